Source: an optimization exercise on an open RTL-to-GDS flow (aim: small area). Production flows keep margins and buffers that such runs may drop. RTL that was checked went through simulation tests only; none was proved equivalent to the original. Order is by start time. A run may have started before the one above it ended, and the first run may already hold edits. Some runs may be left out. An edit can pass the tests and still lose a function that they never use. The RTL of runs 6, 8, 9, 15, 16, 22, 25 and 26 was laid out without a check of its function. No driver is modelled on the clock port, so clocking that relies on it looks cheaper here than on a real chip. Power and IR drop assume default switching activity.

--- flow/config.mk ---
export PLATFORM = sky130hd
export DESIGN_NAME = PongGame
export DESIGN_NICKNAME = PongGame
export VERILOG_FILES = /design/flow/design.v
export SDC_FILE = /design/flow/constraint.sdc
export NUM_CORES = 4
export LEC_CHECK = 0
export CAP_MARGIN = 20
export CORE_MARGIN = 2
export CORE_UTILIZATION = 40
export SLEW_MARGIN = 20
--- flow/constraint.sdc ---
create_clock -name core_clock -period 10.0 [get_ports {CLOCK_50}]
set_input_delay 2.0000 -clock core_clock [delete_from_list [all_inputs] [get_ports {CLOCK_50}]]
set_output_delay 2.0000 -clock core_clock [all_outputs]
set_load 0.01 [all_outputs]
--- flow/design.v ---
module slowClock #(parameter N = 20)
(
	input	 logic	Clock,
	input  logic	Reset,
	output logic	Enable
);
	logic [N-1:0] Count;
	always_ff @(posedge Clock, posedge Reset)
	begin
		if( Reset )
			begin
				Count <= 0;
				Enable <= 0;
			end
		else
			begin
				Count <= Count + 1;
				Enable <= ~| Count;
			end
	end
endmodule
module Divider
#(										 
	dividerTop = 10,				 
	dividerLeft = 10,				 
	dividerWidth = 10,			 
	dividerHeight = 900,			 
	screenWidth = 800,			 
	screenHeight = 600  			 
)
(
	input logic [9:0] yPosition,		 
	input logic [10:0] xPosition,		 
	output logic DrawDivider				 
);	
	logic [10:0] top;
	logic [10:0] bottom;
   	logic [10:0] left;
	logic [10:0] right;
	assign left = dividerLeft;							 
	assign top = dividerTop;							 
	assign right = dividerLeft+ dividerWidth;		 
	assign bottom = dividerTop + dividerHeight;	 
   assign DrawDivider = ((xPosition > left) & (xPosition < right) & (yPosition > top) & (yPosition < bottom)) ? 1 : 0;
endmodule
module Paddle
#(
	paddleTop = 10,			 
   paddleLeft = 10,			 
	paddleWidth = 50,			 
	paddleHeight = 150,		 
	screenWidth = 800,		 
	screenHeight = 600	    
	)
	(
	input Clock,							 
	input Enable,						 
	input Reset,
	input logic upPaddle,
	input logic downPaddle,			 
	input logic [9:0] yPosition,	 
	input logic [10:0] xPosition,	 
	output logic [10:0] topPaddle,
	output logic [10:0] bottomPaddle,
	output logic [10:0] leftPaddle,						
	output logic [10:0] rightPaddle,		
	output logic drawPaddle			 
);
	logic [10:0] top;
	logic [10:0] bottom;
	logic [10:0] left;
	logic [10:0] right;
	logic [10:0] yPaddle;
	logic [10:0] xPaddle;
	assign top = yPaddle;							 
	assign left = xPaddle;							 
	assign right= xPaddle + paddleWidth;		 
	assign bottom = yPaddle + paddleHeight;	 
	always_ff @(posedge Clock)
	begin
	if( Reset == 1 )	
   begin                           		 
		xPaddle <= paddleLeft;				
		yPaddle <= paddleTop;
		topPaddle <= paddleTop;
		bottomPaddle <= paddleTop + paddleHeight;
		leftPaddle <= paddleLeft;
		rightPaddle <= paddleLeft + paddleWidth;
	end			
	else if( Enable )
   begin				  							 
	if ((yPaddle > '0) && (upPaddle == 1))
		yPaddle <= yPaddle - 1 ;
	else if ((yPaddle <= 449) && (downPaddle == 1))	
		yPaddle <= yPaddle + 1;
	else 
		yPaddle <= yPaddle;
	topPaddle <= top;
	bottomPaddle <= bottom;
	leftPaddle <= left;
	rightPaddle <= right;
	end
	end
	assign drawPaddle = ((xPosition > leftPaddle) & (xPosition < rightPaddle) & (yPosition > topPaddle) & (yPosition < bottomPaddle)) ? 1 : '0;
endmodule
module ball
#(								 
	oLeft = 10,				 
	oTop = 10,				 
	oHeight = 20,			 
	oWidth = 20,			 
	screenWidth = 800,			 
	screenHeight = 600,			 
	xDirMove = 1,			 
	yDirMove = 1			 
)
(
	input Clock,						 
	input Enable,						 
	input Reset,						 
	input  logic [10:0] xPosition,		 
	input  logic [ 9:0] yPosition,      
	input logic [10:0] leftPlaneR,
	input logic [10:0] rightPlaneR,
	input logic [10:0] bottomPlaneR,
	input logic [10:0] topPlaneR,
	input logic [10:0] leftPlaneL,
	input logic [10:0] rightPlaneL,
	input logic [10:0] bottomPlaneL,
	input logic [10:0] topPlaneL,
	output logic drawBall			 
);
	logic [10:0] leftBall;						
	logic [10:0] rightBall;						
	logic [10:0] topBall;
	logic [10:0] bottomBall;
	logic [10:0] ballX;
	logic [10:0] ballY;
	logic xdir;
	logic ydir;	
	assign leftBall = ballX;						 
	assign rightBall = ballX + oWidth;		    
	assign topBall = ballY;						 
	assign bottomBall = ballY + oHeight;		 
	always_ff @(posedge Clock)
	begin
		if( Reset == 1 )						 
		begin									 
			ballX <= oLeft;			
			ballY <= oTop;
			xdir <= xDirMove;
			ydir <= yDirMove;
		end
		else if( Enable )
		begin
		ballX <= (xdir == 1) ? ballX + 1 : ballX - 1;	 
		ballY <= (ydir == 1) ? ballY + 1 : ballY - 1;	 
		if( topBall  <= 1 )                                 
				ydir <= 1;
		if ( bottomBall >= screenHeight )
				ydir <= '0;
		if( leftBall <= 1 )                                  
		begin 
			xdir <= 1;
			ydir<= 1;
			ballX <= oLeft;
			ballY <= oTop;
		end
      if( rightBall >= screenWidth )
		begin
		   xdir <= '0;
			ydir<= '0;
		   ballX <= oLeft;
			ballY <= oTop;
		end
		if ((rightBall >= leftPlaneR) & (rightBall <= rightPlaneR)  & (bottomPlaneR > topBall) & (topPlaneR < bottomBall))
			ydir <= '0;
		if ((leftBall <= rightPlaneL) & (leftBall >= leftPlaneL) & ( topBall<bottomPlaneL ) & ( bottomBall > topPlaneL))
			ydir <= '0;
		if ( (rightBall >= leftPlaneR) & (rightBall <= rightPlaneR) & (topPlaneR < topBall) & (bottomPlaneR > topBall))
			ydir <= 1;
		if ((leftBall <= rightPlaneL) & (leftBall >= leftPlaneL) & (bottomBall >= bottomPlaneL) & (topBall<= bottomPlaneL))
			ydir <= 1;		
		if ((bottomBall <= bottomPlaneR) & (topBall >= topPlaneR) &  (rightBall == leftPlaneR))
			xdir <= '0;
		if ((topBall >= topPlaneL) &  (leftBall == rightPlaneL) & (bottomBall <= bottomPlaneL))
			xdir <= 1;		
		end
	end
	assign drawBall = ((xPosition > leftBall) & (yPosition > topBall) & (xPosition < rightBall) & (yPosition < bottomBall) ) ? 1 : '0;
endmodule
module VgaController 
(
 input logic Clock,
 input logic Reset,
 output logic vSync_n,
 output logic hSync_n,
 output logic sync_n,
 output logic blank_n,
 output logic [9:0] nextY,
 output logic [10:0] nextX
 );
 logic [10:0] hCount;
 logic [9:0] vCount;
 always_ff@(posedge Clock, posedge Reset)
 begin
 if(Reset)
	begin
		hCount <= 0;
		vCount <= 0;
	end
 else if (hCount > 1039)
	begin
		hCount <= 0;
		vCount <= vCount + 1;
	end
 else if (vCount > 665)
	vCount <= 0;
 else
	hCount <= hCount + 1;
 end
 always_comb
	begin
		if (hCount < 800)
			nextX = hCount;
		else
			nextX = 0;
		if (vCount < 600)
			nextY = vCount;
		else
			nextY = 0;
		if((hCount >= 800) || (vCount >= 600))
			blank_n = 0;
		else
			blank_n = 1;
		if((hCount >= 856) && (hCount < 976))
			hSync_n = 0;
		else
			hSync_n = 1;
		if((vCount >= 637) && (hCount < 643))
			vSync_n = 0;
		else
			vSync_n = 1;
		if((hCount >= 856 && hCount < 976) || (vCount >= 637 && vCount < 643))
			sync_n = 0;
		else
			sync_n = 1;
	end 
 endmodule
module PongGame
(
	input CLOCK_50,
	input [3:0] KEY,
	input [9:0] SW,
	output logic VGA_BLANK_N,
	output logic VGA_SYNC_N,
	output logic VGA_HS,
	output logic VGA_VS,
	output logic [ 7:0] VGA_R,
	output logic [ 7:0] VGA_G,
	output logic [ 7:0] VGA_B
);
	logic [10:0] xPosition;			 
	logic [ 9:0] yPosition;			 
	logic [10:0] leftPlaneL;
	logic [10:0] rightPlaneL;
	logic [10:0] topPlaneL;
	logic [10:0] bottomPlaneL;
	logic [10:0] leftPlaneR;
	logic [10:0] rightPlaneR;
	logic [10:0] topPlaneR;
	logic [10:0] bottomPlaneR;
	logic drawBall;
	logic pix_stb;					 
	logic DrawDivider;
	VgaController vgaDisplay
	(
		.Clock(CLOCK_50),
		.Reset(SW[9]),
		.blank_n(VGA_BLANK_N),
		.sync_n(VGA_SYNC_N),
		.hSync_n(VGA_HS),
		.vSync_n(VGA_VS),
		.nextX(xPosition),
		.nextY(yPosition)
	);
	slowClock #(10) tick(CLOCK_50, SW[9], pix_stb);
	ball #(.oLeft(390), .oTop(290)) BallObj
	(
		.Clock(CLOCK_50),
		.Enable(pix_stb),
		.Reset(SW[9]),
		.xPosition(xPosition),
		.yPosition(yPosition),
		.drawBall(drawBall),
		.topPlaneL(topPlaneL),
		.topPlaneR(topPlaneR),
		.bottomPlaneL(bottomPlaneL),
		.bottomPlaneR(bottomPlaneR),
		.leftPlaneL(leftPlaneL),
		.leftPlaneR(leftPlaneR),
		.rightPlaneL(rightPlaneL),
		.rightPlaneR(rightPlaneR)
	);
logic drawPaddle_L;
	Paddle #(.paddleLeft(30), .paddleTop(225)) paddle_LObj
	(
		.Clock(CLOCK_50),
		.Enable(pix_stb),
		.Reset(SW[9]),
		.downPaddle(~KEY[3]),
      .upPaddle(~KEY[2]),
		.yPosition(yPosition),
		.xPosition(xPosition),
		.drawPaddle(drawPaddle_L),
		.bottomPaddle(bottomPlaneL),
		.topPaddle(topPlaneL),
		.rightPaddle(rightPlaneL),
		.leftPaddle(leftPlaneL)
	);
	logic drawPaddle_R;
	Paddle #(.paddleLeft(720), .paddleTop(225)) paddle_RObj
	(
		.Clock(CLOCK_50),
		.Enable(pix_stb),
		.Reset(SW[9]),
		.downPaddle(~KEY[1]),
      .upPaddle(~KEY[0]),
		.yPosition(yPosition),
		.xPosition(xPosition),
		.drawPaddle(drawPaddle_R),
		.bottomPaddle(bottomPlaneR),
		.topPaddle(topPlaneR),
		.rightPaddle(rightPlaneR),
		.leftPaddle(leftPlaneR)
	);
	Divider #(.dividerLeft(300), .dividerTop(300)) DividerObj
	(
		.yPosition(yPosition),
		.xPosition(xPosition),
		.DrawDivider(DrawDivider)
	);
	always_comb
	begin
	if( drawBall )													 
	{VGA_R, VGA_G, VGA_B} = {8'hFF, 8'hFF, 8'hFF};
	else if( drawPaddle_R )														
		{VGA_R, VGA_G, VGA_B} = {8'hEF, 8'h2F, 8'h2F};	 
	else if ( drawPaddle_L ) 
		{VGA_R, VGA_G, VGA_B} = {8'h07, 8'h37, 8'hF7};   
	else if( DrawDivider )										 
		{VGA_R, VGA_G, VGA_B} = {8'hFF, 8'hFF, 8'hFF};
	else
		{VGA_R, VGA_G, VGA_B} = {8'h00, 8'h00, 8'h00};	 
	end
endmodule
--- flow/run.sh ---
#!/bin/bash
# synth_recipe.tcl (not shown) runs the flow's synth.tcl, then flattens the netlist and writes it again
# the make line also repeats each setting of config.mk as NAME=value (left out here)
make -C /OpenROAD-flow-scripts/flow DESIGN_CONFIG=/design/flow/config.mk WORK_HOME=/design/flow/orfs CLKGATE_MAP_FILE= SYNTH_SCRIPT=/design/flow/synth_recipe.tcl finish
==> flow_results.org, run 1 <==
** STA
- Setup repair after global routing left no endpoint under its margin.
- For the pin with the worst max-slew slack, the measured transition is roughly 1000 ps.
- Max Slew Vio Count :: 0
- Adding up every negative setup slack in the final design gives 0 ps.
- Number of failing hold endpoints at the final stage :: 0
- Dividing the final minimum period by the clock period gives 0.693.
- Final setup viols :: 0
- Static timing analysis puts the maximum clock frequency at 0.144 GHz.
- Final clock skew :: 10.3 ps
- Max_slew headroom :: 0.306
- Shortest clock period the worst path allows after layout :: 6930 ps

** Cells and area
- The library cells used most frequently in the layout, excluding fill and tap cells, are 192 x sky130_fd_sc_hd__ha_1, 125 x sky130_fd_sc_hd__nand2_1, 117 x sky130_fd_sc_hd__nor2_1.
- Fraction of final layout cells sized beyond drive strength 1 :: 0.0373
- Area occupied by multi-input gates :: 0.00788 mm²
- The final layout contains 1591 nets.
- Layout Area Growth over Synthesis :: 9.78%
- Cell Count, Final, Fillers Out :: 1773
- Number of filler cells placed in the layout :: 2771
- Final Cell Area :: 0.0123 mm²
- Antenna diode count :: 0
- Measured on the finished design, the core utilization comes to 0.444.
- Across the whole layout, storage elements account for 0.00257 mm².
- The library cell used most frequently in the layout, excluding fill and tap cells, is sky130_fd_sc_hd__ha_1.

** Pwr
- In this run the power density over the cells is 95.9 mW/mm².
- The worst-case IR drop observed on VDD is 97.2 µV.
- Leakage power of the design :: 5.41 nW
- Total power draw :: 1.18 mW

** Detailed routing
- For this run, design rule violations remaining after detail routing come to 0.
- WL final :: 30.1 mm
- First drt pass iteration count :: 5
- Drt first-iter violations :: 690
- Summing over every cut layer, the via total after detailed routing is 9731.
- The count of nets left with antenna violations once routing finished came out at 0.
- Vias per cell :: 5.49
- After detailed routing, the average wire length per cell comes to 17.0 µm.

** Global routing
- First-pass GRT wire length :: between 40 and 50 mm
- Entering global routing, the biggest net connects 65 pins.
- Total global routing track utilization :: 0.211
- Summed over all layers, the global routing overflow is 0.
- The number of antenna violations at the first check in global routing was 0.
- Vias in the first global route :: 8916

** CTS
- Worst-Skew Late Latency :: about 430 ps
- Clock tree from TritonCTS :: done
- The clock tree synthesis step divided the H-tree into 4 levels.
- After clock tree synthesis, the clock-pin slew on the worst setup and hold paths is roughly 60 ps.
- For this design, the sink count on the clock tree is 120.
- Clock tree synthesis inserted a total of 17 buffers.
- Cts hold-fix bufs :: 0
- After clock tree synthesis, the setup repair step added 0 buffers.
- Once the clock tree was built, the resizer swapped 0 gates to a different size.
- In this run the deepest clock path goes through 2 buffers.
- Buffer cell driving the clock tree root :: sky130_fd_sc_hd__clkbuf_16

** Job
- Maximum capacitance violations :: 0

** Die
- Chip height :: 171 µm
- Die W :: 171 µm
- Starting utilization of the core area :: 0.404
- Placement Rows :: 61
- Placeable Area :: 0.0277 mm²
- Number of primary I/O pins :: 43
- The floorplan step defined a die boundary enclosing a little under 0.03 mm².

** Critical path
- Startpoint class of the critical path :: register
- Data arrives at the worst endpoint at 4930 ps.
- Required arrival time at the worst endpoint :: 8000 ps
- The worst setup path is captured at an output pin.
- Worst Setup Path Type :: reg2out
- Reg2Reg Depth :: 12
- Worst-path maximum fanout :: 11

** Placed design
- HPWL after detailed placement :: between 20 and 25 mm
- Global placer's final weighted congestion :: a little over 0.9
- Summing all placed instances gives a cell area of 0.0117 mm².
- Placed cell count :: around 1.7k
- Count of input and output buffers :: 33

** Run status
- The run finished with no timing, DRC or antenna violations.

** Hold path
- Along the worst hold path, the cell count comes to 1.
- Worst hold-check path type :: reg2reg

** Synthesis
- In this run, synthesis inferred 0 flip-flops with an integrated enable.
- In this run the cell area of the synthesized design comes to 0.0112 mm².
- Number of distinct standard cells referenced by the synthesized netlist :: between 70 and 80
- For this run, the leading register cell type out of synthesis is sky130_fd_sc_hd__dfxtp_1.
- Largest area contributor in the netlist :: sky130_fd_sc_hd__ha_1
- For this run, the register share of the synthesized area comes to 0.229.
- Mapped Avg Cell Area :: 8.01 µm²
- Yosys attributes the largest share of cell area to sky130_fd_sc_hd__ha_1 21%, sky130_fd_sc_hd__dfxtp_1 16%, sky130_fd_sc_hd__dfrtp_1 7.1%.
- The Yosys step of the flow raised 6 warnings.
- FFs w/ async S/R, synth :: 0.267
- Cell count after synthesis :: 1399
- The share of synthesized area in the top cell type comes to 0.214.
- Register bit count reported by yosys :: 120
[through the flow]
step | setup slack, ps | hold WS [ps]
finish | 3070 | 459
global route | 2580 | 495
CTS | 2930 | 466
detailed placement | 3420 | 454
global placement | 3510 | 451
floorplan | 4660 | 433
[sequential cells by signal, indices dropped and copies added, names as in the netlist, 10 cells and up]
signal and cells:
vgaDisplay.vCount 10, paddle_RObj.bottomPaddle 10, paddle_RObj.topPaddle 11, vgaDisplay.hCount 11, paddle_LObj.bottomPaddle 10, paddle_LObj.topPaddle 11
tick.Count 10, BallObj.ballY 11, paddle_LObj.yPaddle 11, paddle_RObj.yPaddle 11, BallObj.ballX 11
[where the power goes]
part           internal [mW]  switching [mW]  leakage, nW
sequential             0.481         0.00355         1.13
combinational         0.0161          0.0262         3.99
clock                  0.392           0.261        0.293
total                  0.888           0.291         5.41
[area by class of cell]
type                            count  area share
Sequential cell                   120       0.209
Timing Repair Buffer               39      0.0301
Multi-Input combinational cell   1096       0.641
Tap cell                          378      0.0385
Inverter                          108      0.0330
Clock inverter                     12      0.0112
Clock buffer                       20      0.0381
[per-layer routing]
| metal | share of wire | track usage | vias to the layer above | wire, µm |
|---|---|---|---|---|
| met2 | 0.44 | 0.328 | 232 | 13100 |
| li1 | - | - | 4934 | - |
| met5 | 0 | 0 | - | 0 |
| met1 | 0.50 | 0.301 | 4533 | 15000 |
| met3 | 0.050 | 0.0320 | 32 | 1500 |
| met4 | 0.014 | 0.0578 | 0 | 435 |
[worst paths after layout]
kind	startpoint	endpoint	slack, ps
max reg2reg	BallObj.ballY[2]$_SDFFE_PP0P_	BallObj.ydir$_SDFFE_PP1P_	6110
max	vgaDisplay.vCount[7]$_DFFE_PP0P_	VGA_B[1]	3070
max in group asynchronous	SW[9]	tick.Enable$_DFF_PP0_	7110
min in group asynchronous	SW[9]	vgaDisplay.hCount[9]$_DFFE_PP0P_	2260
min	tick.Count[9]$_DFF_PP0_	tick.Count[9]$_DFF_PP0_	460
min reg2reg	tick.Count[9]$_DFF_PP0_	tick.Count[9]$_DFF_PP0_	460
[cell usage after synthesis, drive strengths merged (7+ instances only)]
library cell	count
a211oi	12
a21boi	7
a21o	24
a21oi	85
a31oi	8
and2	19
and3	15
buf	26
clkbuf	50
dfrtp	32
dfxtp	88
ha	192
inv	106
mux2i	20
nand2	125
nand2b	15
nand3	44
nand4	23
nor2	117
nor2b	22
nor3	20
nor4	18
o2111ai	9
o211ai	39
o21a	13
o21ai	75
or3	19
xnor2	64
xor2	23
[worst max-delay path, cell delays in order (launching register included)]
cell,delay [ps]
sky130_fd_sc_hd__dfrtp_1,470
sky130_fd_sc_hd__nor2_1,210
sky130_fd_sc_hd__o21ai_0,160
sky130_fd_sc_hd__a21oi_1,680
sky130_fd_sc_hd__ha_1,370
sky130_fd_sc_hd__nor2b_1,150
sky130_fd_sc_hd__o21a_1,160
sky130_fd_sc_hd__o21ai_0,150
sky130_fd_sc_hd__nand2b_1,100
sky130_fd_sc_hd__maj3_1,400
sky130_fd_sc_hd__a2111oi_0,520
sky130_fd_sc_hd__or4_1,280
sky130_fd_sc_hd__nand3_1,270
sky130_fd_sc_hd__clkdlybuf4s50_1,580
[logic make-up after synthesis]
group | synth area share
adder cells (fa/ha/maj) | 0.221
AO/OA/AOI/OAI | 0.189
flip-flops | 0.229
XOR/XNOR | 0.0680
buffers and inverters | 0.0697
other | 0.000335
multiplexers | 0.0199
AND/OR/NAND/NOR | 0.204
==> run 2, diff against run 1 <==
==> flow/design.v (replaced) <==
module slowClock #(parameter N = 20)
(
	input  logic Clock,
	input  logic Reset,
	output logic Enable
);
	logic [N-1:0] Count;
	logic [N-1:0] CountInc;
	RippleInc #(N) add (.q(Count), .en(1'b1), .d(CountInc));
	always_ff @(posedge Clock, posedge Reset)
	begin
		if (Reset)
		begin
			Count  <= 0;
			Enable <= 0;
		end
		else
		begin
			Count  <= CountInc;
			Enable <= ~|Count;
		end
	end
endmodule
module RippleInc #(parameter W = 8)
(
	input  logic [W-1:0] q,
	input  logic         en,
	output logic [W-1:0] d
);
	logic [W:0] t;
	assign t[0] = en;
	genvar i;
	for (i = 0; i < W; i++) begin : g
		assign d[i]   = q[i] ^ t[i];
		assign t[i+1] = q[i] & t[i];
	end
endmodule
module RippleUpDown #(parameter W = 8)
(
	input  logic [W-1:0] q,
	input  logic         en,
	input  logic         dn,
	output logic [W-1:0] d
);
	logic [W:0] t;
	assign t[0] = en;
	genvar i;
	for (i = 0; i < W; i++) begin : g
		assign d[i]   = q[i] ^ t[i];
		assign t[i+1] = (q[i] ^ dn) & t[i];
	end
endmodule
module RippleSub #(parameter W = 8)
(
	input  logic [W-1:0] a,
	input  logic [W-1:0] b,
	input  logic         cin,
	output logic [W-1:0] s,
	output logic         cout
);
	logic [W:0] c;
	assign c[0] = cin;
	genvar i;
	for (i = 0; i < W; i++) begin : g
		assign s[i]   = a[i] ^ ~b[i] ^ c[i];
		assign c[i+1] = (a[i] & ~b[i]) | (c[i] & (a[i] ^ ~b[i]));
	end
	assign cout = c[W];
endmodule
module Divider
(
	input  logic [9:0]  yPosition,
	input  logic [10:0] xPosition,
	output logic        DrawDivider
);
	assign DrawDivider = xPosition >= 11'd301 && xPosition <= 11'd309 && yPosition >= 10'd301;
endmodule
module Paddle
#(
	paddleTop = 225
)
(
	input  logic       Clock,
	input  logic       Enable,
	input  logic       Reset,
	input  logic       upPaddle,
	input  logic       downPaddle,
	output logic [8:0] topPaddle
);
	logic movedUp, movedDown;
	logic atTop, atBottom;
	assign atTop = (topPaddle == 9'd0 && !movedUp && !movedDown) || (topPaddle == 9'd1 && movedUp);
	assign atBottom = (topPaddle >= 9'd449 && movedDown) || (topPaddle >= 9'd450 && !movedUp);
	logic [8:0] topNext;
	RippleUpDown #(9) step (.q(topPaddle), .en(Enable & (movedUp | movedDown)), .dn(movedUp), .d(topNext));
	always_ff @(posedge Clock)
	begin
		if (Reset)
		begin
			topPaddle <= paddleTop;
			movedUp   <= 0;
			movedDown <= 0;
		end
		else
		begin
			topPaddle <= topNext;
			if (Enable)
			begin
				movedUp   <= !atTop && upPaddle;
				movedDown <= !(!atTop && upPaddle) && !atBottom && downPaddle;
			end
		end
	end
endmodule
module ball
#(
	oLeft = 390,
	oTop = 290
)
(
	input  logic        Clock,
	input  logic        Enable,
	input  logic        Reset,
	input  logic [8:0]  topPlaneL,
	input  logic [8:0]  topPlaneR,
	output logic [9:0]  ballX,
	output logic [10:0] ballY
);
	logic xdir, ydir;
	logic atLeft, atRight;
	assign atLeft  = ballX[9:1] == 9'd0;                                   
	assign atRight = ballX[9] & ballX[8] & ballX[3] & ballX[2];            
	logic zoneR, zoneL, faceR, faceL;
	assign zoneR = ballX >= 10'd700 && ballX <= 10'd750;
	assign zoneL = ballX >= 10'd30 && ballX <= 10'd80;
	assign faceR = ballX == 10'd700;
	assign faceL = ballX == 10'd80;
	logic [8:0]  pTop;
	logic [11:0] d;
	logic        dc;
	assign pTop = ballX[9] ? topPlaneR : topPlaneL;
	RippleSub #(12) sub (.a({1'b0, ballY}), .b({3'b0, pTop}), .cin(1'b1), .s(d), .cout(dc));
	logic wrapB;                          
	assign wrapB = ballY >= 11'd2028;
	logic dNeg, dPos, dLt150, dLe150, dGeM19, dLe130, dGe130;
	assign dNeg   = d[11];
	assign dPos   = !d[11] && d != 12'd0;
	assign dLt150 = d[11] || d[10:0] < 11'd150;
	assign dLe150 = d[11] || d[10:0] <= 11'd150;
	assign dGeM19 = !d[11] || d[10:0] >= 11'd2029;
	assign dLe130 = d[11] || d[10:0] <= 11'd130;
	assign dGe130 = !d[11] && d[10:0] >= 11'd130;
	logic hitTopSide, hitBottomSide, hitLeftBottom, hitFace;
	assign hitTopSide    = dLt150 && dGeM19;                   
	assign hitBottomSide = dPos && dLt150;                     
	assign hitLeftBottom = dGe130 && dLe150;                   
	assign hitFace       = !dNeg && (dLe130 || wrapB);         
	logic atCeil, atFloor;
	assign atCeil  = ballY[10:1] == 10'd0;                     
	assign atFloor = ballY >= 11'd580 && ballY < 11'd2028;     
	logic ydirNext, xdirNext;
	always_comb
	begin
		ydirNext = ydir;
		xdirNext = xdir;
		if (atCeil)  ydirNext = 1;
		if (atFloor) ydirNext = 0;
		if (atLeft)  begin xdirNext = 1; ydirNext = 1; end
		if (atRight) begin xdirNext = 0; ydirNext = 0; end
		if ((zoneR || zoneL) && hitTopSide) ydirNext = 0;
		if (zoneR && hitBottomSide) ydirNext = 1;
		if (zoneL && hitLeftBottom) ydirNext = 1;
		if (faceR && hitFace) xdirNext = 0;
		if (faceL && hitFace) xdirNext = 1;
	end
	logic        recentre;
	logic [9:0]  xStep;
	logic [10:0] yStep;
	assign recentre = atLeft | atRight;
	RippleUpDown #(10) xs (.q(ballX), .en(Enable), .dn(!xdir), .d(xStep));
	RippleUpDown #(11) ys (.q(ballY), .en(Enable), .dn(!ydir), .d(yStep));
	always_ff @(posedge Clock)
	begin
		if (Reset || (Enable && recentre))
		begin
			ballX <= oLeft;
			ballY <= oTop;
		end
		else
		begin
			ballX <= xStep;
			ballY <= yStep;
		end
		if (Reset)
		begin
			xdir <= 1;
			ydir <= 1;
		end
		else if (Enable)
		begin
			xdir <= xdirNext;
			ydir <= ydirNext;
		end
	end
endmodule
module VgaController
(
	input  logic        Clock,
	input  logic        Reset,
	output logic        vSync_n,
	output logic        hSync_n,
	output logic        sync_n,
	output logic        blank_n,
	output logic [10:0] hCount,
	output logic [9:0]  vCount
);
	logic hWrap, vWrap;
	assign hWrap = hCount[10] & hCount[4];
	assign vWrap = vCount[9] & vCount[7] & vCount[4] & vCount[3] & vCount[1];
	logic [10:0] hInc;
	logic [9:0]  vInc;
	RippleInc #(11) hAdd (.q(hCount), .en(1'b1),  .d(hInc));
	RippleInc #(10) vAdd (.q(vCount), .en(hWrap), .d(vInc));
	always_ff @(posedge Clock, posedge Reset)
	begin
		if (Reset)
		begin
			hCount <= 0;
			vCount <= 0;
		end
		else
		begin
			hCount <= (hWrap | vWrap) ? 11'd0 : hInc;
			vCount <= vWrap ? 10'd0 : vInc;
		end
	end
	logic hVis, vVis, hSync, vSyncBand;
	assign hVis = ~(hCount[10] | (hCount[9] & hCount[8] & (hCount[7] | hCount[6] | hCount[5])));   
	assign vVis = ~(vCount[9] & (vCount[8] | vCount[7] | (vCount[6] & (vCount[5] | (vCount[4] & vCount[3])))));   
	assign hSync = (hCount >= 11'd856) && (hCount < 11'd976);
	assign vSyncBand = (vCount >= 10'd637) && (vCount < 10'd643);
	assign blank_n = hVis & vVis;
	assign hSync_n = ~hSync;
	assign vSync_n = ~((vCount >= 10'd637) && (hCount < 11'd643));
	assign sync_n  = ~(hSync | vSyncBand);
endmodule
module PongGame
(
	input CLOCK_50,
	input [3:0] KEY,
	input [9:0] SW,
	output logic VGA_BLANK_N,
	output logic VGA_SYNC_N,
	output logic VGA_HS,
	output logic VGA_VS,
	output logic [ 7:0] VGA_R,
	output logic [ 7:0] VGA_G,
	output logic [ 7:0] VGA_B
);
	logic [10:0] hCount;
	logic [9:0]  vCount;
	logic        pix_stb;
	logic [8:0]  topL, topR;
	logic [9:0]  ballX;
	logic [10:0] ballY;
	VgaController vgaDisplay
	(
		.Clock(CLOCK_50),
		.Reset(SW[9]),
		.blank_n(VGA_BLANK_N),
		.sync_n(VGA_SYNC_N),
		.hSync_n(VGA_HS),
		.vSync_n(VGA_VS),
		.hCount(hCount),
		.vCount(vCount)
	);
	slowClock #(10) tick(CLOCK_50, SW[9], pix_stb);
	ball #(.oLeft(390), .oTop(290)) BallObj
	(
		.Clock(CLOCK_50),
		.Enable(pix_stb),
		.Reset(SW[9]),
		.topPlaneL(topL),
		.topPlaneR(topR),
		.ballX(ballX),
		.ballY(ballY)
	);
	Paddle #(.paddleTop(225)) paddle_LObj
	(
		.Clock(CLOCK_50),
		.Enable(pix_stb),
		.Reset(SW[9]),
		.downPaddle(~KEY[3]),
		.upPaddle(~KEY[2]),
		.topPaddle(topL)
	);
	Paddle #(.paddleTop(225)) paddle_RObj
	(
		.Clock(CLOCK_50),
		.Enable(pix_stb),
		.Reset(SW[9]),
		.downPaddle(~KEY[1]),
		.upPaddle(~KEY[0]),
		.topPaddle(topR)
	);
	logic [10:0] bx, by;
	logic        bxc, byc;
	RippleSub #(11) subBX (.a({1'b0, hCount[9:0]}), .b({1'b0, ballX}), .cin(1'b0), .s(bx), .cout(bxc));
	RippleSub #(11) subBY (.a({1'b0, vCount}), .b({1'b0, ballY[9:0]}), .cin(1'b0), .s(by), .cout(byc));
	logic drawBall;
	assign drawBall = !ballY[10] && bx <= 11'd18 && by <= 11'd18;
	logic [8:0]  pTop;
	logic [10:0] py;
	logic        pyc;
	assign pTop = hCount[9] ? topR : topL;
	RippleSub #(11) subPY (.a({1'b0, vCount}), .b({2'b0, pTop}), .cin(1'b0), .s(py), .cout(pyc));
	logic inPaddleRows, drawPaddle_R, drawPaddle_L;
	assign inPaddleRows = py <= 11'd148;
	assign drawPaddle_R = inPaddleRows && hCount >= 11'd721 && hCount <= 11'd769;
	assign drawPaddle_L = inPaddleRows && hCount >= 11'd31 && hCount <= 11'd79;
	logic DrawDivider;
	Divider DividerObj (.yPosition(vCount), .xPosition(hCount), .DrawDivider(DrawDivider));
	logic white, red, blue;
	assign white = VGA_BLANK_N && (drawBall || DrawDivider);
	assign red   = VGA_BLANK_N && !drawBall && drawPaddle_R;
	assign blue  = VGA_BLANK_N && !drawBall && drawPaddle_L;
	assign VGA_R = {8{white}} | {8{red}} & 8'hEF | {8{blue}} & 8'h07;
	assign VGA_G = {8{white}} | {8{red}} & 8'h2F | {8{blue}} & 8'h37;
	assign VGA_B = {8{white}} | {8{red}} & 8'h2F | {8{blue}} & 8'hF7;
endmodule
==> run 2 against run 1 <==
  * Sequential cell count fell by 43
  * Hold slack worse by 9.3 ps
  * Sequential share of layout area is 5.5 points higher
==> flow_results.org, run 2 <==
** Run status
- The flow ran to the end and the layout has no timing, DRC or antenna violations.

** Detailed routing
- The wire length on met3 came to 561 µm (-63%).
- Met1 layer wirelength in the final routing :: 6.04 mm (-60%)
- Vias per cell :: 5.47 (-0.33%)
- Highest layer used for signal routing :: met4
- The DRC violation count after routing came to 0 (unchanged).
- Routed length on met2 :: 6.14 mm (-53%)
- Wirelength per Cell :: 15.6 µm (-7.9%)
- Antenna Violating Nets Remaining :: 0 (unchanged)
- First drt pass iteration count :: 5 (unchanged)
- The number of DRC violations after detailed-routing iteration 0 is 258 (-63%).
- DR vias :: 4557 (-53%)
- The total detailed-routing wirelength was 13.0 mm (-57%).

** Critical path
- Worst setup slack for register-to-register paths :: 4630 ps (-1480 ps)
- The largest fanout on the critical path is 11 (unchanged).
- The worst endpoint required time came to 8000 ps (about the same).
- Worst Setup Path Type :: reg2out
- Nature of the critical path endpoint :: output pin
- The signal arrival time at the worst endpoint was 6840 ps (+1910 ps).
- Startpoint class of the critical path :: register

** STA
- Period Utilization, post-route :: 0.884 (+0.191)
- The final max-slew violation count is 0 (unchanged).
- The slew of the pin with the lowest slew margin came to 916 ps (-125 ps).
- The headroom to the max-slew limit was 0.383 (+0.0766).
- Shortest clock period the worst path allows after layout :: 8840 ps (+1910 ps)
- Final setup viols :: 0 (unchanged)
- Setup repair after global routing left no endpoint under its margin.
- The total negative setup slack came to 0 ps (unchanged).
- Fmax :: 0.113 GHz (-22%)
- Final clock skew :: 6.83 ps (-3.49 ps)
- The number of hold violations in the final report is 0 (unchanged).

** CTS
- The buffer count from post-CTS setup fixing is 0 (unchanged).
- TritonCTS built the clock tree.
- The later-pin clock latency in the skew report is 350 ps (-80 ps).
- Cts hold-fix bufs :: 0 (unchanged)
- H-tree levels :: 3 (-1)
- The post-cts gate resize count came to 0 (unchanged).
- Number of buffers created by CTS :: 9 (-8)
- The maximum buffer depth of the clock tree is 2 (unchanged).
- The tree is rooted in a sky130_fd_sc_hd__clkbuf_16.
- Clock transition at path regs :: 60 ps (about the same)
- Clock sink total :: 77 (-36%)

** Placed design
- The total instance count after detailed placement is 817 (-53%).
- HPWL after detailed placement :: 9.55 mm (-58%)
- Global placer's final weighted congestion :: 0.826 (-12%)
- The number of input and output port buffers inserted was 33 (unchanged).

** Synthesis
- Largest area contributor in the netlist :: sky130_fd_sc_hd__dfxtp_1
- The post-synthesis instance area was 0.00595 mm² (-47%).
- Area share of the largest cell type after synthesis :: 0.151 (-0.0630)
- Synth Warn # :: 4 (-2)
- Post-synth top cells :: 55 x sky130_fd_sc_hd__inv_1, 50 x sky130_fd_sc_hd__nor2_1, 47 x sky130_fd_sc_hd__nand2_1
- sky130_fd_sc_hd__inv_1 is the most common cell in the netlist.
- The share of synthesized area occupied by flip-flops and latches came to 0.286 (+0.0574).
- The distinct cell type count after synthesis is 73 (-1.4%).
- Cell count after synthesis :: 657 (-53%)
- Main flop type after synthesis :: sky130_fd_sc_hd__dfxtp_1
- Top cells by area in the synthesized netlist :: sky130_fd_sc_hd__dfxtp_1 15%, sky130_fd_sc_hd__dfrtp_1 13%, sky130_fd_sc_hd__fa_1 11%
- The number of flops mapped to enable cells by yosys was 0 (unchanged).
- Mapped Avg Cell Area :: 9.05 µm² (+13%)
- FFs w/ async S/R, synth :: 0.416 (+0.149)
- The number of synthesized register bits was 77 (-36%).

** Cells and area
- Storage cell area :: 0.00170 mm² (-34%)
- Antenna diode count :: 0 (unchanged)
- Final core occ :: 0.445 (+0.000930)
- Layout Area Growth over Synthesis :: 8.71%
- Leading cell types in the layout, fill and taps excluded :: 55 x sky130_fd_sc_hd__inv_1, 50 x sky130_fd_sc_hd__nor2_1, 47 x sky130_fd_sc_hd__nand2_1
- Area occupied by multi-input gates :: 0.00369 mm² (-53%)
- The library cell used most frequently in the layout, excluding fill and tap cells, is sky130_fd_sc_hd__inv_1.
- Cell Count, Final, Fillers Out :: 833 (-53%)
- Number of filler cells placed in the layout :: 1434 (-48%)
- The share of post-route cells with drive strength above 1 came to 0.0647 (+0.0274).
- Final nets :: 728 (-54%)
- Registers with the most flip-flops :: BallObj.ballY x11, vgaDisplay.hCount x11

** Die
- The top-level I/O count was 43 (unchanged).
- The starting utilization of the core area was 0.409 (+0.00485).
- The row count is 44 (-28%).
- The width of the die was 126 µm (-27%).
- The die footprint was 0.0159 mm² (-46%).
- Chip height :: 126 µm (-27%)
- Placeable Area :: 0.0145 mm² (-48%)

** Global routing
- The first-pass GRT wire length is 22.4 mm (-54%).
- The all-layer global routing usage was 0.175 (-0.0358).
- The maximum number of pins on one net before global-route repair is 35 (-46%).
- Number of antenna violations at the first check in global routing :: 0 (unchanged)
- Remaining global-route overflow :: 0 (unchanged)
- The via count of the first global-routing pass is 4651 (-48%).

** Job
- Maximum capacitance violations :: 0 (unchanged)

** Hold path
- Worst hold-check path type :: reg2reg
## run 2: layer usage
layer	GRT usage	vias to the layer above
li1	-	2212
met1	0.233	2222
met2	0.279	101
met3	0.0319	22
met4	0.0769	0
met5	0	-
## run 2: final cells by class
type | count | share of cell area
inverter | 56 | 0.0325
sequential | 77 | 0.263
clock inverter | 7 | 0.0101
multi-input combinational | 465 | 0.570
timing repair buffer | 35 | 0.0534
clock buffer | 9 | 0.0348
tap | 184 | 0.0356
## run 2: cells by family (layout without fill, tap and decap cells)
kind of cell	count (synthesis)	count (layout)	share of synthesized area
xor+xnor	52	52	0.0766
flops	77	77	0.286
simple gates	223	223	0.202
fa+ha+maj	69	69	0.188
mux	21	21	0.0368
buf+inv	115	107	0.0938
compound gates	100	100	0.117
## run 2: per-stage QoR
step / hold WS (ps) / area [µm²] / setup slack [ps]
3_5_place_dp: 444 / 6170 / 1490
6_report: 450 / 6460 / 1160
5_1_grt: 464 / 6460 / 706
3_3_place_gp: 424 / 6170 / 1660
4_1_cts: 453 / 6460 / 1090
2_1_floorplan: 413 / 5950 / 2240
## run 2: path summary, 6_finish.rpt
check / endpoint / from / cells past startpoint
worst max-delay path: VGA_B[2] / BallObj.ballX[0]$_SDFF_PP0_ / 23
worst min-delay path: tick.Enable$_DFF_PP0_ / tick.Count[8]$_DFF_PP0_ / 1
worst max register to register: BallObj.ydir$_SDFFE_PP1P_ / BallObj.ballX[9]$_SDFF_PP0_ / 19
worst min register to register: tick.Enable$_DFF_PP0_ / tick.Count[8]$_DFF_PP0_ / 1
max in group asynchronous: tick.Enable$_DFF_PP0_ / SW[9] / 4
min in group asynchronous: vgaDisplay.hCount[9]$_DFF_PP0_ / SW[9] / 3
## run 2: critical path, stage by stage (launching register included)
cell                              delay, ps
sky130_fd_sc_hd__dfxtp_1                450
sky130_fd_sc_hd__inv_1                  110
sky130_fd_sc_hd__ha_1                   140
sky130_fd_sc_hd__inv_1                   50
sky130_fd_sc_hd__fa_1                   420
sky130_fd_sc_hd__inv_1                   90
sky130_fd_sc_hd__fa_1                   170
sky130_fd_sc_hd__inv_1                   60
sky130_fd_sc_hd__fa_1                   410
sky130_fd_sc_hd__inv_1                   80
sky130_fd_sc_hd__fa_1                   180
sky130_fd_sc_hd__inv_1                   60
sky130_fd_sc_hd__fa_1                   440
sky130_fd_sc_hd__fa_1                   460
sky130_fd_sc_hd__fa_1                   430
sky130_fd_sc_hd__inv_1                   90
sky130_fd_sc_hd__fa_1                   200
sky130_fd_sc_hd__fa_1                   390
sky130_fd_sc_hd__nand4bb_1              190
sky130_fd_sc_hd__nor4b_1                300
sky130_fd_sc_hd__nand4_1                170
sky130_fd_sc_hd__o31a_1                 170
sky130_fd_sc_hd__o21ai_0                730
sky130_fd_sc_hd__clkdlybuf4s50_1        690
Power of run 2 is not shown: the default activity estimate is doubtful for this run.
==> run 3, diff against run 2 <==
--- a/flow/design.v
+++ b/flow/design.v
@@ -10,16 +10,11 @@
 	always_ff @(posedge Clock, posedge Reset)
 	begin
 		if (Reset)
-		begin
-			Count  <= 0;
-			Enable <= 0;
-		end
+			Count <= 0;
 		else
-		begin
-			Count  <= CountInc;
-			Enable <= ~|Count;
-		end
+			Count <= CountInc;
 	end
+	assign Enable = Count == 1;
 endmodule
 module RippleInc #(parameter W = 8)
 (
@@ -221,18 +216,10 @@
 	logic [9:0]  vInc;
 	RippleInc #(11) hAdd (.q(hCount), .en(1'b1),  .d(hInc));
 	RippleInc #(10) vAdd (.q(vCount), .en(hWrap), .d(vInc));
-	always_ff @(posedge Clock, posedge Reset)
+	always_ff @(posedge Clock)
 	begin
-		if (Reset)
-		begin
-			hCount <= 0;
-			vCount <= 0;
-		end
-		else
-		begin
-			hCount <= (hWrap | vWrap) ? 11'd0 : hInc;
-			vCount <= vWrap ? 10'd0 : vInc;
-		end
+		hCount <= (Reset | hWrap | vWrap) ? 11'd0 : hInc;
+		vCount <= (Reset | vWrap) ? 10'd0 : vInc;
 	end
 	logic hVis, vVis, hSync, vSyncBand;
 	assign hVis = ~(hCount[10] | (hCount[9] & hCount[8] & (hCount[7] | hCount[6] | hCount[5])));   
--- a/flow/config.mk
+++ b/flow/config.mk
@@ -8,4 +8,5 @@
 export CAP_MARGIN = 20
 export CORE_MARGIN = 2
 export CORE_UTILIZATION = 40
+export CTS_BUF_LIST = sky130_fd_sc_hd__clkbuf_8
 export SLEW_MARGIN = 20
==> run 3 against run 2 <==
  * Area after synthesis is 4.4% lower
  * Sequential cell count is 1 lower
  * Count of clock-buffer cells in the layout is 1 higher
  * Non-clock buffer count stayed put
  * Setup slack worse by 86 ps
  * Sequential share of layout area is 0.69 points lower
  * Critical path depth is 1 lower
  * Synthesized cell count is 0.91% lower
  * Critical path type unchanged
==> flow_results.org, run 3 <==
** STA
- The final max-slew violation count is 0 (unchanged).
- The slew of the pin with the lowest slew margin came to 943 ps (+27.1 ps).
- Fmax :: 0.112 GHz (-0.97%)
- The total negative setup slack came to 0 ps (unchanged).
- Shortest clock period the worst path allows after layout :: 8930 ps (+86.3 ps)
- The headroom to the max-slew limit came to 0.365 (-0.0182).
- The final-report setup violation count was 0 (unchanged).
- The number of hold violations in the final report is 0 (unchanged).
- The worst clock skew on the final layout came to 11.8 ps (+4.93 ps).
- Worst hold-check slack :: 461 ps (+11.4 ps)
- Period Utilization, post-route :: 0.893 (+0.00863)
- Unrepaired setup endpoints after global routing :: false

** Critical path
- The slowest stage of the critical path belongs to the cell sky130_fd_sc_hd__dfxtp_1.
- The maximum cell stage delay along the critical path was 830 ps (+100 ps).
- The worst endpoint required time came to 8000 ps (about the same).
- STA classifies the critical path endpoint as an output pin.
- The critical path starts at vgaDisplay.hCount[9]$_SDFF_PP0_.
- Arrival time reported for the critical path endpoint :: 6930 ps (+90 ps)
- Among cell families on the critical path, the largest total delay comes from adder cells.
- The startpoint identified for the worst register-to-register timing path is BallObj.ballX[9]$_SDFF_PP0_.
- STA classifies the critical path startpoint as a register.
- The largest fanout on the critical path was 16 (+5).
- In this design, the critical path's most frequently occurring cell is sky130_fd_sc_hd__fa_1.
- Number of buffers and inverters on the critical path :: 6 (-2)
- Cells along the critical path :: mux2i_1 > ha_1 > fa_1 > inv_1 > fa_1 > fa_1 > inv_1 > fa_1 > inv_1 > fa_1 > fa_1 > fa_1 > inv_1 > fa_1 > inv_1 > ha_1 > nor3_1 > o21ai_0 > a21oi_1 > o2111ai_1 > o21ai_0 > clkdlybuf4s50_1
- Worst Setup Path Type :: reg2out

** Cells and area
- The share of post-route cells with drive strength above 1 is 0.0477 (-0.0170).
- The area of all sequential standard cells is 0.00157 mm² (-7.6%).
- The library cell used most frequently in the layout, excluding fill and tap cells, is sky130_fd_sc_hd__dfxtp_1.
- From synthesis to final layout, the design area changed by 7.83%.
- Antenna diode count :: 0 (unchanged)
- In the layout the commonest cells are 66 x sky130_fd_sc_hd__dfxtp_1, 53 x sky130_fd_sc_hd__inv_1, 53 x sky130_fd_sc_hd__nor2_1.
- The total number of nets in the final design is 729 (+0.14%).
- Area occupied by multi-input gates :: 0.00362 mm² (-1.7%)
- Registers with the most flip-flops :: BallObj.ballY x11, vgaDisplay.hCount x11
- Final Cell Area :: 0.00613 mm² (-5.1%)
- Number of filler cells placed in the layout :: 1376 (-4.0%)

** Detailed routing
- Antenna Violating Nets Remaining :: 0 (unchanged)
- The number of DRC violations after detailed-routing iteration 0 was 271 (+5.0%).
- First drt pass iteration count :: 5 (unchanged)
- DR vias :: 4450 (-2.3%)
- Remaining DRCs :: 0 (unchanged)
- The routed wirelength normalized by instance count came to 14.8 µm (-5.6%).
- WL final :: 12.3 mm (-5.9%)
- Vias per cell :: 5.36 (-2.0%)

** Pwr
- IR analysis of the VDD net gives a maximum drop of around 70 µV.
- Summed over all cells, the static leakage comes to roughly 2.3 nW.
- Power spread over the standard cell area amounts to 87.1 mW/mm².

** Placed design
- Count of input and output buffers :: 33 (unchanged)
- The global placement routability congestion is 0.863 (+4.5%).
- Post-place instance area :: 0.00596 mm² (-3.4%)
- HPWL after detailed placement :: 9.26 mm (-3.0%)

** Run status
- Status :: no timing/DRC/antenna violations

** Synthesis
- The share of synthesized area occupied by flip-flops and latches came to 0.276 (-0.00979).
- The synthesized area per cell is 8.74 µm² (-3.5%).
- Synth Warn # :: 4 (unchanged)
- Yosys attributes the largest share of cell area to sky130_fd_sc_hd__dfxtp_1 23%, sky130_fd_sc_hd__fa_1 12%, sky130_fd_sc_hd__ha_1 7.7%.
- The area share of the largest cell type after synthesis is 0.232 (+0.0809).
- Cell count after synthesis :: 651 (-0.91%)
- FFs w/ async S/R, synth :: 0.132 (-0.284)
- Combinational family with the most area after synthesis :: simple AND/OR/NAND/NOR gates
- Register bit count reported by yosys :: 76 (-1.3%)
- In the post-synthesis netlist, the cell with the most instances is sky130_fd_sc_hd__dfxtp_1.
- Multiplexer share of the synthesized area :: 0.0420 (+0.00521)
- Post-synth EDFFs :: 0 (unchanged)
- Area share of and/or/nand/nor cells after synthesis :: 0.217 (+0.0152)
- Post-synth top cells :: 66 x sky130_fd_sc_hd__dfxtp_1, 53 x sky130_fd_sc_hd__nor2_1, 51 x sky130_fd_sc_hd__inv_1
- Among all flip-flop cells after synthesis, the most frequent one is sky130_fd_sc_hd__dfxtp_1.
- Of all cell types, the one taking the most synthesized area is sky130_fd_sc_hd__dfxtp_1.
- The post-synthesis instance area came to 0.00569 mm² (-4.4%).
- The compound-gate portion of the synthesized area is 0.113 (-0.00433).
- The fraction of synthesized cell area in xor and xnor cells was 0.0693 (-0.00728).
- The distinct cell type count after synthesis was 62 (-15%).
- Adder-cell share of the synthesized area :: 0.197 (+0.00861)

** CTS
- The later-pin clock latency in the skew report came to 370 ps (+20 ps).
- Buffer cell driving the clock tree root :: sky130_fd_sc_hd__clkbuf_8
- The maximum buffer depth of the clock tree came to 2 (unchanged).
- The clock buffer count from CTS came to 9 (unchanged).
- The CTS clock-pin slew for the worst setup and hold paths is 80 ps (+20 ps).
- Clock sink total :: 76 (-1.3%)
- Cts hold-fix bufs :: 0 (unchanged)
- The post-cts gate resize count was 0 (unchanged).
- # Post-CTS Setup Buffers :: 0 (unchanged)
- The maximum level of the CTS H-tree was 3 (unchanged).
- Clock tree from TritonCTS :: done

** Hold path
- HP Start :: tick.Count[0]$_DFF_PP0_
- The tightest min-delay check is of the reg2reg type.

** Die
- The width of the die came to 123 µm (-2.1%).
- Die Footprint :: 0.0152 mm² (-4.2%)
- Chip height :: 123 µm (-2.1%)
- The row count was 43 (-2.3%).
- The starting utilization of the core area came to 0.410 (+0.000504).
- Number of primary I/O pins :: 43 (unchanged)
- Placeable Area :: 0.0139 mm² (-4.5%)

** Job
- The max-capacitance violation count was 0 (unchanged).

** Global routing
- Pin count of the biggest net entering global routing :: 20 (-43%)
- The global route total overflow was 0 (unchanged).
- The via count of the first global-routing pass came to 4203 (-9.6%).
- First-pass GRT wire length :: 20.7 mm (-7.5%)
- Total global routing track utilization :: 0.173 (-0.00177)
- Number of antenna violations at the first check in global routing :: 0 (unchanged)
[run 3: cell count changes after synthesis, moves of 5 or more]
cell / delta
sky130_fd_sc_hd__nor3_1: -7
sky130_fd_sc_hd__a21oi_1: +10
sky130_fd_sc_hd__dfrtp_1: -22
sky130_fd_sc_hd__dfxtp_1: +21
sky130_fd_sc_hd__buf_2: -6
sky130_fd_sc_hd__or3_1: +9
sky130_fd_sc_hd__o21ai_0: +7
sky130_fd_sc_hd__nand3_1: +5
[run 3: worst paths after layout]
path	cells past startpoint	end	slack, ps
worst min register to register	1	tick.Count[0]$_DFF_PP0_	460
worst max register to register	19	BallObj.ydir$_SDFFE_PP1P_	4010
worst max-delay path	22	VGA_R[1]	1070
min in group asynchronous	3	tick.Count[4]$_DFF_PP0_	2170
max in group asynchronous	3	tick.Count[8]$_DFF_PP0_	7510
worst min-delay path	1	tick.Count[0]$_DFF_PP0_	460
[run 3: logic make-up after synthesis]
| family | Yosys count |
|---|---|
| simple gates | 231 |
| mux | 23 |
| fa+ha+maj | 69 |
| flops | 76 |
| compound gates | 103 |
| buf+inv | 104 |
| xor+xnor | 45 |
[run 3: per-stage QoR]
step | power, mW | std cells | util | setup WS [ps]
floorplan | 0.322 | 651 | - | 2310
global placement | 0.328 | 814 | 0.430 | 1590
detailed placement | 0.329 | 814 | 0.430 | 1430
CTS | 0.541 | 830 | 0.442 | 978
global route | 0.557 | 830 | 0.442 | 574
finish | 0.534 | 830 | 0.442 | 1070
[run 3: per-layer routing]
metal / GRT usage / wire length [µm]
met1: 0.236 / 5930
met4: 0.0483 / 159
met2: 0.280 / 5750
met3: 0.0341 / 416
met5: 0 / 0
[run 3: power by group]
part | total (mW) | switching [mW] | internal [mW]
combinational | 0.0158 | 0.00988 | 0.00589
clock | 0.212 | 0.118 | 0.0942
sequential | 0.306 | 0.00202 | 0.304
[run 3: area by class of cell]
class,instances,area share
Clock buffer,10,0.0224
Clock inverter,6,0.00531
Multi-Input combinational cell,471,0.591
Inverter,52,0.0318
Sequential cell,76,0.256
Tap cell,180,0.0367
Timing Repair Buffer,35,0.0563
[run 3: worst register-to-register path: stages (launching register included)]
cell and delay, ps:
sky130_fd_sc_hd__dfxtp_1 800, sky130_fd_sc_hd__mux2_2 300, sky130_fd_sc_hd__ha_1 130, sky130_fd_sc_hd__inv_1 40, sky130_fd_sc_hd__fa_1 370, sky130_fd_sc_hd__fa_1 400, sky130_fd_sc_hd__fa_1 400, sky130_fd_sc_hd__fa_1 400
sky130_fd_sc_hd__fa_1 390, sky130_fd_sc_hd__fa_1 390, sky130_fd_sc_hd__fa_1 380, sky130_fd_sc_hd__inv_1 80, sky130_fd_sc_hd__fa_1 170, sky130_fd_sc_hd__ha_1 150, sky130_fd_sc_hd__ha_1 230, sky130_fd_sc_hd__nor4b_1 310
sky130_fd_sc_hd__nand4_1 140, sky130_fd_sc_hd__o211ai_1 170, sky130_fd_sc_hd__a31oi_1 100, sky130_fd_sc_hd__or4_1 520
==> run 4, diff against run 3 <==
==> flow/flow/run.sh (new file) <==
#!/bin/bash
# Standard layout, with the port buffers made from the smallest buffer,
# a clock tree of clkbuf_4 with no dummy loads, and clock-tree leaves whose
# estimated output slew is high upsized to clkbuf_8.
cp standard.sh standard.sh.log
export BUFFER_PORTS_ARGS="-buffer_cell sky130_fd_sc_hd__buf_1"
export CTS_ARGS="-sink_clustering_enable -repair_clock_nets -buf_list sky130_fd_sc_hd__clkbuf_4 -dont_use_dummy_load"
export POST_CTS_TCL="$(pwd)/flow/cts_post.tcl"
bash standard.sh > standard.log 2>&1
==> flow/flow/cts_post.tcl (new file) <==
estimate_parasitics -placement
set n 0
foreach inst [[ord::get_db_block] getInsts] {
  if {[[$inst getMaster] getName] ne "sky130_fd_sc_hd__clkbuf_4"} { continue }
  set pin [get_pins [$inst getName]/X]
  set s [expr {max([get_property $pin slew_max_rise], [get_property $pin slew_max_fall])}]
  if {$s > 0.100} {
    puts "cts_post: upsizing [$inst getName] (slew $s)"
    replace_cell [$inst getName] sky130_fd_sc_hd__clkbuf_8
    incr n
  }
}
puts "cts_post: upsized $n clock buffers"
if {$n > 0} {
  detailed_placement
  check_placement -verbose
  estimate_parasitics -placement
}
==> flow/standard.sh (new file) <==
#!/bin/bash
# synth_recipe.tcl (not shown) runs the flow's synth.tcl, then flattens the netlist and writes it again
# the make line also repeats each setting of config.mk as NAME=value (left out here)
make -C /OpenROAD-flow-scripts/flow DESIGN_CONFIG=/design/flow/config.mk WORK_HOME=/design/flow/orfs CLKGATE_MAP_FILE= SYNTH_SCRIPT=/design/flow/synth_recipe.tcl "${@:-finish}"
--- a/flow/config.mk
+++ b/flow/config.mk
@@ -7,6 +7,6 @@
 export LEC_CHECK = 0
 export CAP_MARGIN = 20
 export CORE_MARGIN = 2
-export CORE_UTILIZATION = 40
-export CTS_BUF_LIST = sky130_fd_sc_hd__clkbuf_8
+export CORE_UTILIZATION = 65
+export CTS_BUF_LIST = sky130_fd_sc_hd__clkbuf_4
 export SLEW_MARGIN = 20
removed: flow/run.sh
==> run 4 against run 3 <==
  * Sequential cell count is the same
  * Die area is 37% lower
  * Non-clock buffer count is 1 higher
  * Count of clock-buffer cells in the layout decreased by 1
  * Clock power down 18%
  * Synthesized cell count unchanged
  * Global-route usage up 9.1 points
  * Setup slack better by 650 ps
  * Clock skew is 15 ps higher
  * Via count rose by 1.6%
  * First-iteration DRC count down 45%
  * Critical endpoint is now VGA_B[5]
  * Largest cell class unchanged
  * Highest routed layer unchanged
==> flow_results.org, run 4 <==
** Critical path
- The signal arrival time at the worst endpoint is 6270 ps (-660 ps).
- The largest fanout on the critical path was 16 (unchanged).
- Timing endpoint of the critical path :: VGA_B[5]
- The worst setup path is captured at an output pin.
- The critical path starts at vgaDisplay.hCount[9]$_SDFF_PP0_.
- The worst setup path is launched from a register.
- The depth of the worst register-to-register path came to 19 (unchanged).
- Worst setup slack for register-to-register paths :: 4010 ps (about the same)
- Required arrival time at the worst endpoint :: 8000 ps (about the same)
- Worst r2r src :: BallObj.ballX[9]$_SDFF_PP0_
- Capture point of the worst reg-to-reg path :: BallObj.ydir$_SDFFE_PP1P_
- Worst Setup Path Type :: reg2out

** STA
- Fmax :: 0.121 GHz (+7.9%)
- Unrepaired setup endpoints after global routing :: false
- Final setup viols :: 0 (unchanged)
- Final clock skew :: 26.3 ps (+14.5 ps)
- Period Utilization, post-route :: 0.827 (-0.0653)
- The number of hold violations in the final report was 0 (unchanged).
- Max_slew headroom :: 0.419 (+0.0542)
- Max Slew Vio Count :: 0 (unchanged)
- Slew of the pin with the lowest slew margin :: 863 ps (-80.5 ps)
- Shortest clock period the worst path allows after layout :: 8270 ps (-653 ps)
- Sum Neg Setup Slack :: 0 ps (unchanged)

** Global routing
- The global route total overflow came to 0 (unchanged).
- The via count of the first global-routing pass was 4216 (+0.31%).
- Number of antenna violations at the first check in global routing :: 0 (unchanged)
- Total global routing track utilization :: 0.264 (+0.0908)
- The maximum number of pins on one net before global-route repair is 20 (unchanged).
- The first-pass GRT wire length is 20.5 mm (-1.4%).

** Cells and area
- Layout Area Growth over Synthesis :: 1.72%
- Fraction of final layout cells sized beyond drive strength 1 :: 0.0419 (-0.00577)
- The final instance area was 0.00578 mm² (-5.7%).
- The antenna cell count came to 0 (unchanged).
- Most common library cell in the layout ignoring fill and taps :: sky130_fd_sc_hd__dfxtp_1
- The top cell types in the final layout, fill and taps aside, are 66 x sky130_fd_sc_hd__dfxtp_1, 53 x sky130_fd_sc_hd__nor2_1, 51 x sky130_fd_sc_hd__inv_1.
- The count of placed standard cells in the final layout, fillers left out is 752 (-9.4%).
- The utilization after layout is 0.673 (+0.231).
- The largest registers in the layout are BallObj.ballY x11, vgaDisplay.hCount x11.
- The total number of nets in the final design is 730 (+0.14%).

** Die
- Number of primary I/O pins :: 43 (unchanged)
- Starting utilization of the core area :: 0.662 (+0.252)
- The width of the die came to 97.5 µm (-21%).
- The row count is 34 (-21%).
- Placeable Area :: 0.00859 mm² (-38%)
- Die Footprint :: 0.00951 mm² (-37%)
- The vertical extent of the die was 97.5 µm (-21%).

** Synthesis
- Number of distinct standard cells referenced by the synthesized netlist :: 62 (unchanged)
- Main flop type after synthesis :: sky130_fd_sc_hd__dfxtp_1
- Combinational family with the most area after synthesis :: simple AND/OR/NAND/NOR gates
- The warning count from the yosys run was 4 (unchanged).
- After synthesis, the cell types taking the most area are sky130_fd_sc_hd__dfxtp_1 23%, sky130_fd_sc_hd__fa_1 12%, sky130_fd_sc_hd__ha_1 7.7%.
- The share of synthesized area occupied by flip-flops and latches came to 0.276 (unchanged).
- The commonest cells after synthesis are 66 x sky130_fd_sc_hd__dfxtp_1, 53 x sky130_fd_sc_hd__nor2_1, 51 x sky130_fd_sc_hd__inv_1.
- Mapped Avg Cell Area :: 8.74 µm² (unchanged)
- The fraction of synthesized cell area in xor and xnor cells was 0.0693 (unchanged).
- The post-synthesis instance area came to 0.00569 mm² (unchanged).
- Post-synth EDFFs :: 0 (unchanged)
- Area share of the largest cell type after synthesis :: 0.232 (unchanged)
- Multiplexer share of the synthesized area :: 0.0420 (unchanged)
- The adder and majority cell fraction of the synthesized area was 0.197 (unchanged).
- FFs w/ async S/R, synth :: 0.132 (unchanged)
- Post-synthesis compound-gate area fraction :: 0.113 (unchanged)
- The synthesized design spends more area on one cell type than any other, namely sky130_fd_sc_hd__dfxtp_1.
- The fraction of the mapped netlist area in simple logic gates came to 0.217 (unchanged).
- The cell count after synthesis was 651 (unchanged).
- Register bit count reported by yosys :: 76 (unchanged)
- Library cell with the highest instance count after synthesis :: sky130_fd_sc_hd__dfxtp_1

** Detailed routing
- The final antenna-violating net count is 0 (unchanged).
- Drt first-iter violations :: 150 (-45%)
- Remaining DRCs :: 0 (unchanged)
- The total detailed-routing wirelength is 11.9 mm (-2.8%).
- The routed wirelength normalized by instance count was 15.8 µm (+7.3%).
- The iteration count of the initial detailed-routing pass came to 4 (-1).
- The ratio of routed vias to standard cells came to 6.01 (+12%).
- The via count came to 4520 (+1.6%).

** Run status
- The flow ran to the end and the layout has no timing, DRC or antenna violations.

** Pwr
- Total power divided by cell area :: 85.4 mW/mm² (-2.0%)
- The leakage power total was 2.23 nW (-4.6%).
- Worst vdd ir :: 59.1 µV (-15%)

** Placed design
- The total instance count after detailed placement came to 743 (-8.7%).
- HPWL after detailed placement :: 8.87 mm (-4.2%)
- Count of input and output buffers :: 33 (unchanged)
- Global placer's final weighted congestion :: 0.959 (+11%)
- Post-place instance area :: 0.00567 mm² (-4.8%)

** CTS
- Worst-Skew Late Latency :: 360 ps (about the same)
- The CTS clock-pin slew for the worst setup and hold paths came to 100 ps (+20 ps).
- TritonCTS built the clock tree.
- The TritonCTS sink count came to 76 (unchanged).

** Hold path
- Worst hold-check path type :: reg2reg

** Job
- The max-capacitance violation count came to 0 (unchanged).
==> run 4: cell count changes in the layout (fill, tap and decap cells not counted), sizes merged <==
cell | previous run | this run
clkbuf | 10 | 9
inv | 53 | 51
clkinv | 3 | 1
clkdlybuf4s50 | 33 | 0
buf | 2 | 36
clkinvlp | 2 | 0
==> run 4: cells by family (layout without fill, tap and decap cells) <==
kind of cell | Yosys count | after routing
AO/OA/AOI/OAI | 103 | 103
XOR/XNOR | 45 | 45
adder cells (fa/ha/maj) | 69 | 69
buffers and inverters | 104 | 97
flip-flops | 76 | 76
multiplexers | 23 | 23
AND/OR/NAND/NOR | 231 | 231
==> run 4: power breakdown <==
part | internal, mW | leakage (nW) | switching (mW) | total, mW
logic | 0.00462 | 1.52 | 0.00970 | 0.0143
registers | 0.304 | 0.658 | 0.00185 | 0.306
clock network | 0.0721 | 0.0595 | 0.102 | 0.174
total | 0.381 | 2.23 | 0.113 | 0.494
==> run 4: area by class of cell <==
cell class / count / area [µm²]
multi-input cells: 471 / 3620
fillers: 739 / 2810
repair buffers: 36 / 146
clock buffers: 9 / 111
inverters: 52 / 195
well taps: 108 / 135
flip-flops and latches: 76 / 1570
==> run 4: worst min-delay path by stage <==
| stage | start | to | slack (ps) | cells past startpoint |
|---|---|---|---|---|
| 3_5_place_dp | tick.Count[0]$_DFF_PP0_ | tick.Count[0]$_DFF_PP0_ | 450 | 1 |
| 3_3_place_gp | tick.Count[0]$_DFF_PP0_ | tick.Count[0]$_DFF_PP0_ | 440 | 1 |
| 5_1_grt | tick.Count[0]$_DFF_PP0_ | tick.Count[0]$_DFF_PP0_ | 480 | 1 |
| 6_report | tick.Count[0]$_DFF_PP0_ | tick.Count[0]$_DFF_PP0_ | 460 | 1 |
| 2_1_floorplan | tick.Count[0]$_DFF_PP0_ | tick.Count[0]$_DFF_PP0_ | 430 | 1 |
==> run 4: through the flow <==
step           hold slack [ps]  total power [mW]  setup WS (ps)
2_1_floorplan              428             0.322           2310
3_3_place_gp               442             0.327           2230
3_5_place_dp               451             0.327           2120
5_1_grt                    483             0.511           1320
6_report                   463             0.494           1730
==> run 4: critical path, cell delays in order (launching register included) <==
cell and delay, ps:
sky130_fd_sc_hd__dfxtp_1 800, sky130_fd_sc_hd__mux2i_1 270, sky130_fd_sc_hd__ha_1 200, sky130_fd_sc_hd__fa_1 170
sky130_fd_sc_hd__inv_1 50, sky130_fd_sc_hd__fa_1 410, sky130_fd_sc_hd__fa_1 390, sky130_fd_sc_hd__inv_1 80
sky130_fd_sc_hd__fa_1 170, sky130_fd_sc_hd__inv_1 50, sky130_fd_sc_hd__fa_1 430, sky130_fd_sc_hd__fa_1 450
sky130_fd_sc_hd__fa_1 400, sky130_fd_sc_hd__inv_1 80, sky130_fd_sc_hd__fa_1 170, sky130_fd_sc_hd__inv_1 40
sky130_fd_sc_hd__ha_1 190, sky130_fd_sc_hd__nor3_1 120, sky130_fd_sc_hd__o21ai_0 100, sky130_fd_sc_hd__a21oi_1 180
sky130_fd_sc_hd__o2111ai_1 190, sky130_fd_sc_hd__o21ai_0 740, sky130_fd_sc_hd__buf_1 220
==> run 4: per-layer routing <==
metal  up-vias  wire [µm]  GRT usage
li1       2219          -          -
met3        23        541     0.0345
met5         -          0          0
met2       111       5450      0.413
met4         0        282      0.110
met1      2167       5630      0.370
==> run 5, diff against run 4 <==
--- a/flow/flow/cts_post.tcl
+++ b/flow/flow/cts_post.tcl
@@ -2,9 +2,14 @@
 set n 0
 foreach inst [[ord::get_db_block] getInsts] {
   if {[[$inst getMaster] getName] ne "sky130_fd_sc_hd__clkbuf_4"} { continue }
+  set leaf 0
+  foreach it [[[$inst findITerm X] getNet] getITerms] {
+    if {[[$it getMTerm] getName] eq "CLK"} { set leaf 1 }
+  }
+  if {!$leaf} { continue }
   set pin [get_pins [$inst getName]/X]
   set s [expr {max([get_property $pin slew_max_rise], [get_property $pin slew_max_fall])}]
-  if {$s > 0.100} {
+  if {$s > 0.105} {
     puts "cts_post: upsizing [$inst getName] (slew $s)"
     replace_cell [$inst getName] sky130_fd_sc_hd__clkbuf_8
     incr n
==> run 5 against run 4 <==
  * Setup slack worse by 48 ps
  * Highest routed layer unchanged
  * Sequential cell count stayed put
  * Critical path depth unchanged
  * Critical endpoint unchanged
  * Still clean on timing, DRC and antenna
  * Register-to-register slack gained 20 ps
  * Final cell count did not move
  * Sequential power hardly changed
==> flow_results.org, run 5 <==
** Run status
- The flow ran to the end and the layout has no timing, DRC or antenna violations.

** Global routing
- The maximum number of pins on one net before global-route repair came to 20 (unchanged).
- Vias in the first global route :: 4219 (+0.071%)
- The all-layer global routing usage came to 0.263 (-0.000915).
- The first-pass GRT wire length came to 20.4 mm (-0.30%).
- Remaining global-route overflow :: 0 (unchanged)
- Number of antenna violations at the first check in global routing :: 0 (unchanged)

** Die
- Starting utilization of the core area :: 0.662 (unchanged)
- The vertical extent of the die came to 97.5 µm (unchanged).
- The width of the die is 97.5 µm (unchanged).
- The top-level I/O count is 43 (unchanged).
- The row count was 34 (unchanged).
- The area of the core was 0.00859 mm² (unchanged).
- The die footprint is 0.00951 mm² (unchanged).

** Hold path
- The tightest min-delay check is of the reg2reg type.
- Number of cells on the worst hold path :: 1 (unchanged)
- WHS Endpoint :: tick.Count[0]$_DFF_PP0_
- HP Start :: tick.Count[0]$_DFF_PP0_

** Critical path
- Worst setup slack for register-to-register paths :: 4030 ps (+20 ps)
- The depth of the worst register-to-register path came to 19 (unchanged).
- The worst endpoint required time is 8000 ps (about the same).
- The maximum cell stage delay along the critical path was 790 ps (about the same).
- Capture point of the worst reg-to-reg path :: BallObj.ydir$_SDFFE_PP1P_
- The signal arrival time at the worst endpoint was 6320 ps (+50 ps).
- STA classifies the critical path endpoint as an output pin.
- The largest fanout on the critical path is 16 (unchanged).
- In this run the critical register-to-register path is launched from BallObj.ballX[9]$_SDFF_PP0_.
- Worst Setup Path Type :: reg2out
- Walking the worst path, the cells encountered are mux2i_1 > ha_1 > fa_1 > inv_1 > fa_1 > fa_1 > inv_1 > fa_1 > inv_1 > fa_1 > fa_1 > fa_1 > inv_1 > fa_1 > inv_1 > ha_1 > nor3_1 > o21ai_0 > a21oi_1 > o2111ai_1 > o21ai_0 > buf_1.
- The critical path buffer and inverter count is 6 (unchanged).
- Startpoint class of the critical path :: register
- The slowest stage of the critical path is the sky130_fd_sc_hd__dfxtp_1 cell.
- Most frequent cell on the critical path :: sky130_fd_sc_hd__fa_1
- Grouping stages by cell kind, the critical path spends the most delay in adder cells.

** Placed design
- The total instance count after detailed placement came to 743 (unchanged).
- Global placer's final weighted congestion :: 0.959 (unchanged)
- HPWL after detailed placement :: 8.87 mm (unchanged)
- Count of input and output buffers :: 33 (unchanged)
- The area of placed instances is 0.00567 mm² (unchanged).

** Synthesis
- The number of flops mapped to enable cells by yosys came to 0 (unchanged).
- sky130_fd_sc_hd__dfxtp_1 takes more of the synthesized area than any other cell.
- The number of synthesized register bits came to 76 (unchanged).
- The area share of the largest cell type after synthesis is 0.232 (unchanged).
- FFs w/ async S/R, synth :: 0.132 (unchanged)
- The distinct cell type count after synthesis is 62 (unchanged).
- Sorting the synthesized cells by area gives the leading types as sky130_fd_sc_hd__dfxtp_1 23%, sky130_fd_sc_hd__fa_1 12%, sky130_fd_sc_hd__ha_1 7.7%.
- Ranked by instance count, the synthesized netlist is headed by 66 x sky130_fd_sc_hd__dfxtp_1, 53 x sky130_fd_sc_hd__nor2_1, 51 x sky130_fd_sc_hd__inv_1.
- The warning count from the yosys run was 4 (unchanged).
- Cell area after synthesis :: 0.00569 mm² (unchanged)
- In the post-synthesis netlist, the cell with the most instances is sky130_fd_sc_hd__dfxtp_1.
- The most used flip-flop cell after synthesis is sky130_fd_sc_hd__dfxtp_1.
- Cell count after synthesis :: 651 (unchanged)
- Register area share after synthesis :: 0.276 (unchanged)
- The synthesized area per cell was 8.74 µm² (unchanged).

** STA
- Unrepaired setup endpoints after global routing :: false
- Max Slew Vio Count :: 0 (unchanged)
- The total negative setup slack came to 0 ps (unchanged).
- Slew of the pin with the lowest slew margin :: 862 ps (-0.983 ps)
- The time the worst path needs with I/O delays and setup came to 8320 ps (+47.7 ps).
- Period Utilization, post-route :: 0.832 (+0.00477)
- The final-report setup violation count came to 0 (unchanged).
- Final clock skew :: 28.1 ps (+1.84 ps)
- Max_slew headroom :: 0.420 (+0.000662)
- The number of hold violations in the final report came to 0 (unchanged).
- The highest attainable clock frequency was 0.120 GHz (-0.57%).

** CTS
- Clock sink total :: 76 (unchanged)
- Worst-Skew Late Latency :: 430 ps (+70 ps)
- The CTS clock-pin slew for the worst setup and hold paths came to 100 ps (about the same).
- TritonCTS built the clock tree.

** Detailed routing
- Antenna Violating Nets Remaining :: 0 (unchanged)
- Remaining DRCs :: 0 (unchanged)
- Vias per cell :: 5.99 (-0.35%)
- The number of DRC violations after detailed-routing iteration 0 was 124 (-17%).
- The via count is 4504 (-0.35%).
- First drt pass iteration count :: 5 (+1)
- The total detailed-routing wirelength is 11.8 mm (-0.65%).
- Wirelength per Cell :: 15.7 µm (-0.65%)

** Cells and area
- The antenna cell count was 0 (unchanged).
- In the final layout, the registers with the most flip-flops are BallObj.ballY x11, vgaDisplay.hCount x11.
- In the layout the commonest cells are 66 x sky130_fd_sc_hd__dfxtp_1, 53 x sky130_fd_sc_hd__nor2_1, 51 x sky130_fd_sc_hd__inv_1.
- Final nets :: 730 (unchanged)
- Cell Count, Final, Fillers Out :: 752 (unchanged)
- The library cell used most frequently in the layout, excluding fill and tap cells, is sky130_fd_sc_hd__dfxtp_1.
- Final Cell Area :: 0.00576 mm² (-0.43%)
- Layout Area Growth over Synthesis :: 1.28%
- Fraction of final layout cells sized beyond drive strength 1 :: 0.0419 (unchanged)
- The final-layout fill cell count was 744 (+0.68%).

** Job
- Maximum capacitance violations :: 0 (unchanged)

** Pwr
- The maximum resistive drop on vdd came to 56.1 µV (-5.2%).
- The leakage power total was 2.22 nW (-0.46%).
- The power per cell area is 82.5 mW/mm² (-3.4%).
[run 5: power by group]
| group | switching (mW) | leakage, nW | internal (mW) |
|---|---|---|---|
| Sequential | 0.00189 | 0.658 | 0.304 |
| Clock | 0.100 | 0.0492 | 0.0545 |
| Combinational | 0.00963 | 1.52 | 0.00462 |
[run 5: cell families (layout without fill, tap and decap cells)]
logic type,after synthesis,count (layout),synth area share
simple gates,231,231,0.217
xor+xnor,45,45,0.0693
compound gates,103,103,0.113
flops,76,76,0.276
fa+ha+maj,69,69,0.197
buf+inv,104,97,0.0862
mux,23,23,0.0420
[run 5: how the worst max path moves through the flow]
stage          cells after the start        to                            start  slack, ps
2_1_floorplan                     23  VGA_B[1]  vgaDisplay.hCount[9]$_SDFF_PP0_       2310
3_3_place_gp                      22  VGA_R[1]  vgaDisplay.hCount[9]$_SDFF_PP0_       2230
3_5_place_dp                      22  VGA_B[5]  vgaDisplay.hCount[9]$_SDFF_PP0_       2120
5_1_grt                           24  VGA_G[0]      BallObj.ballY[0]$_SDFF_PP0_       1250
6_report                          22  VGA_B[5]  vgaDisplay.hCount[9]$_SDFF_PP0_       1680
[run 5: stage by stage]
stage	hold WS, ps	util	power [mW]	worst slack (ps)
2_1_floorplan	428	-	0.322	2310
3_3_place_gp	442	0.660	0.327	2230
3_5_place_dp	451	0.660	0.327	2120
5_1_grt	483	0.670	0.492	1250
6_report	463	0.670	0.475	1680
[run 5: cell type report]
| type | count | area [µm²] | share of cell area |
|---|---|---|---|
| inverters | 52 | 195 | 0.0339 |
| well taps | 108 | 135 | 0.0235 |
| clock buffers | 9 | 86.3 | 0.0150 |
| multi-input cells | 471 | 3620 | 0.629 |
| flip-flops and latches | 76 | 1570 | 0.273 |
| repair buffers | 36 | 146 | 0.0254 |
[run 5: routing by layer]
metal / vias to the layer above / part of all wire / track usage
met1: 2149 / 0.47 / 0.370
met4: 0 / 0.027 / 0.110
met2: 112 / 0.46 / 0.410
li1: 2213 / - / -
met3: 30 / 0.040 / 0.0345
met5: - / 0 / 0
==> run 6, diff against run 5 <==
--- a/flow/design.v
+++ b/flow/design.v
@@ -131,25 +131,26 @@
 	assign faceR = ballX == 10'd700;
 	assign faceL = ballX == 10'd80;
 	logic [8:0]  pTop;
-	logic [11:0] d;
+	logic [10:0] d;
 	logic        dc;
 	assign pTop = ballX[9] ? topPlaneR : topPlaneL;
-	RippleSub #(12) sub (.a({1'b0, ballY}), .b({3'b0, pTop}), .cin(1'b1), .s(d), .cout(dc));
-	logic wrapB;                          
-	assign wrapB = ballY >= 11'd2028;
+	RippleSub #(11) sub (.a({1'b0, ballY[9:0]}), .b({2'b0, pTop}), .cin(1'b1), .s(d), .cout(dc));
+	logic wrapped, wrapB;
+	assign wrapped = ballY[10];
+	assign wrapB = ballY >= 11'd2028;     
 	logic dNeg, dPos, dLt150, dLe150, dGeM19, dLe130, dGe130;
-	assign dNeg   = d[11];
-	assign dPos   = !d[11] && d != 12'd0;
-	assign dLt150 = d[11] || d[10:0] < 11'd150;
-	assign dLe150 = d[11] || d[10:0] <= 11'd150;
-	assign dGeM19 = !d[11] || d[10:0] >= 11'd2029;
-	assign dLe130 = d[11] || d[10:0] <= 11'd130;
-	assign dGe130 = !d[11] && d[10:0] >= 11'd130;
+	assign dNeg   = d[10];
+	assign dPos   = !d[10] && d != 11'd0;
+	assign dLt150 = d[10] || d[9:0] < 10'd150;
+	assign dLe150 = d[10] || d[9:0] <= 10'd150;
+	assign dGeM19 = !d[10] || d[9:0] >= 10'd1005;
+	assign dLe130 = d[10] || d[9:0] <= 10'd130;
+	assign dGe130 = !d[10] && d[9:0] >= 10'd130;
 	logic hitTopSide, hitBottomSide, hitLeftBottom, hitFace;
-	assign hitTopSide    = dLt150 && dGeM19;                   
-	assign hitBottomSide = dPos && dLt150;                     
-	assign hitLeftBottom = dGe130 && dLe150;                   
-	assign hitFace       = !dNeg && (dLe130 || wrapB);         
+	assign hitTopSide    = !wrapped && dLt150 && dGeM19;                   
+	assign hitBottomSide = !wrapped && dPos && dLt150;                     
+	assign hitLeftBottom = !wrapped && dGe130 && dLe150;                   
+	assign hitFace       = wrapped ? wrapB : (!dNeg && dLe130);            
 	logic atCeil, atFloor;
 	assign atCeil  = ballY[10:1] == 10'd0;                     
 	assign atFloor = ballY >= 11'd580 && ballY < 11'd2028;     
@@ -290,19 +291,19 @@
 		.upPaddle(~KEY[0]),
 		.topPaddle(topR)
 	);
-	logic [10:0] bx, by;
-	logic        bxc, byc;
-	RippleSub #(11) subBX (.a({1'b0, hCount[9:0]}), .b({1'b0, ballX}), .cin(1'b0), .s(bx), .cout(bxc));
-	RippleSub #(11) subBY (.a({1'b0, vCount}), .b({1'b0, ballY[9:0]}), .cin(1'b0), .s(by), .cout(byc));
+	logic [9:0] bx, by;
+	logic       bxc, byc;
+	RippleSub #(10) subBX (.a(hCount[9:0]), .b(ballX), .cin(1'b0), .s(bx), .cout(bxc));
+	RippleSub #(10) subBY (.a(vCount), .b(ballY[9:0]), .cin(1'b0), .s(by), .cout(byc));
 	logic drawBall;
-	assign drawBall = !ballY[10] && bx <= 11'd18 && by <= 11'd18;
-	logic [8:0]  pTop;
-	logic [10:0] py;
-	logic        pyc;
+	assign drawBall = !ballY[10] && bx <= 10'd18 && by <= 10'd18;
+	logic [8:0] pTop;
+	logic [9:0] py;
+	logic       pyc;
 	assign pTop = hCount[9] ? topR : topL;
-	RippleSub #(11) subPY (.a({1'b0, vCount}), .b({2'b0, pTop}), .cin(1'b0), .s(py), .cout(pyc));
+	RippleSub #(10) subPY (.a(vCount), .b({1'b0, pTop}), .cin(1'b0), .s(py), .cout(pyc));
 	logic inPaddleRows, drawPaddle_R, drawPaddle_L;
-	assign inPaddleRows = py <= 11'd148;
+	assign inPaddleRows = py <= 10'd148;
 	assign drawPaddle_R = inPaddleRows && hCount >= 11'd721 && hCount <= 11'd769;
 	assign drawPaddle_L = inPaddleRows && hCount >= 11'd31 && hCount <= 11'd79;
 	logic DrawDivider;
==> flow/flow/run.sh (replaced) <==
#!/bin/bash
# Standard layout, with the port buffers made from the smallest buffer,
# cells downsized after floorplan (placement repair restores any that need it),
# a clock tree of clkbuf_4 with no dummy loads, and clock-tree leaves whose
# estimated output slew is high upsized to clkbuf_8.
cp standard.sh standard.sh.log
export BUFFER_PORTS_ARGS="-buffer_cell sky130_fd_sc_hd__buf_1"
export CTS_ARGS="-sink_clustering_enable -repair_clock_nets -buf_list sky130_fd_sc_hd__clkbuf_4 -dont_use_dummy_load"
export POST_CTS_TCL="$(pwd)/flow/cts_post.tcl"
export POST_FLOORPLAN_TCL="$(pwd)/flow/downsize.tcl"
bash standard.sh > standard.log 2>&1
==> flow/flow/downsize.tcl (new file) <==
# Replace each cell by the smallest-area cell of the same function family
# (same name up to the drive-strength suffix). The later placement repair
# steps restore drive strength where timing, slew or capacitance need it.
set smallest [dict create]
foreach lc [get_lib_cells sky130_fd_sc_hd__*] {
  set name [get_name $lc]
  if {![regexp {^(sky130_fd_sc_hd__.*)_(\d+)$} $name -> base size]} { continue }
  if {[get_property $lc dont_use]} { continue }
  set area [get_property $lc area]
  if {![dict exists $smallest $base] || $area < [lindex [dict get $smallest $base] 0]} {
    dict set smallest $base [list $area $name]
  }
}
set n 0
set saved 0.0
foreach inst [[ord::get_db_block] getInsts] {
  set name [[$inst getMaster] getName]
  if {![regexp {^(sky130_fd_sc_hd__.*)_(\d+)$} $name -> base size]} { continue }
  if {![dict exists $smallest $base]} { continue }
  lassign [dict get $smallest $base] area best
  set cur [get_property [get_lib_cells $name] area]
  if {$area < $cur} {
    replace_cell [$inst getName] $best
    incr n
    set saved [expr {$saved + $cur - $area}]
  }
}
puts "downsize: replaced $n cells, [format %.1f $saved] um2 less"
==> run 6 against run 5 <==
  * Utilization rose by 0.16 points
  * Sequential power barely moved
  * Critical path depth fell by 1
  * Clock skew fell by 1.6 ps
  * Maximum frequency rose by 4.4%
  * Final cell count rose by 0.80%
  * Setup slack improved by 350 ps
  * Clock power rose by 8%
  * Global-route usage rose by 0.70 points
  * Die area rose by 1.8%
  * Critical endpoint is now VGA_R[1]
==> flow_results.org, run 6 <==
** Detailed routing
- The ratio of routed vias to standard cells was 6.13 (+2.3%).
- The iteration count of the initial detailed-routing pass was 5 (unchanged).
- Drt first-iter violations :: 228 (+84%)
- Antenna Violating Nets Remaining :: 0 (unchanged)
- The total detailed-routing wirelength was 12.5 mm (+6.1%).
- DR vias :: 4646 (+3.2%)
- Remaining DRCs :: 0 (unchanged)
- Wirelength per Cell :: 16.6 µm (+5.2%)

** STA
- The share of the clock period used by the worst path after layout was 0.797 (-0.0351).
- The time the worst path needs with I/O delays and setup came to 7970 ps (-351 ps).
- The final max-slew violation count was 0 (unchanged).
- Unrepaired setup endpoints after global routing :: false
- The headroom to the max-slew limit is 0.449 (+0.0294).
- Worst hold-check slack :: 465 ps (+1.81 ps)
- The slew of the pin with the lowest slew margin is 826 ps (-36.1 ps).
- The number of hold violations in the final report is 0 (unchanged).
- Final worst slack :: 2030 ps (+351 ps)
- Sum Neg Setup Slack :: 0 ps (unchanged)
- The highest attainable clock frequency came to 0.125 GHz (+4.4%).
- The final-report setup violation count came to 0 (unchanged).
- The worst clock skew on the final layout was 26.5 ps (-1.63 ps).

** Synthesis
- The post-synthesis instance area was 0.00579 mm² (+1.9%).
- Post-synth EDFFs :: 0 (unchanged)
- The proportion of register bits with asynchronous set or reset after synthesis was 0.132 (unchanged).
- The warning count from the yosys run is 4 (unchanged).
- For this run, the leading register cell type out of synthesis is sky130_fd_sc_hd__dfxtp_1.
- By count the netlist is led by 66 x sky130_fd_sc_hd__dfxtp_1, 50 x sky130_fd_sc_hd__nand2_1, 49 x sky130_fd_sc_hd__inv_1.
- The synthesized area per cell was 8.71 µm² (-0.27%).
- Cell count after synthesis :: 665 (+2.2%)
- Summed over all instances, the cell type with the most area after synthesis is sky130_fd_sc_hd__dfxtp_1.
- Sorting the synthesized cells by area gives the leading types as sky130_fd_sc_hd__dfxtp_1 23%, sky130_fd_sc_hd__fa_1 11%, sky130_fd_sc_hd__ha_1 7.1%.
- The number of synthesized register bits came to 76 (unchanged).
- Area share of the largest cell type after synthesis :: 0.228 (-0.00427)
- The share of synthesized area occupied by flip-flops and latches is 0.271 (-0.00507).
- The distinct cell type count after synthesis came to 69 (+11%).
- The most common cell in the synthesized netlist is sky130_fd_sc_hd__dfxtp_1.

** Critical path
- Startpoint class of the critical path :: register
- Nature of the critical path endpoint :: output pin
- Worst-path maximum fanout :: 11 (-5)
- Worst setup slack for register-to-register paths :: 3660 ps (-370 ps)
- Reg2Reg Depth :: 18 (-1)
- The signal arrival time at the worst endpoint came to 5970 ps (-350 ps).
- The worst endpoint required time came to 8000 ps (about the same).
- Worst r2r src :: BallObj.ballX[9]$_SDFF_PP0_
- The endpoint identified for the worst register-to-register timing path is BallObj.xdir$_SDFFE_PP1P_.
- The critical path is of the reg2out type.
- In this run the worst setup path begins at BallObj.ballX[0]$_SDFF_PP0_.
- Timing endpoint of the critical path :: VGA_R[1]

** Die
- Die Footprint :: 0.00968 mm² (+1.8%)
- The top-level I/O count is 43 (unchanged).
- Die W :: 98.4 µm (+0.89%)
- The vertical extent of the die came to 98.4 µm (+0.89%).
- Placement Rows :: 34 (unchanged)
- The starting utilization of the core area is 0.668 (+0.00577).
- The area of the core was 0.00868 mm² (+0.99%).

** Job
- Maximum capacitance violations :: 0 (unchanged)

** Run status
- The run finished with no timing, DRC or antenna violations.

** Global routing
- The all-layer global routing usage came to 0.270 (+0.00703).
- The global route total overflow came to 0 (unchanged).
- The maximum number of pins on one net before global-route repair is 35 (+75%).
- The via count of the first global-routing pass came to 4410 (+4.5%).
- The first-pass GRT wire length is 21.1 mm (+3.5%).
- The number of antenna violations at the first check in global routing was 0 (unchanged).

** Cells and area
- Registers with the most flip-flops :: BallObj.ballY x11, vgaDisplay.hCount x11
- Antenna diode count :: 0 (unchanged)
- The total number of nets in the final design is 732 (+0.27%).
- Layout Area Growth over Synthesis :: 0.648%
- The share of post-route cells with drive strength above 1 was 0.0385 (-0.00346).
- Most common library cell in the layout ignoring fill and taps :: sky130_fd_sc_hd__dfxtp_1
- Final Cell Area :: 0.00583 mm² (+1.2%)
- The final-layout fill cell count came to 750 (+0.81%).
- Leading cell types in the layout, fill and taps excluded :: 66 x sky130_fd_sc_hd__dfxtp_1, 50 x sky130_fd_sc_hd__nand2_1, 49 x sky130_fd_sc_hd__inv_1

** Placed design
- The global placement routability congestion came to 0.838 (-13%).
- Post-place instance area :: 0.00573 mm² (+1.0%)
- Count of input and output buffers :: 33 (unchanged)
- The sum of net half-perimeters after detailed placement is 9.22 mm (+4.0%).
- Post-Place Setup Slack :: 2400 ps (+285 ps)

** Pwr
- Worst vdd ir :: 62.4 µV (+11%)
- The power per cell area is 83.5 mW/mm² (+1.2%).
- Leakage power of the design :: 2.38 nW (+6.9%)

** CTS
- The CTS clock-pin slew for the worst setup and hold paths was 90 ps (about the same).
- Clock sink total :: 76 (unchanged)
- Worst-Skew Late Latency :: 430 ps (about the same)
- Clock tree from TritonCTS :: done

** Hold path
- The worst hold path belongs to the class reg2reg.
==> run 6: worst min path at each step <==
stage | cells after the start | from | end
detailed placement | 1 | tick.Count[0]$_DFF_PP0_ | tick.Count[0]$_DFF_PP0_
finish | 1 | tick.Count[0]$_DFF_PP0_ | tick.Count[0]$_DFF_PP0_
global placement | 1 | tick.Count[0]$_DFF_PP0_ | tick.Count[0]$_DFF_PP0_
global route | 1 | tick.Count[0]$_DFF_PP0_ | tick.Count[0]$_DFF_PP0_
floorplan | 1 | tick.Count[0]$_DFF_PP0_ | tick.Count[0]$_DFF_PP0_
==> run 6: kinds of logic after synthesis <==
| group | after synthesis | synth area share |
|---|---|---|
| simple gates | 242 | 0.225 |
| buf+inv | 111 | 0.0898 |
| compound gates | 98 | 0.115 |
| flops | 76 | 0.271 |
| fa+ha+maj | 65 | 0.182 |
| xor+xnor | 51 | 0.0771 |
| mux | 22 | 0.0395 |
==> run 6: where the power goes <==
group          internal (mW)  switching (mW)  leakage (nW)  total (mW)
clock network         0.0630           0.104        0.0544       0.167
registers              0.304         0.00166         0.658       0.306
logic                0.00482         0.00949          1.66      0.0143
==> run 6: cell type report <==
cell class | instances | area [µm²] | area share
multi-input combinational | 478 | 3680 | 0.632
sequential | 76 | 1570 | 0.270
inverter | 50 | 188 | 0.0322
timing repair buffer | 37 | 154 | 0.0264
tap | 108 | 135 | 0.0232
clock buffer | 9 | 98.8 | 0.0170
==> run 6: through the flow <==
step | power (mW) | cells | utilization
after floorplan | 0.322 | 665 | -
after global placement | 0.326 | 749 | 0.660
after detailed placement | 0.327 | 749 | 0.660
after global routing | 0.503 | 758 | 0.672
final | 0.487 | 758 | 0.672
==> run 6: layer usage <==
layer | track usage | part of all wire
met5 | 0 | 0
met4 | 0.0738 | 0.012
met3 | 0.0437 | 0.057
met2 | 0.418 | 0.46
met1 | 0.395 | 0.47
==> run 6: worst max-delay path: stages (launching register included) <==
cell and delay (ps):
sky130_fd_sc_hd__dfxtp_1 490, sky130_fd_sc_hd__inv_1 80, sky130_fd_sc_hd__ha_1 200, sky130_fd_sc_hd__inv_1 70, sky130_fd_sc_hd__fa_1 160, sky130_fd_sc_hd__inv_1 60
sky130_fd_sc_hd__fa_1 410, sky130_fd_sc_hd__inv_1 80, sky130_fd_sc_hd__fa_1 160, sky130_fd_sc_hd__inv_1 50, sky130_fd_sc_hd__fa_1 450, sky130_fd_sc_hd__fa_1 470
sky130_fd_sc_hd__fa_1 420, sky130_fd_sc_hd__inv_1 80, sky130_fd_sc_hd__fa_1 160, sky130_fd_sc_hd__inv_1 50, sky130_fd_sc_hd__fa_1 460, sky130_fd_sc_hd__or3_1 300
sky130_fd_sc_hd__a2111oi_0 320, sky130_fd_sc_hd__a32oi_1 270, sky130_fd_sc_hd__a31oi_1 590, sky130_fd_sc_hd__buf_1 220
==> run 7, diff against run 6 <==
==> flow/design.v: back to that of run 3 <==
==> run 7 against run 6 <==
  * Count of clock-buffer cells in the layout did not move
  * Clock skew fell by 3.1 ps
  * Final cell count down 1.1%
  * Largest power group unchanged
  * Still clean on timing, DRC and antenna
  * Cell area is 1.7% lower
  * Synthesized cell count is 2.1% lower
==> flow_results.org, run 7 <==
** Run status
- Status :: no timing/DRC/antenna violations

** Synthesis
- The synthesized area per cell is 8.74 µm² (+0.28%).
- Post-synth EDFFs :: 0 (unchanged)
- Register bit count reported by yosys :: 76 (unchanged)
- Number of distinct standard cells referenced by the synthesized netlist :: 62 (-10%)
- Post-synth top cells :: 66 x sky130_fd_sc_hd__dfxtp_1, 53 x sky130_fd_sc_hd__nor2_1, 51 x sky130_fd_sc_hd__inv_1
- The proportion of register bits with asynchronous set or reset after synthesis is 0.132 (unchanged).
- The cell count after synthesis is 651 (-2.1%).
- Largest area contributor in the netlist :: sky130_fd_sc_hd__dfxtp_1
- Register area share after synthesis :: 0.276 (+0.00507)
- Top cells by area in the synthesized netlist :: sky130_fd_sc_hd__dfxtp_1 23%, sky130_fd_sc_hd__fa_1 12%, sky130_fd_sc_hd__ha_1 7.7%
- The area share of the largest cell type after synthesis is 0.232 (+0.00427).
- In the synthesized netlist the dominant register cell turns out to be sky130_fd_sc_hd__dfxtp_1.
- The warning count from the yosys run is 4 (unchanged).
- Cell area after synthesis :: 0.00569 mm² (-1.8%)
- Library cell with the highest instance count after synthesis :: sky130_fd_sc_hd__dfxtp_1

** STA
- Fmax :: 0.119 GHz (-5.0%)
- The worst clock skew on the final layout came to 23.4 ps (-3.12 ps).
- The share of the clock period used by the worst path after layout is 0.839 (+0.0422).
- Final setup viols :: 0 (unchanged)
- Shortest clock period the worst path allows after layout :: 8390 ps (+422 ps)
- The number of hold violations in the final report was 0 (unchanged).
- The final max-slew violation count is 0 (unchanged).
- Slew of the pin with the lowest slew margin :: 952 ps (+126 ps)
- Setup repair after global routing left no endpoint under its margin.
- Max_slew headroom :: 0.359 (-0.0902)
- The total negative setup slack came to 0 ps (unchanged).

** Global routing
- Pin count of the biggest net entering global routing :: 20 (-43%)
- The global route total overflow came to 0 (unchanged).
- Number of antenna violations at the first check in global routing :: 0 (unchanged)
- The via count of the first global-routing pass is 4251 (-3.6%).
- First-pass GRT wire length :: 20.0 mm (-5.4%)
- The all-layer global routing usage came to 0.258 (-0.0118).

** Placed design
- Global placer's final weighted congestion :: 0.945 (+13%)
- The number of input and output port buffers inserted came to 33 (unchanged).
- HPWL after detailed placement :: 8.72 mm (-5.5%)

** Critical path
- The largest fanout on the critical path came to 16 (+5).
- The critical path buffer and inverter count was 6 (-2).
- Most frequent cell on the critical path :: sky130_fd_sc_hd__fa_1
- Startpoint class of the critical path :: register
- Cells along the critical path :: mux2i_1 > ha_1 > fa_1 > inv_1 > fa_1 > fa_1 > inv_1 > fa_1 > inv_1 > fa_1 > fa_1 > fa_1 > inv_1 > fa_1 > inv_1 > ha_1 > nor3_1 > o21ai_0 > a21oi_1 > o2111ai_1 > o21ai_0 > buf_1
- Required arrival time at the worst endpoint :: 8000 ps (about the same)
- The slowest stage of the critical path belongs to the cell sky130_fd_sc_hd__o21ai_0.
- Worst Setup Path Type :: reg2out
- The maximum cell stage delay along the critical path came to 790 ps (+200 ps).
- Category of cells accounting for the largest share of critical-path delay :: adder cells
- The worst setup path is captured at an output pin.
- Worst setup slack for register-to-register paths :: 4040 ps (+380 ps)
- The signal arrival time at the worst endpoint came to 6390 ps (+420 ps).

** Cells and area
- Relative to the synthesized area, the layout overhead comes to 0.770%.
- Number of filler cells placed in the layout :: 759 (+1.2%)
- Leaving out fill and tap cells, the most frequent cells in the layout are 66 x sky130_fd_sc_hd__dfxtp_1, 53 x sky130_fd_sc_hd__nor2_1, 51 x sky130_fd_sc_hd__inv_1.
- Storage cell area :: 0.00157 mm² (unchanged)
- Most common library cell in the layout ignoring fill and taps :: sky130_fd_sc_hd__dfxtp_1
- Final nets :: 728 (-0.55%)
- The share of post-route cells with drive strength above 1 was 0.0312 (-0.00731).
- Antenna diode count :: 0 (unchanged)
- Registers with the most flip-flops :: BallObj.ballY x11, vgaDisplay.hCount x11
- The area taken by multi-input logic gates came to 0.00360 mm² (-2.3%).

** Detailed routing
- The final antenna-violating net count is 0 (unchanged).
- First drt pass iteration count :: 5 (unchanged)
- DR vias :: 4474 (-3.7%)
- The ratio of routed vias to standard cells came to 5.97 (-2.7%).
- Remaining DRCs :: 0 (unchanged)
- WL final :: 11.6 mm (-7.2%)
- Wirelength per Cell :: 15.5 µm (-6.2%)
- Drt first-iter violations :: 219 (-3.9%)

** Pwr
- Leakage power of the design :: 2.21 nW (-6.8%)
- Total power divided by cell area :: 84.0 mW/mm² (+0.58%)
- The overall power consumption came to 0.481 mW (-1.2%).
- The maximum resistive drop on vdd was 105 µV (+69%).

** Die
- Placement Rows :: 34 (unchanged)
- The starting utilization of the core area was 0.662 (-0.00577).
- Die W :: 97.5 µm (-0.88%)
- The vertical extent of the die came to 97.5 µm (-0.88%).
- The die footprint was 0.00951 mm² (-1.8%).
- Number of primary I/O pins :: 43 (unchanged)
- Placeable Area :: 0.00859 mm² (-0.98%)

** Hold path
- Worst hold-check path type :: reg2reg

** Job
- Maximum capacitance violations :: 0 (unchanged)

** CTS
- TritonCTS built the clock tree.
- Clock transition at path regs :: 90 ps (about the same)
- Worst-Skew Late Latency :: 410 ps (-20 ps)
- The TritonCTS sink count was 76 (unchanged).
-- run 7: per-stage QoR --
step | cell area, µm² | std cells | setup WS, ps | hold slack, ps | utilization
2_1_floorplan | 5690 | 651 | 2310 | 428 | -
3_3_place_gp | 5620 | 741 | 2180 | 442 | 0.654
3_5_place_dp | 5620 | 741 | 2040 | 467 | 0.654
5_1_grt | 5730 | 750 | 1180 | 503 | 0.667
6_report | 5730 | 750 | 1610 | 473 | 0.667
-- run 7: metal layers --
layer / vias to the layer above / track usage / wire length, µm
met4: 0 / 0.0865 / 248
met3: 18 / 0.0417 / 335
met2: 85 / 0.399 / 5390
met1: 2159 / 0.371 / 5670
met5: - / 0 / 0
li1: 2212 / - / -
-- run 7: report_power, final --
group          switching [mW]  internal (mW)  leakage, nW  total [mW]
logic                 0.00966        0.00440         1.50      0.0141
clock network          0.0980         0.0629       0.0544       0.161
registers             0.00209          0.304        0.658       0.306
-- run 7: path summary, 6_finish.rpt --
| check | from | endpoint | cells past startpoint |
|---|---|---|---|
| min reg2reg | tick.Count[0]$_DFF_PP0_ | tick.Count[0]$_DFF_PP0_ | 1 |
| max in group asynchronous | SW[9] | tick.Count[4]$_DFF_PP0_ | 3 |
| max | vgaDisplay.hCount[9]$_SDFF_PP0_ | VGA_R[2] | 22 |
| min | tick.Count[0]$_DFF_PP0_ | tick.Count[0]$_DFF_PP0_ | 1 |
| max reg2reg | BallObj.ballX[9]$_SDFF_PP0_ | BallObj.ydir$_SDFFE_PP1P_ | 19 |
| min in group asynchronous | SW[9] | tick.Count[0]$_DFF_PP0_ | 3 |
-- run 7: final cells by class --
cell class | count | share of cell area
flip-flops and latches | 76 | 0.274
multi-input cells | 471 | 0.628
inverters | 52 | 0.0341
repair buffers | 34 | 0.0229
well taps | 108 | 0.0236
clock buffers | 9 | 0.0172
-- run 7: cell families after synthesis --
logic type,Yosys count,share of synthesized area
xor gates and xnor gates,45,0.0693
muxes,23,0.0420
and+or+nand+nor,231,0.217
adders and majority gates,69,0.197
buffers and inverters,104,0.0862
DFF,76,0.276
AOI/OAI and AO/OA,103,0.113
==> run 8, diff against run 7 <==
--- a/flow/design.v
+++ b/flow/design.v
@@ -62,6 +62,23 @@
 	end
 	assign cout = c[W];
 endmodule
+module RippleAdd #(parameter W = 8)
+(
+	input  logic [W-1:0] a,
+	input  logic [W-1:0] b,
+	input  logic         cin,
+	output logic [W-1:0] s,
+	output logic         cout
+);
+	logic [W:0] c;
+	assign c[0] = cin;
+	genvar i;
+	for (i = 0; i < W; i++) begin : g
+		assign s[i]   = a[i] ^ b[i] ^ c[i];
+		assign c[i+1] = (a[i] & b[i]) | (c[i] & (a[i] ^ b[i]));
+	end
+	assign cout = c[W];
+endmodule
 module Divider
 (
 	input  logic [9:0]  yPosition,
@@ -118,10 +135,14 @@
 	input  logic        Reset,
 	input  logic [8:0]  topPlaneL,
 	input  logic [8:0]  topPlaneR,
-	output logic [9:0]  ballX,
-	output logic [10:0] ballY
+	output logic [9:0]  ballXn,
+	output logic [10:0] ballYn
 );
 	logic xdir, ydir;
+	logic [9:0]  ballX;
+	logic [10:0] ballY;
+	assign ballX = ~ballXn;
+	assign ballY = ~ballYn;
 	logic atLeft, atRight;
 	assign atLeft  = ballX[9:1] == 9'd0;                                   
 	assign atRight = ballX[9] & ballX[8] & ballX[3] & ballX[2];            
@@ -131,20 +152,20 @@
 	assign faceR = ballX == 10'd700;
 	assign faceL = ballX == 10'd80;
 	logic [8:0]  pTop;
-	logic [11:0] d;
-	logic        dc;
+	logic [11:0] e;
+	logic        ec;
 	assign pTop = ballX[9] ? topPlaneR : topPlaneL;
-	RippleSub #(12) sub (.a({1'b0, ballY}), .b({3'b0, pTop}), .cin(1'b1), .s(d), .cout(dc));
+	RippleAdd #(12) add (.a({1'b0, ballYn}), .b({3'b0, pTop}), .cin(1'b1), .s(e), .cout(ec));
 	logic wrapB;                          
 	assign wrapB = ballY >= 11'd2028;
-	logic dNeg, dPos, dLt150, dLe150, dGeM19, dLe130, dGe130;
-	assign dNeg   = d[11];
-	assign dPos   = !d[11] && d != 12'd0;
-	assign dLt150 = d[11] || d[10:0] < 11'd150;
-	assign dLe150 = d[11] || d[10:0] <= 11'd150;
-	assign dGeM19 = !d[11] || d[10:0] >= 11'd2029;
-	assign dLe130 = d[11] || d[10:0] <= 11'd130;
-	assign dGe130 = !d[11] && d[10:0] >= 11'd130;
+	logic dNeg, dPos, dLt150, dLe150, dGeM19, dLe130, dGe130;    
+	assign dNeg   = e > 12'd2048;
+	assign dPos   = e < 12'd2048;
+	assign dLt150 = e > 12'd1898;
+	assign dLe150 = e >= 12'd1898;
+	assign dGeM19 = e <= 12'd2067;
+	assign dLe130 = e >= 12'd1918;
+	assign dGe130 = e <= 12'd1918;
 	logic hitTopSide, hitBottomSide, hitLeftBottom, hitFace;
 	assign hitTopSide    = dLt150 && dGeM19;                   
 	assign hitBottomSide = dPos && dLt150;                     
@@ -172,19 +193,19 @@
 	logic [9:0]  xStep;
 	logic [10:0] yStep;
 	assign recentre = atLeft | atRight;
-	RippleUpDown #(10) xs (.q(ballX), .en(Enable), .dn(!xdir), .d(xStep));
-	RippleUpDown #(11) ys (.q(ballY), .en(Enable), .dn(!ydir), .d(yStep));
+	RippleUpDown #(10) xs (.q(ballXn), .en(Enable), .dn(xdir), .d(xStep));
+	RippleUpDown #(11) ys (.q(ballYn), .en(Enable), .dn(ydir), .d(yStep));
 	always_ff @(posedge Clock)
 	begin
 		if (Reset || (Enable && recentre))
 		begin
-			ballX <= oLeft;
-			ballY <= oTop;
+			ballXn <= ~(10'(oLeft));
+			ballYn <= ~(11'(oTop));
 		end
 		else
 		begin
-			ballX <= xStep;
-			ballY <= yStep;
+			ballXn <= xStep;
+			ballYn <= yStep;
 		end
 		if (Reset)
 		begin
@@ -248,8 +269,8 @@
 	logic [9:0]  vCount;
 	logic        pix_stb;
 	logic [8:0]  topL, topR;
-	logic [9:0]  ballX;
-	logic [10:0] ballY;
+	logic [9:0]  ballXn;
+	logic [10:0] ballYn;
 	VgaController vgaDisplay
 	(
 		.Clock(CLOCK_50),
@@ -269,8 +290,8 @@
 		.Reset(SW[9]),
 		.topPlaneL(topL),
 		.topPlaneR(topR),
-		.ballX(ballX),
-		.ballY(ballY)
+		.ballXn(ballXn),
+		.ballYn(ballYn)
 	);
 	Paddle #(.paddleTop(225)) paddle_LObj
 	(
@@ -292,10 +313,10 @@
 	);
 	logic [10:0] bx, by;
 	logic        bxc, byc;
-	RippleSub #(11) subBX (.a({1'b0, hCount[9:0]}), .b({1'b0, ballX}), .cin(1'b0), .s(bx), .cout(bxc));
-	RippleSub #(11) subBY (.a({1'b0, vCount}), .b({1'b0, ballY[9:0]}), .cin(1'b0), .s(by), .cout(byc));
+	RippleAdd #(11) subBX (.a({1'b0, hCount[9:0]}), .b({1'b1, ballXn}), .cin(1'b0), .s(bx), .cout(bxc));
+	RippleAdd #(11) subBY (.a({1'b0, vCount}), .b({1'b1, ballYn[9:0]}), .cin(1'b0), .s(by), .cout(byc));
 	logic drawBall;
-	assign drawBall = !ballY[10] && bx <= 11'd18 && by <= 11'd18;
+	assign drawBall = ballYn[10] && bx <= 11'd18 && by <= 11'd18;
 	logic [8:0]  pTop;
 	logic [10:0] py;
 	logic        pyc;
==> run 8 against run 7 <==
  * Clock skew shrank 1.8 ps
  * Cell area grew 1.7%
  * Critical path type unchanged
  * Largest power group unchanged
  * Clock power is essentially flat
  * Critical endpoint is now VGA_G[5]
==> flow_results.org, run 8 <==
** Synthesis
- By count the netlist is led by 69 x sky130_fd_sc_hd__nand2_1, 66 x sky130_fd_sc_hd__dfxtp_1, 61 x sky130_fd_sc_hd__nor2_1.
- The number of synthesized register bits is 76 (unchanged).
- The share of synthesized area occupied by flip-flops and latches was 0.273 (-0.00342).
- Top cells by area in the synthesized netlist :: sky130_fd_sc_hd__dfxtp_1 23%, sky130_fd_sc_hd__fa_1 12%, sky130_fd_sc_hd__ha_1 7.6%
- Area share of the largest cell type after synthesis :: 0.229 (-0.00288)
- The synthesized area per cell is 8.54 µm² (-2.2%).
- The post-synthesis instance area is 0.00576 mm² (+1.3%).
- Synth Warn # :: 4 (unchanged)
- The cell count after synthesis came to 674 (+3.5%).
- In the synthesized netlist the dominant register cell turns out to be sky130_fd_sc_hd__dfxtp_1.
- The number of flops mapped to enable cells by yosys is 0 (unchanged).
- The distinct cell type count after synthesis is 58 (-6.5%).
- FFs w/ async S/R, synth :: 0.132 (unchanged)
- Among all cell types in the netlist, the one instantiated most often is sky130_fd_sc_hd__nand2_1.
- Largest area contributor in the netlist :: sky130_fd_sc_hd__dfxtp_1

** STA
- The highest attainable clock frequency was 0.118 GHz (-1.0%).
- Final clock skew :: 21.5 ps (-1.84 ps)
- The headroom to the max-slew limit is 0.349 (-0.00985).
- The slew of the pin with the lowest slew margin came to 973 ps (+21.2 ps).
- The number of hold violations in the final report came to 0 (unchanged).
- Unrepaired setup endpoints after global routing :: false
- Max Slew Vio Count :: 0 (unchanged)
- Sum Neg Setup Slack :: 0 ps (unchanged)
- The share of the clock period used by the worst path after layout came to 0.848 (+0.00887).
- Shortest clock period the worst path allows after layout :: 8480 ps (+88.7 ps)
- The final-report setup violation count came to 0 (unchanged).

** Critical path
- Worst-path maximum fanout :: 15 (-1)
- Worst setup slack for register-to-register paths :: 4100 ps (+60 ps)
- STA classifies the critical path startpoint as a register.
- Grouping stages by cell kind, the critical path spends the most delay in adder cells.
- Timing startpoint of the critical path :: vgaDisplay.hCount[9]$_SDFF_PP0_
- Reg2Reg Depth :: 20 (+1)
- The largest individual stage delay along the critical path comes from the cell sky130_fd_sc_hd__dfxtp_1.
- In this design, the critical path's most frequently occurring cell is sky130_fd_sc_hd__fa_1.
- Number of buffers and inverters on the critical path :: 6 (unchanged)
- Critical Path Max Stage Delay :: 780 ps (about the same)
- Worst r2r src :: BallObj.ballXn[9]$_SDFF_PP1_
- Instance count on the critical path :: 23 (+4.5%)
- The worst setup path is captured at an output pin.
- Worst Setup Path Type :: reg2out
- The critical path ends at VGA_G[5].
- Arrival time reported for the critical path endpoint :: 6480 ps (+90 ps)
- Cells along the critical path :: mux2i_1 > ha_1 > fa_1 > inv_1 > fa_1 > fa_1 > inv_1 > fa_1 > inv_1 > fa_1 > fa_1 > inv_1 > fa_1 > inv_1 > fa_1 > ha_1 > nor3_1 > o21ai_0 > nand2_1 > a31oi_1 > or4b_1 > o21ai_1 > buf_1
- Capture point of the worst reg-to-reg path :: BallObj.xdir$_SDFFE_PP1P_
- The worst endpoint required time came to 8000 ps (about the same).

** Global routing
- Pin count of the biggest net entering global routing :: 28 (+40%)
- Total global routing track utilization :: 0.266 (+0.00830)
- Vias in the first global route :: 4359 (+2.5%)
- Number of antenna violations at the first check in global routing :: 1 (+1)
- Remaining global-route overflow :: 0 (unchanged)
- First-pass GRT wire length :: 20.7 mm (+3.7%)

** Cells and area
- Leaving out fill and tap cells, the most frequent cells in the layout are 69 x sky130_fd_sc_hd__nand2_1, 66 x sky130_fd_sc_hd__dfxtp_1, 61 x sky130_fd_sc_hd__nor2_1.
- The share of post-route cells with drive strength above 1 is 0.0375 (+0.00638).
- Registers with the most flip-flops :: BallObj.ballYn x11, vgaDisplay.hCount x11
- Final nets :: 752 (+3.3%)
- The utilization after layout was 0.675 (+0.00773).
- Relative to the synthesized area, the layout overhead comes to 1.17%.
- The library cell used most frequently in the layout, excluding fill and tap cells, is sky130_fd_sc_hd__nand2_1.

** Detailed routing
- DR vias :: 4572 (+2.2%)
- Vias per cell :: 5.90 (-1.1%)
- The final antenna-violating net count came to 0 (unchanged).
- Highest layer used for signal routing :: met4
- The met2 wirelength from detailed routing came to 6.30 mm (+17%).
- The total detailed-routing wirelength is 12.4 mm (+6.7%).
- The DRC violation count after routing came to 0 (unchanged).
- First drt pass iteration count :: 8 (+3)
- The wire length on met3 was 681 µm (+100%).
- Wirelength per Cell :: 16.0 µm (+3.2%)
- The routed length on met1 is 5.26 mm (-7.2%).
- The number of DRC violations after detailed-routing iteration 0 was 223 (+1.8%).

** Die
- Starting utilization of the core area :: 0.667 (+0.00500)
- The vertical extent of the die is 98.1 µm (+0.60%).
- Number of primary I/O pins :: 43 (unchanged)
- The die footprint came to 0.00963 mm² (+1.2%).
- The width of the die is 98.1 µm (+0.60%).
- The area of the core came to 0.00864 mm² (+0.50%).
- Placement Rows :: 34 (unchanged)

** CTS
- The TritonCTS sink count is 76 (unchanged).
- The later-pin clock latency in the skew report is 430 ps (+20 ps).
- Clock tree from TritonCTS :: done
- Clock transition at path regs :: 80 ps (about the same)

** Pwr
- The maximum resistive drop on vdd is 57.6 µV (-45%).
- Proportion of power drawn by flip-flops and latches :: 0.638 (+0.002)
- The overall power consumption is 0.479 mW (-0.36%).
- The power per cell area was 82.3 mW/mm² (-2.0%).
- Switching Power :: 0.108 mW (-1.4%)
- Switching Share :: 0.226 (-0.00234)
- Leakage power of the design :: 2.43 nW (+9.5%)
- The combinational cell fraction of total power is 0.029 (about the same).
- Share of power burned in the clock network :: 0.333 (about the same)
- The internal power component came to 0.371 mW (about the same).

** Run status
- Status :: no timing/DRC/antenna violations

** Hold path
- The tightest min-delay check is of the reg2reg type.
- The startpoint identified for the worst hold timing path is tick.Count[0]$_DFF_PP0_.

** Placed design
- Count of input and output buffers :: 33 (unchanged)
- The global placement routability congestion came to 0.875 (-7.4%).
- HPWL after detailed placement :: 9.23 mm (+5.9%)

** Job
- Maximum capacitance violations :: 0 (unchanged)
run 8: cell type report:
class,instances,area (µm²)
sequential,76,1570
multi-input combinational,490,3660
antenna,1,2.50
fill,769,2810
tap,108,135
timing repair buffer,36,146
clock buffer,9,98.8
inverter,55,206
run 8: worst min path at each step:
stage,end,slack (ps),cells after the start
after floorplan,tick.Count[0]$_DFF_PP0_,430,1
after global placement,tick.Count[0]$_DFF_PP0_,440,1
after detailed placement,tick.Count[0]$_DFF_PP0_,460,1
after global routing,tick.Count[9]$_DFF_PP0_,490,1
final,tick.Count[0]$_DFF_PP0_,460,1
run 8: cell families (layout without fill, tap and decap cells):
kind of cell,count (synthesis),after routing,share of synthesized area
AND/OR/NAND/NOR,245,245,0.219
buffers and inverters,108,100,0.0876
AO/OA/AOI/OAI,105,105,0.111
flip-flops,76,76,0.273
adder cells (fa/ha/maj),69,69,0.194
XOR/XNOR,52,52,0.0791
multiplexers,19,19,0.0354
other,0,1,0
run 8: worst reg2reg max path: stages (launching register included):
cell,delay (ps)
sky130_fd_sc_hd__dfxtp_1,700
sky130_fd_sc_hd__mux2i_1,260
sky130_fd_sc_hd__ha_1,160
sky130_fd_sc_hd__inv_1,40
sky130_fd_sc_hd__fa_1,380
sky130_fd_sc_hd__fa_1,390
sky130_fd_sc_hd__fa_1,360
sky130_fd_sc_hd__inv_1,80
sky130_fd_sc_hd__fa_1,190
sky130_fd_sc_hd__fa_1,180
sky130_fd_sc_hd__inv_1,50
sky130_fd_sc_hd__fa_1,390
sky130_fd_sc_hd__fa_1,400
sky130_fd_sc_hd__fa_1,430
sky130_fd_sc_hd__ha_1,250
sky130_fd_sc_hd__xnor2_1,160
sky130_fd_sc_hd__nor4_1,520
sky130_fd_sc_hd__nand3b_1,180
sky130_fd_sc_hd__nand2_1,110
sky130_fd_sc_hd__o21a_1,210
sky130_fd_sc_hd__o41ai_1,350
run 8: stage by stage:
stage,area (µm²),cells,hold WS (ps),setup slack (ps)
6_report,5830,775,459,1520
5_1_grt,5830,775,491,1160
3_5_place_dp,5720,765,457,2060
3_3_place_gp,5720,765,441,2170
2_1_floorplan,5760,674,428,2290
run 8: routing by layer:
metal	track usage	vias to the layer above
met5	0	-
met4	0.0812	0
met3	0.0444	18
met2	0.469	120
met1	0.336	2179
li1	-	2255
run 8: power groups by stage:
| stage | Combinational (mW) | Clock (mW) | Sequential, mW |
|---|---|---|---|
| 3_3_place_gp | 0.0133 | 0 | 0.313 |
| 3_5_place_dp | 0.0140 | 0 | 0.313 |
| 5_1_grt | 0.0157 | 0.173 | 0.306 |
| 2_1_floorplan | 0.00958 | 0 | 0.313 |
| 6_report | 0.0139 | 0.160 | 0.306 |
==> run 9, diff against run 8 <==
--- a/flow/design.v
+++ b/flow/design.v
@@ -1,18 +1,18 @@
-module slowClock #(parameter N = 20)
+module slowClock #(parameter N = 10)
 (
 	input  logic Clock,
 	input  logic Reset,
 	output logic Enable
 );
 	logic [N-1:0] Count;
-	logic [N-1:0] CountInc;
-	RippleInc #(N) add (.q(Count), .en(1'b1), .d(CountInc));
+	logic feedback;
+	assign feedback = Count[N-1] ^ Count[N-4] ^ (Count[N-2:0] == '0);
 	always_ff @(posedge Clock, posedge Reset)
 	begin
 		if (Reset)
 			Count <= 0;
 		else
-			Count <= CountInc;
+			Count <= {Count[N-2:0], feedback};
 	end
 	assign Enable = Count == 1;
 endmodule
@@ -62,23 +62,6 @@
 	end
 	assign cout = c[W];
 endmodule
-module RippleAdd #(parameter W = 8)
-(
-	input  logic [W-1:0] a,
-	input  logic [W-1:0] b,
-	input  logic         cin,
-	output logic [W-1:0] s,
-	output logic         cout
-);
-	logic [W:0] c;
-	assign c[0] = cin;
-	genvar i;
-	for (i = 0; i < W; i++) begin : g
-		assign s[i]   = a[i] ^ b[i] ^ c[i];
-		assign c[i+1] = (a[i] & b[i]) | (c[i] & (a[i] ^ b[i]));
-	end
-	assign cout = c[W];
-endmodule
 module Divider
 (
 	input  logic [9:0]  yPosition,
@@ -135,14 +118,10 @@
 	input  logic        Reset,
 	input  logic [8:0]  topPlaneL,
 	input  logic [8:0]  topPlaneR,
-	output logic [9:0]  ballXn,
-	output logic [10:0] ballYn
+	output logic [9:0]  ballX,
+	output logic [10:0] ballY
 );
 	logic xdir, ydir;
-	logic [9:0]  ballX;
-	logic [10:0] ballY;
-	assign ballX = ~ballXn;
-	assign ballY = ~ballYn;
 	logic atLeft, atRight;
 	assign atLeft  = ballX[9:1] == 9'd0;                                   
 	assign atRight = ballX[9] & ballX[8] & ballX[3] & ballX[2];            
@@ -152,20 +131,20 @@
 	assign faceR = ballX == 10'd700;
 	assign faceL = ballX == 10'd80;
 	logic [8:0]  pTop;
-	logic [11:0] e;
-	logic        ec;
+	logic [11:0] d;
+	logic        dc;
 	assign pTop = ballX[9] ? topPlaneR : topPlaneL;
-	RippleAdd #(12) add (.a({1'b0, ballYn}), .b({3'b0, pTop}), .cin(1'b1), .s(e), .cout(ec));
+	RippleSub #(12) sub (.a({1'b0, ballY}), .b({3'b0, pTop}), .cin(1'b1), .s(d), .cout(dc));
 	logic wrapB;                          
 	assign wrapB = ballY >= 11'd2028;
-	logic dNeg, dPos, dLt150, dLe150, dGeM19, dLe130, dGe130;    
-	assign dNeg   = e > 12'd2048;
-	assign dPos   = e < 12'd2048;
-	assign dLt150 = e > 12'd1898;
-	assign dLe150 = e >= 12'd1898;
-	assign dGeM19 = e <= 12'd2067;
-	assign dLe130 = e >= 12'd1918;
-	assign dGe130 = e <= 12'd1918;
+	logic dNeg, dPos, dLt150, dLe150, dGeM19, dLe130, dGe130;
+	assign dNeg   = d[11];
+	assign dPos   = !d[11] && d != 12'd0;
+	assign dLt150 = d[11] || d[10:0] < 11'd150;
+	assign dLe150 = d[11] || d[10:0] <= 11'd150;
+	assign dGeM19 = !d[11] || d[10:0] >= 11'd2029;
+	assign dLe130 = d[11] || d[10:0] <= 11'd130;
+	assign dGe130 = !d[11] && d[10:0] >= 11'd130;
 	logic hitTopSide, hitBottomSide, hitLeftBottom, hitFace;
 	assign hitTopSide    = dLt150 && dGeM19;                   
 	assign hitBottomSide = dPos && dLt150;                     
@@ -193,19 +172,19 @@
 	logic [9:0]  xStep;
 	logic [10:0] yStep;
 	assign recentre = atLeft | atRight;
-	RippleUpDown #(10) xs (.q(ballXn), .en(Enable), .dn(xdir), .d(xStep));
-	RippleUpDown #(11) ys (.q(ballYn), .en(Enable), .dn(ydir), .d(yStep));
+	RippleUpDown #(10) xs (.q(ballX), .en(Enable), .dn(!xdir), .d(xStep));
+	RippleUpDown #(11) ys (.q(ballY), .en(Enable), .dn(!ydir), .d(yStep));
 	always_ff @(posedge Clock)
 	begin
 		if (Reset || (Enable && recentre))
 		begin
-			ballXn <= ~(10'(oLeft));
-			ballYn <= ~(11'(oTop));
+			ballX <= oLeft;
+			ballY <= oTop;
 		end
 		else
 		begin
-			ballXn <= xStep;
-			ballYn <= yStep;
+			ballX <= xStep;
+			ballY <= yStep;
 		end
 		if (Reset)
 		begin
@@ -269,8 +248,8 @@
 	logic [9:0]  vCount;
 	logic        pix_stb;
 	logic [8:0]  topL, topR;
-	logic [9:0]  ballXn;
-	logic [10:0] ballYn;
+	logic [9:0]  ballX;
+	logic [10:0] ballY;
 	VgaController vgaDisplay
 	(
 		.Clock(CLOCK_50),
@@ -290,8 +269,8 @@
 		.Reset(SW[9]),
 		.topPlaneL(topL),
 		.topPlaneR(topR),
-		.ballXn(ballXn),
-		.ballYn(ballYn)
+		.ballX(ballX),
+		.ballY(ballY)
 	);
 	Paddle #(.paddleTop(225)) paddle_LObj
 	(
@@ -313,10 +292,10 @@
 	);
 	logic [10:0] bx, by;
 	logic        bxc, byc;
-	RippleAdd #(11) subBX (.a({1'b0, hCount[9:0]}), .b({1'b1, ballXn}), .cin(1'b0), .s(bx), .cout(bxc));
-	RippleAdd #(11) subBY (.a({1'b0, vCount}), .b({1'b1, ballYn[9:0]}), .cin(1'b0), .s(by), .cout(byc));
+	RippleSub #(11) subBX (.a({1'b0, hCount[9:0]}), .b({1'b0, ballX}), .cin(1'b0), .s(bx), .cout(bxc));
+	RippleSub #(11) subBY (.a({1'b0, vCount}), .b({1'b0, ballY[9:0]}), .cin(1'b0), .s(by), .cout(byc));
 	logic drawBall;
-	assign drawBall = ballYn[10] && bx <= 11'd18 && by <= 11'd18;
+	assign drawBall = !ballY[10] && bx <= 11'd18 && by <= 11'd18;
 	logic [8:0]  pTop;
 	logic [10:0] py;
 	logic        pyc;
==> run 9 against run 8 <==
  * First-iteration DRC count is 5.4% higher
  * Maximum frequency up 5.6%
  * Synthesized cell count is 4.7% lower
  * Final cell count down 4.6%
  * Area after synthesis is 3.0% lower
  * Utilization is 1.3 points higher
  * Die area is 2.8% lower
  * Largest cell class unchanged
  * Routed wire length shrank 3.7%
  * Setup slack better by 450 ps
  * Largest power group unchanged
  * Critical path depth fell by 1
  * Sequential cell count stayed put
==> flow_results.org, run 9 <==
** Placed design
- Count of input and output buffers :: 33 (unchanged)
- Post-place instance area :: 0.00557 mm² (-2.7%)
- The global placement routability congestion is 0.877 (+0.14%).
- The pre-CTS setup slack came to 2420 ps (+360 ps).
- The total instance count after detailed placement is 730 (-4.6%).
- HPWL after detailed placement :: 8.93 mm (-3.2%)

** Synthesis
- Parity-gate share of the synthesized area counting xor and xnor cells :: 0.0752 (-0.00386)
- The adder and majority cell fraction of the synthesized area was 0.180 (-0.0142).
- Register area share after synthesis :: 0.281 (+0.00831)
- Area share of and/or/nand/nor cells after synthesis :: 0.213 (-0.00609)
- Register bit count reported by yosys :: 76 (unchanged)
- The proportion of register bits with asynchronous set or reset after synthesis was 0.132 (unchanged).
- The multiplexer share of the synthesized area came to 0.0434 (+0.00802).
- The cell count after synthesis came to 642 (-4.7%).
- Area share of the largest cell type after synthesis :: 0.236 (+0.00699)
- Post-synthesis compound-gate area fraction :: 0.121 (+0.00966)
- The synthesized area per cell came to 8.70 µm² (+1.9%).
- Largest area contributor in the netlist :: sky130_fd_sc_hd__dfxtp_1
- By area, the combinational part of the netlist is dominated by simple AND/OR/NAND/NOR gates.
- The number of flops mapped to enable cells by yosys is 0 (unchanged).
- Among all cell types in the netlist, the one instantiated most often is sky130_fd_sc_hd__dfxtp_1.
- The warning count from the yosys run came to 4 (unchanged).
- Post-synth top cells :: 66 x sky130_fd_sc_hd__dfxtp_1, 52 x sky130_fd_sc_hd__inv_1, 52 x sky130_fd_sc_hd__nor2_1
- Among all flip-flop cells after synthesis, the most frequent one is sky130_fd_sc_hd__dfxtp_1.
- By area the synthesized netlist is led by sky130_fd_sc_hd__dfxtp_1 24%, sky130_fd_sc_hd__fa_1 12%, sky130_fd_sc_hd__ha_1 5.8%.
- Number of distinct standard cells referenced by the synthesized netlist :: 65 (+12%)
- Cell area after synthesis :: 0.00559 mm² (-3.0%)

** Detailed routing
- The total detailed-routing wirelength came to 12.0 mm (-3.7%).
- The routed wirelength normalized by instance count is 16.2 µm (+0.95%).
- Remaining DRCs :: 0 (unchanged)
- The iteration count of the initial detailed-routing pass came to 6 (-2).
- The ratio of routed vias to standard cells came to 5.98 (+1.4%).
- The final antenna-violating net count came to 0 (unchanged).
- DR vias :: 4420 (-3.3%)
- Drt first-iter violations :: 235 (+5.4%)

** STA
- The slew of the pin with the lowest slew margin came to 879 ps (-93.9 ps).
- The headroom to the max-slew limit was 0.399 (+0.0499).
- Setup repair after global routing left no endpoint under its margin.
- The share of the clock period used by the worst path after layout is 0.803 (-0.0449).
- The number of hold violations in the final report came to 0 (unchanged).
- Fmax :: 0.124 GHz (+5.6%)
- The final-report setup violation count is 0 (unchanged).
- The setup slack after layout was 1970 ps (+449 ps).
- Shortest clock period the worst path allows after layout :: 8030 ps (-449 ps)
- The total negative setup slack came to 0 ps (unchanged).
- The final max-slew violation count was 0 (unchanged).
- Final clock skew :: 24.5 ps (+2.95 ps)

** Critical path
- STA classifies the critical path endpoint as an output pin.
- By startpoint and endpoint, the worst setup path is classified as reg2out.
- The worst setup path is launched from a register.
- The worst endpoint required time is 8000 ps (about the same).
- The signal arrival time at the worst endpoint was 6030 ps (-450 ps).
- Worst-path maximum fanout :: 16 (+1)

** Run status
- Status :: no timing/DRC/antenna violations

** Die
- Placeable Area :: 0.00826 mm² (-4.4%)
- Number of primary I/O pins :: 43 (unchanged)
- Starting utilization of the core area :: 0.677 (+0.00990)
- The die footprint came to 0.00935 mm² (-2.8%).
- Die W :: 96.7 µm (-1.4%)
- The row count was 33 (-2.9%).
- The vertical extent of the die was 96.7 µm (-1.4%).

** Cells and area
- The final instance area is 0.00568 mm² (-2.5%).
- Most common library cell in the layout ignoring fill and taps :: sky130_fd_sc_hd__dfxtp_1
- The utilization after layout was 0.688 (+0.0131).
- The final-layout fill cell count was 692 (-10%).
- Leading cell types in the layout, fill and taps excluded :: 66 x sky130_fd_sc_hd__dfxtp_1, 52 x sky130_fd_sc_hd__inv_1, 52 x sky130_fd_sc_hd__nor2_1
- The antenna cell count came to 0 (-1).
- Layout Area Growth over Synthesis :: 1.63%
- The share of post-route cells with drive strength above 1 was 0.0394 (+0.00189).
- Cell Count, Final, Fillers Out :: 739 (-4.6%)
- Final nets :: 711 (-5.5%)
- Registers with the most flip-flops :: BallObj.ballY x11, vgaDisplay.hCount x11

** CTS
- Worst-Skew Late Latency :: 440 ps (about the same)
- Clock transition at path regs :: 80 ps (about the same)
- Clock sink total :: 76 (unchanged)
- Clock tree from TritonCTS :: done

** Global routing
- Total global routing track utilization :: 0.266 (about the same)
- Vias in the first global route :: 4295 (-1.5%)
- The global route total overflow was 0 (unchanged).
- The first-pass GRT wire length was 20.5 mm (-1.0%).
- The number of antenna violations at the first check in global routing was 0 (-1).
- Pin count of the biggest net entering global routing :: 22 (-21%)

** Hold path
- The worst hold path belongs to the class reg2reg.

** Job
- Maximum capacitance violations :: 0 (unchanged)

** Pwr
- Leakage power of the design :: 2.10 nW (-14%)
- Total power divided by cell area :: 86.0 mW/mm² (+4.5%)
- Worst vdd ir :: 61.4 µV (+6.6%)
[run 9: critical path, stage by stage, from the launching register on]
cell,delay (ps)
sky130_fd_sc_hd__dfxtp_1,780
sky130_fd_sc_hd__mux2i_1,270
sky130_fd_sc_hd__ha_1,190
sky130_fd_sc_hd__fa_1,170
sky130_fd_sc_hd__inv_1,50
sky130_fd_sc_hd__fa_1,410
sky130_fd_sc_hd__fa_1,390
sky130_fd_sc_hd__inv_1,80
sky130_fd_sc_hd__fa_1,160
sky130_fd_sc_hd__inv_1,50
sky130_fd_sc_hd__fa_1,410
sky130_fd_sc_hd__fa_1,420
sky130_fd_sc_hd__fa_1,390
sky130_fd_sc_hd__inv_1,80
sky130_fd_sc_hd__fa_1,160
sky130_fd_sc_hd__inv_1,50
sky130_fd_sc_hd__ha_1,200
sky130_fd_sc_hd__nor3_1,130
sky130_fd_sc_hd__o21ai_0,100
sky130_fd_sc_hd__a21oi_1,190
sky130_fd_sc_hd__o2111ai_1,180
sky130_fd_sc_hd__o21ai_0,530
sky130_fd_sc_hd__buf_1,210
[run 9: final timing paths]
kind                                                 start                   endpoint  slack [ps]  cells after the start
min in group asynchronous                            SW[9]    tick.Count[6]$_DFF_PP0_        1920                      3
max in group asynchronous                            SW[9]    tick.Count[1]$_DFF_PP0_        7590                      3
setup reg to reg               BallObj.ballX[9]$_SDFF_PP0_  BallObj.ydir$_SDFFE_PP1P_        4490                     20
hold / removal                     tick.Count[7]$_DFF_PP0_    tick.Count[8]$_DFF_PP0_         380                      0
setup / recovery           vgaDisplay.hCount[9]$_SDFF_PP0_                   VGA_G[3]        1970                     22
hold reg to reg                    tick.Count[7]$_DFF_PP0_    tick.Count[8]$_DFF_PP0_         380                      0
[run 9: cells by family after synthesis]
group                      Yosys count
buffers and inverters              104
muxes                               23
adders and majority gates           60
AOI/OAI and AO/OA                  107
and+or+nand+nor                    224
DFF                                 76
xor gates and xnor gates            48
[run 9: metal layers]
metal  track usage  part of all wire  vias to the layer above
li1              -                 -                     2178
met5             0                 0                        -
met3        0.0513             0.046                       19
met2         0.452              0.49                      118
met1         0.342              0.44                     2105
met4        0.0899             0.018                        0
[run 9: cell type report]
type	instances	area (µm²)	area share
clock buffer	9	105	0.0185
sequential	76	1570	0.277
inverter	52	195	0.0344
timing repair buffer	35	139	0.0245
multi-input combinational	462	3540	0.623
tap	105	131	0.0231
[run 9: power breakdown]
group,switching [mW],internal (mW)
Sequential,0.00178,0.304
Combinational,0.00978,0.00508
Clock,0.101,0.0670
Total,0.112,0.376
[run 9: stage by stage]
| step | hold slack, ps | power (mW) |
|---|---|---|
| after global placement | 361 | 0.327 |
| after floorplan | 354 | 0.323 |
| after global routing | 389 | 0.508 |
| after detailed placement | 358 | 0.328 |
| final | 376 | 0.489 |
==> run 10, diff against run 9 <==
--- a/flow/design.v
+++ b/flow/design.v
@@ -131,25 +131,26 @@
 	assign faceR = ballX == 10'd700;
 	assign faceL = ballX == 10'd80;
 	logic [8:0]  pTop;
-	logic [11:0] d;
+	logic [10:0] d;
 	logic        dc;
 	assign pTop = ballX[9] ? topPlaneR : topPlaneL;
-	RippleSub #(12) sub (.a({1'b0, ballY}), .b({3'b0, pTop}), .cin(1'b1), .s(d), .cout(dc));
-	logic wrapB;                          
-	assign wrapB = ballY >= 11'd2028;
+	RippleSub #(11) sub (.a({1'b0, ballY[9:0]}), .b({2'b0, pTop}), .cin(1'b1), .s(d), .cout(dc));
+	logic wrapped, wrapB;
+	assign wrapped = ballY[10];
+	assign wrapB = ballY >= 11'd2028;     
 	logic dNeg, dPos, dLt150, dLe150, dGeM19, dLe130, dGe130;
-	assign dNeg   = d[11];
-	assign dPos   = !d[11] && d != 12'd0;
-	assign dLt150 = d[11] || d[10:0] < 11'd150;
-	assign dLe150 = d[11] || d[10:0] <= 11'd150;
-	assign dGeM19 = !d[11] || d[10:0] >= 11'd2029;
-	assign dLe130 = d[11] || d[10:0] <= 11'd130;
-	assign dGe130 = !d[11] && d[10:0] >= 11'd130;
+	assign dNeg   = d[10];
+	assign dPos   = !d[10] && d != 11'd0;
+	assign dLt150 = d[10] || d[9:0] < 10'd150;
+	assign dLe150 = d[10] || d[9:0] <= 10'd150;
+	assign dGeM19 = !d[10] || d[9:0] >= 10'd1005;
+	assign dLe130 = d[10] || d[9:0] <= 10'd130;
+	assign dGe130 = !d[10] && d[9:0] >= 10'd130;
 	logic hitTopSide, hitBottomSide, hitLeftBottom, hitFace;
-	assign hitTopSide    = dLt150 && dGeM19;                   
-	assign hitBottomSide = dPos && dLt150;                     
-	assign hitLeftBottom = dGe130 && dLe150;                   
-	assign hitFace       = !dNeg && (dLe130 || wrapB);         
+	assign hitTopSide    = !wrapped && dLt150 && dGeM19;                   
+	assign hitBottomSide = !wrapped && dPos && dLt150;                     
+	assign hitLeftBottom = !wrapped && dGe130 && dLe150;                   
+	assign hitFace       = wrapped ? wrapB : (!dNeg && dLe130);            
 	logic atCeil, atFloor;
 	assign atCeil  = ballY[10:1] == 10'd0;                     
 	assign atFloor = ballY >= 11'd580 && ballY < 11'd2028;     
@@ -290,19 +291,19 @@
 		.upPaddle(~KEY[0]),
 		.topPaddle(topR)
 	);
-	logic [10:0] bx, by;
-	logic        bxc, byc;
-	RippleSub #(11) subBX (.a({1'b0, hCount[9:0]}), .b({1'b0, ballX}), .cin(1'b0), .s(bx), .cout(bxc));
-	RippleSub #(11) subBY (.a({1'b0, vCount}), .b({1'b0, ballY[9:0]}), .cin(1'b0), .s(by), .cout(byc));
+	logic [9:0] bx, by;
+	logic       bxc, byc;
+	RippleSub #(10) subBX (.a(hCount[9:0]), .b(ballX), .cin(1'b0), .s(bx), .cout(bxc));
+	RippleSub #(10) subBY (.a(vCount), .b(ballY[9:0]), .cin(1'b0), .s(by), .cout(byc));
 	logic drawBall;
-	assign drawBall = !ballY[10] && bx <= 11'd18 && by <= 11'd18;
-	logic [8:0]  pTop;
-	logic [10:0] py;
-	logic        pyc;
+	assign drawBall = !ballY[10] && bx <= 10'd18 && by <= 10'd18;
+	logic [8:0] pTop;
+	logic [9:0] py;
+	logic       pyc;
 	assign pTop = hCount[9] ? topR : topL;
-	RippleSub #(11) subPY (.a({1'b0, vCount}), .b({2'b0, pTop}), .cin(1'b0), .s(py), .cout(pyc));
+	RippleSub #(10) subPY (.a(vCount), .b({1'b0, pTop}), .cin(1'b0), .s(py), .cout(pyc));
 	logic inPaddleRows, drawPaddle_R, drawPaddle_L;
-	assign inPaddleRows = py <= 11'd148;
+	assign inPaddleRows = py <= 10'd148;
 	assign drawPaddle_R = inPaddleRows && hCount >= 11'd721 && hCount <= 11'd769;
 	assign drawPaddle_L = inPaddleRows && hCount >= 11'd31 && hCount <= 11'd79;
 	logic DrawDivider;
--- a/flow/config.mk
+++ b/flow/config.mk
@@ -7,6 +7,6 @@
 export LEC_CHECK = 0
 export CAP_MARGIN = 20
 export CORE_MARGIN = 2
-export CORE_UTILIZATION = 65
+export CORE_UTILIZATION = 55
 export CTS_BUF_LIST = sky130_fd_sc_hd__clkbuf_4
 export SLEW_MARGIN = 20
==> run 10 against run 9 <==
  * Die area increased by 16%
  * Combinational power is 38% higher
  * Sequential share of layout area is 0.12 points higher
  * Routed wire length up 1.7%
  * Synthesized cell count shrank 0.93%
  * Count of clock-buffer cells in the layout stayed put
  * Power rose by 3.4%
  * Via count fell by 2.5%
  * Hold slack better by 4.3 ps
  * Utilization decreased by 11 points
  * Sequential cell count unchanged
  * Still clean
==> flow_results.org, run 10 <==
** Synthesis
- Library cell with the highest instance count after synthesis :: sky130_fd_sc_hd__dfxtp_1
- The area share of the largest cell type after synthesis was 0.239 (+0.00257).
- By area, the combinational part of the netlist is dominated by simple AND/OR/NAND/NOR gates.
- Largest area contributor in the netlist :: sky130_fd_sc_hd__dfxtp_1
- Cell area after synthesis :: 0.00553 mm² (-1.1%)
- The proportion of register bits with asynchronous set or reset after synthesis came to 0.132 (unchanged).
- Parity-gate share of the synthesized area counting xor and xnor cells :: 0.0903 (+0.0151)
- Adder-cell share of the synthesized area :: 0.170 (-0.00981)
- Ranked by total cell area, the synthesized netlist is headed by sky130_fd_sc_hd__dfxtp_1 24%, sky130_fd_sc_hd__fa_1 12%, sky130_fd_sc_hd__xnor2_1 5.9%.
- The number of flops mapped to enable cells by yosys came to 0 (unchanged).
- Post-synth top cells :: 66 x sky130_fd_sc_hd__dfxtp_1, 53 x sky130_fd_sc_hd__nor2_1, 47 x sky130_fd_sc_hd__inv_1
- The number of synthesized register bits was 76 (unchanged).
- Area share of and/or/nand/nor cells after synthesis :: 0.211 (-0.00221)
- Register area share after synthesis :: 0.284 (+0.00306)
- The distinct cell type count after synthesis is 61 (-6.2%).
- The cell count after synthesis came to 636 (-0.93%).
- Multiplexer share of the synthesized area :: 0.0437 (+0.000246)
- The synthesized area per cell was 8.69 µm² (-0.14%).
- The warning count from the yosys run was 4 (unchanged).
- Main flop type after synthesis :: sky130_fd_sc_hd__dfxtp_1
- Post-synthesis compound-gate area fraction :: 0.115 (-0.00593)

** Job
- The max-capacitance violation count is 0 (unchanged).

** Pwr
- Proportion of power drawn by flip-flops and latches :: 0.614 (-0.012)
- Switching Power :: 0.125 mW (+11%)
- The share of total power in the clock network was 0.345 (about the same).
- The overall power consumption was 0.505 mW (+3.4%).
- The power per cell area was 89.4 mW/mm² (+3.9%).
- The internal power component is 0.380 mW (+1.1%).
- Logic pwr share :: 0.041 (+0.011)
- Switching Share :: 0.247 (+0.0170)
- Worst vdd ir :: 92.6 µV (+51%)
- Leakage power of the design :: 2.11 nW (+0.61%)

** Critical path
- Worst r2r src :: BallObj.ballX[9]$_SDFF_PP0_
- Critical Path Max Stage Delay :: 690 ps (-90 ps)
- Walking the worst path, the cells encountered are inv_1 > ha_1 > inv_1 > fa_1 > inv_1 > fa_1 > inv_1 > fa_1 > inv_1 > fa_1 > fa_1 > fa_1 > inv_1 > fa_1 > inv_1 > fa_1 > nor2_1 > nand4_1 > a221oi_1 > nand3_1 > or3b_2 > o21ai_0 > buf_1.
- The most numerous cell type found on the critical path is sky130_fd_sc_hd__fa_1.
- Worst Setup Path Type :: reg2out
- Master of the slowest instance on the critical path :: sky130_fd_sc_hd__o21ai_0
- The signal arrival time at the worst endpoint is 6020 ps (about the same).
- Startpoint class of the critical path :: register
- Nature of the critical path endpoint :: output pin
- Worst-path maximum fanout :: 11 (-5)
- The worst endpoint required time came to 8000 ps (about the same).
- Timing startpoint of the critical path :: BallObj.ballY[0]$_SDFF_PP0_
- The depth of the worst register-to-register path came to 19 (-5.0%).

** Detailed routing
- Vias per cell :: 5.67 (-5.2%)
- Drt first-iter violations :: 207 (-12%)
- Antenna Violating Nets Remaining :: 0 (unchanged)
- Wirelength per Cell :: 16.0 µm (-1.1%)
- Remaining DRCs :: 0 (unchanged)
- WL final :: 12.2 mm (+1.7%)
- DR vias :: 4311 (-2.5%)
- First drt pass iteration count :: 7 (+1)

** STA
- Final setup viols :: 0 (unchanged)
- Max Slew Vio Count :: 0 (unchanged)
- Sum Neg Setup Slack :: 0 ps (unchanged)
- The share of the clock period used by the worst path after layout came to 0.802 (-0.00158).
- Max_slew headroom :: 0.437 (+0.0380)
- The slew of the pin with the lowest slew margin is 836 ps (-43.1 ps).
- Worst hold-check slack :: 381 ps (+4.32 ps)
- Setup repair after global routing left no endpoint under its margin.
- Final clock skew :: 23.2 ps (-1.22 ps)
- Number of failing hold endpoints at the final stage :: 0 (unchanged)
- Shortest clock period the worst path allows after layout :: 8020 ps (-15.8 ps)
- The highest attainable clock frequency was 0.125 GHz (+0.20%).

** Global routing
- The global route total overflow is 0 (unchanged).
- The number of antenna violations at the first check in global routing is 0 (unchanged).
- The via count of the first global-routing pass came to 4157 (-3.2%).
- First-pass GRT wire length :: 20.8 mm (+1.6%)
- The maximum number of pins on one net before global-route repair is 21 (-4.5%).
- Total global routing track utilization :: 0.237 (-0.0294)

** Die
- Starting utilization of the core area :: 0.566 (-0.111)
- Die Footprint :: 0.0109 mm² (+16%)
- The row count is 36 (+9.1%).
- The area of the core was 0.00977 mm² (+18%).
- Die W :: 104 µm (+7.8%)
- Chip height :: 104 µm (+7.8%)
- Number of primary I/O pins :: 43 (unchanged)

** Cells and area
- Layout Area Growth over Synthesis :: 2.29%
- Antenna diode count :: 0 (unchanged)
- Final nets :: 700 (-1.5%)
- The final instance area came to 0.00565 mm² (-0.44%).
- Fraction of final layout cells sized beyond drive strength 1 :: 0.0494 (+0.0100)
- Registers with the most flip-flops :: BallObj.ballY x11, vgaDisplay.hCount x11
- Leaving out fill and tap cells, the most frequent cells in the layout are 66 x sky130_fd_sc_hd__dfxtp_1, 53 x sky130_fd_sc_hd__nor2_1, 47 x sky130_fd_sc_hd__inv_1.
- The utilization after layout came to 0.578 (-0.109).
- The final-layout fill cell count is 933 (+35%).
- The library cell used most frequently in the layout, excluding fill and tap cells, is sky130_fd_sc_hd__dfxtp_1.

** Placed design
- HPWL after detailed placement :: 9.05 mm (+1.3%)
- Global placer's final weighted congestion :: 0.880 (+0.41%)
- The number of input and output port buffers inserted is 33 (unchanged).
- The area of placed instances is 0.00555 mm² (-0.45%).

** Run status
- Status :: no timing/DRC/antenna violations

** CTS
- TritonCTS built the clock tree.
- Clock sink total :: 76 (unchanged)
- Worst-Skew Late Latency :: 430 ps (about the same)
- Clock transition at path regs :: 90 ps (about the same)

** Hold path
- In this run the most critical hold path is launched from tick.Count[3]$_DFF_PP0_.
- Number of cells on the worst hold path :: 0 (unchanged)
- Worst hold-check path type :: reg2reg
## run 10: path summary, 6_finish.rpt
path	endpoint	slack [ps]
max in group asynchronous	tick.Count[1]$_DFF_PP0_	7780
worst min-delay path	tick.Count[4]$_DFF_PP0_	380
worst max register to register	BallObj.ydir$_SDFFE_PP1P_	4280
min in group asynchronous	tick.Count[2]$_DFF_PP0_	1740
worst max-delay path	VGA_G[5]	1980
worst min register to register	tick.Count[4]$_DFF_PP0_	380
## run 10: through the flow
step / cells / worst slack (ps)
floorplan: 636 / 2360
global placement: 751 / 2450
detailed placement: 751 / 2390
global route: 760 / 1450
finish: 760 / 1980
## run 10: per-layer routing
layer / part of all wire / track usage
met5: 0 / 0
met4: 0.019 / 0.0685
met3: 0.043 / 0.0451
met2: 0.44 / 0.354
met1: 0.50 / 0.350
## run 10: cell type report
| cell class | count | area, µm² | share of cell area |
|---|---|---|---|
| Sequential cell | 76 | 1570 | 0.278 |
| Timing Repair Buffer | 38 | 161 | 0.0285 |
| Inverter | 47 | 176 | 0.0312 |
| Clock buffer | 9 | 105 | 0.0186 |
| Tap cell | 133 | 166 | 0.0294 |
| Multi-Input combinational cell | 457 | 3470 | 0.614 |
## run 10: cell families (layout without fill, tap and decap cells)
family / after synthesis / in the layout
buffers and inverters: 103 / 94
DFF: 76 / 76
and+or+nand+nor: 220 / 220
muxes: 23 / 23
AOI/OAI and AO/OA: 101 / 101
xor gates and xnor gates: 57 / 57
adders and majority gates: 56 / 56
## run 10: worst max-delay path: cells and delay by family, from the launching register on
family,cells,cell delay (ps)
simple gates,4,720
flops,1,420
compound gates,2,740
fa+ha+maj,9,2960
buf+inv,8,740
## run 10: power groups by stage
stage	Clock (mW)	Combinational (mW)	Sequential, mW
6_report	0.174	0.0206	0.310
2_1_floorplan	0	0.0166	0.314
5_1_grt	0.189	0.0240	0.311
3_3_place_gp	0	0.0198	0.317
3_5_place_dp	0	0.0203	0.317
==> run 11, diff against run 10 <==
--- a/flow/config.mk
+++ b/flow/config.mk
@@ -7,6 +7,6 @@
 export LEC_CHECK = 0
 export CAP_MARGIN = 20
 export CORE_MARGIN = 2
-export CORE_UTILIZATION = 55
+export CORE_UTILIZATION = 80
 export CTS_BUF_LIST = sky130_fd_sc_hd__clkbuf_4
 export SLEW_MARGIN = 20
==> run 11 against run 10 <==
  * Maximum frequency down 2.0%
  * Non-clock buffer count decreased by 2
  * Routed wire length rose by 1.4%
  * Highest routed layer unchanged
  * Hold slack worse by 3.7 ps
  * First-iteration DRC count up 100%
  * Sequential cell count is the same
  * Sequential power about the same
  * Clock power shrank 5%
  * Utilization increased by 25 points
  * Largest power group unchanged
==> flow_results.org, run 11 <==
** Critical path
- The worst setup path is captured at an output pin.
- Critical Path Max Stage Delay :: 720 ps (+30 ps)
- For this design, the slowest cell found on the critical path is sky130_fd_sc_hd__o21ai_0.
- Most frequent cell on the critical path :: sky130_fd_sc_hd__fa_1
- Required arrival time at the worst endpoint :: 8000 ps (about the same)
- Walking the worst path, the cells encountered are inv_1 > ha_1 > inv_1 > fa_1 > inv_1 > fa_1 > inv_1 > fa_1 > inv_1 > fa_1 > fa_1 > fa_1 > inv_1 > fa_1 > inv_1 > fa_1 > xnor2_1 > xnor2_1 > nand3_1 > or3b_2 > o21ai_0 > buf_1.
- The worst setup path is launched from a register.
- Arrival time reported for the critical path endpoint :: 6180 ps (+160 ps)
- Worst Setup Path Type :: reg2out
- The largest fanout on the critical path was 11 (unchanged).

** Detailed routing
- The total detailed-routing wirelength came to 12.3 mm (+1.4%).
- The DRC violation count after routing is 0 (unchanged).
- The ratio of routed vias to standard cells came to 6.48 (+14%).
- The number of DRC violations after detailed-routing iteration 0 is 414 (+100%).
- Wirelength per Cell :: 17.5 µm (+9.3%)
- DR vias :: 4568 (+6.0%)
- First drt pass iteration count :: 5 (-2)
- Antenna Violating Nets Remaining :: 0 (unchanged)

** Placed design
- Placed cell count :: 696 (-7.3%)
- HPWL after detailed placement :: 9.11 mm (+0.65%)
- Global placer's final weighted congestion :: 0.971 (+10%)
- Count of input and output buffers :: 33 (unchanged)
- Post-Place Setup Slack :: 2280 ps (-101 ps)

** Synthesis
- Largest area contributor in the netlist :: sky130_fd_sc_hd__dfxtp_1
- Post-synth top cells :: 66 x sky130_fd_sc_hd__dfxtp_1, 53 x sky130_fd_sc_hd__nor2_1, 47 x sky130_fd_sc_hd__inv_1
- Register bit count reported by yosys :: 76 (unchanged)
- Mapped Avg Cell Area :: 8.69 µm² (unchanged)
- Yosys attributes the largest share of cell area to sky130_fd_sc_hd__dfxtp_1 24%, sky130_fd_sc_hd__fa_1 12%, sky130_fd_sc_hd__xnor2_1 5.9%.
- The area share of the largest cell type after synthesis came to 0.239 (unchanged).
- Library cell with the highest instance count after synthesis :: sky130_fd_sc_hd__dfxtp_1
- The share of synthesized area occupied by flip-flops and latches is 0.284 (unchanged).
- Synth Warn # :: 4 (unchanged)
- Post-synth EDFFs :: 0 (unchanged)
- The post-synthesis instance area was 0.00553 mm² (unchanged).
- FFs w/ async S/R, synth :: 0.132 (unchanged)
- Number of distinct standard cells referenced by the synthesized netlist :: 61 (unchanged)
- Main flop type after synthesis :: sky130_fd_sc_hd__dfxtp_1
- Cell count after synthesis :: 636 (unchanged)

** Die
- Starting utilization of the core area :: 0.818 (+0.253)
- The die footprint is 0.00759 mm² (-30%).
- Placeable Area :: 0.00676 mm² (-31%)
- The top-level I/O count came to 43 (unchanged).
- The vertical extent of the die came to 87.1 µm (-16%).
- Die W :: 87.1 µm (-16%)
- The row count was 30 (-17%).

** STA
- The share of the clock period used by the worst path after layout was 0.818 (+0.0161).
- Final clock skew :: 27.1 ps (+3.89 ps)
- The final max-slew violation count is 0 (unchanged).
- Number of failing hold endpoints at the final stage :: 0 (unchanged)
- The time the worst path needs with I/O delays and setup was 8180 ps (+161 ps).
- Setup repair after global routing left no endpoint under its margin.
- Max_slew headroom :: 0.412 (-0.0248)
- The slew of the pin with the lowest slew margin is 873 ps (+36.9 ps).
- Final setup viols :: 0 (unchanged)
- The final-layout worst hold slack was 377 ps (-3.69 ps).
- The highest attainable clock frequency came to 0.122 GHz (-2.0%).
- Final worst slack :: 1820 ps (-161 ps)
- The total negative setup slack was 0 ps (unchanged).

** Global routing
- Pin count of the biggest net entering global routing :: 21 (unchanged)
- The first-pass GRT wire length is 20.5 mm (-1.5%).
- The number of antenna violations at the first check in global routing was 0 (unchanged).
- Total global routing track utilization :: 0.346 (+0.109)
- The global route total overflow was 0 (unchanged).
- The via count of the first global-routing pass is 4313 (+3.8%).

** Cells and area
- Fraction of final layout cells sized beyond drive strength 1 :: 0.0480 (-0.00144)
- Leaving out fill and tap cells, the most frequent cells in the layout are 66 x sky130_fd_sc_hd__dfxtp_1, 53 x sky130_fd_sc_hd__nor2_1, 47 x sky130_fd_sc_hd__inv_1.
- The antenna cell count came to 0 (unchanged).
- Most common library cell in the layout ignoring fill and taps :: sky130_fd_sc_hd__dfxtp_1
- In the final layout, the registers with the most flip-flops are BallObj.ballY x11, vgaDisplay.hCount x11.
- Final nets :: 698 (-0.29%)
- The count of placed standard cells in the final layout, fillers left out came to 705 (-7.2%).
- Relative to the synthesized area, the layout overhead comes to 0.838%.

** Pwr
- The power per cell area was 89.1 mW/mm² (-0.33%).
- The leakage power total is 2.10 nW (-0.53%).
- Worst vdd ir :: 96.7 µV (+4.5%)
- Total power draw :: 0.496 mW (-1.7%)

** CTS
- The later-pin clock latency in the skew report was 440 ps (about the same).
- Clock sink total :: 76 (unchanged)
- TritonCTS built the clock tree.
- Clock transition at path regs :: 90 ps (about the same)

** Hold path
- The path class of the tightest hold or removal check is reg2reg.

** Run status
- The flow ran to the end and the layout has no timing, DRC or antenna violations.

** Job
- Maximum capacitance violations :: 0 (unchanged)
[run 11: cell types whose count changed in the layout (fill, tap and decap cells not counted)]
| cell | delta |
|---|---|
| sky130_fd_sc_hd__a41oi_1 | -1 |
| sky130_fd_sc_hd__clkbuf_8 | -1 |
| sky130_fd_sc_hd__a41oi_2 | +1 |
| sky130_fd_sc_hd__buf_4 | -2 |
| sky130_fd_sc_hd__clkbuf_4 | +1 |
[run 11: cell families (layout without fill, tap and decap cells)]
family                   Yosys count  in the layout  synth area share
flip-flops                        76             76             0.284
XOR/XNOR                          57             57            0.0903
adder cells (fa/ha/maj)           56             56             0.170
multiplexers                      23             23            0.0437
AO/OA/AOI/OAI                    101            101             0.115
AND/OR/NAND/NOR                  220            220             0.211
buffers and inverters            103             92            0.0853
[run 11: final cells by class]
type / count / area [µm²]
Sequential cell: 76 / 1570
Timing Repair Buffer: 36 / 146
Inverter: 47 / 176
Clock buffer: 9 / 98.8
Tap cell: 80 / 100
Fill cell: 443 / 1180
Multi-Input combinational cell: 457 / 3480
[run 11: worst paths after layout]
path | cells after the start | end | startpoint | slack [ps]
hold reg to reg | 0 | tick.Count[2]$_DFF_PP0_ | tick.Count[1]$_DFF_PP0_ | 380
setup / recovery | 22 | VGA_B[0] | BallObj.ballX[0]$_SDFF_PP0_ | 1820
min in group asynchronous | 3 | tick.Count[2]$_DFF_PP0_ | SW[9] | 1650
hold / removal | 0 | tick.Count[2]$_DFF_PP0_ | tick.Count[1]$_DFF_PP0_ | 380
setup reg to reg | 19 | BallObj.xdir$_SDFFE_PP1P_ | BallObj.ballX[9]$_SDFF_PP0_ | 4120
max in group asynchronous | 4 | tick.Count[1]$_DFF_PP0_ | SW[9] | 7880
[run 11: per-stage QoR]
step,utilization,instance area [µm²]
global placement,0.809,5460
finish,0.825,5570
global route,0.825,5570
floorplan,-,5530
detailed placement,0.809,5460
[run 11: report_power, final]
group / internal, mW / leakage (nW) / switching, mW / total (mW)
sequential: 0.305 / 0.655 / 0.00565 / 0.310
clock: 0.0628 / 0.0544 / 0.103 / 0.165
combinational: 0.00838 / 1.39 / 0.0122 / 0.0206
total: 0.376 / 2.10 / 0.121 / 0.496
[run 11: layer usage]
metal | track usage | wire length, µm | vias up
li1 | - | - | 2151
met1 | 0.469 | 5330 | 2170
met2 | 0.560 | 5910 | 217
met3 | 0.0815 | 869 | 30
met4 | 0.0951 | 215 | 0
met5 | 0 | 0 | -
[run 11: critical path, delay by kind of cell (launching register included)]
kind            cells  cell delay [ps]
fa+ha+maj           9             2880
buf+inv             8              730
compound gates      1              720
simple gates        2              620
flops               1              470
xor+xnor            2              310
==> run 12, diff against run 11 <==
--- a/flow/config.mk
+++ b/flow/config.mk
@@ -7,6 +7,6 @@
 export LEC_CHECK = 0
 export CAP_MARGIN = 20
 export CORE_MARGIN = 2
-export CORE_UTILIZATION = 80
+export CORE_UTILIZATION = 65
 export CTS_BUF_LIST = sky130_fd_sc_hd__clkbuf_4
 export SLEW_MARGIN = 20
==> run 12 against run 11 <==
  * Global-route usage is 6.9 points lower
  * Final cell count is 3.7% higher
  * Clock power is 8% higher
  * Area after synthesis stayed put
  * Clock skew is 0.67 ps lower
  * First-iteration DRC count is 28% lower
  * Die area is 22% higher
  * Utilization is 14 points lower
  * Count of clock-buffer cells in the layout stayed put
  * Largest cell class unchanged
==> flow_results.org, run 12 <==
** Run status
- The flow ran to the end and the layout has no timing, DRC or antenna violations.

** Global routing
- Pin count of the biggest net entering global routing :: 21 (unchanged)
- The all-layer global routing usage is 0.277 (-0.0694).
- Number of antenna violations at the first check in global routing :: 0 (unchanged)
- Remaining global-route overflow :: 0 (unchanged)
- First-pass GRT wire length :: 19.8 mm (-3.7%)
- Vias in the first global route :: 4072 (-5.6%)

** Cells and area
- Registers with the most flip-flops :: BallObj.ballY x11, vgaDisplay.hCount x11
- Leaving out fill and tap cells, the most frequent cell in the layout is sky130_fd_sc_hd__dfxtp_1.
- The share of post-route cells with drive strength above 1 was 0.0463 (-0.00167).
- Layout Area Growth over Synthesis :: 1.56%
- The area taken by multi-input logic gates came to 0.00347 mm² (-0.32%).
- In the layout the commonest cells are 66 x sky130_fd_sc_hd__dfxtp_1, 53 x sky130_fd_sc_hd__nor2_1, 47 x sky130_fd_sc_hd__inv_1.
- Final nets :: 699 (+0.14%)
- Storage cell area :: 0.00157 mm² (unchanged)
- The antenna cell count came to 0 (unchanged).
- Number of filler cells placed in the layout :: 718 (+62%)

** Detailed routing
- The via count came to 4423 (-3.2%).
- The DRC violation count after routing came to 0 (unchanged).
- The iteration count of the initial detailed-routing pass came to 5 (unchanged).
- Wirelength per Cell :: 16.1 µm (-7.7%)
- Antenna Violating Nets Remaining :: 0 (unchanged)
- The total detailed-routing wirelength was 11.8 mm (-4.3%).
- The ratio of routed vias to standard cells is 6.05 (-6.6%).
- Drt first-iter violations :: 300 (-28%)

** Die
- The top-level I/O count is 43 (unchanged).
- Die W :: 96.2 µm (+10%)
- The starting utilization of the core area is 0.673 (-0.145).
- The die footprint was 0.00926 mm² (+22%).
- The row count was 33 (+10%).
- The vertical extent of the die was 96.2 µm (+10%).
- The area of the core came to 0.00822 mm² (+22%).

** STA
- Final setup viols :: 0 (unchanged)
- Slew of the pin with the lowest slew margin :: 1140 ps (+270 ps)
- The share of the clock period used by the worst path after layout is 0.811 (-0.00657).
- Sum Neg Setup Slack :: 0 ps (unchanged)
- The number of hold violations in the final report came to 0 (unchanged).
- The headroom to the max-slew limit was 0.233 (-0.179).
- Final clock skew :: 26.5 ps (-0.670 ps)
- Unrepaired setup endpoints after global routing :: false
- Shortest clock period the worst path allows after layout :: 8110 ps (-65.7 ps)
- Fmax :: 0.123 GHz (+0.81%)
- Max Slew Vio Count :: 0 (unchanged)

** Critical path
- The worst setup path is of the reg2out kind.
- Nature of the critical path endpoint :: output pin
- The signal on the critical path passes through inv_1 > ha_1 > inv_1 > fa_1 > inv_1 > fa_1 > inv_1 > fa_1 > inv_1 > fa_1 > fa_1 > fa_1 > inv_1 > fa_1 > inv_1 > fa_1 > nor2_1 > nand4_1 > a221oi_1 > nand3_1 > or3b_2 > o21ai_0 > buf_1.
- Required arrival time at the worst endpoint :: 8000 ps (about the same)
- Master of the slowest instance on the critical path :: sky130_fd_sc_hd__o21ai_0
- The number of cells on the critical path is 23 (+4.5%).
- The critical path buffer and inverter count is 8 (unchanged).
- The depth of the worst register-to-register path came to 19 (unchanged).
- The worst setup path is launched from a register.
- Most frequent cell on the critical path :: sky130_fd_sc_hd__fa_1
- Critical Path Max Stage Delay :: 720 ps (about the same)
- The largest fanout on the critical path was 11 (unchanged).
- Category of cells accounting for the largest share of critical-path delay :: adder cells
- Arrival time reported for the critical path endpoint :: 6110 ps (-70 ps)

** Pwr
- Total power draw :: 0.508 mW (+2.3%)
- The part of the total power dissipated in sequential elements was 0.611 (-0.014).
- The switching component of the power came to 0.124 mW (+2.6%).
- Switching Share :: 0.243 (+0.000606)
- The maximum resistive drop on vdd came to 64.4 µV (-33%).
- The internal power component came to 0.384 mW (+2.3%).
- Leakage power of the design :: 2.11 nW (+0.39%)
- The share of total power in the clock network came to 0.350 (+0.017).
- Total power divided by cell area :: 90.5 mW/mm² (+1.6%)
- The combinational cell fraction of total power is 0.039 (-0.003).

** Synthesis
- The biggest area contributor in the post-synthesis netlist is sky130_fd_sc_hd__dfxtp_1.
- The fraction of synthesized cell area in xor and xnor cells was 0.0903 (unchanged).
- The compound-gate portion of the synthesized area came to 0.115 (unchanged).
- The post-synthesis instance area is 0.00553 mm² (unchanged).
- Number of distinct standard cells referenced by the synthesized netlist :: 61 (unchanged)
- The adder and majority cell fraction of the synthesized area was 0.170 (unchanged).
- Among all flip-flop cells after synthesis, the most frequent one is sky130_fd_sc_hd__dfxtp_1.
- Cell count after synthesis :: 636 (unchanged)
- Register bit count reported by yosys :: 76 (unchanged)
- Library cell with the highest instance count after synthesis :: sky130_fd_sc_hd__dfxtp_1
- Multiplexer share of the synthesized area :: 0.0437 (unchanged)
- Register area share after synthesis :: 0.284 (unchanged)
- The fraction of the mapped netlist area in simple logic gates came to 0.211 (unchanged).
- FFs w/ async S/R, synth :: 0.132 (unchanged)
- Post-synth EDFFs :: 0 (unchanged)
- Area share of the largest cell type after synthesis :: 0.239 (unchanged)
- Post-synth top cells :: 66 x sky130_fd_sc_hd__dfxtp_1, 53 x sky130_fd_sc_hd__nor2_1, 47 x sky130_fd_sc_hd__inv_1
- After synthesis, the largest family of logic cells by area is simple AND/OR/NAND/NOR gates.
- The synthesized area per cell came to 8.69 µm² (unchanged).
- By area the synthesized netlist is led by sky130_fd_sc_hd__dfxtp_1 24%, sky130_fd_sc_hd__fa_1 12%, sky130_fd_sc_hd__xnor2_1 5.9%.
- Synth Warn # :: 4 (unchanged)

** Hold path
- The path class of the tightest hold or removal check is reg2reg.
- Number of cells on the worst hold path :: 0 (unchanged)

** CTS
- Clock tree from TritonCTS :: done
- Clock transition at path regs :: 80 ps (about the same)
- Worst-Skew Late Latency :: 440 ps (about the same)
- Clock sink total :: 76 (unchanged)

** Job
- Maximum capacitance violations :: 0 (unchanged)

** Placed design
- HPWL after detailed placement :: 8.70 mm (-4.5%)
- The global placement routability congestion was 0.905 (-6.7%).
- The number of input and output port buffers inserted is 33 (unchanged).
[run 12: cell counts after synthesis]
Identical to the previous run, type by type.
[run 12: metal layers]
metal | wire length (µm) | vias to the layer above | GRT usage
li1 | - | 2149 | -
met1 | 5710 | 2133 | 0.405
met2 | 5340 | 127 | 0.424
met3 | 570 | 14 | 0.0352
met4 | 176 | 0 | 0.0905
met5 | 0 | - | 0
[run 12: area by class of cell]
type	instances	share of cell area
repair buffers	37	0.0274
multi-input cells	457	0.618
inverters	47	0.0314
clock buffers	9	0.0198
flip-flops and latches	76	0.280
well taps	105	0.0234
[run 12: power by group through the flow]
stage | Sequential (mW) | Clock (mW) | Combinational (mW)
2_1_floorplan | 0.314 | 0 | 0.0166
3_5_place_dp | 0.317 | 0 | 0.0199
3_3_place_gp | 0.317 | 0 | 0.0196
6_report | 0.310 | 0.178 | 0.0200
5_1_grt | 0.311 | 0.195 | 0.0229
[run 12: kinds of logic (layout without fill, tap and decap cells)]
logic type	after synthesis	in the layout
mux	23	23
fa+ha+maj	56	56
simple gates	220	220
flops	76	76
buf+inv	103	93
xor+xnor	57	57
compound gates	101	101
[run 12: worst paths after layout]
kind	slack [ps]	end	start
hold / removal	370	tick.Count[8]$_DFF_PP0_	tick.Count[7]$_DFF_PP0_
min in group asynchronous	1670	tick.Count[9]$_DFF_PP0_	SW[9]
setup reg to reg	4260	BallObj.ydir$_SDFFE_PP1P_	BallObj.ballX[9]$_SDFF_PP0_
setup / recovery	1890	VGA_B[0]	BallObj.ballY[0]$_SDFF_PP0_
max in group asynchronous	7880	tick.Count[0]$_DFF_PP0_	SW[9]
hold reg to reg	370	tick.Count[8]$_DFF_PP0_	tick.Count[7]$_DFF_PP0_
[run 12: worst reg2reg max path: cells and delay by family (launching register included)]
kind,cells,cell delay (ps)
mux,1,300
buf+inv,2,110
flops,1,830
fa+ha+maj,10,3360
compound gates,4,650
simple gates,2,390
[run 12: metrics by stage]
stage          hold WS (ps)  std cells  utilization  worst slack (ps)  area (µm²)
3_3_place_gp            349        722        0.670              2450        5500
6_report                375        731        0.683              1890        5610
5_1_grt                 385        731        0.683              1370        5610
2_1_floorplan           355        636            -              2360        5530
3_5_place_dp            357        722        0.670              2310        5500
==> run 13, diff against run 12 <==
==> flow/config.mk (replaced) <==
export PLATFORM = sky130hd
export DESIGN_NAME = PongGame
export DESIGN_NICKNAME = PongGame
export VERILOG_FILES = /design/flow/design.v
export SDC_FILE = /design/flow/constraint.sdc
export NUM_CORES = 4
export LEC_CHECK = 0
export CAP_MARGIN = 0
export CORE_MARGIN = 2
export CORE_UTILIZATION = 80
export CTS_BUF_LIST = sky130_fd_sc_hd__clkbuf_4
export SLEW_MARGIN = 0
==> run 13 against run 12 <==
  * Via count increased by 3.0%
  * Routed wire length increased by 3.8%
  * Utilization increased by 14 points
  * Clock skew increased by 1.7 ps
  * Area after synthesis unchanged
  * Hold slack improved by 3.4 ps
  * Count of clock-buffer cells in the layout unchanged
  * Die area decreased by 18%
  * Critical path depth decreased by 1
  * Synthesized cell count unchanged
  * Combinational power increased by 2%
  * Largest power group unchanged
==> flow_results.org, run 13 <==
** Run status
- Status :: no timing/DRC/antenna violations

** Pwr
- Leakage power of the design :: 2.10 nW (-0.47%)
- Total power divided by cell area :: 89.1 mW/mm² (-1.5%)
- Worst vdd ir :: 96.5 µV (+50%)

** Cells and area
- Leading cell types in the layout, fill and taps excluded :: 66 x sky130_fd_sc_hd__dfxtp_1, 53 x sky130_fd_sc_hd__nor2_1, 47 x sky130_fd_sc_hd__inv_1
- The final instance area came to 0.00556 mm² (-0.91%).
- Final nets :: 698 (-0.14%)
- Fraction of final layout cells sized beyond drive strength 1 :: 0.0448 (-0.00153)
- Compared with the post-synthesis result, the final layout area differs by 0.634%.
- Number of filler cells placed in the layout :: 447 (-38%)
- The library cell used most frequently in the layout, excluding fill and tap cells, is sky130_fd_sc_hd__dfxtp_1.
- Antenna diode count :: 0 (unchanged)
- The utilization after layout was 0.823 (+0.140).
- In the final layout, the registers with the most flip-flops are BallObj.ballY x11, vgaDisplay.hCount x11.

** Synthesis
- The number of synthesized register bits came to 76 (unchanged).
- FFs w/ async S/R, synth :: 0.132 (unchanged)
- Register area share after synthesis :: 0.284 (unchanged)
- The distinct cell type count after synthesis was 61 (unchanged).
- Top cells by area in the synthesized netlist :: sky130_fd_sc_hd__dfxtp_1 24%, sky130_fd_sc_hd__fa_1 12%, sky130_fd_sc_hd__xnor2_1 5.9%
- Among all flip-flop cells after synthesis, the most frequent one is sky130_fd_sc_hd__dfxtp_1.
- Post-synth top cells :: 66 x sky130_fd_sc_hd__dfxtp_1, 53 x sky130_fd_sc_hd__nor2_1, 47 x sky130_fd_sc_hd__inv_1
- The number of flops mapped to enable cells by yosys came to 0 (unchanged).
- The synthesized area per cell came to 8.69 µm² (unchanged).
- Area share of the largest cell type after synthesis :: 0.239 (unchanged)
- Library cell with the highest instance count after synthesis :: sky130_fd_sc_hd__dfxtp_1
- Of all cell types, the one taking the most synthesized area is sky130_fd_sc_hd__dfxtp_1.
- Synth Warn # :: 4 (unchanged)
- The post-synthesis instance area was 0.00553 mm² (unchanged).
- Cell count after synthesis :: 636 (unchanged)

** Global routing
- First-pass GRT wire length :: 20.5 mm (+3.9%)
- Total global routing track utilization :: 0.346 (+0.0694)
- Number of antenna violations at the first check in global routing :: 0 (unchanged)
- Vias in the first global route :: 4313 (+5.9%)
- Remaining global-route overflow :: 0 (unchanged)
- Pin count of the biggest net entering global routing :: 21 (unchanged)

** STA
- The total negative setup slack came to 0 ps (unchanged).
- Max_slew headroom :: 0.168 (-0.0648)
- The final max-slew violation count came to 0 (unchanged).
- Period Utilization, post-route :: 0.817 (+0.00561)
- The slew of the pin with the lowest slew margin was 1230 ps (+88.6 ps).
- Setup repair after global routing left no endpoint under its margin.
- Worst hold-check slack :: 378 ps (+3.43 ps)
- Fmax :: 0.122 GHz (-0.69%)
- Shortest clock period the worst path allows after layout :: 8170 ps (+56.1 ps)
- The number of hold violations in the final report came to 0 (unchanged).
- Final clock skew :: 28.2 ps (+1.73 ps)
- The final-report setup violation count came to 0 (unchanged).

** Die
- The row count is 30 (-9.1%).
- Die W :: 87.1 µm (-9.5%)
- The starting utilization of the core area was 0.818 (+0.145).
- The area of the core is 0.00676 mm² (-18%).
- Die Footprint :: 0.00759 mm² (-18%)
- The top-level I/O count was 43 (unchanged).
- The vertical extent of the die came to 87.1 µm (-9.5%).

** Critical path
- The worst setup path is captured at an output pin.
- Most frequent cell on the critical path :: sky130_fd_sc_hd__fa_1
- Among cell families on the critical path, the largest total delay comes from adder cells.
- Worst-path maximum fanout :: 11 (unchanged)
- STA classifies the critical path startpoint as a register.
- The critical path buffer and inverter count came to 8 (unchanged).
- Master of the slowest instance on the critical path :: sky130_fd_sc_hd__o21ai_0
- Arrival time reported for the critical path endpoint :: 6170 ps (+60 ps)
- Required arrival time at the worst endpoint :: 8000 ps (about the same)
- The worst setup path is of the reg2out kind.
- Traced cell by cell, the critical path runs through inv_1 > ha_1 > inv_1 > fa_1 > inv_1 > fa_1 > inv_1 > fa_1 > inv_1 > fa_1 > fa_1 > fa_1 > inv_1 > fa_1 > inv_1 > fa_1 > xnor2_1 > xnor2_1 > nand3_1 > or3b_2 > o21ai_0 > buf_1.
- Critical Path Max Stage Delay :: 710 ps (about the same)
- The register-to-register setup slack is 4110 ps (-150 ps).

** Detailed routing
- The via count is 4554 (+3.0%).
- Remaining DRCs :: 0 (unchanged)
- The routed wirelength normalized by instance count came to 17.4 µm (+7.6%).
- Antenna Violating Nets Remaining :: 0 (unchanged)
- WL final :: 12.2 mm (+3.8%)
- First drt pass iteration count :: 7 (+2)
- Vias per cell :: 6.46 (+6.8%)
- Drt first-iter violations :: 399 (+33%)

** Placed design
- The area of placed instances was 0.00546 mm² (-0.70%).
- Count of input and output buffers :: 33 (unchanged)
- The sum of net half-perimeters after detailed placement came to 9.11 mm (+4.7%).
- Global placer's final weighted congestion :: 0.971 (+7.2%)

** Job
- The max-capacitance violation count came to 0 (unchanged).

** CTS
- Clock tree from TritonCTS :: done
- The later-pin clock latency in the skew report was 440 ps (about the same).
- Clock transition at path regs :: 90 ps (about the same)
- Clock sink total :: 76 (unchanged)

** Hold path
- Worst hold-check path type :: reg2reg
-- run 13: area by class of cell --
class | instances | area [µm²] | area share
Multi-Input combinational cell | 457 | 3470 | 0.624
Timing Repair Buffer | 36 | 146 | 0.0263
Tap cell | 80 | 100 | 0.0180
Inverter | 47 | 176 | 0.0317
Sequential cell | 76 | 1570 | 0.283
Clock buffer | 9 | 98.8 | 0.0178
-- run 13: per-stage QoR --
stage	power, mW	setup WS [ps]	std cells
2_1_floorplan	0.331	2360	636
3_3_place_gp	0.336	2450	696
3_5_place_dp	0.337	2280	696
5_1_grt	0.511	1400	705
6_report	0.496	1830	705
-- run 13: final timing paths --
path                                             startpoint                        end  cells after the start
worst max-delay path            BallObj.ballX[0]$_SDFF_PP0_                   VGA_B[0]                     22
worst min-delay path                tick.Count[1]$_DFF_PP0_    tick.Count[2]$_DFF_PP0_                      0
worst max register to register  BallObj.ballX[9]$_SDFF_PP0_  BallObj.xdir$_SDFFE_PP1P_                     19
worst min register to register      tick.Count[1]$_DFF_PP0_    tick.Count[2]$_DFF_PP0_                      0
max in group asynchronous                             SW[9]    tick.Count[1]$_DFF_PP0_                      4
min in group asynchronous                             SW[9]    tick.Count[2]$_DFF_PP0_                      3
-- run 13: kinds of logic (layout without fill, tap and decap cells) --
family,Yosys count,after routing,synth area share
buffers and inverters,103,92,0.0853
AOI/OAI and AO/OA,101,101,0.115
adders and majority gates,56,56,0.170
and+or+nand+nor,220,220,0.211
muxes,23,23,0.0437
xor gates and xnor gates,57,57,0.0903
DFF,76,76,0.284
-- run 13: power breakdown --
group / leakage, nW / switching, mW / internal, mW
sequential: 0.655 / 0.00564 / 0.305
clock: 0.0544 / 0.102 / 0.0628
combinational: 1.39 / 0.0121 / 0.00827
-- run 13: routing by layer --
| metal | up-vias | wire length, µm | track usage |
|---|---|---|---|
| met1 | 2135 | 5200 | 0.469 |
| li1 | 2141 | - | - |
| met3 | 38 | 929 | 0.0815 |
| met5 | - | 0 | 0 |
| met2 | 240 | 5850 | 0.560 |
| met4 | 0 | 262 | 0.0951 |
-- run 13: worst reg2reg max path, cell delays in order, from the launching register on --
cell                       delay, ps
sky130_fd_sc_hd__dfxtp_1         820
sky130_fd_sc_hd__mux2_2          300
sky130_fd_sc_hd__ha_1            160
sky130_fd_sc_hd__inv_1            60
sky130_fd_sc_hd__fa_1            380
sky130_fd_sc_hd__fa_1            390
sky130_fd_sc_hd__fa_1            400
sky130_fd_sc_hd__fa_1            400
sky130_fd_sc_hd__fa_1            390
sky130_fd_sc_hd__fa_1            390
sky130_fd_sc_hd__fa_1            400
sky130_fd_sc_hd__fa_1            380
sky130_fd_sc_hd__inv_1            70
sky130_fd_sc_hd__ha_1            130
sky130_fd_sc_hd__nor2b_1         260
sky130_fd_sc_hd__nand4_1         160
sky130_fd_sc_hd__o221ai_1        240
sky130_fd_sc_hd__o21ai_0         180
sky130_fd_sc_hd__a21oi_1         170
sky130_fd_sc_hd__o22ai_1          90
==> run 14, diff against run 13 <==
--- a/flow/flow/cts_post.tcl
+++ b/flow/flow/cts_post.tcl
@@ -16,7 +16,10 @@
   }
 }
 puts "cts_post: upsized $n clock buffers"
-if {$n > 0} {
+# Downsize again what placement and clock-tree repair upsized; global
+# routing's repair restores any cell that needs the drive.
+source [file join [file dirname $::env(POST_CTS_TCL)] downsize.tcl]
+if {1} {
   detailed_placement
   check_placement -verbose
   estimate_parasitics -placement
--- a/flow/flow/downsize.tcl
+++ b/flow/flow/downsize.tcl
@@ -17,6 +17,7 @@
   set name [[$inst getMaster] getName]
   if {![regexp {^(sky130_fd_sc_hd__.*)_(\d+)$} $name -> base size]} { continue }
   if {![dict exists $smallest $base]} { continue }
+  if {[string match *clk* $base]} { continue }
   lassign [dict get $smallest $base] area best
   set cur [get_property [get_lib_cells $name] area]
   if {$area < $cur} {
==> run 14 against run 13 <==
  * Routed wire length barely moved
  * Die area did not move
  * Cell area fell by 0.29%
  * Global-route usage barely moved
  * Power fell by 0.12%
  * Hold slack improved by 0.61 ps
  * Clock power barely moved
  * Combinational power fell by 2%
  * Critical endpoint unchanged
  * Highest routed layer unchanged
==> flow_results.org, run 14 <==
** Detailed routing
- The number of DRC violations after detailed-routing iteration 0 came to 429 (+7.5%).
- DR vias :: 4518 (-0.79%)
- First drt pass iteration count :: 5 (-2)
- WL final :: 12.3 mm (about the same)
- The final antenna-violating net count came to 0 (unchanged).
- The DRC violation count after routing was 0 (unchanged).
- Wirelength per Cell :: 17.4 µm (about the same)
- Vias per cell :: 6.41 (-0.79%)

** Critical path
- The cell that appears most often on the critical path is sky130_fd_sc_hd__fa_1.
- Cells along the critical path :: inv_1 > ha_1 > inv_1 > fa_1 > inv_1 > fa_1 > inv_1 > fa_1 > inv_1 > fa_1 > fa_1 > fa_1 > inv_1 > fa_1 > inv_1 > fa_1 > xnor2_1 > xnor2_1 > nand3_1 > or3b_2 > o21ai_0 > buf_1
- Required arrival time at the worst endpoint :: 8000 ps (about the same)
- Startpoint class of the critical path :: register
- The largest fanout on the critical path came to 11 (unchanged).
- The maximum cell stage delay along the critical path came to 720 ps (about the same).
- Arrival time reported for the critical path endpoint :: 6180 ps (about the same)
- The worst setup path is captured at an output pin.
- Worst Setup Path Type :: reg2out
- Among all stages on the critical path, the largest delay is contributed by sky130_fd_sc_hd__o21ai_0.

** STA
- The worst clock skew on the final layout was 28.0 ps (-0.154 ps).
- The final max-slew violation count was 0 (unchanged).
- Period Utilization, post-route :: 0.818 (+0.00137)
- The highest attainable clock frequency came to 0.122 GHz (-0.17%).
- Unrepaired setup endpoints after global routing :: false
- Number of failing hold endpoints at the final stage :: 0 (unchanged)
- The total negative setup slack came to 0 ps (unchanged).
- The time the worst path needs with I/O delays and setup is 8180 ps (+13.7 ps).
- Final setup viols :: 0 (unchanged)
- The slew of the pin with the lowest slew margin came to 1210 ps (-16.5 ps).
- Max_slew headroom :: 0.180 (+0.0111)
- Worst hold-check slack :: 379 ps (+0.614 ps)

** Synthesis
- Top cells by area in the synthesized netlist :: sky130_fd_sc_hd__dfxtp_1 24%, sky130_fd_sc_hd__fa_1 12%, sky130_fd_sc_hd__xnor2_1 5.9%
- Largest area contributor in the netlist :: sky130_fd_sc_hd__dfxtp_1
- The share of synthesized area occupied by flip-flops and latches is 0.284 (unchanged).
- Area share of the largest cell type after synthesis :: 0.239 (unchanged)
- Library cell with the highest instance count after synthesis :: sky130_fd_sc_hd__dfxtp_1
- FFs w/ async S/R, synth :: 0.132 (unchanged)
- Main flop type after synthesis :: sky130_fd_sc_hd__dfxtp_1
- Post-synth EDFFs :: 0 (unchanged)
- Cell count after synthesis :: 636 (unchanged)
- Mapped Avg Cell Area :: 8.69 µm² (unchanged)
- The warning count from the yosys run is 4 (unchanged).
- The commonest cells after synthesis are 66 x sky130_fd_sc_hd__dfxtp_1, 53 x sky130_fd_sc_hd__nor2_1, 47 x sky130_fd_sc_hd__inv_1.
- Register bit count reported by yosys :: 76 (unchanged)
- The distinct cell type count after synthesis was 61 (unchanged).
- Cell area after synthesis :: 0.00553 mm² (unchanged)

** Global routing
- The maximum number of pins on one net before global-route repair came to 21 (unchanged).
- Total global routing track utilization :: 0.346 (about the same)
- The first-pass GRT wire length is 20.5 mm (about the same).
- The via count of the first global-routing pass was 4308 (-0.12%).
- Number of antenna violations at the first check in global routing :: 0 (unchanged)
- The global route total overflow came to 0 (unchanged).

** Die
- Placement Rows :: 30 (unchanged)
- The width of the die came to 87.1 µm (unchanged).
- The die footprint is 0.00759 mm² (unchanged).
- The vertical extent of the die came to 87.1 µm (unchanged).
- Starting utilization of the core area :: 0.818 (unchanged)
- Number of primary I/O pins :: 43 (unchanged)
- The area of the core came to 0.00676 mm² (unchanged).

** Pwr
- The internal power component is 0.375 mW (about the same).
- The combinational cell fraction of total power is 0.040 (about the same).
- Share of power burned in the clock network :: 0.333 (about the same)
- The maximum resistive drop on vdd was 96.7 µV (+0.24%).
- Total power divided by cell area :: 89.3 mW/mm² (+0.17%)
- The switching component of the power was 0.120 mW (-0.22%).
- Leakage power of the design :: 2.09 nW (-0.55%)
- The switching power as a share of total power came to 0.242 (-0.000255).
- The part of the total power dissipated in sequential elements came to 0.627 (about the same).

** Cells and area
- Fraction of final layout cells sized beyond drive strength 1 :: 0.0384 (-0.00640)
- Layout Area Growth over Synthesis :: 0.340%
- Final nets :: 698 (unchanged)
- Most common library cell in the layout ignoring fill and taps :: sky130_fd_sc_hd__dfxtp_1
- The library cells used most frequently in the layout, excluding fill and tap cells, are 66 x sky130_fd_sc_hd__dfxtp_1, 53 x sky130_fd_sc_hd__nor2_1, 47 x sky130_fd_sc_hd__inv_1.
- The final-layout fill cell count is 450 (+0.67%).
- Antenna diode count :: 0 (unchanged)
- The largest registers in the layout are BallObj.ballY x11, vgaDisplay.hCount x11.

** CTS
- Worst-Skew Late Latency :: 440 ps (about the same)
- TritonCTS built the clock tree.
- The CTS clock-pin slew for the worst setup and hold paths is 90 ps (about the same).
- Clock sink total :: 76 (unchanged)

** Run status
- Status :: no timing/DRC/antenna violations

** Hold path
- The min-delay analysis places its worst path in the category reg2reg.

** Placed design
- Count of input and output buffers :: 33 (unchanged)
- Global placer's final weighted congestion :: 0.971 (unchanged)
- HPWL after detailed placement :: 9.11 mm (unchanged)

** Job
- The max-capacitance violation count was 0 (unchanged).
==> run 14: final timing paths <==
path / from / to / slack, ps / cells past startpoint
worst max-delay path: BallObj.ballX[0]$_SDFF_PP0_ / VGA_B[0] / 1820 / 22
worst min-delay path: tick.Count[1]$_DFF_PP0_ / tick.Count[2]$_DFF_PP0_ / 380 / 0
worst max register to register: BallObj.ballX[9]$_SDFF_PP0_ / BallObj.xdir$_SDFFE_PP1P_ / 4120 / 19
worst min register to register: tick.Count[1]$_DFF_PP0_ / tick.Count[2]$_DFF_PP0_ / 380 / 0
max in group asynchronous: SW[9] / tick.Count[1]$_DFF_PP0_ / 6930 / 4
min in group asynchronous: SW[9] / tick.Count[2]$_DFF_PP0_ / 1990 / 3
==> run 14: kinds of logic after synthesis <==
| logic type | count (synthesis) | share of synthesized area |
|---|---|---|
| AOI/OAI and AO/OA | 101 | 0.115 |
| xor gates and xnor gates | 57 | 0.0903 |
| adders and majority gates | 56 | 0.170 |
| buffers and inverters | 103 | 0.0853 |
| DFF | 76 | 0.284 |
| muxes | 23 | 0.0437 |
| and+or+nand+nor | 220 | 0.211 |
==> run 14: final cells by class <==
type,count,area (µm²),area share
inverters,47,176,0.0318
clock buffers,9,98.8,0.0178
repair buffers,36,135,0.0244
multi-input cells,457,3460,0.625
flip-flops and latches,76,1570,0.283
well taps,80,100,0.0180
==> run 14: critical path: cells and delay by family, from the launching register on <==
| family | cells | cell delay [ps] |
|---|---|---|
| adders and majority gates | 9 | 2890 |
| buffers and inverters | 8 | 750 |
| AOI/OAI and AO/OA | 1 | 720 |
| and+or+nand+nor | 2 | 620 |
| DFF | 1 | 480 |
| xor gates and xnor gates | 2 | 310 |
==> run 14: metrics by stage <==
| stage | area (µm²) | util | std cells | power [mW] | setup slack, ps |
|---|---|---|---|---|---|
| 6_report | 5550 | 0.821 | 705 | 0.495 | 1820 |
| 5_1_grt | 5550 | 0.821 | 705 | 0.511 | 1400 |
| 3_5_place_dp | 5460 | 0.809 | 696 | 0.337 | 2280 |
| 3_3_place_gp | 5460 | 0.809 | 696 | 0.336 | 2450 |
| 2_1_floorplan | 5530 | - | 636 | 0.331 | 2360 |
==> run 14: power groups by stage <==
stage	Sequential [mW]	Combinational, mW	Clock (mW)
floorplan	0.314	0.0166	0
global placement	0.317	0.0189	0
detailed placement	0.317	0.0198	0
global route	0.311	0.0225	0.178
finish	0.310	0.0200	0.165
==> run 14: per-layer routing <==
| metal | wire length, µm | track usage | up-vias |
|---|---|---|---|
| li1 | - | - | 2143 |
| met1 | 5210 | 0.469 | 2117 |
| met2 | 5830 | 0.560 | 222 |
| met3 | 950 | 0.0815 | 36 |
| met4 | 265 | 0.0951 | 0 |
| met5 | 0 | 0 | - |
==> run 15, diff against run 14 <==
--- a/flow/design.v
+++ b/flow/design.v
@@ -224,12 +224,14 @@
 	end
 	logic hVis, vVis, hSync, vSyncBand;
 	assign hVis = ~(hCount[10] | (hCount[9] & hCount[8] & (hCount[7] | hCount[6] | hCount[5])));   
-	assign vVis = ~(vCount[9] & (vCount[8] | vCount[7] | (vCount[6] & (vCount[5] | (vCount[4] & vCount[3])))));   
+	assign vVis = ~(vCount[9] & (vCount[7] | (vCount[6] & (vCount[5] | (vCount[4] & vCount[3])))));   
 	assign hSync = (hCount >= 11'd856) && (hCount < 11'd976);
-	assign vSyncBand = (vCount >= 10'd637) && (vCount < 10'd643);
+	logic vGe637;                                                           
+	assign vGe637 = vCount[9] & (vCount[7] | (&vCount[6:2] & (vCount[1] | vCount[0])));
+	assign vSyncBand = vGe637 && (vCount < 10'd643);
 	assign blank_n = hVis & vVis;
 	assign hSync_n = ~hSync;
-	assign vSync_n = ~((vCount >= 10'd637) && (hCount < 11'd643));
+	assign vSync_n = ~(vGe637 && (hCount < 11'd643));
 	assign sync_n  = ~(hSync | vSyncBand);
 endmodule
 module PongGame
@@ -310,8 +312,8 @@
 	Divider DividerObj (.yPosition(vCount), .xPosition(hCount), .DrawDivider(DrawDivider));
 	logic white, red, blue;
 	assign white = VGA_BLANK_N && (drawBall || DrawDivider);
-	assign red   = VGA_BLANK_N && !drawBall && drawPaddle_R;
-	assign blue  = VGA_BLANK_N && !drawBall && drawPaddle_L;
+	assign red   = drawPaddle_R;
+	assign blue  = drawPaddle_L;
 	assign VGA_R = {8{white}} | {8{red}} & 8'hEF | {8{blue}} & 8'h07;
 	assign VGA_G = {8{white}} | {8{red}} & 8'h2F | {8{blue}} & 8'h37;
 	assign VGA_B = {8{white}} | {8{red}} & 8'h2F | {8{blue}} & 8'hF7;
==> run 15 against run 14 <==
  * Combinational power fell by about 30%
  * Power fell by 3.8%
  * Die area rose by 0.97%
  * Count of clock-buffer cells in the layout did not move
  * Clock skew rose by 2.2 ps
  * Global-route usage fell by 2.1 points
  * Register-to-register slack got worse by 40 ps
  * Critical endpoint is now VGA_B[5]
  * Largest cell class unchanged
==> flow_results.org, run 15 <==
** Pwr
- The maximum resistive drop on vdd was 94.1 µV (-2.7%).
- Leakage power of the design :: 2.22 nW (+6.6%)
- Total power divided by cell area :: 85.9 mW/mm² (-3.8%)

** Synthesis
- Of all cell types, the one taking the most synthesized area is sky130_fd_sc_hd__dfxtp_1.
- The proportion of register bits with asynchronous set or reset after synthesis came to 0.132 (unchanged).
- Library cell with the highest instance count after synthesis :: sky130_fd_sc_hd__dfxtp_1
- By count the netlist is led by 66 x sky130_fd_sc_hd__dfxtp_1, 54 x sky130_fd_sc_hd__nand2_1, 53 x sky130_fd_sc_hd__nor2_1.
- By area the synthesized netlist is led by sky130_fd_sc_hd__dfxtp_1 24%, sky130_fd_sc_hd__fa_1 11%, sky130_fd_sc_hd__xnor2_1 5.6%.
- The post-synthesis instance area came to 0.00558 mm² (+1.0%).
- Cell count after synthesis :: 641 (+0.79%)
- The area share of the largest cell type after synthesis was 0.237 (-0.00241).
- The distinct cell type count after synthesis is 64 (+4.9%).
- The share of synthesized area occupied by flip-flops and latches was 0.281 (-0.00287).
- Synth Warn # :: 4 (unchanged)
- Post-synth EDFFs :: 0 (unchanged)
- Register bit count reported by yosys :: 76 (unchanged)
- Main flop type after synthesis :: sky130_fd_sc_hd__dfxtp_1
- The synthesized area per cell was 8.71 µm² (+0.23%).

** Critical path
- Reg2Reg Depth :: 19 (unchanged)
- STA classifies the critical path startpoint as a register.
- Most frequent cell on the critical path :: sky130_fd_sc_hd__fa_1
- Arrival time reported for the critical path endpoint :: 6160 ps (-20 ps)
- The largest fanout on the critical path is 11 (unchanged).
- Cells along the critical path :: inv_1 > ha_1 > inv_1 > fa_1 > inv_1 > fa_1 > inv_1 > fa_1 > inv_1 > fa_1 > fa_1 > fa_1 > inv_1 > fa_1 > inv_1 > fa_1 > nor4b_1 > nand4b_1 > a221oi_1 > a32oi_1 > nor2b_1 > or3_1 > buf_1
- On the critical path, the stage with the largest delay is an instance of sky130_fd_sc_hd__dfxtp_1.
- The worst endpoint required time is 8000 ps (about the same).
- The critical path is of the reg2out type.
- STA classifies the critical path endpoint as an output pin.
- On the critical path the largest part of the delay comes from adder cells.
- Critical Path Max Stage Delay :: 570 ps (-150 ps)
- The critical path buffer and inverter count was 8 (unchanged).
- The number of cells on the critical path was 23 (+4.5%).

** Global routing
- The global route total overflow was 0 (unchanged).
- Vias in the first global route :: 4326 (+0.42%)
- The number of antenna violations at the first check in global routing was 0 (unchanged).
- First-pass GRT wire length :: 19.6 mm (-4.3%)
- Pin count of the biggest net entering global routing :: 21 (unchanged)
- The all-layer global routing usage is 0.325 (-0.0208).

** STA
- Max Slew Vio Count :: 0 (unchanged)
- The final-report setup violation count is 0 (unchanged).
- The share of the clock period used by the worst path after layout was 0.816 (-0.00178).
- Unrepaired setup endpoints after global routing :: false
- The final-layout worst hold slack came to 384 ps (+4.85 ps).
- Shortest clock period the worst path allows after layout :: 8160 ps (-17.8 ps)
- Sum Neg Setup Slack :: 0 ps (unchanged)
- The headroom to the max-slew limit is 0.254 (+0.0747).
- Number of failing hold endpoints at the final stage :: 0 (unchanged)
- Slew of the pin with the lowest slew margin :: 1110 ps (-101 ps)
- The worst clock skew on the final layout was 30.2 ps (+2.18 ps).
- The highest attainable clock frequency was 0.122 GHz (+0.22%).

** CTS
- Clock sink total :: 76 (unchanged)
- TritonCTS built the clock tree.
- Clock transition at path regs :: 100 ps (about the same)
- The later-pin clock latency in the skew report came to 440 ps (about the same).

** Cells and area
- Final nets :: 700 (+0.29%)
- Layout Area Growth over Synthesis :: -0.650%
- Cell Count, Final, Fillers Out :: 707 (+0.28%)
- Antenna diode count :: 0 (unchanged)
- The largest registers in the layout are BallObj.ballY x11, vgaDisplay.hCount x11.
- Number of filler cells placed in the layout :: 417 (-7.3%)
- Most common library cell in the layout ignoring fill and taps :: sky130_fd_sc_hd__dfxtp_1
- Fraction of final layout cells sized beyond drive strength 1 :: 0.0239 (-0.0145)
- The library cells used most frequently in the layout, excluding fill and tap cells, are 66 x sky130_fd_sc_hd__dfxtp_1, 54 x sky130_fd_sc_hd__nand2_1, 53 x sky130_fd_sc_hd__nor2_1.

** Detailed routing
- Antenna Violating Nets Remaining :: 0 (unchanged)
- The total detailed-routing wirelength is 12.1 mm (-1.4%).
- The DRC violation count after routing is 0 (unchanged).
- The routed wirelength normalized by instance count was 17.1 µm (-1.7%).
- First drt pass iteration count :: 7 (+2)
- The via count came to 4579 (+1.4%).
- Drt first-iter violations :: 343 (-20%)
- The ratio of routed vias to standard cells came to 6.48 (+1.1%).

** Hold path
- The number of cells on the worst hold path was 0 (unchanged).
- The path class of the tightest hold or removal check is reg2reg.

** Die
- The area of the core was 0.00676 mm² (unchanged).
- Chip height :: 87.5 µm (+0.48%)
- Starting utilization of the core area :: 0.826 (+0.00833)
- The width of the die is 87.5 µm (+0.48%).
- The die footprint was 0.00766 mm² (+0.97%).
- The top-level I/O count was 43 (unchanged).
- Placement Rows :: 30 (unchanged)

** Placed design
- The sum of net half-perimeters after detailed placement was 8.97 mm (-1.5%).
- Count of input and output buffers :: 33 (unchanged)
- The total instance count after detailed placement is 698 (+0.29%).
- The global placement routability congestion came to 0.906 (-6.6%).

** Job
- The max-capacitance violation count was 0 (unchanged).

** Run status
- The run finished with no timing, DRC or antenna violations.
## run 15: cell families after synthesis
group | share of synthesized area
AO/OA/AOI/OAI | 0.102
adder cells (fa/ha/maj) | 0.168
multiplexers | 0.0408
flip-flops | 0.281
buffers and inverters | 0.0804
AND/OR/NAND/NOR | 0.238
XOR/XNOR | 0.0894
## run 15: report_power, final
part	internal, mW	switching, mW
Sequential	0.304	0.00161
Combinational	0.00433	0.00968
Clock	0.0586	0.0983
Total	0.367	0.110
## run 15: worst register-to-register path, delay by kind of cell, from the launching register on
family / cells / cell delay (ps)
fa+ha+maj: 10 / 3450
flops: 1 / 840
simple gates: 3 / 620
compound gates: 3 / 480
mux: 1 / 310
buf+inv: 2 / 130
## run 15: stage by stage
stage / power [mW] / worst slack (ps) / util / cell area, µm²
finish: 0.477 / 1840 / 0.821 / 5550
floorplan: 0.322 / 2670 / - / 5580
detailed placement: 0.327 / 2320 / 0.808 / 5460
global placement: 0.326 / 2520 / 0.808 / 5460
global route: 0.490 / 1490 / 0.821 / 5550
## run 15: cell type report
cell class,count,area [µm²],area share
Multi-Input combinational cell,468,3510,0.632
Sequential cell,76,1570,0.283
Inverter,40,150,0.0271
Timing Repair Buffer,34,128,0.0230
Tap cell,80,100,0.0180
Clock buffer,9,92.6,0.0167
## run 15: metal layers
layer	global-route usage	vias up	wire length [µm]
met3	0.0603	50	942
met1	0.446	2133	5200
li1	-	2157	-
met4	0.129	0	444
met2	0.513	239	5490
met5	0	-	0
## run 15: worst paths after layout
kind | start | endpoint | slack [ps]
setup / recovery | BallObj.ballX[0]$_SDFF_PP0_ | VGA_B[5] | 1840
hold / removal | tick.Count[2]$_DFF_PP0_ | tick.Count[3]$_DFF_PP0_ | 380
setup reg to reg | BallObj.ballX[9]$_SDFF_PP0_ | BallObj.xdir$_SDFFE_PP1P_ | 4080
hold reg to reg | tick.Count[2]$_DFF_PP0_ | tick.Count[3]$_DFF_PP0_ | 380
max in group asynchronous | SW[9] | tick.Count[3]$_DFF_PP0_ | 7260
min in group asynchronous | SW[9] | tick.Count[1]$_DFF_PP0_ | 2250
==> run 16, diff against run 15 <==
==> flow/flow/run.sh (replaced) <==
#!/bin/bash
# The standard layout (standard.sh, standard synthesis unchanged), with:
# - the port buffers made from the smallest buffer;
# - cells downsized to their smallest drive strength after floorplan and again
#   after clock-tree synthesis (the repair steps that follow restore drive
#   where timing, slew or capacitance need it);
# - after floorplan, the combinational logic re-mapped for area by OpenROAD's
#   restructure (ABC; registers untouched), its files and ABC log in rmp/;
# - a clock tree of clkbuf_4 with no dummy loads, whose leaf buffers with a
#   high estimated output slew are upsized to clkbuf_8.
# The make output of every step goes to standard.log; ORFS keeps each tool's
# own log under orfs/logs.
cp standard.sh standard.sh.log
export BUFFER_PORTS_ARGS="-buffer_cell sky130_fd_sc_hd__buf_1"
export CTS_ARGS="-sink_clustering_enable -repair_clock_nets -buf_list sky130_fd_sc_hd__clkbuf_4 -dont_use_dummy_load"
export POST_CTS_TCL="$(pwd)/flow/cts_post.tcl"
export POST_FLOORPLAN_TCL="$(pwd)/flow/floorplan_post.tcl"
export RMP_WORK="$(pwd)/rmp"
bash standard.sh > standard.log 2>&1
==> flow/flow/floorplan_post.tcl (new file) <==
# After floorplan: downsize every cell to its smallest drive strength, then
# re-map the combinational logic for area with OpenROAD's restructure (ABC).
# Registers are not touched. Placement and repair restore drive strength where
# timing, slew or capacitance need it.
set flowdir [file dirname $::env(POST_FLOORPLAN_TCL)]
source [file join $flowdir downsize.tcl]
report_design_area

# restructure hands ABC a liberty file and does not honour dont_use, so give
# it a copy of the platform's library without the don't-use cells.
file mkdir $::env(RMP_WORK)
set lib_in [lindex $::env(LIB_FILES) 0]
set lib_out [file join $::env(RMP_WORK) no_dont_use.lib]
set patterns {}
foreach c $::env(DONT_USE_CELLS) { lappend patterns $c }
set fin [open $lib_in r]
set fout [open $lib_out w]
set skip 0
set depth 0
set dropped 0
while {[gets $fin line] >= 0} {
  if {!$skip && [regexp {^\s*cell\s*\(\s*"?([A-Za-z0-9_]+)"?\s*\)} $line -> cname]} {
    foreach p $patterns {
      if {[string match $p $cname]} { set skip 1; set depth 0; incr dropped; break }
    }
  }
  if {$skip} {
    incr depth [expr {[regexp -all {\{} $line] - [regexp -all {\}} $line]}]
    if {$depth <= 0 && [regexp {\}} $line]} { set skip 0 }
    continue
  }
  puts $fout $line
}
close $fin
close $fout
puts "floorplan_post: dropped $dropped don't-use cells from the library given to restructure"

restructure -target area -slack_threshold 0.5 \
  -liberty_file $lib_out \
  -tielo_port sky130_fd_sc_hd__conb_1/LO -tiehi_port sky130_fd_sc_hd__conb_1/HI \
  -work_dir $::env(RMP_WORK) -abc_logfile $::env(RMP_WORK)/abc.log
file delete $lib_out
report_design_area
source [file join $flowdir downsize.tcl]
report_design_area
==> run 16 against run 15 <==
  * Still clean on timing, DRC and antenna
  * Cell area down 3.7%
  * Via count increased by 31%
  * Count of clock-buffer cells in the layout stayed put
  * Hold slack got worse by 19 ps
  * First-iteration DRC count is 110% higher
  * Critical endpoint is now VGA_R[1]
==> flow_results.org, run 16 <==
** Die
- The area of the core was 0.00676 mm² (unchanged).
- The top-level I/O count was 43 (unchanged).
- The row count came to 30 (unchanged).
- Starting utilization of the core area :: 0.826 (unchanged)
- Die W :: 87.5 µm (unchanged)
- Die Footprint :: 0.00766 mm² (unchanged)
- Chip height :: 87.5 µm (unchanged)

** Synthesis
- In the synthesized netlist the dominant register cell turns out to be sky130_fd_sc_hd__dfxtp_1.
- By area the synthesized netlist is led by sky130_fd_sc_hd__dfxtp_1 24%, sky130_fd_sc_hd__fa_1 11%, sky130_fd_sc_hd__xnor2_1 5.6%.
- Register bit count reported by yosys :: 76 (unchanged)
- Largest area contributor in the netlist :: sky130_fd_sc_hd__dfxtp_1
- The proportion of register bits with asynchronous set or reset after synthesis was 0.132 (unchanged).
- Synth Warn # :: 4 (unchanged)
- Cell area after synthesis :: 0.00558 mm² (unchanged)
- The synthesized area per cell is 8.71 µm² (unchanged).
- Yosys instantiated no cell more often than sky130_fd_sc_hd__dfxtp_1.
- The area share of the largest cell type after synthesis is 0.237 (unchanged).
- Register area share after synthesis :: 0.281 (unchanged)
- By count the netlist is led by 66 x sky130_fd_sc_hd__dfxtp_1, 54 x sky130_fd_sc_hd__nand2_1, 53 x sky130_fd_sc_hd__nor2_1.
- Post-synth EDFFs :: 0 (unchanged)
- The cell count after synthesis is 641 (unchanged).
- Number of distinct standard cells referenced by the synthesized netlist :: 64 (unchanged)

** Global routing
- The all-layer global routing usage is 0.408 (+0.0833).
- The via count of the first global-routing pass was 5253 (+21%).
- The global route total overflow is 0 (unchanged).
- Pin count of the biggest net entering global routing :: 28 (+33%)
- The number of antenna violations at the first check in global routing was 0 (unchanged).
- First-pass GRT wire length :: 24.6 mm (+26%)

** STA
- The number of hold violations in the final report is 0 (unchanged).
- Max Slew Vio Count :: 0 (unchanged)
- Fmax :: 0.120 GHz (-1.7%)
- Final setup viols :: 0 (unchanged)
- Max_slew headroom :: 0.158 (-0.0961)
- Final clock skew :: 31.8 ps (+1.60 ps)
- Shortest clock period the worst path allows after layout :: 8310 ps (+145 ps)
- The slew of the pin with the lowest slew margin came to 1250 ps (+136 ps).
- The total negative setup slack was 0 ps (unchanged).
- Setup repair after global routing left no endpoint under its margin.
- Period Utilization, post-route :: 0.831 (+0.0145)
- The final-layout worst hold slack was 365 ps (-18.8 ps).

** CTS
- Clock transition at path regs :: 100 ps (about the same)
- TritonCTS built the clock tree.
- The TritonCTS sink count came to 76 (unchanged).
- Worst-Skew Late Latency :: 440 ps (about the same)

** Critical path
- The maximum cell stage delay along the critical path came to 670 ps (+100 ps).
- The endpoint identified for the worst register-to-register timing path is BallObj.xdir$_SDFFE_PP1P_.
- The signal arrival time at the worst endpoint came to 6310 ps (+150 ps).
- Startpoint class of the critical path :: register
- The register-to-register setup slack was 3430 ps (-650 ps).
- The slowest stage of the critical path is the sky130_fd_sc_hd__dfxtp_1 cell.
- Required arrival time at the worst endpoint :: 8000 ps (about the same)
- The setup path with the least slack is of type reg2out.
- Among the stages of the critical path, the cell type that occurs most often is sky130_fd_sc_hd__nor2b_1.
- Cells along the critical path :: clkinv_1 > o22ai_1 > nor2_1 > o22ai_1 > nor2b_1 > o22ai_1 > nor2b_1 > o22ai_1 > nor2b_1 > nor2_1 > nor3_1 > nor3_1 > nor2_1 > o21ai_0 > o21ai_0 > nor2b_1 > a21oi_1 > nor2b_1 > nor2b_1 > a31o_1 > or2_0 > buf_1
- Timing startpoint of the critical path :: vgaDisplay.hCount[9]$_SDFF_PP0_
- The worst setup path is captured at an output pin.
- The largest fanout on the critical path came to 14 (+3).
- Reg2Reg Depth :: 28 (+9)
- Category of cells accounting for the largest share of critical-path delay :: simple AND/OR/NAND/NOR gates
- Worst r2r src :: BallObj.ballX[9]$_SDFF_PP0_
- Number of buffers and inverters on the critical path :: 2 (-6)

** Hold path
- The startpoint identified for the worst hold timing path is tick.Count[1]$_DFF_PP0_.
- For hold timing, the worst endpoint is tick.Count[2]$_DFF_PP0_.
- Number of cells on the worst hold path :: 0 (unchanged)
- In this run the worst hold path is classified as reg2reg.

** Detailed routing
- The final antenna-violating net count is 0 (unchanged).
- Drt first-iter violations :: 734 (+110%)
- The total detailed-routing wirelength came to 15.4 mm (+27%).
- Vias per cell :: 7.22 (+11%)
- The DRC violation count after routing came to 0 (unchanged).
- First drt pass iteration count :: 6 (-1)
- DR vias :: 5991 (+31%)
- Wirelength per Cell :: 18.5 µm (+8.3%)

** Run status
- The flow ran to the end and the layout has no timing, DRC or antenna violations.

** Placed design
- Count of input and output buffers :: 33 (unchanged)
- The sum of net half-perimeters after detailed placement is 11.0 mm (+23%).
- The global placement routability congestion was 0.948 (+4.6%).
- Post-place instance area :: 0.00527 mm² (-3.5%)

** Cells and area
- Antenna diode count :: 0 (unchanged)
- The top cell types in the final layout, fill and taps aside, are 116 x sky130_fd_sc_hd__nor2_1, 108 x sky130_fd_sc_hd__clkinv_1, 80 x sky130_fd_sc_hd__o21ai_0.
- The share of post-route cells with drive strength above 1 is 0.0133 (-0.0106).
- Layout Area Growth over Synthesis :: -4.37%
- Most common library cell in the layout ignoring fill and taps :: sky130_fd_sc_hd__nor2_1
- Registers with the most flip-flops :: BallObj.ballY x11, vgaDisplay.hCount x11
- Final nets :: 767 (+9.6%)
- The final instance area came to 0.00534 mm² (-3.7%).
- The utilization after layout was 0.790 (-0.0307).

** Job
- Maximum capacitance violations :: 0 (unchanged)
## run 16: cell counts after synthesis
No cell type changed its count.
## run 16: area by class of cell
cell class              count  area [µm²]
clock buffers               9        86.3
repair buffers             37         140
fillers                   522        1420
well taps                  80         100
multi-input cells         520        3040
inverters                 108         405
flip-flops and latches     76        1570
## run 16: worst max-delay path by stage
| stage | endpoint | slack, ps | depth (start not counted) |
|---|---|---|---|
| 6_report | VGA_R[1] | 1690 | 22 |
| 3_3_place_gp | VGA_B[0] | 2920 | 22 |
| 5_1_grt | VGA_B[0] | 1280 | 22 |
| 2_1_floorplan | VGA_B[1] | 2670 | 24 |
| 3_5_place_dp | VGA_R[1] | 2480 | 22 |
## run 16: metrics by stage
step	cells	setup WS, ps
detailed placement	821	2480
global placement	821	2920
finish	830	1690
floorplan	641	2670
global route	830	1280
## run 16: metal layers
layer / global-route usage / wire [µm] / vias up
met3: 0.0943 / 1520 / 93
met2: 0.665 / 7070 / 415
li1: - / - / 2768
met1: 0.515 / 6030 / 2715
met4: 0.189 / 734 / 0
met5: 0 / 0 / -
## run 16: logic make-up after synthesis
family | synth area share
xor gates and xnor gates | 0.0894
muxes | 0.0408
AOI/OAI and AO/OA | 0.102
adders and majority gates | 0.168
buffers and inverters | 0.0804
and+or+nand+nor | 0.238
DFF | 0.281
Power of run 16 is not shown: the default activity estimate is doubtful for this run.
==> run 17, diff against run 16 <==
--- a/flow/design.v
+++ b/flow/design.v
@@ -224,14 +224,12 @@
 	end
 	logic hVis, vVis, hSync, vSyncBand;
 	assign hVis = ~(hCount[10] | (hCount[9] & hCount[8] & (hCount[7] | hCount[6] | hCount[5])));   
-	assign vVis = ~(vCount[9] & (vCount[7] | (vCount[6] & (vCount[5] | (vCount[4] & vCount[3])))));   
+	assign vVis = ~(vCount[9] & (vCount[8] | vCount[7] | (vCount[6] & (vCount[5] | (vCount[4] & vCount[3])))));   
 	assign hSync = (hCount >= 11'd856) && (hCount < 11'd976);
-	logic vGe637;                                                           
-	assign vGe637 = vCount[9] & (vCount[7] | (&vCount[6:2] & (vCount[1] | vCount[0])));
-	assign vSyncBand = vGe637 && (vCount < 10'd643);
+	assign vSyncBand = (vCount >= 10'd637) && (vCount < 10'd643);
 	assign blank_n = hVis & vVis;
 	assign hSync_n = ~hSync;
-	assign vSync_n = ~(vGe637 && (hCount < 11'd643));
+	assign vSync_n = ~((vCount >= 10'd637) && (hCount < 11'd643));
 	assign sync_n  = ~(hSync | vSyncBand);
 endmodule
 module PongGame
@@ -312,8 +310,8 @@
 	Divider DividerObj (.yPosition(vCount), .xPosition(hCount), .DrawDivider(DrawDivider));
 	logic white, red, blue;
 	assign white = VGA_BLANK_N && (drawBall || DrawDivider);
-	assign red   = drawPaddle_R;
-	assign blue  = drawPaddle_L;
+	assign red   = VGA_BLANK_N && !drawBall && drawPaddle_R;
+	assign blue  = VGA_BLANK_N && !drawBall && drawPaddle_L;
 	assign VGA_R = {8{white}} | {8{red}} & 8'hEF | {8{blue}} & 8'h07;
 	assign VGA_G = {8{white}} | {8{red}} & 8'h2F | {8{blue}} & 8'h37;
 	assign VGA_B = {8{white}} | {8{red}} & 8'h2F | {8{blue}} & 8'hF7;
==> run 17 against run 16 <==
  * Setup slack got worse by 28 ps
  * Critical path type unchanged
  * First-iteration DRC count rose by 0.27%
  * Global-route usage fell by 1.2 points
  * Sequential cell count did not move
  * Area after synthesis fell by 1.0%
  * Critical path depth rose by 5
  * Maximum frequency fell by 0.33%
  * Die area fell by 0.96%
  * Synthesized cell count fell by 0.78%
  * Register-to-register slack improved by 510 ps
  * Via count fell by 1.8%
  * Non-clock buffer count fell by 1
==> flow_results.org, run 17 <==
** Critical path
- The cell that appears most often on the critical path is sky130_fd_sc_hd__o21ai_0.
- On the critical path the largest part of the delay comes from compound AO/OA/AOI/OAI gates.
- STA classifies the critical path endpoint as an output pin.
- The slowest stage of the critical path is the sky130_fd_sc_hd__dfxtp_1 cell.
- Number of buffers and inverters on the critical path :: 3 (+1)
- The largest fanout on the critical path was 14 (unchanged).
- The maximum cell stage delay along the critical path came to 670 ps (about the same).
- Arrival time reported for the critical path endpoint :: 6340 ps (+30 ps)
- The worst endpoint required time came to 8000 ps (about the same).
- The worst setup path is of the reg2out kind.
- Startpoint class of the critical path :: register

** Detailed routing
- Drt first-iter violations :: 736 (+0.27%)
- DR vias :: 5885 (-1.8%)
- Remaining DRCs :: 0 (unchanged)
- The total detailed-routing wirelength was 14.9 mm (-3.0%).
- Vias per cell :: 7.01 (-2.8%)
- First drt pass iteration count :: 7 (+1)
- The routed wirelength normalized by instance count came to 17.7 µm (-4.1%).
- The final antenna-violating net count was 0 (unchanged).

** Pwr
- Leakage power of the design :: 1.61 nW
- IR analysis of the VDD net gives a maximum drop of 143 µV.
- Total power divided by cell area :: 90.4 mW/mm²

** STA
- The final max-slew violation count came to 0 (unchanged).
- Fmax :: 0.120 GHz (-0.33%)
- The worst clock skew on the final layout came to 34.1 ps (+2.32 ps).
- The number of hold violations in the final report came to 0 (unchanged).
- The headroom to the max-slew limit is 0.184 (+0.0258).
- Period Utilization, post-route :: 0.834 (+0.00277)
- Slew of the pin with the lowest slew margin :: 1210 ps (-38.3 ps)
- The total negative setup slack came to 0 ps (unchanged).
- Final setup viols :: 0 (unchanged)
- Unrepaired setup endpoints after global routing :: false
- The time the worst path needs with I/O delays and setup is 8340 ps (+27.7 ps).

** CTS
- The CTS clock-pin slew for the worst setup and hold paths was 80 ps (-20 ps).
- The later-pin clock latency in the skew report was 440 ps (about the same).
- Clock tree from TritonCTS :: done
- The TritonCTS sink count is 76 (unchanged).

** Placed design
- The number of input and output port buffers inserted was 33 (unchanged).
- The global placement routability congestion came to 0.958 (+1.1%).
- HPWL after detailed placement :: 11.0 mm (about the same)

** Cells and area
- The share of post-route cells with drive strength above 1 was 0.0119 (-0.00148).
- Registers with the most flip-flops :: BallObj.ballY x11, vgaDisplay.hCount x11
- The total number of nets in the final design is 776 (+1.2%).
- Leading cell types in the layout, fill and taps excluded :: 121 x sky130_fd_sc_hd__clkinv_1, 113 x sky130_fd_sc_hd__nor2_1, 80 x sky130_fd_sc_hd__o21ai_0
- Antenna diode count :: 0 (unchanged)
- The area growth from synthesis to layout is -4.07%.
- The library cell used most frequently in the layout, excluding fill and tap cells, is sky130_fd_sc_hd__clkinv_1.
- The utilization after layout came to 0.785 (-0.00555).

** Global routing
- The first-pass GRT wire length was 24.0 mm (-2.8%).
- The global route total overflow is 0 (unchanged).
- The via count of the first global-routing pass came to 5308 (+1.0%).
- Number of antenna violations at the first check in global routing :: 0 (unchanged)
- Total global routing track utilization :: 0.397 (-0.0119)
- Pin count of the biggest net entering global routing :: 23 (-18%)

** Die
- Placement Rows :: 30 (unchanged)
- The vertical extent of the die came to 87.1 µm (-0.48%).
- Die Footprint :: 0.00759 mm² (-0.96%)
- Number of primary I/O pins :: 43 (unchanged)
- Die W :: 87.1 µm (-0.48%)
- Starting utilization of the core area :: 0.818 (-0.00833)
- Placeable Area :: 0.00676 mm² (unchanged)

** Synthesis
- Register area share after synthesis :: 0.284 (+0.00287)
- Library cell with the highest instance count after synthesis :: sky130_fd_sc_hd__dfxtp_1
- Register bit count reported by yosys :: 76 (unchanged)
- The proportion of register bits with asynchronous set or reset after synthesis came to 0.132 (unchanged).
- The cell count after synthesis was 636 (-0.78%).
- The synthesized area per cell came to 8.69 µm² (-0.23%).
- The area share of the largest cell type after synthesis came to 0.239 (+0.00241).
- In the synthesized netlist, the cells that appear most often are 66 x sky130_fd_sc_hd__dfxtp_1, 53 x sky130_fd_sc_hd__nor2_1, 47 x sky130_fd_sc_hd__inv_1.
- The distinct cell type count after synthesis is 61 (-4.7%).
- Sorting the synthesized cells by area gives the leading types as sky130_fd_sc_hd__dfxtp_1 24%, sky130_fd_sc_hd__fa_1 12%, sky130_fd_sc_hd__xnor2_1 5.9%.
- The post-synthesis instance area came to 0.00553 mm² (-1.0%).
- Synth Warn # :: 4 (unchanged)
- Post-synth EDFFs :: 0 (unchanged)
- The largest total area in the synthesized netlist belongs to sky130_fd_sc_hd__dfxtp_1.
- In the synthesized netlist the dominant register cell turns out to be sky130_fd_sc_hd__dfxtp_1.

** Run status
- The run finished with no timing, DRC or antenna violations.

** Hold path
- Worst hold-check path type :: reg2reg

** Job
- The max-capacitance violation count is 0 (unchanged).
run 17: metrics by stage:
stage	cells	hold WS, ps	area (µm²)	worst slack, ps	power [mW]
after global routing	839	391	5300	1250	0.496
final	839	376	5300	1660	0.480
after global placement	830	350	5230	2830	0.331
after floorplan	636	355	5530	2360	0.331
after detailed placement	830	361	5230	2410	0.332
run 17: worst register-to-register path: cells and delay by family, from the launching register on:
family                 cells  cell delay (ps)
AND/OR/NAND/NOR           11             1120
buffers and inverters      1              520
flip-flops                 1              660
AO/OA/AOI/OAI             15             3690
run 17: area by class of cell:
| cell class | count | area, µm² |
|---|---|---|
| multi-input combinational | 517 | 2960 |
| timing repair buffer | 36 | 135 |
| sequential | 76 | 1570 |
| tap | 80 | 100 |
| inverter | 121 | 454 |
| clock buffer | 9 | 86.3 |
| fill | 514 | 1450 |
run 17: cells by family after synthesis:
family | count (synthesis) | synth area share
compound gates | 101 | 0.115
fa+ha+maj | 56 | 0.170
buf+inv | 103 | 0.0853
mux | 23 | 0.0437
flops | 76 | 0.284
simple gates | 220 | 0.211
xor+xnor | 57 | 0.0903
run 17: path summary, 6_finish.rpt:
path / cells after the start / slack (ps) / to / start
worst max-delay path: 27 / 1660 / VGA_B[2] / vgaDisplay.hCount[9]$_SDFF_PP0_
worst min-delay path: 0 / 380 / tick.Count[9]$_DFF_PP0_ / tick.Count[8]$_DFF_PP0_
worst max register to register: 27 / 3940 / BallObj.xdir$_SDFFE_PP1P_ / BallObj.ballX[9]$_SDFF_PP0_
worst min register to register: 0 / 380 / tick.Count[9]$_DFF_PP0_ / tick.Count[8]$_DFF_PP0_
max in group asynchronous: 3 / 7450 / tick.Count[1]$_DFF_PP0_ / SW[9]
min in group asynchronous: 3 / 2170 / tick.Count[9]$_DFF_PP0_ / SW[9]
run 17: metal layers:
metal / GRT usage / part of all wire / up-vias
met5: 0 / 0 / -
met4: 0.215 / 0.051 / 0
met3: 0.0863 / 0.097 / 100
met2: 0.635 / 0.46 / 384
met1: 0.498 / 0.39 / 2626
li1: - / - / 2775
run 17: report_power, final:
group	internal (mW)	leakage (nW)	switching, mW	total, mW
Sequential	0.305	0.655	0.00322	0.308
Clock	0.0545	0.0492	0.100	0.155
Combinational	0.00463	0.903	0.0125	0.0171
==> run 18, diff against run 17 <==
--- a/flow/flow/floorplan_post.tcl
+++ b/flow/flow/floorplan_post.tcl
@@ -35,10 +35,14 @@
 close $fout
 puts "floorplan_post: dropped $dropped don't-use cells from the library given to restructure"
 
-restructure -target area -slack_threshold 0.5 \
-  -liberty_file $lib_out \
-  -tielo_port sky130_fd_sc_hd__conb_1/LO -tiehi_port sky130_fd_sc_hd__conb_1/HI \
-  -work_dir $::env(RMP_WORK) -abc_logfile $::env(RMP_WORK)/abc.log
+# two passes: the second finds a little more to share
+foreach pass {1 2} {
+  restructure -target area -slack_threshold 0.5 \
+    -liberty_file $lib_out \
+    -tielo_port sky130_fd_sc_hd__conb_1/LO -tiehi_port sky130_fd_sc_hd__conb_1/HI \
+    -work_dir $::env(RMP_WORK) -abc_logfile $::env(RMP_WORK)/abc$pass.log
+  report_design_area
+}
 file delete $lib_out
 report_design_area
 source [file join $flowdir downsize.tcl]
==> run 18 against run 17 <==
  * Area after synthesis did not move
  * Die area unchanged
  * Still clean on timing, DRC and antenna
  * Largest cell class unchanged
  * Clock power is essentially flat
  * Routed wire length is 0.32% lower
  * Critical path type unchanged
  * Via count grew 0.65%
  * Hold slack got worse by 0.56 ps
  * Sequential share of layout area is 0.11 points higher
  * Clock skew down 5.9 ps
  * Final cell count decreased by 0.60%
  * Combinational power hardly changed
  * Maximum frequency up 1.8%
==> flow_results.org, run 18 <==
** Cells and area
- Antenna diode count :: 0 (unchanged)
- Most common library cell in the layout ignoring fill and taps :: sky130_fd_sc_hd__nor2_1
- In the final layout, the registers with the most flip-flops are BallObj.ballY x11, vgaDisplay.hCount x11.
- The top cell types in the final layout, fill and taps aside, are 121 x sky130_fd_sc_hd__nor2_1, 113 x sky130_fd_sc_hd__clkinv_1, 70 x sky130_fd_sc_hd__o21ai_0.
- Layout Area Growth over Synthesis :: -4.44%
- Fraction of final layout cells sized beyond drive strength 1 :: 0.0133 (+0.00140)
- The utilization after layout was 0.782 (-0.00296).
- Final nets :: 771 (-0.64%)

** Global routing
- First-pass GRT wire length :: 24.0 mm (+0.18%)
- Total global routing track utilization :: 0.395 (-0.00170)
- The number of antenna violations at the first check in global routing was 0 (unchanged).
- Vias in the first global route :: 5341 (+0.62%)
- The global route total overflow was 0 (unchanged).
- The maximum number of pins on one net before global-route repair is 24 (+4.3%).

** Synthesis
- After synthesis, the largest family of logic cells by area is simple AND/OR/NAND/NOR gates.
- The multiplexer share of the synthesized area was 0.0437 (unchanged).
- The fraction of the mapped netlist area in simple logic gates is 0.211 (unchanged).
- The biggest area contributor in the post-synthesis netlist is sky130_fd_sc_hd__dfxtp_1.
- Register area share after synthesis :: 0.284 (unchanged)
- Register bit count reported by yosys :: 76 (unchanged)
- The commonest cells after synthesis are 66 x sky130_fd_sc_hd__dfxtp_1, 53 x sky130_fd_sc_hd__nor2_1, 47 x sky130_fd_sc_hd__inv_1.
- The fraction of synthesized cell area in xor and xnor cells was 0.0903 (unchanged).
- The post-synthesis instance area is 0.00553 mm² (unchanged).
- The warning count from the yosys run came to 4 (unchanged).
- Library cell with the highest instance count after synthesis :: sky130_fd_sc_hd__dfxtp_1
- Mapped Avg Cell Area :: 8.69 µm² (unchanged)
- Top cells by area in the synthesized netlist :: sky130_fd_sc_hd__dfxtp_1 24%, sky130_fd_sc_hd__fa_1 12%, sky130_fd_sc_hd__xnor2_1 5.9%
- Post-synth EDFFs :: 0 (unchanged)
- Area share of the largest cell type after synthesis :: 0.239 (unchanged)
- FFs w/ async S/R, synth :: 0.132 (unchanged)
- The compound-gate portion of the synthesized area was 0.115 (unchanged).
- The distinct cell type count after synthesis is 61 (unchanged).
- Main flop type after synthesis :: sky130_fd_sc_hd__dfxtp_1
- The cell count after synthesis is 636 (unchanged).
- The adder and majority cell fraction of the synthesized area is 0.170 (unchanged).

** STA
- The share of the clock period used by the worst path after layout is 0.819 (-0.0145).
- Sum Neg Setup Slack :: 0 ps (unchanged)
- Number of failing hold endpoints at the final stage :: 0 (unchanged)
- Max_slew headroom :: 0.409 (+0.226)
- Shortest clock period the worst path allows after layout :: 8190 ps (-145 ps)
- Final setup viols :: 0 (unchanged)
- The highest attainable clock frequency was 0.122 GHz (+1.8%).
- The final max-slew violation count was 0 (unchanged).
- Setup repair after global routing left no endpoint under its margin.
- The slew of the pin with the lowest slew margin was 886 ps (-325 ps).
- Worst hold-check slack :: 375 ps (-0.561 ps)
- Final clock skew :: 28.2 ps (-5.91 ps)

** Critical path
- Worst Setup Path Type :: reg2out
- Timing startpoint of the critical path :: vgaDisplay.hCount[9]$_SDFF_PP0_
- The worst endpoint required time is 8000 ps (about the same).
- The signal arrival time at the worst endpoint came to 6190 ps (-150 ps).
- Startpoint class of the critical path :: register
- Nature of the critical path endpoint :: output pin
- In this run the critical register-to-register path is launched from BallObj.ballX[9]$_SDFF_PP0_.
- Worst-path maximum fanout :: 14 (unchanged)

** Pwr
- Proportion of power drawn by flip-flops and latches :: 0.637 (-0.005)
- Switching Share :: 0.238 (-0.00338)
- Share of power burned in the clock network :: 0.328 (+0.006)
- The power per cell area is 91.5 mW/mm² (+1.2%).
- P_int :: 0.368 mW (+1.2%)
- The combinational cell fraction of total power was 0.035 (about the same).
- Leakage power of the design :: 1.63 nW (+1.6%)
- The maximum resistive drop on vdd came to 93.2 µV (-35%).
- The overall power consumption was 0.483 mW (+0.77%).
- Switching Power :: 0.115 mW (-0.64%)

** Job
- The max-capacitance violation count came to 0 (unchanged).

** CTS
- The CTS clock-pin slew for the worst setup and hold paths is 80 ps (about the same).
- Clock sink total :: 76 (unchanged)
- The later-pin clock latency in the skew report was 430 ps (about the same).
- Clock tree from TritonCTS :: done

** Detailed routing
- The iteration count of the initial detailed-routing pass is 8 (+1).
- Vias per cell :: 7.10 (+1.2%)
- Drt first-iter violations :: 743 (+0.95%)
- The DRC violation count after routing is 0 (unchanged).
- The routed wirelength normalized by instance count came to 17.8 µm (+0.28%).
- WL final :: 14.8 mm (-0.32%)
- The via count is 5923 (+0.65%).
- Antenna Violating Nets Remaining :: 0 (unchanged)

** Die
- Die W :: 87.1 µm (unchanged)
- The die footprint is 0.00759 mm² (unchanged).
- The area of the core is 0.00676 mm² (unchanged).
- Placement Rows :: 30 (unchanged)
- The starting utilization of the core area is 0.818 (unchanged).
- Chip height :: 87.1 µm (unchanged)
- The top-level I/O count is 43 (unchanged).

** Placed design
- The number of input and output port buffers inserted came to 33 (unchanged).
- HPWL after detailed placement :: 11.0 mm (-0.39%)
- The global placement routability congestion was 0.978 (+2.1%).

** Run status
- Status :: no timing/DRC/antenna violations

** Hold path
- Worst hold-check path type :: reg2reg
- The startpoint identified for the worst hold timing path is tick.Count[8]$_DFF_PP0_.
==> run 18: cell count changes in the layout (fill, tap and decap cells not counted), moves of 3 or more <==
| cell | previous run | this run |
|---|---|---|
| sky130_fd_sc_hd__o21ai_0 | 80 | 70 |
| sky130_fd_sc_hd__nor4_1 | 26 | 17 |
| sky130_fd_sc_hd__clkinv_1 | 121 | 113 |
| sky130_fd_sc_hd__nand2_1 | 32 | 40 |
| sky130_fd_sc_hd__nor2_1 | 113 | 121 |
| sky130_fd_sc_hd__nor4b_1 | 2 | 7 |
| sky130_fd_sc_hd__a211oi_1 | 33 | 29 |
| sky130_fd_sc_hd__a221oi_1 | 11 | 7 |
| sky130_fd_sc_hd__a222oi_1 | 1 | 4 |
| sky130_fd_sc_hd__nor2b_1 | 4 | 1 |
| sky130_fd_sc_hd__o21a_1 | 8 | 11 |
| sky130_fd_sc_hd__o22a_1 | 2 | 5 |
| sky130_fd_sc_hd__o32ai_1 | 3 | 0 |
==> run 18: cell families after synthesis <==
logic type               after synthesis
AND/OR/NAND/NOR                      220
adder cells (fa/ha/maj)               56
multiplexers                          23
AO/OA/AOI/OAI                        101
XOR/XNOR                              57
buffers and inverters                103
flip-flops                            76
==> run 18: layout make-up <==
class / instances / area (µm²)
sequential: 76 / 1570
timing repair buffer: 37 / 143
clock buffer: 9 / 92.6
tap: 80 / 100
fill: 510 / 1470
inverter: 113 / 424
multi-input combinational: 519 / 2950
==> run 18: critical path: stages, from the launching register on <==
cell and delay (ps):
sky130_fd_sc_hd__dfxtp_1 710, sky130_fd_sc_hd__clkinv_1 590, sky130_fd_sc_hd__o22ai_1 390, sky130_fd_sc_hd__nand2_1 140, sky130_fd_sc_hd__nand2_1 100, sky130_fd_sc_hd__o21ai_0 110
sky130_fd_sc_hd__nor2b_1 180, sky130_fd_sc_hd__nor2_1 110, sky130_fd_sc_hd__nor2_1 70, sky130_fd_sc_hd__nand2_1 90, sky130_fd_sc_hd__clkinv_1 70, sky130_fd_sc_hd__o22ai_1 200
sky130_fd_sc_hd__nor2_1 60, sky130_fd_sc_hd__nor2_1 190, sky130_fd_sc_hd__o21a_1 160, sky130_fd_sc_hd__nor2_1 70, sky130_fd_sc_hd__nor3_1 380, sky130_fd_sc_hd__nor3_1 120
sky130_fd_sc_hd__a2111oi_0 400, sky130_fd_sc_hd__a222oi_1 200, sky130_fd_sc_hd__nor2_1 150, sky130_fd_sc_hd__nand2_1 60, sky130_fd_sc_hd__o21bai_1 160, sky130_fd_sc_hd__o21bai_1 150
sky130_fd_sc_hd__nand2b_1 180, sky130_fd_sc_hd__a21oi_1 120, sky130_fd_sc_hd__or2_0 390, sky130_fd_sc_hd__buf_1 210
==> run 18: path summary, 6_finish.rpt <==
| check | endpoint | slack, ps | cells after the start |
|---|---|---|---|
| worst max-delay path | VGA_G[2] | 1810 | 27 |
| worst min-delay path | tick.Count[9]$_DFF_PP0_ | 380 | 0 |
| worst max register to register | BallObj.xdir$_SDFFE_PP1P_ | 4010 | 28 |
| worst min register to register | tick.Count[9]$_DFF_PP0_ | 380 | 0 |
| max in group asynchronous | tick.Count[4]$_DFF_PP0_ | 7490 | 3 |
| min in group asynchronous | tick.Count[5]$_DFF_PP0_ | 2120 | 3 |
==> run 18: layer usage <==
layer | part of all wire | GRT usage | vias to the layer above
met1 | 0.39 | 0.472 | 2670
li1 | - | - | 2740
met2 | 0.48 | 0.678 | 438
met5 | 0 | 0 | -
met3 | 0.093 | 0.0891 | 75
met4 | 0.034 | 0.173 | 0
==> run 18: power groups by stage <==
stage	clock, mW	combinational [mW]	sequential [mW]
6_report	0.158	0.0170	0.308
5_1_grt	0.170	0.0181	0.308
3_5_place_dp	0	0.0165	0.315
3_3_place_gp	0	0.0158	0.314
2_1_floorplan	0	0.0166	0.314
==> run 18: through the flow <==
stage | instance area [µm²] | setup slack, ps | std cells
after global routing | 5280 | 1410 | 834
after detailed placement | 5200 | 2510 | 824
after floorplan | 5530 | 2360 | 636
final | 5280 | 1810 | 834
after global placement | 5200 | 2850 | 824
==> run 19, diff against run 18 <==
--- a/flow/design.v
+++ b/flow/design.v
@@ -62,6 +62,23 @@
 	end
 	assign cout = c[W];
 endmodule
+module RippleAdd #(parameter W = 8)
+(
+	input  logic [W-1:0] a,
+	input  logic [W-1:0] b,
+	input  logic         cin,
+	output logic [W-1:0] s,
+	output logic         cout
+);
+	logic [W:0] c;
+	assign c[0] = cin;
+	genvar i;
+	for (i = 0; i < W; i++) begin : g
+		assign s[i]   = a[i] ^ b[i] ^ c[i];
+		assign c[i+1] = (a[i] & b[i]) | (c[i] & (a[i] ^ b[i]));
+	end
+	assign cout = c[W];
+endmodule
 module Divider
 (
 	input  logic [9:0]  yPosition,
@@ -118,10 +135,14 @@
 	input  logic        Reset,
 	input  logic [8:0]  topPlaneL,
 	input  logic [8:0]  topPlaneR,
-	output logic [9:0]  ballX,
-	output logic [10:0] ballY
+	output logic [9:0]  ballXn,
+	output logic [10:0] ballYn
 );
 	logic xdir, ydir;
+	logic [9:0]  ballX;
+	logic [10:0] ballY;
+	assign ballX = ~ballXn;
+	assign ballY = ~ballYn;
 	logic atLeft, atRight;
 	assign atLeft  = ballX[9:1] == 9'd0;                                   
 	assign atRight = ballX[9] & ballX[8] & ballX[3] & ballX[2];            
@@ -131,21 +152,21 @@
 	assign faceR = ballX == 10'd700;
 	assign faceL = ballX == 10'd80;
 	logic [8:0]  pTop;
-	logic [10:0] d;
-	logic        dc;
+	logic [10:0] e;
+	logic        ec;
 	assign pTop = ballX[9] ? topPlaneR : topPlaneL;
-	RippleSub #(11) sub (.a({1'b0, ballY[9:0]}), .b({2'b0, pTop}), .cin(1'b1), .s(d), .cout(dc));
+	RippleAdd #(11) add (.a({1'b0, ballYn[9:0]}), .b({2'b0, pTop}), .cin(1'b1), .s(e), .cout(ec));
 	logic wrapped, wrapB;
 	assign wrapped = ballY[10];
 	assign wrapB = ballY >= 11'd2028;     
-	logic dNeg, dPos, dLt150, dLe150, dGeM19, dLe130, dGe130;
-	assign dNeg   = d[10];
-	assign dPos   = !d[10] && d != 11'd0;
-	assign dLt150 = d[10] || d[9:0] < 10'd150;
-	assign dLe150 = d[10] || d[9:0] <= 10'd150;
-	assign dGeM19 = !d[10] || d[9:0] >= 10'd1005;
-	assign dLe130 = d[10] || d[9:0] <= 10'd130;
-	assign dGe130 = !d[10] && d[9:0] >= 10'd130;
+	logic dNeg, dPos, dLt150, dLe150, dGeM19, dLe130, dGe130;    
+	assign dNeg   = e > 11'd1024;
+	assign dPos   = e < 11'd1024;
+	assign dLt150 = e > 11'd874;
+	assign dLe150 = e >= 11'd874;
+	assign dGeM19 = e <= 11'd1043;
+	assign dLe130 = e >= 11'd894;
+	assign dGe130 = e <= 11'd894;
 	logic hitTopSide, hitBottomSide, hitLeftBottom, hitFace;
 	assign hitTopSide    = !wrapped && dLt150 && dGeM19;                   
 	assign hitBottomSide = !wrapped && dPos && dLt150;                     
@@ -173,19 +194,19 @@
 	logic [9:0]  xStep;
 	logic [10:0] yStep;
 	assign recentre = atLeft | atRight;
-	RippleUpDown #(10) xs (.q(ballX), .en(Enable), .dn(!xdir), .d(xStep));
-	RippleUpDown #(11) ys (.q(ballY), .en(Enable), .dn(!ydir), .d(yStep));
+	RippleUpDown #(10) xs (.q(ballXn), .en(Enable), .dn(xdir), .d(xStep));
+	RippleUpDown #(11) ys (.q(ballYn), .en(Enable), .dn(ydir), .d(yStep));
 	always_ff @(posedge Clock)
 	begin
 		if (Reset || (Enable && recentre))
 		begin
-			ballX <= oLeft;
-			ballY <= oTop;
+			ballXn <= ~(10'(oLeft));
+			ballYn <= ~(11'(oTop));
 		end
 		else
 		begin
-			ballX <= xStep;
-			ballY <= yStep;
+			ballXn <= xStep;
+			ballYn <= yStep;
 		end
 		if (Reset)
 		begin
@@ -249,8 +270,8 @@
 	logic [9:0]  vCount;
 	logic        pix_stb;
 	logic [8:0]  topL, topR;
-	logic [9:0]  ballX;
-	logic [10:0] ballY;
+	logic [9:0]  ballXn;
+	logic [10:0] ballYn;
 	VgaController vgaDisplay
 	(
 		.Clock(CLOCK_50),
@@ -270,8 +291,8 @@
 		.Reset(SW[9]),
 		.topPlaneL(topL),
 		.topPlaneR(topR),
-		.ballX(ballX),
-		.ballY(ballY)
+		.ballXn(ballXn),
+		.ballYn(ballYn)
 	);
 	Paddle #(.paddleTop(225)) paddle_LObj
 	(
@@ -293,10 +314,10 @@
 	);
 	logic [9:0] bx, by;
 	logic       bxc, byc;
-	RippleSub #(10) subBX (.a(hCount[9:0]), .b(ballX), .cin(1'b0), .s(bx), .cout(bxc));
-	RippleSub #(10) subBY (.a(vCount), .b(ballY[9:0]), .cin(1'b0), .s(by), .cout(byc));
+	RippleAdd #(10) subBX (.a(hCount[9:0]), .b(ballXn), .cin(1'b0), .s(bx), .cout(bxc));
+	RippleAdd #(10) subBY (.a(vCount), .b(ballYn[9:0]), .cin(1'b0), .s(by), .cout(byc));
 	logic drawBall;
-	assign drawBall = !ballY[10] && bx <= 10'd18 && by <= 10'd18;
+	assign drawBall = ballYn[10] && bx <= 10'd18 && by <= 10'd18;
 	logic [8:0] pTop;
 	logic [9:0] py;
 	logic       pyc;
==> run 19 against run 18 <==
  * Synthesized cell count grew 0.94%
  * Sequential share of layout area down 0.084 points
  * Cell area is 0.28% higher
  * Power shrank 2.1%
  * Maximum frequency rose by 3.8%
  * Largest power group unchanged
  * Final cell count up 1.3%
  * Setup slack better by 300 ps
  * Critical endpoint is now VGA_R[1]
  * Via count fell by 5.1%
==> flow_results.org, run 19 <==
** Critical path
- The largest fanout on the critical path came to 17 (+3).
- Worst setup slack for register-to-register paths :: 3850 ps (-160 ps)
- Required arrival time at the worst endpoint :: 8000 ps (about the same)
- The worst setup path is launched from a register.
- STA classifies the critical path endpoint as an output pin.
- Tracing the worst setup path back leads to its startpoint at vgaDisplay.hCount[9]$_SDFF_PP0_.
- The critical path is of the reg2out type.
- Following the worst setup path forward leads to its endpoint at VGA_R[1].
- Reg2Reg Depth :: 29 (+3.6%)
- Capture point of the worst reg-to-reg path :: BallObj.xdir$_SDFFE_PP1P_
- The worst register-to-register path begins at BallObj.ballXn[9]$_SDFF_PP1_.
- Arrival time reported for the critical path endpoint :: 5890 ps (-300 ps)

** Synthesis
- In the post-synthesis netlist, the cell with the most instances is sky130_fd_sc_hd__dfxtp_1.
- In the synthesized netlist the dominant register cell turns out to be sky130_fd_sc_hd__dfxtp_1.
- Area share of and/or/nand/nor cells after synthesis :: 0.220 (+0.00907)
- Register bit count reported by yosys :: 76 (unchanged)
- Number of distinct standard cells referenced by the synthesized netlist :: 74 (+21%)
- Parity-gate share of the synthesized area counting xor and xnor cells :: 0.0772 (-0.0131)
- Largest area contributor in the netlist :: sky130_fd_sc_hd__dfxtp_1
- The multiplexer share of the synthesized area came to 0.0350 (-0.00870).
- The cell count after synthesis was 642 (+0.94%).
- After synthesis, the cell types taking the most area are sky130_fd_sc_hd__dfxtp_1 23%, sky130_fd_sc_hd__fa_1 11%, sky130_fd_sc_hd__ha_1 5.3%.
- After synthesis, the largest family of logic cells by area is simple AND/OR/NAND/NOR gates.
- Adder-cell share of the synthesized area :: 0.165 (-0.00476)
- Synth Warn # :: 4 (unchanged)
- Post-synth EDFFs :: 0 (unchanged)
- The post-synthesis instance area is 0.00569 mm² (+2.9%).
- Counting instances in the post-synthesis netlist gives the leading cell types as 66 x sky130_fd_sc_hd__dfxtp_1, 54 x sky130_fd_sc_hd__nand2_1, 43 x sky130_fd_sc_hd__inv_1.
- Area share of the largest cell type after synthesis :: 0.232 (-0.00668)
- The compound-gate portion of the synthesized area was 0.142 (+0.0271).
- The synthesized area per cell is 8.86 µm² (+1.9%).
- FFs w/ async S/R, synth :: 0.132 (unchanged)
- Register area share after synthesis :: 0.276 (-0.00794)

** Cells and area
- In the layout the commonest cells are 114 x sky130_fd_sc_hd__nor2_1, 113 x sky130_fd_sc_hd__clkinv_1, 66 x sky130_fd_sc_hd__dfxtp_1, 66 x sky130_fd_sc_hd__o21ai_0, 44 x sky130_fd_sc_hd__a21oi_1.
- The total number of nets in the final design was 766 (-0.65%).
- The final instance area is 0.00530 mm² (+0.28%).
- Compared with the post-synthesis result, the final layout area differs by -6.84%.
- Antenna diode count :: 0 (unchanged)
- The share of post-route cells with drive strength above 1 was 0.0120 (-0.00125).
- Number of filler cells placed in the layout :: 553 (+8.4%)
- The largest registers in the layout are BallObj.ballYn x11, vgaDisplay.hCount x11.
- The library cell used most frequently in the layout, excluding fill and tap cells, is sky130_fd_sc_hd__nor2_1.

** Global routing
- Remaining global-route overflow :: 0 (unchanged)
- Most Used Layer, Global Route :: met2
- The met3 track demand over resource was 0.0625 (-0.0266).
- The via count of the first global-routing pass is 5126 (-4.0%).
- The first-pass GRT wire length came to 22.7 mm (-5.3%).
- The global routing usage on met1 is 0.438 (-0.0341).
- The all-layer global routing usage is 0.366 (-0.0291).
- Number of antenna violations at the first check in global routing :: 0 (unchanged)
- Met2 track demand over resource :: 0.641 (-0.0369)
- Pin count of the biggest net entering global routing :: 21 (-13%)

** STA
- Final worst slack :: 2110 ps (+301 ps)
- The final max-slew violation count is 0 (unchanged).
- The highest attainable clock frequency came to 0.127 GHz (+3.8%).
- Final clock skew :: 37.0 ps (+8.77 ps)
- Final setup viols :: 0 (unchanged)
- Max_slew headroom :: 0.354 (-0.0550)
- The time the worst path needs with I/O delays and setup came to 7890 ps (-301 ps).
- Slew of the pin with the lowest slew margin :: 968 ps (+82.5 ps)
- Number of failing hold endpoints at the final stage :: 0 (unchanged)
- The total negative setup slack is 0 ps (unchanged).
- The share of the clock period used by the worst path after layout is 0.789 (-0.0301).
- Unrepaired setup endpoints after global routing :: false

** Die
- Placeable Area :: 0.00683 mm² (+1.1%)
- The vertical extent of the die is 88.3 µm (+1.4%).
- The width of the die was 88.3 µm (+1.4%).
- The top-level I/O count is 43 (unchanged).
- Die Footprint :: 0.00780 mm² (+2.7%)
- The row count is 30 (unchanged).
- The starting utilization of the core area was 0.832 (+0.0143).

** Run status
- The run finished with no timing, DRC or antenna violations.

** Detailed routing
- The number of DRC violations after detailed-routing iteration 0 was 547 (-26%).
- Antenna Violating Nets Remaining :: 0 (unchanged)
- DR vias :: 5618 (-5.1%)
- The total detailed-routing wirelength is 13.8 mm (-7.2%).
- The routed wirelength normalized by instance count is 16.3 µm (-8.4%).
- The iteration count of the initial detailed-routing pass is 6 (-2).
- The DRC violation count after routing is 0 (unchanged).
- Vias per cell :: 6.65 (-6.4%)

** Placed design
- Post-Place Setup Slack :: 2630 ps (+122 ps)
- HPWL after detailed placement :: 10.5 mm (-4.9%)
- The number of input and output port buffers inserted came to 33 (unchanged).
- Post-place instance area :: 0.00523 mm² (+0.51%)
- The global placement routability congestion came to 0.965 (-1.4%).

** Pwr
- The leakage power total was 1.64 nW (+0.15%).
- The maximum resistive drop on vdd came to 87.4 µV (-6.2%).
- Switching Power :: 0.107 mW (-6.6%)
- Logic pwr share :: 0.028 (-0.007)
- Total power divided by cell area :: 89.3 mW/mm² (-2.3%)
- The share of total power in the clock network is 0.328 (about the same).
- Switching Share :: 0.227 (-0.0110)
- P_int :: 0.366 mW (-0.65%)
- Proportion of power drawn by flip-flops and latches :: 0.644 (+0.007)

** Job
- The max-capacitance violation count came to 0 (unchanged).

** CTS
- The later-pin clock latency in the skew report is 440 ps (about the same).
- Clock tree from TritonCTS :: done
- Clock transition at path regs :: 80 ps (about the same)
- The TritonCTS sink count came to 76 (unchanged).

** Hold path
- In this run the worst hold path is classified as reg2reg.
run 19: cell count changes in the layout (fill, tap and decap cells not counted), sizes merged, moves of 4 or more:
cell / change
a211oi: -4
a21oi: +15
a22oi: -7
a2bb2oi: +5
nand2: -8
nor2: -7
nor4b: -5
o21a: +5
o21ai: -4
run 19: logic make-up after synthesis:
logic type	count (synthesis)
xor gates and xnor gates	47
muxes	19
DFF	76
adders and majority gates	56
buffers and inverters	100
AOI/OAI and AO/OA	120
and+or+nand+nor	224
run 19: metal layers:
layer,routed length (µm),part of all wire,up-vias
met5,0,0,-
met4,403,0.029,0
met3,1000,0.073,46
met2,6790,0.49,279
met1,5580,0.41,2562
li1,-,-,2731
run 19: how the worst min path moves through the flow:
stage	start	end	cells after the start
2_1_floorplan	tick.Count[0]$_DFF_PP0_	tick.Count[1]$_DFF_PP0_	0
3_3_place_gp	tick.Count[8]$_DFF_PP0_	tick.Count[9]$_DFF_PP0_	0
3_5_place_dp	tick.Count[5]$_DFF_PP0_	tick.Count[6]$_DFF_PP0_	0
5_1_grt	tick.Count[5]$_DFF_PP0_	tick.Count[6]$_DFF_PP0_	0
6_report	tick.Count[5]$_DFF_PP0_	tick.Count[6]$_DFF_PP0_	0
run 19: area by class of cell:
| cell class | instances | area, µm² | share of cell area |
|---|---|---|---|
| clock buffer | 9 | 92.6 | 0.0175 |
| sequential | 76 | 1570 | 0.297 |
| multi-input combinational | 514 | 2950 | 0.557 |
| tap | 96 | 120 | 0.0227 |
| timing repair buffer | 37 | 139 | 0.0262 |
| inverter | 113 | 424 | 0.0801 |
run 19: worst max-delay path, cell delays in order, from the launching register on:
cell                       delay [ps]
sky130_fd_sc_hd__dfxtp_1          560
sky130_fd_sc_hd__clkinv_1         480
sky130_fd_sc_hd__o22ai_1          350
sky130_fd_sc_hd__nand2_1          130
sky130_fd_sc_hd__nand2_1          100
sky130_fd_sc_hd__o21ai_0          130
sky130_fd_sc_hd__a21oi_1          240
sky130_fd_sc_hd__nor2_1           100
sky130_fd_sc_hd__nor2_1           120
sky130_fd_sc_hd__o21ai_0          120
sky130_fd_sc_hd__nor2b_1          170
sky130_fd_sc_hd__nor2_1           160
sky130_fd_sc_hd__o21a_1           160
sky130_fd_sc_hd__nor2_1            70
sky130_fd_sc_hd__nor3_1           240
sky130_fd_sc_hd__nor2_1           100
sky130_fd_sc_hd__nor2_1           170
sky130_fd_sc_hd__nor2_1            80
sky130_fd_sc_hd__o21ai_0          320
sky130_fd_sc_hd__nand2_1          100
sky130_fd_sc_hd__a32oi_1          200
sky130_fd_sc_hd__o21ai_0          110
sky130_fd_sc_hd__nor2_1            90
sky130_fd_sc_hd__nor2b_1          120
sky130_fd_sc_hd__o21ai_0          140
sky130_fd_sc_hd__o21ai_0          710
sky130_fd_sc_hd__buf_1            220
run 19: power groups by stage:
stage          registers [mW]  logic [mW]  clock network (mW)
2_1_floorplan           0.312     0.00965                   0
3_3_place_gp            0.312      0.0128                   0
3_5_place_dp            0.312      0.0134                   0
5_1_grt                 0.305      0.0145               0.168
6_report                0.305      0.0132               0.155
run 19: metrics by stage:
step / std cells / hold WS [ps] / total power [mW] / utilization
after floorplan: 642 / 367 / 0.322 / -
after global placement: 836 / 355 / 0.325 / 0.765
after detailed placement: 836 / 363 / 0.325 / 0.765
after global routing: 845 / 393 / 0.487 / 0.775
final: 845 / 383 / 0.473 / 0.775
==> run 20, diff against run 19 <==
==> flow/design.v: back to that of run 10 <==
--- a/flow/config.mk
+++ b/flow/config.mk
@@ -5,6 +5,7 @@
 export SDC_FILE = /design/flow/constraint.sdc
 export NUM_CORES = 4
 export LEC_CHECK = 0
+export ABC_AREA = 1
 export CAP_MARGIN = 0
 export CORE_MARGIN = 2
 export CORE_UTILIZATION = 80
==> run 20 against run 19 <==
  * Synthesized cell count up 36%
  * Non-clock buffer count down 1
  * Still clean on timing, DRC and antenna
  * Setup slack worse by 200 ps
  * Area after synthesis up 6.9%
  * Utilization down 4.9 points
  * Sequential share of layout area about the same
==> flow_results.org, run 20 <==
** Run status
- Status :: no timing/DRC/antenna violations

** Critical path
- Worst-path maximum fanout :: 16 (-1)
- Grouping stages by cell kind, the critical path spends the most delay in compound AO/OA/AOI/OAI gates.
- Critical Path Max Stage Delay :: 680 ps (-30 ps)
- Startpoint class of the critical path :: register
- The worst endpoint required time came to 8000 ps (about the same).
- Master of the slowest instance on the critical path :: sky130_fd_sc_hd__dfxtp_1
- The worst setup path is of the reg2out kind.
- Number of buffers and inverters on the critical path :: 2 (unchanged)
- Most frequent cell on the critical path :: sky130_fd_sc_hd__nor2_1
- Nature of the critical path endpoint :: output pin
- Arrival time reported for the critical path endpoint :: 6090 ps (+200 ps)

** Global routing
- Total global routing track utilization :: 0.349 (-0.0172)
- First-pass GRT wire length :: 23.7 mm (+4.3%)
- Pin count of the biggest net entering global routing :: 21 (unchanged)
- The global route total overflow came to 0 (unchanged).
- Number of antenna violations at the first check in global routing :: 0 (unchanged)
- Vias in the first global route :: 5015 (-2.2%)

** CTS
- The TritonCTS sink count was 76 (unchanged).
- TritonCTS built the clock tree.
- Worst-Skew Late Latency :: 450 ps (about the same)
- Clock transition at path regs :: 90 ps (about the same)

** Synthesis
- The proportion of register bits with asynchronous set or reset after synthesis came to 0.132 (unchanged).
- The number of flops mapped to enable cells by yosys was 0 (unchanged).
- Summed over all instances, the cell type with the most area after synthesis is sky130_fd_sc_hd__dfxtp_1.
- The area share of the largest cell type after synthesis was 0.217 (-0.0150).
- Library cell with the highest instance count after synthesis :: sky130_fd_sc_hd__nand2_1
- The warning count from the yosys run is 4 (unchanged).
- The synthesized area per cell was 6.97 µm² (-21%).
- The number of synthesized register bits was 76 (unchanged).
- The cell count after synthesis came to 872 (+36%).
- Top cells by area in the synthesized netlist :: sky130_fd_sc_hd__dfxtp_1 22%, sky130_fd_sc_hd__nand2_1 11%, sky130_fd_sc_hd__fa_1 11%
- Main flop type after synthesis :: sky130_fd_sc_hd__dfxtp_1
- Register area share after synthesis :: 0.259 (-0.0178)
- The distinct cell type count after synthesis came to 52 (-30%).
- The post-synthesis instance area came to 0.00608 mm² (+6.9%).
- Post-synth top cells :: 185 x sky130_fd_sc_hd__nand2_1, 130 x sky130_fd_sc_hd__inv_1, 94 x sky130_fd_sc_hd__nor2_1

** Die
- The width of the die came to 91.2 µm (+3.2%).
- The starting utilization of the core area is 0.834 (+0.00114).
- Chip height :: 91.2 µm (+3.2%)
- The area of the core is 0.00729 mm² (+6.7%).
- Die Footprint :: 0.00831 mm² (+6.6%)
- Placement Rows :: 31 (+3.3%)
- Number of primary I/O pins :: 43 (unchanged)

** STA
- Shortest clock period the worst path allows after layout :: 8090 ps (+203 ps)
- Setup repair after global routing left no endpoint under its margin.
- The highest attainable clock frequency was 0.124 GHz (-2.5%).
- Max_slew headroom :: 0.325 (-0.0289)
- The share of the clock period used by the worst path after layout is 0.809 (+0.0203).
- Final clock skew :: 30.9 ps (-6.07 ps)
- The slew of the pin with the lowest slew margin was 1010 ps (+43.4 ps).
- The number of hold violations in the final report was 0 (unchanged).
- The final max-slew violation count came to 0 (unchanged).
- Final setup viols :: 0 (unchanged)
- The total negative setup slack is 0 ps (unchanged).

** Cells and area
- Storage cell area :: 0.00157 mm² (unchanged)
- Area occupied by multi-input gates :: 0.00298 mm² (+1.1%)
- The final-layout fill cell count is 651 (+18%).
- From synthesis to final layout, the design area changed by -12.8%.
- The share of post-route cells with drive strength above 1 came to 0.0120 (-0.0000320).
- Final nets :: 768 (+0.26%)
- Most common library cell in the layout ignoring fill and taps :: sky130_fd_sc_hd__nor2_1
- Registers with the most flip-flops :: BallObj.ballY x11, vgaDisplay.hCount x11
- The antenna cell count was 0 (unchanged).
- In the layout the commonest cells are 131 x sky130_fd_sc_hd__nor2_1, 103 x sky130_fd_sc_hd__clkinv_1, 75 x sky130_fd_sc_hd__o21ai_0.

** Detailed routing
- The iteration count of the initial detailed-routing pass came to 5 (-1).
- The final antenna-violating net count was 0 (unchanged).
- Length of routed met3 wiring :: 1.23 mm (+23%)
- Routed length on met2 :: 7.00 mm (+3.0%)
- The DRC violation count after routing is 0 (unchanged).
- The routed wirelength normalized by instance count came to 17.2 µm (+5.6%).
- The ratio of routed vias to standard cells was 6.69 (+0.63%).
- The routed length on met1 is 6.06 mm (+8.5%).
- DR vias :: 5687 (+1.2%)
- The total detailed-routing wirelength is 14.6 mm (+6.3%).
- Highest layer used for signal routing :: met4
- The number of DRC violations after detailed-routing iteration 0 came to 565 (+3.3%).

** Placed design
- HPWL after detailed placement :: 10.8 mm (+2.9%)
- The number of input and output port buffers inserted is 33 (unchanged).
- Global placer's final weighted congestion :: 0.925 (-4.2%)

** Hold path
- The min-delay analysis places its worst path in the category reg2reg.

** Job
- The max-capacitance violation count came to 0 (unchanged).
-- run 20: cell types whose count changed after synthesis, sizes merged, moves of 16 or more --
| cell | previous run | this run |
|---|---|---|
| nand2 | 54 | 193 |
| nor2 | 34 | 105 |
| xnor2 | 29 | 8 |
| and3 | 17 | 0 |
| nand3 | 13 | 67 |
| clkbuf | 24 | 8 |
| o21ai | 32 | 65 |
| inv | 44 | 156 |
-- run 20: cell type report --
cell class / count / area share
Inverter: 103 / 0.0729
Multi-Input combinational cell: 527 / 0.563
Timing Repair Buffer: 36 / 0.0255
Tap cell: 99 / 0.0234
Sequential cell: 76 / 0.297
Clock buffer: 9 / 0.0186
-- run 20: through the flow --
step	cells	utilization	worst slack, ps	hold slack, ps	area, µm²
3_5_place_dp	841	0.715	2620	361	5210
5_1_grt	850	0.727	1300	384	5300
2_1_floorplan	872	-	3150	354	6080
3_3_place_gp	841	0.715	2770	360	5210
6_report	850	0.727	1910	365	5300
-- run 20: logic make-up after synthesis --
| kind of cell | Yosys count | share of synthesized area |
|---|---|---|
| and+or+nand+nor | 403 | 0.303 |
| buffers and inverters | 197 | 0.140 |
| AOI/OAI and AO/OA | 126 | 0.124 |
| DFF | 76 | 0.259 |
| adders and majority gates | 56 | 0.155 |
| xor gates and xnor gates | 14 | 0.0202 |
-- run 20: worst paths after layout --
check                                           startpoint                         to  slack, ps  cells after the start
max in group asynchronous                            SW[9]    tick.Count[1]$_DFF_PP0_       7530                      3
min reg2reg                        tick.Count[4]$_DFF_PP0_    tick.Count[5]$_DFF_PP0_        360                      0
max                        vgaDisplay.hCount[9]$_SDFF_PP0_                   VGA_R[2]       1910                     25
min in group asynchronous                            SW[9]    tick.Count[3]$_DFF_PP0_       2140                      3
min                                tick.Count[4]$_DFF_PP0_    tick.Count[5]$_DFF_PP0_        360                      0
max reg2reg                    BallObj.ballX[9]$_SDFF_PP0_  BallObj.xdir$_SDFFE_PP1P_       3910                     28
-- run 20: metal layers --
layer | track usage | vias to the layer above
met4 | 0.128 | 0
met5 | 0 | -
met2 | 0.595 | 296
li1 | - | 2751
met1 | 0.434 | 2589
met3 | 0.0705 | 51
Power of run 20 is not shown: the default activity estimate is doubtful for this run.
==> run 21, diff against run 20 <==
==> flow/design.v: back to that of run 19 <==
==> run 21 against run 20 <==
  * Still clean on timing, DRC and antenna
  * Sequential cell count stayed put
  * Clock skew about the same
  * Sequential share of layout area is 0.25 points higher
  * Area after synthesis down 3.7%
  * Via count down 1.7%
  * Synthesized cell count shrank 4.0%
  * First-iteration DRC count up 7.3%
  * Critical path depth stayed put
  * Count of clock-buffer cells in the layout is the same
  * Setup slack got worse by 160 ps
==> flow_results.org, run 21 <==
** Synthesis
- The number of synthesized register bits is 76 (unchanged).
- FFs w/ async S/R, synth :: 0.132 (unchanged)
- The share of synthesized area occupied by flip-flops and latches came to 0.268 (+0.00989).
- The post-synthesis instance area is 0.00585 mm² (-3.7%).
- In the post-synthesis netlist, the cell with the most instances is sky130_fd_sc_hd__nand2_1.
- Of all cell types, the one taking the most synthesized area is sky130_fd_sc_hd__dfxtp_1.
- Area share of the largest cell type after synthesis :: 0.226 (+0.00832)
- Among all flip-flop cells after synthesis, the most frequent one is sky130_fd_sc_hd__dfxtp_1.
- The synthesized area per cell is 6.99 µm² (+0.34%).
- Cell count after synthesis :: 837 (-4.0%)
- The distinct cell type count after synthesis came to 45 (-13%).
- Post-synth EDFFs :: 0 (unchanged)
- The warning count from the yosys run was 4 (unchanged).
- Sorting the synthesized cells by how often they occur yields 173 x sky130_fd_sc_hd__nand2_1, 130 x sky130_fd_sc_hd__inv_1, 89 x sky130_fd_sc_hd__nor2_1.
- Top cells by area in the synthesized netlist :: sky130_fd_sc_hd__dfxtp_1 23%, sky130_fd_sc_hd__nand2_1 11%, sky130_fd_sc_hd__fa_1 11%

** CTS
- The CTS clock-pin slew for the worst setup and hold paths is 90 ps (about the same).
- TritonCTS built the clock tree.
- Clock sink total :: 76 (unchanged)
- The later-pin clock latency in the skew report came to 430 ps (-20 ps).

** Cells and area
- Final core occ :: 0.732 (+0.00551)
- Cell Count, Final, Fillers Out :: 836 (-1.6%)
- The area growth from synthesis to layout is -10.2%.
- Number of filler cells placed in the layout :: 609 (-6.5%)
- Final Cell Area :: 0.00526 mm² (-0.85%)
- The share of post-route cells with drive strength above 1 was 0.0122 (+0.000228).
- Registers with the most flip-flops :: BallObj.ballYn x11, vgaDisplay.hCount x11
- Most common library cell in the layout ignoring fill and taps :: sky130_fd_sc_hd__nor2_1
- The total number of nets in the final design is 754 (-1.8%).
- Antenna diode count :: 0 (unchanged)
- Leading cell types in the layout, fill and taps excluded :: 129 x sky130_fd_sc_hd__nor2_1, 117 x sky130_fd_sc_hd__clkinv_1, 66 x sky130_fd_sc_hd__dfxtp_1

** Run status
- The run finished with no timing, DRC or antenna violations.

** STA
- The final-report setup violation count came to 0 (unchanged).
- The highest attainable clock frequency is 0.121 GHz (-1.9%).
- The worst clock skew on the final layout was 30.5 ps (-0.428 ps).
- The slew of the pin with the lowest slew margin came to 1270 ps (+258 ps).
- The total negative setup slack came to 0 ps (unchanged).
- Number of failing hold endpoints at the final stage :: 0 (unchanged)
- Shortest clock period the worst path allows after layout :: 8250 ps (+161 ps)
- The share of the clock period used by the worst path after layout came to 0.825 (+0.0161).
- Max_slew headroom :: 0.145 (-0.181)
- Setup repair after global routing left no endpoint under its margin.
- The final max-slew violation count was 0 (unchanged).

** Die
- The width of the die came to 89.5 µm (-1.8%).
- Placement Rows :: 31 (unchanged)
- Placeable Area :: 0.00718 mm² (-1.6%)
- Chip height :: 89.5 µm (-1.8%)
- The starting utilization of the core area came to 0.816 (-0.0177).
- The die footprint came to 0.00802 mm² (-3.5%).
- The top-level I/O count was 43 (unchanged).

** Critical path
- The signal arrival time at the worst endpoint is 6250 ps (+160 ps).
- STA classifies the critical path endpoint as an output pin.
- Worst Setup Path Type :: reg2out
- Worst-path maximum fanout :: 14 (-2)
- The worst endpoint required time came to 8000 ps (about the same).
- STA classifies the critical path startpoint as a register.

** Placed design
- The total instance count after detailed placement is 827 (-1.7%).
- The global placement routability congestion came to 0.989 (+7.0%).
- HPWL after detailed placement :: 10.3 mm (-4.2%)
- Count of input and output buffers :: 33 (unchanged)
- Post-place instance area :: 0.00517 mm² (-0.77%)

** Detailed routing
- Drt first-iter violations :: 606 (+7.3%)
- Antenna Violating Nets Remaining :: 0 (unchanged)
- The DRC violation count after routing is 0 (unchanged).
- The via count came to 5592 (-1.7%).
- The routed wirelength normalized by instance count came to 16.4 µm (-5.0%).
- The iteration count of the initial detailed-routing pass is 7 (+2).
- The ratio of routed vias to standard cells is 6.69 (about the same).
- WL final :: 13.7 mm (-6.6%)

** Global routing
- Remaining global-route overflow :: 0 (unchanged)
- The via count of the first global-routing pass came to 4833 (-3.6%).
- The number of antenna violations at the first check in global routing was 0 (unchanged).
- The first-pass GRT wire length was 21.4 mm (-9.6%).
- The maximum number of pins on one net before global-route repair came to 26 (+24%).
- Total global routing track utilization :: 0.339 (-0.0100)

** Hold path
- The min-delay analysis places its worst path in the category reg2reg.

** Job
- Maximum capacitance violations :: 0 (unchanged)
==> run 21: cell types whose count changed in the layout (fill, tap and decap cells not counted), moves of 4 or more <==
cell / change
sky130_fd_sc_hd__o21ai_0: -24
sky130_fd_sc_hd__clkinv_1: +14
sky130_fd_sc_hd__o221ai_1: +12
sky130_fd_sc_hd__nand2_1: -8
sky130_fd_sc_hd__a2bb2oi_1: -7
sky130_fd_sc_hd__a22oi_1: +5
sky130_fd_sc_hd__o22ai_1: -5
sky130_fd_sc_hd__a21oi_1: +4
sky130_fd_sc_hd__o21bai_1: -4
==> run 21: cells by family (layout without fill, tap and decap cells) <==
group,count (synthesis),after routing,share of synthesized area
compound gates,139,267,0.134
xor+xnor,13,2,0.0194
fa+ha+maj,56,0,0.161
buf+inv,180,160,0.135
flops,76,76,0.268
simple gates,373,232,0.283
==> run 21: worst paths after layout <==
| check | startpoint | end | slack (ps) | cells after the start |
|---|---|---|---|---|
| min | tick.Count[1]$_DFF_PP0_ | tick.Count[2]$_DFF_PP0_ | 380 | 0 |
| max reg2reg | BallObj.ballXn[9]$_SDFF_PP1_ | BallObj.xdir$_SDFFE_PP1P_ | 3600 | 31 |
| min in group asynchronous | SW[9] | tick.Count[2]$_DFF_PP0_ | 2240 | 3 |
| max | vgaDisplay.hCount[9]$_SDFF_PP0_ | VGA_B[5] | 1750 | 25 |
| min reg2reg | tick.Count[1]$_DFF_PP0_ | tick.Count[2]$_DFF_PP0_ | 380 | 0 |
| max in group asynchronous | SW[9] | tick.Count[6]$_DFF_PP0_ | 7070 | 3 |
==> run 21: through the flow <==
stage / setup slack (ps) / hold WS (ps)
detailed placement: 2330 / 355
floorplan: 3220 / 354
global placement: 2630 / 357
finish: 1750 / 379
global route: 1180 / 388
==> run 21: layout make-up <==
cell class | count | area [µm²] | share of cell area
clock buffers | 9 | 86.3 | 0.0164
inverters | 117 | 439 | 0.0836
flip-flops and latches | 76 | 1570 | 0.299
multi-input cells | 501 | 2910 | 0.553
well taps | 99 | 124 | 0.0236
repair buffers | 34 | 128 | 0.0243
==> run 21: layer usage <==
layer  global-route usage  vias to the layer above  wire length, µm
li1                     -                     2700                -
met2                0.612                      272             6700
met4                0.141                        0              375
met1                0.395                     2582             5640
met5                    0                        -                0
met3               0.0517                       38              963
==> run 21: worst max-delay path, stage by stage (launching register included) <==
cell and delay, ps:
sky130_fd_sc_hd__dfxtp_1 710, sky130_fd_sc_hd__clkinv_1 570, sky130_fd_sc_hd__o22ai_1 420, sky130_fd_sc_hd__nand2_1 140, sky130_fd_sc_hd__a21oi_1 230, sky130_fd_sc_hd__nor2b_1 200
sky130_fd_sc_hd__o22ai_1 110, sky130_fd_sc_hd__nor2_1 170, sky130_fd_sc_hd__nor2_1 90, sky130_fd_sc_hd__nor3_1 370, sky130_fd_sc_hd__o21a_1 220, sky130_fd_sc_hd__nor2_1 70
sky130_fd_sc_hd__nor3_1 340, sky130_fd_sc_hd__nor2_1 90, sky130_fd_sc_hd__nor2_1 190, sky130_fd_sc_hd__nor2_1 60, sky130_fd_sc_hd__nor2_1 140, sky130_fd_sc_hd__a21oi_1 70
sky130_fd_sc_hd__nand2_1 130, sky130_fd_sc_hd__clkinv_1 70, sky130_fd_sc_hd__o21a_1 180, sky130_fd_sc_hd__nor2b_1 110, sky130_fd_sc_hd__nor2b_1 230, sky130_fd_sc_hd__a31o_1 300
sky130_fd_sc_hd__or2_0 410, sky130_fd_sc_hd__buf_1 200
Power of run 21 is not shown: the default activity estimate is doubtful for this run.
==> run 22, diff against run 21 <==
==> flow/design.v: back to that of run 15 <==
==> run 22 against run 21 <==
  * Global-route usage grew 1.7 points
  * Count of clock-buffer cells in the layout is the same
  * Sequential share of layout area is essentially flat
  * Final cell count grew 0.60%
  * Area after synthesis shrank 0.94%
  * Clock skew shrank 8.0 ps
  * Routed wire length grew 4.1%
  * Non-clock buffer count grew 1
  * Critical endpoint is now VGA_B[2]
  * Setup slack gained 280 ps
  * Cell area is essentially flat
  * Largest cell class unchanged
  * Critical path type unchanged
==> flow_results.org, run 22 <==
** Hold path
- HP Start :: tick.Count[5]$_DFF_PP0_
- The path class of the tightest hold or removal check is reg2reg.

** Cells and area
- The final-layout fill cell count came to 632 (+3.8%).
- Final core occ :: 0.736 (+0.00345)
- The total number of nets in the final design came to 759 (+0.66%).
- Leading cell types in the layout, fill and taps excluded :: 135 x sky130_fd_sc_hd__nor2_1, 109 x sky130_fd_sc_hd__clkinv_1, 66 x sky130_fd_sc_hd__dfxtp_1
- Most common library cell in the layout ignoring fill and taps :: sky130_fd_sc_hd__nor2_1
- Registers with the most flip-flops :: BallObj.ballY x11, vgaDisplay.hCount x11
- Fraction of final layout cells sized beyond drive strength 1 :: 0.0121 (-0.0000823)
- Antenna diode count :: 0 (unchanged)
- From synthesis to final layout, the design area changed by -9.45%.

** CTS
- The later-pin clock latency in the skew report was 430 ps (about the same).
- The CTS clock-pin slew for the worst setup and hold paths came to 80 ps (about the same).
- Clock sink total :: 76 (unchanged)
- TritonCTS built the clock tree.

** STA
- The slew of the pin with the lowest slew margin is 1300 ps (+26.1 ps).
- Max Slew Vio Count :: 0 (unchanged)
- Final setup viols :: 0 (unchanged)
- Fmax :: 0.125 GHz (+3.5%)
- Period Utilization, post-route :: 0.797 (-0.0280)
- Max_slew headroom :: 0.130 (-0.0142)
- The worst clock skew on the final layout is 22.5 ps (-8.01 ps).
- Final worst slack :: 2030 ps (+280 ps)
- Sum Neg Setup Slack :: 0 ps (unchanged)
- The time the worst path needs with I/O delays and setup is 7970 ps (-280 ps).
- The number of hold violations in the final report came to 0 (unchanged).
- Unrepaired setup endpoints after global routing :: false

** Placed design
- Count of input and output buffers :: 33 (unchanged)
- Global placer's final weighted congestion :: 0.959 (-3.1%)
- The sum of net half-perimeters after detailed placement was 10.6 mm (+3.2%).
- The pre-CTS setup slack came to 2570 ps (+245 ps).

** Synthesis
- Cell count after synthesis :: 836 (-0.12%)
- Library cell with the highest instance count after synthesis :: sky130_fd_sc_hd__nand2_1
- Cell area after synthesis :: 0.00580 mm² (-0.94%)
- Top cells by area in the synthesized netlist :: sky130_fd_sc_hd__dfxtp_1 23%, sky130_fd_sc_hd__nand2_1 12%, sky130_fd_sc_hd__fa_1 11%
- The synthesized design spends more area on one cell type than any other, namely sky130_fd_sc_hd__dfxtp_1.
- The proportion of register bits with asynchronous set or reset after synthesis was 0.132 (unchanged).
- Post-synth EDFFs :: 0 (unchanged)
- Mapped Avg Cell Area :: 6.94 µm² (-0.82%)
- Number of distinct standard cells referenced by the synthesized netlist :: 47 (+4.4%)
- Synth Warn # :: 4 (unchanged)
- In the synthesized netlist the dominant register cell turns out to be sky130_fd_sc_hd__dfxtp_1.
- The number of synthesized register bits was 76 (unchanged).
- Register area share after synthesis :: 0.271 (+0.00255)
- The area share of the largest cell type after synthesis is 0.228 (+0.00214).
- After synthesis, the most frequently instantiated cells are 187 x sky130_fd_sc_hd__nand2_1, 137 x sky130_fd_sc_hd__inv_1, 83 x sky130_fd_sc_hd__nor2_1.

** Pwr
- Of the total power, registers draw 0.641.
- Switching Share :: 0.240
- The share of total power dissipated in combinational logic is 0.033.
- Worst vdd ir :: 77.0 µV
- Share of power burned in the clock network :: 0.327
- The internal portion of the total power is 0.363 mW.
- In this run the static leakage power is between 1.5 and 2 nW.
- Power spread over the standard cell area amounts to 91.0 mW/mm².
- The analysis attributes to net switching a power of ~0.11 mW.

** Critical path
- Startpoint class of the critical path :: register
- The largest fanout on the critical path is 14 (unchanged).
- Critical Path Max Stage Delay :: 640 ps (-70 ps)
- Most frequent cell on the critical path :: sky130_fd_sc_hd__nor2_1
- Nature of the critical path endpoint :: output pin
- Master of the slowest instance on the critical path :: sky130_fd_sc_hd__dfxtp_1
- Arrival time reported for the critical path endpoint :: 5970 ps (-280 ps)
- Category of cells accounting for the largest share of critical-path delay :: simple AND/OR/NAND/NOR gates
- Timing startpoint of the critical path :: vgaDisplay.hCount[9]$_SDFF_PP0_
- Worst r2r src :: BallObj.ballX[9]$_SDFF_PP0_
- The worst endpoint required time was 8000 ps (about the same).
- The critical path buffer and inverter count came to 2 (-1).
- Cells along the critical path :: clkinv_1 > o22ai_1 > o21ai_0 > nor2b_1 > o22ai_1 > nor2b_1 > nor2_1 > nor3_1 > o21a_1 > nor2_1 > nor3_1 > nor2_1 > nor3_1 > nor2_1 > nor2_1 > a21oi_1 > a21oi_1 > o21a_1 > a21boi_0 > nand2b_1 > o21bai_1 > or2_0 > buf_1
- The critical path in this run is classified as reg2out.

** Detailed routing
- The DRC violation count after routing came to 0 (unchanged).
- First drt pass iteration count :: 9 (+2)
- The via count is 5655 (+1.1%).
- The final antenna-violating net count was 0 (unchanged).
- WL final :: 14.2 mm (+4.1%)
- Wirelength per Cell :: 16.9 µm (+3.5%)
- The ratio of routed vias to standard cells came to 6.72 (+0.53%).
- Drt first-iter violations :: 596 (-1.7%)

** Global routing
- Pin count of the biggest net entering global routing :: 23 (-12%)
- Total global routing track utilization :: 0.355 (+0.0167)
- First-pass GRT wire length :: 22.2 mm (+3.3%)
- Number of antenna violations at the first check in global routing :: 0 (unchanged)
- The global route total overflow is 0 (unchanged).
- The via count of the first global-routing pass came to 5050 (+4.5%).

** Run status
- Status :: no timing/DRC/antenna violations

** Die
- Die Footprint :: 0.00795 mm² (-0.90%)
- The width of the die was 89.1 µm (-0.45%).
- Chip height :: 89.1 µm (-0.45%)
- The starting utilization of the core area was 0.813 (-0.00328).
- Placement Rows :: 31 (unchanged)
- Number of primary I/O pins :: 43 (unchanged)
- The area of the core is 0.00714 mm² (-0.54%).

** Job
- Maximum capacitance violations :: 0 (unchanged)
## run 22: changes by cell type after synthesis, sizes merged, moves of 3 or more
cell    previous run  this run
a211oi             1         4
a21oi             42        47
buf               30        26
clkbuf             7        11
nand2            179       191
nand3             56        53
nand3b             2         5
nand4             15        12
nor2              96        89
nor3              19        15
o21ai             80        68
or2                1        10
## run 22: logic make-up (layout without fill, tap and decap cells)
kind of cell	count (synthesis)	after routing	share of synthesized area
xor gates and xnor gates	14	1	0.0211
DFF	76	76	0.271
and+or+nand+nor	381	230	0.291
adders and majority gates	56	0	0.162
buffers and inverters	177	153	0.131
AOI/OAI and AO/OA	132	282	0.124
## run 22: cell type report
class                   count  area, µm²  share of cell area
flip-flops and latches     76       1570               0.299
well taps                  99        124              0.0236
inverters                 109        409              0.0779
clock buffers               9       86.3              0.0164
repair buffers             35        131              0.0250
multi-input cells         513       2930               0.558
## run 22: power by group through the flow
stage | clock (mW) | combinational [mW] | sequential [mW]
floorplan | 0 | 0.0119 | 0.312
global placement | 0 | 0.0147 | 0.313
detailed placement | 0 | 0.0153 | 0.313
global route | 0.167 | 0.0169 | 0.307
finish | 0.156 | 0.0156 | 0.306
## run 22: metal layers
metal  up-vias  track usage  routed length (µm)
met5         -            0                   0
met4         0        0.216                 630
met3        66       0.0545                1030
met2       301        0.626                6970
met1      2570        0.402                5610
li1       2718            -                   -
## run 22: final timing paths
| kind | endpoint | slack, ps | cells after the start |
|---|---|---|---|
| max | VGA_B[2] | 2030 | 23 |
| max reg2reg | BallObj.ydir$_SDFFE_PP1P_ | 4240 | 28 |
| max in group asynchronous | tick.Count[0]$_DFF_PP0_ | 7670 | 2 |
| min in group asynchronous | tick.Count[7]$_DFF_PP0_ | 1940 | 2 |
| min reg2reg | tick.Count[6]$_DFF_PP0_ | 370 | 0 |
| min | tick.Count[6]$_DFF_PP0_ | 370 | 0 |
## run 22: per-stage QoR
stage | hold slack, ps | std cells | area (µm²) | power, mW
2_1_floorplan | 354 | 836 | 5800 | 0.324
3_3_place_gp | 348 | 832 | 5180 | 0.328
3_5_place_dp | 354 | 832 | 5180 | 0.328
5_1_grt | 384 | 841 | 5250 | 0.491
6_report | 372 | 841 | 5250 | 0.478
## run 22: worst register-to-register path: cells and delay by family, from the launching register on
kind,cells,cell delay (ps)
buf+inv,1,540
flops,1,670
simple gates,13,1510
compound gates,14,2940
==> run 23, diff against run 22 <==
--- a/flow/design.v
+++ b/flow/design.v
@@ -62,6 +62,23 @@
 	end
 	assign cout = c[W];
 endmodule
+module RippleAdd #(parameter W = 8)
+(
+	input  logic [W-1:0] a,
+	input  logic [W-1:0] b,
+	input  logic         cin,
+	output logic [W-1:0] s,
+	output logic         cout
+);
+	logic [W:0] c;
+	assign c[0] = cin;
+	genvar i;
+	for (i = 0; i < W; i++) begin : g
+		assign s[i]   = a[i] ^ b[i] ^ c[i];
+		assign c[i+1] = (a[i] & b[i]) | (c[i] & (a[i] ^ b[i]));
+	end
+	assign cout = c[W];
+endmodule
 module Divider
 (
 	input  logic [9:0]  yPosition,
@@ -118,10 +135,14 @@
 	input  logic        Reset,
 	input  logic [8:0]  topPlaneL,
 	input  logic [8:0]  topPlaneR,
-	output logic [9:0]  ballX,
-	output logic [10:0] ballY
+	output logic [9:0]  ballXn,
+	output logic [10:0] ballYn
 );
 	logic xdir, ydir;
+	logic [9:0]  ballX;
+	logic [10:0] ballY;
+	assign ballX = ~ballXn;
+	assign ballY = ~ballYn;
 	logic atLeft, atRight;
 	assign atLeft  = ballX[9:1] == 9'd0;                                   
 	assign atRight = ballX[9] & ballX[8] & ballX[3] & ballX[2];            
@@ -131,21 +152,21 @@
 	assign faceR = ballX == 10'd700;
 	assign faceL = ballX == 10'd80;
 	logic [8:0]  pTop;
-	logic [10:0] d;
-	logic        dc;
+	logic [10:0] e;
+	logic        ec;
 	assign pTop = ballX[9] ? topPlaneR : topPlaneL;
-	RippleSub #(11) sub (.a({1'b0, ballY[9:0]}), .b({2'b0, pTop}), .cin(1'b1), .s(d), .cout(dc));
+	RippleAdd #(11) add (.a({1'b0, ballYn[9:0]}), .b({2'b0, pTop}), .cin(1'b1), .s(e), .cout(ec));
 	logic wrapped, wrapB;
 	assign wrapped = ballY[10];
 	assign wrapB = ballY >= 11'd2028;     
-	logic dNeg, dPos, dLt150, dLe150, dGeM19, dLe130, dGe130;
-	assign dNeg   = d[10];
-	assign dPos   = !d[10] && d != 11'd0;
-	assign dLt150 = d[10] || d[9:0] < 10'd150;
-	assign dLe150 = d[10] || d[9:0] <= 10'd150;
-	assign dGeM19 = !d[10] || d[9:0] >= 10'd1005;
-	assign dLe130 = d[10] || d[9:0] <= 10'd130;
-	assign dGe130 = !d[10] && d[9:0] >= 10'd130;
+	logic dNeg, dPos, dLt150, dLe150, dGeM19, dLe130, dGe130;    
+	assign dNeg   = e > 11'd1024;
+	assign dPos   = e < 11'd1024;
+	assign dLt150 = e > 11'd874;
+	assign dLe150 = e >= 11'd874;
+	assign dGeM19 = e <= 11'd1043;
+	assign dLe130 = e >= 11'd894;
+	assign dGe130 = e <= 11'd894;
 	logic hitTopSide, hitBottomSide, hitLeftBottom, hitFace;
 	assign hitTopSide    = !wrapped && dLt150 && dGeM19;                   
 	assign hitBottomSide = !wrapped && dPos && dLt150;                     
@@ -173,19 +194,19 @@
 	logic [9:0]  xStep;
 	logic [10:0] yStep;
 	assign recentre = atLeft | atRight;
-	RippleUpDown #(10) xs (.q(ballX), .en(Enable), .dn(!xdir), .d(xStep));
-	RippleUpDown #(11) ys (.q(ballY), .en(Enable), .dn(!ydir), .d(yStep));
+	RippleUpDown #(10) xs (.q(ballXn), .en(Enable), .dn(xdir), .d(xStep));
+	RippleUpDown #(11) ys (.q(ballYn), .en(Enable), .dn(ydir), .d(yStep));
 	always_ff @(posedge Clock)
 	begin
 		if (Reset || (Enable && recentre))
 		begin
-			ballX <= oLeft;
-			ballY <= oTop;
+			ballXn <= ~(10'(oLeft));
+			ballYn <= ~(11'(oTop));
 		end
 		else
 		begin
-			ballX <= xStep;
-			ballY <= yStep;
+			ballXn <= xStep;
+			ballYn <= yStep;
 		end
 		if (Reset)
 		begin
@@ -226,7 +247,7 @@
 	assign hVis = ~(hCount[10] | (hCount[9] & hCount[8] & (hCount[7] | hCount[6] | hCount[5])));   
 	assign vVis = ~(vCount[9] & (vCount[7] | (vCount[6] & (vCount[5] | (vCount[4] & vCount[3])))));   
 	assign hSync = (hCount >= 11'd856) && (hCount < 11'd976);
-	logic vGe637;                                                           
+	logic vGe637;                         
 	assign vGe637 = vCount[9] & (vCount[7] | (&vCount[6:2] & (vCount[1] | vCount[0])));
 	assign vSyncBand = vGe637 && (vCount < 10'd643);
 	assign blank_n = hVis & vVis;
@@ -251,8 +272,8 @@
 	logic [9:0]  vCount;
 	logic        pix_stb;
 	logic [8:0]  topL, topR;
-	logic [9:0]  ballX;
-	logic [10:0] ballY;
+	logic [9:0]  ballXn;
+	logic [10:0] ballYn;
 	VgaController vgaDisplay
 	(
 		.Clock(CLOCK_50),
@@ -272,8 +293,8 @@
 		.Reset(SW[9]),
 		.topPlaneL(topL),
 		.topPlaneR(topR),
-		.ballX(ballX),
-		.ballY(ballY)
+		.ballXn(ballXn),
+		.ballYn(ballYn)
 	);
 	Paddle #(.paddleTop(225)) paddle_LObj
 	(
@@ -295,10 +316,10 @@
 	);
 	logic [9:0] bx, by;
 	logic       bxc, byc;
-	RippleSub #(10) subBX (.a(hCount[9:0]), .b(ballX), .cin(1'b0), .s(bx), .cout(bxc));
-	RippleSub #(10) subBY (.a(vCount), .b(ballY[9:0]), .cin(1'b0), .s(by), .cout(byc));
+	RippleAdd #(10) subBX (.a(hCount[9:0]), .b(ballXn), .cin(1'b0), .s(bx), .cout(bxc));
+	RippleAdd #(10) subBY (.a(vCount), .b(ballYn[9:0]), .cin(1'b0), .s(by), .cout(byc));
 	logic drawBall;
-	assign drawBall = !ballY[10] && bx <= 10'd18 && by <= 10'd18;
+	assign drawBall = ballYn[10] && bx <= 10'd18 && by <= 10'd18;
 	logic [8:0] pTop;
 	logic [9:0] py;
 	logic       pyc;
==> run 23 against run 22 <==
  * Still clean
  * Final cell count is 1.7% lower
  * Clock skew rose by 12 ps
  * Routed wire length is 3.0% lower
  * Non-clock buffer count unchanged
  * Register-to-register slack worse by 890 ps
  * Sequential share of layout area hardly changed
  * Die area is 0.64% higher
  * Hold slack better by 2.1 ps
  * Global-route usage fell by 0.91 points
  * Critical path type unchanged
  * Largest cell class unchanged
  * Highest routed layer unchanged
==> flow_results.org, run 23 <==
** Run status
- Status :: no timing/DRC/antenna violations

** Die
- The vertical extent of the die came to 89.4 µm (+0.32%).
- The top-level I/O count is 43 (unchanged).
- The row count came to 31 (unchanged).
- The width of the die is 89.4 µm (+0.32%).
- The die footprint is 0.00800 mm² (+0.64%).
- The starting utilization of the core area is 0.814 (+0.00101).
- The area of the core came to 0.00718 mm² (+0.54%).

** CTS
- Clock tree from TritonCTS :: done
- Worst-Skew Late Latency :: 430 ps (about the same)
- The CTS clock-pin slew for the worst setup and hold paths came to 100 ps (+20 ps).
- Clock sink total :: 76 (unchanged)

** Global routing
- The all-layer global routing usage was 0.346 (-0.00915).
- The number of antenna violations at the first check in global routing was 0 (unchanged).
- The first-pass GRT wire length is 21.7 mm (-2.3%).
- Remaining global-route overflow :: 0 (unchanged)
- Vias in the first global route :: 4610 (-8.7%)
- Pin count of the biggest net entering global routing :: 28 (+22%)

** Hold path
- WHS Endpoint :: tick.Count[8]$_DFF_PP0_
- Number of cells on the worst hold path :: 0 (unchanged)
- The worst hold path belongs to the class reg2reg.
- The worst hold path begins at tick.Count[7]$_DFF_PP0_.

** Critical path
- The maximum cell stage delay along the critical path is 640 ps (about the same).
- Required arrival time at the worst endpoint :: 8000 ps (about the same)
- Capture point of the worst reg-to-reg path :: BallObj.xdir$_SDFFE_PP1P_
- Walking the worst path, the cells encountered are clkinv_1 > o22ai_1 > nand2_1 > a21oi_1 > nor2_1 > o21ai_0 > nor2b_1 > nor2_1 > nor3_1 > nor2_1 > nor2_1 > nor2_1 > nor3_1 > nor2_1 > nor2_1 > nand2_1 > o21ai_0 > a222oi_1 > o21bai_1 > a21oi_1 > nor2b_1 > a21o_1 > or2_0 > buf_1.
- In this design, the largest share of critical-path delay is due to simple AND/OR/NAND/NOR gates.
- The depth of the worst register-to-register path came to 30 (+7.1%).
- Counting stages on the worst path, the most repeated cell is sky130_fd_sc_hd__nor2_1.
- Worst setup slack for register-to-register paths :: 3350 ps (-890 ps)
- STA classifies the critical path startpoint as a register.
- The largest fanout on the critical path came to 15 (+1).
- Master of the slowest instance on the critical path :: sky130_fd_sc_hd__dfxtp_1
- Worst Setup Path Type :: reg2out
- Arrival time reported for the critical path endpoint :: 6080 ps (+110 ps)
- The startpoint identified for the worst register-to-register timing path is BallObj.ballXn[9]$_SDFF_PP1_.
- Number of buffers and inverters on the critical path :: 2 (unchanged)
- STA classifies the critical path endpoint as an output pin.

** STA
- The setup slack after layout came to 1920 ps (-109 ps).
- The worst clock skew on the final layout is 34.3 ps (+11.8 ps).
- Max_slew headroom :: 0.151 (+0.0210)
- Period Utilization, post-route :: 0.808 (+0.0109)
- The final max-slew violation count was 0 (unchanged).
- Setup repair after global routing left no endpoint under its margin.
- Slew of the pin with the lowest slew margin :: 1260 ps (-36.2 ps)
- The total negative setup slack was 0 ps (unchanged).
- Number of failing hold endpoints at the final stage :: 0 (unchanged)
- The highest attainable clock frequency came to 0.124 GHz (-1.3%).
- The final-report setup violation count came to 0 (unchanged).
- Shortest clock period the worst path allows after layout :: 8080 ps (+109 ps)

** Detailed routing
- The iteration count of the initial detailed-routing pass came to 6 (-3).
- The wire length on met3 is 1.40 mm (+36%).
- The DRC violation count after routing was 0 (unchanged).
- The met2 wirelength from detailed routing was 5.96 mm (-14%).
- Highest layer used for signal routing :: met4
- DR vias :: 5581 (-1.3%)
- The final antenna-violating net count was 0 (unchanged).
- Met1 layer wirelength in the final routing :: 6.10 mm (+8.6%)
- WL final :: 13.8 mm (-3.0%)
- The ratio of routed vias to standard cells is 6.75 (+0.36%).
- Wirelength per Cell :: 16.7 µm (-1.4%)
- The number of DRC violations after detailed-routing iteration 0 was 642 (+7.7%).

** Synthesis
- Top cells by area in the synthesized netlist :: sky130_fd_sc_hd__dfxtp_1 23%, sky130_fd_sc_hd__nand2_1 12%, sky130_fd_sc_hd__fa_1 11%
- Post-synth EDFFs :: 0 (unchanged)
- The warning count from the yosys run is 4 (unchanged).
- Mapped Avg Cell Area :: 6.93 µm² (-0.17%)
- Cell count after synthesis :: 843 (+0.84%)
- The proportion of register bits with asynchronous set or reset after synthesis was 0.132 (unchanged).
- Number of distinct standard cells referenced by the synthesized netlist :: 44 (-6.4%)
- The share of synthesized area occupied by flip-flops and latches came to 0.269 (-0.00180).
- The number of synthesized register bits was 76 (unchanged).
- By count the netlist is led by 179 x sky130_fd_sc_hd__nand2_1, 127 x sky130_fd_sc_hd__inv_1, 91 x sky130_fd_sc_hd__nor2_1.
- Largest area contributor in the netlist :: sky130_fd_sc_hd__dfxtp_1
- The area share of the largest cell type after synthesis is 0.226 (-0.00151).
- Library cell with the highest instance count after synthesis :: sky130_fd_sc_hd__nand2_1
- In the synthesized netlist the dominant register cell turns out to be sky130_fd_sc_hd__dfxtp_1.
- Cell area after synthesis :: 0.00584 mm² (+0.67%)

** Cells and area
- Number of filler cells placed in the layout :: 605 (-4.3%)
- The antenna cell count was 0 (unchanged).
- Leading cell types in the layout, fill and taps excluded :: 120 x sky130_fd_sc_hd__nor2_1, 116 x sky130_fd_sc_hd__clkinv_1, 66 x sky130_fd_sc_hd__dfxtp_1
- The total number of nets in the final design is 745 (-1.8%).
- Fraction of final layout cells sized beyond drive strength 1 :: 0.0124 (+0.000233)
- The area taken by multi-input logic gates came to 0.00289 mm² (-1.5%).
- Layout Area Growth over Synthesis :: -10.1%
- The utilization after layout was 0.731 (-0.00450).
- Registers with the most flip-flops :: BallObj.ballYn x11, vgaDisplay.hCount x11
- Most common library cell in the layout ignoring fill and taps :: sky130_fd_sc_hd__nor2_1
- Storage cell area :: 0.00157 mm² (unchanged)

** Placed design
- The pre-CTS setup slack is 2640 ps (+61.2 ps).
- Count of input and output buffers :: 33 (unchanged)
- HPWL after detailed placement :: 10.3 mm (-3.0%)
- The global placement routability congestion was 0.920 (-4.1%).

** Job
- Maximum capacitance violations :: 0 (unchanged)
-- run 23: cells by family (layout without fill, tap and decap cells) --
group / count (synthesis) / in the layout / synth area share
and+or+nand+nor: 387 / 211 / 0.297
buffers and inverters: 178 / 160 / 0.131
AOI/OAI and AO/OA: 134 / 278 / 0.124
DFF: 76 / 76 / 0.269
adders and majority gates: 56 / 0 / 0.161
xor gates and xnor gates: 12 / 2 / 0.0180
muxes: 0 / 1 / 0
-- run 23: worst max-delay path by stage --
stage | slack [ps] | endpoint | startpoint | cells past startpoint
finish | 1920 | VGA_R[2] | vgaDisplay.hCount[9]$_SDFF_PP0_ | 24
global route | 1510 | VGA_R[0] | vgaDisplay.hCount[9]$_SDFF_PP0_ | 24
detailed placement | 2640 | VGA_R[2] | vgaDisplay.hCount[9]$_SDFF_PP0_ | 24
global placement | 2880 | VGA_B[1] | vgaDisplay.hCount[9]$_SDFF_PP0_ | 24
floorplan | 3230 | VGA_B[1] | vgaDisplay.hCount[0]$_SDFF_PP0_ | 21
-- run 23: layout make-up --
cell class	count	area share
Inverter	116	0.0830
Clock buffer	9	0.0188
Tap cell	99	0.0236
Multi-Input combinational cell	492	0.550
Timing Repair Buffer	35	0.0250
Sequential cell	76	0.299
-- run 23: through the flow --
step / hold WS [ps] / std cells / instance area (µm²)
finish: 374 / 827 / 5250
global route: 388 / 827 / 5250
detailed placement: 368 / 818 / 5160
global placement: 359 / 818 / 5160
floorplan: 354 / 843 / 5840
-- run 23: per-layer routing --
| layer | up-vias | track usage |
|---|---|---|
| met5 | - | 0 |
| met3 | 39 | 0.0591 |
| met2 | 337 | 0.509 |
| li1 | 2674 | - |
| met1 | 2531 | 0.501 |
| met4 | 0 | 0.142 |
Power of run 23 is not shown: the default activity estimate is doubtful for this run.
==> run 24, diff against run 23 <==
==> flow/design.v: back to that of run 3 <==
==> run 24 against run 23 <==
  * Critical endpoint unchanged
  * Utilization up 0.086 points
  * Sequential cell count unchanged
  * Critical path depth up 2
  * Still clean
  * Synthesized cell count up 2.0%
  * Global-route usage down 0.70 points
  * Non-clock buffer count up 1
  * Critical path type unchanged
  * Via count up 2.6%
  * Cell area up 1.7%
  * Count of clock-buffer cells in the layout unchanged
  * Register-to-register slack better by 990 ps
  * Clock skew down 6.5 ps
  * Die area up 3.2%
==> flow_results.org, run 24 <==
** Synthesis
- The synthesized area per cell was 7.02 µm² (+1.3%).
- The area share of the largest cell type after synthesis is 0.219 (-0.00741).
- Register area share after synthesis :: 0.260 (-0.00882)
- The post-synthesis instance area came to 0.00604 mm² (+3.4%).
- Main flop type after synthesis :: sky130_fd_sc_hd__dfxtp_1
- FFs w/ async S/R, synth :: 0.132 (unchanged)
- In the post-synthesis netlist, the cell with the most instances is sky130_fd_sc_hd__nand2_1.
- The number of synthesized register bits came to 76 (unchanged).
- The number of flops mapped to enable cells by yosys came to 0 (unchanged).
- Summed over all instances, the cell type with the most area after synthesis is sky130_fd_sc_hd__dfxtp_1.
- Number of distinct standard cells referenced by the synthesized netlist :: 43 (-2.3%)
- The cell count after synthesis came to 860 (+2.0%).
- The commonest cells after synthesis are 194 x sky130_fd_sc_hd__nand2_1, 142 x sky130_fd_sc_hd__inv_1, 70 x sky130_fd_sc_hd__nand3_1.
- The warning count from the yosys run was 4 (unchanged).
- By area the synthesized netlist is led by sky130_fd_sc_hd__dfxtp_1 22%, sky130_fd_sc_hd__nand2_1 12%, sky130_fd_sc_hd__fa_1 11%.

** Detailed routing
- Met1 layer wirelength in the final routing :: 5.86 mm (-3.9%)
- Wirelength per Cell :: 16.0 µm (-4.2%)
- Remaining DRCs :: 0 (unchanged)
- The wire length on met3 came to 1.19 mm (-15%).
- Drt first-iter violations :: 532 (-17%)
- The final antenna-violating net count is 0 (unchanged).
- Routed length on met2 :: 6.26 mm (+5.0%)
- Vias per cell :: 6.67 (-1.2%)
- The total detailed-routing wirelength came to 13.7 mm (-0.52%).
- DR vias :: 5727 (+2.6%)
- First drt pass iteration count :: 6 (unchanged)
- The detailed router used layers up to and including met4.

** Die
- The vertical extent of the die is 90.9 µm (+1.6%).
- Die W :: 90.9 µm (+1.6%)
- The starting utilization of the core area came to 0.828 (+0.0141).
- The row count is 31 (unchanged).
- Number of primary I/O pins :: 43 (unchanged)
- The die footprint came to 0.00826 mm² (+3.2%).
- The area of the core is 0.00729 mm² (+1.6%).

** Cells and area
- The share of post-route cells with drive strength above 1 was 0.0118 (-0.000521).
- Registers with the most flip-flops :: BallObj.ballY x11, vgaDisplay.hCount x11
- The total number of nets in the final design is 777 (+4.3%).
- Antenna diode count :: 0 (unchanged)
- The final instance area is 0.00534 mm² (+1.7%).
- Leading cell types in the layout, fill and taps excluded :: 134 x sky130_fd_sc_hd__nor2_1, 118 x sky130_fd_sc_hd__clkinv_1, 66 x sky130_fd_sc_hd__dfxtp_1, 66 x sky130_fd_sc_hd__o21ai_0, 38 x sky130_fd_sc_hd__a21oi_1
- The library cell used most frequently in the layout, excluding fill and tap cells, is sky130_fd_sc_hd__nor2_1.
- Layout Area Growth over Synthesis :: -11.5%
- The count of placed standard cells in the final layout, fillers left out came to 859 (+3.9%).

** Global routing
- Vias in the first global route :: 5164 (+12%)
- First-pass GRT wire length :: 23.0 mm (+6.3%)
- Pin count of the biggest net entering global routing :: 25 (-11%)
- The number of antenna violations at the first check in global routing is 0 (unchanged).
- Total global routing track utilization :: 0.339 (-0.00700)
- Remaining global-route overflow :: 0 (unchanged)

** Placed design
- Global placer's final weighted congestion :: 0.994 (+8.1%)
- The area of placed instances is 0.00527 mm² (+2.2%).
- HPWL after detailed placement :: 10.2 mm (-0.86%)
- Placed cell count :: 850 (+3.9%)
- The number of input and output port buffers inserted was 33 (unchanged).

** Critical path
- The largest fanout on the critical path was 14 (-1).
- Nature of the critical path endpoint :: output pin
- The cell that appears most often on the critical path is sky130_fd_sc_hd__nor2_1.
- The signal arrival time at the worst endpoint is 6430 ps (+350 ps).
- Master of the slowest instance on the critical path :: sky130_fd_sc_hd__dfxtp_1
- Required arrival time at the worst endpoint :: 8000 ps (about the same)
- STA classifies the critical path startpoint as a register.
- The critical path buffer and inverter count was 2 (unchanged).
- Category of cells accounting for the largest share of critical-path delay :: simple AND/OR/NAND/NOR gates
- The maximum cell stage delay along the critical path came to 720 ps (+80 ps).
- The worst setup path is of the reg2out kind.

** STA
- The final-layout worst hold slack came to 477 ps (+103 ps).
- The headroom to the max-slew limit came to 0.208 (+0.0566).
- The slew of the pin with the lowest slew margin is 1180 ps (-84.0 ps).
- The final-report setup violation count is 0 (unchanged).
- The total negative setup slack came to 0 ps (unchanged).
- The highest attainable clock frequency was 0.119 GHz (-4.2%).
- Max Slew Vio Count :: 0 (unchanged)
- Unrepaired setup endpoints after global routing :: false
- The time the worst path needs with I/O delays and setup is 8430 ps (+352 ps).
- The share of the clock period used by the worst path after layout is 0.843 (+0.0352).
- The number of hold violations in the final report is 0 (unchanged).
- The worst clock skew on the final layout came to 27.8 ps (-6.50 ps).

** CTS
- TritonCTS built the clock tree.
- The later-pin clock latency in the skew report is 440 ps (about the same).
- The TritonCTS sink count came to 76 (unchanged).
- Clock transition at path regs :: 100 ps (about the same)

** Run status
- The run finished with no timing, DRC or antenna violations.

** Job
- Maximum capacitance violations :: 0 (unchanged)

** Hold path
- Worst hold-check path type :: reg2reg
[run 24: cell types whose count changed after synthesis, sizes merged, moves of 10 or more]
cell   previous run  this run
nor2             94        74
inv             133       152
nand2           181       197
ha               24        35
a21oi            38        48
[run 24: worst paths after layout]
path	from	end	slack, ps	cells past startpoint
max	vgaDisplay.hCount[9]$_SDFF_PP0_	VGA_R[2]	1570	26
min	tick.Count[9]$_DFF_PP0_	tick.Count[9]$_DFF_PP0_	480	1
max reg2reg	BallObj.ballX[9]$_SDFF_PP0_	BallObj.xdir$_SDFFE_PP1P_	4340	26
min reg2reg	tick.Count[9]$_DFF_PP0_	tick.Count[9]$_DFF_PP0_	480	1
max in group asynchronous	SW[9]	tick.Count[9]$_DFF_PP0_	7040	3
min in group asynchronous	SW[9]	tick.Count[5]$_DFF_PP0_	2280	3
[run 24: metrics by stage]
step	worst slack, ps	utilization
after floorplan	2880	-
after global placement	2320	0.723
after detailed placement	2160	0.723
after global routing	751	0.732
final	1570	0.732
[run 24: final cells by class]
type / instances / area, µm²
inverters: 118 / 443
fillers: 623 / 1950
repair buffers: 36 / 135
clock buffers: 9 / 86.3
multi-input cells: 521 / 2980
well taps: 99 / 124
flip-flops and latches: 76 / 1570
[run 24: metal layers]
layer  global-route usage  vias up
li1                     -     2775
met1                0.440     2573
met2                0.553      332
met3               0.0676       47
met4                0.139        0
met5                    0        -
[run 24: logic make-up (layout without fill, tap and decap cells)]
group | count (synthesis) | after routing | share of synthesized area
xor+xnor | 10 | 2 | 0.0145
fa+ha+maj | 69 | 0 | 0.185
simple gates | 385 | 232 | 0.282
compound gates | 129 | 287 | 0.120
flops | 76 | 76 | 0.260
buf+inv | 191 | 163 | 0.138
Power of run 24 is not shown: the default activity estimate is doubtful for this run.
==> run 25, diff against run 24 <==
--- a/flow/design.v
+++ b/flow/design.v
@@ -1,18 +1,18 @@
-module slowClock #(parameter N = 20)
+module slowClock #(parameter N = 10)
 (
 	input  logic Clock,
 	input  logic Reset,
 	output logic Enable
 );
 	logic [N-1:0] Count;
-	logic [N-1:0] CountInc;
-	RippleInc #(N) add (.q(Count), .en(1'b1), .d(CountInc));
+	logic feedback;
+	assign feedback = Count[N-1] ^ Count[N-4] ^ (Count[N-2:0] == '0);
 	always_ff @(posedge Clock, posedge Reset)
 	begin
 		if (Reset)
 			Count <= 0;
 		else
-			Count <= CountInc;
+			Count <= {Count[N-2:0], feedback};
 	end
 	assign Enable = Count == 1;
 endmodule
==> run 25 against run 24 <==
  * Sequential share of layout area is 0.31 points higher
  * Utilization fell by 0.77 points
  * Via count fell by 3.0%
  * Die area grew 0.62%
  * First-iteration DRC count shrank 3.9%
  * Non-clock buffer count rose by 2
  * Global-route usage shrank 0.22 points
==> flow_results.org, run 25 <==
** Die
- Placeable Area :: 0.00729 mm² (unchanged)
- Die Footprint :: 0.00831 mm² (+0.62%)
- The vertical extent of the die came to 91.1 µm (+0.31%).
- The width of the die is 91.1 µm (+0.31%).
- Starting utilization of the core area :: 0.833 (+0.00532)
- The row count was 31 (unchanged).
- The top-level I/O count was 43 (unchanged).

** Synthesis
- The largest total area in the synthesized netlist belongs to sky130_fd_sc_hd__dfxtp_1.
- The post-synthesis instance area was 0.00607 mm² (+0.64%).
- Register area share after synthesis :: 0.259 (-0.00166)
- Top cells by area in the synthesized netlist :: sky130_fd_sc_hd__dfxtp_1 22%, sky130_fd_sc_hd__nand2_1 12%, sky130_fd_sc_hd__fa_1 11%
- Library cell with the highest instance count after synthesis :: sky130_fd_sc_hd__nand2_1
- Synth Warn # :: 4 (unchanged)
- Mapped Avg Cell Area :: 6.92 µm² (-1.4%)
- Number of distinct standard cells referenced by the synthesized netlist :: 45 (+4.7%)
- Area share of the largest cell type after synthesis :: 0.218 (-0.00140)
- The number of synthesized register bits is 76 (unchanged).
- Main flop type after synthesis :: sky130_fd_sc_hd__dfxtp_1
- FFs w/ async S/R, synth :: 0.132 (unchanged)
- The cell count after synthesis is 878 (+2.1%).
- The number of flops mapped to enable cells by yosys was 0 (unchanged).
- Ranked by instance count, the synthesized netlist is headed by 198 x sky130_fd_sc_hd__nand2_1, 131 x sky130_fd_sc_hd__inv_1, 88 x sky130_fd_sc_hd__nor2_1.

** Global routing
- Remaining global-route overflow :: 0 (unchanged)
- Number of antenna violations at the first check in global routing :: 0 (unchanged)
- The all-layer global routing usage was 0.337 (-0.00220).
- Vias in the first global route :: 5070 (-1.8%)
- Pin count of the biggest net entering global routing :: 26 (+4.0%)
- The first-pass GRT wire length is 23.1 mm (+0.18%).

** Critical path
- Among the stages of the critical path, the cell type that occurs most often is sky130_fd_sc_hd__nor2_1.
- Startpoint class of the critical path :: register
- The cell family contributing the most delay on the critical path is simple AND/OR/NAND/NOR gates.
- The critical path buffer and inverter count was 2 (unchanged).
- STA classifies the critical path endpoint as an output pin.
- The critical path is of the reg2out type.
- The worst endpoint required time came to 8000 ps (about the same).
- The largest fanout on the critical path is 15 (+1).
- Master of the slowest instance on the critical path :: sky130_fd_sc_hd__dfxtp_1
- The maximum cell stage delay along the critical path was 670 ps (-50 ps).
- The signal arrival time at the worst endpoint is 6450 ps (+20 ps).
- Walking the worst path, the cells encountered are clkinv_1 > o22ai_1 > nor2_1 > nor2_1 > nor2_1 > nor2_1 > o21ai_0 > nor2b_1 > nor2_1 > nor2_1 > nor2_1 > nor2_1 > nor2_1 > nand2_1 > a211oi_1 > nor2_1 > nor2_1 > nor2_1 > nor3_1 > o22ai_1 > or4b_1 > a2111oi_0 > or2_0 > buf_1.

** Placed design
- Post-place instance area :: 0.00522 mm² (-1.0%)
- The pre-CTS setup slack came to 2260 ps (+94.3 ps).
- The global placement routability congestion is 0.976 (-1.8%).
- Count of input and output buffers :: 33 (unchanged)
- HPWL after detailed placement :: 10.5 mm (+2.6%)

** CTS
- The later-pin clock latency in the skew report is 420 ps (-20 ps).
- Clock transition at path regs :: 80 ps (-20 ps)
- Clock sink total :: 76 (unchanged)
- Clock tree from TritonCTS :: done

** STA
- Number of failing hold endpoints at the final stage :: 0 (unchanged)
- Sum Neg Setup Slack :: 0 ps (unchanged)
- Final worst slack :: 1550 ps (-18.7 ps)
- The worst clock skew on the final layout came to 25.5 ps (-2.30 ps).
- Period Utilization, post-route :: 0.845 (+0.00187)
- Unrepaired setup endpoints after global routing :: false
- The slew of the pin with the lowest slew margin came to 1240 ps (+64.6 ps).
- Final setup viols :: 0 (unchanged)
- The time the worst path needs with I/O delays and setup is 8450 ps (+18.7 ps).
- The headroom to the max-slew limit is 0.173 (-0.0348).
- The highest attainable clock frequency was 0.118 GHz (-0.22%).
- Max Slew Vio Count :: 0 (unchanged)

** Detailed routing
- The via count came to 5553 (-3.0%).
- Vias per cell :: 6.61 (-0.85%)
- WL final :: 14.0 mm (+1.9%)
- The routed wirelength normalized by instance count was 16.7 µm (+4.2%).
- The iteration count of the initial detailed-routing pass was 5 (-1).
- Remaining DRCs :: 0 (unchanged)
- Antenna Violating Nets Remaining :: 0 (unchanged)
- The number of DRC violations after detailed-routing iteration 0 came to 511 (-3.9%).

** Cells and area
- Leaving out fill and tap cells, the most frequent cell in the layout is sky130_fd_sc_hd__nor2_1.
- The final instance area came to 0.00528 mm² (-1.1%).
- Final nets :: 758 (-2.4%)
- Leading cell types in the layout, fill and taps excluded :: 138 x sky130_fd_sc_hd__nor2_1, 116 x sky130_fd_sc_hd__clkinv_1, 66 x sky130_fd_sc_hd__dfxtp_1
- The largest registers in the layout are BallObj.ballY x11, vgaDisplay.hCount x11.
- Relative to the synthesized area, the layout overhead comes to -13.0%.
- Fraction of final layout cells sized beyond drive strength 1 :: 0.0121 (+0.000304)
- Antenna diode count :: 0 (unchanged)

** Job
- Maximum capacitance violations :: 0 (unchanged)

** Hold path
- Worst hold-check path type :: reg2reg

** Run status
- Status :: no timing/DRC/antenna violations
run 25: final timing paths:
kind                                                       from                         to  slack, ps  depth (start not counted)
worst max-delay path            vgaDisplay.hCount[9]$_SDFF_PP0_                   VGA_R[2]       1550                         24
worst min-delay path                    tick.Count[3]$_DFF_PP0_    tick.Count[4]$_DFF_PP0_        380                          0
worst max register to register      BallObj.ballX[9]$_SDFF_PP0_  BallObj.xdir$_SDFFE_PP1P_       4400                         28
worst min register to register          tick.Count[3]$_DFF_PP0_    tick.Count[4]$_DFF_PP0_        380                          0
max in group asynchronous                                 SW[9]    tick.Count[4]$_DFF_PP0_       7020                          3
min in group asynchronous                                 SW[9]    tick.Count[1]$_DFF_PP0_       2230                          3
run 25: logic make-up (layout without fill, tap and decap cells):
| logic type | Yosys count | in the layout | share of synthesized area |
|---|---|---|---|
| compound gates | 118 | 267 | 0.107 |
| xor+xnor | 8 | 5 | 0.0115 |
| fa+ha+maj | 60 | 0 | 0.166 |
| flops | 76 | 76 | 0.259 |
| buf+inv | 189 | 163 | 0.137 |
| simple gates | 427 | 230 | 0.320 |
run 25: metal layers:
metal	GRT usage	part of all wire
met5	0	0
met4	0.164	0.028
met3	0.0589	0.076
met2	0.579	0.48
met1	0.406	0.41
run 25: stage by stage:
step / utilization / cells / hold WS (ps)
finish: 0.724 / 840 / 384
global route: 0.724 / 840 / 400
detailed placement: 0.715 / 831 / 366
global placement: 0.715 / 831 / 362
floorplan: - / 878 / 354
run 25: layout make-up:
| cell class | instances | area [µm²] |
|---|---|---|
| sequential | 76 | 1570 |
| tap | 99 | 124 |
| multi-input combinational | 502 | 2920 |
| inverter | 116 | 435 |
| clock buffer | 9 | 86.3 |
| timing repair buffer | 38 | 143 |
| fill | 639 | 2010 |
Power of run 25 is not shown: the default activity estimate is doubtful for this run.
==> run 26, diff against run 25 <==
--- a/flow/design.v
+++ b/flow/design.v
@@ -62,6 +62,23 @@
 	end
 	assign cout = c[W];
 endmodule
+module RippleAdd #(parameter W = 8)
+(
+	input  logic [W-1:0] a,
+	input  logic [W-1:0] b,
+	input  logic         cin,
+	output logic [W-1:0] s,
+	output logic         cout
+);
+	logic [W:0] c;
+	assign c[0] = cin;
+	genvar i;
+	for (i = 0; i < W; i++) begin : g
+		assign s[i]   = a[i] ^ b[i] ^ c[i];
+		assign c[i+1] = (a[i] & b[i]) | (c[i] & (a[i] ^ b[i]));
+	end
+	assign cout = c[W];
+endmodule
 module Divider
 (
 	input  logic [9:0]  yPosition,
@@ -84,8 +101,8 @@
 );
 	logic movedUp, movedDown;
 	logic atTop, atBottom;
-	assign atTop = (topPaddle == 9'd0 && !movedUp && !movedDown) || (topPaddle == 9'd1 && movedUp);
-	assign atBottom = (topPaddle >= 9'd449 && movedDown) || (topPaddle >= 9'd450 && !movedUp);
+	assign atTop = (topPaddle == 9'd0 && !movedDown) || (topPaddle == 9'd1 && movedUp);
+	assign atBottom = (&topPaddle[8:6] && topPaddle[0] && movedDown) || (&topPaddle[8:6] && topPaddle[1] && !movedUp);
 	logic [8:0] topNext;
 	RippleUpDown #(9) step (.q(topPaddle), .en(Enable & (movedUp | movedDown)), .dn(movedUp), .d(topNext));
 	always_ff @(posedge Clock)
@@ -118,10 +135,14 @@
 	input  logic        Reset,
 	input  logic [8:0]  topPlaneL,
 	input  logic [8:0]  topPlaneR,
-	output logic [9:0]  ballX,
-	output logic [10:0] ballY
+	output logic [9:0]  ballXn,
+	output logic [10:0] ballYn
 );
 	logic xdir, ydir;
+	logic [9:0]  ballX;
+	logic [10:0] ballY;
+	assign ballX = ~ballXn;
+	assign ballY = ~ballYn;
 	logic atLeft, atRight;
 	assign atLeft  = ballX[9:1] == 9'd0;                                   
 	assign atRight = ballX[9] & ballX[8] & ballX[3] & ballX[2];            
@@ -131,25 +152,26 @@
 	assign faceR = ballX == 10'd700;
 	assign faceL = ballX == 10'd80;
 	logic [8:0]  pTop;
-	logic [11:0] d;
-	logic        dc;
+	logic [10:0] e;
+	logic        ec;
 	assign pTop = ballX[9] ? topPlaneR : topPlaneL;
-	RippleSub #(12) sub (.a({1'b0, ballY}), .b({3'b0, pTop}), .cin(1'b1), .s(d), .cout(dc));
-	logic wrapB;                          
-	assign wrapB = ballY >= 11'd2028;
-	logic dNeg, dPos, dLt150, dLe150, dGeM19, dLe130, dGe130;
-	assign dNeg   = d[11];
-	assign dPos   = !d[11] && d != 12'd0;
-	assign dLt150 = d[11] || d[10:0] < 11'd150;
-	assign dLe150 = d[11] || d[10:0] <= 11'd150;
-	assign dGeM19 = !d[11] || d[10:0] >= 11'd2029;
-	assign dLe130 = d[11] || d[10:0] <= 11'd130;
-	assign dGe130 = !d[11] && d[10:0] >= 11'd130;
+	RippleAdd #(11) add (.a({1'b0, ballYn[9:0]}), .b({2'b0, pTop}), .cin(1'b1), .s(e), .cout(ec));
+	logic wrapped, wrapB;
+	assign wrapped = ballY[10];
+	assign wrapB = ballY >= 11'd2028;     
+	logic dNeg, dPos, dLt150, dLe150, dGeM19, dLe130, dGe130;    
+	assign dNeg   = e > 11'd1024;
+	assign dPos   = e < 11'd1024;
+	assign dLt150 = e > 11'd874;
+	assign dLe150 = e >= 11'd874;
+	assign dGeM19 = e <= 11'd1043;
+	assign dLe130 = e >= 11'd894;
+	assign dGe130 = e <= 11'd894;
 	logic hitTopSide, hitBottomSide, hitLeftBottom, hitFace;
-	assign hitTopSide    = dLt150 && dGeM19;                   
-	assign hitBottomSide = dPos && dLt150;                     
-	assign hitLeftBottom = dGe130 && dLe150;                   
-	assign hitFace       = !dNeg && (dLe130 || wrapB);         
+	assign hitTopSide    = !wrapped && dLt150 && dGeM19;                   
+	assign hitBottomSide = !wrapped && dPos && dLt150;                     
+	assign hitLeftBottom = !wrapped && dGe130 && dLe150;                   
+	assign hitFace       = wrapped ? wrapB : (!dNeg && dLe130);            
 	logic atCeil, atFloor;
 	assign atCeil  = ballY[10:1] == 10'd0;                     
 	assign atFloor = ballY >= 11'd580 && ballY < 11'd2028;     
@@ -172,19 +194,19 @@
 	logic [9:0]  xStep;
 	logic [10:0] yStep;
 	assign recentre = atLeft | atRight;
-	RippleUpDown #(10) xs (.q(ballX), .en(Enable), .dn(!xdir), .d(xStep));
-	RippleUpDown #(11) ys (.q(ballY), .en(Enable), .dn(!ydir), .d(yStep));
+	RippleUpDown #(10) xs (.q(ballXn), .en(Enable), .dn(xdir), .d(xStep));
+	RippleUpDown #(11) ys (.q(ballYn), .en(Enable), .dn(ydir), .d(yStep));
 	always_ff @(posedge Clock)
 	begin
 		if (Reset || (Enable && recentre))
 		begin
-			ballX <= oLeft;
-			ballY <= oTop;
+			ballXn <= ~(10'(oLeft));
+			ballYn <= ~(11'(oTop));
 		end
 		else
 		begin
-			ballX <= xStep;
-			ballY <= yStep;
+			ballXn <= xStep;
+			ballYn <= yStep;
 		end
 		if (Reset)
 		begin
@@ -223,12 +245,14 @@
 	end
 	logic hVis, vVis, hSync, vSyncBand;
 	assign hVis = ~(hCount[10] | (hCount[9] & hCount[8] & (hCount[7] | hCount[6] | hCount[5])));   
-	assign vVis = ~(vCount[9] & (vCount[8] | vCount[7] | (vCount[6] & (vCount[5] | (vCount[4] & vCount[3])))));   
+	assign vVis = ~(vCount[9] & (vCount[7] | (vCount[6] & (vCount[5] | (vCount[4] & vCount[3])))));   
 	assign hSync = (hCount >= 11'd856) && (hCount < 11'd976);
-	assign vSyncBand = (vCount >= 10'd637) && (vCount < 10'd643);
+	logic vGe637;                         
+	assign vGe637 = vCount[9] & (vCount[7] | (&vCount[6:2] & (vCount[1] | vCount[0])));
+	assign vSyncBand = vGe637 && (vCount < 10'd643);
 	assign blank_n = hVis & vVis;
 	assign hSync_n = ~hSync;
-	assign vSync_n = ~((vCount >= 10'd637) && (hCount < 11'd643));
+	assign vSync_n = ~(vGe637 && (hCount < 11'd643));
 	assign sync_n  = ~(hSync | vSyncBand);
 endmodule
 module PongGame
@@ -248,8 +272,8 @@
 	logic [9:0]  vCount;
 	logic        pix_stb;
 	logic [8:0]  topL, topR;
-	logic [9:0]  ballX;
-	logic [10:0] ballY;
+	logic [9:0]  ballXn;
+	logic [10:0] ballYn;
 	VgaController vgaDisplay
 	(
 		.Clock(CLOCK_50),
@@ -269,8 +293,8 @@
 		.Reset(SW[9]),
 		.topPlaneL(topL),
 		.topPlaneR(topR),
-		.ballX(ballX),
-		.ballY(ballY)
+		.ballXn(ballXn),
+		.ballYn(ballYn)
 	);
 	Paddle #(.paddleTop(225)) paddle_LObj
 	(
@@ -290,27 +314,27 @@
 		.upPaddle(~KEY[0]),
 		.topPaddle(topR)
 	);
-	logic [10:0] bx, by;
-	logic        bxc, byc;
-	RippleSub #(11) subBX (.a({1'b0, hCount[9:0]}), .b({1'b0, ballX}), .cin(1'b0), .s(bx), .cout(bxc));
-	RippleSub #(11) subBY (.a({1'b0, vCount}), .b({1'b0, ballY[9:0]}), .cin(1'b0), .s(by), .cout(byc));
+	logic [9:0] bx, by;
+	logic       bxc, byc;
+	RippleAdd #(10) subBX (.a(hCount[9:0]), .b(ballXn), .cin(1'b0), .s(bx), .cout(bxc));
+	RippleAdd #(10) subBY (.a(vCount), .b(ballYn[9:0]), .cin(1'b0), .s(by), .cout(byc));
 	logic drawBall;
-	assign drawBall = !ballY[10] && bx <= 11'd18 && by <= 11'd18;
-	logic [8:0]  pTop;
-	logic [10:0] py;
-	logic        pyc;
+	assign drawBall = ballYn[10] && bx <= 10'd18 && by <= 10'd18;
+	logic [8:0] pTop;
+	logic [9:0] py;
+	logic       pyc;
 	assign pTop = hCount[9] ? topR : topL;
-	RippleSub #(11) subPY (.a({1'b0, vCount}), .b({2'b0, pTop}), .cin(1'b0), .s(py), .cout(pyc));
+	RippleSub #(10) subPY (.a(vCount), .b({1'b0, pTop}), .cin(1'b0), .s(py), .cout(pyc));
 	logic inPaddleRows, drawPaddle_R, drawPaddle_L;
-	assign inPaddleRows = py <= 11'd148;
+	assign inPaddleRows = py <= 10'd148;
 	assign drawPaddle_R = inPaddleRows && hCount >= 11'd721 && hCount <= 11'd769;
 	assign drawPaddle_L = inPaddleRows && hCount >= 11'd31 && hCount <= 11'd79;
 	logic DrawDivider;
 	Divider DividerObj (.yPosition(vCount), .xPosition(hCount), .DrawDivider(DrawDivider));
 	logic white, red, blue;
 	assign white = VGA_BLANK_N && (drawBall || DrawDivider);
-	assign red   = VGA_BLANK_N && !drawBall && drawPaddle_R;
-	assign blue  = VGA_BLANK_N && !drawBall && drawPaddle_L;
+	assign red   = drawPaddle_R;
+	assign blue  = drawPaddle_L;
 	assign VGA_R = {8{white}} | {8{red}} & 8'hEF | {8{blue}} & 8'h07;
 	assign VGA_G = {8{white}} | {8{red}} & 8'h2F | {8{blue}} & 8'h37;
 	assign VGA_B = {8{white}} | {8{red}} & 8'h2F | {8{blue}} & 8'hF7;
==> run 26 against run 25 <==
  * Hold slack is essentially flat
  * Still clean on timing, DRC and antenna
  * Die area shrank 5.2%
  * Synthesized cell count shrank 6.5%
  * Global-route usage grew 0.71 points
  * Non-clock buffer count shrank 3
  * First-iteration DRC count grew 12%
  * Cell area shrank 0.26%
  * Critical endpoint is now VGA_R[0]
  * Clock skew shrank 1.7 ps
  * Critical path type unchanged
==> flow_results.org, run 26 <==
** Synthesis
- The proportion of register bits with asynchronous set or reset after synthesis was 0.132 (unchanged).
- Post-synth top cells :: 181 x sky130_fd_sc_hd__nand2_1, 125 x sky130_fd_sc_hd__inv_1, 86 x sky130_fd_sc_hd__nor2_1
- Cell count after synthesis :: 821 (-6.5%)
- By area the synthesized netlist is led by sky130_fd_sc_hd__dfxtp_1 23%, sky130_fd_sc_hd__nand2_1 12%, sky130_fd_sc_hd__fa_1 11%.
- The number of flops mapped to enable cells by yosys came to 0 (unchanged).
- Synth Warn # :: 4 (unchanged)
- Area share of the largest cell type after synthesis :: 0.230 (+0.0125)
- The distinct cell type count after synthesis came to 45 (unchanged).
- Register area share after synthesis :: 0.274 (+0.0149)
- Yosys instantiated no cell more often than sky130_fd_sc_hd__nand2_1.
- The number of synthesized register bits came to 76 (unchanged).
- Summed over all instances, the cell type with the most area after synthesis is sky130_fd_sc_hd__dfxtp_1.
- Mapped Avg Cell Area :: 7.00 µm² (+1.1%)
- The post-synthesis instance area is 0.00574 mm² (-5.4%).
- Main flop type after synthesis :: sky130_fd_sc_hd__dfxtp_1

** Critical path
- The signal arrival time at the worst endpoint came to 5840 ps (-610 ps).
- STA classifies the critical path endpoint as an output pin.
- The worst endpoint required time came to 8000 ps (about the same).
- The startpoint identified for the worst register-to-register timing path is BallObj.ballXn[9]$_SDFF_PP1_.
- Startpoint class of the critical path :: register
- Worst Setup Path Type :: reg2out
- Reg2Reg Depth :: 31 (+11%)
- In this run the critical register-to-register path is captured at BallObj.xdir$_SDFFE_PP1P_.
- Worst setup slack for register-to-register paths :: 3160 ps (-1240 ps)
- Worst-path maximum fanout :: 14 (-1)

** Cells and area
- The total number of nets in the final design is 755 (-0.40%).
- Leading cell types in the layout, fill and taps excluded :: 121 x sky130_fd_sc_hd__clkinv_1, 115 x sky130_fd_sc_hd__nor2_1, 66 x sky130_fd_sc_hd__dfxtp_1
- Most common library cell in the layout ignoring fill and taps :: sky130_fd_sc_hd__clkinv_1
- The share of post-route cells with drive strength above 1 is 0.0122 (+0.0000494).
- Registers with the most flip-flops :: BallObj.ballYn x11, vgaDisplay.hCount x11
- Relative to the synthesized area, the layout overhead comes to -8.28%.
- Number of filler cells placed in the layout :: 534 (-16%)
- Antenna diode count :: 0 (unchanged)

** STA
- The highest attainable clock frequency came to 0.128 GHz (+7.9%).
- Shortest clock period the worst path allows after layout :: 7840 ps (-616 ps)
- Setup repair after global routing left no endpoint under its margin.
- The share of the clock period used by the worst path after layout is 0.784 (-0.0616).
- The headroom to the max-slew limit is 0.412 (+0.239).
- The worst clock skew on the final layout is 23.9 ps (-1.65 ps).
- Number of failing hold endpoints at the final stage :: 0 (unchanged)
- The final max-slew violation count was 0 (unchanged).
- The total negative setup slack came to 0 ps (unchanged).
- The slew of the pin with the lowest slew margin is 872 ps (-368 ps).
- The final-report setup violation count was 0 (unchanged).

** Hold path
- HP Start :: tick.Count[7]$_DFF_PP0_
- The min-delay analysis places its worst path in the category reg2reg.
- Number of cells on the worst hold path :: 0 (unchanged)
- For hold timing, the worst endpoint is tick.Count[8]$_DFF_PP0_.

** Die
- Starting utilization of the core area :: 0.836 (+0.00320)
- The top-level I/O count came to 43 (unchanged).
- The row count is 30 (-3.2%).
- Placeable Area :: 0.00687 mm² (-5.8%)
- The width of the die was 88.7 µm (-2.6%).
- The die footprint is 0.00787 mm² (-5.2%).
- Chip height :: 88.7 µm (-2.6%)

** Global routing
- The met2 routing resource usage after global routing came to 0.590 (+0.0105).
- Number of antenna violations at the first check in global routing :: 0 (unchanged)
- The global routing usage on met1 came to 0.420 (+0.0139).
- First-pass GRT wire length :: 21.4 mm (-7.1%)
- The met3 track demand over resource came to 0.0569 (-0.00202).
- Pin count of the biggest net entering global routing :: 23 (-12%)
- Vias in the first global route :: 4846 (-4.4%)
- Most Used Layer, Global Route :: met2
- The global route total overflow was 0 (unchanged).
- The all-layer global routing usage is 0.344 (+0.00710).

** Detailed routing
- Drt first-iter violations :: 571 (+12%)
- The final antenna-violating net count is 0 (unchanged).
- The total detailed-routing wirelength was 13.3 mm (-5.2%).
- Wirelength per Cell :: 15.9 µm (-4.5%)
- The via count came to 5631 (+1.4%).
- The ratio of routed vias to standard cells is 6.75 (+2.1%).
- Remaining DRCs :: 0 (unchanged)
- The iteration count of the initial detailed-routing pass is 5 (unchanged).

** CTS
- Clock tree from TritonCTS :: done
- The CTS clock-pin slew for the worst setup and hold paths was 100 ps (+20 ps).
- The TritonCTS sink count was 76 (unchanged).
- The later-pin clock latency in the skew report was 430 ps (about the same).

** Placed design
- HPWL after detailed placement :: 9.88 mm (-5.9%)
- The global placement routability congestion came to 0.913 (-6.4%).
- Count of input and output buffers :: 33 (unchanged)

** Run status
- Status :: no timing/DRC/antenna violations

** Job
- The max-capacitance violation count was 0 (unchanged).
[run 26: critical path: stages, from the launching register on]
cell and delay, ps:
sky130_fd_sc_hd__dfxtp_1 640, sky130_fd_sc_hd__clkinv_1 500, sky130_fd_sc_hd__o22ai_1 330, sky130_fd_sc_hd__nand2_1 140, sky130_fd_sc_hd__a21oi_1 250, sky130_fd_sc_hd__nor2_1 70, sky130_fd_sc_hd__o21ai_0 200, sky130_fd_sc_hd__nor2b_1 240
sky130_fd_sc_hd__nor2_1 90, sky130_fd_sc_hd__nor3_1 400, sky130_fd_sc_hd__o21a_1 240, sky130_fd_sc_hd__nor2_1 70, sky130_fd_sc_hd__nor3_1 250, sky130_fd_sc_hd__nor2_1 110, sky130_fd_sc_hd__nor2_1 160, sky130_fd_sc_hd__nor2_1 50
sky130_fd_sc_hd__o21ai_0 240, sky130_fd_sc_hd__nor2_1 80, sky130_fd_sc_hd__a2bb2oi_1 140, sky130_fd_sc_hd__nor2_1 110, sky130_fd_sc_hd__o211ai_1 150, sky130_fd_sc_hd__o21bai_1 320, sky130_fd_sc_hd__or2_0 420, sky130_fd_sc_hd__buf_1 200
[run 26: routing by layer]
metal / share of wire / wire [µm] / vias to the layer above
li1: - / - / 2701
met1: 0.41 / 5450 / 2580
met2: 0.48 / 6340 / 284
met3: 0.075 / 1000 / 66
met4: 0.037 / 488 / 0
met5: 0 / 0 / -
[run 26: worst max-delay path by stage]
stage / start / end / slack, ps / depth (start not counted)
floorplan: vgaDisplay.hCount[9]$_SDFF_PP0_ / VGA_B[1] / 3190 / 23
global placement: vgaDisplay.hCount[9]$_SDFF_PP0_ / VGA_G[5] / 3040 / 23
detailed placement: vgaDisplay.hCount[9]$_SDFF_PP0_ / VGA_R[0] / 2710 / 23
global route: vgaDisplay.hCount[9]$_SDFF_PP0_ / VGA_R[0] / 1370 / 23
finish: vgaDisplay.hCount[9]$_SDFF_PP0_ / VGA_R[0] / 2160 / 23
[run 26: kinds of logic (layout without fill, tap and decap cells)]
logic type | after synthesis | in the layout | synth area share
buffers and inverters | 170 | 165 | 0.127
multiplexers | 0 | 1 | 0
adder cells (fa/ha/maj) | 56 | 0 | 0.164
XOR/XNOR | 15 | 1 | 0.0229
flip-flops | 76 | 76 | 0.274
AND/OR/NAND/NOR | 371 | 230 | 0.288
AO/OA/AOI/OAI | 133 | 265 | 0.125
[run 26: final cells by class]
type                    count  area, µm²  share of cell area
well taps                  96        120              0.0228
flip-flops and latches     76       1570               0.298
clock buffers               9       92.6              0.0176
multi-input cells         497       2900               0.550
inverters                 121        454              0.0862
repair buffers             35        131              0.0249
[run 26: metrics by stage]
stage	cell area (µm²)	instances	setup slack [ps]	hold WS [ps]	util
2_1_floorplan	5740	821	3190	354	-
3_3_place_gp	5180	825	3040	360	0.755
3_5_place_dp	5180	825	2710	364	0.755
5_1_grt	5270	834	1370	395	0.767
6_report	5270	834	2160	385	0.767
Power of run 26 is not shown: the default activity estimate is doubtful for this run.
==> run 27, diff against run 26 <==
--- a/flow/design.v
+++ b/flow/design.v
@@ -101,8 +101,8 @@
 );
 	logic movedUp, movedDown;
 	logic atTop, atBottom;
-	assign atTop = (topPaddle == 9'd0 && !movedDown) || (topPaddle == 9'd1 && movedUp);
-	assign atBottom = (&topPaddle[8:6] && topPaddle[0] && movedDown) || (&topPaddle[8:6] && topPaddle[1] && !movedUp);
+	assign atTop = (topPaddle == 9'd0 && !movedUp && !movedDown) || (topPaddle == 9'd1 && movedUp);
+	assign atBottom = (topPaddle >= 9'd449 && movedDown) || (topPaddle >= 9'd450 && !movedUp);
 	logic [8:0] topNext;
 	RippleUpDown #(9) step (.q(topPaddle), .en(Enable & (movedUp | movedDown)), .dn(movedUp), .d(topNext));
 	always_ff @(posedge Clock)
--- a/flow/config.mk
+++ b/flow/config.mk
@@ -8,6 +8,6 @@
 export ABC_AREA = 1
 export CAP_MARGIN = 0
 export CORE_MARGIN = 2
-export CORE_UTILIZATION = 80
+export CORE_UTILIZATION = 65
 export CTS_BUF_LIST = sky130_fd_sc_hd__clkbuf_4
 export SLEW_MARGIN = 0
==> run 27 against run 26 <==
  * Non-clock buffer count increased by 2
  * Utilization decreased by 16 points
  * Sequential cell count unchanged
  * Area after synthesis increased by 1.6%
  * Critical path depth increased by 1
  * Clock skew decreased by 0.93 ps
  * Still clean on timing, DRC and antenna
  * Die area increased by 24%
  * Setup slack got worse by 32 ps
  * First-iteration DRC count decreased by 17%
  * Maximum frequency decreased by 0.40%
  * Cell area decreased by 0.17%
==> flow_results.org, run 27 <==
** Run status
- The flow ran to the end and the layout has no timing, DRC or antenna violations.

** Placed design
- The number of input and output port buffers inserted is 33 (unchanged).
- The sum of net half-perimeters after detailed placement came to 10.4 mm (+5.2%).
- Global placer's final weighted congestion :: 0.868 (-5.0%)

** Detailed routing
- The ratio of routed vias to standard cells is 6.46 (-4.3%).
- Drt first-iter violations :: 472 (-17%)
- The routed wirelength normalized by instance count is 16.2 µm (+2.0%).
- The via count came to 5416 (-3.8%).
- The total detailed-routing wirelength was 13.6 mm (+2.5%).
- Remaining DRCs :: 0 (unchanged)
- First drt pass iteration count :: 6 (+1)
- Antenna Violating Nets Remaining :: 0 (unchanged)

** Global routing
- The via count of the first global-routing pass was 4682 (-3.4%).
- The met3 track demand over resource came to 0.0355 (-0.0214).
- The maximum number of pins on one net before global-route repair was 27 (+17%).
- First-pass GRT wire length :: 22.5 mm (+5.0%)
- The global route total overflow is 0 (unchanged).
- Global routing met1 resource utilization :: 0.424 (+0.00417)
- Number of antenna violations at the first check in global routing :: 0 (unchanged)
- Most Used Layer, Global Route :: met1
- Total global routing track utilization :: 0.281 (-0.0631)
- The met2 routing resource usage after global routing is 0.418 (-0.171).

** Cells and area
- Antenna diode count :: 0 (unchanged)
- Leaving out fill and tap cells, the most frequent cell in the layout is sky130_fd_sc_hd__nor2_1.
- The share of post-route cells with drive strength above 1 is 0.0123 (+0.000134).
- The final-layout fill cell count is 821 (+54%).
- Final nets :: 747 (-1.1%)
- Layout Area Growth over Synthesis :: -9.90%
- In the layout the commonest cells are 120 x sky130_fd_sc_hd__nor2_1, 116 x sky130_fd_sc_hd__clkinv_1, 66 x sky130_fd_sc_hd__dfxtp_1.
- Registers with the most flip-flops :: BallObj.ballYn x11, vgaDisplay.hCount x11

** Synthesis
- The number of flops mapped to enable cells by yosys is 0 (unchanged).
- For this run, the leading register cell type out of synthesis is sky130_fd_sc_hd__dfxtp_1.
- FFs w/ async S/R, synth :: 0.132 (unchanged)
- Top cells by area in the synthesized netlist :: sky130_fd_sc_hd__dfxtp_1 23%, sky130_fd_sc_hd__nand2_1 12%, sky130_fd_sc_hd__fa_1 11%
- Mapped Avg Cell Area :: 6.93 µm² (-1.0%)
- Largest area contributor in the netlist :: sky130_fd_sc_hd__dfxtp_1
- Cell area after synthesis :: 0.00584 mm² (+1.6%)
- The warning count from the yosys run came to 4 (unchanged).
- Sorting the synthesized cells by how often they occur yields 179 x sky130_fd_sc_hd__nand2_1, 127 x sky130_fd_sc_hd__inv_1, 91 x sky130_fd_sc_hd__nor2_1.
- The area share of the largest cell type after synthesis was 0.226 (-0.00370).
- The distinct cell type count after synthesis is 44 (-2.2%).
- Register bit count reported by yosys :: 76 (unchanged)
- The cell count after synthesis came to 843 (+2.7%).
- Library cell with the highest instance count after synthesis :: sky130_fd_sc_hd__nand2_1
- Register area share after synthesis :: 0.269 (-0.00440)

** Critical path
- The depth of the worst register-to-register path is 31 (unchanged).
- In this run the worst setup path terminates at VGA_R[1].
- In this run the critical register-to-register path is launched from BallObj.ballXn[9]$_SDFF_PP1_.
- The critical path goes through clkinv_1 > o22ai_1 > nand2_1 > a21oi_1 > nor2_1 > o21ai_0 > nor2b_1 > nor2_1 > nor3_1 > nor2_1 > nor2_1 > nor2_1 > nor3_1 > nor2_1 > nor2_1 > nand2_1 > o21ai_0 > a222oi_1 > o21bai_1 > a21oi_1 > nor2b_1 > a21o_1 > or2_0 > buf_1.
- The worst endpoint required time was 8000 ps (about the same).
- Worst setup slack for register-to-register paths :: 3150 ps (about the same)
- In this run the critical register-to-register path is captured at BallObj.xdir$_SDFFE_PP1P_.
- Master of the slowest instance on the critical path :: sky130_fd_sc_hd__dfxtp_1
- The largest fanout on the critical path was 15 (+1).
- The number of cells on the critical path was 24 (+4.3%).
- The critical path starts at vgaDisplay.hCount[9]$_SDFF_PP0_.
- The critical path buffer and inverter count was 2 (unchanged).
- Worst Setup Path Type :: reg2out
- The worst setup path is captured at an output pin.
- Arrival time reported for the critical path endpoint :: 5870 ps (+30 ps)
- Critical Path Max Stage Delay :: 640 ps (about the same)
- Category of cells accounting for the largest share of critical-path delay :: simple AND/OR/NAND/NOR gates
- Startpoint class of the critical path :: register
- Counting stages on the worst path, the most repeated cell is sky130_fd_sc_hd__nor2_1.

** CTS
- Worst-Skew Late Latency :: 420 ps (about the same)
- Clock transition at path regs :: 80 ps (-20 ps)
- Clock tree from TritonCTS :: done
- The TritonCTS sink count is 76 (unchanged).

** Die
- The row count was 34 (+13%).
- Placeable Area :: 0.00872 mm² (+27%)
- The die footprint came to 0.00976 mm² (+24%).
- The vertical extent of the die was 98.8 µm (+11%).
- The top-level I/O count came to 43 (unchanged).
- Starting utilization of the core area :: 0.669 (-0.167)
- Die W :: 98.8 µm (+11%)

** STA
- Worst hold-check slack :: 386 ps (+1.64 ps)
- The total negative setup slack is 0 ps (unchanged).
- Period Utilization, post-route :: 0.787 (+0.00318)
- The time the worst path needs with I/O delays and setup is 7870 ps (+31.8 ps).
- The worst clock skew on the final layout came to 22.9 ps (-0.933 ps).
- Setup repair after global routing left no endpoint under its margin.
- The slew of the pin with the lowest slew margin was 1250 ps (+377 ps).
- Max Slew Vio Count :: 0 (unchanged)
- Number of failing hold endpoints at the final stage :: 0 (unchanged)
- Final setup viols :: 0 (unchanged)
- The highest attainable clock frequency was 0.127 GHz (-0.40%).
- Max_slew headroom :: 0.167 (-0.245)

** Job
- Maximum capacitance violations :: 0 (unchanged)

** Hold path
- The worst hold path belongs to the class reg2reg.
==> run 27: cell count changes after synthesis, moves of 4 or more <==
cell	previous run	this run
sky130_fd_sc_hd__buf_2	3	7
sky130_fd_sc_hd__nand4_1	18	10
sky130_fd_sc_hd__nand3b_1	6	2
sky130_fd_sc_hd__nor3_1	8	15
sky130_fd_sc_hd__o21ai_0	68	63
sky130_fd_sc_hd__o21ai_1	4	12
sky130_fd_sc_hd__a21oi_1	42	38
sky130_fd_sc_hd__nand3_1	53	69
sky130_fd_sc_hd__o211ai_1	1	5
sky130_fd_sc_hd__nor2_1	86	91
==> run 27: area by class of cell <==
cell class	count	area (µm²)	share of cell area
multi-input combinational	492	2890	0.549
timing repair buffer	37	139	0.0264
tap	108	135	0.0257
inverter	116	435	0.0828
clock buffer	9	92.6	0.0176
sequential	76	1570	0.299
==> run 27: cells by family after synthesis <==
group	synth area share
xor+xnor	0.0180
simple gates	0.297
buf+inv	0.131
compound gates	0.124
flops	0.269
fa+ha+maj	0.161
==> run 27: per-layer routing <==
layer | share of wire | vias up
li1 | - | 2687
met1 | 0.48 | 2474
met2 | 0.42 | 237
met3 | 0.081 | 18
met4 | 0.021 | 0
met5 | 0 | -
==> run 27: metrics by stage <==
stage / setup slack, ps / utilization / cells / cell area, µm²
floorplan: 3230 / - / 843 / 5840
global placement: 2860 / 0.594 / 829 / 5180
detailed placement: 2710 / 0.594 / 829 / 5180
global route: 1540 / 0.603 / 838 / 5260
finish: 2130 / 0.603 / 838 / 5260
==> run 27: worst min path at each step <==
stage | start | end | slack, ps | cells past startpoint
finish | tick.Count[1]$_DFF_PP0_ | tick.Count[2]$_DFF_PP0_ | 390 | 0
floorplan | tick.Count[4]$_DFF_PP0_ | tick.Count[5]$_DFF_PP0_ | 350 | 0
global placement | tick.Count[1]$_DFF_PP0_ | tick.Count[2]$_DFF_PP0_ | 360 | 0
global route | tick.Count[8]$_DFF_PP0_ | tick.Count[9]$_DFF_PP0_ | 400 | 0
detailed placement | tick.Count[7]$_DFF_PP0_ | tick.Count[8]$_DFF_PP0_ | 360 | 0
Power of run 27 is not shown: the default activity estimate is doubtful for this run.
==> run 28, diff against run 27 <==
--- a/flow/flow/floorplan_post.tcl
+++ b/flow/flow/floorplan_post.tcl
@@ -35,14 +35,10 @@
 close $fout
 puts "floorplan_post: dropped $dropped don't-use cells from the library given to restructure"
 
-# two passes: the second finds a little more to share
-foreach pass {1 2} {
-  restructure -target area -slack_threshold 0.5 \
-    -liberty_file $lib_out \
-    -tielo_port sky130_fd_sc_hd__conb_1/LO -tiehi_port sky130_fd_sc_hd__conb_1/HI \
-    -work_dir $::env(RMP_WORK) -abc_logfile $::env(RMP_WORK)/abc$pass.log
-  report_design_area
-}
+restructure -target area -slack_threshold 0.5 \
+  -liberty_file $lib_out \
+  -tielo_port sky130_fd_sc_hd__conb_1/LO -tiehi_port sky130_fd_sc_hd__conb_1/HI \
+  -work_dir $::env(RMP_WORK) -abc_logfile $::env(RMP_WORK)/abc.log
 file delete $lib_out
 report_design_area
 source [file join $flowdir downsize.tcl]
--- a/flow/config.mk
+++ b/flow/config.mk
@@ -8,6 +8,6 @@
 export ABC_AREA = 1
 export CAP_MARGIN = 0
 export CORE_MARGIN = 2
-export CORE_UTILIZATION = 65
+export CORE_UTILIZATION = 80
 export CTS_BUF_LIST = sky130_fd_sc_hd__clkbuf_4
 export SLEW_MARGIN = 0
==> run 28 against run 27 <==
  * Still clean
  * Synthesized cell count unchanged
  * Register-to-register slack improved by 400 ps
  * Routed wire length increased by 0.52%
  * First-iteration DRC count increased by 49%
  * Area after synthesis unchanged
  * Utilization increased by 13 points
  * Clock skew increased by 4.9 ps
  * Count of clock-buffer cells in the layout unchanged
  * Critical path depth increased by 1
  * Via count increased by 2.7%
  * Non-clock buffer count decreased by 2
==> flow_results.org, run 28 <==
** Run status
- The flow ran to the end and the layout has no timing, DRC or antenna violations.

** Critical path
- The critical path buffer and inverter count is 3 (+1).
- Timing startpoint of the critical path :: vgaDisplay.hCount[9]$_SDFF_PP0_
- Nature of the critical path endpoint :: output pin
- Most frequent cell on the critical path :: sky130_fd_sc_hd__nor2_1
- Arrival time reported for the critical path endpoint :: 6280 ps (+410 ps)
- Startpoint class of the critical path :: register
- Category of cells accounting for the largest share of critical-path delay :: simple AND/OR/NAND/NOR gates
- The worst setup path is of the reg2out kind.
- The largest fanout on the critical path was 14 (-1).
- The worst register-to-register path begins at BallObj.ballXn[9]$_SDFF_PP1_.
- The maximum cell stage delay along the critical path was 700 ps (+60 ps).
- The worst endpoint required time is 8000 ps (about the same).
- The slowest stage of the critical path is the sky130_fd_sc_hd__dfxtp_1 cell.

** Cells and area
- Cell Count, Final, Fillers Out :: 839 (+0.12%)
- Final nets :: 757 (+1.3%)
- Final core occ :: 0.734 (+0.130)
- The library cell used most frequently in the layout, excluding fill and tap cells, is sky130_fd_sc_hd__nor2_1.
- Layout Area Growth over Synthesis :: -9.84% (about the same)
- In the final layout, the registers with the most flip-flops are BallObj.ballYn x11, vgaDisplay.hCount x11.
- Antenna diode count :: 0 (unchanged)
- Leading cell types in the layout, fill and taps excluded :: 128 x sky130_fd_sc_hd__nor2_1, 110 x sky130_fd_sc_hd__clkinv_1, 66 x sky130_fd_sc_hd__dfxtp_1
- Fraction of final layout cells sized beyond drive strength 1 :: 0.0122 (-0.000167)
- Number of filler cells placed in the layout :: 581 (-29%)

** CTS
- Clock sink total :: 76 (unchanged)
- The CTS clock-pin slew for the worst setup and hold paths was 90 ps (about the same).
- Worst-Skew Late Latency :: 420 ps (about the same)
- Clock tree from TritonCTS :: done

** Global routing
- Remaining global-route overflow :: 0 (unchanged)
- The all-layer global routing usage was 0.342 (+0.0609).
- The met2 routing resource usage after global routing came to 0.532 (+0.114).
- First-pass GRT wire length :: 21.4 mm (-5.1%)
- The layer flagged by global routing as most heavily used is met2.
- Pin count of the biggest net entering global routing :: 23 (-15%)
- The met3 track demand over resource came to 0.0517 (+0.0162).
- Number of antenna violations at the first check in global routing :: 0 (unchanged)
- The via count of the first global-routing pass is 4646 (-0.77%).
- Global routing met1 resource utilization :: 0.471 (+0.0475)

** Die
- Placeable Area :: 0.00718 mm² (-18%)
- The width of the die came to 89.4 µm (-9.5%).
- Number of primary I/O pins :: 43 (unchanged)
- Die Footprint :: 0.00800 mm² (-18%)
- Placement Rows :: 31 (-8.8%)
- Starting utilization of the core area :: 0.814 (+0.144)
- The vertical extent of the die was 89.4 µm (-9.5%).

** Detailed routing
- Wirelength per Cell :: 16.3 µm (+0.40%)
- WL final :: 13.7 mm (+0.52%)
- Antenna Violating Nets Remaining :: 0 (unchanged)
- Remaining DRCs :: 0 (unchanged)
- Drt first-iter violations :: 705 (+49%)
- The ratio of routed vias to standard cells was 6.63 (+2.6%).
- First drt pass iteration count :: 7 (+1)
- DR vias :: 5561 (+2.7%)

** Synthesis
- Top cells by area in the synthesized netlist :: sky130_fd_sc_hd__dfxtp_1 23%, sky130_fd_sc_hd__nand2_1 12%, sky130_fd_sc_hd__fa_1 11%
- The proportion of register bits with asynchronous set or reset after synthesis came to 0.132 (unchanged).
- Cell count after synthesis :: 843 (unchanged)
- Mapped Avg Cell Area :: 6.93 µm² (unchanged)
- Largest area contributor in the netlist :: sky130_fd_sc_hd__dfxtp_1
- The area share of the largest cell type after synthesis came to 0.226 (unchanged).
- The post-synthesis instance area came to 0.00584 mm² (unchanged).
- Main flop type after synthesis :: sky130_fd_sc_hd__dfxtp_1
- The number of flops mapped to enable cells by yosys was 0 (unchanged).
- Synth Warn # :: 4 (unchanged)
- Number of distinct standard cells referenced by the synthesized netlist :: 44 (unchanged)
- Sorting the synthesized cells by how often they occur yields 179 x sky130_fd_sc_hd__nand2_1, 127 x sky130_fd_sc_hd__inv_1, 91 x sky130_fd_sc_hd__nor2_1.
- The number of synthesized register bits is 76 (unchanged).
- Library cell with the highest instance count after synthesis :: sky130_fd_sc_hd__nand2_1
- The share of synthesized area occupied by flip-flops and latches came to 0.269 (unchanged).

** STA
- The final max-slew violation count came to 0 (unchanged).
- Fmax :: 0.121 GHz (-4.9%)
- The number of hold violations in the final report is 0 (unchanged).
- Period Utilization, post-route :: 0.828 (+0.0409)
- Sum Neg Setup Slack :: 0 ps (unchanged)
- Shortest clock period the worst path allows after layout :: 8280 ps (+409 ps)
- Setup repair after global routing left no endpoint under its margin.
- Final setup viols :: 0 (unchanged)
- Slew of the pin with the lowest slew margin :: 1370 ps (+124 ps)
- Max_slew headroom :: 0.0752 (-0.0921)
- The worst clock skew on the final layout was 27.9 ps (+4.93 ps).

** Placed design
- Placed cell count :: 830 (+0.12%)
- HPWL after detailed placement :: 10.2 mm (-1.6%)
- Global placer's final weighted congestion :: 0.984 (+13%)
- The number of input and output port buffers inserted is 33 (unchanged).

** Hold path
- The worst hold path belongs to the class reg2reg.
- HP Start :: tick.Count[5]$_DFF_PP0_

** Job
- The max-capacitance violation count is 0 (unchanged).
run 28: changes by cell type in the layout (fill, tap and decap cells not counted), moves of 5 or more:
cell                       delta
sky130_fd_sc_hd__clkinv_1     -6
sky130_fd_sc_hd__o221ai_1    -13
sky130_fd_sc_hd__nor2_1       +8
sky130_fd_sc_hd__a221oi_1     +5
sky130_fd_sc_hd__a211oi_1     +7
sky130_fd_sc_hd__a21oi_1     +14
run 28: logic make-up after synthesis:
kind of cell	synth area share
AOI/OAI and AO/OA	0.124
buffers and inverters	0.131
and+or+nand+nor	0.297
DFF	0.269
adders and majority gates	0.161
xor gates and xnor gates	0.0180
run 28: worst paths after layout:
kind,depth (start not counted),slack (ps),endpoint
setup / recovery,25,1720,VGA_G[2]
hold / removal,0,380,tick.Count[6]$_DFF_PP0_
setup reg to reg,27,3550,BallObj.xdir$_SDFFE_PP1P_
hold reg to reg,0,380,tick.Count[6]$_DFF_PP0_
max in group asynchronous,2,7700,tick.Count[9]$_DFF_PP0_
min in group asynchronous,2,2020,tick.Count[2]$_DFF_PP0_
run 28: metrics by stage:
stage | area (µm²) | worst slack [ps] | hold WS [ps]
floorplan | 5840 | 3230 | 354
finish | 5260 | 1720 | 381
global placement | 5180 | 2670 | 352
detailed placement | 5180 | 2390 | 360
global route | 5260 | 1090 | 393
run 28: metal layers:
metal	wire length [µm]	vias to the layer above
met1	5960	2517
met2	6170	283
met5	0	-
met4	425	0
li1	-	2712
met3	1120	49
run 28: final cells by class:
type	count	area (µm²)	area share
Inverter	110	413	0.0784
Multi-Input combinational cell	510	2940	0.558
Clock buffer	9	86.3	0.0164
Timing Repair Buffer	35	131	0.0250
Sequential cell	76	1570	0.299
Tap cell	99	124	0.0235
Power of run 28 is not shown: the default activity estimate is doubtful for this run.

==> separate check: timing with driven ports <==
No port has a modelled driver above. Below, the same layouts with a new extraction and two added sets of constraints. Step 1: set_driving_cell puts a clkbuf_16 on CLOCK_50 and a buf_2 on each other input, an assumption about the parent block. Step 2 times the ports against the registers' clock, not the clock port: input delays grow and output delays shrink by t, the midpoint of the rising clock arrivals with the driver on. Three values: no drivers, after step 1, after step 2; two values: the first two.
run	t (ns)	slack for setup (ns)	worst setup path after step 2	latest minus earliest clock arrival (ns)
run 1	0.479	3.067 / 3.014 / 3.494	register to output	0.011 / 0.011
run 2	0.387	1.158 / 1.122 / 1.509	register to output	0.007 / 0.007
run 3	0.400	1.072 / 1.037 / 1.436	register to output	0.012 / 0.011
run 4	0.382	1.725 / 1.692 / 2.073	register to output	0.031 / 0.031
run 5	0.449	1.677 / 1.646 / 2.095	register to output	0.031 / 0.030
run 6	0.449	2.028 / 1.997 / 2.446	register to output	0.026 / 0.026
run 7	0.436	1.607 / 1.575 / 2.011	register to output	0.027 / 0.026
run 8	0.457	1.518 / 1.482 / 1.938	register to output	0.024 / 0.023
run 9	0.455	1.967 / 1.936 / 2.391	register to output	0.025 / 0.024
run 10	0.455	1.983 / 1.951 / 2.406	register to output	0.023 / 0.024
run 11	0.453	1.822 / 1.796 / 2.248	register to output	0.027 / 0.027
run 12	0.456	1.887 / 1.857 / 2.313	register to output	0.027 / 0.026
run 13	0.453	1.831 / 1.806 / 2.258	register to output	0.028 / 0.029
run 14	0.449	1.818 / 1.792 / 2.240	register to output	0.028 / 0.029
run 15	0.454	1.835 / 1.811 / 2.265	register to output	0.030 / 0.030
run 16	0.454	1.691 / 1.661 / 2.114	register to output	0.033 / 0.033
run 17	0.451	1.663 / 1.633 / 2.084	register to output	0.034 / 0.034
run 18	0.443	1.809 / 1.779 / 2.222	register to output	0.029 / 0.028
run 19	0.451	2.110 / 2.079 / 2.530	register to output	0.037 / 0.037
run 20	0.470	1.907 / 1.874 / 2.344	register to output	0.032 / 0.032
run 21	0.444	1.746 / 1.715 / 2.158	register to output	0.030 / 0.031
run 22	0.448	2.027 / 1.995 / 2.443	register to output	0.023 / 0.023
run 23	0.450	1.918 / 1.886 / 2.336	register to output	0.035 / 0.035
run 24	0.459	1.566 / 1.533 / 1.992	register to output	0.028 / 0.028
run 25	0.444	1.547 / 1.515 / 1.959	register to output	0.026 / 0.026
run 26	0.444	2.163 / 2.137 / 2.581	register to output	0.026 / 0.026
run 27	0.443	2.132 / 2.098 / 2.541	register to output	0.023 / 0.024
run 28	0.444	1.722 / 1.688 / 2.132	register to output	0.033 / 0.034
After both steps setup and hold are still met in every run listed.
